Context: an optimization exercise on an open-source flow, tuned for small area. The choices shown serve that exercise and are no tape-out recipe.
In this exercise RTL edits were held to simulation tests only and were not proved equivalent to the original.
Order is by start time. A run may have started before the one above it ended, and the first run may already hold edits.
Some runs may be left out. An edit can pass the tests and still lose a function that they never use.

==> flow/run.sh <==
#!/bin/bash
# synth_recipe.tcl (not shown) runs the flow's synth.tcl, then flattens the netlist and writes it again
# the make line also repeats each setting of config.mk as NAME=value (left out here)
make -C /OpenROAD-flow-scripts/flow DESIGN_CONFIG=/design/flow/config.mk WORK_HOME=/design/flow/orfs CLKGATE_MAP_FILE= SYNTH_SCRIPT=/design/flow/synth_recipe.tcl finish
==> flow/config.mk <==
export PLATFORM = sky130hd
export DESIGN_NAME = matrix_top
export DESIGN_NICKNAME = matrix_top
export VERILOG_FILES = /design/flow/design.v
export SDC_FILE = /design/flow/constraint.sdc
export NUM_CORES = 4
export LEC_CHECK = 0
export CAP_MARGIN = 20
export CORE_MARGIN = 2
export CORE_UTILIZATION = 40
export SLEW_MARGIN = 20
==> flow/constraint.sdc <==
create_clock -name core_clock -period 10.0 [get_ports {mtxClk}]
set_input_delay 2.0000 -clock core_clock [delete_from_list [all_inputs] [get_ports {mtxClk}]]
set_output_delay 2.0000 -clock core_clock [all_outputs]
set_load 0.01 [all_outputs]
==> flow/design.v <==
`timescale 1ns / 1ns
`timescale 1ns / 1ns
module matrix_register(DataIn, DataOut, Write, Clk, Reset, SyncReset);
parameter WIDTH = 32;  
parameter RESET_VALUE = 0;
input [WIDTH-1:0] DataIn;
input Write;
input Clk;
input Reset;
input SyncReset;
output [WIDTH-1:0] DataOut;
reg    [WIDTH-1:0] DataOut;
always @ (posedge Clk or posedge Reset)
begin
  if(Reset)
    DataOut<= RESET_VALUE;
  else
  if(SyncReset)
    DataOut<= RESET_VALUE;
  else
  if(Write)                          
    DataOut<= DataIn;
end
endmodule    
`timescale 1ns / 1ns
module matrix_registers(DataIn, Address, Rw, Cs, Clk, Reset, DataOut,
                        r_HCSR_HostInvNumber, r_HCSR_FilterOpStatus, r_HCSR_InvOpStatus,
                        r_HCSR_AccessOpStatus, s_RstHostCmd, r_ExecHostCmd,
                        int_o, i_Crc16_error_irq, i_Fltr_match_irq, i_Tx_error_irq, i_Rx_error_irq, i_Host_purge_cmplt_irq, 
                        i_Host_access_cmplt_irq, i_Host_inv_cmplt_irq, i_Host_flt_cmplt_irq, i_Seq_stall_irq, i_Cb_ovf_irq, 
                        i_Fdb_ovf_irq,
                        r_TxRxModer_TxModType, r_TxRxModer_FHSS_E, r_TxRxModer_RxTrExt, r_TxRxModer_RxM,
                        r_TxRxModer_RxModType, r_TxRxModer_ScanMode,
                        r_Data0Len, r_Data1Len, r_PiePWLen, r_RTCalLen, r_TRCalLen, r_DR_Ratio, r_LnkFreq, r_ChanNum,
                        r_LnkTimer1, r_LnkTimer2, r_LnkTimer3, r_LnkTimer4, r_RplyTimer,
                        r_CmdReg, r_CmdPntReg, r_CmdCntReg, r_HndlReg, 
                        r_FltrOpReg_BufferOp, r_FltrOpReg_HostOp, r_FltrOpReg_IntOp, r_FltrOpReg_StickyOp, 
                        r_FltrOpReg_PhraseOp, r_FltrOpReg_LogicOp,
                        r_FltrCntReg, 
                        r_DfltFltrOpReg_BufferOp, r_DfltFltrOpReg_HostOp, r_DfltFltrOpReg_IntOp, r_DfltFltrOpReg_StickyOp,
                        r_PhyCSR_TxCW, r_PwrManReg_Onoff, r_TxRxCtrlReg_Tx_E, r_TxRxCtrlReg_Rx_E,
                        r_BigData, r_BigDataSel, r_Delimiter
                        );
parameter Tp = 1;
input [31:0] DataIn;
input [7:0] Address;
input Rw;
input [3:0] Cs;
input Clk;
input Reset;
output [31:0] DataOut;
reg    [31:0] DataOut;
output [15:0]  r_HCSR_HostInvNumber;
output r_HCSR_FilterOpStatus;
output r_HCSR_InvOpStatus;
output r_HCSR_AccessOpStatus;
input s_RstHostCmd;
output [3:0] r_ExecHostCmd;
output int_o;
input i_Crc16_error_irq;
input i_Fltr_match_irq;
input i_Tx_error_irq;
input i_Rx_error_irq;
input i_Host_purge_cmplt_irq;
input i_Host_access_cmplt_irq;
input i_Host_inv_cmplt_irq;
input i_Host_flt_cmplt_irq;
input i_Seq_stall_irq;
input i_Cb_ovf_irq;
input i_Fdb_ovf_irq;
output [1:0] r_TxRxModer_TxModType;
output r_TxRxModer_FHSS_E;
output r_TxRxModer_RxTrExt;
output [1:0]r_TxRxModer_RxM;
output r_TxRxModer_RxModType;
output r_TxRxModer_ScanMode;
output [15:0] r_Data0Len;
output [15:0] r_Data1Len;
output [15:0] r_PiePWLen;
output [15:0] r_RTCalLen;
output [15:0] r_TRCalLen;
output [12:0] r_DR_Ratio;
output [31:0] r_LnkFreq;
output [7:0] r_ChanNum;
output [15:0] r_LnkTimer1;
output [15:0] r_LnkTimer2;
output [15:0] r_LnkTimer3;
output [15:0] r_LnkTimer4;
output [31:0] r_RplyTimer;
output [31:0] r_CmdReg;
output [31:0] r_CmdPntReg;
output [31:0] r_CmdCntReg;
output [15:0] r_HndlReg;
output r_FltrOpReg_BufferOp;
output r_FltrOpReg_HostOp;
output r_FltrOpReg_IntOp;
output r_FltrOpReg_StickyOp; 
output r_FltrOpReg_PhraseOp;
output [1:0] r_FltrOpReg_LogicOp; 
output [7:0] r_FltrCntReg;  
output r_DfltFltrOpReg_BufferOp;
output r_DfltFltrOpReg_HostOp;
output r_DfltFltrOpReg_IntOp;
output r_DfltFltrOpReg_StickyOp;
output r_PhyCSR_TxCW;
output r_PwrManReg_Onoff;
output r_TxRxCtrlReg_Tx_E;
output r_TxRxCtrlReg_Rx_E;
output [255:0] r_BigData;
input [1:0] r_BigDataSel;
output [15:0] r_Delimiter;
wire [3:0] Write =   Cs  & {4{Rw}};
wire       Read  = (|Cs) &   ~Rw;
wire HCSR_Sel      = (Address == 8'h00       );
wire [3:0] HCSR_Wr;
wire HCSRInvN_Wr;
assign HCSR_Wr[0]       = Write[0]  & HCSR_Sel;
assign HCSR_Wr[1]       = Write[1]  & HCSR_Sel;
assign HCSR_Wr[2]       = Write[2]  & HCSR_Sel;
assign HCSR_Wr[3]       = Write[3]  & HCSR_Sel;
assign HCSRInvN_Wr      = HCSR_Wr[0] & HCSR_Wr[1];
wire [31:0] HCSROut;
matrix_register #(16, 16'h0000)        HCSR_0
  (
   .DataIn    (DataIn[16 - 1:0]),
   .DataOut   (HCSROut[16 - 1:0]),
   .Write     (HCSRInvN_Wr),
   .Clk       (Clk),
   .Reset     (Reset),
   .SyncReset (1'b0)
  );
matrix_register #(3, 3'h0)        HCSR_1
  (
   .DataIn    (DataIn[3 + 15:16]),
   .DataOut   (HCSROut[3 + 15:16]),
   .Write     (HCSR_Wr[2]),
   .Clk       (Clk),
   .Reset     (Reset),
   .SyncReset (1'b0)
  );
matrix_register #(4, 4'h0)        HCSR_2
   (
    .DataIn    (DataIn[4 + 23:24]),
    .DataOut   (HCSROut[4 + 23:24]),
    .Write     (HCSR_Wr[3]),
    .Clk       (Clk),
    .Reset     (Reset),
    .SyncReset (s_RstHostCmd)
   );
assign HCSROut[23:3 + 16] = 0;
assign HCSROut[31:4 + 24] = 0;
assign r_HCSR_HostInvNumber[15:0] = HCSROut[15:0];
assign r_HCSR_FilterOpStatus = HCSROut[16];
assign r_HCSR_InvOpStatus = HCSROut[17];
assign r_HCSR_AccessOpStatus = HCSROut[18];
assign r_ExecHostCmd[3:0] = HCSROut[27:24];
wire INT_MASK_Sel      = (Address == 8'h02       );
wire [1:0] INT_MASK_Wr;
assign INT_MASK_Wr[0]     = Write[0]  & INT_MASK_Sel;
assign INT_MASK_Wr[1]     = Write[1]  & INT_MASK_Sel;
wire [31:0] INT_MASKOut;
matrix_register #(8, 8'h00)  INT_MASK_0
(
.DataIn    (DataIn[8 - 1:0]),  
.DataOut   (INT_MASKOut[8 - 1:0]),
.Write     (INT_MASK_Wr[0]),
.Clk       (Clk),
.Reset     (Reset),
.SyncReset (1'b0)
);
matrix_register #(3, 3'h0)  INT_MASK_1
(
.DataIn    (DataIn[3 + 7:8]),  
.DataOut   (INT_MASKOut[3 + 7:8]),
.Write     (INT_MASK_Wr[1]),
.Clk       (Clk),
.Reset     (Reset),
.SyncReset (1'b0)
);
assign INT_MASKOut[31:3 + 8] = 0;
wire INT_SRC_Sel      = (Address == 8'h01       );
wire [1:0] INT_SRC_Wr;
assign INT_SRC_Wr[0]     = Write[0]  & INT_SRC_Sel;
assign INT_SRC_Wr[1]     = Write[1]  & INT_SRC_Sel;
wire [31:0] INT_SOURCEOut;
reg irq_fdb_ovf;
reg irq_cb_ovf;
reg irq_seq_stall;
reg irq_host_flt_cmplt;
reg irq_host_inv_cmplt;
reg irq_host_access_cmplt;
reg irq_host_purge_cmplt;
reg irq_rx_error;
reg irq_tx_error;
reg irq_fltr_match;
reg irq_crc16_error;
always @ (posedge Clk or posedge Reset)
begin
   if(Reset)
      irq_fdb_ovf <= 1'b0;
   else
   if(i_Fdb_ovf_irq)
      irq_fdb_ovf <= 1'b1;
   else
   if(INT_SRC_Wr[0] & DataIn[0])
      irq_fdb_ovf <= 1'b0;
end
always @ (posedge Clk or posedge Reset)
begin
   if(Reset)
      irq_cb_ovf <= 1'b0;
   else
   if(i_Cb_ovf_irq)
      irq_cb_ovf <= 1'b1;
   else
   if(INT_SRC_Wr[0] & DataIn[1])
      irq_cb_ovf <= 1'b0;
end
always @ (posedge Clk or posedge Reset)
begin
   if(Reset)
      irq_seq_stall <= 1'b0;
   else
   if(i_Seq_stall_irq)
      irq_seq_stall <= 1'b1;
   else
   if(INT_SRC_Wr[0] & DataIn[2])
      irq_seq_stall <= 1'b0;
end
always @ (posedge Clk or posedge Reset)
begin
   if(Reset)
      irq_host_flt_cmplt <= 1'b0;
   else
   if(i_Host_flt_cmplt_irq)
      irq_host_flt_cmplt <= 1'b1;
   else
   if(INT_SRC_Wr[0] & DataIn[3])
      irq_host_flt_cmplt <= 1'b0;
end
always @ (posedge Clk or posedge Reset)
begin
   if(Reset)
      irq_host_inv_cmplt <= 1'b0;
   else
   if(i_Host_inv_cmplt_irq)
      irq_host_inv_cmplt <= 1'b1;
   else
   if(INT_SRC_Wr[0] & DataIn[4])
      irq_host_inv_cmplt <= 1'b0;
end
always @ (posedge Clk or posedge Reset)
begin
   if(Reset)
      irq_host_access_cmplt <= 1'b0;
   else
   if(i_Host_access_cmplt_irq)
      irq_host_access_cmplt <= 1'b1;
   else
   if(INT_SRC_Wr[0] & DataIn[5])
      irq_host_access_cmplt <= 1'b0;
end
always @ (posedge Clk or posedge Reset)
begin
   if(Reset)
      irq_host_purge_cmplt <= 1'b0;
   else
   if(i_Host_purge_cmplt_irq)
      irq_host_purge_cmplt <= 1'b1;
   else
   if(INT_SRC_Wr[0] & DataIn[6])
      irq_host_purge_cmplt <= 1'b0;
end
always @ (posedge Clk or posedge Reset)
begin
   if(Reset)
      irq_rx_error <= 1'b0;
   else
   if(i_Rx_error_irq)
      irq_rx_error <= 1'b1;
   else
   if(INT_SRC_Wr[0] & DataIn[7])
      irq_rx_error <= 1'b0;
end
always @ (posedge Clk or posedge Reset)
begin
   if(Reset)
      irq_tx_error <= 1'b0;
   else
   if(i_Tx_error_irq)
      irq_tx_error <= 1'b1;
   else
   if(INT_SRC_Wr[1] & DataIn[8])
      irq_tx_error <= 1'b0;
end
always @ (posedge Clk or posedge Reset)
begin
   if(Reset)
      irq_fltr_match <= 1'b0;
   else
   if(i_Fltr_match_irq)
      irq_fltr_match <= 1'b1;
   else
   if(INT_SRC_Wr[1] & DataIn[9])
      irq_fltr_match <= 1'b0;
end
always @ (posedge Clk or posedge Reset)
begin
   if(Reset)
      irq_crc16_error <= 1'b0;
   else
   if(i_Crc16_error_irq)
      irq_crc16_error <= 1'b1;
   else
   if(INT_SRC_Wr[1] & DataIn[10])
      irq_crc16_error <= 1'b0;
end
assign int_o = irq_fdb_ovf           & INT_MASKOut[0] | 
               irq_cb_ovf            & INT_MASKOut[1] | 
               irq_seq_stall         & INT_MASKOut[2] | 
               irq_host_flt_cmplt    & INT_MASKOut[3] | 
               irq_host_inv_cmplt    & INT_MASKOut[4] | 
               irq_host_access_cmplt & INT_MASKOut[5] | 
               irq_host_purge_cmplt  & INT_MASKOut[6] |
               irq_rx_error          & INT_MASKOut[7] |  
               irq_tx_error          & INT_MASKOut[8] |
               irq_fltr_match        & INT_MASKOut[9] |
               irq_crc16_error       & INT_MASKOut[10];
assign INT_SOURCEOut = {{(32-3-8){1'b0}}, irq_crc16_error, irq_fltr_match, 
                        irq_tx_error, irq_rx_error, irq_host_purge_cmplt, irq_host_access_cmplt, irq_host_inv_cmplt,
                        irq_host_flt_cmplt, irq_seq_stall, irq_cb_ovf, irq_fdb_ovf};
wire TxRx_Moder_Sel      = (Address == 8'h03       );
wire TxRx_Moder_Wr;
assign TxRx_Moder_Wr     = Write[0]  & TxRx_Moder_Sel;
wire [31:0] TxRx_ModerOut;
matrix_register #(8, 8'h00)  TXRX_MODER
(
.DataIn    (DataIn[8 - 1:0]),  
.DataOut   (TxRx_ModerOut[8 - 1:0]),
.Write     (TxRx_Moder_Wr),
.Clk       (Clk),
.Reset     (Reset),
.SyncReset (1'b0)
);
assign TxRx_ModerOut[31:8] = 0;
assign r_TxRxModer_TxModType[1:0] = TxRx_ModerOut[1:0];
assign r_TxRxModer_FHSS_E = TxRx_ModerOut[2];
assign r_TxRxModer_RxTrExt = TxRx_ModerOut[3];
assign r_TxRxModer_RxM[1:0] = TxRx_ModerOut[5:4];
assign r_TxRxModer_RxModType = TxRx_ModerOut[6];
assign r_TxRxModer_ScanMode = TxRx_ModerOut[7];
wire DATA0LEN_Sel      = (Address == 8'h04       );
wire DATA0LEN16_Wr;
assign DATA0LEN16_Wr      = Write[0]  & Write[1]  & DATA0LEN_Sel;
wire [31:0] DATA0LENOut;
matrix_register #(16, 16'h0000)  DATA0LEN
(
.DataIn    (DataIn[16 - 1:0]),  
.DataOut   (DATA0LENOut[16 - 1:0]),
.Write     (DATA0LEN16_Wr),
.Clk       (Clk),
.Reset     (Reset),
.SyncReset (1'b0)
);
assign DATA0LENOut[31:16] = 0;
assign r_Data0Len[15:0] = DATA0LENOut[15:0];
wire DATA1LEN_Sel      = (Address == 8'h05       );
wire DATA1LEN16_Wr;
assign DATA1LEN16_Wr      = Write[0]  & Write[1]  & DATA1LEN_Sel;
wire [31:0] DATA1LENOut;
matrix_register #(16, 16'h0000)  DATA1LEN
(
.DataIn    (DataIn[16 - 1:0]),  
.DataOut   (DATA1LENOut[16 - 1:0]),
.Write     (DATA1LEN16_Wr),
.Clk       (Clk),
.Reset     (Reset),
.SyncReset (1'b0)
);
assign DATA1LENOut[31:16] = 0;
assign r_Data1Len[15:0] = DATA1LENOut[15:0];
wire PIEPWLEN_Sel      = (Address == 8'h06       );
wire PIEPWLEN16_Wr;
assign PIEPWLEN16_Wr   = Write[0]  & Write[1]  & PIEPWLEN_Sel;
wire [31:0] PIEPWLENOut;
matrix_register #(16, 16'h0000)  PIEPWLEN
(
.DataIn    (DataIn[16 - 1:0]),  
.DataOut   (PIEPWLENOut[16 - 1:0]),
.Write     (PIEPWLEN16_Wr),
.Clk       (Clk),
.Reset     (Reset),
.SyncReset (1'b0)
);
assign PIEPWLENOut[31:16] = 0;
assign r_PiePWLen[15:0] = PIEPWLENOut[15:0];
wire RTCALLEN_Sel      = (Address == 8'h07       );
wire RTCALLEN16_Wr;
assign RTCALLEN16_Wr   = Write[0]  & Write[1]  & RTCALLEN_Sel;
wire [31:0] RTCALLENOut;
matrix_register #(16, 16'h0000)  RTCALLEN
(
.DataIn    (DataIn[16 - 1:0]),  
.DataOut   (RTCALLENOut[16 - 1:0]),
.Write     (RTCALLEN16_Wr),
.Clk       (Clk),
.Reset     (Reset),
.SyncReset (1'b0)
);
assign RTCALLENOut[31:16] = 0;
assign r_RTCalLen[15:0] = RTCALLENOut[15:0];
wire TRCALLEN_Sel      = (Address == 8'h08       );
wire TRCALLEN16_Wr;
assign TRCALLEN16_Wr      = Write[0]  & Write[1]  & TRCALLEN_Sel;
wire [31:0] TRCALLENOut;
matrix_register #(16, 16'h0000)  TRCALLEN
(
.DataIn    (DataIn[16 - 1:0]),  
.DataOut   (TRCALLENOut[16 - 1:0]),
.Write     (TRCALLEN16_Wr),
.Clk       (Clk),
.Reset     (Reset),
.SyncReset (1'b0)
);
assign TRCALLENOut[31:16] = 0;
assign r_TRCalLen[15:0] = TRCALLENOut[15:0];
wire DR_RATIO_Sel      = (Address == 8'h09       );
wire DR_RATIO_Wr;
assign DR_RATIO_Wr     = Write[0] & Write[1] & DR_RATIO_Sel;
wire [31:0] DR_RATIOOut;
matrix_register #(13, 13'h0000)  DR_RATIO
(
.DataIn    (DataIn[13 - 1:0]),  
.DataOut   (DR_RATIOOut[13 - 1:0]),
.Write     (DR_RATIO_Wr),
.Clk       (Clk),
.Reset     (Reset),
.SyncReset (1'b0)
);
assign DR_RATIOOut[31:13] = 0;
assign r_DR_Ratio[12:0] = DR_RATIOOut[12:0];
wire LNKFREQ_Sel      = (Address == 8'h0A       );
wire LNKFREQ32_Wr;
assign LNKFREQ32_Wr   = Write[0] & Write[1] & Write[2] & Write[3] & LNKFREQ_Sel;
wire [31:0] LNKFREQOut;
matrix_register #(32, 32'h00000000)  LNKFREQ
(
.DataIn    (DataIn[32 - 1:0]),  
.DataOut   (LNKFREQOut[32 - 1:0]),
.Write     (LNKFREQ32_Wr),
.Clk       (Clk),
.Reset     (Reset),
.SyncReset (1'b0)
);
assign r_LnkFreq[31:0] = LNKFREQOut[31:0];
wire CHANNUM_Sel      = (Address == 8'h0B       );
wire CHANNUM_Wr;
assign CHANNUM_Wr     = Write[0]  & CHANNUM_Sel;
wire [31:0] CHANNUMOut;
matrix_register #(8, 8'h00)  CHANNUM
(
.DataIn    (DataIn[8 - 1:0]),  
.DataOut   (CHANNUMOut[8 - 1:0]),
.Write     (CHANNUM_Wr),
.Clk       (Clk),
.Reset     (Reset),
.SyncReset (1'b0)
);
assign CHANNUMOut[31:8] = 0;
assign r_ChanNum[7:0] = CHANNUMOut[7:0];
wire LNKTIMER1_Sel      = (Address == 8'h0C       );
wire LNKTIMER116_Wr;
assign LNKTIMER116_Wr   = Write[0]  & Write[1]  & LNKTIMER1_Sel;
wire [31:0] LNKTIMER1Out;
matrix_register #(16, 16'h0000)  LNKTIMER1
(
.DataIn    (DataIn[16 - 1:0]),  
.DataOut   (LNKTIMER1Out[16 - 1:0]),
.Write     (LNKTIMER116_Wr),
.Clk       (Clk),
.Reset     (Reset),
.SyncReset (1'b0)
);
assign LNKTIMER1Out[31:16] = 0;
assign r_LnkTimer1[15:0] = LNKTIMER1Out[15:0];
wire LNKTIMER2_Sel      = (Address == 8'h0D       );
wire LNKTIMER216_Wr;
assign LNKTIMER216_Wr   = Write[0]  & Write[1]  & LNKTIMER2_Sel;
wire [31:0] LNKTIMER2Out;
matrix_register #(16, 16'h0000)  LNKTIMER2
(
.DataIn    (DataIn[16 - 1:0]),  
.DataOut   (LNKTIMER2Out[16 - 1:0]),
.Write     (LNKTIMER216_Wr),
.Clk       (Clk),
.Reset     (Reset),
.SyncReset (1'b0)
);
assign LNKTIMER2Out[31:16] = 0;
assign r_LnkTimer2[15:0] = LNKTIMER2Out[15:0];
wire LNKTIMER3_Sel      = (Address == 8'h0E       );
wire LNKTIMER3_Wr;
assign LNKTIMER3_Wr   = Write[0] & LNKTIMER3_Sel;
wire [31:0] LNKTIMER3Out;
matrix_register #(16, 16'h0000)  LNKTIMER3
(
.DataIn    (DataIn[16 - 1:0]),  
.DataOut   (LNKTIMER3Out[16 - 1:0]),
.Write     (LNKTIMER3_Wr),
.Clk       (Clk),
.Reset     (Reset),
.SyncReset (1'b0)
);
assign LNKTIMER3Out[31:16] = 0;
assign r_LnkTimer3[15:0] = LNKTIMER3Out[15:0];
wire LNKTIMER4_Sel      = (Address == 8'h0F       );
wire LNKTIMER416_Wr;
assign LNKTIMER416_Wr   = Write[0]  & Write[1]  & LNKTIMER4_Sel;
wire [31:0] LNKTIMER4Out;
matrix_register #(16, 16'h0000)  LNKTIMER4
(
.DataIn    (DataIn[16 - 1:0]),  
.DataOut   (LNKTIMER4Out[16 - 1:0]),
.Write     (LNKTIMER416_Wr),
.Clk       (Clk),
.Reset     (Reset),
.SyncReset (1'b0)
);
assign LNKTIMER4Out[31:16] = 0;
assign r_LnkTimer4[15:0] = LNKTIMER4Out[15:0];
wire RPLYTIMER_Sel      = (Address == 8'h10       );
wire RPLYTIMER32_Wr;
assign RPLYTIMER32_Wr   = Write[0] & Write[1] & Write[2] & Write[3] & RPLYTIMER_Sel;
wire [31:0] RPLYTIMEROut;
matrix_register #(32, 32'h00000000)  RPLYTIMER
(
.DataIn    (DataIn[32 - 1:0]),  
.DataOut   (RPLYTIMEROut[32 - 1:0]),
.Write     (RPLYTIMER32_Wr),
.Clk       (Clk),
.Reset     (Reset),
.SyncReset (1'b0)
);
assign r_RplyTimer[31:0] = RPLYTIMEROut[31:0];
wire CMDREG_Sel      = (Address == 8'h11       );
wire CMDREG32_Wr;
assign CMDREG32_Wr   = Write[0] & Write[1] & Write[2] & Write[3] & CMDREG_Sel;
wire [31:0] CMDREGOut;
matrix_register #(32, 32'h00000000)  CMDREG
(
.DataIn    (DataIn[32 - 1:0]),  
.DataOut   (CMDREGOut[32 - 1:0]),
.Write     (CMDREG32_Wr),
.Clk       (Clk),
.Reset     (Reset),
.SyncReset (1'b0)
);
assign r_CmdReg[31:0] = CMDREGOut[31:0];
wire CMDPNTREG_Sel      = (Address == 8'h12       );
wire CMDPNTREG32_Wr;
assign CMDPNTREG32_Wr   = Write[0] & Write[1] & Write[2] & Write[3] & CMDPNTREG_Sel;
wire [31:0] CMDPNTREGOut;
matrix_register #(32, 32'h00000000)  CMDPNTREG
(
.DataIn    (DataIn[32 - 1:0]),  
.DataOut   (CMDPNTREGOut[32 - 1:0]),
.Write     (CMDPNTREG32_Wr),
.Clk       (Clk),
.Reset     (Reset),
.SyncReset (1'b0)
);
assign r_CmdPntReg[31:0] = CMDPNTREGOut[31:0];
wire CMDCNTREG_Sel      = (Address == 8'h13       );
wire CMDCNTREG32_Wr;
assign CMDCNTREG32_Wr   = Write[0] & Write[1] & Write[2] & Write[3] & CMDCNTREG_Sel;
wire [31:0] CMDCNTREGOut;
matrix_register #(32, 32'h00000000)  CMDCNTREG
(
.DataIn    (DataIn[32 - 1:0]),  
.DataOut   (CMDCNTREGOut[32 - 1:0]),
.Write     (CMDCNTREG32_Wr),
.Clk       (Clk),
.Reset     (Reset),
.SyncReset (1'b0)
);
assign r_CmdCntReg[31:0] = CMDCNTREGOut[31:0];
wire HNDLREG_Sel      = (Address == 8'h14       );
wire HNDLREG16_Wr;
assign HNDLREG16_Wr   = Write[0]  & Write[1]  & HNDLREG_Sel;
wire [31:0] HNDLREGOut;
matrix_register #(16, 16'h0000)  HNDLREG
(
.DataIn    (DataIn[16 - 1:0]),  
.DataOut   (HNDLREGOut[16 - 1:0]),
.Write     (HNDLREG16_Wr),
.Clk       (Clk),
.Reset     (Reset),
.SyncReset (1'b0)
);
assign HNDLREGOut[31:16] = 0;
assign r_HndlReg[15:0] = HNDLREGOut[15:0];
wire FLTROPREG_Sel      = (Address == 8'h15       );
wire FLTROPREG_Wr;
assign FLTROPREG_Wr   = Write[0] & FLTROPREG_Sel;
wire [31:0] FLTROPREGOut;
matrix_register #(7, 7'h00)  FLTROPREG
(
.DataIn    (DataIn[7 - 1:0]),  
.DataOut   (FLTROPREGOut[7 - 1:0]),
.Write     (FLTROPREG_Wr),
.Clk       (Clk),
.Reset     (Reset),
.SyncReset (1'b0)
);
assign FLTROPREGOut[31:7] = 0;
assign r_FltrOpReg_BufferOp = FLTROPREGOut[0];
assign r_FltrOpReg_HostOp = FLTROPREGOut[1];
assign r_FltrOpReg_IntOp = FLTROPREGOut[2];
assign r_FltrOpReg_StickyOp = FLTROPREGOut[3]; 
assign r_FltrOpReg_PhraseOp = FLTROPREGOut[4];
assign r_FltrOpReg_LogicOp[1:0] = FLTROPREGOut[6:5];
wire FLTRCNTREG_Sel      = (Address == 8'h16       );
wire FLTRCNTREG_Wr;
assign FLTRCNTREG_Wr   = Write[0] & FLTRCNTREG_Sel;
wire [31:0] FLTRCNTREGOut;
matrix_register #(8, 8'h0)  FLTRCNTREG
(
.DataIn    (DataIn[8 - 1:0]),  
.DataOut   (FLTRCNTREGOut[8 - 1:0]),
.Write     (FLTRCNTREG_Wr),
.Clk       (Clk),
.Reset     (Reset),
.SyncReset (1'b0)
);
assign FLTRCNTREGOut[31:8] = 0;
assign r_FltrCntReg[7:0] = FLTRCNTREGOut[7:0];
wire DFLTFLTROPREG_Sel      = (Address == 8'h17       );
wire DFLTFLTROPREG_Wr;
assign DFLTFLTROPREG_Wr   = Write[0] & DFLTFLTROPREG_Sel;
wire [31:0] DFLTFLTROPREGOut;
matrix_register #(4, 4'h0)  DFLTFLTROPREG
(
.DataIn    (DataIn[4 - 1:0]),  
.DataOut   (DFLTFLTROPREGOut[4 - 1:0]),
.Write     (DFLTFLTROPREG_Wr),
.Clk       (Clk),
.Reset     (Reset),
.SyncReset (1'b0)
);
assign DFLTFLTROPREGOut[31:4] = 0;
assign r_DfltFltrOpReg_BufferOp = FLTRCNTREGOut[0];
assign r_DfltFltrOpReg_HostOp = FLTRCNTREGOut[1];
assign r_DfltFltrOpReg_IntOp = FLTRCNTREGOut[2];
assign r_DfltFltrOpReg_StickyOp = FLTRCNTREGOut[3];
wire CMDATAREG0_Sel      = (Address == 8'h18       );
wire CMDATAREG032_Wr;
assign CMDATAREG032_Wr   = Write[0] & Write[1] & Write[2] & Write[3] & CMDATAREG0_Sel;
wire [31:0] CMDATAREG0Out;
matrix_register #(32, 32'h00000000)  CMDATAREG0
(
.DataIn    (DataIn[32 - 1:0]),  
.DataOut   (CMDATAREG0Out[32 - 1:0]),
.Write     (CMDATAREG032_Wr),
.Clk       (Clk),
.Reset     (Reset),
.SyncReset (1'b0)
);
wire CMDATAREG1_Sel      = (Address == 8'h19       );
wire CMDATAREG132_Wr;
assign CMDATAREG132_Wr   = Write[0] & Write[1] & Write[2] & Write[3] & CMDATAREG1_Sel;
wire [31:0] CMDATAREG1Out;
matrix_register #(32, 32'h00000000)  CMDATAREG1
(
.DataIn    (DataIn[32 - 1:0]),  
.DataOut   (CMDATAREG1Out[32 - 1:0]),
.Write     (CMDATAREG132_Wr),
.Clk       (Clk),
.Reset     (Reset),
.SyncReset (1'b0)
);
wire CMDATAREG2_Sel      = (Address == 8'h1A       );
wire CMDATAREG232_Wr;
assign CMDATAREG232_Wr   = Write[0] & Write[1] & Write[2] & Write[3] & CMDATAREG2_Sel;
wire [31:0] CMDATAREG2Out;
matrix_register #(32, 32'h00000000)  CMDATAREG2
(
.DataIn    (DataIn[32 - 1:0]),  
.DataOut   (CMDATAREG2Out[32 - 1:0]),
.Write     (CMDATAREG232_Wr),
.Clk       (Clk),
.Reset     (Reset),
.SyncReset (1'b0)
);
wire CMDATAREG3_Sel      = (Address == 8'h1B       );
wire CMDATAREG332_Wr;
assign CMDATAREG332_Wr   = Write[0] & Write[1] & Write[2] & Write[3] & CMDATAREG3_Sel;
wire [31:0] CMDATAREG3Out;
matrix_register #(32, 32'h00000000)  CMDATAREG3
(
.DataIn    (DataIn[32 - 1:0]),  
.DataOut   (CMDATAREG3Out[32 - 1:0]),
.Write     (CMDATAREG332_Wr),
.Clk       (Clk),
.Reset     (Reset),
.SyncReset (1'b0)
);
wire CMDATAREG4_Sel      = (Address == 8'h1C       );
wire CMDATAREG432_Wr;
assign CMDATAREG432_Wr   = Write[0] & Write[1] & Write[2] & Write[3] & CMDATAREG4_Sel;
wire [31:0] CMDATAREG4Out;
matrix_register #(32, 32'h00000000)  CMDATAREG4
(
.DataIn    (DataIn[32 - 1:0]),  
.DataOut   (CMDATAREG4Out[32 - 1:0]),
.Write     (CMDATAREG432_Wr),
.Clk       (Clk),
.Reset     (Reset),
.SyncReset (1'b0)
);
wire CMDATAREG5_Sel      = (Address == 8'h1D       );
wire CMDATAREG532_Wr;
assign CMDATAREG532_Wr   = Write[0] & Write[1] & Write[2] & Write[3] & CMDATAREG5_Sel;
wire [31:0] CMDATAREG5Out;
matrix_register #(32, 32'h00000000)  CMDATAREG5
(
.DataIn    (DataIn[32 - 1:0]),  
.DataOut   (CMDATAREG5Out[32 - 1:0]),
.Write     (CMDATAREG532_Wr),
.Clk       (Clk),
.Reset     (Reset),
.SyncReset (1'b0)
);
wire CMDATAREG6_Sel      = (Address == 8'h1E       );
wire CMDATAREG632_Wr;
assign CMDATAREG632_Wr   = Write[0] & Write[1] & Write[2] & Write[3] & CMDATAREG6_Sel;
wire [31:0] CMDATAREG6Out;
matrix_register #(32, 32'h00000000)  CMDATAREG6
(
.DataIn    (DataIn[32 - 1:0]),  
.DataOut   (CMDATAREG6Out[32 - 1:0]),
.Write     (CMDATAREG632_Wr),
.Clk       (Clk),
.Reset     (Reset),
.SyncReset (1'b0)
);
wire CMDATAREG7_Sel      = (Address == 8'h1F       );
wire CMDATAREG732_Wr;
assign CMDATAREG732_Wr   = Write[0] & Write[1] & Write[2] & Write[3] & CMDATAREG7_Sel;
wire [31:0] CMDATAREG7Out;
matrix_register #(32, 32'h00000000)  CMDATAREG7
(
.DataIn    (DataIn[32 - 1:0]),  
.DataOut   (CMDATAREG7Out[32 - 1:0]),
.Write     (CMDATAREG732_Wr),
.Clk       (Clk),
.Reset     (Reset),
.SyncReset (1'b0)
);
wire CMDATAREG8_Sel      = (Address == 8'h20       );
wire CMDATAREG832_Wr;
assign CMDATAREG832_Wr   = Write[0] & Write[1] & Write[2] & Write[3] & CMDATAREG8_Sel;
wire [31:0] CMDATAREG8Out;
matrix_register #(32, 32'h00000000)  CMDATAREG8
(
.DataIn    (DataIn[32 - 1:0]),  
.DataOut   (CMDATAREG8Out[32 - 1:0]),
.Write     (CMDATAREG832_Wr),
.Clk       (Clk),
.Reset     (Reset),
.SyncReset (1'b0)
);
wire CMDATAREG9_Sel      = (Address == 8'h21       );
wire CMDATAREG932_Wr;
assign CMDATAREG932_Wr   = Write[0] & Write[1] & Write[2] & Write[3] & CMDATAREG9_Sel;
wire [31:0] CMDATAREG9Out;
matrix_register #(32, 32'h00000000)  CMDATAREG9
(
.DataIn    (DataIn[32 - 1:0]),  
.DataOut   (CMDATAREG9Out[32 - 1:0]),
.Write     (CMDATAREG932_Wr),
.Clk       (Clk),
.Reset     (Reset),
.SyncReset (1'b0)
);
wire CMDATAREGA_Sel      = (Address == 8'h22       );
wire CMDATAREGA32_Wr;
assign CMDATAREGA32_Wr   = Write[0] & Write[1] & Write[2] & Write[3] & CMDATAREGA_Sel;
wire [31:0] CMDATAREGAOut;
matrix_register #(32, 32'h00000000)  CMDATAREGA
(
.DataIn    (DataIn[32 - 1:0]),  
.DataOut   (CMDATAREGAOut[32 - 1:0]),
.Write     (CMDATAREGA32_Wr),
.Clk       (Clk),
.Reset     (Reset),
.SyncReset (1'b0)
);
wire CLASSIFIEREG0_Sel      = (Address == 8'h23       );
wire CLASSIFIEREG032_Wr;
assign CLASSIFIEREG032_Wr   = Write[0] & Write[1] & Write[2] & Write[3] & CLASSIFIEREG0_Sel;
wire [31:0] CLASSIFIEREG0Out;
matrix_register #(32, 32'h00000000)  CLASSIFIEREG0
(
.DataIn    (DataIn[32 - 1:0]),  
.DataOut   (CLASSIFIEREG0Out[32 - 1:0]),
.Write     (CLASSIFIEREG032_Wr),
.Clk       (Clk),
.Reset     (Reset),
.SyncReset (1'b0)
);
wire CLASSIFIEREG1_Sel      = (Address == 8'h24       );
wire CLASSIFIEREG132_Wr;
assign CLASSIFIEREG132_Wr   = Write[0] & Write[1] & Write[2] & Write[3] & CLASSIFIEREG1_Sel;
wire [31:0] CLASSIFIEREG1Out;
matrix_register #(32, 32'h00000000)  CLASSIFIEREG1
(
.DataIn    (DataIn[32 - 1:0]),  
.DataOut   (CLASSIFIEREG1Out[32 - 1:0]),
.Write     (CLASSIFIEREG132_Wr),
.Clk       (Clk),
.Reset     (Reset),
.SyncReset (1'b0)
);
wire CLASSIFIEREG2_Sel      = (Address == 8'h25       );
wire CLASSIFIEREG232_Wr;
assign CLASSIFIEREG232_Wr   = Write[0] & Write[1] & Write[2] & Write[3] & CLASSIFIEREG2_Sel;
wire [31:0] CLASSIFIEREG2Out;
matrix_register #(32, 32'h00000000)  CLASSIFIEREG2
(
.DataIn    (DataIn[32 - 1:0]),  
.DataOut   (CLASSIFIEREG2Out[32 - 1:0]),
.Write     (CLASSIFIEREG232_Wr),
.Clk       (Clk),
.Reset     (Reset),
.SyncReset (1'b0)
);
wire CLASSIFIEREG3_Sel      = (Address == 8'h26       );
wire CLASSIFIEREG332_Wr;
assign CLASSIFIEREG332_Wr   = Write[0] & Write[1] & Write[2] & Write[3] & CLASSIFIEREG3_Sel;
wire [31:0] CLASSIFIEREG3Out;
matrix_register #(32, 32'h00000000)  CLASSIFIEREG3
(
.DataIn    (DataIn[32 - 1:0]),  
.DataOut   (CLASSIFIEREG3Out[32 - 1:0]),
.Write     (CLASSIFIEREG332_Wr),
.Clk       (Clk),
.Reset     (Reset),
.SyncReset (1'b0)
);
wire CLASSIFIEREG4_Sel      = (Address == 8'h27       );
wire CLASSIFIEREG432_Wr;
assign CLASSIFIEREG432_Wr   = Write[0] & Write[1] & Write[2] & Write[3] & CLASSIFIEREG4_Sel;
wire [31:0] CLASSIFIEREG4Out;
matrix_register #(32, 32'h00000000)  CLASSIFIEREG4
(
.DataIn    (DataIn[32 - 1:0]),  
.DataOut   (CLASSIFIEREG4Out[32 - 1:0]),
.Write     (CLASSIFIEREG432_Wr),
.Clk       (Clk),
.Reset     (Reset),
.SyncReset (1'b0)
);
wire CLASSIFIEREG5_Sel      = (Address == 8'h28       );
wire CLASSIFIEREG532_Wr;
assign CLASSIFIEREG532_Wr   = Write[0] & Write[1] & Write[2] & Write[3] & CLASSIFIEREG5_Sel;
wire [31:0] CLASSIFIEREG5Out;
matrix_register #(32, 32'h00000000)  CLASSIFIEREG5
(
.DataIn    (DataIn[32 - 1:0]),  
.DataOut   (CLASSIFIEREG5Out[32 - 1:0]),
.Write     (CLASSIFIEREG532_Wr),
.Clk       (Clk),
.Reset     (Reset),
.SyncReset (1'b0)
);
wire CLASSIFIEREG6_Sel      = (Address == 8'h29       );
wire CLASSIFIEREG632_Wr;
assign CLASSIFIEREG632_Wr   = Write[0] & Write[1] & Write[2] & Write[3] & CLASSIFIEREG6_Sel;
wire [31:0] CLASSIFIEREG6Out;
matrix_register #(32, 32'h00000000)  CLASSIFIEREG6
(
.DataIn    (DataIn[32 - 1:0]),  
.DataOut   (CLASSIFIEREG6Out[32 - 1:0]),
.Write     (CLASSIFIEREG632_Wr),
.Clk       (Clk),
.Reset     (Reset),
.SyncReset (1'b0)
);
wire CLASSIFIEREG7_Sel      = (Address == 8'h2A       );
wire CLASSIFIEREG732_Wr;
assign CLASSIFIEREG732_Wr   = Write[0] & Write[1] & Write[2] & Write[3] & CLASSIFIEREG7_Sel;
wire [31:0] CLASSIFIEREG7Out;
matrix_register #(32, 32'h00000000)  CLASSIFIEREG7
(
.DataIn    (DataIn[32 - 1:0]),  
.DataOut   (CLASSIFIEREG7Out[32 - 1:0]),
.Write     (CLASSIFIEREG732_Wr),
.Clk       (Clk),
.Reset     (Reset),
.SyncReset (1'b0)
);
wire CLASSIFIEREG8_Sel      = (Address == 8'h2B       );
wire CLASSIFIEREG832_Wr;
assign CLASSIFIEREG832_Wr   = Write[0] & Write[1] & Write[2] & Write[3] & CLASSIFIEREG8_Sel;
wire [31:0] CLASSIFIEREG8Out;
matrix_register #(32, 32'h00000000)  CLASSIFIEREG8
(
.DataIn    (DataIn[32 - 1:0]),  
.DataOut   (CLASSIFIEREG8Out[32 - 1:0]),
.Write     (CLASSIFIEREG832_Wr),
.Clk       (Clk),
.Reset     (Reset),
.SyncReset (1'b0)
);
wire CLASSIFIEREG9_Sel      = (Address == 8'h2C       );
wire CLASSIFIEREG932_Wr;
assign CLASSIFIEREG932_Wr   = Write[0] & Write[1] & Write[2] & Write[3] & CLASSIFIEREG9_Sel;
wire [31:0] CLASSIFIEREG9Out;
matrix_register #(32, 32'h00000000)  CLASSIFIEREG9
(
.DataIn    (DataIn[32 - 1:0]),  
.DataOut   (CLASSIFIEREG9Out[32 - 1:0]),
.Write     (CLASSIFIEREG932_Wr),
.Clk       (Clk),
.Reset     (Reset),
.SyncReset (1'b0)
);
wire CLASSIFIEREGA_Sel      = (Address == 8'h2D       );
wire CLASSIFIEREGA32_Wr;
assign CLASSIFIEREGA32_Wr   = Write[0] & Write[1] & Write[2] & Write[3] & CLASSIFIEREGA_Sel;
wire [31:0] CLASSIFIEREGAOut;
matrix_register #(32, 32'h00000000)  CLASSIFIEREGA
(
.DataIn    (DataIn[32 - 1:0]),  
.DataOut   (CLASSIFIEREGAOut[32 - 1:0]),
.Write     (CLASSIFIEREGA32_Wr),
.Clk       (Clk),
.Reset     (Reset),
.SyncReset (1'b0)
);
assign r_BigData[255:224]  = (r_BigDataSel == 2'b00) ? CMDATAREG0Out[31:0]:
                            ((r_BigDataSel == 2'b01)? CLASSIFIEREG0Out[31:0]:
                            ((r_BigDataSel == 2'b10)? CMDATAREG8Out[31:0]:CLASSIFIEREG8Out[31:0]));
assign r_BigData[223:192] = (r_BigDataSel == 2'b00) ? CMDATAREG1Out[31:0]:
                            ((r_BigDataSel == 2'b01)? CLASSIFIEREG1Out[31:0]:
                            ((r_BigDataSel == 2'b10)? CMDATAREG9Out[31:0]:CLASSIFIEREG9Out[31:0]));
assign r_BigData[191:160] = (r_BigDataSel == 2'b00) ? CMDATAREG2Out[31:0]:
                            ((r_BigDataSel == 2'b01)? CLASSIFIEREG2Out[31:0]:
                            ((r_BigDataSel == 2'b10)? CMDATAREGAOut[31:0]:CLASSIFIEREGAOut[31:0]));
assign r_BigData[159:128] = (r_BigDataSel == 2'b00) ? CMDATAREG3Out[31:0]:
                            ((r_BigDataSel == 2'b01)? CLASSIFIEREG3Out[31:0]: 32'h0);
assign r_BigData[127:96]  = (r_BigDataSel == 2'b00) ? CMDATAREG4Out[31:0]:
                            ((r_BigDataSel == 2'b01)? CLASSIFIEREG4Out[31:0]: 32'h0);
assign r_BigData[95:64]   = (r_BigDataSel == 2'b00) ? CMDATAREG5Out[31:0]:
                            ((r_BigDataSel == 2'b01)? CLASSIFIEREG5Out[31:0]: 32'h0);
assign r_BigData[63:32]   = (r_BigDataSel == 2'b00) ? CMDATAREG6Out[31:0]:
                            ((r_BigDataSel == 2'b01)? CLASSIFIEREG6Out[31:0]: 32'h0);
assign r_BigData[31:0]    = (r_BigDataSel == 2'b00) ? CMDATAREG7Out[31:0]:
                            ((r_BigDataSel == 2'b01)? CLASSIFIEREG7Out[31:0]: 32'h0);
wire PHYCSR_Sel      = (Address == 8'h2E       );
wire PHYCSR_Wr;
assign PHYCSR_Wr     = Write[0]  & PHYCSR_Sel;
wire [31:0] PHYCSROut;
matrix_register #(1, 1'h0)  PHYCSR
(
.DataIn    (DataIn[1 - 1:0]),  
.DataOut   (PHYCSROut[1 - 1:0]),
.Write     (PHYCSR_Wr),
.Clk       (Clk),
.Reset     (Reset),
.SyncReset (1'b0)
);
assign PHYCSROut[31:1] = 0;
assign r_PhyCSR_TxCW = PHYCSROut[0];
wire PWRMANREG_Sel      = (Address == 8'h2F       );
wire PWRMANREG_Wr;
assign PWRMANREG_Wr     = Write[0]  & PWRMANREG_Sel;
wire [31:0] PWRMANREGOut;
matrix_register #(1, 1'h0)  PWRMANREG
(
.DataIn    (DataIn[1 - 1:0]),  
.DataOut   (PWRMANREGOut[1 - 1:0]),
.Write     (PWRMANREG_Wr),
.Clk       (Clk),
.Reset     (Reset),
.SyncReset (1'b0)
);
assign PWRMANREGOut[31:1] = 0;
assign r_PwrManReg_Onoff = PWRMANREGOut[0];
wire TXRXCTRLREG_Sel      = (Address == 8'h30       );
wire TXRXCTRLREG_Wr;
assign TXRXCTRLREG_Wr     = Write[0]  & TXRXCTRLREG_Sel;
wire [31:0] TXRXCTRLREGOut;
matrix_register #(3, 3'h0)  TXRXCTRLREG
(
.DataIn    (DataIn[3 - 1:0]),  
.DataOut   (TXRXCTRLREGOut[3 - 1:0]),
.Write     (TXRXCTRLREG_Wr),
.Clk       (Clk),
.Reset     (Reset),
.SyncReset (1'b0)
);
assign TXRXCTRLREGOut[31:3] = 0;
assign r_TxRxCtrlReg_Tx_E = TXRXCTRLREGOut[0];
assign r_TxRxCtrlReg_Rx_E = TXRXCTRLREGOut[1];
wire DELIMITER_Sel      = (Address == 8'h31       );
wire DELIMITER16_Wr;
assign DELIMITER16_Wr      = Write[0]  & Write[1]  & DELIMITER_Sel;
wire [31:0] DELIMITEROut;
matrix_register #(16, 16'h0000)  DELIMITER
(
.DataIn    (DataIn[16 - 1:0]),  
.DataOut   (DELIMITEROut[16 - 1:0]),
.Write     (DELIMITER16_Wr),
.Clk       (Clk),
.Reset     (Reset),
.SyncReset (1'b0)
);
assign DELIMITEROut[31:16] = 0;
assign r_Delimiter[15:0] = DELIMITEROut[15:0];
always @ (Address or Read or HCSROut or INT_SOURCEOut or INT_MASKOut or TxRx_ModerOut or
          DATA0LENOut or DATA1LENOut or PIEPWLENOut or RTCALLENOut or TRCALLENOut or
          DR_RATIOOut or LNKFREQOut or CHANNUMOut or LNKTIMER1Out or LNKTIMER2Out or
          LNKTIMER3Out or LNKTIMER4Out or RPLYTIMEROut or CMDREGOut or CMDPNTREGOut or
          CMDCNTREGOut or HNDLREGOut or FLTROPREGOut or FLTRCNTREGOut or DFLTFLTROPREGOut or
          CMDATAREG0Out or CMDATAREG1Out or CMDATAREG2Out or CMDATAREG3Out or CMDATAREG4Out or
          CMDATAREG5Out or CMDATAREG6Out or CMDATAREG7Out or CMDATAREG8Out or CMDATAREG9Out or 
          CMDATAREGAOut or CLASSIFIEREG0Out or CLASSIFIEREG1Out or CLASSIFIEREG2Out or
          CLASSIFIEREG3Out or CLASSIFIEREG4Out or CLASSIFIEREG5Out or CLASSIFIEREG6Out or
          CLASSIFIEREG7Out or CLASSIFIEREG8Out or CLASSIFIEREG9Out or CLASSIFIEREGAOut or
          PHYCSROut or PWRMANREGOut or TXRXCTRLREGOut or DELIMITEROut
         )
begin
   if(Read)   
      begin
         case(Address)
            8'h00:  	   DataOut <= HCSROut;
            8'h01:       DataOut <= INT_SOURCEOut;
            8'h02:       DataOut <= INT_MASKOut;
            8'h03:      DataOut <= TxRx_ModerOut;
            8'h04:      DataOut <= DATA0LENOut;
            8'h05:      DataOut <= DATA1LENOut;
            8'h06:      DataOut <= PIEPWLENOut;
            8'h07:      DataOut <= RTCALLENOut;
            8'h08:      DataOut <= TRCALLENOut;
            8'h09:      DataOut <= DR_RATIOOut;
            8'h0A:       DataOut <= LNKFREQOut;
            8'h0B:       DataOut <= CHANNUMOut;
            8'h0C:     DataOut <= LNKTIMER1Out;
            8'h0D:     DataOut <= LNKTIMER2Out;
            8'h0E:     DataOut <= LNKTIMER3Out;
            8'h0F:     DataOut <= LNKTIMER4Out;
            8'h10:     DataOut <= RPLYTIMEROut;
            8'h11:        DataOut <= CMDREGOut;
            8'h12:     DataOut <= CMDPNTREGOut;
            8'h13:     DataOut <= CMDCNTREGOut;
            8'h14:       DataOut <= HNDLREGOut;
            8'h15:     DataOut <= FLTROPREGOut;
            8'h16:    DataOut <= FLTRCNTREGOut;
            8'h17: DataOut <= DFLTFLTROPREGOut;
            8'h18:    DataOut <= CMDATAREG0Out;
            8'h19:    DataOut <= CMDATAREG1Out;
            8'h1A:    DataOut <= CMDATAREG2Out;
            8'h1B:    DataOut <= CMDATAREG3Out;
            8'h1C:    DataOut <= CMDATAREG4Out;
            8'h1D:    DataOut <= CMDATAREG5Out;
            8'h1E:    DataOut <= CMDATAREG6Out;
            8'h1F:    DataOut <= CMDATAREG7Out;
            8'h20:    DataOut <= CMDATAREG8Out;
            8'h21:    DataOut <= CMDATAREG9Out;
            8'h22:    DataOut <= CMDATAREGAOut;
            8'h23: DataOut <= CLASSIFIEREG0Out;
            8'h24: DataOut <= CLASSIFIEREG1Out;
            8'h25: DataOut <= CLASSIFIEREG2Out;
            8'h26: DataOut <= CLASSIFIEREG3Out;
            8'h27: DataOut <= CLASSIFIEREG4Out;
            8'h28: DataOut <= CLASSIFIEREG5Out;
            8'h29: DataOut <= CLASSIFIEREG6Out;
            8'h2A: DataOut <= CLASSIFIEREG7Out;
            8'h2B: DataOut <= CLASSIFIEREG8Out;
            8'h2C: DataOut <= CLASSIFIEREG9Out;
            8'h2D: DataOut <= CLASSIFIEREGAOut;
            8'h2E:        DataOut <= PHYCSROut;
            8'h2F:     DataOut <= PWRMANREGOut;
            8'h30:   DataOut <= TXRXCTRLREGOut;
            8'h31:     DataOut <= DELIMITEROut;
            default:  				          DataOut <= 32'h0;
         endcase
      end
   else
      DataOut <= 32'h0;
end
endmodule
`timescale 1ns / 1ns
module matrix_sequencer(Clk, Reset, SeqState, r_ExecHostCmd, s_RstHostCmd, h_StartHInvRound, h_EndHinvRound
                        );
parameter Tp = 1;
input Clk;
input Reset;
output [4:0] SeqState;
input [3:0] r_ExecHostCmd; 
output s_RstHostCmd;
output h_StartHInvRound;
input h_EndHinvRound;
reg s_RstHostCmd;
parameter [4:0]          
          HST_IDLE     = 5'b00001,
          HST_FILTER   = 5'b00010,
          HST_INV      = 5'b00100,
          HST_REQRN    = 5'b01000,
          HST_ACCESS   = 5'b10000;
reg [4:0] SeqState, next_state;
wire r_ExecHostCmdOn;
assign r_ExecHostCmdOn = (r_ExecHostCmd == 4'b1000)    |
                         (r_ExecHostCmd == 4'b1001) |
                         (r_ExecHostCmd == 4'b1010)    |
                         (r_ExecHostCmd == 4'b1011)     |
                         (r_ExecHostCmd == 4'b1100); 
assign h_StartHInvRound = (SeqState == HST_INV);
always @(posedge Clk or posedge Reset)
begin
   if (Reset)
      s_RstHostCmd <= 1'b0;
   else
      s_RstHostCmd <= r_ExecHostCmdOn;
end
always @(posedge Clk or posedge Reset)
begin
   if(Reset)
      begin
         SeqState <= HST_IDLE; 
      end
   else
      SeqState <= next_state;
end
always @(SeqState or r_ExecHostCmd or h_EndHinvRound)   
begin
   next_state = SeqState;
	case(SeqState)
       HST_IDLE:
          begin
              if (r_ExecHostCmd == 4'b1000)
                  next_state = HST_FILTER;
              else if (r_ExecHostCmd == 4'b1001)
						next_state = HST_INV;
              else if (r_ExecHostCmd == 4'b1010)
                  next_state = HST_IDLE;
              else if (r_ExecHostCmd == 4'b1011)
                  next_state = HST_IDLE;
              else if (r_ExecHostCmd == 4'b1100)
                  next_state = HST_IDLE;
          end
       HST_FILTER:
          begin
          end
       HST_INV:
          begin
              if(h_EndHinvRound)
					begin
                 next_state = HST_IDLE;
					end
          end
       HST_REQRN:
          begin
          end
       HST_ACCESS:
          begin
          end
       default:
          begin
          end
   endcase
end
endmodule
`timescale 1ns / 1ns
module matrix_timer(Clk, Reset, TimerIn, TimerStart, TimedOut);
parameter Tp = 1;
input Clk;
input Reset;
input [15:0] TimerIn;
input TimerStart; 
output TimedOut;
reg [15:0] Timer;
wire TimerCntGT2;
wire TimerCntEQ2;
assign TimerCntGT2 = TimerStart & (Timer > 16'h0002);
assign TimerCntEQ2 = TimerStart & (Timer == 16'h0002);
reg TimerStart_q;
always @(posedge Clk or posedge Reset)
begin
   if(Reset)
      TimerStart_q <= 1'b0;
   else
      TimerStart_q <= TimerStart;
end
wire TimerLoad;
assign TimerLoad = (TimerStart & ~TimerStart_q); 
wire TimerClear;
assign TimerClear = (~TimerStart & TimerStart_q); 
always @(posedge Clk or posedge Reset)
begin
   if(Reset)
      begin
         Timer <= 16'h0000;
      end
   else
   if(TimerLoad)
      begin
         Timer <= TimerIn;
      end
   else
   if(TimerCntGT2)
      begin
         Timer <= Timer - 1;
      end
   else
   if(TimerClear)
      begin
         Timer <= 16'h0000; 
      end
end
assign TimedOut = TimerCntEQ2;
endmodule
`timescale 1ns / 1ns
module matrix_crc16(Clk, Reset, Crc16Preset, Crc16PresetValue, Crc16DataIn, Crc16Enable, Crc16Out, Crc16Error
                   );
parameter Tp = 1;
input Clk;
input Reset;
input Crc16Preset;
input [15:0] Crc16PresetValue;
input Crc16DataIn;
input Crc16Enable;
output [15:0] Crc16Out;
output Crc16Error;
reg  [15:0] Crc16Out;
wire [15:0] next_crc16;
assign next_crc16[0] = Crc16Enable & (Crc16Out[15]^Crc16DataIn);
assign next_crc16[1] = Crc16Out[0];
assign next_crc16[2] = Crc16Out[1];
assign next_crc16[3] = Crc16Out[2];
assign next_crc16[4] = Crc16Out[3];
assign next_crc16[5] = Crc16Out[4]^next_crc16[0];
assign next_crc16[6] = Crc16Out[5];
assign next_crc16[7] = Crc16Out[6];
assign next_crc16[8] = Crc16Out[7];
assign next_crc16[9] = Crc16Out[8];
assign next_crc16[10] = Crc16Out[9];
assign next_crc16[11] = Crc16Out[10];
assign next_crc16[12] = Crc16Out[11]^next_crc16[0];
assign next_crc16[13] = Crc16Out[12];
assign next_crc16[14] = Crc16Out[13];
assign next_crc16[15] = Crc16Out[14];
always @ (posedge Clk or posedge Reset)
begin
  if (Reset)
    Crc16Out <= 32'hffffffff;
  else
  if(Crc16Preset)
    Crc16Out <= Crc16PresetValue;
  else
    Crc16Out <= next_crc16;
end
assign Crc16Error = (Crc16Out[15:0] != 16'h1d0f);   
endmodule
module matrix_crc5(Clk, Reset, Crc5Preset, Crc5PresetValue, Crc5DataIn, Crc5Enable, Crc5Out, Crc5Error
                  );
parameter Tp = 1;
input Clk;
input Reset;
input Crc5Preset;
input [4:0] Crc5PresetValue;
input Crc5DataIn;
input Crc5Enable;
output [4:0] Crc5Out;
output Crc5Error;
reg  [4:0] Crc5Out;
wire [15:0] next_crc5;
assign next_crc5[0] = Crc5Enable & (Crc5Out[4]^Crc5DataIn);
assign next_crc5[1] = Crc5Out[0];
assign next_crc5[2] = Crc5Out[1];
assign next_crc5[3] = Crc5Out[2]^next_crc5[0];
assign next_crc5[4] = Crc5Out[3];
always @ (posedge Clk or posedge Reset)
begin
  if (Reset)
    Crc5Out <= 5'b01001;
  else
  if(Crc5Preset)
    Crc5Out <= Crc5PresetValue;
  else
    Crc5Out <= next_crc5;
end
assign Crc5Error = (Crc5Out[4:0] != 5'b00000);   
endmodule
module matrix_buffered_crc16(Clk, Reset, StartCRC16Tr, c_ShiftDataIn, c_ShiftBitCnt, c_ShiftLoad, BufCrc16Out, BufCrc16Error
                            );
parameter Tp = 1;
input Clk;
input Reset;
input StartCRC16Tr;
input [31:0] c_ShiftDataIn;
input [7:0] c_ShiftBitCnt;
input c_ShiftLoad;
output [15:0] BufCrc16Out;
output BufCrc16Error;
reg [31:0] ShiftDataIn;
reg [7:0] ShiftBitCnt;
reg [15:0] BufCrc16;
reg BufCrc16Error;
wire [15:0] BufCrc16Out;
assign BufCrc16Out[15:0] = BufCrc16[15:0];
wire ShiftBitCntGT0;
wire ShiftBitCntEQ0;
wire ShiftBitCntEQ80;
assign ShiftBitCntGT0 = (ShiftBitCnt > 0);
assign ShiftBitCntEQ0 = (ShiftBitCnt == 0);
assign ShiftBitCntEQ80 = (ShiftBitCnt == 8'h80);
wire [15:0] Crc16Out;
wire Crc16Error;
reg StartCRC16Tr_q;
always @(posedge Clk or posedge Reset)
begin
   if (Reset)
      StartCRC16Tr_q <= 1'h0;
   else
      StartCRC16Tr_q <= StartCRC16Tr;
end
wire InitCrc16Tr;
wire CrcShiftLoad;
wire CrcShiftBitCntGT0;
wire CrcShiftBitCntEQ0;
assign InitCrc16Tr = (StartCRC16Tr & ~StartCRC16Tr_q);
assign CrcShiftLoad = (StartCRC16Tr & c_ShiftLoad);
assign CrcShiftBitCntGT0 = (StartCRC16Tr & ShiftBitCntGT0 & ~ShiftBitCntEQ80);
assign CrcShiftBitCntEQ0 = (StartCRC16Tr & ShiftBitCntEQ0);
always @ (posedge Clk or posedge Reset)
begin
  if (Reset)
     begin
       BufCrc16 <= 32'hffffffff;
       BufCrc16Error <= 1'b0;
       ShiftDataIn <= 32'h00000000;
       ShiftBitCnt <= 8'h80;
     end
  else
  if(InitCrc16Tr)
     begin
       BufCrc16 <= 32'hffffffff;
       BufCrc16Error <= 1'b0;
       ShiftDataIn <= 32'h00000000;
       ShiftBitCnt <= 8'h80; 
     end
  else
  if(CrcShiftLoad)
     begin
        ShiftDataIn <= c_ShiftDataIn;
        ShiftBitCnt <= c_ShiftBitCnt;
     end
  else
  if(CrcShiftBitCntGT0)
     begin
        ShiftDataIn[31:0] <= {ShiftDataIn[30:0], 1'b0};
        ShiftBitCnt <= ShiftBitCnt -1;
     end
  else
  if(CrcShiftBitCntEQ0)
     begin
        BufCrc16 <= Crc16Out;
        BufCrc16Error <= Crc16Error;
        ShiftBitCnt <= 8'h80;
     end
end
wire Crc16Preset;
wire Crc16DataIn;
wire Crc16Enable;
assign Crc16Preset = c_ShiftLoad;
assign Crc16DataIn = ShiftDataIn[31];
assign Crc16Enable = (ShiftBitCntGT0 & ~ShiftBitCntEQ80);
matrix_crc16 mtxcrc161
(
.Clk(Clk),                                .Reset(Reset),                                 .Crc16Preset(Crc16Preset),
.Crc16PresetValue(BufCrc16Out),           .Crc16DataIn(Crc16DataIn),                     .Crc16Enable(Crc16Enable), 
.Crc16Out(Crc16Out),                      .Crc16Error(Crc16Error)
);
endmodule  
module matrix_buffered_crc5(Clk, Reset, StartCRC5Tr, c_ShiftDataIn, c_ShiftBitCnt, c_ShiftLoad, BufCrc5Out, BufCrc5Error
                            );
parameter Tp = 1;
input Clk;
input Reset;
input StartCRC5Tr;
input [31:0] c_ShiftDataIn;
input [7:0] c_ShiftBitCnt;
input c_ShiftLoad;
output [4:0] BufCrc5Out;
output BufCrc5Error;
reg [31:0] ShiftDataIn;
reg [7:0] ShiftBitCnt;
reg [5:0] BufCrc5;
reg BufCrc5Error;
wire [4:0] BufCrc5Out;
assign BufCrc5Out[4:0] = BufCrc5[4:0];
wire ShiftBitCntGT0;
wire ShiftBitCntEQ0;
wire ShiftBitCntEQ80;
assign ShiftBitCntGT0 = (ShiftBitCnt > 0);
assign ShiftBitCntEQ0 = (ShiftBitCnt == 0);
assign ShiftBitCntEQ80 = (ShiftBitCnt == 8'h80);
wire [4:0] Crc5Out;
wire Crc5Error;
reg StartCRC5Tr_q;
always @(posedge Clk or posedge Reset)
begin
   if (Reset)
      StartCRC5Tr_q <= 1'h0;
   else
      StartCRC5Tr_q <= StartCRC5Tr;
end
wire InitCrc5Tr;
wire CrcShiftLoad;
wire CrcShiftBitCntGT0;
wire CrcShiftBitCntEQ0;
assign InitCrc5Tr = (StartCRC5Tr & ~StartCRC5Tr_q);
assign CrcShiftLoad = (StartCRC5Tr & c_ShiftLoad);
assign CrcShiftBitCntGT0 = (StartCRC5Tr & ShiftBitCntGT0 & ~ShiftBitCntEQ80);
assign CrcShiftBitCntEQ0 = (StartCRC5Tr & ShiftBitCntEQ0);
always @ (posedge Clk or posedge Reset)
begin
  if (Reset)
     begin
       BufCrc5 <= 5'b01001;
       BufCrc5Error <= 1'b0;
       ShiftDataIn <= 32'h00000000;
       ShiftBitCnt <= 8'h80;
     end
  else
  if(InitCrc5Tr)
     begin
       BufCrc5 <= 5'b01001;
       BufCrc5Error <= 1'b0;
       ShiftDataIn <= 32'h00000000;
       ShiftBitCnt <= 8'h80; 
     end
  else
  if(CrcShiftLoad)
     begin
        ShiftDataIn <= c_ShiftDataIn;
        ShiftBitCnt <= c_ShiftBitCnt;
     end
  else
  if(CrcShiftBitCntGT0)
     begin
        ShiftDataIn[31:0] <= {ShiftDataIn[30:0], 1'b0};
        ShiftBitCnt <= ShiftBitCnt -1;
     end
  else
  if(CrcShiftBitCntEQ0)
     begin
        BufCrc5 <= Crc5Out;
        BufCrc5Error <= Crc5Error;
        ShiftBitCnt <= 8'h80;
     end
end
wire Crc5Preset;
wire Crc5DataIn;
wire Crc5Enable;
assign Crc5Preset = c_ShiftLoad;
assign Crc5DataIn = ShiftDataIn[31];
assign Crc5Enable = (ShiftBitCntGT0 & ~ShiftBitCntEQ80);
matrix_crc5 mtxcrc51
(
.Clk(Clk),                                .Reset(Reset),                                 .Crc5Preset(Crc5Preset),
.Crc5PresetValue(BufCrc5Out),             .Crc5DataIn(Crc5DataIn),                       .Crc5Enable(Crc5Enable), 
.Crc5Out(Crc5Out),                        .Crc5Error(Crc5Error)
);
endmodule  
`timescale 1ns / 1ns
module matrix_txshiftreg(Clk, Reset, tx_ShiftDataIn, tx_ShiftBitCnt, tx_ShiftLoad, tx_ShiftStart, 
                         tx_ShiftEmpty, tx_ShiftOut, tx_LoadPIE, tx_StartPIE, tx_ShiftNextBitToPIE,
                         tx_FinalShiftLoadErase
                         );
parameter Tp=1;
input Clk;
input Reset;
input [31:0] tx_ShiftDataIn;
input [7:0] tx_ShiftBitCnt;
input tx_ShiftLoad;
input tx_ShiftStart;
output tx_ShiftEmpty;
output tx_ShiftOut;
output tx_LoadPIE;
output tx_StartPIE;
input tx_ShiftNextBitToPIE;
input tx_FinalShiftLoadErase;
reg [31:0] ShiftReg;  
reg [7:0] ShiftBitCnt;
assign tx_StartPIE = tx_ShiftStart;
wire ShiftBitCntEQ1;
assign ShiftBitCntEQ1   = (tx_ShiftStart & (ShiftBitCnt == 8'h01));
assign tx_ShiftEmpty = tx_ShiftStart & ShiftBitCntEQ1 & tx_ShiftNextBitToPIE;
assign tx_LoadPIE = (tx_ShiftLoad | tx_ShiftNextBitToPIE) & ~tx_FinalShiftLoadErase;
always @(posedge Clk or posedge Reset)
begin
   if (Reset)
      begin
         ShiftReg <= 32'h00000000;
         ShiftBitCnt <= 8'h0;
      end
   else
   if(tx_ShiftLoad)
      begin
          ShiftReg <= tx_ShiftDataIn;
          ShiftBitCnt <= tx_ShiftBitCnt;
      end
   else
   if(tx_ShiftNextBitToPIE)
      begin
         ShiftReg[31:0] <= {ShiftReg[30:0], 1'b0};
         ShiftBitCnt[7:0] <= ShiftBitCnt[7:0] - 1'b1;
      end
end
assign tx_ShiftOut = ShiftReg[31];
endmodule
module matrix_rxshiftreg(Clk, Reset, rx_ShiftDataOut, rx_ShiftBitCnt, rx_ShiftLoad,
                         rx_ChainDataReady, rx_ChainOut, rx_CollisionDetected, r_LnkFreq
                         );
parameter Tp=1;
input Clk;
input Reset;
output [31:0] rx_ShiftDataOut;
output [7:0] rx_ShiftBitCnt;
output rx_ShiftLoad;           
input rx_ChainDataReady;
input rx_ChainOut;
input rx_CollisionDetected;
input [31:0] r_LnkFreq;
reg [31:0] TsamplingCnt;
reg [31:0] ShiftReg0, ShiftReg1;
reg [7:0] ShiftBitCnt0, ShiftBitCnt1;
parameter [3:0]                  
          RXSHIFTST_IDLE         = 4'h1,
          RXSHIFTST_FILL0        = 4'h2,
          RXSHIFTST_FILL1        = 4'h4,
          RXSHIFTST_COLLDTCTED   = 4'h8;
reg [3:0] RxShiftState, rxshiftnext_state;
reg rx_ChainDataReady_q;
always @(posedge Clk or posedge Reset)
begin
    if(Reset)
       rx_ChainDataReady_q <= 0;
    else
       rx_ChainDataReady_q <= rx_ChainDataReady;
end
reg prevRxChainOut;
always @(posedge Clk or posedge Reset)
begin
   if(Reset)
      prevRxChainOut <= 0;
   else
      prevRxChainOut <= rx_ChainOut;
end
wire rx_TsampleLoad;
wire TsamplingCntEQ0;
wire TsamplingCntGT0;
wire TsamplingCntOn;
wire rx_Shift0NextBit;
wire rx_Shift1NextBit;
wire AdjustTsampleCnt;
assign rx_TsampleLoad = (rx_ChainDataReady & ~rx_ChainDataReady_q);
assign TsamplingCntEQ0 = (TsamplingCnt == 32'h00000000);
assign TsamplingCntGT0 = (TsamplingCnt > 32'h00000000);
assign TsamplingCntOn = (((RxShiftState == RXSHIFTST_FILL0) | (RxShiftState == RXSHIFTST_FILL1)) & rx_ChainDataReady & TsamplingCntGT0);
assign rx_Shift0NextBit = ((RxShiftState == RXSHIFTST_FILL0) & rx_ChainDataReady & TsamplingCntEQ0);
assign rx_Shift1NextBit = ((RxShiftState == RXSHIFTST_FILL1) & rx_ChainDataReady & TsamplingCntEQ0);
assign AdjustTsampleCnt = (TsamplingCntOn & (prevRxChainOut ^ rx_ChainOut));
always @(posedge Clk or posedge Reset)
begin
   if (Reset)
      begin
         ShiftReg0 <= 32'h00000000;
         ShiftBitCnt0 <= 8'h0;
         ShiftReg1 <= 32'h00000000;
         ShiftBitCnt1 <= 8'h0;
         TsamplingCnt <= 32'h00000000;
      end
   else
   if(rx_TsampleLoad)
      begin
         ShiftReg0 <= 32'h00000000;
         ShiftBitCnt0 <= 8'h0;
         ShiftReg1 <= 32'h00000000;
         ShiftBitCnt1 <= 8'h0;
         TsamplingCnt <= {1'b0, r_LnkFreq[31:1]};
      end
   else
   if(TsamplingCntOn)
      begin
         TsamplingCnt <= TsamplingCnt - 1; 
      end
   else
   if(rx_Shift0NextBit)
      begin
         ShiftReg0[31:0] <= {ShiftReg0[30:0], rx_ChainOut};
         ShiftBitCnt0[7:0] <= ShiftBitCnt0[7:0] + 1'b1;
         TsamplingCnt <= r_LnkFreq;
      end
   else
   if(rx_Shift1NextBit)
      begin
         ShiftReg1[31:0] <= {ShiftReg1[30:0], rx_ChainOut};
         ShiftBitCnt1[7:0] <= ShiftBitCnt1[7:0] + 1'b1;
         TsamplingCnt <= r_LnkFreq;
      end
   else
   if(AdjustTsampleCnt)
      begin
         TsamplingCnt <= {1'b0, r_LnkFreq[31:1]}; 
      end
end
wire ShiftBitCnt0EQ32;
wire ShiftBitCnt0LT32;
wire ShiftBitCnt1EQ32;
wire ShiftBitCnt1LT32;
assign ShiftBitCnt0EQ32 = (ShiftBitCnt0 == 8'h20);
assign ShiftBitCnt0LT32 = (ShiftBitCnt0 < 8'h20);
assign ShiftBitCnt1EQ32 = (ShiftBitCnt1 == 8'h20);
assign ShiftBitCnt1LT32 = (ShiftBitCnt1 < 8'h20);
assign rx_ShiftLoad  = ((RxShiftState == RXSHIFTST_FILL0) & ShiftBitCnt0EQ32)                      | 
                       ((RxShiftState == RXSHIFTST_FILL0) & ShiftBitCnt0LT32 & ~rx_ChainDataReady) |
                       ((RxShiftState == RXSHIFTST_FILL1) & ShiftBitCnt1EQ32)                      |
                       ((RxShiftState == RXSHIFTST_FILL1) & ShiftBitCnt1LT32 & ~rx_ChainDataReady);
always @(posedge Clk or posedge Reset)
begin
   if(Reset)
      begin
         RxShiftState <= RXSHIFTST_IDLE;
      end
   else
      begin
          RxShiftState <= rxshiftnext_state;
      end
end
reg [31:0] rx_ShiftDataOut;
reg [7:0] rx_ShiftBitCnt;
always @(RxShiftState or rx_ChainDataReady or rx_CollisionDetected or ShiftBitCnt0EQ32 or ShiftBitCnt0LT32 or
         ShiftReg0 or ShiftBitCnt0 or ShiftBitCnt1EQ32 or ShiftBitCnt1LT32 or ShiftReg1 or ShiftBitCnt1)  
begin
   rxshiftnext_state = RxShiftState;
   rx_ShiftDataOut = 32'h00000000;
   rx_ShiftBitCnt = 8'h00;
	case(RxShiftState)
	    RXSHIFTST_IDLE:
	       begin
	           if(rx_ChainDataReady)
	              rxshiftnext_state = RXSHIFTST_FILL0;
	           else
	           if(rx_CollisionDetected)
	              rxshiftnext_state = RXSHIFTST_COLLDTCTED;
	       end
	    RXSHIFTST_FILL0:
	       begin
	           if(ShiftBitCnt0EQ32)
	              begin
	                 rx_ShiftDataOut = ShiftReg0;
	                 rx_ShiftBitCnt = ShiftBitCnt0;
	                 rxshiftnext_state = RXSHIFTST_FILL1;
	              end
	           else
	           if(ShiftBitCnt0LT32 & ~rx_ChainDataReady)
	              begin
	                 rx_ShiftDataOut = ShiftReg0;
                    rx_ShiftBitCnt = ShiftBitCnt0;         
	                 rxshiftnext_state = RXSHIFTST_IDLE;
	              end
	           else
	           if(rx_CollisionDetected)
	              begin
	                 rxshiftnext_state = RXSHIFTST_COLLDTCTED;
	              end
	       end
	    RXSHIFTST_FILL1:
	       begin
	           if(ShiftBitCnt1EQ32)
	              begin
	                 rx_ShiftDataOut = ShiftReg1;
	                 rx_ShiftBitCnt = ShiftBitCnt1;	                
                    rxshiftnext_state = RXSHIFTST_FILL0;
                 end
	           else
	           if(ShiftBitCnt1LT32 & ~rx_ChainDataReady)
	              begin
	                 rx_ShiftDataOut = ShiftReg1;
	                 rx_ShiftBitCnt = ShiftBitCnt1;		            
	                 rxshiftnext_state = RXSHIFTST_IDLE;
	              end
	           else
	           if(rx_CollisionDetected)
	              begin
	                 rxshiftnext_state = RXSHIFTST_COLLDTCTED;
	              end
	       end
	    RXSHIFTST_COLLDTCTED:
	       begin
	           if(~rx_CollisionDetected)
	              rxshiftnext_state = RXSHIFTST_IDLE;
	       end
	    default:    
          begin
          end
	endcase
end
endmodule
`timescale 1ns / 1ns
module matrix_pieenc(Clk, Reset, tx_ShiftOut, tx_LoadPIE, tx_StartPIE, tx_ShiftNextBitToPIE, tx_ShiftPIEOut,
                     r_Data0Len, r_Data1Len, r_PiePWLen, r_RTCalLen, r_TRCalLen, r_Delimiter, 
                     p_FrameSyncLoad, p_FrameSyncStart, p_FrameSyncDone, 
                     p_PreambleLoad, p_PreambleStart, p_PreambleDone
                     );
parameter Tp=1;
input Clk;
input Reset;
input tx_ShiftOut;
input tx_LoadPIE;
input tx_StartPIE;
output tx_ShiftNextBitToPIE;
output tx_ShiftPIEOut;
input [15:0] r_Data0Len;  
input [15:0] r_Data1Len;
input [15:0] r_PiePWLen;
input [15:0] r_RTCalLen;
input [15:0] r_TRCalLen;
input [15:0] r_Delimiter;
input p_FrameSyncLoad;
input p_FrameSyncStart;
output p_FrameSyncDone;
input p_PreambleLoad;
input p_PreambleStart;
output p_PreambleDone;
wire tx_ShiftPIEOut1;
wire tx_ShiftPIEOut2;
wire tx_ShiftPIEOut3;
assign tx_ShiftPIEOut = (tx_ShiftPIEOut1 | tx_ShiftPIEOut2 | tx_ShiftPIEOut3);
matrix_txPieEncShiftReg txpieshiftreg1
(
.Clk(Clk),                                .Reset(Reset),                                 .tx_ShiftOut(tx_ShiftOut), 
.tx_LoadPIE(tx_LoadPIE),                  .tx_StartPIE(tx_StartPIE),                     .tx_ShiftNextBitToPIE(tx_ShiftNextBitToPIE), 
.tx_ShiftPIEOut(tx_ShiftPIEOut1),         .r_Data0Len(r_Data0Len),                       .r_Data1Len(r_Data1Len), 
.r_PiePWLen(r_PiePWLen)
);
matrix_txPieEncFrameSync txpieframesync
(
.Clk(Clk),                                .Reset(Reset),                                 .tx_ShiftPIEOut(tx_ShiftPIEOut2), 
.r_Data0Len(r_Data0Len),                  .r_PiePWLen(r_PiePWLen),                       .r_RTCalLen(r_RTCalLen),  
.r_Delimiter(r_Delimiter),                .p_FrameSyncLoad(p_FrameSyncLoad),             .p_FrameSyncStart(p_FrameSyncStart), 
.p_FrameSyncDone(p_FrameSyncDone)
);
matrix_txPieEncPreamble txpiepreamble
(
.Clk(Clk),                                .Reset(Reset),                                 .tx_ShiftPIEOut(tx_ShiftPIEOut3), 
.r_Data0Len(r_Data0Len),                  .r_PiePWLen(r_PiePWLen),                       .r_RTCalLen(r_RTCalLen),  
.r_TRCalLen(r_TRCalLen),                  .r_Delimiter(r_Delimiter),                     .p_PreambleLoad(p_PreambleLoad), 
.p_PreambleStart(p_PreambleStart),        .p_PreambleDone(p_PreambleDone)
);
endmodule
module matrix_txPieEncShiftReg(Clk, Reset, tx_ShiftOut, tx_LoadPIE, tx_StartPIE, tx_ShiftNextBitToPIE, tx_ShiftPIEOut,
                               r_Data0Len, r_Data1Len, r_PiePWLen
                               );
parameter Tp=1;
input Clk;
input Reset;
input tx_ShiftOut;
input tx_LoadPIE;
input tx_StartPIE;
output tx_ShiftNextBitToPIE;
output tx_ShiftPIEOut;
input [15:0] r_Data0Len;  
input [15:0] r_Data1Len;
input [15:0] r_PiePWLen;
reg tx_ShiftPIEOut;
reg [15:0] DataLenCnt;
reg [15:0] PiePWLenCnt;
wire LoadData0LenReg;
wire LoadData1LenReg;
wire PieOneCntOn;
wire PieZeroCntOn;
wire DataLenCntEQ0;
wire DataLenCntGT0;
wire PiePWLenCntEQ0;
wire PiePWLenCntGT0;
wire PiePWLenCntEQ1;
assign DataLenCntEQ0  = (DataLenCnt == 16'h0);
assign DataLenCntGT0  = (DataLenCnt > 16'h0);
assign PiePWLenCntEQ0  = (PiePWLenCnt == 16'h0);
assign PiePWLenCntGT0 = (PiePWLenCnt > 16'h0);
assign PiePWLenCntEQ1 = (PiePWLenCnt == 16'h1);
reg tx_LoadPIE_q;
always @(posedge Clk or posedge Reset)
begin
   if (Reset)
      tx_LoadPIE_q <= 1'h0;
   else
      tx_LoadPIE_q <= tx_LoadPIE;
end
assign LoadData0LenReg  = (tx_StartPIE & tx_LoadPIE_q & ~tx_ShiftOut);
assign LoadData1LenReg  = (tx_StartPIE & tx_LoadPIE_q & tx_ShiftOut);
assign PieOneCntOn  = (tx_StartPIE & DataLenCntGT0);
assign PieZeroCntOn = (tx_StartPIE & DataLenCntEQ0 & PiePWLenCntGT0);
wire DataLenEQ1;
assign DataLenEQ1   = (tx_StartPIE & DataLenCntEQ0 & PiePWLenCntEQ1);
always @(posedge Clk or posedge Reset)
begin
   if (Reset)
      tx_ShiftPIEOut <= 1'b0;
   else
   if(tx_LoadPIE)
      tx_ShiftPIEOut <= 1'b1;
   else
   if(PieZeroCntOn)
      tx_ShiftPIEOut <= 1'b0;
end
always @(posedge Clk or posedge Reset)
begin
   if (Reset)
      begin
         DataLenCnt <= 16'h0;
         PiePWLenCnt <= 16'h0;
      end
   else
   if(LoadData0LenReg)
      begin
          DataLenCnt <= r_Data0Len - 1;
          PiePWLenCnt <= r_PiePWLen;
      end
   else
   if(LoadData1LenReg)
      begin
          DataLenCnt <= r_Data1Len - 1;
          PiePWLenCnt <= r_PiePWLen;
      end
   else
   if(PieOneCntOn)
      begin
         DataLenCnt[15:0] <= DataLenCnt[15:0] - 1'b1;
     end
   else
   if(PieZeroCntOn)
      begin
         PiePWLenCnt[15:0] <= PiePWLenCnt[15:0] - 1'b1;
      end
end
assign tx_ShiftNextBitToPIE = DataLenEQ1;
endmodule
module matrix_txPieEncFrameSync(Clk, Reset, tx_ShiftPIEOut, r_Data0Len, r_PiePWLen, r_RTCalLen,  r_Delimiter, 
                                p_FrameSyncLoad, p_FrameSyncStart, p_FrameSyncDone
                                );
parameter Tp=1;
input Clk;
input Reset;
output tx_ShiftPIEOut;
input [15:0] r_Data0Len;  
input [15:0] r_PiePWLen;
input [15:0] r_RTCalLen;
input [15:0] r_Delimiter;
input p_FrameSyncLoad;
input p_FrameSyncStart;
output p_FrameSyncDone;
reg tx_ShiftPIEOut;
reg [15:0] DelimiterCnt;
reg [15:0] DataLenCnt;
reg [15:0] PiePWLenCnt;
reg [15:0] RTCalLenCnt;
reg [15:0] RTCalPWLenCnt;
wire DelimiterCntOn;
wire Data0OneCntOn;
wire Data0ZeroCntOn;
wire RTCalOneCntOn;
wire RTCalZeroCntOn;
wire DataLenCntEQ0;
wire DataLenCntGT0;
wire PiePWLenCntEQ0;
wire PiePWLenCntGT0;
wire DelimiterCntEQ0;
wire DelimiterCntGT0;
wire RTCalLenCntEQ0;
wire RTCalLenCntGT0;
wire RTCalPWLenCntEQ0;
wire RTCalPWLenCntEQ1;
wire RTCalPWLenCntGT0;
assign DataLenCntEQ0  = (DataLenCnt == 16'h0);
assign DataLenCntGT0  = (DataLenCnt > 16'h0);
assign PiePWLenCntEQ0  = (PiePWLenCnt == 16'h0);
assign PiePWLenCntGT0 = (PiePWLenCnt > 16'h0);
assign DelimiterCntEQ0 = (DelimiterCnt == 16'h0);
assign DelimiterCntGT0 = (DelimiterCnt > 16'h0);
assign RTCalLenCntEQ0  = (RTCalLenCnt == 16'h0);
assign RTCalLenCntGT0  = (RTCalLenCnt > 16'h0);
assign RTCalPWLenCntEQ0= (RTCalPWLenCnt == 16'h0);
assign RTCalPWLenCntEQ1= (RTCalPWLenCnt == 16'h1);
assign RTCalPWLenCntGT0 =(RTCalPWLenCnt > 16'h0);
assign DelimiterCntOn = (p_FrameSyncStart & DelimiterCntGT0);
assign Data0OneCntOn  = (p_FrameSyncStart & DelimiterCntEQ0 & DataLenCntGT0);
assign Data0ZeroCntOn = (p_FrameSyncStart & DelimiterCntEQ0 & DataLenCntEQ0 & PiePWLenCntGT0);
assign RTCalOneCntOn  = (p_FrameSyncStart & DelimiterCntEQ0 & DataLenCntEQ0 & PiePWLenCntEQ0 & RTCalLenCntGT0);
assign RTCalZeroCntOn = (p_FrameSyncStart & DelimiterCntEQ0 & DataLenCntEQ0 & PiePWLenCntEQ0 & RTCalLenCntEQ0 & RTCalPWLenCntGT0);
wire FrameSyncLenEQ1;
assign FrameSyncLenEQ1= (p_FrameSyncStart & DelimiterCntEQ0 & DataLenCntEQ0 & PiePWLenCntEQ0 & RTCalLenCntEQ0 & RTCalPWLenCntEQ1);
always @(posedge Clk or posedge Reset)
begin
	if(Reset)
	   begin
			tx_ShiftPIEOut <= 1'b0;
         DelimiterCnt <= 16'h0;
         DataLenCnt <= 16'h0;
         PiePWLenCnt <= 16'h0;
         RTCalLenCnt <= 16'h0;
         RTCalPWLenCnt <= 16'h0;
     end
	else
   if(p_FrameSyncLoad)
      begin
          DelimiterCnt <= r_Delimiter;
          DataLenCnt <= r_Data0Len;
          PiePWLenCnt <= r_PiePWLen;   
          RTCalLenCnt <= r_RTCalLen;
          RTCalPWLenCnt <= r_PiePWLen;
          tx_ShiftPIEOut <= 1'b0;
      end
   else
   if(DelimiterCntOn)
      begin
         DelimiterCnt[15:0] <= DelimiterCnt[15:0] - 1'b1;
         tx_ShiftPIEOut <= 1'b0;
      end
   else
   if(Data0OneCntOn)
      begin
         DataLenCnt[15:0] <= DataLenCnt[15:0] - 1'b1;
         tx_ShiftPIEOut <= 1'b1;
      end
   else
   if(Data0ZeroCntOn)
      begin
         PiePWLenCnt[15:0] <= PiePWLenCnt[15:0] - 1'b1;
         tx_ShiftPIEOut <= 1'b0;
      end
   else
   if(RTCalOneCntOn)
      begin
         RTCalLenCnt[15:0] <= RTCalLenCnt[15:0] - 1'b1;
         tx_ShiftPIEOut <= 1'b1;
      end
   else
   if(RTCalZeroCntOn)
      begin
         RTCalPWLenCnt[15:0] <= RTCalPWLenCnt[15:0] - 1'b1;
         tx_ShiftPIEOut <= 1'b0;
      end
end
assign p_FrameSyncDone = FrameSyncLenEQ1;
endmodule
module matrix_txPieEncPreamble(Clk, Reset, tx_ShiftPIEOut, r_Data0Len, r_PiePWLen, r_RTCalLen, r_TRCalLen, r_Delimiter, 
                               p_PreambleLoad, p_PreambleStart, p_PreambleDone
                               );
parameter Tp=1;
input Clk;
input Reset;
output tx_ShiftPIEOut;
input [15:0] r_Data0Len;  
input [15:0] r_PiePWLen;
input [15:0] r_RTCalLen;
input [15:0] r_TRCalLen;
input [15:0] r_Delimiter;
input p_PreambleLoad;
input p_PreambleStart;
output p_PreambleDone;
reg tx_ShiftPIEOut;
reg [15:0] DelimiterCnt;
reg [15:0] DataLenCnt;
reg [15:0] PiePWLenCnt;
reg [15:0] RTCalLenCnt;
reg [15:0] RTCalPWLenCnt;
reg [15:0] TRCalLenCnt;
reg [15:0] TRCalPWLenCnt;
wire DataLenCntEQ0;
wire DataLenCntGT0;
wire PiePWLenCntEQ0;
wire PiePWLenCntGT0;
wire DelimiterCntEQ0;
wire DelimiterCntGT0;
wire RTCalLenCntEQ0;
wire RTCalLenCntGT0;
wire RTCalPWLenCntEQ0;
wire RTCalPWLenCntGT0;
wire TRCalLenCntEQ0;
wire TRCalLenCntGT0;
wire TRCalPWLenCntEQ1;
wire TRCalPWLenCntGT0;
wire DelimiterCntOn;
wire Data0OneCntOn;
wire Data0ZeroCntOn;
wire RTCalOneCntOn;
wire RTCalZeroCntOn;
wire TRCalOneCntOn;
wire TRCalZeroCntOn;
assign DataLenCntEQ0  = (DataLenCnt == 16'h0);
assign DataLenCntGT0  = (DataLenCnt > 16'h0);
assign PiePWLenCntEQ0  = (PiePWLenCnt == 16'h0);
assign PiePWLenCntGT0 = (PiePWLenCnt > 16'h0);
assign DelimiterCntEQ0 = (DelimiterCnt == 16'h0);
assign DelimiterCntGT0 = (DelimiterCnt > 16'h0);
assign RTCalLenCntEQ0  = (RTCalLenCnt == 16'h0);
assign RTCalLenCntGT0  = (RTCalLenCnt > 16'h0);
assign RTCalPWLenCntEQ0= (RTCalPWLenCnt == 16'h0);
assign RTCalPWLenCntGT0 =(RTCalPWLenCnt > 16'h0);
assign TRCalLenCntEQ0 = (TRCalLenCnt == 16'h0);
assign TRCalLenCntGT0 = (TRCalLenCnt > 16'h0);
assign TRCalPWLenCntEQ1 = (TRCalPWLenCnt == 16'h1);
assign TRCalPWLenCntGT0 = (TRCalPWLenCnt > 16'h0);
assign DelimiterCntOn = (p_PreambleStart & DelimiterCntGT0);
assign Data0OneCntOn  = (p_PreambleStart & DelimiterCntEQ0 & DataLenCntGT0);
assign Data0ZeroCntOn = (p_PreambleStart & DelimiterCntEQ0 & DataLenCntEQ0 & PiePWLenCntGT0);
assign RTCalOneCntOn  = (p_PreambleStart & DelimiterCntEQ0 & DataLenCntEQ0 & PiePWLenCntEQ0 & RTCalLenCntGT0);
assign RTCalZeroCntOn = (p_PreambleStart & DelimiterCntEQ0 & DataLenCntEQ0 & PiePWLenCntEQ0 & RTCalLenCntEQ0 & RTCalPWLenCntGT0);
assign TRCalOneCntOn  = (p_PreambleStart & DelimiterCntEQ0 & DataLenCntEQ0 & PiePWLenCntEQ0 & RTCalLenCntEQ0 & RTCalPWLenCntEQ0 & 
                         TRCalLenCntGT0);
assign TRCalZeroCntOn = (p_PreambleStart & DelimiterCntEQ0 & DataLenCntEQ0 & PiePWLenCntEQ0 & RTCalLenCntEQ0 & RTCalPWLenCntEQ0 & 
                         TRCalLenCntEQ0 & TRCalPWLenCntGT0);
wire PreambleLenEQ1;
assign PreambleLenEQ1 = (p_PreambleStart & DelimiterCntEQ0 & DataLenCntEQ0 & PiePWLenCntEQ0 & RTCalLenCntEQ0 & RTCalPWLenCntEQ0 & 
                         TRCalLenCntEQ0 & TRCalPWLenCntEQ1);
always @(posedge Clk or posedge Reset)
begin
	if(Reset)
	   begin
			tx_ShiftPIEOut <= 1'b0;
         DelimiterCnt <= 16'h0;
         DataLenCnt <= 16'h0;
         PiePWLenCnt <= 16'h0;
         RTCalLenCnt <= 16'h0;
         RTCalPWLenCnt <= 16'h0;
         TRCalLenCnt <= 16'h0;
         TRCalPWLenCnt <= 16'h0;
     end
	else
   if(p_PreambleLoad)
      begin
          DelimiterCnt <= r_Delimiter;
          DataLenCnt <= r_Data0Len;
          PiePWLenCnt <= r_PiePWLen;   
          RTCalLenCnt <= r_RTCalLen;
          RTCalPWLenCnt <= r_PiePWLen;
          TRCalLenCnt <= r_TRCalLen;
          TRCalPWLenCnt <= r_PiePWLen;
          tx_ShiftPIEOut <= 1'b0;
      end
   else
   if(DelimiterCntOn)
      begin
         DelimiterCnt[15:0] <= DelimiterCnt[15:0] - 1'b1;
         tx_ShiftPIEOut <= 1'b0;
      end
   else
   if(Data0OneCntOn)
      begin
         DataLenCnt[15:0] <= DataLenCnt[15:0] - 1'b1;
         tx_ShiftPIEOut <= 1'b1;
      end
   else
   if(Data0ZeroCntOn)
      begin
         PiePWLenCnt[15:0] <= PiePWLenCnt[15:0] - 1'b1;
         tx_ShiftPIEOut <= 1'b0;
      end
   else
   if(RTCalOneCntOn)
      begin
         RTCalLenCnt[15:0] <= RTCalLenCnt[15:0] - 1'b1;
         tx_ShiftPIEOut <= 1'b1;
      end
   else
   if(RTCalZeroCntOn)
      begin
         RTCalPWLenCnt[15:0] <= RTCalPWLenCnt[15:0] - 1'b1;
         tx_ShiftPIEOut <= 1'b0;
      end
   else
   if(TRCalOneCntOn)
      begin
         TRCalLenCnt[15:0] <= TRCalLenCnt[15:0] - 1'b1;
         tx_ShiftPIEOut <= 1'b1;
      end
   else
   if(TRCalZeroCntOn)
      begin
         TRCalPWLenCnt[15:0] <= TRCalPWLenCnt[15:0] - 1'b1;
         tx_ShiftPIEOut <= 1'b0;
      end
end
assign p_PreambleDone = PreambleLenEQ1;
endmodule
`timescale 1ns / 1ns
module matrix_inventory(Clk, Reset, h_StartHInvRound, h_EndHinvRound, 
                        r_CmdReg, r_CmdPntReg, r_CmdCntReg, r_BigData, r_InvBigDataSel,
                        tx_InvShiftDataIn, tx_InvShiftBitCnt, tx_InvShiftLoad, tx_InvShiftStart, tx_InvShiftEmpty,
                        p_InvFrameSyncLoad, p_InvFrameSyncStart, p_InvFrameSyncDone, 
                        p_InvPreambleLoad, p_InvPreambleStart, p_InvPreambleDone,
                        rx_RN16Received, rx_CollisionDetected, tx_InvStartCRC16Tr, BufCrc16Out, tx_InvFinalShiftLoadErase,
                        r_LnkTimer1, r_LnkTimer2, r_LnkTimer3, r_LnkTimer4,
                        r_DR_Ratio, tx_InvStartCRC5Tr, BufCrc5Out, TagDataType
                        );
parameter Tp = 1;
input Clk;
input Reset;
input h_StartHInvRound;
output h_EndHinvRound;
input [31:0] r_CmdReg;
input [31:0] r_CmdPntReg;
input [31:0] r_CmdCntReg;
input [255:0] r_BigData;
output [1:0] r_InvBigDataSel;
output [31:0] tx_InvShiftDataIn;
output [7:0] tx_InvShiftBitCnt;
output tx_InvShiftLoad;
output tx_InvShiftStart;
input tx_InvShiftEmpty;
output p_InvFrameSyncLoad;
output p_InvFrameSyncStart;
input p_InvFrameSyncDone;
output p_InvPreambleLoad;
output p_InvPreambleStart;
input p_InvPreambleDone;
input rx_RN16Received;
input rx_CollisionDetected;
output tx_InvStartCRC16Tr;
input [15:0] BufCrc16Out;
output tx_InvFinalShiftLoadErase;
input [15:0] r_LnkTimer1;
input [15:0] r_LnkTimer2;
input [15:0] r_LnkTimer3;
input [15:0] r_LnkTimer4;
input [12:0] r_DR_Ratio;
output tx_InvStartCRC5Tr;
input [4:0] BufCrc5Out;
output TagDataType;
wire [1:0] MuxTimer;
wire TimerStart;
wire [15:0] TimerIn;
wire TimedOut;
parameter [1:0]
          MUX_LT_1               = 2'b00,
          MUX_LT_2               = 2'b01,
          MUX_LT_3               = 2'b10,
          MUX_LT_4               = 2'b11;
parameter [23:0]                  
          INVST_IDLE             = 24'h000001,
          INVST_SELECT           = 24'h000002,
          INVST_SELECTIMER       = 24'h000004,
          INVST_QUERY            = 24'h000008, 
          INVST_QUERYSENT        = 24'h000010,
          INVST_RN16RCVDTIMER    = 24'h000020,
          INVST_ACK              = 24'h000040,
          INVST_ACKTIMER         = 24'h000080,
          INVST_T3TIMER          = 24'h000100,
          INVST_T3TIMER2         = 24'h000200, 
          INVST_QUERYREP         = 24'h000400, 
          INVST_QUERYREPSENT     = 24'h000800, 
          INVST_QUERYREPSENTIMER = 24'h001000,
          INVST_PCEPC            = 24'h002000, 
          INVST_PCEPCTIMER       = 24'h004000,
          INVST_PCEPCRCVD        = 24'h008000, 
          INVST_PCEPCRCVDTIMER   = 24'h010000,
          INVST_NAK              = 24'h020000, 
          INVST_NAKSENT          = 24'h040000,
          INVST_COLLISION        = 24'h080000,
          INVST_QUERYADJ         = 24'h100000,
          INVST_QUERYADJSENT     = 24'h200000,
          INVST_QUERYADJSENTIMER = 24'h400000,
          INVST_FAILURE_RCVRY    = 24'h800000;
reg [14:0] InvState, invnext_state;
reg [14:0] PrevInvState;
wire StartSelect;
wire [1:0] SelectDone;
wire StartQuery;
wire [1:0] QueryDone;
wire StartQueryAdjust;
wire StartQueryRep;
wire StartACK;
wire StartNAK;
assign h_EndHinvRound =  (PrevInvState == INVST_QUERYREP) & (InvState == INVST_IDLE);
assign StartSelect = (InvState == INVST_SELECT);
assign StartQuery = (InvState == INVST_QUERY);
assign TimerStart = (InvState == INVST_SELECTIMER) | (InvState == INVST_QUERYSENT);   
assign MuxTimer = (InvState == INVST_SELECTIMER) ? MUX_LT_4:
                  ((InvState == INVST_QUERYSENT) ? MUX_LT_1 : MUX_LT_2);
assign TagDataType = (InvState == INVST_PCEPC | InvState == INVST_PCEPCTIMER) ? 1'b1 : 1'b0;
always @(posedge Clk or posedge Reset)
begin
   if(Reset)
      begin
         InvState <= INVST_IDLE;
         PrevInvState <= INVST_IDLE;
      end
   else
      begin
          PrevInvState <= InvState;
          InvState <= invnext_state;
      end
end
always @(InvState or h_StartHInvRound or SelectDone or TimedOut or QueryDone or rx_RN16Received or 
         rx_CollisionDetected)  
begin
   invnext_state = InvState;
	case(InvState)
       INVST_IDLE:
          begin
              if(h_StartHInvRound)
                 invnext_state = INVST_SELECT;
          end
       INVST_SELECT:
          begin
              if(SelectDone == 2'b10)
                 begin
                    invnext_state = INVST_SELECTIMER;
                 end 
              else
              if(SelectDone == 2'b11)
                 invnext_state = INVST_FAILURE_RCVRY;
          end
       INVST_SELECTIMER:
          begin
              if(TimedOut)
                 begin
                    invnext_state = INVST_QUERY;  
                 end
          end
       INVST_QUERY:
          begin
              if(QueryDone == 2'b10)
                 begin
                    invnext_state = INVST_QUERYSENT;
                 end 
              else
              if(QueryDone == 2'b11)
                 invnext_state = INVST_FAILURE_RCVRY;
          end
       INVST_QUERYSENT:
          begin
              if(rx_RN16Received)
                 begin
                    invnext_state = INVST_RN16RCVDTIMER;
                 end
              else
              if(rx_CollisionDetected)
                 begin
                    invnext_state = INVST_QUERYREP;
                 end
              else
              if(TimedOut)
                 begin
                    invnext_state = INVST_T3TIMER;  
                 end
          end    
       INVST_RN16RCVDTIMER:
          begin
          end
       INVST_ACK:
          begin
          end
       INVST_ACKTIMER:
          begin
          end
       INVST_T3TIMER:
          begin
          end
       INVST_T3TIMER2:
          begin
          end
       INVST_QUERYREP:
          begin
          end
       INVST_QUERYREPSENT:
          begin
          end
       INVST_QUERYREPSENTIMER:
          begin
          end
       INVST_PCEPC:
          begin
          end
       INVST_PCEPCTIMER:
          begin
          end
       INVST_PCEPCRCVD:
          begin
          end
       INVST_PCEPCRCVDTIMER:
          begin
          end
       INVST_NAK:
          begin
          end
       INVST_NAKSENT:
          begin
          end
       INVST_COLLISION:
          begin
          end
       INVST_QUERYADJ:
          begin
          end
       INVST_QUERYADJSENT:
          begin
          end
       INVST_QUERYADJSENTIMER:
          begin
          end
       INVST_FAILURE_RCVRY:
          begin
          end
       default:
          begin
          end
   endcase
end
wire [1:0] r_SelBigDataSel;
wire [31:0] tx_SelShiftDataIn;
wire [7:0] tx_SelShiftBitCnt;
wire tx_SelShiftLoad;
wire tx_SelShiftStart;
wire p_SelFrameSyncLoad;
wire p_SelFrameSyncStart;
wire p_SelPreambleLoad;
wire p_SelPreambleStart;
wire tx_SelFinalShiftLoadErase;
wire [31:0] tx_QueryShiftDataIn;
wire [7:0] tx_QueryShiftBitCnt;
wire tx_QueryShiftLoad;
wire tx_QueryShiftStart;
wire p_QueryFrameSyncLoad;
wire p_QueryFrameSyncStart;
wire p_QueryPreambleLoad;
wire p_QueryPreambleStart;
wire tx_QueryFinalShiftLoadErase;
assign r_InvBigDataSel     = r_SelBigDataSel;     
assign tx_InvShiftDataIn   = tx_SelShiftDataIn   | tx_QueryShiftDataIn;
assign tx_InvShiftBitCnt   = tx_SelShiftBitCnt   | tx_QueryShiftBitCnt;  
assign tx_InvShiftLoad     = tx_SelShiftLoad     | tx_QueryShiftLoad; 
assign tx_InvShiftStart    = tx_SelShiftStart    | tx_QueryShiftStart;
assign p_InvFrameSyncLoad  = p_SelFrameSyncLoad  | p_QueryFrameSyncLoad; 
assign p_InvFrameSyncStart = p_SelFrameSyncStart | p_QueryFrameSyncStart;  
assign p_InvPreambleLoad   = p_SelPreambleLoad   | p_QueryPreambleLoad;
assign p_InvPreambleStart  = p_SelPreambleStart  | p_QueryPreambleStart;
assign tx_InvFinalShiftLoadErase = tx_SelFinalShiftLoadErase | tx_QueryFinalShiftLoadErase;
wire tx_SelStartCRC16Tr;
assign tx_InvStartCRC16Tr = tx_SelStartCRC16Tr;  
matrix_inv_select mtxinvselect1
(
.Clk(Clk),                                .Reset(Reset),                                 .StartSelect(StartSelect), 
.SelectDone(SelectDone),                  .r_CmdReg(r_CmdReg),                           .r_CmdPntReg(r_CmdPntReg), 
.r_CmdCntReg(r_CmdCntReg),                .r_BigData(r_BigData),                         .r_SelBigDataSel(r_SelBigDataSel),
.tx_SelShiftDataIn(tx_SelShiftDataIn),    .tx_SelShiftBitCnt(tx_SelShiftBitCnt),         .tx_SelShiftLoad(tx_SelShiftLoad), 
.tx_SelShiftStart(tx_SelShiftStart),      .tx_SelShiftEmpty(tx_InvShiftEmpty),           .p_SelFrameSyncLoad(p_SelFrameSyncLoad), 
.p_SelFrameSyncStart(p_SelFrameSyncStart),.p_SelFrameSyncDone(p_InvFrameSyncDone),       .p_SelPreambleLoad(p_SelPreambleLoad),
.p_SelPreambleStart(p_SelPreambleStart),  .tx_SelStartCRC16Tr(tx_SelStartCRC16Tr),       .BufCrc16Out(BufCrc16Out),
.tx_SelFinalShiftLoadErase(tx_SelFinalShiftLoadErase)
);
wire tx_QueryStartCRC5Tr;
assign tx_InvStartCRC5Tr = tx_QueryStartCRC5Tr;  
matrix_inv_query mtxinvquery1
(
.Clk(Clk),                                .Reset(Reset),                                 .StartQuery(StartQuery), 
.QueryDone(QueryDone),                    .r_DR_Ratio(r_DR_Ratio),                       .tx_QueryShiftDataIn(tx_QueryShiftDataIn), 
.tx_QueryShiftBitCnt(tx_QueryShiftBitCnt),.tx_QueryShiftLoad(tx_QueryShiftLoad),         .tx_QueryShiftStart(tx_QueryShiftStart), 
.tx_QueryShiftEmpty(tx_InvShiftEmpty),    .p_QueryPreambleLoad(p_QueryPreambleLoad),     .p_QueryPreambleStart(p_QueryPreambleStart), 
.p_QueryPreambleDone(p_InvPreambleDone),  .p_QueryFrameSyncLoad(p_QueryFrameSyncLoad),   .p_QueryFrameSyncStart(p_QueryFrameSyncStart),
.tx_QueryStartCRC5Tr(tx_QueryStartCRC5Tr),.BufCrc5Out(BufCrc5Out),                       .tx_QueryFinalShiftLoadErase(tx_QueryFinalShiftLoadErase)
);
assign TimerIn = (MuxTimer == MUX_LT_1)  ? r_LnkTimer1 :
                 ((MuxTimer == MUX_LT_2) ? r_LnkTimer2 :
                 ((MuxTimer == MUX_LT_3) ? r_LnkTimer3 : r_LnkTimer4));
matrix_timer mtxinvtimer1
(
.Clk(Clk),                                 .Reset(Reset),                                .TimerIn(TimerIn), 
.TimerStart(TimerStart),                   .TimedOut(TimedOut)
);
endmodule
module matrix_inv_select(Clk, Reset, StartSelect, SelectDone, r_CmdReg, r_CmdPntReg, r_CmdCntReg, r_BigData, r_SelBigDataSel,
                         tx_SelShiftDataIn, tx_SelShiftBitCnt, tx_SelShiftLoad, tx_SelShiftStart, tx_SelShiftEmpty,
                         p_SelFrameSyncLoad, p_SelFrameSyncStart, p_SelFrameSyncDone, p_SelPreambleLoad, p_SelPreambleStart,
                         tx_SelStartCRC16Tr, BufCrc16Out, tx_SelFinalShiftLoadErase
                         );
parameter Tp = 1;
input Clk;
input Reset;
input StartSelect;
output [1:0] SelectDone;
input [31:0] r_CmdReg;
input [31:0] r_CmdPntReg;
input [31:0] r_CmdCntReg;
input [255:0] r_BigData;
output [1:0] r_SelBigDataSel;
output [31:0] tx_SelShiftDataIn;
output [7:0] tx_SelShiftBitCnt;
output tx_SelShiftLoad;
output tx_SelShiftStart;
input tx_SelShiftEmpty;
output p_SelFrameSyncLoad;
output p_SelFrameSyncStart;
input p_SelFrameSyncDone;
output p_SelPreambleLoad;
output p_SelPreambleStart;
output tx_SelStartCRC16Tr;
input [15:0] BufCrc16Out;
output tx_SelFinalShiftLoadErase;
reg [31:0] tx_SelShiftDataIn;  
reg [7:0] tx_SelShiftBitCnt;
parameter [8:0]                   
          SELECTST_IDLE          = 9'h001,
          SELECTST_TXFRAMESYNC   = 9'h002,     
          SELECTST_TXCMDREG      = 9'h004,   
          SELECTST_TXPOINTER     = 9'h008,
          SELECTST_TXLENGTH      = 9'h010,
          SELECTST_TXMASK        = 9'h020,
          SELECTST_TXTRUNC       = 9'h040,
          SELECTST_TXCRC16       = 9'h080,
          SELECTST_FAILURE_RCVRY = 9'h100;
reg [7:0] SelectState, selnext_state;
reg p_SelFrameSyncStart_q;
always @(posedge Clk or posedge Reset)
begin
    if(Reset)
        p_SelFrameSyncStart_q <= 0;
    else
       p_SelFrameSyncStart_q <= p_SelFrameSyncStart;
end
assign tx_SelShiftStart = (SelectState == SELECTST_TXCMDREG)  | 
                          (SelectState == SELECTST_TXPOINTER) | 
                          (SelectState == SELECTST_TXLENGTH)  | 
                          (SelectState == SELECTST_TXMASK)    | 
                          (SelectState == SELECTST_TXTRUNC)   |
                          (SelectState == SELECTST_TXCRC16); 
wire tx_SelStartCRC16Tr;
assign tx_SelStartCRC16Tr = (SelectState == SELECTST_TXFRAMESYNC) | tx_SelShiftStart;
wire tx_SelFinalShiftLoadErase;
assign tx_SelFinalShiftLoadErase = (SelectState == SELECTST_TXCRC16 & tx_SelShiftEmpty);
assign tx_SelShiftLoad = (tx_SelShiftEmpty | p_SelFrameSyncDone);       
assign p_SelFrameSyncStart = (SelectState == SELECTST_TXFRAMESYNC);
assign p_SelFrameSyncLoad = (p_SelFrameSyncStart & (p_SelFrameSyncStart_q == 0));
assign p_SelPreambleLoad = 1'b0;
assign p_SelPreambleStart = 1'b0;
wire [4:0] hCmd;
wire [3:0] SelCmdCode;
assign hCmd = r_CmdReg[4:0];
assign SelCmdCode = r_CmdReg[31:28];
wire [7:0] EBVCnt;
assign EBVCnt[7:0] = (r_CmdPntReg[31] == 1) ? 8'h20:
                     ((r_CmdPntReg[23] == 1)? 8'h18:
                     ((r_CmdPntReg[15] == 1)? 8'h10: 8'h08));
wire [31:0] EBVCmdPnt;
assign EBVCmdPnt[31:0] = (r_CmdPntReg[31] == 1) ? r_CmdPntReg[31:0]:
                         ((r_CmdPntReg[23] == 1)? {r_CmdPntReg[23:0], 8'h00}:
                         ((r_CmdPntReg[15] == 1)? {r_CmdPntReg[15:0], 16'h0000}: {r_CmdPntReg[7:0], 24'h000000}));
assign r_SelBigDataSel = (SelectState == SELECTST_TXPOINTER & tx_SelShiftEmpty)? 2'b00: 2'b00;
reg [255:0] MaskReg;
reg [7:0] MaskLength;
wire MaskLengthEQ0;
wire MaskLengthGT0;
wire MaskLengthGT32;
assign MaskLengthEQ0 = (MaskLength == 8'h0);
assign MaskLengthGT0 = (MaskLength > 8'h0);
assign MaskLengthGT32 = (MaskLength > 8'h20);
always @(posedge Clk or posedge Reset)
begin
    if(Reset)
       begin
          MaskReg <= 256'h0;
          MaskLength <= 8'h00;
       end
    else
    if(SelectState == SELECTST_TXPOINTER & tx_SelShiftEmpty)
       begin
          MaskReg <= r_BigData;
          MaskLength[7:0] <= r_CmdCntReg[7:0];
       end
    else
    if(SelectState == SELECTST_TXLENGTH & tx_SelShiftEmpty)
       begin
          MaskReg[255:0] <= {MaskReg[223:0], 32'h00000000};
          if(MaskLengthGT32)
             MaskLength <= MaskLength - 8'h20;
         else
             MaskLength <= 8'h00;
       end
    else
    if(SelectState == SELECTST_TXMASK & tx_SelShiftEmpty & MaskLengthGT32)
       begin
           MaskReg[255:0] <= {MaskReg[223:0], 32'h00000000};
           MaskLength <= MaskLength - 8'h20;
       end
    else
    if(SelectState == SELECTST_TXMASK & tx_SelShiftEmpty & ~MaskLengthGT32 & MaskLengthGT0)
       begin
           MaskReg[255:0] <= {MaskReg[223:0], 32'h00000000};
           MaskLength <= 8'h00;
       end
end
wire [1:0] SelectDone;
assign SelectDone = (SelectState == SELECTST_TXCRC16 & tx_SelShiftEmpty) ? 2'b10:
                    ((SelectState == SELECTST_FAILURE_RCVRY) ? 2'b11 : 
                    ((SelectState == SELECTST_IDLE) ? 2'b00 : 2'b01));
always @(posedge Clk or posedge Reset)
begin
   if(Reset)
      begin
         SelectState <= SELECTST_IDLE;
      end
   else
      begin
          SelectState <= selnext_state;
      end
end
always @(SelectState or StartSelect or p_SelFrameSyncDone or tx_SelShiftEmpty or hCmd or SelCmdCode or r_CmdReg or EBVCmdPnt or
	      EBVCnt or r_CmdCntReg or MaskReg or MaskLengthGT32 or MaskLength or MaskLengthGT0 or MaskLengthEQ0 or BufCrc16Out)  
begin
   selnext_state = SelectState;
   tx_SelShiftDataIn = 32'h00000000;
   tx_SelShiftBitCnt = 8'h00;
	case(SelectState)
       SELECTST_IDLE:
          begin
              if(StartSelect) 
                 begin
                    if(hCmd != 5'b00101 | SelCmdCode != 4'b1010)
                       begin
                         selnext_state = SELECTST_FAILURE_RCVRY;
                       end
                    else
                       begin
                          selnext_state = SELECTST_TXFRAMESYNC;
                       end
                end
          end
       SELECTST_TXFRAMESYNC:
          begin
              if(p_SelFrameSyncDone) 
                 begin
                    tx_SelShiftDataIn = {r_CmdReg[31:20], 20'h00000};
                    tx_SelShiftBitCnt = 8'h0c;
                    selnext_state = SELECTST_TXCMDREG;
                end
          end
       SELECTST_TXCMDREG:
          begin
              if(tx_SelShiftEmpty)
                 begin
                    tx_SelShiftDataIn = EBVCmdPnt;
                    tx_SelShiftBitCnt = EBVCnt;
                    selnext_state = SELECTST_TXPOINTER;     
                 end
          end
       SELECTST_TXPOINTER:
          begin
              if(tx_SelShiftEmpty)
                 begin
                    tx_SelShiftDataIn = {r_CmdCntReg[7:0], 24'h000000};
                    tx_SelShiftBitCnt = 8'h08;
                    selnext_state = SELECTST_TXLENGTH;     
                 end
          end          
       SELECTST_TXLENGTH:
          begin
              if(tx_SelShiftEmpty)
                 begin
                    tx_SelShiftDataIn[31:0] = MaskReg[255:224];
                    if(MaskLengthGT32)
                       begin
                          tx_SelShiftBitCnt = 8'h20;
                       end
                    else
                       begin
                          tx_SelShiftBitCnt = MaskLength;
                       end
                    selnext_state = SELECTST_TXMASK;     
                 end
          end             
       SELECTST_TXMASK:
          begin
              if(tx_SelShiftEmpty & MaskLengthGT32)
                 begin
                     tx_SelShiftDataIn = MaskReg[255:224];
                     tx_SelShiftBitCnt = 8'h20;
                 end
              else
              if(tx_SelShiftEmpty & ~MaskLengthGT32 & MaskLengthGT0)
                 begin
                     tx_SelShiftDataIn = MaskReg[255:224];
                     tx_SelShiftBitCnt = MaskLength;
                 end
              else
              if(tx_SelShiftEmpty & MaskLengthEQ0)
                 begin
                    tx_SelShiftDataIn = {r_CmdReg[19], 31'h00000000};
                    tx_SelShiftBitCnt = 8'h01;
                    selnext_state = SELECTST_TXTRUNC;
                 end
          end
       SELECTST_TXTRUNC:
          begin
              if(tx_SelShiftEmpty)
                 begin
                    tx_SelShiftDataIn[31:16] = ~BufCrc16Out[15:0];
                    tx_SelShiftBitCnt = 8'h10;
                    selnext_state = SELECTST_TXCRC16;     
                 end
          end          
       SELECTST_TXCRC16:
          begin
              if(tx_SelShiftEmpty)
                 begin
                    tx_SelShiftDataIn = 32'h00000000;
                    tx_SelShiftBitCnt = 8'h00;
                    selnext_state = SELECTST_IDLE;     
                 end
          end 
       SELECTST_FAILURE_RCVRY:
          begin
          end            
       default:    
          begin
          end
   endcase
end
endmodule
module matrix_inv_query(Clk, Reset, StartQuery, QueryDone, r_DR_Ratio, tx_QueryShiftDataIn, tx_QueryShiftBitCnt, 
                        tx_QueryShiftLoad, tx_QueryShiftStart, tx_QueryShiftEmpty,
                        p_QueryPreambleLoad, p_QueryPreambleStart, p_QueryPreambleDone, p_QueryFrameSyncLoad, p_QueryFrameSyncStart,
                        tx_QueryStartCRC5Tr, BufCrc5Out, tx_QueryFinalShiftLoadErase
                        );
parameter Tp = 1;
input Clk;
input Reset;
input StartQuery;
output [1:0] QueryDone;
input [12:0] r_DR_Ratio;
output [31:0] tx_QueryShiftDataIn;
output [7:0] tx_QueryShiftBitCnt;
output tx_QueryShiftLoad;
output tx_QueryShiftStart;
input tx_QueryShiftEmpty;
output p_QueryPreambleLoad; 
output p_QueryPreambleStart;
input p_QueryPreambleDone;
output p_QueryFrameSyncLoad;
output p_QueryFrameSyncStart;
output tx_QueryStartCRC5Tr;
input [4:0] BufCrc5Out;
output tx_QueryFinalShiftLoadErase;
reg [31:0] tx_QueryShiftDataIn;  
reg [7:0] tx_QueryShiftBitCnt;
parameter [4:0]                   
          QUERYST_IDLE           = 5'h01,
          QUERYST_TXPREAMBLE     = 5'h02,     
          QUERYST_TXDRREG        = 5'h04,   
          QUERYST_TXCRC5         = 5'h08,
          QUERYST_FAILURE_RCVRY  = 5'h10;
reg [7:0] QueryState, querynext_state;
reg p_QueryPreambleStart_q;
always @(posedge Clk or posedge Reset)
begin
    if(Reset)
       p_QueryPreambleStart_q <= 0;
    else
       p_QueryPreambleStart_q <= p_QueryPreambleStart;
end
assign tx_QueryShiftStart = (QueryState == QUERYST_TXDRREG)  | 
                            (QueryState == QUERYST_TXCRC5); 
wire tx_QueryStartCRC5Tr;
assign tx_QueryStartCRC5Tr = (QueryState == QUERYST_TXPREAMBLE) | tx_QueryShiftStart;
wire tx_QueryFinalShiftLoadErase;
assign tx_QueryFinalShiftLoadErase = (QueryState == QUERYST_TXCRC5 & tx_QueryShiftEmpty);
assign tx_QueryShiftLoad = (tx_QueryShiftEmpty | p_QueryPreambleDone);       
assign p_QueryPreambleStart = (QueryState ==  QUERYST_TXPREAMBLE);
assign p_QueryPreambleLoad = (p_QueryPreambleStart & (p_QueryPreambleStart_q == 0));
assign p_QueryFrameSyncLoad = 1'b0;
assign p_QueryFrameSyncStart = 1'b0;
wire [1:0] QueryDone;
assign QueryDone =  (QueryState == QUERYST_TXCRC5 & tx_QueryShiftEmpty) ? 2'b10:
                    ((QueryState == QUERYST_FAILURE_RCVRY) ? 2'b11 : 
                    ((QueryState == QUERYST_IDLE) ? 2'b00 : 2'b01));
always @(posedge Clk or posedge Reset)
begin
   if(Reset)
      begin
         QueryState <= QUERYST_IDLE;
      end
   else
      begin
          QueryState <= querynext_state;
      end
end
always @(QueryState or StartQuery or p_QueryPreambleDone or tx_QueryShiftEmpty or BufCrc5Out)  
begin
   querynext_state = QueryState;
   tx_QueryShiftDataIn = 32'h00000000;
   tx_QueryShiftBitCnt = 8'h00;
	case(QueryState)
       QUERYST_IDLE:
          begin
              if(StartQuery)
                 querynext_state = QUERYST_TXPREAMBLE;
          end
       QUERYST_TXPREAMBLE:
          begin
              if(p_QueryPreambleDone) 
                 begin
                    tx_QueryShiftDataIn = {4'b1000, r_DR_Ratio[12:0], 15'h0000};
                    tx_QueryShiftBitCnt = 8'h11;
                    querynext_state =  QUERYST_TXDRREG;
                end
          end
       QUERYST_TXDRREG:
          begin
              if(tx_QueryShiftEmpty)
                 begin
                    tx_QueryShiftDataIn[31:27] = BufCrc5Out[4:0];
                    tx_QueryShiftBitCnt = 8'h05;
                    querynext_state =  QUERYST_TXCRC5;  
                 end
          end
       QUERYST_TXCRC5:
          begin
              if(tx_QueryShiftEmpty)
                 begin
                    tx_QueryShiftDataIn = 32'h00000000;
                    tx_QueryShiftBitCnt = 8'h00;
                    querynext_state = QUERYST_IDLE;     
                 end
          end 
       QUERYST_FAILURE_RCVRY:
          begin
          end            
       default:    
          begin
          end
   endcase
end
endmodule
`timescale 1ns / 1ns
module matrix_top(mtxDataIn, mtxAddress, mtxRw, mtxCs, mtxClk, mtxReset, mtxDataOut,
                  irq_reg, SeqState, tx_ShiftPIEOut,
                  int_o
                  );
parameter Tp = 1;
input [31:0] mtxDataIn;
input [7:0] mtxAddress;
input mtxRw;
input [3:0] mtxCs;
input mtxClk;
input mtxReset;
output [31:0] mtxDataOut;
wire [15:0] r_HCSR_HostInvNumber;
wire r_HCSR_FilterOpStatus;
wire r_HCSR_InvOpStatus;
wire r_HCSR_AccessOpStatus;
wire i_Crc16_error_irq;
wire i_Fltr_match_irq;
wire i_Tx_error_irq;
wire i_Rx_error_irq;
wire i_Host_purge_cmplt_irq;
wire i_Host_access_cmplt_irq;
wire i_Host_inv_cmplt_irq;
wire i_Host_flt_cmplt_irq;
wire i_Seq_stall_irq;
wire i_Cb_ovf_irq;
wire i_Fdb_ovf_irq;
wire s_RstHostCmd;
input [31:0] irq_reg;
assign i_Crc16_error_irq = irq_reg[10];
assign i_Fltr_match_irq = irq_reg[9];
assign i_Tx_error_irq = irq_reg[8];
assign i_Rx_error_irq = irq_reg[7];
assign i_Host_purge_cmplt_irq = irq_reg[6];
assign i_Host_access_cmplt_irq = irq_reg[5];
assign i_Host_inv_cmplt_irq = irq_reg[4];
assign i_Host_flt_cmplt_irq = irq_reg[3];
assign i_Seq_stall_irq = irq_reg[2];
assign i_Cb_ovf_irq = irq_reg[1];
assign i_Fdb_ovf_irq = irq_reg[0];
output [4:0] SeqState;
output tx_ShiftPIEOut;
wire [3:0] r_ExecHostCmd;
output int_o;
wire [1:0] r_TxRxModer_TxModType;
wire r_TxRxModer_FHSS_E;
wire r_TxRxModer_RxTrExt;
wire [1:0]r_TxRxModer_RxM;
wire r_TxRxModer_RxModType;
wire r_TxRxModer_ScanMode;
wire [15:0] r_Data0Len;
wire [15:0] r_Data1Len;
wire [15:0] r_PiePWLen;
wire [15:0] r_RTCalLen;
wire [15:0] r_TRCalLen;
wire [12:0] r_DR_Ratio;
wire [31:0] r_LnkFreq;
wire [7:0] r_ChanNum;
wire [15:0] r_LnkTimer1;
wire [15:0] r_LnkTimer2;
wire [15:0] r_LnkTimer3;
wire [15:0] r_LnkTimer4;
wire [31:0] r_RplyTimer;
wire [31:0] r_CmdReg;
wire [31:0] r_CmdPntReg;
wire [31:0] r_CmdCntReg;
wire [15:0] r_HndlReg;
wire r_FltrOpReg_BufferOp;
wire r_FltrOpReg_HostOp;
wire r_FltrOpReg_IntOp;
wire r_FltrOpReg_StickyOp; 
wire r_FltrOpReg_PhraseOp;
wire [1:0] r_FltrOpReg_LogicOp; 
wire [7:0] r_FltrCntReg;
wire r_DfltFltrOpReg_BufferOp;
wire r_DfltFltrOpReg_HostOp;
wire r_DfltFltrOpReg_IntOp;
wire r_DfltFltrOpReg_StickyOp;
wire r_PhyCSR_TxCW;
wire r_PwrManReg_Onoff;
wire r_TxRxCtrlReg_Tx_E;
wire r_TxRxCtrlReg_Rx_E;
wire [255:0] r_BigData;
wire [1:0] r_BigDataSel;
wire [15:0] r_Delimiter;
matrix_registers mtxreg1
(
.DataIn(mtxDataIn),                      .Address(mtxAddress),                           .Rw(mtxRw), 
.Cs(mtxCs),                              .Clk(mtxClk),                                   .Reset(mtxReset), 
.DataOut(mtxDataOut),                    .r_HCSR_HostInvNumber(r_HCSR_HostInvNumber),    .r_HCSR_FilterOpStatus(r_HCSR_FilterOpStatus),
.r_HCSR_InvOpStatus(r_HCSR_InvOpStatus), .r_HCSR_AccessOpStatus(r_HCSR_AccessOpStatus),  .s_RstHostCmd(s_RstHostCmd),
.r_ExecHostCmd(r_ExecHostCmd),
.int_o(int_o),                           
.i_Crc16_error_irq(i_Crc16_error_irq),   .i_Fltr_match_irq(i_Fltr_match_irq),            .i_Tx_error_irq(i_Tx_error_irq),         
.i_Rx_error_irq(i_Rx_error_irq),         .i_Host_purge_cmplt_irq(i_Host_purge_cmplt_irq),.i_Host_access_cmplt_irq(i_Host_access_cmplt_irq),
.i_Host_inv_cmplt_irq(i_Host_inv_cmplt_irq),.i_Host_flt_cmplt_irq(i_Host_flt_cmplt_irq), .i_Seq_stall_irq(i_Seq_stall_irq),
.i_Cb_ovf_irq(i_Cb_ovf_irq),              .i_Fdb_ovf_irq(i_Fdb_ovf_irq),
.r_TxRxModer_TxModType(r_TxRxModer_TxModType),.r_TxRxModer_FHSS_E(r_TxRxModer_FHSS_E),   .r_TxRxModer_RxTrExt(r_TxRxModer_RxTrExt),
.r_TxRxModer_RxM(r_TxRxModer_RxM),        .r_TxRxModer_RxModType(r_TxRxModer_RxModType), .r_TxRxModer_ScanMode(r_TxRxModer_ScanMode),
.r_Data0Len(r_Data0Len),                  .r_Data1Len(r_Data1Len),                       .r_PiePWLen(r_PiePWLen), 
.r_RTCalLen(r_RTCalLen),                  .r_TRCalLen(r_TRCalLen),                       .r_DR_Ratio(r_DR_Ratio), 
.r_LnkFreq(r_LnkFreq),                    .r_ChanNum(r_ChanNum),                         .r_LnkTimer1(r_LnkTimer1), 
.r_LnkTimer2(r_LnkTimer2),                .r_LnkTimer3(r_LnkTimer3),                     .r_LnkTimer4(r_LnkTimer4), 
.r_RplyTimer(r_RplyTimer), 
.r_CmdReg(r_CmdReg),                      .r_CmdPntReg(r_CmdPntReg),                     .r_CmdCntReg(r_CmdCntReg), 
.r_HndlReg(),                             .r_FltrOpReg_BufferOp(),                       .r_FltrOpReg_HostOp(), 
.r_FltrOpReg_IntOp(r_FltrOpReg_IntOp),    .r_FltrOpReg_StickyOp(r_FltrOpReg_StickyOp),   .r_FltrOpReg_PhraseOp(r_FltrOpReg_PhraseOp), 
.r_FltrOpReg_LogicOp(r_FltrOpReg_LogicOp),.r_FltrCntReg(r_FltrCntReg),                   .r_DfltFltrOpReg_BufferOp(r_DfltFltrOpReg_BufferOp), 
.r_DfltFltrOpReg_HostOp(r_DfltFltrOpReg_HostOp),.r_DfltFltrOpReg_IntOp(r_DfltFltrOpReg_IntOp),.r_DfltFltrOpReg_StickyOp(r_DfltFltrOpReg_StickyOp),
.r_PhyCSR_TxCW(r_PhyCSR_TxCW),            .r_PwrManReg_Onoff(r_PwrManReg_Onoff),         .r_TxRxCtrlReg_Tx_E(r_TxRxCtrlReg_Tx_E), 
.r_TxRxCtrlReg_Rx_E(r_TxRxCtrlReg_Rx_E),  .r_BigData(r_BigData),                         .r_BigDataSel(r_BigDataSel),
.r_Delimiter(r_Delimiter)
);
wire h_StartHInvRound;
wire h_EndHinvRound;
matrix_sequencer mtxseq1
(
.Clk(mtxClk),                             .Reset(mtxReset),                              .SeqState(SeqState),
.r_ExecHostCmd(r_ExecHostCmd),            .s_RstHostCmd(s_RstHostCmd),                   .h_StartHInvRound(h_StartHInvRound), 
.h_EndHinvRound(h_EndHinvRound)
);
wire [1:0] r_InvBigDataSel;
wire [31:0] tx_InvShiftDataIn;
wire [7:0] tx_InvShiftBitCnt;
wire tx_InvShiftLoad;
wire tx_InvShiftStart;
wire p_InvFrameSyncLoad; 
wire p_InvFrameSyncStart;
wire p_InvPreambleLoad; 
wire p_InvPreambleStart;
wire rx_RN16Received; 
wire rx_CollisionDetected;
assign rx_RN16Received = 1'b0;
assign rx_CollisionDetected = 1'b0;
wire tx_ShiftEmpty;
wire p_FrameSyncDone;
wire p_PreambleDone;
wire tx_InvFinalShiftLoadErase;
assign r_BigDataSel = r_InvBigDataSel;  
wire tx_InvStartCRC16Tr;
wire [15:0] BufCrc16Out;
wire tx_InvStartCRC5Tr;
wire [4:0] BufCrc5Out;
wire TagDataType;
matrix_inventory mtxinv1
(
.Clk(mtxClk),                             .Reset(mtxReset),                              .h_StartHInvRound(h_StartHInvRound), 
.h_EndHinvRound(h_EndHinvRound),          .r_CmdReg(r_CmdReg),                           .r_CmdPntReg(r_CmdPntReg), 
.r_CmdCntReg(r_CmdCntReg),                .r_BigData(r_BigData),                         .r_InvBigDataSel(r_InvBigDataSel),
.tx_InvShiftDataIn(tx_InvShiftDataIn),    .tx_InvShiftBitCnt(tx_InvShiftBitCnt),         .tx_InvShiftLoad(tx_InvShiftLoad), 
.tx_InvShiftStart(tx_InvShiftStart),      .tx_InvShiftEmpty(tx_ShiftEmpty),              .p_InvFrameSyncLoad(p_InvFrameSyncLoad), 
.p_InvFrameSyncStart(p_InvFrameSyncStart),.p_InvFrameSyncDone(p_FrameSyncDone),          .p_InvPreambleLoad(p_InvPreambleLoad), 
.p_InvPreambleStart(p_InvPreambleStart),  .p_InvPreambleDone(p_PreambleDone),            .rx_RN16Received(rx_RN16Received), 
.rx_CollisionDetected(rx_CollisionDetected),.tx_InvStartCRC16Tr(tx_InvStartCRC16Tr),     .BufCrc16Out(BufCrc16Out),
.tx_InvFinalShiftLoadErase(tx_InvFinalShiftLoadErase), .r_LnkTimer1(r_LnkTimer1),        .r_LnkTimer2(r_LnkTimer2), 
.r_LnkTimer3(r_LnkTimer3),                .r_LnkTimer4(r_LnkTimer4),                     .r_DR_Ratio(r_DR_Ratio),
.tx_InvStartCRC5Tr(tx_InvStartCRC5Tr),    .BufCrc5Out(BufCrc5Out),                       .TagDataType(TagDataType)
);
wire [31:0] tx_ShiftDataIn;
wire [7:0] tx_ShiftBitCnt;
wire tx_ShiftLoad;
wire tx_ShiftStart;
wire tx_ShiftOut;
wire tx_ShiftPIEOut;
wire tx_FinalShiftLoadErase;
assign tx_ShiftDataIn = tx_InvShiftDataIn;  
assign tx_ShiftBitCnt = tx_InvShiftBitCnt;
assign tx_ShiftLoad = tx_InvShiftLoad;
assign tx_ShiftStart = tx_InvShiftStart;
assign tx_FinalShiftLoadErase = tx_InvFinalShiftLoadErase;
wire tx_LoadPIE;
wire tx_StartPIE;
wire tx_ShiftNextBitToPIE;
wire p_FrameSyncLoad;
wire p_FrameSyncStart;
wire p_PreambleLoad;
wire p_PreambleStart; 
matrix_txshiftreg mtxtxshiftreg1
(
.Clk(mtxClk),                             .Reset(mtxReset),                              .tx_ShiftDataIn(tx_ShiftDataIn), 
.tx_ShiftBitCnt(tx_ShiftBitCnt),          .tx_ShiftLoad(tx_ShiftLoad),                   .tx_ShiftStart(tx_ShiftStart), 
.tx_ShiftEmpty(tx_ShiftEmpty),            .tx_ShiftOut(tx_ShiftOut),                     .tx_LoadPIE(tx_LoadPIE),
.tx_StartPIE(tx_StartPIE),                .tx_ShiftNextBitToPIE(tx_ShiftNextBitToPIE),   .tx_FinalShiftLoadErase(tx_FinalShiftLoadErase)
);
assign p_FrameSyncLoad  = p_InvFrameSyncLoad;   
assign p_FrameSyncStart = p_InvFrameSyncStart;
assign p_PreambleLoad   = p_InvPreambleLoad;
assign p_PreambleStart  = p_InvPreambleStart; 
matrix_pieenc mtxpieenc1
(
.Clk(mtxClk),                             .Reset(mtxReset),                              .tx_ShiftOut(tx_ShiftOut), 
.tx_LoadPIE(tx_LoadPIE),                  .tx_StartPIE(tx_StartPIE),                     .tx_ShiftNextBitToPIE(tx_ShiftNextBitToPIE), 
.tx_ShiftPIEOut(tx_ShiftPIEOut),          .r_Data0Len(r_Data0Len),                       .r_Data1Len(r_Data1Len), 
.r_PiePWLen(r_PiePWLen),                  .r_RTCalLen(r_RTCalLen),                       .r_TRCalLen(r_TRCalLen), 
.r_Delimiter(r_Delimiter),                .p_FrameSyncLoad(p_FrameSyncLoad),             .p_FrameSyncStart(p_FrameSyncStart), 
.p_FrameSyncDone(p_FrameSyncDone),        .p_PreambleLoad(p_PreambleLoad),               .p_PreambleStart(p_PreambleStart), 
.p_PreambleDone(p_PreambleDone)
);
wire StartCRC16Tr;
wire BufCrc16Error;
assign StartCRC16Tr = tx_InvStartCRC16Tr;  
matrix_buffered_crc16 mtxbufcrc161
(
.Clk(mtxClk),                            .Reset(mtxReset),                              .StartCRC16Tr(StartCRC16Tr), 
.c_ShiftDataIn(tx_ShiftDataIn),          .c_ShiftBitCnt(tx_ShiftBitCnt),                .c_ShiftLoad(tx_ShiftLoad), 
.BufCrc16Out(BufCrc16Out),               .BufCrc16Error(BufCrc16Error)
);
wire StartCRC5Tr;
wire BufCrc5Error;
assign StartCRC5Tr = tx_InvStartCRC5Tr;  
matrix_buffered_crc5 mtxbufcrc51
(
.Clk(mtxClk),                            .Reset(mtxReset),                              .StartCRC5Tr(StartCRC5Tr),
.c_ShiftDataIn(tx_ShiftDataIn),          .c_ShiftBitCnt(tx_ShiftBitCnt),                .c_ShiftLoad(tx_ShiftLoad), 
.BufCrc5Out(BufCrc5Out),                 .BufCrc5Error(BufCrc5Error) 
);
endmodule
==> impl_metrics.csv, run 1 <==
group,metric,value,unit
status,status,"timing/DRC/antenna clean",
global_route,first_global_vias,66200,
clock_tree,h-tree-depth,4,
clock_tree,clock_path_buffers,3,
min_path,min-delay-path-class,"reg2reg",
yosys,syn_inst,7698,
cells_and_area,syn2layout_area_growth,12.8,%
routing,postRouteAntennaNets,0,
global_route,grt_pass1_wl,479,mm
yosys,synth.largest_area_cell,"dfrtp_1",
global_route,grt_max_degree,183,
clock_tree,cts_tree,"done",
cells_and_area,largest_reg_flops,256,
worst_setup_path,start_kind,"primary input",
sta,max_clock_freq,111,MHz
yosys,ys_seq_area_share,52.9,%
yosys,netlist_area,0.0868,mm2
yosys,synth-edff-count,0,
placement,place.gp.congestion,0.943,
placement,numPortBuffers,94,
yosys,ys_ff_latch,1835,
yosys,ys.flop_type,"dfrtp_1",
floorplan,io_pins,118,
routing,vias_per_cell,6.37,
cells_and_area,finalNetCount,7691,
sta,setup_tns,0,ps
worst_setup_path,critPathKind,"in2out",
clock_tree,root_buffer,"clkbuf_16",
sta,hold_viol,0,
sta,fin_crit,9000,ps
clock_tree,clock_latency,890,ps
routing,num_vias,67600,
cells_and_area,largest-register,"mtxinv1.mtxinvselect1.MaskReg",
routing,drcViolationCount,0,
job,max_cap_viol_count,0,
global_route,gr-total-overflow,0,
sta,rsz0062_at_grt,"no",
cells_and_area,drive_gt1_share,24.5,%
floorplan,die_w,470,um
sta,fin_crit_sh,90.0,%
yosys,synthArstFlopShare,100,%
worst_setup_path,required,8000,ps
yosys,ys.warnings.count,22,
sta,fin_skew,92.7,ps
routing,routedWlPerCell,31.2,um
clock_tree,clkSinkCount,1835,
yosys,ys_types,89,
yosys,syn_area_per_cell,11.3,um2
floorplan,fp.dieArea,0.221,mm2
global_route,antenna_found_initial,26,
floorplan,coreArea,0.217,mm2
global_route,track_usage,29.4,%
clock_tree,cts_buffers,196,
clock_tree,ctsResizeCount,0,
worst_setup_path,cp_max_fo,19,
clock_tree,clkTransAtPathRegs,60,ps
worst_setup_path,end_kind,"output pin",
floorplan,die_y,470,um
routing,wirelength,331,mm
clock_tree,hold_buffers,0,
sta,worst_pin_slew,1300,ps
cells_and_area,fillers,20100,
floorplan,num_rows,171,
yosys,synth_top_cell_area_share,51.7,%
floorplan,initial_core_util,40.1,%
sta,setup_viol,0,
placement,place_hpwl,216,mm
sta,slew-limit-headroom,13.5,%
routing,firstDrtPassIters,8,
yosys,synthTopCellsByArea,"dfrtp_1 52%, mux2_2 15%, a22oi_1 3.8%",
routing,drtIter0Drc,8548,
clock_tree,postCtsSetupBuffers,0,
sta,maxSlewViolCount,0,
worst_setup_path,arrival,7000,ps
[synthesized netlist by cell type (15+ instances only)]
cell / n
o221a_2: 18
o21ai_0: 468
or3_1: 47
and3_1: 44
dfstp_2: 42
xor2_1: 65
a22oi_1: 436
a31oi_1: 44
mux2i_1: 280
or4_1: 40
nand3_1: 115
o31ai_1: 18
mux2_2: 1146
a221o_1: 30
a211oi_1: 18
nor2_1: 303
nor4_1: 104
ha_1: 26
nand2b_1: 51
a21o_1: 21
and2_1: 26
a221oi_1: 63
a21oi_1: 215
buf_1: 82
inv_1: 85
nand4_1: 119
nor2b_1: 18
clkbuf_1: 524
a211o_1: 15
nor4b_1: 17
o22ai_1: 29
o2bb2ai_1: 80
xnor2_1: 73
and4_1: 18
a222oi_1: 34
nor3_1: 192
a41oi_1: 19
o211ai_1: 31
dfrtp_1: 1793
nand2_1: 654
a22o_1: 95
or2_2: 15
[worst max-delay path, stage by stage]
cell and delay (ps):
clkdlybuf4s50_1 920, nand2b_1 460, nor2_1 270, or4b_2 680, or4_1 490, o21ai_4 800
buf_4 530, a41oi_1 220, clkdlybuf4s50_1 580
[metal layers]
metal	GRT usage [%]	share of wire, %
met1	38.8	40
met2	45.2	45
met3	6.87	9.4
met4	15.1	5.9
met5	0	0.050
[final cells by class]
cell class                 count  area (um2)  area share [%]
sequential                  1835       46000            47.0
multi-input combinational   5157       38800            39.6
clock buffer                 299        5840            5.96
tap                         2854        3570            3.65
timing repair buffer         307        2610            2.67
clock inverter                60         761           0.777
inverter                      89         338           0.345
antenna                        9        22.5          0.0230
[logic make-up after synthesis]
group | share of synthesized area (%)
other cells | 0.00432
xor+xnor | 1.39
flops | 52.9
buf+inv | 3.12
simple gates | 10.3
fa+ha+maj | 0.375
compound gates | 13.8
mux | 18.1
[through the flow]
step	area, um2	worst slack, ps	util [%]	hold WS, ps	instances
global route	97900	1050	45.2	476	10600
finish	97900	1000	45.2	454	10600
floorplan	86800	-17420	-	435	7699
CTS	97800	1140	45.2	457	10600
detailed placement	91200	1130	42.1	448	10200
global placement	91200	1230	42.1	450	10200
[placed cells by master (no fill, tap or decap), types with 40 or more instances in the layout]
master	instances
dfrtp_1	1793
mux2_2	1146
nand2_1	648
o21ai_0	468
a22oi_1	436
mux2i_1	280
nor2_1	273
a21oi_1	215
buf_4	200
clkbuf_16	199
nor3_1	156
nand4_1	119
nand3_1	115
a22o_1	95
nor4_1	89
inv_1	84
o2bb2ai_1	80
clkdlybuf4s50_1	74
xnor2_1	73
xor2_1	65
a221oi_1	63
clkbuf_1	52
nand2b_1	51
clkbuf_8	48
or3_1	47
a31oi_1	43
and3_1	42
dfstp_2	42
or4_1	40
[path summary, 6_finish.rpt]
check,startpoint,to,slack [ps],cells after the start
max,mtxAddress[3],mtxDataOut[22],1000,9
min,mtxbufcrc161.mtxcrc161.Crc16Out[3],mtxbufcrc161.mtxcrc161.Crc16Out[4],450,2
max reg2reg,mtxinv1.mtxinvselect1.SelectState[4],mtxbufcrc161.BufCrc16[14],4880,8
min reg2reg,mtxbufcrc161.mtxcrc161.Crc16Out[3],mtxbufcrc161.mtxcrc161.Crc16Out[4],450,2
max in group asynchronous,mtxReset,mtxbufcrc161.ShiftDataIn[15],6000,5
min in group asynchronous,mtxReset,mtxpieenc1.txpiepreamble.DelimiterCnt[5],1540,2
Power of run 1 is not shown: the default activity estimate is doubtful for this run.
==> inputs of run 2 (changes only) <==
==> flow/design.v (replaced) <==
`timescale 1ns / 1ns
`timescale 1ns / 1ns
module matrix_register(DataIn, DataOut, Write, Clk, Reset, Valid);
parameter WIDTH = 32;
input  [WIDTH-1:0] DataIn;
input              Write;
input              Clk;
input              Reset;
output [WIDTH-1:0] DataOut;
output             Valid;
reg    [WIDTH-1:0] DataOut;
reg                Valid;
always @ (posedge Clk)
begin
  if(Write)
    DataOut <= DataIn;
end
always @ (posedge Clk or posedge Reset)
begin
  if(Reset)
    Valid <= 1'b0;
  else
  if(Write)
    Valid <= 1'b1;
end
endmodule
module matrix_rregister(DataIn, DataOut, Write, Clk, Reset);
parameter WIDTH = 32;
input  [WIDTH-1:0] DataIn;
input              Write;
input              Clk;
input              Reset;
output [WIDTH-1:0] DataOut;
reg    [WIDTH-1:0] DataOut;
always @ (posedge Clk or posedge Reset)
begin
  if(Reset)
    DataOut <= {WIDTH{1'b0}};
  else
  if(Write)
    DataOut <= DataIn;
end
endmodule
`timescale 1ns / 1ns
module matrix_registers(DataIn, Address, Rw, Cs, Clk, Reset, DataOut, irq, int_o,
                        s_RstHostCmd, r_ExecHostCmd,
                        r_Data0Len, v_Data0Len, r_Data1Len, v_Data1Len, r_PiePWLen, v_PiePWLen,
                        r_RTCalLen, v_RTCalLen, r_TRCalLen, v_TRCalLen, r_Delimiter, v_Delimiter,
                        r_DR_Ratio, v_DR_Ratio, r_LnkTimer4, v_LnkTimer4,
                        r_CmdReg, v_CmdReg, r_CmdPntReg, v_CmdPntReg, r_CmdCntReg, v_CmdCntReg,
                        r_CmdData, v_CmdData
                        );
input  [31:0] DataIn;
input  [7:0]  Address;
input         Rw;
input  [3:0]  Cs;
input         Clk;
input         Reset;
output [31:0] DataOut;
input  [10:0] irq;
output        int_o;
input         s_RstHostCmd;
output [3:0]  r_ExecHostCmd;
output [15:0] r_Data0Len;   output v_Data0Len;
output [15:0] r_Data1Len;   output v_Data1Len;
output [15:0] r_PiePWLen;   output v_PiePWLen;
output [15:0] r_RTCalLen;   output v_RTCalLen;
output [15:0] r_TRCalLen;   output v_TRCalLen;
output [15:0] r_Delimiter;  output v_Delimiter;
output [12:0] r_DR_Ratio;   output v_DR_Ratio;
output [15:0] r_LnkTimer4;  output v_LnkTimer4;
output [31:0] r_CmdReg;     output v_CmdReg;
output [31:0] r_CmdPntReg;  output v_CmdPntReg;
output [7:0]  r_CmdCntReg;  output v_CmdCntReg;
output [255:0] r_CmdData;    
output [7:0]  v_CmdData;     
wire [3:0] Write = Cs & {4{Rw}};
wire       Read  = (|Cs) & ~Rw;
wire       W01   = Write[0] & Write[1];
wire       W0123 = W01 & Write[2] & Write[3];
wire [63:0] sel;
genvar g;
generate
  for (g = 0; g < 64; g = g + 1) begin : dec
    assign sel[g] = (Address == g);
  end
endgenerate
wire [15:0] hcsr0;  wire v_hcsr0;
wire [2:0]  hcsr1;
reg  [3:0]  hcsr2;
matrix_register  #(16) HCSR_0 (.DataIn(DataIn[15:0]),  .DataOut(hcsr0), .Write(W01 & sel[0]),      .Clk(Clk), .Reset(Reset), .Valid(v_hcsr0));
matrix_rregister #(3)  HCSR_1 (.DataIn(DataIn[18:16]), .DataOut(hcsr1), .Write(Write[2] & sel[0]), .Clk(Clk), .Reset(Reset));
always @ (posedge Clk or posedge Reset)
begin
  if(Reset)
    hcsr2 <= 4'h0;
  else
  if(s_RstHostCmd)
    hcsr2 <= 4'h0;
  else
  if(Write[3] & sel[0])
    hcsr2 <= DataIn[27:24];
end
assign r_ExecHostCmd = hcsr2;
wire [7:0] imsk0;
wire [2:0] imsk1;
matrix_rregister #(8) INT_MASK_0 (.DataIn(DataIn[7:0]),  .DataOut(imsk0), .Write(Write[0] & sel[2]), .Clk(Clk), .Reset(Reset));
matrix_rregister #(3) INT_MASK_1 (.DataIn(DataIn[10:8]), .DataOut(imsk1), .Write(Write[1] & sel[2]), .Clk(Clk), .Reset(Reset));
wire [10:0] imsk = {imsk1, imsk0};
reg [10:0] isrc;
wire [10:0] isrc_clr = {{3{Write[1] & sel[1]}}, {8{Write[0] & sel[1]}}} & DataIn[10:0];
integer i;
always @ (posedge Clk or posedge Reset)
begin
  if(Reset)
    isrc <= 11'h0;
  else
    for (i = 0; i < 11; i = i + 1)
      if(irq[i])
        isrc[i] <= 1'b1;
      else
      if(isrc_clr[i])
        isrc[i] <= 1'b0;
end
assign int_o = |(isrc & imsk);
wire [7:0] TXRX_MODER_d; wire TXRX_MODER_v;
matrix_register #(8) TXRX_MODER (.DataIn(DataIn[7:0]), .DataOut(TXRX_MODER_d), .Write(Write[0] & sel[3]), .Clk(Clk), .Reset(Reset), .Valid(TXRX_MODER_v));
wire [15:0] DATA0LEN_d; wire DATA0LEN_v;
matrix_register #(16) DATA0LEN (.DataIn(DataIn[15:0]), .DataOut(DATA0LEN_d), .Write(W01 & sel[4]), .Clk(Clk), .Reset(Reset), .Valid(DATA0LEN_v));
wire [15:0] DATA1LEN_d; wire DATA1LEN_v;
matrix_register #(16) DATA1LEN (.DataIn(DataIn[15:0]), .DataOut(DATA1LEN_d), .Write(W01 & sel[5]), .Clk(Clk), .Reset(Reset), .Valid(DATA1LEN_v));
wire [15:0] PIEPWLEN_d; wire PIEPWLEN_v;
matrix_register #(16) PIEPWLEN (.DataIn(DataIn[15:0]), .DataOut(PIEPWLEN_d), .Write(W01 & sel[6]), .Clk(Clk), .Reset(Reset), .Valid(PIEPWLEN_v));
wire [15:0] RTCALLEN_d; wire RTCALLEN_v;
matrix_register #(16) RTCALLEN (.DataIn(DataIn[15:0]), .DataOut(RTCALLEN_d), .Write(W01 & sel[7]), .Clk(Clk), .Reset(Reset), .Valid(RTCALLEN_v));
wire [15:0] TRCALLEN_d; wire TRCALLEN_v;
matrix_register #(16) TRCALLEN (.DataIn(DataIn[15:0]), .DataOut(TRCALLEN_d), .Write(W01 & sel[8]), .Clk(Clk), .Reset(Reset), .Valid(TRCALLEN_v));
wire [12:0] DR_RATIO_d; wire DR_RATIO_v;
matrix_register #(13) DR_RATIO (.DataIn(DataIn[12:0]), .DataOut(DR_RATIO_d), .Write(W01 & sel[9]), .Clk(Clk), .Reset(Reset), .Valid(DR_RATIO_v));
wire [31:0] LNKFREQ_d; wire LNKFREQ_v;
matrix_register #(32) LNKFREQ (.DataIn(DataIn[31:0]), .DataOut(LNKFREQ_d), .Write(W0123 & sel[10]), .Clk(Clk), .Reset(Reset), .Valid(LNKFREQ_v));
wire [7:0] CHANNUM_d; wire CHANNUM_v;
matrix_register #(8) CHANNUM (.DataIn(DataIn[7:0]), .DataOut(CHANNUM_d), .Write(Write[0] & sel[11]), .Clk(Clk), .Reset(Reset), .Valid(CHANNUM_v));
wire [15:0] LNKTIMER1_d; wire LNKTIMER1_v;
matrix_register #(16) LNKTIMER1 (.DataIn(DataIn[15:0]), .DataOut(LNKTIMER1_d), .Write(W01 & sel[12]), .Clk(Clk), .Reset(Reset), .Valid(LNKTIMER1_v));
wire [15:0] LNKTIMER2_d; wire LNKTIMER2_v;
matrix_register #(16) LNKTIMER2 (.DataIn(DataIn[15:0]), .DataOut(LNKTIMER2_d), .Write(W01 & sel[13]), .Clk(Clk), .Reset(Reset), .Valid(LNKTIMER2_v));
wire [15:0] LNKTIMER3_d; wire LNKTIMER3_v;
matrix_register #(16) LNKTIMER3 (.DataIn(DataIn[15:0]), .DataOut(LNKTIMER3_d), .Write(Write[0] & sel[14]), .Clk(Clk), .Reset(Reset), .Valid(LNKTIMER3_v));
wire [15:0] LNKTIMER4_d; wire LNKTIMER4_v;
matrix_register #(16) LNKTIMER4 (.DataIn(DataIn[15:0]), .DataOut(LNKTIMER4_d), .Write(W01 & sel[15]), .Clk(Clk), .Reset(Reset), .Valid(LNKTIMER4_v));
wire [31:0] RPLYTIMER_d; wire RPLYTIMER_v;
matrix_register #(32) RPLYTIMER (.DataIn(DataIn[31:0]), .DataOut(RPLYTIMER_d), .Write(W0123 & sel[16]), .Clk(Clk), .Reset(Reset), .Valid(RPLYTIMER_v));
wire [31:0] CMDREG_d; wire CMDREG_v;
matrix_register #(32) CMDREG (.DataIn(DataIn[31:0]), .DataOut(CMDREG_d), .Write(W0123 & sel[17]), .Clk(Clk), .Reset(Reset), .Valid(CMDREG_v));
wire [31:0] CMDPNTREG_d; wire CMDPNTREG_v;
matrix_register #(32) CMDPNTREG (.DataIn(DataIn[31:0]), .DataOut(CMDPNTREG_d), .Write(W0123 & sel[18]), .Clk(Clk), .Reset(Reset), .Valid(CMDPNTREG_v));
wire [31:0] CMDCNTREG_d; wire CMDCNTREG_v;
matrix_register #(32) CMDCNTREG (.DataIn(DataIn[31:0]), .DataOut(CMDCNTREG_d), .Write(W0123 & sel[19]), .Clk(Clk), .Reset(Reset), .Valid(CMDCNTREG_v));
wire [15:0] HNDLREG_d; wire HNDLREG_v;
matrix_register #(16) HNDLREG (.DataIn(DataIn[15:0]), .DataOut(HNDLREG_d), .Write(W01 & sel[20]), .Clk(Clk), .Reset(Reset), .Valid(HNDLREG_v));
wire [7:0] FLTRCNTREG_d; wire FLTRCNTREG_v;
matrix_register #(8) FLTRCNTREG (.DataIn(DataIn[7:0]), .DataOut(FLTRCNTREG_d), .Write(Write[0] & sel[22]), .Clk(Clk), .Reset(Reset), .Valid(FLTRCNTREG_v));
wire [15:0] DELIMITER_d; wire DELIMITER_v;
matrix_register #(16) DELIMITER (.DataIn(DataIn[15:0]), .DataOut(DELIMITER_d), .Write(W01 & sel[49]), .Clk(Clk), .Reset(Reset), .Valid(DELIMITER_v));
wire [6:0] fltrop;
wire [3:0] dfltfltrop;
wire       phycsr, pwrman;
wire [2:0] txrxctrl;
matrix_rregister #(7) FLTROPREG     (.DataIn(DataIn[6:0]), .DataOut(fltrop),     .Write(Write[0] & sel[21]), .Clk(Clk), .Reset(Reset));
matrix_rregister #(4) DFLTFLTROPREG (.DataIn(DataIn[3:0]), .DataOut(dfltfltrop), .Write(Write[0] & sel[23]), .Clk(Clk), .Reset(Reset));
matrix_rregister #(1) PHYCSR        (.DataIn(DataIn[0]),   .DataOut(phycsr),     .Write(Write[0] & sel[46]), .Clk(Clk), .Reset(Reset));
matrix_rregister #(1) PWRMANREG     (.DataIn(DataIn[0]),   .DataOut(pwrman),     .Write(Write[0] & sel[47]), .Clk(Clk), .Reset(Reset));
matrix_rregister #(3) TXRXCTRLREG   (.DataIn(DataIn[2:0]), .DataOut(txrxctrl),   .Write(Write[0] & sel[48]), .Clk(Clk), .Reset(Reset));
wire [32*11-1:0] cmdata_d;  wire [10:0] cmdata_v;
wire [32*11-1:0] class_d;   wire [10:0] class_v;
generate
  for (g = 0; g < 11; g = g + 1) begin : big
    matrix_register #(32) CMDATAREG (.DataIn(DataIn), .DataOut(cmdata_d[32*g +: 32]), .Write(W0123 & sel[24 + g]),
                                     .Clk(Clk), .Reset(Reset), .Valid(cmdata_v[g]));
    matrix_register #(32) CLASSIFIEREG (.DataIn(DataIn), .DataOut(class_d[32*g +: 32]), .Write(W0123 & sel[35 + g]),
                                        .Clk(Clk), .Reset(Reset), .Valid(class_v[g]));
  end
endgenerate
wire [31:0] rd_vreg =
    ({32{Read & sel[0]  & v_hcsr0}}       & {16'h0, hcsr0})
  | ({32{Read & sel[3]  & TXRX_MODER_v}}  & {24'h0, TXRX_MODER_d})
  | ({32{Read & sel[4]  & DATA0LEN_v}}    & {16'h0, DATA0LEN_d})
  | ({32{Read & sel[5]  & DATA1LEN_v}}    & {16'h0, DATA1LEN_d})
  | ({32{Read & sel[6]  & PIEPWLEN_v}}    & {16'h0, PIEPWLEN_d})
  | ({32{Read & sel[7]  & RTCALLEN_v}}    & {16'h0, RTCALLEN_d})
  | ({32{Read & sel[8]  & TRCALLEN_v}}    & {16'h0, TRCALLEN_d})
  | ({32{Read & sel[9]  & DR_RATIO_v}}    & {19'h0, DR_RATIO_d})
  | ({32{Read & sel[10] & LNKFREQ_v}}     & LNKFREQ_d)
  | ({32{Read & sel[11] & CHANNUM_v}}     & {24'h0, CHANNUM_d})
  | ({32{Read & sel[12] & LNKTIMER1_v}}   & {16'h0, LNKTIMER1_d})
  | ({32{Read & sel[13] & LNKTIMER2_v}}   & {16'h0, LNKTIMER2_d})
  | ({32{Read & sel[14] & LNKTIMER3_v}}   & {16'h0, LNKTIMER3_d})
  | ({32{Read & sel[15] & LNKTIMER4_v}}   & {16'h0, LNKTIMER4_d})
  | ({32{Read & sel[16] & RPLYTIMER_v}}   & RPLYTIMER_d)
  | ({32{Read & sel[17] & CMDREG_v}}      & CMDREG_d)
  | ({32{Read & sel[18] & CMDPNTREG_v}}   & CMDPNTREG_d)
  | ({32{Read & sel[19] & CMDCNTREG_v}}   & CMDCNTREG_d)
  | ({32{Read & sel[20] & HNDLREG_v}}     & {16'h0, HNDLREG_d})
  | ({32{Read & sel[22] & FLTRCNTREG_v}}  & {24'h0, FLTRCNTREG_d})
  | ({32{Read & sel[49] & DELIMITER_v}}   & {16'h0, DELIMITER_d});
wire [31:0] rd_rreg =
    ({32{Read & sel[0]}}  & {4'h0, hcsr2, 5'h0, hcsr1, 16'h0})
  | ({32{Read & sel[1]}}  & {21'h0, isrc})
  | ({32{Read & sel[2]}}  & {21'h0, imsk})
  | ({32{Read & sel[21]}} & {25'h0, fltrop})
  | ({32{Read & sel[23]}} & {28'h0, dfltfltrop})
  | ({32{Read & sel[46]}} & {31'h0, phycsr})
  | ({32{Read & sel[47]}} & {31'h0, pwrman})
  | ({32{Read & sel[48]}} & {29'h0, txrxctrl});
reg [31:0] rd_big;
always @*
begin
  rd_big = 32'h0;
  for (i = 0; i < 11; i = i + 1)
    rd_big = rd_big | ({32{Read & sel[24 + i] & cmdata_v[i]}} & cmdata_d[32*i +: 32])
                    | ({32{Read & sel[35 + i] & class_v[i]}}  & class_d[32*i +: 32]);
end
assign DataOut = rd_vreg | rd_rreg | rd_big;
assign r_Data0Len  = DATA0LEN_d;   assign v_Data0Len  = DATA0LEN_v;
assign r_Data1Len  = DATA1LEN_d;   assign v_Data1Len  = DATA1LEN_v;
assign r_PiePWLen  = PIEPWLEN_d;   assign v_PiePWLen  = PIEPWLEN_v;
assign r_RTCalLen  = RTCALLEN_d;   assign v_RTCalLen  = RTCALLEN_v;
assign r_TRCalLen  = TRCALLEN_d;   assign v_TRCalLen  = TRCALLEN_v;
assign r_Delimiter = DELIMITER_d;  assign v_Delimiter = DELIMITER_v;
assign r_DR_Ratio  = DR_RATIO_d;   assign v_DR_Ratio  = DR_RATIO_v;
assign r_LnkTimer4 = LNKTIMER4_d;  assign v_LnkTimer4 = LNKTIMER4_v;
assign r_CmdReg    = CMDREG_d;     assign v_CmdReg    = CMDREG_v;
assign r_CmdPntReg = CMDPNTREG_d;  assign v_CmdPntReg = CMDPNTREG_v;
assign r_CmdCntReg = CMDCNTREG_d[7:0]; assign v_CmdCntReg = CMDCNTREG_v;
generate
  for (g = 0; g < 8; g = g + 1) begin : cmdout
    assign r_CmdData[255 - 32*g -: 32] = cmdata_d[32*g +: 32];
    assign v_CmdData[g] = cmdata_v[g];
  end
endgenerate
endmodule
`timescale 1ns / 1ns
module matrix_sequencer(Clk, Reset, SeqState, r_ExecHostCmd, s_RstHostCmd, h_Inv);
input        Clk;
input        Reset;
output [4:0] SeqState;
input  [3:0] r_ExecHostCmd;
output       s_RstHostCmd;
output       h_Inv;
reg s_RstHostCmd;
reg st_filter;
reg st_inv;
wire st_idle = ~(st_filter | st_inv);
wire r_ExecHostCmdOn = (r_ExecHostCmd == 4'b1000)    |
                       (r_ExecHostCmd == 4'b1001) |
                       (r_ExecHostCmd == 4'b1010)    |
                       (r_ExecHostCmd == 4'b1011)     |
                       (r_ExecHostCmd == 4'b1100);
always @(posedge Clk or posedge Reset)
begin
   if (Reset)
      begin
         s_RstHostCmd <= 1'b0;
         st_filter <= 1'b0;
         st_inv <= 1'b0;
      end
   else
      begin
         s_RstHostCmd <= r_ExecHostCmdOn;
         if (st_idle & (r_ExecHostCmd == 4'b1000))
            st_filter <= 1'b1;
         if (st_idle & (r_ExecHostCmd == 4'b1001))
            st_inv <= 1'b1;
      end
end
assign SeqState = {2'b00, st_inv, st_filter, st_idle};
assign h_Inv = st_inv;
endmodule
`timescale 1ns / 1ns
module matrix_inventory(Clk, Reset, h_Inv, tx_ShiftPIEOut,
                        r_Data0Len, v_Data0Len, r_Data1Len, v_Data1Len, r_PiePWLen, v_PiePWLen,
                        r_RTCalLen, v_RTCalLen, r_TRCalLen, v_TRCalLen, r_Delimiter, v_Delimiter,
                        r_DR_Ratio, v_DR_Ratio, r_LnkTimer4, v_LnkTimer4,
                        r_CmdReg, v_CmdReg, r_CmdPntReg, v_CmdPntReg, r_CmdCntReg, v_CmdCntReg,
                        r_CmdData, v_CmdData
                        );
input         Clk;
input         Reset;
input         h_Inv;
output        tx_ShiftPIEOut;
input [15:0]  r_Data0Len;   input v_Data0Len;
input [15:0]  r_Data1Len;   input v_Data1Len;
input [15:0]  r_PiePWLen;   input v_PiePWLen;
input [15:0]  r_RTCalLen;   input v_RTCalLen;
input [15:0]  r_TRCalLen;   input v_TRCalLen;
input [15:0]  r_Delimiter;  input v_Delimiter;
input [12:0]  r_DR_Ratio;   input v_DR_Ratio;
input [15:0]  r_LnkTimer4;  input v_LnkTimer4;
input [31:0]  r_CmdReg;     input v_CmdReg;
input [31:0]  r_CmdPntReg;  input v_CmdPntReg;
input [7:0]   r_CmdCntReg;  input v_CmdCntReg;
input [255:0] r_CmdData;    input [7:0] v_CmdData;
localparam [3:0] S_IDLE    = 4'd0,    
                 S_W1      = 4'd1,    
                 S_FSLOAD  = 4'd2,    
                 S_RUN     = 4'd3,    
                 S_SYMLOAD = 4'd4,    
                 S_TLOAD   = 4'd5,    
                 S_TIMER   = 4'd6,    
                 S_Q       = 4'd7,    
                 S_PRELOAD = 4'd8,    
                 S_DEAD    = 4'd9;    
localparam [1:0] M_FS = 2'd0, M_PRE = 2'd1, M_SYM = 2'd2;
localparam [2:0] SG_CMD = 3'd0, SG_PNT = 3'd1, SG_CNT = 3'd2, SG_MASK = 3'd3,
                 SG_TRUNC = 3'd4, SG_CRC16 = 3'd5, SG_QW = 3'd6, SG_CRC5 = 3'd7;
reg [3:0]  st;
reg        pie;
reg [1:0]  mode;
reg [2:0]  ph;       
reg [15:0] cnt;
reg [2:0]  seg;
reg [2:0]  k;        
reg [7:0]  j;        
reg [15:0] crc;
assign tx_ShiftPIEOut = pie;
wire [15:0] eD0  = r_Data0Len  & {16{v_Data0Len}};
wire [15:0] eD1  = r_Data1Len  & {16{v_Data1Len}};
wire [15:0] eP   = r_PiePWLen  & {16{v_PiePWLen}};
wire [15:0] eR   = r_RTCalLen  & {16{v_RTCalLen}};
wire [15:0] eT   = r_TRCalLen  & {16{v_TRCalLen}};
wire [15:0] eDLM = r_Delimiter & {16{v_Delimiter}};
wire [12:0] eDR  = r_DR_Ratio  & {13{v_DR_Ratio}};
wire [15:0] eLT4 = r_LnkTimer4 & {16{v_LnkTimer4}};
wire [31:0] eCMD = r_CmdReg    & {32{v_CmdReg}};
wire [31:0] ePNT = r_CmdPntReg & {32{v_CmdPntReg}};
wire [7:0]  eCNT = r_CmdCntReg & {8{v_CmdCntReg}};
wire [6:0] nzl = {|eP, |eT, |eP, |eR, |eP, |eD0, |eDLM};
wire [2:0] last = (mode == M_FS) ? 3'd4 : ((mode == M_PRE) ? 3'd6 : 3'd2);
wire       start = (ph == 3'd7);
wire       cnz = (|cnt) & ~start;
reg [2:0] nxt;
reg       nfound;
integer q;
always @*
begin
   nfound = 1'b0;
   nxt = 3'd0;
   for (q = 6; q >= 0; q = q - 1)
      if ((start | (q > ph)) & (q <= last) & nzl[q])
         begin
            nxt = q;
            nfound = 1'b1;
         end
end
wire [2:0] act   = cnz ? ph : nxt;
wire       found = cnz | nfound;
wire [2:0] mh = eCNT[7:5];
wire [4:0] ml = eCNT[4:0];
wire       cnt0 = (eCNT == 8'h00);
wire [7:0] mend = cnt0 ? 8'h20 : ((mh != k) ? 8'h00 : {3'b000, 5'd0 - ml});
wire       mlast = (mh == k) | (({1'b0, mh} == ({1'b0, k} + 4'd1)) & (ml == 5'd0));
wire       mbit = r_CmdData[{~k, j[4:0]}] & v_CmdData[k] & (j[7:5] == 3'b000);
wire [16:0] qword = {4'b1000, eDR};
function [4:0] crc5f;
   input [16:0] d;
   integer n;
   reg [4:0] c;
   reg f;
   begin
      c = 5'b01001;
      for (n = 16; n >= 0; n = n - 1)
         begin
            f = c[4] ^ d[n];
            c = {c[3:0], 1'b0} ^ {1'b0, f, 2'b00, f};
         end
      crc5f = c;
   end
endfunction
wire [4:0] crc5 = crc5f(qword);
reg b;
reg empty;
always @*
begin
   case (seg)
      SG_CMD, SG_TRUNC: b = eCMD[j[4:0]];
      SG_PNT:           b = ePNT[j[4:0]];
      SG_CNT:           b = eCNT[j[2:0]];
      SG_MASK:          b = mbit;
      SG_CRC16:         b = ~crc[j[3:0]];
      SG_QW:            b = qword[j[4:0]];
      default:          b = crc5[j[2:0]];
   endcase
   case (seg)
      SG_CMD:   empty = (j[4:0] == 5'd20);
      SG_MASK:  empty = (j == mend);
      SG_TRUNC: empty = 1'b1;
      default:  empty = (j == 8'h00);
   endcase
end
wire [4:0] ebvtop = ePNT[31] ? 5'd31 : (ePNT[23] ? 5'd23 : (ePNT[15] ? 5'd15 : 5'd7));
wire dur2  = (b ? (eD1 == 16'd1) : (eD0 == 16'd1)) & (eP == 16'd1);
wire n1    = (seg == SG_TRUNC) | ((seg == SG_MASK) & (j == 8'd31) & empty);
wire incl  = (seg <= SG_TRUNC) & ~((seg == SG_MASK) & cnt0) & ~(n1 & dur2);
wire fb    = crc[15] ^ b;
wire [15:0] crc_upd = {crc[14:0], 1'b0} ^ ({16{fb}} & 16'h1021);
reg [15:0] plen;
always @*
begin
   case (nxt)
      3'd0:    plen = eDLM;
      3'd1:    plen = eD0;
      3'd3:    plen = eR;
      3'd5:    plen = eT;
      default: plen = eP;
   endcase
end
reg [15:0] cur;
always @*
begin
   if (((st == S_RUN) & cnz) | (st == S_TIMER))
      cur = cnt;
   else
   if (st == S_SYMLOAD)
      cur = b ? eD1 : eD0;
   else
   if (st == S_TLOAD)
      cur = eLT4;
   else
      cur = plen;
end
wire [15:0] dec = cur - 16'd1;
wire        cur1 = (cur == 16'd1);
wire        done = found & (act == last) & cur1;
wire cmd_ok = (eCMD[4:0] == 5'b00101) & (eCMD[31:28] == 4'b1010);
always @(posedge Clk or posedge Reset)
begin
   if (Reset)
      begin
         st  <= S_IDLE;
         pie <= 1'b0;
      end
   else
      case (st)
         S_IDLE:    if (h_Inv) st <= S_W1;
         S_W1:      st <= cmd_ok ? S_FSLOAD : S_DEAD;
         S_FSLOAD:  begin st <= S_RUN; pie <= 1'b0; end
         S_PRELOAD: begin st <= S_RUN; pie <= 1'b0; end
         S_SYMLOAD: st <= S_RUN;
         S_TLOAD:   st <= (eLT4[15:1] == 15'd0) ? S_DEAD : S_TIMER;
         S_TIMER:   if (cur1) st <= S_Q;
         S_Q:       st <= S_PRELOAD;
         S_RUN:
            if (found)
               begin
                  if (done)
                     begin
                        if ((mode == M_SYM) & empty & (seg == SG_CRC16))
                           begin
                              pie <= 1'b0;
                              st <= S_TLOAD;
                           end
                        else
                        if ((mode == M_SYM) & empty & (seg == SG_CRC5))
                           begin
                              pie <= 1'b0;
                              st <= S_DEAD;
                           end
                        else
                           begin
                              pie <= 1'b1;
                              st <= S_SYMLOAD;
                           end
                     end
                  else
                     pie <= act[0];
               end
         default: ;
      endcase
end
always @(posedge Clk)
begin
   case (st)
      S_FSLOAD:
         begin
            mode <= M_FS;
            ph <= 3'd7;
            crc <= 16'hffff;
         end
      S_PRELOAD:
         begin
            mode <= M_PRE;
            ph <= 3'd7;
         end
      S_SYMLOAD:
         begin
            cnt <= dec;
            ph <= 3'd1;
         end
      S_TLOAD, S_TIMER:
         cnt <= dec;
      S_RUN:
         if (found)
            begin
               if (~done)
                  begin
                     ph <= act;
                     cnt <= dec;
                  end
               else
               if (mode == M_FS)
                  begin
                     mode <= M_SYM;
                     seg <= SG_CMD;
                     j <= 8'd31;
                  end
               else
               if (mode == M_PRE)
                  begin
                     mode <= M_SYM;
                     seg <= SG_QW;
                     j <= 8'd16;
                  end
               else
                  begin
                     if (incl)
                        crc <= crc_upd;
                     if (~empty)
                        j <= j - 8'd1;
                     else
                        case (seg)
                           SG_CMD:   begin seg <= SG_PNT;   j <= {3'b000, ebvtop}; end
                           SG_PNT:   begin seg <= SG_CNT;   j <= 8'd7; end
                           SG_CNT:   begin seg <= SG_MASK;  j <= 8'd31; k <= 3'd0; end
                           SG_MASK:
                              if (mlast)
                                 begin seg <= SG_TRUNC; j <= 8'd19; end
                              else
                                 begin j <= 8'd31; k <= k + 3'd1; end
                           SG_TRUNC: begin seg <= SG_CRC16; j <= 8'd15; end
                           SG_QW:    begin seg <= SG_CRC5;  j <= 8'd4; end
                           default: ;
                        endcase
                  end
            end
      default: ;
   endcase
end
endmodule
`timescale 1ns / 1ns
module matrix_top(mtxDataIn, mtxAddress, mtxRw, mtxCs, mtxClk, mtxReset, mtxDataOut,
                  irq_reg, SeqState, tx_ShiftPIEOut,
                  int_o
                  );
input  [31:0] mtxDataIn;
input  [7:0]  mtxAddress;
input         mtxRw;
input  [3:0]  mtxCs;
input         mtxClk;
input         mtxReset;
output [31:0] mtxDataOut;
input  [31:0] irq_reg;
output [4:0]  SeqState;
output        tx_ShiftPIEOut;
output        int_o;
wire [3:0]   r_ExecHostCmd;
wire         s_RstHostCmd;
wire         h_Inv;
wire [15:0]  r_Data0Len, r_Data1Len, r_PiePWLen, r_RTCalLen, r_TRCalLen, r_Delimiter, r_LnkTimer4;
wire         v_Data0Len, v_Data1Len, v_PiePWLen, v_RTCalLen, v_TRCalLen, v_Delimiter, v_LnkTimer4;
wire [12:0]  r_DR_Ratio;
wire         v_DR_Ratio;
wire [31:0]  r_CmdReg, r_CmdPntReg;
wire         v_CmdReg, v_CmdPntReg;
wire [7:0]   r_CmdCntReg;
wire         v_CmdCntReg;
wire [255:0] r_CmdData;
wire [7:0]   v_CmdData;
matrix_registers mtxreg1
(
.DataIn(mtxDataIn), .Address(mtxAddress), .Rw(mtxRw), .Cs(mtxCs), .Clk(mtxClk), .Reset(mtxReset),
.DataOut(mtxDataOut), .irq(irq_reg[10:0]), .int_o(int_o),
.s_RstHostCmd(s_RstHostCmd), .r_ExecHostCmd(r_ExecHostCmd),
.r_Data0Len(r_Data0Len), .v_Data0Len(v_Data0Len), .r_Data1Len(r_Data1Len), .v_Data1Len(v_Data1Len),
.r_PiePWLen(r_PiePWLen), .v_PiePWLen(v_PiePWLen), .r_RTCalLen(r_RTCalLen), .v_RTCalLen(v_RTCalLen),
.r_TRCalLen(r_TRCalLen), .v_TRCalLen(v_TRCalLen), .r_Delimiter(r_Delimiter), .v_Delimiter(v_Delimiter),
.r_DR_Ratio(r_DR_Ratio), .v_DR_Ratio(v_DR_Ratio), .r_LnkTimer4(r_LnkTimer4), .v_LnkTimer4(v_LnkTimer4),
.r_CmdReg(r_CmdReg), .v_CmdReg(v_CmdReg), .r_CmdPntReg(r_CmdPntReg), .v_CmdPntReg(v_CmdPntReg),
.r_CmdCntReg(r_CmdCntReg), .v_CmdCntReg(v_CmdCntReg), .r_CmdData(r_CmdData), .v_CmdData(v_CmdData)
);
matrix_sequencer mtxseq1
(
.Clk(mtxClk), .Reset(mtxReset), .SeqState(SeqState), .r_ExecHostCmd(r_ExecHostCmd),
.s_RstHostCmd(s_RstHostCmd), .h_Inv(h_Inv)
);
matrix_inventory mtxinv1
(
.Clk(mtxClk), .Reset(mtxReset), .h_Inv(h_Inv), .tx_ShiftPIEOut(tx_ShiftPIEOut),
.r_Data0Len(r_Data0Len), .v_Data0Len(v_Data0Len), .r_Data1Len(r_Data1Len), .v_Data1Len(v_Data1Len),
.r_PiePWLen(r_PiePWLen), .v_PiePWLen(v_PiePWLen), .r_RTCalLen(r_RTCalLen), .v_RTCalLen(v_RTCalLen),
.r_TRCalLen(r_TRCalLen), .v_TRCalLen(v_TRCalLen), .r_Delimiter(r_Delimiter), .v_Delimiter(v_Delimiter),
.r_DR_Ratio(r_DR_Ratio), .v_DR_Ratio(v_DR_Ratio), .r_LnkTimer4(r_LnkTimer4), .v_LnkTimer4(v_LnkTimer4),
.r_CmdReg(r_CmdReg), .v_CmdReg(v_CmdReg), .r_CmdPntReg(r_CmdPntReg), .v_CmdPntReg(v_CmdPntReg),
.r_CmdCntReg(r_CmdCntReg), .v_CmdCntReg(v_CmdCntReg), .r_CmdData(r_CmdData), .v_CmdData(v_CmdData)
);
endmodule
==> run 2 against run 1 <==
  * Final cell count shrank 49%
  * Maximum frequency grew 1.8%
  * Sequential cell count shrank 595
  * Via count shrank 44%
  * First-iteration DRC count shrank 13%
  * Area after synthesis shrank 40%
  * Non-clock buffer count shrank 82
  * Clock-buffer cell count shrank 140
  * Worst hold slack gained 3.1 ps
  * Critical endpoint is now mtxDataOut[0]
  * Largest cell class unchanged
==> impl_metrics.csv, run 2 <==
group,metric,value,unit
yosys,synth_top_cell_area_share,65.7,%
worst_setup_path,arrival,6840,ps
yosys,syn_inst,3451,
global_route,antenna_found_initial,12,
routing,postRouteAntennaNets,0,
cells_and_area,drive_gt1_share,15.4,%
clock_tree,cts_buffers,130,
sta,maxSlewViolCount,0,
cells_and_area,top_regs,"mtxreg1.big.CLASSIFIEREG.DataOut: 352 flops, mtxreg1.big.CMDATAREG.DataOut: 352 flops",
yosys,synth-edff-count,1144,
worst_setup_path,r2r-start,"mtxinv1.seg[1]",
cells_and_area,instances_no_fill,5414,
worst_setup_path,r2r-end,"mtxinv1.crc[9]",
worst_setup_path,required,8000,ps
clock_tree,postCtsSetupBuffers,0,
worst_setup_path,crit_path_top_delay_cell,"a222oi_1",
worst_setup_path,critPathMostFrequentCell,"clkdlybuf4s50_1",
sta,hold_viol,0,
yosys,synthTopCellsByCount,"1144 x edfxtp_1, 249 x a22oi_1, 190 x clkbuf_1",
global_route,grt_max_degree,77,
routing,routedWlPerCell,40.7,um
worst_setup_path,cp-startpoint,"mtxCs[0]",
clock_tree,clock_latency,780,ps
status,status,"timing/DRC/antenna clean",
floorplan,die_y,365,um
placement,numPortBuffers,94,
cells_and_area,fillers,11300,
min_path,hold_end,"mtxreg1.big[0].CLASSIFIEREG.Valid",
sta,fin_hold_ws,457,ps
placement,place_hpwl,141,mm
routing,drcViolationCount,0,
floorplan,coreArea,0.130,mm2
clock_tree,hold_buffers,0,
sta,rsz0062_at_grt,"no",
floorplan,die_w,365,um
yosys,yosysMostFrequentCell,"edfxtp_1",
routing,drtIter0Drc,7465,
global_route,gr-total-overflow,0,
min_path,min_from,"mtxreg1.big[0].CLASSIFIEREG.Valid",
worst_setup_path,end_kind,"output pin",
cells_and_area,finalNetCount,3653,
floorplan,initial_core_util,40.3,%
sta,fin_crit_sh,88.4,%
clock_tree,h-tree-depth,4,
worst_setup_path,cp_max_fo,22,
clock_tree,clkTransAtPathRegs,60,ps
sta,worst_pin_slew,1250,ps
yosys,synthArstFlopShare,7.74,%
worst_setup_path,path_cells,"clkdlybuf4s50_1 > o41ai_2 > buf_4 > nor2_1 > and3_2 > a222oi_1 > o2111ai_1 > or4_1 > clkdlybuf4s50_1",
yosys,ys.flop_type,"edfxtp_1",
yosys,ys_seq_area_share,70.3,%
worst_setup_path,rr_worst_depth,16,
global_route,first_global_vias,35400,
global_route,grt_pass1_wl,297,mm
routing,wirelength,220,mm
clock_tree,ctsResizeCount,0,
cells_and_area,final_common_cell,"edfxtp_1",
routing,firstDrtPassIters,9,
routing,num_vias,37800,
yosys,synthTopCellsByArea,"edfxtp_1 66%, dfrtp_1 4.6%, a22oi_1 3.6%",
yosys,syn_area_per_cell,15.1,um2
yosys,ys.warnings.count,12,
sta,fin_crit,8840,ps
yosys,ys_types,104,
placement,dpl.cell_count,5176,
cells_and_area,final_cell_mix,"1144 x edfxtp_1, 249 x a22oi_1, 161 x a22o_1",
clock_tree,clkSinkCount,1240,
job,max_cap_viol_count,0,
sta,setup_viol,0,
yosys,netlist_area,0.0523,mm2
yosys,synth.largest_area_cell,"edfxtp_1",
worst_setup_path,r2r_slack,2600,ps
global_route,track_usage,32.6,%
sta,fin_skew,27.1,ps
worst_setup_path,crit_path_max_incr_delay,1080,ps
clock_tree,clock_path_buffers,3,
yosys,ys_ff_latch,1240,
clock_tree,cts_tree,"done",
min_path,min-delay-path-class,"reg2reg",
min_path,whs_path_depth,1,
placement,place.gp.congestion,0.988,
floorplan,num_rows,132,
worst_setup_path,start_kind,"primary input",
floorplan,fp.dieArea,0.134,mm2
sta,setup_tns,0,ps
floorplan,io_pins,118,
worst_setup_path,critPathKind,"in2out",
sta,max_clock_freq,113,MHz
routing,vias_per_cell,6.97,
cells_and_area,syn2layout_area_growth,14.2,%
clock_tree,root_buffer,"clkbuf_16",
sta,slew-limit-headroom,16.6,%
run 2: cell count changes after synthesis, moves of 242 or more:
cell | previous run | this run
o21ai_0 | 468 | 61
clkbuf_1 | 524 | 190
edfxtp_1 | 0 | 1144
dfrtp_1 | 1793 | 96
nand2_1 | 654 | 149
mux2_2 | 1146 | 52
mux2i_1 | 280 | 38
run 2: how the worst max path moves through the flow:
stage / cells past startpoint / slack [ps] / end
final: 9 / 1160 / mtxDataOut[0]
after CTS: 10 / 1380 / mtxDataOut[12]
after global routing: 10 / 1160 / mtxDataOut[12]
after global placement: 10 / 1410 / mtxDataOut[12]
after floorplan: 9 / 3490 / mtxDataOut[4]
after detailed placement: 10 / 1390 / mtxDataOut[12]
run 2: worst max-delay path: cells and delay by family:
kind	cells	cell delay [ps]
AO/OA/AOI/OAI	3	1760
AND/OR/NAND/NOR	3	1670
buffers and inverters	3	1380
run 2: metal layers:
| layer | wire [um] | up-vias | track usage, % |
|---|---|---|---|
| met5 | 42 | - | 0 |
| met4 | 14700 | 6 | 18.6 |
| met3 | 31600 | 700 | 9.89 |
| met2 | 93700 | 3363 | 47.1 |
| met1 | 80200 | 19200 | 43.7 |
| li1 | - | 14500 | - |
run 2: layout make-up:
| cell class | count | area, um2 | share of cell area, % |
|---|---|---|---|
| Clock buffer | 159 | 3450 | 5.78 |
| Multi-Input combinational cell | 1937 | 14700 | 24.6 |
| Tap cell | 1742 | 2180 | 3.65 |
| Clock inverter | 72 | 541 | 0.906 |
| Timing Repair Buffer | 225 | 1920 | 3.22 |
| Sequential cell | 1240 | 36800 | 61.6 |
| Antenna cell | 7 | 17.5 | 0.0294 |
| Inverter | 32 | 123 | 0.205 |
run 2: through the flow:
step | cell area, um2 | utilization, % | worst slack (ps)
after floorplan | 52300 | - | 3490
after global placement | 55700 | 42.9 | 1410
after detailed placement | 55700 | 42.9 | 1390
after CTS | 59700 | 46.0 | 1380
after global routing | 59700 | 46.0 | 1160
final | 59700 | 46.0 | 1160
run 2: cells by family (layout without fill, tap and decap cells):
kind of cell	count (synthesis)	count (layout)	synth area share, %
other cells	1	9	0.00717
compound gates	946	946	14.2
mux	147	147	4.19
fa+ha+maj	8	8	0.192
flops	1240	1240	70.3
buf+inv	275	488	2.24
xor+xnor	53	53	1.02
simple gates	781	781	7.83
Power of run 2 is not shown: the default activity estimate is doubtful for this run.
==> inputs of run 3 (changes only) <==
--- a/flow/design.v
+++ b/flow/design.v
@@ -50,3 +50,3 @@
                         r_CmdReg, v_CmdReg, r_CmdPntReg, v_CmdPntReg, r_CmdCntReg, v_CmdCntReg,
-                        r_CmdData, v_CmdData
+                        r_CmdData, v_CmdData, r_Raw, r_ShWr
                         );
@@ -76,2 +76,4 @@
 output [7:0]  v_CmdData;     
+output [31:0] r_Raw;         
+output [15:0] r_ShWr;        
 wire [3:0] Write = Cs & {4{Rw}};
@@ -185,32 +187,32 @@
 wire [31:0] rd_vreg =
-    ({32{Read & sel[0]  & v_hcsr0}}       & {16'h0, hcsr0})
-  | ({32{Read & sel[3]  & TXRX_MODER_v}}  & {24'h0, TXRX_MODER_d})
-  | ({32{Read & sel[4]  & DATA0LEN_v}}    & {16'h0, DATA0LEN_d})
-  | ({32{Read & sel[5]  & DATA1LEN_v}}    & {16'h0, DATA1LEN_d})
-  | ({32{Read & sel[6]  & PIEPWLEN_v}}    & {16'h0, PIEPWLEN_d})
-  | ({32{Read & sel[7]  & RTCALLEN_v}}    & {16'h0, RTCALLEN_d})
-  | ({32{Read & sel[8]  & TRCALLEN_v}}    & {16'h0, TRCALLEN_d})
-  | ({32{Read & sel[9]  & DR_RATIO_v}}    & {19'h0, DR_RATIO_d})
-  | ({32{Read & sel[10] & LNKFREQ_v}}     & LNKFREQ_d)
-  | ({32{Read & sel[11] & CHANNUM_v}}     & {24'h0, CHANNUM_d})
-  | ({32{Read & sel[12] & LNKTIMER1_v}}   & {16'h0, LNKTIMER1_d})
-  | ({32{Read & sel[13] & LNKTIMER2_v}}   & {16'h0, LNKTIMER2_d})
-  | ({32{Read & sel[14] & LNKTIMER3_v}}   & {16'h0, LNKTIMER3_d})
-  | ({32{Read & sel[15] & LNKTIMER4_v}}   & {16'h0, LNKTIMER4_d})
-  | ({32{Read & sel[16] & RPLYTIMER_v}}   & RPLYTIMER_d)
-  | ({32{Read & sel[17] & CMDREG_v}}      & CMDREG_d)
-  | ({32{Read & sel[18] & CMDPNTREG_v}}   & CMDPNTREG_d)
-  | ({32{Read & sel[19] & CMDCNTREG_v}}   & CMDCNTREG_d)
-  | ({32{Read & sel[20] & HNDLREG_v}}     & {16'h0, HNDLREG_d})
-  | ({32{Read & sel[22] & FLTRCNTREG_v}}  & {24'h0, FLTRCNTREG_d})
-  | ({32{Read & sel[49] & DELIMITER_v}}   & {16'h0, DELIMITER_d});
+    ({32{sel[0]  & v_hcsr0}}       & {16'h0, hcsr0})
+  | ({32{sel[3]  & TXRX_MODER_v}}  & {24'h0, TXRX_MODER_d})
+  | ({32{sel[4]  & DATA0LEN_v}}    & {16'h0, DATA0LEN_d})
+  | ({32{sel[5]  & DATA1LEN_v}}    & {16'h0, DATA1LEN_d})
+  | ({32{sel[6]  & PIEPWLEN_v}}    & {16'h0, PIEPWLEN_d})
+  | ({32{sel[7]  & RTCALLEN_v}}    & {16'h0, RTCALLEN_d})
+  | ({32{sel[8]  & TRCALLEN_v}}    & {16'h0, TRCALLEN_d})
+  | ({32{sel[9]  & DR_RATIO_v}}    & {19'h0, DR_RATIO_d})
+  | ({32{sel[10] & LNKFREQ_v}}     & LNKFREQ_d)
+  | ({32{sel[11] & CHANNUM_v}}     & {24'h0, CHANNUM_d})
+  | ({32{sel[12] & LNKTIMER1_v}}   & {16'h0, LNKTIMER1_d})
+  | ({32{sel[13] & LNKTIMER2_v}}   & {16'h0, LNKTIMER2_d})
+  | ({32{sel[14] & LNKTIMER3_v}}   & {16'h0, LNKTIMER3_d})
+  | ({32{sel[15] & LNKTIMER4_v}}   & {16'h0, LNKTIMER4_d})
+  | ({32{sel[16] & RPLYTIMER_v}}   & RPLYTIMER_d)
+  | ({32{sel[17] & CMDREG_v}}      & CMDREG_d)
+  | ({32{sel[18] & CMDPNTREG_v}}   & CMDPNTREG_d)
+  | ({32{sel[19] & CMDCNTREG_v}}   & CMDCNTREG_d)
+  | ({32{sel[20] & HNDLREG_v}}     & {16'h0, HNDLREG_d})
+  | ({32{sel[22] & FLTRCNTREG_v}}  & {24'h0, FLTRCNTREG_d})
+  | ({32{sel[49] & DELIMITER_v}}   & {16'h0, DELIMITER_d});
 wire [31:0] rd_rreg =
-    ({32{Read & sel[0]}}  & {4'h0, hcsr2, 5'h0, hcsr1, 16'h0})
-  | ({32{Read & sel[1]}}  & {21'h0, isrc})
-  | ({32{Read & sel[2]}}  & {21'h0, imsk})
-  | ({32{Read & sel[21]}} & {25'h0, fltrop})
-  | ({32{Read & sel[23]}} & {28'h0, dfltfltrop})
-  | ({32{Read & sel[46]}} & {31'h0, phycsr})
-  | ({32{Read & sel[47]}} & {31'h0, pwrman})
-  | ({32{Read & sel[48]}} & {29'h0, txrxctrl});
+    ({32{sel[0]}}  & {4'h0, hcsr2, 5'h0, hcsr1, 16'h0})
+  | ({32{sel[1]}}  & {21'h0, isrc})
+  | ({32{sel[2]}}  & {21'h0, imsk})
+  | ({32{sel[21]}} & {25'h0, fltrop})
+  | ({32{sel[23]}} & {28'h0, dfltfltrop})
+  | ({32{sel[46]}} & {31'h0, phycsr})
+  | ({32{sel[47]}} & {31'h0, pwrman})
+  | ({32{sel[48]}} & {29'h0, txrxctrl});
 reg [31:0] rd_big;
@@ -220,6 +222,7 @@
   for (i = 0; i < 11; i = i + 1)
-    rd_big = rd_big | ({32{Read & sel[24 + i] & cmdata_v[i]}} & cmdata_d[32*i +: 32])
-                    | ({32{Read & sel[35 + i] & class_v[i]}}  & class_d[32*i +: 32]);
+    rd_big = rd_big | ({32{sel[24 + i] & cmdata_v[i]}} & cmdata_d[32*i +: 32])
+                    | ({32{sel[35 + i] & class_v[i]}}  & class_d[32*i +: 32]);
 end
-assign DataOut = rd_vreg | rd_rreg | rd_big;
+assign r_Raw = rd_vreg | rd_rreg | rd_big;
+assign DataOut = {32{Read}} & r_Raw;
 assign r_Data0Len  = DATA0LEN_d;   assign v_Data0Len  = DATA0LEN_v;
@@ -235,2 +238,4 @@
 assign r_CmdCntReg = CMDCNTREG_d[7:0]; assign v_CmdCntReg = CMDCNTREG_v;
+assign r_ShWr = {{8{W0123}} & sel[31:24], W01 & sel[9], W0123 & sel[18], W0123 & sel[17],
+                 W01 & sel[8], W01 & sel[7], W01 & sel[6], W01 & sel[4], W01 & sel[49]};
 generate
@@ -285,3 +290,3 @@
                         r_CmdReg, v_CmdReg, r_CmdPntReg, v_CmdPntReg, r_CmdCntReg, v_CmdCntReg,
-                        r_CmdData, v_CmdData
+                        r_CmdData, v_CmdData, r_Raw, r_ShWr
                         );
@@ -303,2 +308,4 @@
 input [255:0] r_CmdData;    input [7:0] v_CmdData;
+input [31:0]  r_Raw;         
+input [15:0]  r_ShWr;        
 localparam [3:0] S_IDLE    = 4'd0,    
@@ -326,14 +333,21 @@
 assign tx_ShiftPIEOut = pie;
-wire [15:0] eD0  = r_Data0Len  & {16{v_Data0Len}};
-wire [15:0] eD1  = r_Data1Len  & {16{v_Data1Len}};
-wire [15:0] eP   = r_PiePWLen  & {16{v_PiePWLen}};
-wire [15:0] eR   = r_RTCalLen  & {16{v_RTCalLen}};
-wire [15:0] eT   = r_TRCalLen  & {16{v_TRCalLen}};
-wire [15:0] eDLM = r_Delimiter & {16{v_Delimiter}};
-wire [12:0] eDR  = r_DR_Ratio  & {13{v_DR_Ratio}};
-wire [15:0] eLT4 = r_LnkTimer4 & {16{v_LnkTimer4}};
-wire [31:0] eCMD = r_CmdReg    & {32{v_CmdReg}};
-wire [31:0] ePNT = r_CmdPntReg & {32{v_CmdPntReg}};
-wire [7:0]  eCNT = r_CmdCntReg & {8{v_CmdCntReg}};
-wire [6:0] nzl = {|eP, |eT, |eP, |eR, |eP, |eD0, |eDLM};
+localparam [3:0] SH_DLM = 4'd0, SH_D0 = 4'd1, SH_P = 4'd2, SH_R = 4'd3, SH_T = 4'd4,
+                 SH_CMD = 4'd5, SH_PNT = 4'd6, SH_DR = 4'd7;    
+reg [31:0] sh_val;
+reg [3:0]  sh_id;
+reg        sh_v;
+wire [15:0] sh = {16{sh_v}} & (16'h0001 << sh_id);
+wire        nzS = |sh_val[15:0];
+reg [7:0] ml;        
+reg       dur2f;     
+wire nzD0  = sh[SH_D0]  ? nzS : (v_Data0Len  & (|r_Data0Len));
+wire nzP   = sh[SH_P]   ? nzS : (v_PiePWLen  & (|r_PiePWLen));
+wire nzR   = sh[SH_R]   ? nzS : (v_RTCalLen  & (|r_RTCalLen));
+wire nzT   = sh[SH_T]   ? nzS : (v_TRCalLen  & (|r_TRCalLen));
+wire nzDLM = sh[SH_DLM] ? nzS : (v_Delimiter & (|r_Delimiter));
+wire eq1D0 = v_Data0Len  & (r_Data0Len == 16'd1);
+wire eq1D1 = v_Data1Len  & (r_Data1Len == 16'd1);
+wire eq1P  = v_PiePWLen  & (r_PiePWLen == 16'd1);
+wire [7:0] eCNT = r_CmdCntReg & {8{v_CmdCntReg}};
+wire [6:0] nzl = {nzP, nzT, nzP, nzR, nzP, nzD0, nzDLM};
 wire [2:0] last = (mode == M_FS) ? 3'd4 : ((mode == M_PRE) ? 3'd6 : 3'd2);
@@ -357,26 +371,29 @@
 wire       found = cnz | nfound;
-wire [2:0] mh = eCNT[7:5];
-wire [4:0] ml = eCNT[4:0];
-wire       cnt0 = (eCNT == 8'h00);
-wire [7:0] mend = cnt0 ? 8'h20 : ((mh != k) ? 8'h00 : {3'b000, 5'd0 - ml});
-wire       mlast = (mh == k) | (({1'b0, mh} == ({1'b0, k} + 4'd1)) & (ml == 5'd0));
-wire       mbit = r_CmdData[{~k, j[4:0]}] & v_CmdData[k] & (j[7:5] == 3'b000);
-wire [16:0] qword = {4'b1000, eDR};
-function [4:0] crc5f;
-   input [16:0] d;
-   integer n;
-   reg [4:0] c;
-   reg f;
-   begin
-      c = 5'b01001;
-      for (n = 16; n >= 0; n = n - 1)
-         begin
-            f = c[4] ^ d[n];
-            c = {c[3:0], 1'b0} ^ {1'b0, f, 2'b00, f};
-         end
-      crc5f = c;
-   end
-endfunction
-wire [4:0] crc5 = crc5f(qword);
-reg b;
+wire [2:0] mh = ml[7:5];
+wire [4:0] mlo = ml[4:0];
+wire       ml0 = (ml == 8'h00);
+wire [7:0] mend = ml0 ? 8'h20 : ((mh != k) ? 8'h00 : {3'b000, 5'd0 - mlo});
+wire       mlast = (mh == k) | (({1'b0, mh} == ({1'b0, k} + 4'd1)) & (mlo == 5'd0));
+wire sg_cmd  = (seg == SG_CMD) | (seg == SG_TRUNC);
+wire sg_pnt  = (seg == SG_PNT);
+wire sg_mask = (seg == SG_MASK);
+wire sg_qw   = (seg == SG_QW);
+wire sg_crc  = (seg == SG_CRC16) | (seg == SG_CRC5);
+wire [7:0] kdec = 8'h01 << k;
+wire sh_mask = |(sh[15:8] & kdec);
+reg [31:0] wsrc;
+integer m;
+always @*
+begin
+   wsrc = ({32{sg_cmd & v_CmdReg & ~sh[SH_CMD]}} & r_CmdReg)
+        | ({32{sg_pnt & v_CmdPntReg & ~sh[SH_PNT]}} & r_CmdPntReg)
+        | ({32{seg == SG_CNT}} & {24'h0, ml})
+        | ({32{sg_qw}} & {15'h0, 1'b1, 3'b000, r_DR_Ratio & {13{v_DR_Ratio & ~sh[SH_DR]}}})
+        | ({32{(sg_cmd & sh[SH_CMD]) | (sg_pnt & sh[SH_PNT]) | (sg_mask & sh_mask)}} & sh_val)
+        | ({32{sg_qw & sh[SH_DR]}} & {19'h0, sh_val[12:0]})
+        | ({32{sg_crc}} & {16'h0, crc ^ {16{seg == SG_CRC16}}});
+   for (m = 0; m < 8; m = m + 1)
+      wsrc = wsrc | ({32{sg_mask & kdec[m] & v_CmdData[m] & ~sh[8 + m]}} & r_CmdData[255 - 32*m -: 32]);
+end
+wire b = wsrc[j[4:0]] & (j[7:5] == 3'b000);
 reg empty;
@@ -385,11 +402,2 @@
    case (seg)
-      SG_CMD, SG_TRUNC: b = eCMD[j[4:0]];
-      SG_PNT:           b = ePNT[j[4:0]];
-      SG_CNT:           b = eCNT[j[2:0]];
-      SG_MASK:          b = mbit;
-      SG_CRC16:         b = ~crc[j[3:0]];
-      SG_QW:            b = qword[j[4:0]];
-      default:          b = crc5[j[2:0]];
-   endcase
-   case (seg)
       SG_CMD:   empty = (j[4:0] == 5'd20);
@@ -400,37 +408,86 @@
 end
-wire [4:0] ebvtop = ePNT[31] ? 5'd31 : (ePNT[23] ? 5'd23 : (ePNT[15] ? 5'd15 : 5'd7));
-wire dur2  = (b ? (eD1 == 16'd1) : (eD0 == 16'd1)) & (eP == 16'd1);
-wire n1    = (seg == SG_TRUNC) | ((seg == SG_MASK) & (j == 8'd31) & empty);
-wire incl  = (seg <= SG_TRUNC) & ~((seg == SG_MASK) & cnt0) & ~(n1 & dur2);
-wire fb    = crc[15] ^ b;
-wire [15:0] crc_upd = {crc[14:0], 1'b0} ^ ({16{fb}} & 16'h1021);
-reg [15:0] plen;
+wire [4:0] ebvtop = (v_CmdPntReg & r_CmdPntReg[31]) ? 5'd31 :
+                    ((v_CmdPntReg & r_CmdPntReg[23]) ? 5'd23 :
+                    ((v_CmdPntReg & r_CmdPntReg[15]) ? 5'd15 : 5'd7));
+wire n1    = (seg == SG_TRUNC) | (sg_mask & (j == 8'd31) & empty);
+wire incl  = (seg <= SG_TRUNC) & ~(sg_mask & ml0) & ~(n1 & dur2f);
+wire fb    = b ^ (sg_qw ? crc[4] : crc[15]);
+wire [15:0] crc_upd = {crc[14:0], 1'b0} ^ {3'b000, fb & ~sg_qw, 6'h00, fb & ~sg_qw, 1'b0, fb & sg_qw, 2'b00, fb};
+wire run_len = (st == S_RUN) & ~cnz;
+wire selDLM = run_len & (nxt == 3'd0);
+wire selD0  = run_len & (nxt == 3'd1);
+wire selR   = run_len & (nxt == 3'd3);
+wire selT   = run_len & (nxt == 3'd5);
+wire selP   = run_len & ~nxt[0] & (nxt != 3'd0);
+wire selS   = (selDLM & sh[SH_DLM]) | (selD0 & sh[SH_D0]) | (selR & sh[SH_R]) | (selT & sh[SH_T]) | (selP & sh[SH_P]);
+wire [15:0] cur = ({16{((st == S_RUN) & cnz) | (st == S_TIMER)}} & cnt)
+                | ({16{v_Data0Len  & (((st == S_SYMLOAD) & ~b) | (selD0 & ~sh[SH_D0]))}} & r_Data0Len)
+                | ({16{v_Data1Len  & (st == S_SYMLOAD) & b}} & r_Data1Len)
+                | ({16{v_LnkTimer4 & (st == S_TLOAD)}} & r_LnkTimer4)
+                | ({16{v_Delimiter & selDLM & ~sh[SH_DLM]}} & r_Delimiter)
+                | ({16{v_RTCalLen  & selR & ~sh[SH_R]}} & r_RTCalLen)
+                | ({16{v_TRCalLen  & selT & ~sh[SH_T]}} & r_TRCalLen)
+                | ({16{v_PiePWLen  & selP & ~sh[SH_P]}} & r_PiePWLen)
+                | ({16{selS}} & sh_val[15:0]);
+wire [15:0] dec = cur - 16'd1;
+wire        cur1 = (cur == 16'd1);
+wire        done = found & (act == last) & cur1;
+wire cmd_ok = v_CmdReg & (r_CmdReg[4:0] == 5'b00101) & (r_CmdReg[31:28] == 4'b1010);
+wire lt4_lt2 = ~v_LnkTimer4 | (r_LnkTimer4[15:1] == 15'd0);
+wire in_sym  = (mode == M_SYM) & ((st == S_RUN) | (st == S_SYMLOAD));
+wire nb      = (st == S_RUN) & done & (mode == M_SYM);
+wire lastnb  = nb & empty;
+wire fsdone  = (st == S_RUN) & done & (mode == M_FS);
+wire predone = (st == S_RUN) & done & (mode == M_PRE);
+wire fs_win  = (st == S_FSLOAD) | (st == S_PRELOAD) | ((st == S_RUN) & (mode != M_SYM) & ~done);
+wire pre_win = (st == S_PRELOAD) | ((st == S_RUN) & (mode == M_PRE) & ~done);
+wire p_read  = (st == S_RUN) & (mode == M_SYM) & (ph == 3'd1) & ~cnz;    
+wire sym_win = (st == S_SYMLOAD) | ((st == S_RUN) & (mode == M_SYM) & (ph == 3'd1) & cnz);
+wire ptr_end = lastnb & sg_pnt;
+wire [7:0] kfrom = ~(kdec - 8'h01);                             
+wire [7:0] mask_win = ({8{ptr_end | (in_sym & (seg == SG_CNT))}}
+                    | ({8{in_sym & sg_mask & ~(lastnb & mlast)}} & kfrom))
+                    & ~({8{lastnb & sg_mask}} & kdec);
+wire [15:0] win;
+assign win[SH_DLM] = fs_win;
+assign win[SH_D0]  = fs_win;
+assign win[SH_P]   = fs_win | sym_win;
+assign win[SH_R]   = fs_win;
+assign win[SH_T]   = pre_win;
+assign win[SH_CMD] = fsdone | (in_sym & sg_cmd & ~lastnb) | (lastnb & sg_mask & mlast);
+assign win[SH_PNT] = (lastnb & (seg == SG_CMD)) | (in_sym & sg_pnt & ~lastnb);
+assign win[SH_DR]  = predone | (in_sym & sg_qw & ~lastnb);
+assign win[15:8]   = mask_win;
+wire sh_done = fsdone | predone | (p_read & sh[SH_P]) | (lastnb & ~sg_mask & (seg != SG_CNT)) |
+               (lastnb & sg_mask & (sh_mask | mlast));
+wire [15:0] sh_hit = r_ShWr & win;
+wire sh_take = (~sh_v | sh_done) & (|sh_hit);
+reg  [3:0] sh_enc;
+integer e;
 always @*
 begin
-   case (nxt)
-      3'd0:    plen = eDLM;
-      3'd1:    plen = eD0;
-      3'd3:    plen = eR;
-      3'd5:    plen = eT;
-      default: plen = eP;
-   endcase
+   sh_enc = 4'd0;
+   for (e = 0; e < 16; e = e + 1)
+      if (r_ShWr[e])
+         sh_enc = e;
 end
-reg [15:0] cur;
-always @*
+always @(posedge Clk or posedge Reset)
 begin
-   if (((st == S_RUN) & cnz) | (st == S_TIMER))
-      cur = cnt;
-   else
-   if (st == S_SYMLOAD)
-      cur = b ? eD1 : eD0;
+   if (Reset)
+      sh_v <= 1'b0;
    else
-   if (st == S_TLOAD)
-      cur = eLT4;
+   if (sh_take)
+      sh_v <= 1'b1;
    else
-      cur = plen;
+   if (sh_done)
+      sh_v <= 1'b0;
+end
+always @(posedge Clk)
+begin
+   if (sh_take)
+      begin
+         sh_val <= r_Raw;
+         sh_id <= sh_enc;
+      end
 end
-wire [15:0] dec = cur - 16'd1;
-wire        cur1 = (cur == 16'd1);
-wire        done = found & (act == last) & cur1;
-wire cmd_ok = (eCMD[4:0] == 5'b00101) & (eCMD[31:28] == 4'b1010);
 always @(posedge Clk or posedge Reset)
@@ -449,3 +506,3 @@
          S_SYMLOAD: st <= S_RUN;
-         S_TLOAD:   st <= (eLT4[15:1] == 15'd0) ? S_DEAD : S_TIMER;
+         S_TLOAD:   st <= lt4_lt2 ? S_DEAD : S_TIMER;
          S_TIMER:   if (cur1) st <= S_Q;
@@ -493,2 +550,3 @@
             ph <= 3'd7;
+            crc[4:0] <= 5'b01001;
          end
@@ -498,2 +556,3 @@
             ph <= 3'd1;
+            dur2f <= (b ? eq1D1 : eq1D0) & eq1P;
          end
@@ -525,3 +584,3 @@
                   begin
-                     if (incl)
+                     if (incl | sg_qw)
                         crc <= crc_upd;
@@ -532,3 +591,3 @@
                            SG_CMD:   begin seg <= SG_PNT;   j <= {3'b000, ebvtop}; end
-                           SG_PNT:   begin seg <= SG_CNT;   j <= 8'd7; end
+                           SG_PNT:   begin seg <= SG_CNT;   j <= 8'd7; ml <= eCNT; end
                            SG_CNT:   begin seg <= SG_MASK;  j <= 8'd31; k <= 3'd0; end
@@ -578,2 +637,4 @@
 wire [7:0]   v_CmdData;
+wire [31:0]  r_Raw;
+wire [15:0]  r_ShWr;
 matrix_registers mtxreg1
@@ -588,3 +649,4 @@
 .r_CmdReg(r_CmdReg), .v_CmdReg(v_CmdReg), .r_CmdPntReg(r_CmdPntReg), .v_CmdPntReg(v_CmdPntReg),
-.r_CmdCntReg(r_CmdCntReg), .v_CmdCntReg(v_CmdCntReg), .r_CmdData(r_CmdData), .v_CmdData(v_CmdData)
+.r_CmdCntReg(r_CmdCntReg), .v_CmdCntReg(v_CmdCntReg), .r_CmdData(r_CmdData), .v_CmdData(v_CmdData),
+.r_Raw(r_Raw), .r_ShWr(r_ShWr)
 );
@@ -603,3 +665,4 @@
 .r_CmdReg(r_CmdReg), .v_CmdReg(v_CmdReg), .r_CmdPntReg(r_CmdPntReg), .v_CmdPntReg(v_CmdPntReg),
-.r_CmdCntReg(r_CmdCntReg), .v_CmdCntReg(v_CmdCntReg), .r_CmdData(r_CmdData), .v_CmdData(v_CmdData)
+.r_CmdCntReg(r_CmdCntReg), .v_CmdCntReg(v_CmdCntReg), .r_CmdData(r_CmdData), .v_CmdData(v_CmdData),
+.r_Raw(r_Raw), .r_ShWr(r_ShWr)
 );
==> run 3 against run 2 <==
  * Still clean
  * Non-clock buffer count up 24
  * Area after synthesis increased by 4.3%
  * Sequential share of layout area decreased by 0.85 points
  * Final cell count up 7.0%
  * Highest routed layer unchanged
==> impl_metrics.csv, run 3 <==
group,metric,value,unit
yosys,synth-edff-count,1189,
global_route,grt_pass1_wl,343,mm
yosys,yosysMostFrequentCell,"edfxtp_1",
global_route,track_usage,36.2,%
worst_setup_path,r2r-end,"mtxinv1.sh_val[19]",
clock_tree,clock_path_buffers,3,
job,max_cap_viol_count,0,
routing,wirelength,258,mm
routing,vias_per_cell,7.26,
routing,routedWlPerCell,44.5,um
cells_and_area,final_common_cell,"edfxtp_1",
yosys,ys.flop_type,"edfxtp_1",
global_route,gr-total-overflow,0,
cells_and_area,drive_gt1_share,14.7,%
worst_setup_path,end_kind,"output pin",
yosys,ys_ff_latch,1286,
yosys,synth.largest_area_cell,"edfxtp_1",
sta,max_clock_freq,112,MHz
placement,place_hpwl,156,mm
yosys,synth_top_cell_area_share,65.5,%
worst_setup_path,start_kind,"primary input",
sta,worst_pin_slew,1300,ps
floorplan,die_y,373,um
yosys,syn_inst,3743,
yosys,ys_seq_area_share,69.9,%
worst_setup_path,r2r-start,"mtxinv1.seg[0]",
min_path,min-delay-path-class,"reg2reg",
routing,num_vias,42100,
worst_setup_path,critPathKind,"in2out",
clock_tree,clock_latency,830,ps
cells_and_area,syn2layout_area_growth,15.2,%
global_route,antenna_found_initial,13,
yosys,ys.warnings.count,12,
clock_tree,clkTransAtPathRegs,60,ps
routing,firstDrtPassIters,10,
sta,fin_hold_ws,460,ps
sta,setup_viol,0,
cells_and_area,final_cell_mix,"1189 x edfxtp_1, 350 x a22oi_1, 190 x nand2_1",
sta,hold_viol,0,
worst_setup_path,required,8000,ps
worst_setup_path,crit_path_max_incr_delay,860,ps
min_path,min_from,"mtxreg1.CHANNUM.Valid",
sta,maxSlewViolCount,0,
sta,fin_skew,63.8,ps
cells_and_area,fillers,11700,
clock_tree,cts_buffers,140,
worst_setup_path,arrival,6920,ps
floorplan,coreArea,0.135,mm2
floorplan,die_w,373,um
worst_setup_path,cp_max_fo,19,
sta,fin_crit,8920,ps
cells_and_area,top_regs,"mtxreg1.big.CLASSIFIEREG.DataOut: 352 flops, mtxreg1.big.CMDATAREG.DataOut: 352 flops",
min_path,hold_end,"mtxreg1.CHANNUM.Valid",
yosys,synthArstFlopShare,7.54,%
clock_tree,ctsResizeCount,0,
yosys,netlist_area,0.0545,mm2
worst_setup_path,crit_path_top_delay_cell,"and3_2",
placement,place.gp.congestion,1.01,
sta,setup_tns,0,ps
clock_tree,postCtsSetupBuffers,0,
routing,postRouteAntennaNets,0,
routing,drcViolationCount,0,
cells_and_area,instances_no_fill,5794,
yosys,synthTopCellsByCount,"1189 x edfxtp_1, 350 x a22oi_1, 190 x nand2_1",
floorplan,io_pins,118,
floorplan,initial_core_util,40.3,%
yosys,synthTopCellsByArea,"edfxtp_1 65%, a22oi_1 4.8%, dfrtp_1 4.5%",
placement,dpl.cell_count,5521,
worst_setup_path,rr_worst_depth,18,
routing,drtIter0Drc,9016,
floorplan,num_rows,135,
global_route,grt_max_degree,58,
cells_and_area,finalNetCount,3976,
clock_tree,root_buffer,"clkbuf_16",
yosys,ys_types,117,
placement,numPortBuffers,94,
sta,fin_crit_sh,89.2,%
worst_setup_path,critPathMostFrequentCell,"clkdlybuf4s50_1",
yosys,syn_area_per_cell,14.6,um2
status,status,"timing/DRC/antenna clean",
clock_tree,hold_buffers,0,
worst_setup_path,path_cells,"clkdlybuf4s50_1 > nand2b_1 > nor3_1 > and3_2 > buf_4 > a22o_1 > a221oi_1 > nand4_1 > or4_1 > and2_1 > clkdlybuf4s50_1",
floorplan,fp.dieArea,0.139,mm2
worst_setup_path,cp.buffers_inverters,3,
clock_tree,clkSinkCount,1286,
clock_tree,cts_tree,"done",
clock_tree,h-tree-depth,4,
worst_setup_path,r2r_slack,1180,ps
min_path,whs_path_depth,1,
sta,slew-limit-headroom,13.2,%
worst_setup_path,crit_family,"simple AND/OR/NAND/NOR gates",
global_route,first_global_vias,38700,
sta,rsz0062_at_grt,"no",
-- run 3: stage by stage --
step / worst slack, ps / area [um2] / util (%)
2_1_floorplan: 2390 / 54500 / -
3_3_place_gp: 1370 / 58100 / 42.9
3_5_place_dp: 1270 / 58100 / 43.0
4_1_cts: 1260 / 62700 / 46.4
5_1_grt: 908 / 62800 / 46.4
6_report: 1080 / 62800 / 46.4
-- run 3: kinds of logic (layout without fill, tap and decap cells) --
family | count (synthesis) | count (layout) | share of synthesized area (%)
AOI/OAI and AO/OA | 1089 | 1089 | 16.2
xor gates and xnor gates | 47 | 47 | 0.755
muxes | 46 | 46 | 0.920
adders and majority gates | 14 | 14 | 0.321
other | 1 | 14 | 0.00688
DFF | 1286 | 1286 | 69.9
buffers and inverters | 294 | 551 | 2.43
and+or+nand+nor | 966 | 966 | 9.47
-- run 3: layer usage --
layer  vias to the layer above  part of all wire, %  track usage, %
met3                       972                   16            13.6
met1                     21300                   35            46.5
met2                      4095                   42            51.9
met4                        14                  7.5            21.8
li1                      15700                    -               -
met5                         -                0.089           0.755
-- run 3: worst max path at each step --
stage,start,endpoint,slack (ps),depth (start not counted)
2_1_floorplan,mtxinv1.k[0],mtxinv1.sh_id[0],2390,24
3_3_place_gp,mtxAddress[1],mtxDataOut[30],1370,12
3_5_place_dp,mtxAddress[1],mtxDataOut[30],1270,12
4_1_cts,mtxAddress[1],mtxDataOut[30],1260,12
5_1_grt,mtxAddress[1],mtxDataOut[30],910,12
6_report,mtxAddress[2],mtxDataOut[10],1080,11
-- run 3: cell type report --
class,instances,area (um2),area share [%]
Multi-Input combinational cell,2164,15500,24.6
Clock inverter,82,881,1.40
Antenna cell,12,30.0,0.0478
Timing Repair Buffer,249,2150,3.43
Clock buffer,178,3720,5.92
Inverter,42,163,0.259
Sequential cell,1286,38100,60.7
Tap cell,1781,2230,3.55
Power of run 3 is not shown: the default activity estimate is doubtful for this run.
==> run 4: too many edits to list; what changed since run 3 <==
flow/design.v: 669 -> 1662 lines; modules unchanged: 0
  matrix_rd_aoi3: new, 5 lines
  matrix_rd_aoi2: new, 5 lines
  matrix_rd_nand4: new, 5 lines
  matrix_rd_nand3: new, 5 lines
  matrix_rd_nand2: new, 5 lines
  matrix_top: edited, 60 -> 1634 lines, shown in part
  removed: matrix_register, matrix_rregister, matrix_registers, matrix_sequencer, matrix_inventory
  code outside the modules changed too, not shown
==> module matrix_rd_aoi3 as of run 4 <==
module matrix_rd_aoi3(s0, a0, s1, a1, s2, a2, yn);
input s0, a0, s1, a1, s2, a2;
output yn;
assign yn = ~((s0 & a0) | (s1 & a1) | (s2 & a2));
endmodule
==> module matrix_rd_aoi2 as of run 4 <==
module matrix_rd_aoi2(s0, a0, s1, a1, yn);
input s0, a0, s1, a1;
output yn;
assign yn = ~((s0 & a0) | (s1 & a1));
endmodule
==> module matrix_rd_nand4 as of run 4 <==
module matrix_rd_nand4(a, b, c, d, y);
input a, b, c, d;
output y;
assign y = ~(a & b & c & d);
endmodule
==> module matrix_rd_nand3 as of run 4 <==
module matrix_rd_nand3(a, b, c, y);
input a, b, c;
output y;
assign y = ~(a & b & c);
endmodule
==> module matrix_rd_nand2 as of run 4 <==
module matrix_rd_nand2(a, b, y);
input a, b;
output y;
assign y = ~(a & b);
endmodule
==> module matrix_top, changes in run 4, first 38 of 1641 lines <==
@@ -15,4 +15,12 @@
 output        int_o;
+wire [31:0] DataIn  = mtxDataIn;
+wire [7:0]  Address = mtxAddress;
+wire        Rw      = mtxRw;
+wire [3:0]  Cs      = mtxCs;
+wire        Clk     = mtxClk;
+wire        Reset   = mtxReset;
+wire [10:0] irq     = irq_reg[10:0];
+wire [31:0] DataOut;
+assign mtxDataOut = DataOut;
 wire [3:0]   r_ExecHostCmd;
-wire         s_RstHostCmd;
 wire         h_Inv;
@@ -30,31 +38,1597 @@
 wire [15:0]  r_ShWr;
-matrix_registers mtxreg1
-(
-.DataIn(mtxDataIn), .Address(mtxAddress), .Rw(mtxRw), .Cs(mtxCs), .Clk(mtxClk), .Reset(mtxReset),
-.DataOut(mtxDataOut), .irq(irq_reg[10:0]), .int_o(int_o),
-.s_RstHostCmd(s_RstHostCmd), .r_ExecHostCmd(r_ExecHostCmd),
-.r_Data0Len(r_Data0Len), .v_Data0Len(v_Data0Len), .r_Data1Len(r_Data1Len), .v_Data1Len(v_Data1Len),
-.r_PiePWLen(r_PiePWLen), .v_PiePWLen(v_PiePWLen), .r_RTCalLen(r_RTCalLen), .v_RTCalLen(v_RTCalLen),
-.r_TRCalLen(r_TRCalLen), .v_TRCalLen(v_TRCalLen), .r_Delimiter(r_Delimiter), .v_Delimiter(v_Delimiter),
-.r_DR_Ratio(r_DR_Ratio), .v_DR_Ratio(v_DR_Ratio), .r_LnkTimer4(r_LnkTimer4), .v_LnkTimer4(v_LnkTimer4),
-.r_CmdReg(r_CmdReg), .v_CmdReg(v_CmdReg), .r_CmdPntReg(r_CmdPntReg), .v_CmdPntReg(v_CmdPntReg),
-.r_CmdCntReg(r_CmdCntReg), .v_CmdCntReg(v_CmdCntReg), .r_CmdData(r_CmdData), .v_CmdData(v_CmdData),
-.r_Raw(r_Raw), .r_ShWr(r_ShWr)
-);
-matrix_sequencer mtxseq1
-(
-.Clk(mtxClk), .Reset(mtxReset), .SeqState(SeqState), .r_ExecHostCmd(r_ExecHostCmd),
-.s_RstHostCmd(s_RstHostCmd), .h_Inv(h_Inv)
-);
-matrix_inventory mtxinv1
-(
-.Clk(mtxClk), .Reset(mtxReset), .h_Inv(h_Inv), .tx_ShiftPIEOut(tx_ShiftPIEOut),
-.r_Data0Len(r_Data0Len), .v_Data0Len(v_Data0Len), .r_Data1Len(r_Data1Len), .v_Data1Len(v_Data1Len),
--- a/flow/config.mk
+++ b/flow/config.mk
@@ -11 +11,2 @@
 export SLEW_MARGIN = 20
+export SYNTH_HIERARCHICAL = 1
==> run 4 against run 3 <==
  * Critical path type unchanged
  * Global-route usage is 7.4 points lower
  * Clock skew is 32 ps lower
  * Highest routed layer unchanged
  * Maximum frequency hardly changed
  * Register-to-register slack improved by 570 ps
  * Area after synthesis down 3.0%
  * Die area decreased by 2.9%
==> impl_metrics.csv, run 4 <==
group,metric,value,unit
yosys,synthArstFlopShare,7.54,%
sta,rsz0062_at_grt,"no",
job,max_cap_viol_count,0,
worst_setup_path,path_cells,"clkdlybuf4s50_1 > nand2b_1 > nor3_1 > and3_1 > buf_4 > a222oi_1 > nand4_1 > or4_1 > nor2b_1 > clkdlybuf4s50_1",
yosys,yosysMostFrequentCell,"edfxtp_1",
clock_tree,h-tree-depth,4,
worst_setup_path,arrival,6930,ps
global_route,track_usage,28.9,%
worst_setup_path,crit_end,"mtxDataOut[12]",
clock_tree,clkSinkCount,1286,
floorplan,num_rows,133,
sta,setup_slack,1070,ps
sta,maxSlewViolCount,0,
placement,place_hpwl,135,mm
cells_and_area,final_common_cell,"edfxtp_1",
yosys,netlist_area,0.0529,mm2
sta,slew-limit-headroom,17.6,%
yosys,ys_seq_area_share,72.1,%
clock_tree,clock_path_buffers,3,
cells_and_area,top_regs,"big.CLASSIFIEREG_q: 352 flops, big.CMDATAREG_q: 352 flops",
routing,vias_per_cell,6.85,
clock_tree,postCtsSetupBuffers,0,
clock_tree,ctsResizeCount,0,
yosys,synthTopCellsByArea,"edfxtp_1 67%, a222oi_1 7.7%, dfrtp_1 4.6%",
yosys,synth_top_cell_area_share,67.5,%
yosys,synth-edff-count,1189,
sta,worst_pin_slew,1240,ps
worst_setup_path,r2r-end,"sh_val[24]",
routing,drcViolationCount,0,
worst_setup_path,end_kind,"output pin",
routing,num_vias,38100,
yosys,synthTopCellsByCount,"1189 x edfxtp_1, 408 x a222oi_1, 214 x nand2_1",
floorplan,io_pins,118,
cells_and_area,fillers,11400,
yosys,ys.flop_type,"edfxtp_1",
routing,wirelength,200,mm
sta,fin_crit,8930,ps
global_route,gr-total-overflow,0,
clock_tree,cts_tree,"done",
floorplan,fp.dieArea,0.135,mm2
worst_setup_path,cp-startpoint,"mtxAddress[0]",
global_route,grt_max_degree,52,
placement,placed_cell_area,0.0569,mm2
yosys,ys_ff_latch,1286,
sta,setup_viol,0,
clock_tree,cts_buffers,132,
cells_and_area,fin_area,0.0612,mm2
global_route,antenna_found_initial,15,
clock_tree,clock_latency,800,ps
sta,setup_tns,0,ps
global_route,first_global_vias,35300,
worst_setup_path,crit_cells,10,
placement,pre_cts_ws,1300,ps
floorplan,initial_core_util,40.3,%
worst_setup_path,crit_family,"simple AND/OR/NAND/NOR gates",
worst_setup_path,required,8000,ps
routing,routedWlPerCell,36.0,um
worst_setup_path,cp_max_fo,18,
sta,fin_crit_sh,89.3,%
floorplan,die_y,368,um
worst_setup_path,crit_path_top_delay_cell,"clkdlybuf4s50_1",
routing,postRouteAntennaNets,0,
yosys,syn_area_per_cell,15.4,um2
global_route,grt_pass1_wl,277,mm
worst_setup_path,cp.buffers_inverters,3,
yosys,ys_types,110,
worst_setup_path,critPathKind,"in2out",
cells_and_area,syn2layout_area_growth,15.6,%
min_path,min-delay-path-class,"reg2reg",
clock_tree,clkTransAtPathRegs,60,ps
routing,firstDrtPassIters,11,
status,status,"timing/DRC/antenna clean",
worst_setup_path,r2r_slack,1750,ps
worst_setup_path,start_kind,"primary input",
sta,fin_skew,31.9,ps
worst_setup_path,rr_worst_depth,22,
floorplan,coreArea,0.131,mm2
clock_tree,hold_buffers,0,
floorplan,die_w,368,um
sta,max_clock_freq,112,MHz
cells_and_area,final_cell_mix,"1189 x edfxtp_1, 408 x a222oi_1, 214 x nand2_1",
clock_tree,root_buffer,"clkbuf_16",
cells_and_area,fin_util,46.6,%
worst_setup_path,critPathMostFrequentCell,"clkdlybuf4s50_1",
worst_setup_path,crit_path_max_incr_delay,1060,ps
yosys,synth.largest_area_cell,"edfxtp_1",
placement,place.gp.congestion,0.981,
cells_and_area,finalNetCount,3786,
routing,drtIter0Drc,7984,
sta,hold_viol,0,
yosys,ys.warnings.count,7,
cells_and_area,drive_gt1_share,13.7,%
worst_setup_path,r2r-start,"seg[0]",
yosys,syn_inst,3430,
placement,numPortBuffers,94,
==> run 4: cell count changes in the layout (fill, tap and decap cells not counted), sizes merged, moves of 39 or more <==
cell | before | now
a222oi | 52 | 408
a221oi | 173 | 38
a22oi | 350 | 87
a22o | 170 | 28
nand4 | 75 | 114
nand3 | 124 | 80
==> run 4: routing by layer <==
metal	track usage [%]	vias to the layer above	wire length (um)
li1	-	15300	-
met5	0	-	107
met1	40.2	19200	77000
met2	41.8	3049	85300
met4	11.7	16	9070
met3	9.26	450	28700
==> run 4: layout make-up <==
class	instances	area [um2]	share of cell area, %
timing repair buffer	247	2090	3.41
clock buffer	166	3530	5.78
clock inverter	74	759	1.24
multi-input combinational	1984	14300	23.4
tap	1755	2200	3.59
sequential	1286	38100	62.3
antenna	2	5.00	0.00818
inverter	42	160	0.262
==> run 4: worst min-delay path by stage <==
stage	startpoint	endpoint	cells after the start
3_3_place_gp	big[7].CLASSIFIEREG_vq	big[7].CLASSIFIEREG_vq	1
4_1_cts	big[10].CLASSIFIEREG_vq	big[10].CLASSIFIEREG_vq	1
3_5_place_dp	LNKTIMER2_vq	LNKTIMER2_vq	1
5_1_grt	HNDLREG_vq	HNDLREG_vq	1
6_report	big[8].CLASSIFIEREG_vq	big[8].CLASSIFIEREG_vq	1
2_1_floorplan	CHANNUM_vq	CHANNUM_vq	1
==> run 4: Yosys stat by module, one instance, submodules excluded <==
module	times used	cells inside	flops+latches	area, um2
matrix_rd_nand2	24	1	0	3.75
matrix_rd_nand3	1	1	0	5.00
matrix_top	1	2942	1286	48500
matrix_rd_aoi3	374	1	0	10.0
matrix_rd_aoi2	2	1	0	12.5
matrix_rd_nand4	87	1	0	6.26
==> run 4: worst register-to-register path, delay by kind of cell (launching register included) <==
kind / cells / cell delay (ps)
and+or+nand+nor: 10 / 4390
AOI/OAI and AO/OA: 7 / 1700
DFF: 1 / 750
buffers and inverters: 3 / 660
muxes: 1 / 250
adders and majority gates: 1 / 160
==> run 4: cells by family (layout without fill, tap and decap cells) <==
group | count (synthesis) | in the layout | synth area share [%]
AO/OA/AOI/OAI | 892 | 892 | 14.5
XOR/XNOR | 47 | 47 | 0.778
adder cells (fa/ha/maj) | 14 | 14 | 0.331
buffers and inverters | 161 | 529 | 1.45
flip-flops | 1286 | 1286 | 72.1
multiplexers | 54 | 54 | 1.10
other | 1 | 4 | 0.00709
AND/OR/NAND/NOR | 975 | 975 | 9.75
==> run 4: through the flow <==
stage	hold slack, ps	instances
finish	460	5556
global route	470	5555
CTS	459	5552
detailed placement	444	5312
global placement	443	5312
floorplan	430	3431
Power of run 4 is not shown: the default activity estimate is doubtful for this run.
==> inputs of run 5 (changes only) <==
==> flow/design.v: back to that of run 3 <==
==> flow/flow/run.sh (new file) <==
#!/bin/bash
# Layout flow: the standard flow (standard.sh) unchanged, except that Yosys maps the
# combinational logic with ABC's default script instead of ORFS's delay-oriented script
# (the clock is 10 ns, so the delay-oriented mapping only adds area).  Flip-flop mapping,
# register names, flattening and renaming are those of the standard synthesis.
set -euo pipefail
HERE=$(pwd)

# synthesis script: ORFS's synth.tcl with the ABC call reduced to the library arguments
sed -e 's#^  log_cmd abc {\*}$abc_args$#  log_cmd abc {*}$lib_args {*}$lib_dont_use_args#' \
    "$FLOW_HOME/scripts/synth.tcl" > "$HERE/flow_synth_core.tcl"
grep -q 'log_cmd abc {\*}$lib_args {\*}$lib_dont_use_args' "$HERE/flow_synth_core.tcl"
sed -e "s#source \$::env(SCRIPTS_DIR)/synth.tcl#source $HERE/flow_synth_core.tcl#" \
    synth_recipe.tcl > "$HERE/flow_synth.tcl"
grep -q "flow_synth_core.tcl" "$HERE/flow_synth.tcl"

# the standard flow with that synthesis script
sed -e "s#SYNTH_SCRIPT=[^ ]*#SYNTH_SCRIPT=$HERE/flow_synth.tcl#" standard.sh > "$HERE/flow_standard.sh"
grep -q "SYNTH_SCRIPT=$HERE/flow_synth.tcl" "$HERE/flow_standard.sh"

bash "$HERE/flow_standard.sh" > "$HERE/flow_make.log" 2>&1
==> flow/standard.sh (new file) <==
#!/bin/bash
# synth_recipe.tcl (not shown) runs the flow's synth.tcl, then flattens the netlist and writes it again
# the make line also repeats each setting of config.mk as NAME=value (left out here)
make -C /OpenROAD-flow-scripts/flow DESIGN_CONFIG=/design/flow/config.mk WORK_HOME=/design/flow/orfs CLKGATE_MAP_FILE= SYNTH_SCRIPT=/design/flow/synth_recipe.tcl "${@:-finish}"
--- a/flow/config.mk
+++ b/flow/config.mk
@@ -11,2 +11 @@
 export SLEW_MARGIN = 20
-export SYNTH_HIERARCHICAL = 1
removed: flow/run.sh
==> run 5 against run 4 <==
  * Die area fell by 3.0%
  * Global-route usage rose by 4.7 points
  * Clock-buffer cell count rose by 15
  * Clock skew rose by 2.7 ps
  * Synthesized cell count fell by 7.2%
  * Critical path depth rose by 20
  * Highest routed layer unchanged
==> impl_metrics.csv, run 5 <==
group,metric,value,unit
worst_setup_path,crit_path_top_delay_cell,"a211oi_4",
yosys,synthTopCellsByArea,"edfxtp_1 70%, a222oi_1 6.6%, dfrtp_1 4.7%",
yosys,ys.warnings.count,12,
yosys,yosysMostFrequentCell,"edfxtp_1",
yosys,synthTopCellsByCount,"1189 x edfxtp_1, 339 x a222oi_1, 212 x nand2_1",
cells_and_area,finalNetCount,3665,
worst_setup_path,r2r-end,"mtxinv1.sh_val[22]",
clock_tree,clkSinkCount,1286,
clock_tree,clock_latency,790,ps
cells_and_area,final_common_cell,"edfxtp_1",
clock_tree,cts_tree,"done",
worst_setup_path,required,10460,ps
worst_setup_path,rr_worst_depth,30,
floorplan,coreArea,0.127,mm2
worst_setup_path,arrival,9600,ps
worst_setup_path,crit_family,"simple AND/OR/NAND/NOR gates",
clock_tree,h-tree-depth,4,
yosys,synth_top_cell_area_share,69.6,%
status,status,"timing/DRC/antenna clean",
clock_tree,root_buffer,"clkbuf_16",
clock_tree,clock_path_buffers,3,
worst_setup_path,r2r_slack,850,ps
global_route,grt_max_degree,52,
routing,drcViolationCount,0,
worst_setup_path,cp.buffers_inverters,7,
min_path,whs_path_depth,1,
yosys,netlist_area,0.0513,mm2
cells_and_area,final_cell_mix,"1189 x edfxtp_1, 339 x a222oi_1, 212 x nand2_1",
cells_and_area,top_regs,"mtxreg1.big.CLASSIFIEREG.DataOut: 352 flops, mtxreg1.big.CMDATAREG.DataOut: 352 flops",
worst_setup_path,crit_path_max_incr_delay,1130,ps
yosys,ys_types,60,
worst_setup_path,cp_max_fo,36,
placement,placed_cell_area,0.0558,mm2
yosys,ys_seq_area_share,74.3,%
min_path,min_from,"mtxreg1.HCSR_0.Valid",
global_route,antenna_found_initial,10,
sta,hold_viol,0,
worst_setup_path,cp-startpoint,"mtxinv1.seg[2]",
cells_and_area,drive_gt1_share,12.0,%
job,max_cap_viol_count,0,
global_route,first_global_vias,36300,
routing,wirelength,225,mm
routing,num_vias,39200,
yosys,synthArstFlopShare,7.54,%
sta,setup_slack,853,ps
cells_and_area,instances_no_fill,5346,
routing,drtIter0Drc,9835,
worst_setup_path,end_kind,"flip-flop",
placement,numPortBuffers,94,
sta,fin_crit,9150,ps
cells_and_area,fillers,10800,
routing,postRouteAntennaNets,0,
yosys,syn_inst,3184,
yosys,ys_ff_latch,1286,
sta,setup_viol,0,
yosys,synth.largest_area_cell,"edfxtp_1",
worst_setup_path,critPathMostFrequentCell,"buf_4",
clock_tree,cts_buffers,132,
placement,place.gp.congestion,0.963,
floorplan,fp.dieArea,0.131,mm2
worst_setup_path,critPathKind,"reg2reg",
sta,rsz0062_at_grt,"no",
floorplan,initial_core_util,40.3,%
cells_and_area,fin_area,0.0601,mm2
global_route,grt_pass1_wl,303,mm
yosys,syn_area_per_cell,16.1,um2
global_route,gr-total-overflow,0,
floorplan,die_y,362,um
placement,place_hpwl,136,mm
placement,pre_cts_ws,1310,ps
yosys,ys.flop_type,"edfxtp_1",
worst_setup_path,r2r-start,"mtxinv1.seg[2]",
sta,worst_pin_slew,1270,ps
sta,maxSlewViolCount,0,
yosys,synth-edff-count,1189,
sta,max_clock_freq,109,MHz
floorplan,num_rows,131,
sta,fin_skew,34.6,ps
sta,slew-limit-headroom,15.4,%
floorplan,die_w,362,um
sta,setup_tns,0,ps
routing,vias_per_cell,7.33,
clock_tree,clkTransAtPathRegs,70,ps
sta,fin_crit_sh,91.5,%
placement,dpl.cell_count,5099,
routing,routedWlPerCell,42.0,um
global_route,track_usage,33.6,%
floorplan,io_pins,118,
clock_tree,postCtsSetupBuffers,0,
cells_and_area,syn2layout_area_growth,17.2,%
clock_tree,ctsResizeCount,0,
worst_setup_path,start_kind,"flip-flop",
min_path,hold_end,"mtxreg1.HCSR_0.Valid",
clock_tree,hold_buffers,0,
min_path,min-delay-path-class,"reg2reg",
routing,firstDrtPassIters,12,
-- run 5: metal layers --
metal | up-vias | wire [um] | share of wire [%] | GRT usage, %
met3 | 844 | 35100 | 16 | 10.4
li1 | 14800 | - | - | -
met2 | 3958 | 96500 | 43 | 49.9
met5 | - | 42 | 0.019 | 0
met4 | 6 | 16700 | 7.4 | 20.0
met1 | 19600 | 76500 | 34 | 43.4
-- run 5: kinds of logic after synthesis --
group | synth area share [%]
muxes | 0.756
other | 0.00731
DFF | 74.3
and+or+nand+nor | 9.40
xor gates and xnor gates | 0.751
AOI/OAI and AO/OA | 14.0
buffers and inverters | 0.395
adders and majority gates | 0.342
-- run 5: per-stage QoR --
| step | hold slack (ps) | utilization, % |
|---|---|---|
| floorplan | 435 | - |
| global placement | 450 | 43.8 |
| detailed placement | 456 | 43.8 |
| CTS | 471 | 47.2 |
| global route | 487 | 47.2 |
| finish | 469 | 47.2 |
-- run 5: worst max-delay path by stage --
| stage | slack, ps | depth (start not counted) | to |
|---|---|---|---|
| floorplan | 720 | 21 | mtxinv1.sh_id[0] |
| global placement | 1300 | 8 | mtxDataOut[3] |
| detailed placement | 1310 | 29 | mtxinv1.sh_val[27] |
| CTS | 1240 | 29 | mtxinv1.sh_val[20] |
| global route | 570 | 29 | mtxinv1.sh_val[23] |
| finish | 850 | 30 | mtxinv1.sh_val[22] |
-- run 5: layout make-up --
class | count | area [um2] | area share [%]
flip-flops and latches | 1286 | 38100 | 63.4
multi-input cells | 1850 | 13200 | 22.0
clock buffers | 181 | 3680 | 6.13
repair buffers | 258 | 2220 | 3.70
well taps | 1662 | 2080 | 3.46
clock inverters | 60 | 576 | 0.957
inverters | 44 | 168 | 0.279
diodes | 5 | 12.5 | 0.0208
Power of run 5 is not shown: the default activity estimate is doubtful for this run.
==> inputs of run 6 (changes only) <==
==> flow/run.sh (new file) <==
#!/bin/bash
# synth_recipe.tcl (not shown) runs the flow's synth.tcl, then flattens the netlist and writes it again
# the make line also repeats each setting of config.mk as NAME=value (left out here)
make -C /OpenROAD-flow-scripts/flow DESIGN_CONFIG=/design/flow/config.mk WORK_HOME=/design/flow/orfs CLKGATE_MAP_FILE= SYNTH_SCRIPT=/design/flow/synth_recipe.tcl finish
--- a/flow/config.mk
+++ b/flow/config.mk
@@ -10,2 +10,5 @@
 export CORE_UTILIZATION = 40
+export CTS_BUF_LIST = sky130_fd_sc_hd__clkbuf_8
+export CTS_CLUSTER_DIAMETER = 40
+export CTS_CLUSTER_SIZE = 16
 export SLEW_MARGIN = 20
removed: flow/flow/run.sh
removed: flow/standard.sh
==> run 6 against run 5 <==
  * Setup slack better by 190 ps
  * Maximum frequency is 2.2% higher
  * Area after synthesis rose by 6.3%
  * Clock-buffer cell count fell by 1
  * Routed wire length increased by 14%
  * Die area increased by 6.2%
  * Via count up 7.6%
  * Synthesized cell count grew 18%
  * Critical endpoint is now mtxDataOut[3]
  * Highest routed layer unchanged
==> impl_metrics.csv, run 6 <==
group,metric,value,unit
status,status,"timing/DRC/antenna clean",
sta,rsz0062_at_grt,"no",
placement,place.gp.congestion,1.01,
global_route,antenna_found_initial,17,
yosys,synthArstFlopShare,7.54,%
worst_setup_path,end_kind,"output pin",
yosys,muxShareOfSynthArea,0.920,%
clock_tree,ctsResizeCount,0,
sta,setup_slack,1050,ps
clock_tree,cts_buffers,172,
routing,firstDrtPassIters,7,
yosys,synthTopCellsByArea,"edfxtp_1 65%, a22oi_1 4.8%, dfrtp_1 4.5%",
worst_setup_path,required,8000,ps
yosys,ys.warnings.count,12,
yosys,synth_compound_area_share,16.2,%
yosys,synthTopCellsByCount,"1189 x edfxtp_1, 350 x a22oi_1, 190 x nand2_1",
clock_tree,cts_tree,"done",
cells_and_area,final_cell_mix,"1189 x edfxtp_1, 350 x a22oi_1, 190 x nand2_1",
sta,worst_pin_slew,1330,ps
worst_setup_path,start_kind,"primary input",
placement,place_hpwl,156,mm
clock_tree,hold_buffers,0,
sta,hold_viol,0,
floorplan,io_pins,118,
sta,max_clock_freq,112,MHz
routing,drtIter0Drc,8970,
yosys,ys_ff_latch,1286,
yosys,syn_inst,3743,
yosys,synth-edff-count,1189,
floorplan,initial_core_util,40.3,%
clock_tree,clkSinkCount,1286,
routing,wirelength,257,mm
job,max_cap_viol_count,0,
routing,num_vias,42200,
global_route,gr-total-overflow,0,
cells_and_area,multi_input_comb_area,0.0155,mm2
cells_and_area,syn2layout_area_growth,14.0,%
worst_setup_path,arrival,6950,ps
cells_and_area,drive_gt1_share,16.9,%
routing,postRouteAntennaNets,0,
sta,fin_skew,122,ps
floorplan,coreArea,0.135,mm2
yosys,synth-xor-area-share,0.755,%
sta,maxSlewViolCount,0,
clock_tree,clock_latency,970,ps
floorplan,num_rows,135,
min_path,min-delay-path-class,"reg2reg",
routing,routedWlPerCell,43.9,um
yosys,ys_types,117,
clock_tree,clock_path_buffers,3,
yosys,synth_top_cell_area_share,65.5,%
floorplan,fp.dieArea,0.139,mm2
placement,dpl.cell_count,5521,
global_route,grt_pass1_wl,342,mm
cells_and_area,fillers,11800,
cells_and_area,final_common_cell,"edfxtp_1",
cells_and_area,finalNetCount,4007,
cells_and_area,instances_no_fill,5856,
routing,drcViolationCount,0,
sta,fin_crit,8950,ps
yosys,yosysMostFrequentCell,"edfxtp_1",
cells_and_area,top_regs,"mtxreg1.big.CLASSIFIEREG.DataOut: 352 flops, mtxreg1.big.CMDATAREG.DataOut: 352 flops",
clock_tree,h-tree-depth,4,
floorplan,die_y,373,um
worst_setup_path,critPathKind,"in2out",
sta,fin_crit_sh,89.5,%
clock_tree,clkTransAtPathRegs,70,ps
worst_setup_path,cp_max_fo,21,
yosys,synthAdderAreaFrac,0.321,%
yosys,ys.flop_type,"edfxtp_1",
routing,vias_per_cell,7.20,
placement,numPortBuffers,94,
yosys,netlist_area,0.0545,mm2
yosys,synth.largest_area_cell,"edfxtp_1",
cells_and_area,seqCellArea,0.0381,mm2
sta,setup_viol,0,
clock_tree,root_buffer,"clkbuf_8",
global_route,first_global_vias,38800,
yosys,synth-simple-area-share,9.47,%
clock_tree,postCtsSetupBuffers,0,
placement,pre_cts_ws,1270,ps
global_route,grt_max_degree,58,
yosys,syn_area_per_cell,14.6,um2
global_route,track_usage,36.1,%
floorplan,die_w,373,um
sta,slew-limit-headroom,11.2,%
yosys,ys_seq_area_share,69.9,%
cells_and_area,fin_util,45.9,%
sta,setup_tns,0,ps
yosys,synth_top_family_by_area,"compound AO/OA/AOI/OAI gates",
-- run 6: cell types whose count changed after synthesis, sizes merged, moves of 19 or more --
cell / previous run / this run
nor3: 47 / 66
inv: 0 / 41
nand3: 101 / 124
nor2: 95 / 164
buf: 5 / 72
a222oi: 339 / 52
clkinv: 44 / 1
a22oi: 154 / 350
nand2: 212 / 192
clkbuf: 0 / 180
a221oi: 66 / 173
a22o: 22 / 170
nand4: 96 / 75
and3: 114 / 76
-- run 6: critical path, cell delays in order --
cell and delay [ps]:
clkdlybuf4s50_1 940, nand2b_1 370, nor2_1 220, and3_2 580
a22oi_1 290, nand2_1 80, a221oi_1 1030, nand4_1 150
or4_1 510, and2_1 260, clkdlybuf4s50_1 520
-- run 6: cell families (layout without fill, tap and decap cells) --
kind of cell             count (synthesis)  in the layout
adder cells (fa/ha/maj)                 14             14
XOR/XNOR                                47             47
buffers and inverters                  294            612
other                                    1             15
flip-flops                            1286           1286
multiplexers                            46             46
AO/OA/AOI/OAI                         1089           1089
AND/OR/NAND/NOR                        966            966
-- run 6: final cells by class --
cell class | count | area share [%]
diodes | 13 | 0.0524
clock buffers | 180 | 3.99
clock inverters | 142 | 2.37
inverters | 42 | 0.262
multi-input cells | 2164 | 24.9
flip-flops and latches | 1286 | 61.4
well taps | 1781 | 3.59
repair buffers | 248 | 3.46
-- run 6: metrics by stage --
step	cell area, um2	hold WS, ps
after global placement	58100	442
after floorplan	54500	430
final	62100	463
after CTS	62100	463
after global routing	62100	472
after detailed placement	58100	444
-- run 6: final timing paths --
path / endpoint / depth (start not counted) / startpoint / slack [ps]
min in group asynchronous: mtxreg1.big[4].CLASSIFIEREG.Valid / 2 / mtxReset / 1510
min: mtxreg1.FLTRCNTREG.Valid / 1 / mtxreg1.FLTRCNTREG.Valid / 460
max in group asynchronous: mtxreg1.hcsr2[2] / 3 / mtxReset / 7120
max reg2reg: mtxinv1.sh_val[19] / 18 / mtxinv1.seg[0] / 1150
min reg2reg: mtxreg1.FLTRCNTREG.Valid / 1 / mtxreg1.FLTRCNTREG.Valid / 460
max: mtxDataOut[3] / 11 / mtxAddress[1] / 1050
-- run 6: metal layers --
| layer | part of all wire [%] | up-vias | GRT usage [%] | wire length [um] |
|---|---|---|---|---|
| li1 | - | 15800 | - | - |
| met1 | 35 | 21300 | 46.2 | 90200 |
| met2 | 42 | 4119 | 51.4 | 107000 |
| met3 | 16 | 944 | 14.1 | 40600 |
| met4 | 7.5 | 12 | 22.2 | 19300 |
| met5 | 0.033 | - | 0 | 86 |
Power of run 6 is not shown: the default activity estimate is doubtful for this run.
==> inputs of run 7 (changes only) <==
==> flow/design.v: back to that of run 4 <==
==> flow/flow/run.sh (new file) <==
#!/bin/bash
# Layout flow: the standard flow (standard.sh) unchanged, except that Yosys maps the
# combinational logic with ABC's default script instead of ORFS's delay-oriented script
# (the clock is 10 ns, so the delay-oriented mapping only adds area).  Flip-flop mapping,
# register names, flattening and renaming are those of the standard synthesis.
set -euo pipefail
HERE=$(pwd)

# synthesis script: ORFS's synth.tcl with the ABC call reduced to the library arguments
sed -e 's#^  log_cmd abc {\*}$abc_args$#  log_cmd abc {*}$lib_args {*}$lib_dont_use_args#' \
    "$FLOW_HOME/scripts/synth.tcl" > "$HERE/flow_synth_core.tcl"
grep -q 'log_cmd abc {\*}$lib_args {\*}$lib_dont_use_args' "$HERE/flow_synth_core.tcl"
sed -e "s#source \$::env(SCRIPTS_DIR)/synth.tcl#source $HERE/flow_synth_core.tcl#" \
    synth_recipe.tcl > "$HERE/flow_synth.tcl"
grep -q "flow_synth_core.tcl" "$HERE/flow_synth.tcl"

# the standard flow with that synthesis script
sed -e "s#SYNTH_SCRIPT=[^ ]*#SYNTH_SCRIPT=$HERE/flow_synth.tcl#" standard.sh > "$HERE/flow_standard.sh"
grep -q "SYNTH_SCRIPT=$HERE/flow_synth.tcl" "$HERE/flow_standard.sh"

bash "$HERE/flow_standard.sh" > "$HERE/flow_make.log" 2>&1
==> flow/standard.sh (new file) <==
#!/bin/bash
# synth_recipe.tcl (not shown) runs the flow's synth.tcl, then flattens the netlist and writes it again
# the make line also repeats each setting of config.mk as NAME=value (left out here)
make -C /OpenROAD-flow-scripts/flow DESIGN_CONFIG=/design/flow/config.mk WORK_HOME=/design/flow/orfs CLKGATE_MAP_FILE= SYNTH_SCRIPT=/design/flow/synth_recipe.tcl "${@:-finish}"
--- a/flow/config.mk
+++ b/flow/config.mk
@@ -14 +14,2 @@
 export SLEW_MARGIN = 20
+export SYNTH_HIERARCHICAL = 1
removed: flow/run.sh
==> run 7 against run 6 <==
  * Sequential share of layout area rose by 3.6 points
  * First-iteration DRC count is 10% lower
  * Synthesized cell count shrank 18%
  * Utilization increased by 0.65 points
  * Register-to-register slack worse by 340 ps
  * Clock skew fell by 65 ps
  * Final cell count fell by 10%
  * Design area down 5.5%
  * Maximum frequency fell by 2.6%
  * Non-clock buffer count fell by 1
  * Critical path type is now reg2reg
  * Largest cell class unchanged
==> impl_metrics.csv, run 7 <==
group,metric,value,unit
sta,fin_crit_sh,91.9,%
worst_setup_path,required,10570,ps
sta,slew-limit-headroom,17.5,%
sta,maxSlewViolCount,0,
placement,place.gp.congestion,1.01,
global_route,first_global_vias,33700,
cells_and_area,finalNetCount,3565,
worst_setup_path,crit_path_top_delay_cell,"nor2_4",
yosys,synth-simple-area-share,8.77,%
yosys,ys_seq_area_share,74.9,%
routing,firstDrtPassIters,13,
clock_tree,root_buffer,"clkbuf_8",
placement,place_hpwl,124,mm
floorplan,coreArea,0.126,mm2
cells_and_area,final_common_cell,"edfxtp_1",
routing,routedWlPerCell,36.1,um
worst_setup_path,crit_path_max_incr_delay,810,ps
routing,wirelength,190,mm
sta,fin_crit,9190,ps
yosys,yosysMostFrequentCell,"edfxtp_1",
global_route,grt_use_met1,39.3,%
sta,worst_pin_slew,1240,ps
routing,drtIter0Drc,8070,
yosys,synth-xor-area-share,0.567,%
routing,drcViolationCount,0,
floorplan,fp.dieArea,0.130,mm2
floorplan,num_rows,130,
job,max_cap_viol_count,0,
yosys,muxShareOfSynthArea,0.803,%
cells_and_area,multi_input_comb_area,0.0127,mm2
floorplan,initial_core_util,40.4,%
global_route,gr-usage-met3,8.06,%
cells_and_area,fillers,10900,
yosys,synthTopCellsByCount,"1189 x edfxtp_1, 444 x a222oi_1, 174 x nand2_1",
cells_and_area,top_regs,"big.CLASSIFIEREG_q: 352 flops, big.CMDATAREG_q: 352 flops",
clock_tree,clkTransAtPathRegs,80,ps
sta,hold_viol,0,
global_route,grt_util_met2,41.5,%
yosys,synthTopCellsByArea,"edfxtp_1 70%, a222oi_1 8.7%, dfrtp_1 4.8%",
worst_setup_path,end_kind,"flip-flop",
cells_and_area,syn2layout_area_growth,15.3,%
clock_tree,clock_path_buffers,3,
cells_and_area,drive_gt1_share,12.9,%
yosys,synthAdderAreaFrac,0.344,%
clock_tree,cts_buffers,150,
yosys,syn_area_per_cell,16.6,um2
global_route,track_usage,28.4,%
floorplan,die_y,361,um
clock_tree,cts_tree,"done",
floorplan,die_w,361,um
routing,postRouteAntennaNets,0,
clock_tree,hold_buffers,0,
global_route,gr-total-overflow,0,
worst_setup_path,critPathKind,"reg2reg",
yosys,ys_ff_latch,1286,
clock_tree,clock_latency,920,ps
worst_setup_path,arrival,9760,ps
yosys,synth.largest_area_cell,"edfxtp_1",
yosys,synth_top_family_by_area,"compound AO/OA/AOI/OAI gates",
floorplan,io_pins,118,
worst_setup_path,cp_max_fo,22,
global_route,grt_busiest_layer,"met2",
worst_setup_path,start_kind,"flip-flop",
worst_setup_path,critPathMostFrequentCell,"buf_4",
yosys,ys_types,67,
cells_and_area,seqCellArea,0.0381,mm2
yosys,ys.flop_type,"edfxtp_1",
cells_and_area,final_cell_mix,"1189 x edfxtp_1, 444 x a222oi_1, 174 x nand2_1",
sta,setup_tns,0,ps
routing,vias_per_cell,6.91,
clock_tree,postCtsSetupBuffers,0,
clock_tree,ctsResizeCount,0,
routing,num_vias,36400,
status,status,"timing/DRC/antenna clean",
clock_tree,h-tree-depth,4,
yosys,synth-edff-count,1189,
yosys,synth_top_cell_area_share,70.1,%
yosys,synthArstFlopShare,7.54,%
global_route,grt_max_degree,57,
placement,numPortBuffers,94,
sta,fin_skew,56.5,ps
sta,setup_viol,0,
clock_tree,clkSinkCount,1286,
sta,rsz0062_at_grt,"no",
global_route,grt_pass1_wl,262,mm
yosys,syn_inst,3077,
min_path,min-delay-path-class,"reg2reg",
sta,max_clock_freq,109,MHz
yosys,netlist_area,0.0509,mm2
global_route,antenna_found_initial,14,
yosys,ys.warnings.count,7,
yosys,synth_compound_area_share,14.3,%
sta,fin_hold_ws,474,ps
## run 7: final cells by class
type / instances / area share [%]
antenna: 13 / 0.0554
clock buffer: 158 / 3.70
clock inverter: 120 / 2.26
inverter: 43 / 0.279
multi-input combinational: 1744 / 21.7
sequential: 1286 / 64.9
tap: 1650 / 3.52
timing repair buffer: 247 / 3.53
## run 7: logic make-up (layout without fill, tap and decap cells)
| group | count (synthesis) | in the layout |
|---|---|---|
| AND/OR/NAND/NOR | 826 | 826 |
| buffers and inverters | 48 | 568 |
| multiplexers | 37 | 37 |
| AO/OA/AOI/OAI | 832 | 832 |
| other | 1 | 15 |
| XOR/XNOR | 33 | 33 |
| adder cells (fa/ha/maj) | 14 | 14 |
| flip-flops | 1286 | 1286 |
## run 7: worst paths after layout
kind / to / slack (ps) / cells after the start / from
max: sh_val[6] / 810 / 36 / k[0]
min: big[0].CLASSIFIEREG_vq / 470 / 1 / big[0].CLASSIFIEREG_vq
max reg2reg: sh_val[6] / 810 / 36 / k[0]
min reg2reg: big[0].CLASSIFIEREG_vq / 470 / 1 / big[0].CLASSIFIEREG_vq
max in group asynchronous: hcsr2[2] / 6940 / 3 / mtxReset
min in group asynchronous: isrc[8] / 1580 / 2 / mtxReset
## run 7: worst max-delay path: cells and delay by family, from the launching register on
family	cells	cell delay [ps]
AOI/OAI and AO/OA	12	2900
adders and majority gates	2	480
buffers and inverters	11	2200
DFF	1	480
and+or+nand+nor	11	2770
## run 7: metrics by stage
| step | utilization [%] | instances | instance area [um2] | setup slack [ps] |
|---|---|---|---|---|
| floorplan | - | 3078 | 51000 | 51.2 |
| global placement | 43.7 | 4968 | 55100 | 1020 |
| detailed placement | 43.7 | 4968 | 55100 | 1020 |
| CTS | 46.5 | 5246 | 58600 | 932 |
| global route | 46.6 | 5249 | 58700 | 524 |
| finish | 46.6 | 5261 | 58700 | 812 |
## run 7: layer usage
metal	share of wire, %	routed length [um]	vias to the layer above
met2	43	81400	2934
met5	0.050	94	-
met4	5.3	10000	14
li1	-	-	14600
met3	14	26300	484
met1	38	71800	18400
## run 7: modules after synthesis (local to each module, per instance)
module,flip-flops and latches,copies in the design
matrix_rd_nand2,0,24
matrix_rd_nand4,0,87
matrix_rd_nand3,0,1
matrix_top,1286,1
matrix_rd_aoi2,0,2
matrix_rd_aoi3,0,374
Power of run 7 is not shown: the default activity estimate is doubtful for this run.
==> inputs of run 8 (changes only) <==
--- a/flow/config.mk
+++ b/flow/config.mk
@@ -7,3 +7,3 @@
 export LEC_CHECK = 0
-export CAP_MARGIN = 20
+export CAP_MARGIN = 10
 export CORE_MARGIN = 2
@@ -12,4 +12,4 @@
 export CTS_CLUSTER_DIAMETER = 40
-export CTS_CLUSTER_SIZE = 16
-export SLEW_MARGIN = 20
+export CTS_CLUSTER_SIZE = 20
+export SLEW_MARGIN = 10
 export SYNTH_HIERARCHICAL = 1
==> run 8 against run 7 <==
  * Still clean on timing, DRC and antenna
  * Via count increased by 0.31%
  * Routed wire length is 0.17% lower
  * Non-clock buffer count is 2 lower
  * Synthesized cell count unchanged
  * Largest cell class unchanged
==> impl_metrics.csv, run 8 <==
group,metric,value,unit
placement,place.gp.congestion,1.01,
yosys,synthTopCellsByArea,"edfxtp_1 70%, a222oi_1 8.7%, dfrtp_1 4.8%",
sta,setup_tns,0,ps
clock_tree,hold_buffers,0,
routing,postRouteAntennaNets,0,
yosys,ys.warnings.count,7,
routing,drtIter0Drc,7796,
cells_and_area,fin_area,0.0585,mm2
clock_tree,clkTransAtPathRegs,80,ps
yosys,synth_top_cell_area_share,70.1,%
global_route,gr-total-overflow,0,
min_path,min-delay-path-class,"reg2reg",
routing,vias_per_cell,6.95,
yosys,synthArstFlopShare,7.54,%
global_route,antenna_found_initial,16,
clock_tree,postCtsSetupBuffers,0,
global_route,grt_max_degree,57,
worst_setup_path,r2r-start,"k[0]",
worst_setup_path,start_kind,"flip-flop",
clock_tree,cts_buffers,147,
floorplan,die_w,361,um
placement,place_hpwl,124,mm
worst_setup_path,r2r-end,"sh_val[6]",
routing,wirelength,189,mm
yosys,muxShareOfSynthArea,0.803,%
global_route,grt_pass1_wl,261,mm
routing,drcViolationCount,0,
clock_tree,clkSinkCount,1286,
sta,fin_skew,59.3,ps
worst_setup_path,crit_path_top_delay_cell,"nor2_4",
sta,slew-limit-headroom,16.7,%
worst_setup_path,critPathKind,"reg2reg",
worst_setup_path,required,10570,ps
yosys,netlist_area,0.0509,mm2
cells_and_area,fillers,10900,
clock_tree,ctsResizeCount,0,
status,status,"timing/DRC/antenna clean",
clock_tree,clock_path_buffers,3,
floorplan,initial_core_util,40.4,%
job,max_cap_viol_count,0,
sta,hold_viol,0,
sta,fin_crit,9290,ps
yosys,synthAdderAreaFrac,0.344,%
yosys,ys_seq_area_share,74.9,%
floorplan,coreArea,0.126,mm2
placement,numPortBuffers,94,
yosys,yosysMostFrequentCell,"edfxtp_1",
placement,placed_cell_area,0.0551,mm2
worst_setup_path,crit_path_max_incr_delay,800,ps
worst_setup_path,arrival,9860,ps
yosys,synth_compound_area_share,14.3,%
global_route,first_global_vias,33600,
global_route,track_usage,28.3,%
yosys,ys_ff_latch,1286,
routing,firstDrtPassIters,14,
yosys,synth-edff-count,1189,
clock_tree,root_buffer,"clkbuf_8",
yosys,syn_area_per_cell,16.6,um2
floorplan,fp.dieArea,0.130,mm2
worst_setup_path,crit_end,"sh_val[6]",
cells_and_area,seqCellArea,0.0381,mm2
sta,fin_crit_sh,92.9,%
clock_tree,h-tree-depth,4,
cells_and_area,top_regs,"big.CLASSIFIEREG_q: 352 flops, big.CMDATAREG_q: 352 flops",
yosys,synth_top_family_by_area,"compound AO/OA/AOI/OAI gates",
sta,max_clock_freq,108,MHz
yosys,syn_inst,3077,
clock_tree,clock_latency,920,ps
floorplan,die_y,361,um
floorplan,num_rows,130,
yosys,synthTopCellsByCount,"1189 x edfxtp_1, 444 x a222oi_1, 174 x nand2_1",
yosys,ys.flop_type,"edfxtp_1",
yosys,ys_types,67,
cells_and_area,finalNetCount,3560,
cells_and_area,instances_no_fill,5250,
yosys,synth-simple-area-share,8.77,%
sta,rsz0062_at_grt,"no",
sta,maxSlewViolCount,0,
yosys,synth-xor-area-share,0.567,%
cells_and_area,final_cell_mix,"1189 x edfxtp_1, 444 x a222oi_1, 174 x nand2_1",
sta,setup_viol,0,
cells_and_area,syn2layout_area_growth,14.8,%
worst_setup_path,rr_worst_depth,36,
routing,routedWlPerCell,36.1,um
sta,worst_pin_slew,1250,ps
worst_setup_path,critPathMostFrequentCell,"buf_4",
worst_setup_path,cp-startpoint,"k[0]",
cells_and_area,final_common_cell,"edfxtp_1",
cells_and_area,multi_input_comb_area,0.0127,mm2
worst_setup_path,cp_max_fo,22,
cells_and_area,drive_gt1_share,12.6,%
worst_setup_path,r2r_slack,710,ps
routing,num_vias,36500,
clock_tree,cts_tree,"done",
yosys,synth.largest_area_cell,"edfxtp_1",
worst_setup_path,end_kind,"flip-flop",
placement,dpl.cell_count,4968,
floorplan,io_pins,118,
## run 8: cell counts after synthesis
Identical to the previous run, type by type.
## run 8: Yosys stat by module (local to each module, per instance)
module / cells inside / times used / flip-flops and latches / cell area (um2)
matrix_top: 2589 / 1 / 1286 / 46500
matrix_rd_aoi3: 1 / 374 / 0 / 10.0
matrix_rd_aoi2: 1 / 2 / 0 / 7.51
matrix_rd_nand4: 1 / 87 / 0 / 6.26
matrix_rd_nand3: 1 / 1 / 0 / 5.00
matrix_rd_nand2: 1 / 24 / 0 / 3.75
## run 8: cell type report
class / count / share of cell area (%)
Antenna cell: 8 / 0.0342
Clock buffer: 154 / 3.62
Clock inverter: 120 / 2.09
Inverter: 43 / 0.280
Multi-Input combinational cell: 1744 / 21.8
Sequential cell: 1286 / 65.2
Tap cell: 1650 / 3.53
Timing Repair Buffer: 245 / 3.49
## run 8: critical path: cells and delay by family (launching register included)
kind                       cells  cell delay (ps)
buffers and inverters         11             2230
adders and majority gates      2              480
DFF                            1              480
AOI/OAI and AO/OA             12             2930
and+or+nand+nor               11             2810
## run 8: kinds of logic (layout without fill, tap and decap cells)
kind of cell,Yosys count,in the layout
XOR/XNOR,33,33
flip-flops,1286,1286
multiplexers,37,37
AO/OA/AOI/OAI,832,832
AND/OR/NAND/NOR,826,826
other,1,10
adder cells (fa/ha/maj),14,14
buffers and inverters,48,562
## run 8: worst min path at each step
stage	start	endpoint	slack, ps	cells past startpoint
after floorplan	CHANNUM_vq	CHANNUM_vq	430	1
after global placement	HNDLREG_vq	HNDLREG_vq	450	1
after detailed placement	big[0].CLASSIFIEREG_vq	big[0].CLASSIFIEREG_vq	460	1
after CTS	big[0].CLASSIFIEREG_vq	big[0].CLASSIFIEREG_vq	480	1
after global routing	big[2].CLASSIFIEREG_vq	big[2].CLASSIFIEREG_vq	490	1
final	big[6].CLASSIFIEREG_vq	big[6].CLASSIFIEREG_vq	480	1
## run 8: through the flow
stage               setup slack, ps  hold WS [ps]  util [%]
floorplan                      51.2           435         -
global placement               1020           451      43.7
detailed placement             1020           457      43.7
CTS                             930           478      46.4
global route                    492           491      46.4
finish                          707           476      46.4
## run 8: layer usage
layer	vias to the layer above	part of all wire, %	GRT usage (%)
met2	3045	43	41.6
met3	492	14	8.16
met1	18400	37	39.0
met4	12	5.0	12.9
met5	-	0.042	0
li1	14500	-	-
Power of run 8 is not shown: the default activity estimate is doubtful for this run.
==> inputs of run 9 (changes only) <==
--- a/flow/design.v
+++ b/flow/design.v
@@ -1437,16 +1437,390 @@
 wire sh_mask = |(sh[15:8] & kdec);
-reg [31:0] wsrc;
-integer m;
-always @*
-begin
-   wsrc = ({32{sg_cmd & v_CmdReg & ~sh[SH_CMD]}} & r_CmdReg)
-        | ({32{sg_pnt & v_CmdPntReg & ~sh[SH_PNT]}} & r_CmdPntReg)
-        | ({32{seg == SG_CNT}} & {24'h0, ml})
-        | ({32{sg_qw}} & {15'h0, 1'b1, 3'b000, r_DR_Ratio & {13{v_DR_Ratio & ~sh[SH_DR]}}})
-        | ({32{(sg_cmd & sh[SH_CMD]) | (sg_pnt & sh[SH_PNT]) | (sg_mask & sh_mask)}} & sh_val)
-        | ({32{sg_qw & sh[SH_DR]}} & {19'h0, sh_val[12:0]})
-        | ({32{sg_crc}} & {16'h0, crc ^ {16{seg == SG_CRC16}}});
-   for (m = 0; m < 8; m = m + 1)
-      wsrc = wsrc | ({32{sg_mask & kdec[m] & v_CmdData[m] & ~sh[8 + m]}} & r_CmdData[255 - 32*m -: 32]);
-end
+wire       ws_cmd = sg_cmd & v_CmdReg & ~sh[SH_CMD];
+wire       ws_pnt = sg_pnt & v_CmdPntReg & ~sh[SH_PNT];
+wire       ws_cnt = (seg == SG_CNT);
+wire       ws_dr  = sg_qw & v_DR_Ratio & ~sh[SH_DR];
+wire       ws_s   = (sg_cmd & sh[SH_CMD]) | (sg_pnt & sh[SH_PNT]) | (sg_mask & sh_mask);
+wire       ws_sdr = ws_s | (sg_qw & sh[SH_DR]);
+wire       ws_crc = sg_crc;
+wire [15:0] crcx  = crc ^ {16{seg == SG_CRC16}};
+wire [7:0] ws_k   = {8{sg_mask}} & kdec & v_CmdData & ~sh[15:8];
+wire [31:0] wsrc;
+wire wsl_0_0;
+matrix_rd_aoi3 u_wsl_0_0 (.s0(ws_k[0]), .a0(r_CmdData[224]), .s1(ws_k[1]), .a1(r_CmdData[192]), .s2(ws_k[2]), .a2(r_CmdData[160]), .yn(wsl_0_0));
+wire wsl_0_1;
+matrix_rd_aoi3 u_wsl_0_1 (.s0(ws_k[3]), .a0(r_CmdData[128]), .s1(ws_k[4]), .a1(r_CmdData[96]), .s2(ws_k[5]), .a2(r_CmdData[64]), .yn(wsl_0_1));
+wire wsl_0_2;
+matrix_rd_aoi3 u_wsl_0_2 (.s0(ws_k[6]), .a0(r_CmdData[32]), .s1(ws_k[7]), .a1(r_CmdData[0]), .s2(ws_cmd), .a2(r_CmdReg[0]), .yn(wsl_0_2));
+wire wsl_0_3;
+matrix_rd_aoi3 u_wsl_0_3 (.s0(ws_pnt), .a0(r_CmdPntReg[0]), .s1(ws_sdr), .a1(sh_val[0]), .s2(ws_cnt), .a2(ml[0]), .yn(wsl_0_3));
+wire wsl_0_4;
+matrix_rd_aoi2 u_wsl_0_4 (.s0(ws_dr), .a0(r_DR_Ratio[0]), .s1(ws_crc), .a1(crcx[0]), .yn(wsl_0_4));
+wire wsm_0_0;
+matrix_rd_nand4 u_wsm_0_0 (.a(wsl_0_0), .b(wsl_0_1), .c(wsl_0_2), .d(wsl_0_3), .y(wsm_0_0));
+assign wsrc[0] = wsm_0_0 | ~wsl_0_4;
+wire wsl_1_0;
+matrix_rd_aoi3 u_wsl_1_0 (.s0(ws_k[0]), .a0(r_CmdData[225]), .s1(ws_k[1]), .a1(r_CmdData[193]), .s2(ws_k[2]), .a2(r_CmdData[161]), .yn(wsl_1_0));
+wire wsl_1_1;
+matrix_rd_aoi3 u_wsl_1_1 (.s0(ws_k[3]), .a0(r_CmdData[129]), .s1(ws_k[4]), .a1(r_CmdData[97]), .s2(ws_k[5]), .a2(r_CmdData[65]), .yn(wsl_1_1));
+wire wsl_1_2;
+matrix_rd_aoi3 u_wsl_1_2 (.s0(ws_k[6]), .a0(r_CmdData[33]), .s1(ws_k[7]), .a1(r_CmdData[1]), .s2(ws_cmd), .a2(r_CmdReg[1]), .yn(wsl_1_2));
+wire wsl_1_3;
+matrix_rd_aoi3 u_wsl_1_3 (.s0(ws_pnt), .a0(r_CmdPntReg[1]), .s1(ws_sdr), .a1(sh_val[1]), .s2(ws_cnt), .a2(ml[1]), .yn(wsl_1_3));
+wire wsl_1_4;
+matrix_rd_aoi2 u_wsl_1_4 (.s0(ws_dr), .a0(r_DR_Ratio[1]), .s1(ws_crc), .a1(crcx[1]), .yn(wsl_1_4));
+wire wsm_1_0;
+matrix_rd_nand4 u_wsm_1_0 (.a(wsl_1_0), .b(wsl_1_1), .c(wsl_1_2), .d(wsl_1_3), .y(wsm_1_0));
+assign wsrc[1] = wsm_1_0 | ~wsl_1_4;
+wire wsl_2_0;
+matrix_rd_aoi3 u_wsl_2_0 (.s0(ws_k[0]), .a0(r_CmdData[226]), .s1(ws_k[1]), .a1(r_CmdData[194]), .s2(ws_k[2]), .a2(r_CmdData[162]), .yn(wsl_2_0));
+wire wsl_2_1;
+matrix_rd_aoi3 u_wsl_2_1 (.s0(ws_k[3]), .a0(r_CmdData[130]), .s1(ws_k[4]), .a1(r_CmdData[98]), .s2(ws_k[5]), .a2(r_CmdData[66]), .yn(wsl_2_1));
+wire wsl_2_2;
+matrix_rd_aoi3 u_wsl_2_2 (.s0(ws_k[6]), .a0(r_CmdData[34]), .s1(ws_k[7]), .a1(r_CmdData[2]), .s2(ws_cmd), .a2(r_CmdReg[2]), .yn(wsl_2_2));
+wire wsl_2_3;
+matrix_rd_aoi3 u_wsl_2_3 (.s0(ws_pnt), .a0(r_CmdPntReg[2]), .s1(ws_sdr), .a1(sh_val[2]), .s2(ws_cnt), .a2(ml[2]), .yn(wsl_2_3));
+wire wsl_2_4;
+matrix_rd_aoi2 u_wsl_2_4 (.s0(ws_dr), .a0(r_DR_Ratio[2]), .s1(ws_crc), .a1(crcx[2]), .yn(wsl_2_4));
+wire wsm_2_0;
+matrix_rd_nand4 u_wsm_2_0 (.a(wsl_2_0), .b(wsl_2_1), .c(wsl_2_2), .d(wsl_2_3), .y(wsm_2_0));
+assign wsrc[2] = wsm_2_0 | ~wsl_2_4;
+wire wsl_3_0;
+matrix_rd_aoi3 u_wsl_3_0 (.s0(ws_k[0]), .a0(r_CmdData[227]), .s1(ws_k[1]), .a1(r_CmdData[195]), .s2(ws_k[2]), .a2(r_CmdData[163]), .yn(wsl_3_0));
+wire wsl_3_1;
+matrix_rd_aoi3 u_wsl_3_1 (.s0(ws_k[3]), .a0(r_CmdData[131]), .s1(ws_k[4]), .a1(r_CmdData[99]), .s2(ws_k[5]), .a2(r_CmdData[67]), .yn(wsl_3_1));
+wire wsl_3_2;
+matrix_rd_aoi3 u_wsl_3_2 (.s0(ws_k[6]), .a0(r_CmdData[35]), .s1(ws_k[7]), .a1(r_CmdData[3]), .s2(ws_cmd), .a2(r_CmdReg[3]), .yn(wsl_3_2));
+wire wsl_3_3;
+matrix_rd_aoi3 u_wsl_3_3 (.s0(ws_pnt), .a0(r_CmdPntReg[3]), .s1(ws_sdr), .a1(sh_val[3]), .s2(ws_cnt), .a2(ml[3]), .yn(wsl_3_3));
+wire wsl_3_4;
+matrix_rd_aoi2 u_wsl_3_4 (.s0(ws_dr), .a0(r_DR_Ratio[3]), .s1(ws_crc), .a1(crcx[3]), .yn(wsl_3_4));
+wire wsm_3_0;
+matrix_rd_nand4 u_wsm_3_0 (.a(wsl_3_0), .b(wsl_3_1), .c(wsl_3_2), .d(wsl_3_3), .y(wsm_3_0));
+assign wsrc[3] = wsm_3_0 | ~wsl_3_4;
+wire wsl_4_0;
+matrix_rd_aoi3 u_wsl_4_0 (.s0(ws_k[0]), .a0(r_CmdData[228]), .s1(ws_k[1]), .a1(r_CmdData[196]), .s2(ws_k[2]), .a2(r_CmdData[164]), .yn(wsl_4_0));
+wire wsl_4_1;
+matrix_rd_aoi3 u_wsl_4_1 (.s0(ws_k[3]), .a0(r_CmdData[132]), .s1(ws_k[4]), .a1(r_CmdData[100]), .s2(ws_k[5]), .a2(r_CmdData[68]), .yn(wsl_4_1));
+wire wsl_4_2;
+matrix_rd_aoi3 u_wsl_4_2 (.s0(ws_k[6]), .a0(r_CmdData[36]), .s1(ws_k[7]), .a1(r_CmdData[4]), .s2(ws_cmd), .a2(r_CmdReg[4]), .yn(wsl_4_2));
+wire wsl_4_3;
+matrix_rd_aoi3 u_wsl_4_3 (.s0(ws_pnt), .a0(r_CmdPntReg[4]), .s1(ws_sdr), .a1(sh_val[4]), .s2(ws_cnt), .a2(ml[4]), .yn(wsl_4_3));
+wire wsl_4_4;
+matrix_rd_aoi2 u_wsl_4_4 (.s0(ws_dr), .a0(r_DR_Ratio[4]), .s1(ws_crc), .a1(crcx[4]), .yn(wsl_4_4));
+wire wsm_4_0;
+matrix_rd_nand4 u_wsm_4_0 (.a(wsl_4_0), .b(wsl_4_1), .c(wsl_4_2), .d(wsl_4_3), .y(wsm_4_0));
+assign wsrc[4] = wsm_4_0 | ~wsl_4_4;
+wire wsl_5_0;
+matrix_rd_aoi3 u_wsl_5_0 (.s0(ws_k[0]), .a0(r_CmdData[229]), .s1(ws_k[1]), .a1(r_CmdData[197]), .s2(ws_k[2]), .a2(r_CmdData[165]), .yn(wsl_5_0));
+wire wsl_5_1;
+matrix_rd_aoi3 u_wsl_5_1 (.s0(ws_k[3]), .a0(r_CmdData[133]), .s1(ws_k[4]), .a1(r_CmdData[101]), .s2(ws_k[5]), .a2(r_CmdData[69]), .yn(wsl_5_1));
+wire wsl_5_2;
+matrix_rd_aoi3 u_wsl_5_2 (.s0(ws_k[6]), .a0(r_CmdData[37]), .s1(ws_k[7]), .a1(r_CmdData[5]), .s2(ws_cmd), .a2(r_CmdReg[5]), .yn(wsl_5_2));
+wire wsl_5_3;
+matrix_rd_aoi3 u_wsl_5_3 (.s0(ws_pnt), .a0(r_CmdPntReg[5]), .s1(ws_sdr), .a1(sh_val[5]), .s2(ws_cnt), .a2(ml[5]), .yn(wsl_5_3));
+wire wsl_5_4;
+matrix_rd_aoi2 u_wsl_5_4 (.s0(ws_dr), .a0(r_DR_Ratio[5]), .s1(ws_crc), .a1(crcx[5]), .yn(wsl_5_4));
+wire wsm_5_0;
+matrix_rd_nand4 u_wsm_5_0 (.a(wsl_5_0), .b(wsl_5_1), .c(wsl_5_2), .d(wsl_5_3), .y(wsm_5_0));
+assign wsrc[5] = wsm_5_0 | ~wsl_5_4;
+wire wsl_6_0;
+matrix_rd_aoi3 u_wsl_6_0 (.s0(ws_k[0]), .a0(r_CmdData[230]), .s1(ws_k[1]), .a1(r_CmdData[198]), .s2(ws_k[2]), .a2(r_CmdData[166]), .yn(wsl_6_0));
+wire wsl_6_1;
+matrix_rd_aoi3 u_wsl_6_1 (.s0(ws_k[3]), .a0(r_CmdData[134]), .s1(ws_k[4]), .a1(r_CmdData[102]), .s2(ws_k[5]), .a2(r_CmdData[70]), .yn(wsl_6_1));
+wire wsl_6_2;
+matrix_rd_aoi3 u_wsl_6_2 (.s0(ws_k[6]), .a0(r_CmdData[38]), .s1(ws_k[7]), .a1(r_CmdData[6]), .s2(ws_cmd), .a2(r_CmdReg[6]), .yn(wsl_6_2));
+wire wsl_6_3;
+matrix_rd_aoi3 u_wsl_6_3 (.s0(ws_pnt), .a0(r_CmdPntReg[6]), .s1(ws_sdr), .a1(sh_val[6]), .s2(ws_cnt), .a2(ml[6]), .yn(wsl_6_3));
+wire wsl_6_4;
+matrix_rd_aoi2 u_wsl_6_4 (.s0(ws_dr), .a0(r_DR_Ratio[6]), .s1(ws_crc), .a1(crcx[6]), .yn(wsl_6_4));
+wire wsm_6_0;
+matrix_rd_nand4 u_wsm_6_0 (.a(wsl_6_0), .b(wsl_6_1), .c(wsl_6_2), .d(wsl_6_3), .y(wsm_6_0));
+assign wsrc[6] = wsm_6_0 | ~wsl_6_4;
+wire wsl_7_0;
+matrix_rd_aoi3 u_wsl_7_0 (.s0(ws_k[0]), .a0(r_CmdData[231]), .s1(ws_k[1]), .a1(r_CmdData[199]), .s2(ws_k[2]), .a2(r_CmdData[167]), .yn(wsl_7_0));
+wire wsl_7_1;
+matrix_rd_aoi3 u_wsl_7_1 (.s0(ws_k[3]), .a0(r_CmdData[135]), .s1(ws_k[4]), .a1(r_CmdData[103]), .s2(ws_k[5]), .a2(r_CmdData[71]), .yn(wsl_7_1));
+wire wsl_7_2;
+matrix_rd_aoi3 u_wsl_7_2 (.s0(ws_k[6]), .a0(r_CmdData[39]), .s1(ws_k[7]), .a1(r_CmdData[7]), .s2(ws_cmd), .a2(r_CmdReg[7]), .yn(wsl_7_2));
+wire wsl_7_3;
+matrix_rd_aoi3 u_wsl_7_3 (.s0(ws_pnt), .a0(r_CmdPntReg[7]), .s1(ws_sdr), .a1(sh_val[7]), .s2(ws_cnt), .a2(ml[7]), .yn(wsl_7_3));
+wire wsl_7_4;
+matrix_rd_aoi2 u_wsl_7_4 (.s0(ws_dr), .a0(r_DR_Ratio[7]), .s1(ws_crc), .a1(crcx[7]), .yn(wsl_7_4));
+wire wsm_7_0;
+matrix_rd_nand4 u_wsm_7_0 (.a(wsl_7_0), .b(wsl_7_1), .c(wsl_7_2), .d(wsl_7_3), .y(wsm_7_0));
+assign wsrc[7] = wsm_7_0 | ~wsl_7_4;
+wire wsl_8_0;
+matrix_rd_aoi3 u_wsl_8_0 (.s0(ws_k[0]), .a0(r_CmdData[232]), .s1(ws_k[1]), .a1(r_CmdData[200]), .s2(ws_k[2]), .a2(r_CmdData[168]), .yn(wsl_8_0));
+wire wsl_8_1;
+matrix_rd_aoi3 u_wsl_8_1 (.s0(ws_k[3]), .a0(r_CmdData[136]), .s1(ws_k[4]), .a1(r_CmdData[104]), .s2(ws_k[5]), .a2(r_CmdData[72]), .yn(wsl_8_1));
+wire wsl_8_2;
+matrix_rd_aoi3 u_wsl_8_2 (.s0(ws_k[6]), .a0(r_CmdData[40]), .s1(ws_k[7]), .a1(r_CmdData[8]), .s2(ws_cmd), .a2(r_CmdReg[8]), .yn(wsl_8_2));
+wire wsl_8_3;
+matrix_rd_aoi3 u_wsl_8_3 (.s0(ws_pnt), .a0(r_CmdPntReg[8]), .s1(ws_sdr), .a1(sh_val[8]), .s2(ws_dr), .a2(r_DR_Ratio[8]), .yn(wsl_8_3));
+wire wsl_8_4;
+matrix_rd_nand2 u_wsl_8_4 (.a(ws_crc), .b(crcx[8]), .y(wsl_8_4));
+wire wsm_8_0;
+matrix_rd_nand4 u_wsm_8_0 (.a(wsl_8_0), .b(wsl_8_1), .c(wsl_8_2), .d(wsl_8_3), .y(wsm_8_0));
+assign wsrc[8] = wsm_8_0 | ~wsl_8_4;
+wire wsl_9_0;
+matrix_rd_aoi3 u_wsl_9_0 (.s0(ws_k[0]), .a0(r_CmdData[233]), .s1(ws_k[1]), .a1(r_CmdData[201]), .s2(ws_k[2]), .a2(r_CmdData[169]), .yn(wsl_9_0));
+wire wsl_9_1;
+matrix_rd_aoi3 u_wsl_9_1 (.s0(ws_k[3]), .a0(r_CmdData[137]), .s1(ws_k[4]), .a1(r_CmdData[105]), .s2(ws_k[5]), .a2(r_CmdData[73]), .yn(wsl_9_1));
+wire wsl_9_2;
+matrix_rd_aoi3 u_wsl_9_2 (.s0(ws_k[6]), .a0(r_CmdData[41]), .s1(ws_k[7]), .a1(r_CmdData[9]), .s2(ws_cmd), .a2(r_CmdReg[9]), .yn(wsl_9_2));
+wire wsl_9_3;
+matrix_rd_aoi3 u_wsl_9_3 (.s0(ws_pnt), .a0(r_CmdPntReg[9]), .s1(ws_sdr), .a1(sh_val[9]), .s2(ws_dr), .a2(r_DR_Ratio[9]), .yn(wsl_9_3));
+wire wsl_9_4;
+matrix_rd_nand2 u_wsl_9_4 (.a(ws_crc), .b(crcx[9]), .y(wsl_9_4));
+wire wsm_9_0;
+matrix_rd_nand4 u_wsm_9_0 (.a(wsl_9_0), .b(wsl_9_1), .c(wsl_9_2), .d(wsl_9_3), .y(wsm_9_0));
+assign wsrc[9] = wsm_9_0 | ~wsl_9_4;
+wire wsl_10_0;
+matrix_rd_aoi3 u_wsl_10_0 (.s0(ws_k[0]), .a0(r_CmdData[234]), .s1(ws_k[1]), .a1(r_CmdData[202]), .s2(ws_k[2]), .a2(r_CmdData[170]), .yn(wsl_10_0));
+wire wsl_10_1;
+matrix_rd_aoi3 u_wsl_10_1 (.s0(ws_k[3]), .a0(r_CmdData[138]), .s1(ws_k[4]), .a1(r_CmdData[106]), .s2(ws_k[5]), .a2(r_CmdData[74]), .yn(wsl_10_1));
+wire wsl_10_2;
+matrix_rd_aoi3 u_wsl_10_2 (.s0(ws_k[6]), .a0(r_CmdData[42]), .s1(ws_k[7]), .a1(r_CmdData[10]), .s2(ws_cmd), .a2(r_CmdReg[10]), .yn(wsl_10_2));
+wire wsl_10_3;
+matrix_rd_aoi3 u_wsl_10_3 (.s0(ws_pnt), .a0(r_CmdPntReg[10]), .s1(ws_sdr), .a1(sh_val[10]), .s2(ws_dr), .a2(r_DR_Ratio[10]), .yn(wsl_10_3));
+wire wsl_10_4;
+matrix_rd_nand2 u_wsl_10_4 (.a(ws_crc), .b(crcx[10]), .y(wsl_10_4));
+wire wsm_10_0;
+matrix_rd_nand4 u_wsm_10_0 (.a(wsl_10_0), .b(wsl_10_1), .c(wsl_10_2), .d(wsl_10_3), .y(wsm_10_0));
+assign wsrc[10] = wsm_10_0 | ~wsl_10_4;
+wire wsl_11_0;
+matrix_rd_aoi3 u_wsl_11_0 (.s0(ws_k[0]), .a0(r_CmdData[235]), .s1(ws_k[1]), .a1(r_CmdData[203]), .s2(ws_k[2]), .a2(r_CmdData[171]), .yn(wsl_11_0));
+wire wsl_11_1;
+matrix_rd_aoi3 u_wsl_11_1 (.s0(ws_k[3]), .a0(r_CmdData[139]), .s1(ws_k[4]), .a1(r_CmdData[107]), .s2(ws_k[5]), .a2(r_CmdData[75]), .yn(wsl_11_1));
+wire wsl_11_2;
+matrix_rd_aoi3 u_wsl_11_2 (.s0(ws_k[6]), .a0(r_CmdData[43]), .s1(ws_k[7]), .a1(r_CmdData[11]), .s2(ws_cmd), .a2(r_CmdReg[11]), .yn(wsl_11_2));
+wire wsl_11_3;
+matrix_rd_aoi3 u_wsl_11_3 (.s0(ws_pnt), .a0(r_CmdPntReg[11]), .s1(ws_sdr), .a1(sh_val[11]), .s2(ws_dr), .a2(r_DR_Ratio[11]), .yn(wsl_11_3));
+wire wsl_11_4;
+matrix_rd_nand2 u_wsl_11_4 (.a(ws_crc), .b(crcx[11]), .y(wsl_11_4));
+wire wsm_11_0;
+matrix_rd_nand4 u_wsm_11_0 (.a(wsl_11_0), .b(wsl_11_1), .c(wsl_11_2), .d(wsl_11_3), .y(wsm_11_0));
+assign wsrc[11] = wsm_11_0 | ~wsl_11_4;
+wire wsl_12_0;
+matrix_rd_aoi3 u_wsl_12_0 (.s0(ws_k[0]), .a0(r_CmdData[236]), .s1(ws_k[1]), .a1(r_CmdData[204]), .s2(ws_k[2]), .a2(r_CmdData[172]), .yn(wsl_12_0));
+wire wsl_12_1;
+matrix_rd_aoi3 u_wsl_12_1 (.s0(ws_k[3]), .a0(r_CmdData[140]), .s1(ws_k[4]), .a1(r_CmdData[108]), .s2(ws_k[5]), .a2(r_CmdData[76]), .yn(wsl_12_1));
+wire wsl_12_2;
+matrix_rd_aoi3 u_wsl_12_2 (.s0(ws_k[6]), .a0(r_CmdData[44]), .s1(ws_k[7]), .a1(r_CmdData[12]), .s2(ws_cmd), .a2(r_CmdReg[12]), .yn(wsl_12_2));
+wire wsl_12_3;
+matrix_rd_aoi3 u_wsl_12_3 (.s0(ws_pnt), .a0(r_CmdPntReg[12]), .s1(ws_sdr), .a1(sh_val[12]), .s2(ws_dr), .a2(r_DR_Ratio[12]), .yn(wsl_12_3));
+wire wsl_12_4;
+matrix_rd_nand2 u_wsl_12_4 (.a(ws_crc), .b(crcx[12]), .y(wsl_12_4));
+wire wsm_12_0;
+matrix_rd_nand4 u_wsm_12_0 (.a(wsl_12_0), .b(wsl_12_1), .c(wsl_12_2), .d(wsl_12_3), .y(wsm_12_0));
+assign wsrc[12] = wsm_12_0 | ~wsl_12_4;
+wire wsl_13_0;
+matrix_rd_aoi3 u_wsl_13_0 (.s0(ws_k[0]), .a0(r_CmdData[237]), .s1(ws_k[1]), .a1(r_CmdData[205]), .s2(ws_k[2]), .a2(r_CmdData[173]), .yn(wsl_13_0));
+wire wsl_13_1;
+matrix_rd_aoi3 u_wsl_13_1 (.s0(ws_k[3]), .a0(r_CmdData[141]), .s1(ws_k[4]), .a1(r_CmdData[109]), .s2(ws_k[5]), .a2(r_CmdData[77]), .yn(wsl_13_1));
+wire wsl_13_2;
+matrix_rd_aoi3 u_wsl_13_2 (.s0(ws_k[6]), .a0(r_CmdData[45]), .s1(ws_k[7]), .a1(r_CmdData[13]), .s2(ws_cmd), .a2(r_CmdReg[13]), .yn(wsl_13_2));
+wire wsl_13_3;
+matrix_rd_aoi3 u_wsl_13_3 (.s0(ws_pnt), .a0(r_CmdPntReg[13]), .s1(ws_s), .a1(sh_val[13]), .s2(ws_crc), .a2(crcx[13]), .yn(wsl_13_3));
+wire wsm_13_0;
+matrix_rd_nand4 u_wsm_13_0 (.a(wsl_13_0), .b(wsl_13_1), .c(wsl_13_2), .d(wsl_13_3), .y(wsm_13_0));
+assign wsrc[13] = wsm_13_0;
+wire wsl_14_0;
+matrix_rd_aoi3 u_wsl_14_0 (.s0(ws_k[0]), .a0(r_CmdData[238]), .s1(ws_k[1]), .a1(r_CmdData[206]), .s2(ws_k[2]), .a2(r_CmdData[174]), .yn(wsl_14_0));
+wire wsl_14_1;
+matrix_rd_aoi3 u_wsl_14_1 (.s0(ws_k[3]), .a0(r_CmdData[142]), .s1(ws_k[4]), .a1(r_CmdData[110]), .s2(ws_k[5]), .a2(r_CmdData[78]), .yn(wsl_14_1));
+wire wsl_14_2;
+matrix_rd_aoi3 u_wsl_14_2 (.s0(ws_k[6]), .a0(r_CmdData[46]), .s1(ws_k[7]), .a1(r_CmdData[14]), .s2(ws_cmd), .a2(r_CmdReg[14]), .yn(wsl_14_2));
+wire wsl_14_3;
+matrix_rd_aoi3 u_wsl_14_3 (.s0(ws_pnt), .a0(r_CmdPntReg[14]), .s1(ws_s), .a1(sh_val[14]), .s2(ws_crc), .a2(crcx[14]), .yn(wsl_14_3));
+wire wsm_14_0;
+matrix_rd_nand4 u_wsm_14_0 (.a(wsl_14_0), .b(wsl_14_1), .c(wsl_14_2), .d(wsl_14_3), .y(wsm_14_0));
+assign wsrc[14] = wsm_14_0;
+wire wsl_15_0;
+matrix_rd_aoi3 u_wsl_15_0 (.s0(ws_k[0]), .a0(r_CmdData[239]), .s1(ws_k[1]), .a1(r_CmdData[207]), .s2(ws_k[2]), .a2(r_CmdData[175]), .yn(wsl_15_0));
+wire wsl_15_1;
+matrix_rd_aoi3 u_wsl_15_1 (.s0(ws_k[3]), .a0(r_CmdData[143]), .s1(ws_k[4]), .a1(r_CmdData[111]), .s2(ws_k[5]), .a2(r_CmdData[79]), .yn(wsl_15_1));
+wire wsl_15_2;
+matrix_rd_aoi3 u_wsl_15_2 (.s0(ws_k[6]), .a0(r_CmdData[47]), .s1(ws_k[7]), .a1(r_CmdData[15]), .s2(ws_cmd), .a2(r_CmdReg[15]), .yn(wsl_15_2));
+wire wsl_15_3;
+matrix_rd_aoi3 u_wsl_15_3 (.s0(ws_pnt), .a0(r_CmdPntReg[15]), .s1(ws_s), .a1(sh_val[15]), .s2(ws_crc), .a2(crcx[15]), .yn(wsl_15_3));
+wire wsm_15_0;
+matrix_rd_nand4 u_wsm_15_0 (.a(wsl_15_0), .b(wsl_15_1), .c(wsl_15_2), .d(wsl_15_3), .y(wsm_15_0));
+assign wsrc[15] = wsm_15_0;
+wire wsl_16_0;
+matrix_rd_aoi3 u_wsl_16_0 (.s0(ws_k[0]), .a0(r_CmdData[240]), .s1(ws_k[1]), .a1(r_CmdData[208]), .s2(ws_k[2]), .a2(r_CmdData[176]), .yn(wsl_16_0));
+wire wsl_16_1;
+matrix_rd_aoi3 u_wsl_16_1 (.s0(ws_k[3]), .a0(r_CmdData[144]), .s1(ws_k[4]), .a1(r_CmdData[112]), .s2(ws_k[5]), .a2(r_CmdData[80]), .yn(wsl_16_1));
+wire wsl_16_2;
+matrix_rd_aoi3 u_wsl_16_2 (.s0(ws_k[6]), .a0(r_CmdData[48]), .s1(ws_k[7]), .a1(r_CmdData[16]), .s2(ws_cmd), .a2(r_CmdReg[16]), .yn(wsl_16_2));
+wire wsl_16_3;
+matrix_rd_aoi2 u_wsl_16_3 (.s0(ws_pnt), .a0(r_CmdPntReg[16]), .s1(ws_s), .a1(sh_val[16]), .yn(wsl_16_3));
+wire wsm_16_0;
+matrix_rd_nand4 u_wsm_16_0 (.a(wsl_16_0), .b(wsl_16_1), .c(wsl_16_2), .d(wsl_16_3), .y(wsm_16_0));
+assign wsrc[16] = wsm_16_0 | sg_qw;
+wire wsl_17_0;
+matrix_rd_aoi3 u_wsl_17_0 (.s0(ws_k[0]), .a0(r_CmdData[241]), .s1(ws_k[1]), .a1(r_CmdData[209]), .s2(ws_k[2]), .a2(r_CmdData[177]), .yn(wsl_17_0));
+wire wsl_17_1;
+matrix_rd_aoi3 u_wsl_17_1 (.s0(ws_k[3]), .a0(r_CmdData[145]), .s1(ws_k[4]), .a1(r_CmdData[113]), .s2(ws_k[5]), .a2(r_CmdData[81]), .yn(wsl_17_1));
+wire wsl_17_2;
+matrix_rd_aoi3 u_wsl_17_2 (.s0(ws_k[6]), .a0(r_CmdData[49]), .s1(ws_k[7]), .a1(r_CmdData[17]), .s2(ws_cmd), .a2(r_CmdReg[17]), .yn(wsl_17_2));
+wire wsl_17_3;
+matrix_rd_aoi2 u_wsl_17_3 (.s0(ws_pnt), .a0(r_CmdPntReg[17]), .s1(ws_s), .a1(sh_val[17]), .yn(wsl_17_3));
+wire wsm_17_0;
+matrix_rd_nand4 u_wsm_17_0 (.a(wsl_17_0), .b(wsl_17_1), .c(wsl_17_2), .d(wsl_17_3), .y(wsm_17_0));
+assign wsrc[17] = wsm_17_0;
+wire wsl_18_0;
+matrix_rd_aoi3 u_wsl_18_0 (.s0(ws_k[0]), .a0(r_CmdData[242]), .s1(ws_k[1]), .a1(r_CmdData[210]), .s2(ws_k[2]), .a2(r_CmdData[178]), .yn(wsl_18_0));
+wire wsl_18_1;
+matrix_rd_aoi3 u_wsl_18_1 (.s0(ws_k[3]), .a0(r_CmdData[146]), .s1(ws_k[4]), .a1(r_CmdData[114]), .s2(ws_k[5]), .a2(r_CmdData[82]), .yn(wsl_18_1));
+wire wsl_18_2;
+matrix_rd_aoi3 u_wsl_18_2 (.s0(ws_k[6]), .a0(r_CmdData[50]), .s1(ws_k[7]), .a1(r_CmdData[18]), .s2(ws_cmd), .a2(r_CmdReg[18]), .yn(wsl_18_2));
+wire wsl_18_3;
+matrix_rd_aoi2 u_wsl_18_3 (.s0(ws_pnt), .a0(r_CmdPntReg[18]), .s1(ws_s), .a1(sh_val[18]), .yn(wsl_18_3));
+wire wsm_18_0;
+matrix_rd_nand4 u_wsm_18_0 (.a(wsl_18_0), .b(wsl_18_1), .c(wsl_18_2), .d(wsl_18_3), .y(wsm_18_0));
+assign wsrc[18] = wsm_18_0;
+wire wsl_19_0;
+matrix_rd_aoi3 u_wsl_19_0 (.s0(ws_k[0]), .a0(r_CmdData[243]), .s1(ws_k[1]), .a1(r_CmdData[211]), .s2(ws_k[2]), .a2(r_CmdData[179]), .yn(wsl_19_0));
+wire wsl_19_1;
+matrix_rd_aoi3 u_wsl_19_1 (.s0(ws_k[3]), .a0(r_CmdData[147]), .s1(ws_k[4]), .a1(r_CmdData[115]), .s2(ws_k[5]), .a2(r_CmdData[83]), .yn(wsl_19_1));
+wire wsl_19_2;
+matrix_rd_aoi3 u_wsl_19_2 (.s0(ws_k[6]), .a0(r_CmdData[51]), .s1(ws_k[7]), .a1(r_CmdData[19]), .s2(ws_cmd), .a2(r_CmdReg[19]), .yn(wsl_19_2));
+wire wsl_19_3;
+matrix_rd_aoi2 u_wsl_19_3 (.s0(ws_pnt), .a0(r_CmdPntReg[19]), .s1(ws_s), .a1(sh_val[19]), .yn(wsl_19_3));
+wire wsm_19_0;
+matrix_rd_nand4 u_wsm_19_0 (.a(wsl_19_0), .b(wsl_19_1), .c(wsl_19_2), .d(wsl_19_3), .y(wsm_19_0));
+assign wsrc[19] = wsm_19_0;
+wire wsl_20_0;
+matrix_rd_aoi3 u_wsl_20_0 (.s0(ws_k[0]), .a0(r_CmdData[244]), .s1(ws_k[1]), .a1(r_CmdData[212]), .s2(ws_k[2]), .a2(r_CmdData[180]), .yn(wsl_20_0));
+wire wsl_20_1;
+matrix_rd_aoi3 u_wsl_20_1 (.s0(ws_k[3]), .a0(r_CmdData[148]), .s1(ws_k[4]), .a1(r_CmdData[116]), .s2(ws_k[5]), .a2(r_CmdData[84]), .yn(wsl_20_1));
+wire wsl_20_2;
+matrix_rd_aoi3 u_wsl_20_2 (.s0(ws_k[6]), .a0(r_CmdData[52]), .s1(ws_k[7]), .a1(r_CmdData[20]), .s2(ws_cmd), .a2(r_CmdReg[20]), .yn(wsl_20_2));
+wire wsl_20_3;
+matrix_rd_aoi2 u_wsl_20_3 (.s0(ws_pnt), .a0(r_CmdPntReg[20]), .s1(ws_s), .a1(sh_val[20]), .yn(wsl_20_3));
+wire wsm_20_0;
+matrix_rd_nand4 u_wsm_20_0 (.a(wsl_20_0), .b(wsl_20_1), .c(wsl_20_2), .d(wsl_20_3), .y(wsm_20_0));
+assign wsrc[20] = wsm_20_0;
+wire wsl_21_0;
+matrix_rd_aoi3 u_wsl_21_0 (.s0(ws_k[0]), .a0(r_CmdData[245]), .s1(ws_k[1]), .a1(r_CmdData[213]), .s2(ws_k[2]), .a2(r_CmdData[181]), .yn(wsl_21_0));
+wire wsl_21_1;
+matrix_rd_aoi3 u_wsl_21_1 (.s0(ws_k[3]), .a0(r_CmdData[149]), .s1(ws_k[4]), .a1(r_CmdData[117]), .s2(ws_k[5]), .a2(r_CmdData[85]), .yn(wsl_21_1));
+wire wsl_21_2;
+matrix_rd_aoi3 u_wsl_21_2 (.s0(ws_k[6]), .a0(r_CmdData[53]), .s1(ws_k[7]), .a1(r_CmdData[21]), .s2(ws_cmd), .a2(r_CmdReg[21]), .yn(wsl_21_2));
+wire wsl_21_3;
+matrix_rd_aoi2 u_wsl_21_3 (.s0(ws_pnt), .a0(r_CmdPntReg[21]), .s1(ws_s), .a1(sh_val[21]), .yn(wsl_21_3));
+wire wsm_21_0;
+matrix_rd_nand4 u_wsm_21_0 (.a(wsl_21_0), .b(wsl_21_1), .c(wsl_21_2), .d(wsl_21_3), .y(wsm_21_0));
+assign wsrc[21] = wsm_21_0;
+wire wsl_22_0;
+matrix_rd_aoi3 u_wsl_22_0 (.s0(ws_k[0]), .a0(r_CmdData[246]), .s1(ws_k[1]), .a1(r_CmdData[214]), .s2(ws_k[2]), .a2(r_CmdData[182]), .yn(wsl_22_0));
+wire wsl_22_1;
+matrix_rd_aoi3 u_wsl_22_1 (.s0(ws_k[3]), .a0(r_CmdData[150]), .s1(ws_k[4]), .a1(r_CmdData[118]), .s2(ws_k[5]), .a2(r_CmdData[86]), .yn(wsl_22_1));
+wire wsl_22_2;
+matrix_rd_aoi3 u_wsl_22_2 (.s0(ws_k[6]), .a0(r_CmdData[54]), .s1(ws_k[7]), .a1(r_CmdData[22]), .s2(ws_cmd), .a2(r_CmdReg[22]), .yn(wsl_22_2));
+wire wsl_22_3;
+matrix_rd_aoi2 u_wsl_22_3 (.s0(ws_pnt), .a0(r_CmdPntReg[22]), .s1(ws_s), .a1(sh_val[22]), .yn(wsl_22_3));
+wire wsm_22_0;
+matrix_rd_nand4 u_wsm_22_0 (.a(wsl_22_0), .b(wsl_22_1), .c(wsl_22_2), .d(wsl_22_3), .y(wsm_22_0));
+assign wsrc[22] = wsm_22_0;
+wire wsl_23_0;
+matrix_rd_aoi3 u_wsl_23_0 (.s0(ws_k[0]), .a0(r_CmdData[247]), .s1(ws_k[1]), .a1(r_CmdData[215]), .s2(ws_k[2]), .a2(r_CmdData[183]), .yn(wsl_23_0));
+wire wsl_23_1;
+matrix_rd_aoi3 u_wsl_23_1 (.s0(ws_k[3]), .a0(r_CmdData[151]), .s1(ws_k[4]), .a1(r_CmdData[119]), .s2(ws_k[5]), .a2(r_CmdData[87]), .yn(wsl_23_1));
+wire wsl_23_2;
+matrix_rd_aoi3 u_wsl_23_2 (.s0(ws_k[6]), .a0(r_CmdData[55]), .s1(ws_k[7]), .a1(r_CmdData[23]), .s2(ws_cmd), .a2(r_CmdReg[23]), .yn(wsl_23_2));
+wire wsl_23_3;
+matrix_rd_aoi2 u_wsl_23_3 (.s0(ws_pnt), .a0(r_CmdPntReg[23]), .s1(ws_s), .a1(sh_val[23]), .yn(wsl_23_3));
+wire wsm_23_0;
+matrix_rd_nand4 u_wsm_23_0 (.a(wsl_23_0), .b(wsl_23_1), .c(wsl_23_2), .d(wsl_23_3), .y(wsm_23_0));
+assign wsrc[23] = wsm_23_0;
+wire wsl_24_0;
+matrix_rd_aoi3 u_wsl_24_0 (.s0(ws_k[0]), .a0(r_CmdData[248]), .s1(ws_k[1]), .a1(r_CmdData[216]), .s2(ws_k[2]), .a2(r_CmdData[184]), .yn(wsl_24_0));
+wire wsl_24_1;
+matrix_rd_aoi3 u_wsl_24_1 (.s0(ws_k[3]), .a0(r_CmdData[152]), .s1(ws_k[4]), .a1(r_CmdData[120]), .s2(ws_k[5]), .a2(r_CmdData[88]), .yn(wsl_24_1));
+wire wsl_24_2;
+matrix_rd_aoi3 u_wsl_24_2 (.s0(ws_k[6]), .a0(r_CmdData[56]), .s1(ws_k[7]), .a1(r_CmdData[24]), .s2(ws_cmd), .a2(r_CmdReg[24]), .yn(wsl_24_2));
+wire wsl_24_3;
+matrix_rd_aoi2 u_wsl_24_3 (.s0(ws_pnt), .a0(r_CmdPntReg[24]), .s1(ws_s), .a1(sh_val[24]), .yn(wsl_24_3));
+wire wsm_24_0;
+matrix_rd_nand4 u_wsm_24_0 (.a(wsl_24_0), .b(wsl_24_1), .c(wsl_24_2), .d(wsl_24_3), .y(wsm_24_0));
+assign wsrc[24] = wsm_24_0;
+wire wsl_25_0;
+matrix_rd_aoi3 u_wsl_25_0 (.s0(ws_k[0]), .a0(r_CmdData[249]), .s1(ws_k[1]), .a1(r_CmdData[217]), .s2(ws_k[2]), .a2(r_CmdData[185]), .yn(wsl_25_0));
+wire wsl_25_1;
+matrix_rd_aoi3 u_wsl_25_1 (.s0(ws_k[3]), .a0(r_CmdData[153]), .s1(ws_k[4]), .a1(r_CmdData[121]), .s2(ws_k[5]), .a2(r_CmdData[89]), .yn(wsl_25_1));
+wire wsl_25_2;
+matrix_rd_aoi3 u_wsl_25_2 (.s0(ws_k[6]), .a0(r_CmdData[57]), .s1(ws_k[7]), .a1(r_CmdData[25]), .s2(ws_cmd), .a2(r_CmdReg[25]), .yn(wsl_25_2));
+wire wsl_25_3;
+matrix_rd_aoi2 u_wsl_25_3 (.s0(ws_pnt), .a0(r_CmdPntReg[25]), .s1(ws_s), .a1(sh_val[25]), .yn(wsl_25_3));
+wire wsm_25_0;
+matrix_rd_nand4 u_wsm_25_0 (.a(wsl_25_0), .b(wsl_25_1), .c(wsl_25_2), .d(wsl_25_3), .y(wsm_25_0));
+assign wsrc[25] = wsm_25_0;
+wire wsl_26_0;
+matrix_rd_aoi3 u_wsl_26_0 (.s0(ws_k[0]), .a0(r_CmdData[250]), .s1(ws_k[1]), .a1(r_CmdData[218]), .s2(ws_k[2]), .a2(r_CmdData[186]), .yn(wsl_26_0));
+wire wsl_26_1;
+matrix_rd_aoi3 u_wsl_26_1 (.s0(ws_k[3]), .a0(r_CmdData[154]), .s1(ws_k[4]), .a1(r_CmdData[122]), .s2(ws_k[5]), .a2(r_CmdData[90]), .yn(wsl_26_1));
+wire wsl_26_2;
+matrix_rd_aoi3 u_wsl_26_2 (.s0(ws_k[6]), .a0(r_CmdData[58]), .s1(ws_k[7]), .a1(r_CmdData[26]), .s2(ws_cmd), .a2(r_CmdReg[26]), .yn(wsl_26_2));
+wire wsl_26_3;
+matrix_rd_aoi2 u_wsl_26_3 (.s0(ws_pnt), .a0(r_CmdPntReg[26]), .s1(ws_s), .a1(sh_val[26]), .yn(wsl_26_3));
+wire wsm_26_0;
+matrix_rd_nand4 u_wsm_26_0 (.a(wsl_26_0), .b(wsl_26_1), .c(wsl_26_2), .d(wsl_26_3), .y(wsm_26_0));
+assign wsrc[26] = wsm_26_0;
+wire wsl_27_0;
+matrix_rd_aoi3 u_wsl_27_0 (.s0(ws_k[0]), .a0(r_CmdData[251]), .s1(ws_k[1]), .a1(r_CmdData[219]), .s2(ws_k[2]), .a2(r_CmdData[187]), .yn(wsl_27_0));
+wire wsl_27_1;
+matrix_rd_aoi3 u_wsl_27_1 (.s0(ws_k[3]), .a0(r_CmdData[155]), .s1(ws_k[4]), .a1(r_CmdData[123]), .s2(ws_k[5]), .a2(r_CmdData[91]), .yn(wsl_27_1));
+wire wsl_27_2;
+matrix_rd_aoi3 u_wsl_27_2 (.s0(ws_k[6]), .a0(r_CmdData[59]), .s1(ws_k[7]), .a1(r_CmdData[27]), .s2(ws_cmd), .a2(r_CmdReg[27]), .yn(wsl_27_2));
+wire wsl_27_3;
+matrix_rd_aoi2 u_wsl_27_3 (.s0(ws_pnt), .a0(r_CmdPntReg[27]), .s1(ws_s), .a1(sh_val[27]), .yn(wsl_27_3));
+wire wsm_27_0;
+matrix_rd_nand4 u_wsm_27_0 (.a(wsl_27_0), .b(wsl_27_1), .c(wsl_27_2), .d(wsl_27_3), .y(wsm_27_0));
+assign wsrc[27] = wsm_27_0;
+wire wsl_28_0;
+matrix_rd_aoi3 u_wsl_28_0 (.s0(ws_k[0]), .a0(r_CmdData[252]), .s1(ws_k[1]), .a1(r_CmdData[220]), .s2(ws_k[2]), .a2(r_CmdData[188]), .yn(wsl_28_0));
+wire wsl_28_1;
+matrix_rd_aoi3 u_wsl_28_1 (.s0(ws_k[3]), .a0(r_CmdData[156]), .s1(ws_k[4]), .a1(r_CmdData[124]), .s2(ws_k[5]), .a2(r_CmdData[92]), .yn(wsl_28_1));
+wire wsl_28_2;
+matrix_rd_aoi3 u_wsl_28_2 (.s0(ws_k[6]), .a0(r_CmdData[60]), .s1(ws_k[7]), .a1(r_CmdData[28]), .s2(ws_cmd), .a2(r_CmdReg[28]), .yn(wsl_28_2));
+wire wsl_28_3;
+matrix_rd_aoi2 u_wsl_28_3 (.s0(ws_pnt), .a0(r_CmdPntReg[28]), .s1(ws_s), .a1(sh_val[28]), .yn(wsl_28_3));
+wire wsm_28_0;
+matrix_rd_nand4 u_wsm_28_0 (.a(wsl_28_0), .b(wsl_28_1), .c(wsl_28_2), .d(wsl_28_3), .y(wsm_28_0));
+assign wsrc[28] = wsm_28_0;
+wire wsl_29_0;
+matrix_rd_aoi3 u_wsl_29_0 (.s0(ws_k[0]), .a0(r_CmdData[253]), .s1(ws_k[1]), .a1(r_CmdData[221]), .s2(ws_k[2]), .a2(r_CmdData[189]), .yn(wsl_29_0));
+wire wsl_29_1;
+matrix_rd_aoi3 u_wsl_29_1 (.s0(ws_k[3]), .a0(r_CmdData[157]), .s1(ws_k[4]), .a1(r_CmdData[125]), .s2(ws_k[5]), .a2(r_CmdData[93]), .yn(wsl_29_1));
+wire wsl_29_2;
+matrix_rd_aoi3 u_wsl_29_2 (.s0(ws_k[6]), .a0(r_CmdData[61]), .s1(ws_k[7]), .a1(r_CmdData[29]), .s2(ws_cmd), .a2(r_CmdReg[29]), .yn(wsl_29_2));
+wire wsl_29_3;
+matrix_rd_aoi2 u_wsl_29_3 (.s0(ws_pnt), .a0(r_CmdPntReg[29]), .s1(ws_s), .a1(sh_val[29]), .yn(wsl_29_3));
+wire wsm_29_0;
+matrix_rd_nand4 u_wsm_29_0 (.a(wsl_29_0), .b(wsl_29_1), .c(wsl_29_2), .d(wsl_29_3), .y(wsm_29_0));
+assign wsrc[29] = wsm_29_0;
+wire wsl_30_0;
+matrix_rd_aoi3 u_wsl_30_0 (.s0(ws_k[0]), .a0(r_CmdData[254]), .s1(ws_k[1]), .a1(r_CmdData[222]), .s2(ws_k[2]), .a2(r_CmdData[190]), .yn(wsl_30_0));
+wire wsl_30_1;
+matrix_rd_aoi3 u_wsl_30_1 (.s0(ws_k[3]), .a0(r_CmdData[158]), .s1(ws_k[4]), .a1(r_CmdData[126]), .s2(ws_k[5]), .a2(r_CmdData[94]), .yn(wsl_30_1));
+wire wsl_30_2;
+matrix_rd_aoi3 u_wsl_30_2 (.s0(ws_k[6]), .a0(r_CmdData[62]), .s1(ws_k[7]), .a1(r_CmdData[30]), .s2(ws_cmd), .a2(r_CmdReg[30]), .yn(wsl_30_2));
+wire wsl_30_3;
+matrix_rd_aoi2 u_wsl_30_3 (.s0(ws_pnt), .a0(r_CmdPntReg[30]), .s1(ws_s), .a1(sh_val[30]), .yn(wsl_30_3));
+wire wsm_30_0;
+matrix_rd_nand4 u_wsm_30_0 (.a(wsl_30_0), .b(wsl_30_1), .c(wsl_30_2), .d(wsl_30_3), .y(wsm_30_0));
+assign wsrc[30] = wsm_30_0;
+wire wsl_31_0;
+matrix_rd_aoi3 u_wsl_31_0 (.s0(ws_k[0]), .a0(r_CmdData[255]), .s1(ws_k[1]), .a1(r_CmdData[223]), .s2(ws_k[2]), .a2(r_CmdData[191]), .yn(wsl_31_0));
+wire wsl_31_1;
+matrix_rd_aoi3 u_wsl_31_1 (.s0(ws_k[3]), .a0(r_CmdData[159]), .s1(ws_k[4]), .a1(r_CmdData[127]), .s2(ws_k[5]), .a2(r_CmdData[95]), .yn(wsl_31_1));
+wire wsl_31_2;
+matrix_rd_aoi3 u_wsl_31_2 (.s0(ws_k[6]), .a0(r_CmdData[63]), .s1(ws_k[7]), .a1(r_CmdData[31]), .s2(ws_cmd), .a2(r_CmdReg[31]), .yn(wsl_31_2));
+wire wsl_31_3;
+matrix_rd_aoi2 u_wsl_31_3 (.s0(ws_pnt), .a0(r_CmdPntReg[31]), .s1(ws_s), .a1(sh_val[31]), .yn(wsl_31_3));
+wire wsm_31_0;
+matrix_rd_nand4 u_wsm_31_0 (.a(wsl_31_0), .b(wsl_31_1), .c(wsl_31_2), .d(wsl_31_3), .y(wsm_31_0));
+assign wsrc[31] = wsm_31_0;
 wire b = wsrc[j[4:0]] & (j[7:5] == 3'b000);
--- a/flow/config.mk
+++ b/flow/config.mk
@@ -7,9 +7,10 @@
 export LEC_CHECK = 0
-export CAP_MARGIN = 10
+export CAP_MARGIN = 20
 export CORE_MARGIN = 2
-export CORE_UTILIZATION = 40
+export CORE_UTILIZATION = 45
 export CTS_BUF_LIST = sky130_fd_sc_hd__clkbuf_8
 export CTS_CLUSTER_DIAMETER = 40
-export CTS_CLUSTER_SIZE = 20
-export SLEW_MARGIN = 10
+export CTS_CLUSTER_SIZE = 16
+export PLACE_DENSITY = 0.7
+export SLEW_MARGIN = 20
 export SYNTH_HIERARCHICAL = 1
==> run 9 against run 8 <==
  * Die area shrank 11%
  * Final cell count shrank 5.1%
  * Design area shrank 0.99%
  * Area after synthesis shrank 0.29%
  * Clock skew shrank 7.1 ps
  * Global-route usage grew 1.7 points
  * Maximum frequency shrank 1.9%
  * Via count shrank 1.3%
==> impl_metrics.csv, run 9 <==
group,metric,value,unit
status,status,"timing/DRC/antenna clean",
routing,routedWlPerCell,35.6,um
routing,num_vias,36000,
placement,numPortBuffers,94,
clock_tree,cts_tree,"done",
clock_tree,clock_latency,900,ps
clock_tree,clock_path_buffers,3,
global_route,track_usage,30.1,%
routing,wirelength,178,mm
clock_tree,clkTransAtPathRegs,80,ps
cells_and_area,final_cell_mix,"1189 x edfxtp_1, 507 x a222oi_1, 155 x nand2_1",
worst_setup_path,crit_path_top_delay_cell,"a221oi_1",
sta,fin_skew,52.2,ps
yosys,ys_seq_area_share,75.1,%
worst_setup_path,critPathKind,"reg2reg",
sta,fin_crit,9470,ps
worst_setup_path,crit_path_max_incr_delay,750,ps
floorplan,num_rows,123,
floorplan,coreArea,0.112,mm2
routing,drcViolationCount,0,
cells_and_area,fillers,9064,
yosys,ys.warnings.count,7,
sta,worst_pin_slew,1220,ps
worst_setup_path,required,10540,ps
yosys,netlist_area,0.0508,mm2
yosys,yosysMostFrequentCell,"edfxtp_1",
job,max_cap_viol_count,0,
yosys,syn_area_per_cell,16.9,um2
clock_tree,h-tree-depth,4,
sta,fin_crit_sh,94.7,%
floorplan,initial_core_util,45.3,%
yosys,synthTopCellsByCount,"1189 x edfxtp_1, 507 x a222oi_1, 155 x nand2_1",
routing,postRouteAntennaNets,0,
worst_setup_path,end_kind,"flip-flop",
global_route,first_global_vias,33300,
cells_and_area,syn2layout_area_growth,14.0,%
sta,hold_viol,0,
global_route,antenna_found_initial,17,
floorplan,die_y,340,um
worst_setup_path,cp_max_fo,36,
yosys,synth-edff-count,1189,
worst_setup_path,start_kind,"flip-flop",
placement,place_hpwl,115,mm
clock_tree,cts_buffers,142,
sta,setup_viol,0,
clock_tree,ctsResizeCount,0,
sta,setup_tns,0,ps
yosys,ys.flop_type,"edfxtp_1",
clock_tree,hold_buffers,0,
routing,drtIter0Drc,8732,
floorplan,die_w,340,um
worst_setup_path,cp.buffers_inverters,6,
yosys,synthTopCellsByArea,"edfxtp_1 70%, a222oi_1 10%, dfrtp_1 4.8%",
global_route,grt_max_degree,51,
yosys,ys_types,64,
clock_tree,clkSinkCount,1286,
sta,slew-limit-headroom,18.7,%
sta,maxSlewViolCount,0,
placement,place.gp.congestion,0.998,
yosys,synthArstFlopShare,7.54,%
min_path,min-delay-path-class,"reg2reg",
clock_tree,postCtsSetupBuffers,0,
yosys,synth_top_cell_area_share,70.3,%
routing,vias_per_cell,7.23,
sta,rsz0062_at_grt,"no",
cells_and_area,final_common_cell,"edfxtp_1",
cells_and_area,top_regs,"big.CLASSIFIEREG_q: 352 flops, big.CMDATAREG_q: 352 flops",
cells_and_area,finalNetCount,3447,
floorplan,fp.dieArea,0.116,mm2
worst_setup_path,critPathMostFrequentCell,"buf_4",
worst_setup_path,crit_family,"compound AO/OA/AOI/OAI gates",
routing,firstDrtPassIters,14,
sta,max_clock_freq,106,MHz
worst_setup_path,arrival,10010,ps
global_route,gr-total-overflow,0,
yosys,ys_ff_latch,1286,
yosys,synth.largest_area_cell,"edfxtp_1",
clock_tree,root_buffer,"clkbuf_8",
cells_and_area,drive_gt1_share,12.0,%
yosys,syn_inst,3014,
floorplan,io_pins,118,
global_route,grt_pass1_wl,249,mm
run 9: logic make-up (layout without fill, tap and decap cells):
family / count (synthesis) / count (layout) / synth area share, %
AOI/OAI and AO/OA: 744 / 744 / 13.3
muxes: 41 / 41 / 0.934
DFF: 1286 / 1286 / 75.1
and+or+nand+nor: 825 / 825 / 9.00
xor gates and xnor gates: 53 / 53 / 0.914
other: 1 / 10 / 0.00738
buffers and inverters: 50 / 509 / 0.406
adders and majority gates: 14 / 14 / 0.345
run 9: modules after synthesis (local to each module, per instance):
module	flops+latches	times used
matrix_top	1286	1
matrix_rd_aoi3	0	486
matrix_rd_aoi2	0	26
matrix_rd_nand4	0	119
matrix_rd_nand3	0	1
matrix_rd_nand2	0	29
run 9: area by class of cell:
type | instances | area, um2 | area share, %
multi-input cells | 1679 | 12700 | 21.9
clock inverters | 118 | 1270 | 2.20
well taps | 1500 | 1880 | 3.24
repair buffers | 200 | 1750 | 3.02
diodes | 8 | 20.0 | 0.0346
flip-flops and latches | 1286 | 38100 | 65.8
clock buffers | 146 | 2010 | 3.47
inverters | 45 | 171 | 0.296
run 9: metrics by stage:
step	cells	util (%)	setup slack, ps	cell area (um2)	hold WS [ps]
2_1_floorplan	3015	-	220	50900	435
3_3_place_gp	4708	48.6	1080	54600	450
3_5_place_dp	4708	48.6	958	54600	456
4_1_cts	4972	51.6	906	57900	477
5_1_grt	4975	51.6	260	57900	491
6_report	4982	51.6	526	57900	475
run 9: per-layer routing:
layer / track usage [%] / vias to the layer above / wire [um]
met5: 0.204 / - / 126
met3: 10.1 / 521 / 29400
met4: 12.0 / 14 / 8440
met2: 44.2 / 3280 / 77400
li1: - / 14300 / -
met1: 41.2 / 17900 / 62300
run 9: final timing paths:
kind	from	endpoint	slack, ps	cells after the start
max	k[2]	sh_val[27]	530	31
min in group asynchronous	mtxReset	TRCALLEN_vq	1680	2
max reg2reg	k[2]	sh_val[27]	530	31
max in group asynchronous	mtxReset	big[5].CLASSIFIEREG_vq	6990	3
min reg2reg	big[8].CLASSIFIEREG_vq	big[8].CLASSIFIEREG_vq	470	1
min	big[8].CLASSIFIEREG_vq	big[8].CLASSIFIEREG_vq	470	1
Power of run 9 is not shown: the default activity estimate is doubtful for this run.
==> inputs of run 10 (changes only) <==
--- a/flow/flow/run.sh
+++ b/flow/flow/run.sh
@@ -1,6 +1,8 @@
 #!/bin/bash
-# Layout flow: the standard flow (standard.sh) unchanged, except that Yosys maps the
-# combinational logic with ABC's default script instead of ORFS's delay-oriented script
-# (the clock is 10 ns, so the delay-oriented mapping only adds area).  Flip-flop mapping,
-# register names, flattening and renaming are those of the standard synthesis.
+# Layout flow: the standard flow (standard.sh), with two changes:
+#  - Yosys maps the combinational logic with ABC's default script instead of ORFS's
+#    delay-oriented script (the clock is 10 ns, so the delay-oriented mapping only adds area).
+#    Flip-flop mapping, register names, flattening and renaming are the standard synthesis's.
+#  - clock tree synthesis does not add dummy loads to balance the clock buffers (same
+#    clustering and buffer settings as config.mk otherwise).
 set -euo pipefail
@@ -20,2 +22,4 @@
 
+export CTS_ARGS="-sink_clustering_enable -repair_clock_nets -sink_clustering_size 20 -sink_clustering_max_diameter 40 -buf_list sky130_fd_sc_hd__clkbuf_8 -dont_use_dummy_load"
+
 bash "$HERE/flow_standard.sh" > "$HERE/flow_make.log" 2>&1
--- a/flow/config.mk
+++ b/flow/config.mk
@@ -9,7 +9,6 @@
 export CORE_MARGIN = 2
-export CORE_UTILIZATION = 45
+export CORE_UTILIZATION = 40
 export CTS_BUF_LIST = sky130_fd_sc_hd__clkbuf_8
 export CTS_CLUSTER_DIAMETER = 40
-export CTS_CLUSTER_SIZE = 16
-export PLACE_DENSITY = 0.7
+export CTS_CLUSTER_SIZE = 20
 export SLEW_MARGIN = 20
==> run 10 against run 9 <==
  * Now fails the layout checks on antenna violations
  * Clock skew increased by 73 ps
  * Via count decreased by 0.86%
  * Die area increased by 12%
  * Critical path depth decreased by 3
  * Final cell count increased by 1.1%
  * Setup slack improved by 44 ps
  * Maximum frequency increased by 0.47%
  * First-iteration DRC count increased by 0.64%
  * Worst hold slack got worse by 3.7 ps
  * Highest routed layer unchanged
==> impl_metrics.csv, run 10 <==
group,metric,value,unit
status,status,"complete, but fails checks",
status,violatedChecks,"antenna violations",
cells_and_area,top_regs,"big.CLASSIFIEREG_q: 352 flops, big.CMDATAREG_q: 352 flops",
floorplan,coreArea,0.126,mm2
clock_tree,root_buffer,"clkbuf_8",
floorplan,initial_core_util,40.3,%
clock_tree,cts_tree,"done",
global_route,antenna_found_initial,15,
cells_and_area,instances_no_fill,5039,
global_route,grt_pass1_wl,258,mm
sta,worst_pin_slew,1240,ps
yosys,synth-edff-count,1189,
global_route,track_usage,28.0,%
cells_and_area,syn2layout_area_growth,12.3,%
worst_setup_path,crit_path_max_incr_delay,810,ps
yosys,yosysMostFrequentCell,"edfxtp_1",
sta,fin_hold_ws,471,ps
routing,drcViolationCount,0,
routing,num_vias,35700,
yosys,syn_area_per_cell,16.9,um2
routing,wirelength,187,mm
sta,fin_crit_sh,94.3,%
worst_setup_path,start_kind,"flip-flop",
sta,setup_tns,0,ps
sta,slew-limit-headroom,17.5,%
worst_setup_path,crit_family,"compound AO/OA/AOI/OAI gates",
yosys,synthArstFlopShare,7.54,%
yosys,ys_ff_latch,1286,
placement,numPortBuffers,94,
worst_setup_path,required,10490,ps
worst_setup_path,cp.buffers_inverters,4,
cells_and_area,final_cell_mix,"1189 x edfxtp_1, 507 x a222oi_1, 155 x nand2_1",
worst_setup_path,critPathKind,"reg2reg",
cells_and_area,multi_input_comb_area,0.0127,mm2
global_route,grt_max_degree,59,
floorplan,num_rows,130,
yosys,syn_inst,3014,
sta,maxSlewViolCount,0,
yosys,synthTopCellsByCount,"1189 x edfxtp_1, 507 x a222oi_1, 155 x nand2_1",
yosys,synth.largest_area_cell,"edfxtp_1",
routing,drtIter0Drc,8788,
min_path,min-delay-path-class,"reg2reg",
sta,max_clock_freq,106,MHz
sta,rsz0062_at_grt,"no",
yosys,synth_top_cell_area_share,70.3,%
sta,fin_skew,125,ps
cells_and_area,drive_gt1_share,10.2,%
sta,fin_crit,9430,ps
cells_and_area,seqCellArea,0.0381,mm2
worst_setup_path,cp_max_fo,36,
clock_tree,clock_path_buffers,3,
clock_tree,h-tree-depth,4,
sta,setup_viol,0,
global_route,gr-total-overflow,0,
yosys,ys_seq_area_share,75.1,%
global_route,first_global_vias,32800,
routing,firstDrtPassIters,13,
placement,place_hpwl,122,mm
worst_setup_path,arrival,9920,ps
yosys,ys.flop_type,"edfxtp_1",
clock_tree,hold_buffers,0,
floorplan,fp.dieArea,0.130,mm2
cells_and_area,final_common_cell,"edfxtp_1",
worst_setup_path,crit_path_top_delay_cell,"a221oi_1",
clock_tree,cts_buffers,151,
worst_setup_path,end_kind,"flip-flop",
clock_tree,clkTransAtPathRegs,60,ps
routing,postRouteAntennaNets,1,
placement,place.gp.congestion,0.973,
floorplan,die_w,360,um
clock_tree,clkSinkCount,1286,
floorplan,die_y,360,um
placement,dpl.cell_count,4874,
floorplan,io_pins,118,
yosys,synthTopCellsByArea,"edfxtp_1 70%, a222oi_1 10%, dfrtp_1 4.8%",
cells_and_area,finalNetCount,3470,
clock_tree,clock_latency,930,ps
routing,routedWlPerCell,37.1,um
sta,hold_viol,0,
yosys,netlist_area,0.0508,mm2
cells_and_area,fillers,11100,
yosys,ys_types,64,
yosys,ys.warnings.count,7,
routing,vias_per_cell,7.08,
job,max_cap_viol_count,0,
==> run 10: cell counts after synthesis <==
Identical to the previous run, type by type.
==> run 10: kinds of logic (layout without fill, tap and decap cells) <==
group / after synthesis / count (layout) / synth area share [%]
compound gates: 744 / 744 / 13.3
xor+xnor: 53 / 53 / 0.914
fa+ha+maj: 14 / 14 / 0.345
buf+inv: 50 / 410 / 0.406
flops: 1286 / 1286 / 75.1
mux: 41 / 41 / 0.934
other cells: 1 / 16 / 0.00738
simple gates: 825 / 825 / 9.00
==> run 10: final cells by class <==
type,instances,area share (%)
tap,1650,3.62
multi-input combinational,1679,22.3
timing repair buffer,214,3.22
sequential,1286,66.9
clock buffer,151,3.64
inverter,45,0.301
antenna,14,0.0614
==> run 10: metal layers <==
metal / vias to the layer above / global-route usage, % / part of all wire, %
li1: 14200 / - / -
met1: 18200 / 40.4 / 39
met2: 2914 / 41.2 / 43
met3: 344 / 7.70 / 14
met4: 2 / 8.75 / 3.4
met5: - / 0 / 0.0086
==> run 10: worst register-to-register path: cells and delay by family, from the launching register on <==
kind,cells,cell delay (ps)
buffers and inverters,4,1070
adders and majority gates,2,570
AOI/OAI and AO/OA,16,4730
DFF,1,500
and+or+nand+nor,6,2160
==> run 10: metrics by stage <==
step / instance area, um2 / setup WS (ps) / util [%]
floorplan: 50900 / 220 / -
global route: 57000 / 30.2 / 45.3
detailed placement: 54900 / 724 / 43.6
global placement: 54900 / 778 / 43.6
finish: 57000 / 570 / 45.3
CTS: 57000 / 661 / 45.3
==> run 10: path summary, 6_finish.rpt <==
check | startpoint | end | slack [ps] | cells after the start
worst max-delay path | k[0] | sh_val[15] | 570 | 28
worst min-delay path | big[4].CLASSIFIEREG_vq | big[4].CLASSIFIEREG_vq | 470 | 1
worst max register to register | k[0] | sh_val[15] | 570 | 28
worst min register to register | big[4].CLASSIFIEREG_vq | big[4].CLASSIFIEREG_vq | 470 | 1
max in group asynchronous | mtxReset | big[8].CMDATAREG_vq | 7000 | 3
min in group asynchronous | mtxReset | TRCALLEN_vq | 1640 | 2
==> run 10: timing repair <==
item	CTS	global route
resized for setup	0	1
setup buffers	0	0
endpoints found under the setup margin	0	36
hold endpoints to repair	0	0
==> run 10: per-module statistics from Yosys (local to each module, per instance) <==
module,flip-flops and latches,copies in the design,area (um2)
matrix_rd_aoi2,0,26,7.51
matrix_rd_nand2,0,29,3.75
matrix_top,1286,1,44900
matrix_rd_nand3,0,1,5.00
matrix_rd_nand4,0,119,6.26
matrix_rd_aoi3,0,486,10.0
Power of run 10 is not shown: the default activity estimate is doubtful for this run.
==> inputs of run 11 (changes only) <==
--- a/flow/config.mk
+++ b/flow/config.mk
@@ -9,3 +9,3 @@
 export CORE_MARGIN = 2
-export CORE_UTILIZATION = 40
+export CORE_UTILIZATION = 45
 export CTS_BUF_LIST = sky130_fd_sc_hd__clkbuf_8
@@ -13,2 +13,3 @@
 export CTS_CLUSTER_SIZE = 20
+export PLACE_DENSITY = 0.7
 export SLEW_MARGIN = 20
==> run 11 against run 10 <==
  * Now clean on timing, DRC and antenna
  * First-iteration DRC count down 4.2%
  * Worst hold slack better by 1.2 ps
  * Die area down 11%
  * Maximum frequency down 1.1%
  * Final cell count down 3.6%
  * Area after synthesis unchanged
  * Setup slack worse by 100 ps
==> impl_metrics.csv, run 11 <==
group,metric,value,unit
floorplan,coreArea,0.112,mm2
sta,worst_pin_slew,1250,ps
clock_tree,clock_latency,890,ps
cells_and_area,syn2layout_area_growth,11.4,%
global_route,antenna_found_initial,17,
worst_setup_path,cp_max_fo,36,
worst_setup_path,critPathKind,"reg2reg",
status,status,"timing/DRC/antenna clean",
floorplan,num_rows,123,
routing,vias_per_cell,7.37,
worst_setup_path,start_kind,"flip-flop",
worst_setup_path,crit_path_max_incr_delay,700,ps
floorplan,die_y,340,um
placement,dpl.cell_count,4708,
global_route,gr-total-overflow,0,
yosys,synthTopCellsByCount,"1189 x edfxtp_1, 507 x a222oi_1, 155 x nand2_1",
clock_tree,clkSinkCount,1286,
yosys,synthArstFlopShare,7.54,%
placement,numPortBuffers,94,
sta,fin_skew,118,ps
clock_tree,ctsResizeCount,0,
worst_setup_path,crit_path_top_delay_cell,"or4_1",
cells_and_area,drive_gt1_share,9.28,%
sta,rsz0062_at_grt,"no",
yosys,ys.warnings.count,7,
routing,routedWlPerCell,36.4,um
cells_and_area,instances_no_fill,4856,
sta,hold_viol,0,
floorplan,io_pins,118,
clock_tree,postCtsSetupBuffers,0,
sta,fin_crit,9530,ps
cells_and_area,final_common_cell,"edfxtp_1",
placement,pre_cts_ws,958,ps
worst_setup_path,crit_cells,31,
yosys,ys_ff_latch,1286,
routing,postRouteAntennaNets,0,
floorplan,fp.dieArea,0.116,mm2
sta,setup_tns,0,ps
yosys,yosysMostFrequentCell,"edfxtp_1",
yosys,synth-xor-area-share,0.914,%
yosys,synthTopCellsByArea,"edfxtp_1 70%, a222oi_1 10%, dfrtp_1 4.8%",
yosys,ys_seq_area_share,75.1,%
placement,place_hpwl,115,mm
yosys,synthAdderAreaFrac,0.345,%
global_route,first_global_vias,33100,
sta,max_clock_freq,105,MHz
yosys,synth-edff-count,1189,
min_path,min-delay-path-class,"reg2reg",
cells_and_area,final_cell_mix,"1189 x edfxtp_1, 507 x a222oi_1, 155 x nand2_1",
clock_tree,clkTransAtPathRegs,60,ps
routing,drtIter0Drc,8417,
yosys,ys_types,64,
clock_tree,cts_buffers,141,
sta,maxSlewViolCount,0,
floorplan,die_w,340,um
yosys,synth_top_cell_area_share,70.3,%
min_path,whs_path_depth,1,
sta,setup_slack,467,ps
sta,fin_crit_sh,95.3,%
routing,wirelength,177,mm
clock_tree,h-tree-depth,4,
worst_setup_path,critPathMostFrequentCell,"buf_4",
placement,place.gp.congestion,0.998,
global_route,grt_pass1_wl,247,mm
job,max_cap_viol_count,0,
yosys,syn_area_per_cell,16.9,um2
yosys,synth-simple-area-share,9.00,%
yosys,ys.flop_type,"edfxtp_1",
clock_tree,cts_tree,"done",
yosys,synth.largest_area_cell,"edfxtp_1",
floorplan,initial_core_util,45.3,%
yosys,netlist_area,0.0508,mm2
routing,drcViolationCount,0,
routing,num_vias,35800,
worst_setup_path,required,10480,ps
worst_setup_path,arrival,10010,ps
worst_setup_path,cp.buffers_inverters,6,
worst_setup_path,end_kind,"flip-flop",
global_route,track_usage,29.9,%
sta,slew-limit-headroom,16.7,%
cells_and_area,finalNetCount,3446,
clock_tree,hold_buffers,0,
sta,setup_viol,0,
worst_setup_path,crit_family,"compound AO/OA/AOI/OAI gates",
clock_tree,clock_path_buffers,3,
worst_setup_path,rr_worst_depth,31,
yosys,syn_inst,3014,
clock_tree,root_buffer,"clkbuf_8",
yosys,synth_top_family_by_area,"compound AO/OA/AOI/OAI gates",
cells_and_area,top_regs,"big.CLASSIFIEREG_q: 352 flops, big.CMDATAREG_q: 352 flops",
yosys,synth_compound_area_share,13.3,%
global_route,grt_max_degree,51,
yosys,muxShareOfSynthArea,0.934,%
cells_and_area,fin_util,50.4,%
routing,firstDrtPassIters,15,
run 11: changes by cell type in the layout (fill, tap and decap cells not counted), sizes merged:
cell,delta
buf,-19
diode,-9
clkdlybuf4s50,+5
clkbuf,-10
run 11: per-stage QoR:
step                      hold slack [ps]  cell area, um2
final                                 472           56600
after detailed placement              456           54600
after CTS                             470           56500
after global placement                450           54600
after global routing                  485           56600
after floorplan                       435           50900
run 11: final timing paths:
path                               startpoint                   to  slack, ps
max in group asynchronous            mtxReset       FLTROPREG_q[4]       6920
worst min register to register  FLTRCNTREG_vq        FLTRCNTREG_vq        470
min in group asynchronous            mtxReset  big[5].CMDATAREG_vq       1730
worst max register to register           k[2]           sh_val[27]        470
worst max-delay path                     k[2]           sh_val[27]        470
worst min-delay path            FLTRCNTREG_vq        FLTRCNTREG_vq        470
run 11: cells by family (layout without fill, tap and decap cells):
family,count (synthesis),count (layout)
and+or+nand+nor,825,825
muxes,41,41
xor gates and xnor gates,53,53
buffers and inverters,50,386
AOI/OAI and AO/OA,744,744
DFF,1286,1286
adders and majority gates,14,14
other,1,7
run 11: metal layers:
metal	GRT usage, %	wire (um)
met3	10.2	28500
met1	41.0	62800
met5	0	91
met4	12.3	8870
met2	43.9	76600
run 11: Yosys stat by module, one instance, submodules excluded:
| module | cells inside | flip-flops and latches | times used |
|---|---|---|---|
| matrix_rd_aoi2 | 1 | 0 | 26 |
| matrix_rd_nand3 | 1 | 0 | 1 |
| matrix_rd_aoi3 | 1 | 0 | 486 |
| matrix_rd_nand2 | 1 | 0 | 29 |
| matrix_rd_nand4 | 1 | 0 | 119 |
| matrix_top | 2353 | 1286 | 1 |
run 11: worst register-to-register path, delay by kind of cell (launching register included):
family	cells	cell delay [ps]
buf+inv	6	1350
fa+ha+maj	1	390
flops	1	630
compound gates	18	4640
simple gates	6	2090
run 11: final cells by class:
class | count | area (um2)
multi-input cells | 1679 | 12700
inverters | 45 | 171
well taps | 1500 | 1880
flip-flops and latches | 1286 | 38100
clock buffers | 141 | 1940
repair buffers | 200 | 1750
fillers | 9178 | 55600
diodes | 5 | 12.5
Power of run 11 is not shown: the default activity estimate is doubtful for this run.
==> inputs of run 12 (changes only) <==
--- a/flow/flow/run.sh
+++ b/flow/flow/run.sh
@@ -22,2 +22,4 @@
 
+# a few more antenna repair rounds after detailed routing than the default 5
+export MAX_REPAIR_ANTENNAS_ITER_DRT=8
 export CTS_ARGS="-sink_clustering_enable -repair_clock_nets -sink_clustering_size 20 -sink_clustering_max_diameter 40 -buf_list sky130_fd_sc_hd__clkbuf_8 -dont_use_dummy_load"
--- a/flow/config.mk
+++ b/flow/config.mk
@@ -9,3 +9,3 @@
 export CORE_MARGIN = 2
-export CORE_UTILIZATION = 45
+export CORE_UTILIZATION = 42
 export CTS_BUF_LIST = sky130_fd_sc_hd__clkbuf_8
@@ -13,3 +13,3 @@
 export CTS_CLUSTER_SIZE = 20
-export PLACE_DENSITY = 0.7
+export PLACE_DENSITY = 0.65
 export SLEW_MARGIN = 20
==> run 12 against run 11 <==
  * Critical endpoint unchanged
  * Critical path type unchanged
  * First-iteration DRC count down 2.3%
  * Critical path depth down 3
  * Sequential share of layout area down 0.17 points
  * Die area up 7.1%
  * Synthesized cell count unchanged
==> impl_metrics.csv, run 12 <==
group,metric,value,unit
routing,drtIter0Drc,8224,
sta,slew-limit-headroom,16.4,%
cells_and_area,final_common_cell,"edfxtp_1",
yosys,syn_area_per_cell,16.9,um2
sta,maxSlewViolCount,0,
routing,num_vias,35500,
worst_setup_path,cp_max_fo,36,
worst_setup_path,crit_path_top_delay_cell,"a221oi_1",
sta,worst_pin_slew,1250,ps
yosys,ys.flop_type,"edfxtp_1",
yosys,synthTopCellsByArea,"edfxtp_1 70%, a222oi_1 10%, dfrtp_1 4.8%",
clock_tree,clock_latency,860,ps
clock_tree,h-tree-depth,4,
clock_tree,clkSinkCount,1286,
yosys,synth-edff-count,1189,
yosys,syn_inst,3014,
worst_setup_path,required,10490,ps
clock_tree,cts_tree,"done",
floorplan,initial_core_util,42.3,%
yosys,synthArstFlopShare,7.54,%
worst_setup_path,arrival,9990,ps
clock_tree,postCtsSetupBuffers,0,
worst_setup_path,start_kind,"flip-flop",
floorplan,die_w,352,um
routing,routedWlPerCell,35.8,um
sta,fin_hold_ws,470,ps
global_route,grt_max_degree,52,
sta,hold_viol,0,
placement,pre_cts_ws,835,ps
clock_tree,root_buffer,"clkbuf_8",
clock_tree,ctsResizeCount,0,
placement,numPortBuffers,94,
floorplan,die_y,352,um
yosys,netlist_area,0.0508,mm2
sta,fin_crit,9500,ps
cells_and_area,syn2layout_area_growth,11.7,%
global_route,grt_pass1_wl,248,mm
sta,fin_crit_sh,95.0,%
placement,place_hpwl,116,mm
yosys,ys_ff_latch,1286,
sta,rsz0062_at_grt,"no",
global_route,antenna_found_initial,15,
sta,setup_slack,504,ps
clock_tree,hold_buffers,0,
sta,fin_skew,97.4,ps
sta,setup_viol,0,
yosys,yosysMostFrequentCell,"edfxtp_1",
global_route,track_usage,28.4,%
routing,postRouteAntennaNets,0,
yosys,synthTopCellsByCount,"1189 x edfxtp_1, 507 x a222oi_1, 155 x nand2_1",
yosys,ys_types,64,
routing,firstDrtPassIters,14,
global_route,first_global_vias,32500,
clock_tree,cts_buffers,141,
floorplan,fp.dieArea,0.124,mm2
clock_tree,clock_path_buffers,3,
yosys,synth_top_cell_area_share,70.3,%
routing,vias_per_cell,7.12,
sta,max_clock_freq,105,MHz
yosys,synth.largest_area_cell,"edfxtp_1",
cells_and_area,finalNetCount,3453,
floorplan,num_rows,127,
sta,setup_tns,0,ps
cells_and_area,final_cell_mix,"1189 x edfxtp_1, 507 x a222oi_1, 155 x nand2_1",
cells_and_area,drive_gt1_share,9.59,%
floorplan,coreArea,0.120,mm2
worst_setup_path,end_kind,"flip-flop",
worst_setup_path,critPathKind,"reg2reg",
routing,drcViolationCount,0,
yosys,ys.warnings.count,7,
placement,place.gp.congestion,1.01,
status,status,"timing/DRC/antenna clean",
job,max_cap_viol_count,0,
global_route,gr-total-overflow,0,
min_path,min-delay-path-class,"reg2reg",
clock_tree,clkTransAtPathRegs,70,ps
floorplan,io_pins,118,
cells_and_area,top_regs,"big.CLASSIFIEREG_q: 352 flops, big.CMDATAREG_q: 352 flops",
worst_setup_path,crit_path_max_incr_delay,660,ps
yosys,ys_seq_area_share,75.1,%
routing,wirelength,178,mm
run 12: path summary, 6_finish.rpt:
kind                            slack, ps                   start  cells past startpoint                      to
worst max-delay path                  500                    k[0]                     28              sh_val[27]
worst min-delay path                  470  big[1].CLASSIFIEREG_vq                      1  big[1].CLASSIFIEREG_vq
worst max register to register        500                    k[0]                     28              sh_val[27]
worst min register to register        470  big[1].CLASSIFIEREG_vq                      1  big[1].CLASSIFIEREG_vq
max in group asynchronous            6950                mtxReset                      3  big[9].CLASSIFIEREG_vq
min in group asynchronous            1710                mtxReset                      2            CMDPNTREG_vq
run 12: final cells by class:
type	instances	area (um2)
inverter	45	171
antenna	14	35.0
clock buffer	141	1940
tap	1612	2020
timing repair buffer	207	1720
sequential	1286	38100
fill	10200	63300
multi-input combinational	1679	12700
run 12: per-module statistics from Yosys, one instance, submodules excluded:
module,times used,cell area (um2),flops+latches,cells inside
matrix_rd_aoi2,26,7.51,0,1
matrix_rd_aoi3,486,10.0,0,1
matrix_rd_nand4,119,6.26,0,1
matrix_rd_nand2,29,3.75,0,1
matrix_top,1,44900,1286,2353
matrix_rd_nand3,1,5.00,0,1
run 12: cell families after synthesis:
kind of cell,after synthesis,synth area share (%)
AOI/OAI and AO/OA,744,13.3
xor gates and xnor gates,53,0.914
adders and majority gates,14,0.345
buffers and inverters,50,0.406
DFF,1286,75.1
muxes,41,0.934
other,1,0.00738
and+or+nand+nor,825,9.00
run 12: stage by stage:
step	std cells	area [um2]	util, %
after floorplan	3015	50900	-
after global placement	4829	54700	45.6
after detailed placement	4829	54700	45.6
after CTS	4970	56700	47.3
after global routing	4971	56700	47.2
final	4984	56700	47.3
run 12: worst max-delay path: cells and delay by family, from the launching register on:
kind	cells	cell delay (ps)
simple gates	6	2350
fa+ha+maj	2	570
compound gates	17	5070
flops	1	500
buf+inv	3	560
run 12: routing by layer:
| metal | vias up | GRT usage, % | wire [um] |
|---|---|---|---|
| met4 | 8 | 11.1 | 8400 |
| li1 | 14200 | - | - |
| met1 | 17900 | 39.2 | 65500 |
| met5 | - | 0 | 50 |
| met3 | 444 | 9.33 | 27300 |
| met2 | 2957 | 41.5 | 77100 |
Power of run 12 is not shown: the default activity estimate is doubtful for this run.
==> inputs of run 13 (changes only) <==
--- a/flow/flow/run.sh
+++ b/flow/flow/run.sh
@@ -22,4 +22,2 @@
 
-# a few more antenna repair rounds after detailed routing than the default 5
-export MAX_REPAIR_ANTENNAS_ITER_DRT=8
 export CTS_ARGS="-sink_clustering_enable -repair_clock_nets -sink_clustering_size 20 -sink_clustering_max_diameter 40 -buf_list sky130_fd_sc_hd__clkbuf_8 -dont_use_dummy_load"
--- a/flow/config.mk
+++ b/flow/config.mk
@@ -9,3 +9,3 @@
 export CORE_MARGIN = 2
-export CORE_UTILIZATION = 42
+export CORE_UTILIZATION = 50
 export CTS_BUF_LIST = sky130_fd_sc_hd__clkbuf_8
@@ -13,3 +13,3 @@
 export CTS_CLUSTER_SIZE = 20
-export PLACE_DENSITY = 0.65
+export PLACE_DENSITY = 0.75
 export SLEW_MARGIN = 20
==> run 13 against run 12 <==
  * Area after synthesis is the same
  * Still clean
  * Die area is 16% lower
  * Setup slack got worse by 230 ps
  * Largest cell class unchanged
  * Critical endpoint unchanged
  * Clock-buffer cell count unchanged
==> impl_metrics.csv, run 13 <==
group,metric,value,unit
worst_setup_path,r2r_slack,270,ps
status,status,"timing/DRC/antenna clean",
routing,drtIter0Drc,9351,
clock_tree,h-tree-depth,4,
yosys,synth.largest_area_cell,"edfxtp_1",
sta,max_clock_freq,103,MHz
global_route,antenna_found_initial,14,
worst_setup_path,r2r-end,"sh_val[27]",
cells_and_area,fin_util,56.3,%
cells_and_area,fillers,7772,
clock_tree,clock_latency,880,ps
yosys,netlist_area,0.0508,mm2
sta,hold_viol,0,
routing,postRouteAntennaNets,0,
clock_tree,clkSinkCount,1286,
worst_setup_path,crit_path_top_delay_cell,"a221oi_1",
worst_setup_path,crit_path_max_incr_delay,790,ps
floorplan,fp.dieArea,0.104,mm2
routing,drcViolationCount,0,
global_route,first_global_vias,33400,
yosys,synthTopCellsByCount,"1189 x edfxtp_1, 507 x a222oi_1, 155 x nand2_1",
worst_setup_path,rr_worst_depth,28,
sta,worst_pin_slew,1280,ps
worst_setup_path,cp_max_fo,36,
job,max_cap_viol_count,0,
yosys,synth-edff-count,1189,
sta,fin_crit_sh,97.3,%
worst_setup_path,start_kind,"flip-flop",
sta,slew-limit-headroom,14.9,%
global_route,gr-total-overflow,0,
yosys,syn_area_per_cell,16.9,um2
cells_and_area,finalNetCount,3454,
routing,routedWlPerCell,37.4,um
min_path,min_from,"big[8].CMDATAREG_vq",
cells_and_area,multi_input_comb_area,0.0128,mm2
cells_and_area,final_cell_mix,"1189 x edfxtp_1, 507 x a222oi_1, 155 x nand2_1",
global_route,grt_max_degree,67,
worst_setup_path,required,10470,ps
global_route,track_usage,33.5,%
floorplan,initial_core_util,50.6,%
min_path,hold_end,"big[8].CMDATAREG_vq",
yosys,ys.warnings.count,7,
sta,rsz0062_at_grt,"no",
cells_and_area,syn2layout_area_growth,11.3,%
global_route,grt_pass1_wl,247,mm
yosys,ys_ff_latch,1286,
cells_and_area,seqCellArea,0.0381,mm2
sta,setup_viol,0,
yosys,synthArstFlopShare,7.54,%
sta,fin_crit,9730,ps
floorplan,io_pins,118,
routing,wirelength,177,mm
routing,num_vias,36100,
sta,setup_tns,0,ps
floorplan,coreArea,0.100,mm2
clock_tree,cts_buffers,141,
clock_tree,clock_path_buffers,3,
clock_tree,cts_tree,"done",
yosys,yosysMostFrequentCell,"edfxtp_1",
cells_and_area,top_regs,"big.CLASSIFIEREG_q: 352 flops, big.CMDATAREG_q: 352 flops",
routing,firstDrtPassIters,14,
worst_setup_path,r2r-start,"k[2]",
floorplan,die_y,323,um
cells_and_area,drive_gt1_share,9.62,%
clock_tree,clkTransAtPathRegs,70,ps
min_path,min-delay-path-class,"reg2reg",
worst_setup_path,end_kind,"flip-flop",
worst_setup_path,critPathKind,"reg2reg",
yosys,ys_seq_area_share,75.1,%
min_path,whs_path_depth,1,
placement,place.gp.congestion,1.02,
yosys,ys.flop_type,"edfxtp_1",
placement,numPortBuffers,94,
placement,place_hpwl,114,mm
cells_and_area,final_common_cell,"edfxtp_1",
sta,fin_skew,118,ps
worst_setup_path,arrival,10200,ps
yosys,syn_inst,3014,
routing,vias_per_cell,7.65,
clock_tree,root_buffer,"clkbuf_8",
yosys,ys_types,64,
sta,maxSlewViolCount,0,
yosys,synth_top_cell_area_share,70.3,%
floorplan,num_rows,116,
yosys,synthTopCellsByArea,"edfxtp_1 70%, a222oi_1 10%, dfrtp_1 4.8%",
floorplan,die_w,323,um
run 13: cell counts after synthesis:
No cell type changed its count.
run 13: per-stage QoR:
step           cell area, um2  hold slack [ps]  setup WS, ps  cells
2_1_floorplan           50900              435           220   3015
3_3_place_gp            54500              450           601   4574
3_5_place_dp            54500              456           580   4574
4_1_cts                 56500              472           528   4715
5_1_grt                 56500              493          27.2   4718
6_report                56500              472           272   4723
run 13: how the worst max path moves through the flow:
stage,slack (ps),from,depth (start not counted),to
3_5_place_dp,580,k[2],29,sh_val[20]
6_report,270,k[2],28,sh_val[27]
5_1_grt,30,k[2],28,sh_val[11]
3_3_place_gp,600,k[2],29,sh_val[19]
2_1_floorplan,220,seg[2],23,sh_id[0]
4_1_cts,530,k[2],29,sh_val[9]
run 13: per-layer routing:
layer	vias to the layer above	GRT usage (%)	share of wire, %
met2	3667	48.3	42
met3	577	12.1	18
met5	-	0.0463	0.090
met1	17700	45.9	34
li1	14200	-	-
met4	12	14.9	5.2
run 13: cell families after synthesis:
family / Yosys count / synth area share [%]
compound gates: 744 / 13.3
xor+xnor: 53 / 0.914
fa+ha+maj: 14 / 0.345
buf+inv: 50 / 0.406
flops: 1286 / 75.1
mux: 41 / 0.934
other cells: 1 / 0.00738
simple gates: 825 / 9.00
run 13: final cells by class:
cell class	count	area share, %
tap	1357	3.00
timing repair buffer	208	3.24
sequential	1286	67.4
inverter	45	0.303
multi-input combinational	1679	22.6
antenna	7	0.0310
clock buffer	141	3.43
run 13: what timing repair did:
| item | in CTS | in global routing |
|---|---|---|
| setup endpoints to repair | 0 | 36 |
| setup buffers | 0 | 0 |
| resized for setup | 0 | 8 |
| hold buffers | 0 | 0 |
run 13: modules after synthesis (local to each module, per instance):
module           area, um2  flops+latches
matrix_top           44900           1286
matrix_rd_aoi3        10.0              0
matrix_rd_aoi2        7.51              0
matrix_rd_nand4       6.26              0
matrix_rd_nand3       5.00              0
matrix_rd_nand2       3.75              0
run 13: worst max-delay path, delay by kind of cell (launching register included):
family / cells / cell delay [ps]
buffers and inverters: 4 / 1030
adders and majority gates: 1 / 410
DFF: 1 / 650
and+or+nand+nor: 6 / 2220
AOI/OAI and AO/OA: 17 / 4960
Power of run 13 is not shown: the default activity estimate is doubtful for this run.

## re-timing with driven ports
The flow's constraints put no driver on any port. The routed layouts listed below were extracted and timed again, unchanged, in two steps. Step 1: set_driving_cell puts a clkbuf_16 on mtxClk and a buf_2 on each other input, an assumption about the parent block. Step 2 times the ports against the registers' clock, not the clock port: input delays grow and output delays shrink by t, the midpoint of the rising clock arrivals with the driver on. Slacks: ideal / step 1 / step 2; pairs: ideal / step 1.
run	t, ns	setup WS [ns]	hold slack, ns
run 1	0.934	1.005 / 0.899 / 0.899	0.454 / 0.454 / 0.454
run 2	0.835	1.164 / 1.135 / 1.135	0.457 / 0.457 / 0.457
run 3	0.879	1.077 / 1.049 / 1.049	0.460 / 0.460 / 0.460
run 4	0.853	1.072 / 0.991 / 0.991	0.460 / 0.460 / 0.460
run 5	0.856	0.853 / 0.853 / 0.853	0.469 / 0.469 / 0.469
run 6	0.982	1.047 / 1.011 / 1.011	0.463 / 0.463 / 0.463
run 7	0.960	0.812 / 0.812 / 0.812	0.474 / 0.474 / 0.474
run 8	0.962	0.707 / 0.707 / 0.707	0.476 / 0.476 / 0.476
run 9	0.936	0.526 / 0.526 / 0.526	0.475 / 0.475 / 0.475
run 10	0.934	0.570 / 0.570 / 0.570	0.471 / 0.471 / 0.471
run 11	0.898	0.467 / 0.467 / 0.467	0.472 / 0.472 / 0.472
run 12	0.894	0.504 / 0.504 / 0.504	0.470 / 0.470 / 0.470
run 13	0.877	0.272 / 0.272 / 0.272	0.472 / 0.472 / 0.472
For run 1, which loses most, drivers alone change the setup slack by -0.106 ns; drivers and shift together by -0.106 ns.
